What follows belongs to an exercise in optimizing a design on an open flow for small area and a short achievable clock period; a production flow would make more cautious choices. Where RTL was checked, it was by simulation tests only, not by an equivalence proof against the original. The runs stand in the order in which they began. Some may have run side by side, so a run need not build on the results above it, and the first need not be the original design. The series may have gaps, and a smaller design here may also do less where the tests do not look. No functional check of the RTL was part of runs 7, 11 to 15 and 23. Power figures rest on the tool's default switching activity, not on a simulated workload.

`flow/config.mk`:
```
export PLATFORM = sky130hd
export DESIGN_NAME = three_stage_mult
export DESIGN_NICKNAME = three_stage_mult
export VERILOG_FILES = /design/flow/design.v
export SDC_FILE = /design/flow/constraint.sdc
export NUM_CORES = 4
export LEC_CHECK = 0
export CAP_MARGIN = 20
export CORE_MARGIN = 2
export CORE_UTILIZATION = 40
export SLEW_MARGIN = 20
```
`flow/run.sh`:
```
#!/bin/bash
# synth_recipe.tcl (not shown) runs the flow's synth.tcl, then flattens the netlist and writes it again
# the make line also repeats each setting of config.mk as NAME=value (left out here)
make -C /OpenROAD-flow-scripts/flow DESIGN_CONFIG=/design/flow/config.mk WORK_HOME=/design/flow/orfs CLKGATE_MAP_FILE= SYNTH_SCRIPT=/design/flow/synth_recipe.tcl finish
```
`flow/design.v`:
```
module three_stage_mult(input [15:0] a, input [15:0] b, output [31:0] out, input clk);
    logic [31:0] register;
    logic [31:0] register2;
    logic [31:0] register3;
    always @ (posedge clk) begin
        register <= a * b;
        register2 <= register;
        register3 <= register2;
    end
    assign out = register3;
endmodule
```
`flow/constraint.sdc`:
```
create_clock -name core_clock -period 8.0 [get_ports {clk}]
set_input_delay 1.6000 -clock core_clock [delete_from_list [all_inputs] [get_ports {clk}]]
set_output_delay 1.6000 -clock core_clock [all_outputs]
set_load 0.01 [all_outputs]
```
==> results of run 1 <==
## registers in the layout, indices dropped and copies added (netlist names)
register,count
register2,32
register3,32
register,32
## per-layer routing
| metal | up-vias | global-route usage [%] |
|---|---|---|
| li1 | 3446 | - |
| met2 | 173 | 32.70 |
| met5 | - | 0 |
| met4 | 0 | 4.723 |
| met3 | 40 | 2.329 |
| met1 | 3733 | 23.29 |
## cell usage in the layout (no fill, tap or decap), types with 5 or more instances in the layout
master and instances:
nor2_1 15, o21ai_0 17, nand2_1 151, a21oi_1 22, a21o_1 10, xnor2_1 18
buf_4 33, and2_1 125, dfxtp_1 96, inv_1 227, nand3_1 8, ha_1 104
a211oi_1 5, xor2_1 6, nor3_1 5, clkdlybuf4s50_1 64, fa_1 194, o21bai_1 7
clkbuf_16 9
## per-stage QoR
step	area [um^2]	utilization [%]	hold slack, ns
2_1_floorplan	10590	-	0.3096
4_1_cts	12060	46.29	0.3269
3_5_place_dp	11750	45.10	0.3121
5_1_grt	12060	46.29	0.3236
6_report	12060	46.29	0.3203
3_3_place_gp	11750	45.10	0.3104
## worst max path at each step
stage | end | slack (ns) | cells past startpoint
floorplan | register[23] | 1.30 | 19
global placement | register[31] | 0.34 | 19
detailed placement | register[31] | 0.25 | 19
CTS | register[31] | 0.60 | 19
global route | register[31] | 0.21 | 19
finish | register[31] | 0.62 | 19
## cell families (layout without fill, tap and decap cells)
kind of cell	count (synthesis)	in the layout	synth area share (%)
AOI/OAI and AO/OA	94	94	6.295
xor gates and xnor gates	24	24	1.984
adders and majority gates	298	298	48.94
buffers and inverters	264	340	9.448
DFF	96	96	18.14
muxes	1	1	0.09449
and+or+nand+nor	320	320	15.09
## area by class of cell
cell class / count / area (um^2)
well taps: 335 / 419.2
multi-input cells: 737 / 7671
repair buffers: 97 / 888.4
clock buffers: 9 / 225.2
inverters: 227 / 852.1
clock inverters: 7 / 85.08
flip-flops and latches: 96 / 1922
fillers: 2499 / 14000
==> results.sh, run 1 <==
export IMPL_drt_iter0_markers=315
export IMPL_hold_path_end="register2[4]"
export IMPL_worst_pin_slew_ns=0.7287
export IMPL_cp_end_kind="flop"
export IMPL_via_per_inst=4.902
export IMPL_io_pins=65
export IMPL_yosys_most_used_dff="dfxtp_1"
export IMPL_cts_buffers=9
export IMPL_critPathBufInv=4
export IMPL_dr_max_layer_used="met4"
export IMPL_cpPeakStageDelay_ns=0.88
export IMPL_rows=59
export IMPL_period_share_pct=92.23
export IMPL_yosys_warnings=1
export IMPL_outcome="no timing/DRC/antenna violations"
export IMPL_initial_utilization_pct=40.65
export IMPL_antenna_found_initial=0
export IMPL_detail_route_antenna_nets=0
export IMPL_nNetsFinal=1499
export IMPL_setup_tns_ns=0
export IMPL_stdcell_count=1508
export IMPL_worst_path_max_delay_cell="clkdlybuf4s50_1"
export IMPL_ys_seq_area_share_pct=18.14
export IMPL_synth_common_cells="inv_1, fa_1, nand2_1"
export IMPL_path_class="input port to flop"
export IMPL_cts_tree="done"
export IMPL_cts_sinks=96
export IMPL_hold_depth=0
export IMPL_rr_startpoint="register[29]"
export IMPL_synthCells=1097
export IMPL_placed_cells=1492
export IMPL_synth_seq_cells=96
export IMPL_cp_cell_sequence="clkdlybuf4s50_1 > nand2_1 > fa_1 > fa_1 > fa_1 > inv_1 > fa_1 > fa_1 > inv_1 > fa_1 > inv_1 > ha_1 > a21oi_1 > o21ai_0 > nor4_2 > o21ai_1 > a21oi_1 > nor2_1 > a211oi_1"
export IMPL_finalHoldViolCount=0
export IMPL_crit_family="adder cells"
export IMPL_worstPathRequired_ns=8.25
export IMPL_cts_hold_buffers=0
export IMPL_core_area_um2=26060
export IMPL_maxSlewViolCount=0
export IMPL_syn_area_um2=10590
export IMPL_clkLatencyLatePin_ns=0.34
export IMPL_rsz0062_at_grt="no"
export IMPL_vias=7392
export IMPL_worstSetupStartpoint="a[11]"
export IMPL_dp_slack_ns=0.2502
export IMPL_drc=0
export IMPL_clk_pin_slew_ns=0.07
export IMPL_grt_pass1_vias=7937
export IMPL_grt_max_degree=19
export IMPL_setup_viol=0
export IMPL_fmax_mhz=135.5
export IMPL_cp_max_fo=13
export IMPL_syn_to_final_growth_pct=13.87
export IMPL_worst_r2r_path_depth=0
export IMPL_fp_dieW_um=166.7
export IMPL_hp_start="register[4]"
export IMPL_wl_met2_um=12560
export IMPL_insertedDiodeCount=0
export IMPL_synth_top_area_cell="fa_1"
export IMPL_routedWlPerCell_um=16.00
export IMPL_dp_hpwl_um=20040
export IMPL_yosys_top_cells_area="fa_1, dfxtp_1, ha_1"
export IMPL_cap_violations=0
export IMPL_fin_crit_ns=7.378
export IMPL_die_area_um2=27800
export IMPL_met3_length_um=914
export IMPL_skew_ns=0.006802
export IMPL_rr_endpoint="register2[29]"
export IMPL_die_height_um=166.7
export IMPL_synth_edf_count=0
export IMPL_start_kind="input port"
export IMPL_slew_headroom_pct=51.27
export IMPL_wirelength_um=24130
export IMPL_worstPathArrival_ns=7.63
export IMPL_grt_use_total_pct=18.24
export IMPL_routedLengthMet1_um=10080
export IMPL_setup_ws_ns=0.6216
export IMPL_gr_total_overflow=0
export IMPL_crit_top_cell="fa_1"
export IMPL_rrSetupSlack_ns=7.57
export IMPL_synth_cell_types=48
export IMPL_clockBufferDepth=2
export IMPL_synth_top_area_share_pct=36.66
export IMPL_yosysMostFrequentCell="inv_1"
export IMPL_async_flop_share_pct=0
export IMPL_grt_first_pass_wirelength_um=40370
export IMPL_hold_class="flop to flop"
export IMPL_cts_root_buffer="clkbuf_16"
export IMPL_drive_gt1_share_pct=5.712
export IMPL_synth_area_per_cell_um2=9.657
export IMPL_place_gp_congestion=0.8769
export IMPL_htreeDepth=3
export IMPL_cts_resized=0
export IMPL_dr_pass1_iters=5
export IMPL_port_buffers=64
export IMPL_cts_setup_buffers=0
Power of run 1 is not shown: the default activity estimate is doubtful for this run.
==> run 2: changes to the inputs <==
==> flow/design.v (replaced) <==
module three_stage_mult(input [15:0] a, input [15:0] b, output [31:0] out, input clk);
  reg [15:0] ra;
  reg [7:0] rone, rtwo, rneg;
  reg [5:0] rl;
  reg [25:0] rx, ry;
  reg rc;
  reg [31:0] rp;
  wire pp1;
  wire pp2;
  wire pp3;
  wire pp4;
  wire pp5;
  wire pp6;
  wire pp7;
  wire pp8;
  wire pp9;
  wire pp10;
  wire pp11;
  wire pp12;
  wire pp13;
  wire pp14;
  wire pp15;
  wire pp16;
  wire pp17;
  wire ns18;
  wire pp19;
  wire pp20;
  wire pp21;
  wire pp22;
  wire pp23;
  wire pp24;
  wire pp25;
  wire pp26;
  wire pp27;
  wire pp28;
  wire pp29;
  wire pp30;
  wire pp31;
  wire pp32;
  wire pp33;
  wire pp34;
  wire pp35;
  wire ns36;
  wire pp37;
  wire pp38;
  wire pp39;
  wire pp40;
  wire pp41;
  wire pp42;
  wire pp43;
  wire pp44;
  wire pp45;
  wire pp46;
  wire pp47;
  wire pp48;
  wire pp49;
  wire pp50;
  wire pp51;
  wire pp52;
  wire pp53;
  wire ns54;
  wire pp55;
  wire pp56;
  wire pp57;
  wire pp58;
  wire pp59;
  wire pp60;
  wire pp61;
  wire pp62;
  wire pp63;
  wire pp64;
  wire pp65;
  wire pp66;
  wire pp67;
  wire pp68;
  wire pp69;
  wire pp70;
  wire pp71;
  wire ns72;
  wire pp73;
  wire pp74;
  wire pp75;
  wire pp76;
  wire pp77;
  wire pp78;
  wire pp79;
  wire pp80;
  wire pp81;
  wire pp82;
  wire pp83;
  wire pp84;
  wire pp85;
  wire pp86;
  wire pp87;
  wire pp88;
  wire pp89;
  wire ns90;
  wire pp91;
  wire pp92;
  wire pp93;
  wire pp94;
  wire pp95;
  wire pp96;
  wire pp97;
  wire pp98;
  wire pp99;
  wire pp100;
  wire pp101;
  wire pp102;
  wire pp103;
  wire pp104;
  wire pp105;
  wire pp106;
  wire pp107;
  wire ns108;
  wire pp109;
  wire pp110;
  wire pp111;
  wire pp112;
  wire pp113;
  wire pp114;
  wire pp115;
  wire pp116;
  wire pp117;
  wire pp118;
  wire pp119;
  wire pp120;
  wire pp121;
  wire pp122;
  wire pp123;
  wire pp124;
  wire pp125;
  wire ns126;
  wire pp127;
  wire pp128;
  wire pp129;
  wire pp130;
  wire pp131;
  wire pp132;
  wire pp133;
  wire pp134;
  wire pp135;
  wire pp136;
  wire pp137;
  wire pp138;
  wire pp139;
  wire pp140;
  wire pp141;
  wire pp142;
  wire pp143;
  wire ns144;
  wire pp145;
  wire pp146;
  wire pp147;
  wire pp148;
  wire pp149;
  wire pp150;
  wire pp151;
  wire pp152;
  wire pp153;
  wire pp154;
  wire pp155;
  wire pp156;
  wire pp157;
  wire pp158;
  wire pp159;
  wire pp160;
  wire s161;
  wire c162;
  wire s163;
  wire c164;
  wire s165;
  wire c166;
  wire s167;
  wire c168;
  wire s169;
  wire c170;
  wire s171;
  wire c172;
  wire s173;
  wire c174;
  wire s175;
  wire c176;
  wire s177;
  wire c178;
  wire s179;
  wire c180;
  wire s181;
  wire c182;
  wire s183;
  wire c184;
  wire s185;
  wire c186;
  wire s187;
  wire c188;
  wire s189;
  wire c190;
  wire s191;
  wire c192;
  wire s193;
  wire c194;
  wire s195;
  wire c196;
  wire s197;
  wire c198;
  wire s199;
  wire c200;
  wire s201;
  wire c202;
  wire s203;
  wire c204;
  wire s205;
  wire c206;
  wire s207;
  wire c208;
  wire s209;
  wire c210;
  wire s211;
  wire c212;
  wire s213;
  wire c214;
  wire s215;
  wire c216;
  wire s217;
  wire c218;
  wire s219;
  wire c220;
  wire s221;
  wire c222;
  wire s223;
  wire c224;
  wire s225;
  wire c226;
  wire s227;
  wire c228;
  wire s229;
  wire c230;
  wire s231;
  wire c232;
  wire s233;
  wire c234;
  wire s235;
  wire c236;
  wire s237;
  wire c238;
  wire s239;
  wire c240;
  wire s241;
  wire c242;
  wire s243;
  wire c244;
  wire s245;
  wire c246;
  wire s247;
  wire c248;
  wire s249;
  wire c250;
  wire s251;
  wire c252;
  wire s253;
  wire c254;
  wire s255;
  wire c256;
  wire s257;
  wire c258;
  wire s259;
  wire c260;
  wire s261;
  wire c262;
  wire s263;
  wire c264;
  wire s265;
  wire c266;
  wire s267;
  wire c268;
  wire s269;
  wire c270;
  wire s271;
  wire c272;
  wire s273;
  wire c274;
  wire s275;
  wire c276;
  wire s277;
  wire c278;
  wire s279;
  wire c280;
  wire s281;
  wire c282;
  wire s283;
  wire c284;
  wire s285;
  wire c286;
  wire s287;
  wire c288;
  wire s289;
  wire c290;
  wire s291;
  wire c292;
  wire s293;
  wire c294;
  wire s295;
  wire c296;
  wire s297;
  wire c298;
  wire s299;
  wire c300;
  wire s301;
  wire c302;
  wire s303;
  wire c304;
  wire s305;
  wire c306;
  wire s307;
  wire c308;
  wire s309;
  wire c310;
  wire s311;
  wire c312;
  wire s313;
  wire c314;
  wire s315;
  wire c316;
  wire s317;
  wire c318;
  wire s319;
  wire c320;
  wire s321;
  wire c322;
  wire s323;
  wire c324;
  wire s325;
  wire c326;
  wire s327;
  wire c328;
  wire s329;
  wire c330;
  wire s331;
  wire c332;
  wire s333;
  wire c334;
  wire s335;
  wire c336;
  wire s337;
  wire c338;
  wire s339;
  wire c340;
  wire s341;
  wire c342;
  wire s343;
  wire c344;
  wire s345;
  wire c346;
  wire s347;
  wire c348;
  wire s349;
  wire c350;
  wire s351;
  wire c352;
  wire s353;
  wire c354;
  wire s355;
  wire c356;
  wire s357;
  wire c358;
  wire s359;
  wire c360;
  wire s361;
  wire c362;
  wire s363;
  wire c364;
  wire s365;
  wire c366;
  wire s367;
  wire c368;
  wire s369;
  wire c370;
  wire s371;
  wire c372;
  wire s373;
  wire c374;
  wire s375;
  wire c376;
  wire s377;
  wire c378;
  wire s379;
  wire c380;
  wire s381;
  wire c382;
  wire s383;
  wire c384;
  wire s385;
  wire c386;
  wire s387;
  wire c388;
  wire s389;
  wire c390;
  wire s391;
  wire c392;
  wire s393;
  wire c394;
  wire s395;
  wire c396;
  wire s397;
  wire c398;
  wire s399;
  wire c400;
  wire s401;
  wire c402;
  wire s403;
  wire c404;
  wire s405;
  wire c406;
  wire s407;
  wire c408;
  wire s409;
  wire c410;
  wire s411;
  wire c412;
  wire s413;
  wire c414;
  wire s415;
  wire c416;
  wire s417;
  wire c418;
  wire s419;
  wire c420;
  wire s421;
  wire c422;
  wire s423;
  wire c424;
  wire s425;
  wire c426;
  wire s427;
  wire c428;
  wire s429;
  wire c430;
  wire s431;
  wire c432;
  wire s433;
  wire c434;
  wire s435;
  wire c436;
  wire s437;
  wire c438;
  wire s439;
  wire c440;
  wire s441;
  wire c442;
  assign pp1 = ((rone[0] & ra[0]) | (rtwo[0] & 1'b0)) ^ rneg[0];
  assign pp2 = ((rone[0] & ra[1]) | (rtwo[0] & ra[0])) ^ rneg[0];
  assign pp3 = ((rone[0] & ra[2]) | (rtwo[0] & ra[1])) ^ rneg[0];
  assign pp4 = ((rone[0] & ra[3]) | (rtwo[0] & ra[2])) ^ rneg[0];
  assign pp5 = ((rone[0] & ra[4]) | (rtwo[0] & ra[3])) ^ rneg[0];
  assign pp6 = ((rone[0] & ra[5]) | (rtwo[0] & ra[4])) ^ rneg[0];
  assign pp7 = ((rone[0] & ra[6]) | (rtwo[0] & ra[5])) ^ rneg[0];
  assign pp8 = ((rone[0] & ra[7]) | (rtwo[0] & ra[6])) ^ rneg[0];
  assign pp9 = ((rone[0] & ra[8]) | (rtwo[0] & ra[7])) ^ rneg[0];
  assign pp10 = ((rone[0] & ra[9]) | (rtwo[0] & ra[8])) ^ rneg[0];
  assign pp11 = ((rone[0] & ra[10]) | (rtwo[0] & ra[9])) ^ rneg[0];
  assign pp12 = ((rone[0] & ra[11]) | (rtwo[0] & ra[10])) ^ rneg[0];
  assign pp13 = ((rone[0] & ra[12]) | (rtwo[0] & ra[11])) ^ rneg[0];
  assign pp14 = ((rone[0] & ra[13]) | (rtwo[0] & ra[12])) ^ rneg[0];
  assign pp15 = ((rone[0] & ra[14]) | (rtwo[0] & ra[13])) ^ rneg[0];
  assign pp16 = ((rone[0] & ra[15]) | (rtwo[0] & ra[14])) ^ rneg[0];
  assign pp17 = ((rone[0] & 1'b0) | (rtwo[0] & ra[15])) ^ rneg[0];
  assign ns18 = ~rneg[0];
  assign pp19 = ((rone[1] & ra[0]) | (rtwo[1] & 1'b0)) ^ rneg[1];
  assign pp20 = ((rone[1] & ra[1]) | (rtwo[1] & ra[0])) ^ rneg[1];
  assign pp21 = ((rone[1] & ra[2]) | (rtwo[1] & ra[1])) ^ rneg[1];
  assign pp22 = ((rone[1] & ra[3]) | (rtwo[1] & ra[2])) ^ rneg[1];
  assign pp23 = ((rone[1] & ra[4]) | (rtwo[1] & ra[3])) ^ rneg[1];
  assign pp24 = ((rone[1] & ra[5]) | (rtwo[1] & ra[4])) ^ rneg[1];
  assign pp25 = ((rone[1] & ra[6]) | (rtwo[1] & ra[5])) ^ rneg[1];
  assign pp26 = ((rone[1] & ra[7]) | (rtwo[1] & ra[6])) ^ rneg[1];
  assign pp27 = ((rone[1] & ra[8]) | (rtwo[1] & ra[7])) ^ rneg[1];
  assign pp28 = ((rone[1] & ra[9]) | (rtwo[1] & ra[8])) ^ rneg[1];
  assign pp29 = ((rone[1] & ra[10]) | (rtwo[1] & ra[9])) ^ rneg[1];
  assign pp30 = ((rone[1] & ra[11]) | (rtwo[1] & ra[10])) ^ rneg[1];
  assign pp31 = ((rone[1] & ra[12]) | (rtwo[1] & ra[11])) ^ rneg[1];
  assign pp32 = ((rone[1] & ra[13]) | (rtwo[1] & ra[12])) ^ rneg[1];
  assign pp33 = ((rone[1] & ra[14]) | (rtwo[1] & ra[13])) ^ rneg[1];
  assign pp34 = ((rone[1] & ra[15]) | (rtwo[1] & ra[14])) ^ rneg[1];
  assign pp35 = ((rone[1] & 1'b0) | (rtwo[1] & ra[15])) ^ rneg[1];
  assign ns36 = ~rneg[1];
  assign pp37 = ((rone[2] & ra[0]) | (rtwo[2] & 1'b0)) ^ rneg[2];
  assign pp38 = ((rone[2] & ra[1]) | (rtwo[2] & ra[0])) ^ rneg[2];
  assign pp39 = ((rone[2] & ra[2]) | (rtwo[2] & ra[1])) ^ rneg[2];
  assign pp40 = ((rone[2] & ra[3]) | (rtwo[2] & ra[2])) ^ rneg[2];
  assign pp41 = ((rone[2] & ra[4]) | (rtwo[2] & ra[3])) ^ rneg[2];
  assign pp42 = ((rone[2] & ra[5]) | (rtwo[2] & ra[4])) ^ rneg[2];
  assign pp43 = ((rone[2] & ra[6]) | (rtwo[2] & ra[5])) ^ rneg[2];
  assign pp44 = ((rone[2] & ra[7]) | (rtwo[2] & ra[6])) ^ rneg[2];
  assign pp45 = ((rone[2] & ra[8]) | (rtwo[2] & ra[7])) ^ rneg[2];
  assign pp46 = ((rone[2] & ra[9]) | (rtwo[2] & ra[8])) ^ rneg[2];
  assign pp47 = ((rone[2] & ra[10]) | (rtwo[2] & ra[9])) ^ rneg[2];
  assign pp48 = ((rone[2] & ra[11]) | (rtwo[2] & ra[10])) ^ rneg[2];
  assign pp49 = ((rone[2] & ra[12]) | (rtwo[2] & ra[11])) ^ rneg[2];
  assign pp50 = ((rone[2] & ra[13]) | (rtwo[2] & ra[12])) ^ rneg[2];
  assign pp51 = ((rone[2] & ra[14]) | (rtwo[2] & ra[13])) ^ rneg[2];
  assign pp52 = ((rone[2] & ra[15]) | (rtwo[2] & ra[14])) ^ rneg[2];
  assign pp53 = ((rone[2] & 1'b0) | (rtwo[2] & ra[15])) ^ rneg[2];
  assign ns54 = ~rneg[2];
  assign pp55 = ((rone[3] & ra[0]) | (rtwo[3] & 1'b0)) ^ rneg[3];
  assign pp56 = ((rone[3] & ra[1]) | (rtwo[3] & ra[0])) ^ rneg[3];
  assign pp57 = ((rone[3] & ra[2]) | (rtwo[3] & ra[1])) ^ rneg[3];
  assign pp58 = ((rone[3] & ra[3]) | (rtwo[3] & ra[2])) ^ rneg[3];
  assign pp59 = ((rone[3] & ra[4]) | (rtwo[3] & ra[3])) ^ rneg[3];
  assign pp60 = ((rone[3] & ra[5]) | (rtwo[3] & ra[4])) ^ rneg[3];
  assign pp61 = ((rone[3] & ra[6]) | (rtwo[3] & ra[5])) ^ rneg[3];
  assign pp62 = ((rone[3] & ra[7]) | (rtwo[3] & ra[6])) ^ rneg[3];
  assign pp63 = ((rone[3] & ra[8]) | (rtwo[3] & ra[7])) ^ rneg[3];
  assign pp64 = ((rone[3] & ra[9]) | (rtwo[3] & ra[8])) ^ rneg[3];
  assign pp65 = ((rone[3] & ra[10]) | (rtwo[3] & ra[9])) ^ rneg[3];
  assign pp66 = ((rone[3] & ra[11]) | (rtwo[3] & ra[10])) ^ rneg[3];
  assign pp67 = ((rone[3] & ra[12]) | (rtwo[3] & ra[11])) ^ rneg[3];
  assign pp68 = ((rone[3] & ra[13]) | (rtwo[3] & ra[12])) ^ rneg[3];
  assign pp69 = ((rone[3] & ra[14]) | (rtwo[3] & ra[13])) ^ rneg[3];
  assign pp70 = ((rone[3] & ra[15]) | (rtwo[3] & ra[14])) ^ rneg[3];
  assign pp71 = ((rone[3] & 1'b0) | (rtwo[3] & ra[15])) ^ rneg[3];
  assign ns72 = ~rneg[3];
  assign pp73 = ((rone[4] & ra[0]) | (rtwo[4] & 1'b0)) ^ rneg[4];
  assign pp74 = ((rone[4] & ra[1]) | (rtwo[4] & ra[0])) ^ rneg[4];
  assign pp75 = ((rone[4] & ra[2]) | (rtwo[4] & ra[1])) ^ rneg[4];
  assign pp76 = ((rone[4] & ra[3]) | (rtwo[4] & ra[2])) ^ rneg[4];
  assign pp77 = ((rone[4] & ra[4]) | (rtwo[4] & ra[3])) ^ rneg[4];
  assign pp78 = ((rone[4] & ra[5]) | (rtwo[4] & ra[4])) ^ rneg[4];
  assign pp79 = ((rone[4] & ra[6]) | (rtwo[4] & ra[5])) ^ rneg[4];
  assign pp80 = ((rone[4] & ra[7]) | (rtwo[4] & ra[6])) ^ rneg[4];
  assign pp81 = ((rone[4] & ra[8]) | (rtwo[4] & ra[7])) ^ rneg[4];
  assign pp82 = ((rone[4] & ra[9]) | (rtwo[4] & ra[8])) ^ rneg[4];
  assign pp83 = ((rone[4] & ra[10]) | (rtwo[4] & ra[9])) ^ rneg[4];
  assign pp84 = ((rone[4] & ra[11]) | (rtwo[4] & ra[10])) ^ rneg[4];
  assign pp85 = ((rone[4] & ra[12]) | (rtwo[4] & ra[11])) ^ rneg[4];
  assign pp86 = ((rone[4] & ra[13]) | (rtwo[4] & ra[12])) ^ rneg[4];
  assign pp87 = ((rone[4] & ra[14]) | (rtwo[4] & ra[13])) ^ rneg[4];
  assign pp88 = ((rone[4] & ra[15]) | (rtwo[4] & ra[14])) ^ rneg[4];
  assign pp89 = ((rone[4] & 1'b0) | (rtwo[4] & ra[15])) ^ rneg[4];
  assign ns90 = ~rneg[4];
  assign pp91 = ((rone[5] & ra[0]) | (rtwo[5] & 1'b0)) ^ rneg[5];
  assign pp92 = ((rone[5] & ra[1]) | (rtwo[5] & ra[0])) ^ rneg[5];
  assign pp93 = ((rone[5] & ra[2]) | (rtwo[5] & ra[1])) ^ rneg[5];
  assign pp94 = ((rone[5] & ra[3]) | (rtwo[5] & ra[2])) ^ rneg[5];
  assign pp95 = ((rone[5] & ra[4]) | (rtwo[5] & ra[3])) ^ rneg[5];
  assign pp96 = ((rone[5] & ra[5]) | (rtwo[5] & ra[4])) ^ rneg[5];
  assign pp97 = ((rone[5] & ra[6]) | (rtwo[5] & ra[5])) ^ rneg[5];
  assign pp98 = ((rone[5] & ra[7]) | (rtwo[5] & ra[6])) ^ rneg[5];
  assign pp99 = ((rone[5] & ra[8]) | (rtwo[5] & ra[7])) ^ rneg[5];
  assign pp100 = ((rone[5] & ra[9]) | (rtwo[5] & ra[8])) ^ rneg[5];
  assign pp101 = ((rone[5] & ra[10]) | (rtwo[5] & ra[9])) ^ rneg[5];
  assign pp102 = ((rone[5] & ra[11]) | (rtwo[5] & ra[10])) ^ rneg[5];
  assign pp103 = ((rone[5] & ra[12]) | (rtwo[5] & ra[11])) ^ rneg[5];
  assign pp104 = ((rone[5] & ra[13]) | (rtwo[5] & ra[12])) ^ rneg[5];
  assign pp105 = ((rone[5] & ra[14]) | (rtwo[5] & ra[13])) ^ rneg[5];
  assign pp106 = ((rone[5] & ra[15]) | (rtwo[5] & ra[14])) ^ rneg[5];
  assign pp107 = ((rone[5] & 1'b0) | (rtwo[5] & ra[15])) ^ rneg[5];
  assign ns108 = ~rneg[5];
  assign pp109 = ((rone[6] & ra[0]) | (rtwo[6] & 1'b0)) ^ rneg[6];
  assign pp110 = ((rone[6] & ra[1]) | (rtwo[6] & ra[0])) ^ rneg[6];
  assign pp111 = ((rone[6] & ra[2]) | (rtwo[6] & ra[1])) ^ rneg[6];
  assign pp112 = ((rone[6] & ra[3]) | (rtwo[6] & ra[2])) ^ rneg[6];
  assign pp113 = ((rone[6] & ra[4]) | (rtwo[6] & ra[3])) ^ rneg[6];
  assign pp114 = ((rone[6] & ra[5]) | (rtwo[6] & ra[4])) ^ rneg[6];
  assign pp115 = ((rone[6] & ra[6]) | (rtwo[6] & ra[5])) ^ rneg[6];
  assign pp116 = ((rone[6] & ra[7]) | (rtwo[6] & ra[6])) ^ rneg[6];
  assign pp117 = ((rone[6] & ra[8]) | (rtwo[6] & ra[7])) ^ rneg[6];
  assign pp118 = ((rone[6] & ra[9]) | (rtwo[6] & ra[8])) ^ rneg[6];
  assign pp119 = ((rone[6] & ra[10]) | (rtwo[6] & ra[9])) ^ rneg[6];
  assign pp120 = ((rone[6] & ra[11]) | (rtwo[6] & ra[10])) ^ rneg[6];
  assign pp121 = ((rone[6] & ra[12]) | (rtwo[6] & ra[11])) ^ rneg[6];
  assign pp122 = ((rone[6] & ra[13]) | (rtwo[6] & ra[12])) ^ rneg[6];
  assign pp123 = ((rone[6] & ra[14]) | (rtwo[6] & ra[13])) ^ rneg[6];
  assign pp124 = ((rone[6] & ra[15]) | (rtwo[6] & ra[14])) ^ rneg[6];
  assign pp125 = ((rone[6] & 1'b0) | (rtwo[6] & ra[15])) ^ rneg[6];
  assign ns126 = ~rneg[6];
  assign pp127 = ((rone[7] & ra[0]) | (rtwo[7] & 1'b0)) ^ rneg[7];
  assign pp128 = ((rone[7] & ra[1]) | (rtwo[7] & ra[0])) ^ rneg[7];
  assign pp129 = ((rone[7] & ra[2]) | (rtwo[7] & ra[1])) ^ rneg[7];
  assign pp130 = ((rone[7] & ra[3]) | (rtwo[7] & ra[2])) ^ rneg[7];
  assign pp131 = ((rone[7] & ra[4]) | (rtwo[7] & ra[3])) ^ rneg[7];
  assign pp132 = ((rone[7] & ra[5]) | (rtwo[7] & ra[4])) ^ rneg[7];
  assign pp133 = ((rone[7] & ra[6]) | (rtwo[7] & ra[5])) ^ rneg[7];
  assign pp134 = ((rone[7] & ra[7]) | (rtwo[7] & ra[6])) ^ rneg[7];
  assign pp135 = ((rone[7] & ra[8]) | (rtwo[7] & ra[7])) ^ rneg[7];
  assign pp136 = ((rone[7] & ra[9]) | (rtwo[7] & ra[8])) ^ rneg[7];
  assign pp137 = ((rone[7] & ra[10]) | (rtwo[7] & ra[9])) ^ rneg[7];
  assign pp138 = ((rone[7] & ra[11]) | (rtwo[7] & ra[10])) ^ rneg[7];
  assign pp139 = ((rone[7] & ra[12]) | (rtwo[7] & ra[11])) ^ rneg[7];
  assign pp140 = ((rone[7] & ra[13]) | (rtwo[7] & ra[12])) ^ rneg[7];
  assign pp141 = ((rone[7] & ra[14]) | (rtwo[7] & ra[13])) ^ rneg[7];
  assign pp142 = ((rone[7] & ra[15]) | (rtwo[7] & ra[14])) ^ rneg[7];
  assign pp143 = ((rone[7] & 1'b0) | (rtwo[7] & ra[15])) ^ rneg[7];
  assign ns144 = ~rneg[7];
  assign pp145 = ra[0] & rneg[7];
  assign pp146 = ra[1] & rneg[7];
  assign pp147 = ra[2] & rneg[7];
  assign pp148 = ra[3] & rneg[7];
  assign pp149 = ra[4] & rneg[7];
  assign pp150 = ra[5] & rneg[7];
  assign pp151 = ra[6] & rneg[7];
  assign pp152 = ra[7] & rneg[7];
  assign pp153 = ra[8] & rneg[7];
  assign pp154 = ra[9] & rneg[7];
  assign pp155 = ra[10] & rneg[7];
  assign pp156 = ra[11] & rneg[7];
  assign pp157 = ra[12] & rneg[7];
  assign pp158 = ra[13] & rneg[7];
  assign pp159 = ra[14] & rneg[7];
  assign pp160 = ra[15] & rneg[7];
  mult_ha u_s161 (.x(1'b1), .y(ns18), .s(s161), .c(c162));
  mult_ha u_s163 (.x(1'b1), .y(pp147), .s(s163), .c(c164));
  mult_ha u_s165 (.x(rneg[5]), .y(pp11), .s(s165), .c(c166));
  mult_ha u_s167 (.x(pp12), .y(pp28), .s(s167), .c(c168));
  mult_fa u_s169 (.x(rneg[6]), .y(pp13), .z(pp29), .s(s169), .c(c170));
  mult_ha u_s171 (.x(pp45), .y(pp61), .s(s171), .c(c172));
  mult_fa u_s173 (.x(pp14), .y(pp30), .z(pp46), .s(s173), .c(c174));
  mult_ha u_s175 (.x(pp62), .y(pp78), .s(s175), .c(c176));
  mult_fa u_s177 (.x(rneg[7]), .y(pp15), .z(pp31), .s(s177), .c(c178));
  mult_fa u_s179 (.x(pp47), .y(pp63), .z(pp79), .s(s179), .c(c180));
  mult_ha u_s181 (.x(pp95), .y(pp111), .s(s181), .c(c182));
  mult_fa u_s183 (.x(pp16), .y(pp32), .z(pp48), .s(s183), .c(c184));
  mult_fa u_s185 (.x(pp64), .y(pp80), .z(pp96), .s(s185), .c(c186));
  mult_ha u_s187 (.x(pp112), .y(pp128), .s(s187), .c(c188));
  mult_fa u_s189 (.x(pp145), .y(pp17), .z(pp33), .s(s189), .c(c190));
  mult_fa u_s191 (.x(pp49), .y(pp65), .z(pp81), .s(s191), .c(c192));
  mult_fa u_s193 (.x(pp97), .y(pp113), .z(pp129), .s(s193), .c(c194));
  mult_fa u_s195 (.x(pp146), .y(s161), .z(pp34), .s(s195), .c(c196));
  mult_fa u_s197 (.x(pp50), .y(pp66), .z(pp82), .s(s197), .c(c198));
  mult_fa u_s199 (.x(pp98), .y(pp114), .z(pp130), .s(s199), .c(c200));
  mult_fa u_s201 (.x(c162), .y(s163), .z(pp35), .s(s201), .c(c202));
  mult_fa u_s203 (.x(pp51), .y(pp67), .z(pp83), .s(s203), .c(c204));
  mult_fa u_s205 (.x(pp99), .y(pp115), .z(pp131), .s(s205), .c(c206));
  mult_fa u_s207 (.x(ns36), .y(pp148), .z(c164), .s(s207), .c(c208));
  mult_fa u_s209 (.x(pp52), .y(pp68), .z(pp84), .s(s209), .c(c210));
  mult_fa u_s211 (.x(pp100), .y(pp116), .z(pp132), .s(s211), .c(c212));
  mult_fa u_s213 (.x(1'b1), .y(pp149), .z(pp53), .s(s213), .c(c214));
  mult_fa u_s215 (.x(pp69), .y(pp85), .z(pp101), .s(s215), .c(c216));
  mult_ha u_s217 (.x(pp117), .y(pp133), .s(s217), .c(c218));
  mult_fa u_s219 (.x(ns54), .y(pp150), .z(pp70), .s(s219), .c(c220));
  mult_fa u_s221 (.x(pp86), .y(pp102), .z(pp118), .s(s221), .c(c222));
  mult_fa u_s223 (.x(1'b1), .y(pp151), .z(pp71), .s(s223), .c(c224));
  mult_ha u_s225 (.x(pp87), .y(pp103), .s(s225), .c(c226));
  mult_fa u_s227 (.x(ns72), .y(pp152), .z(pp88), .s(s227), .c(c228));
  mult_ha u_s229 (.x(1'b1), .y(pp153), .s(s229), .c(c230));
  mult_ha u_s231 (.x(rneg[3]), .y(pp7), .s(s231), .c(c232));
  mult_ha u_s233 (.x(pp8), .y(pp24), .s(s233), .c(c234));
  mult_fa u_s235 (.x(rneg[4]), .y(pp9), .z(pp25), .s(s235), .c(c236));
  mult_ha u_s237 (.x(pp41), .y(pp57), .s(s237), .c(c238));
  mult_fa u_s239 (.x(pp10), .y(pp26), .z(pp42), .s(s239), .c(c240));
  mult_ha u_s241 (.x(pp58), .y(pp74), .s(s241), .c(c242));
  mult_fa u_s243 (.x(pp27), .y(pp43), .z(pp59), .s(s243), .c(c244));
  mult_fa u_s245 (.x(pp75), .y(pp91), .z(s165), .s(s245), .c(c246));
  mult_fa u_s247 (.x(pp44), .y(pp60), .z(pp76), .s(s247), .c(c248));
  mult_fa u_s249 (.x(pp92), .y(c166), .z(s167), .s(s249), .c(c250));
  mult_fa u_s251 (.x(pp77), .y(pp93), .z(pp109), .s(s251), .c(c252));
  mult_fa u_s253 (.x(c168), .y(s171), .z(s169), .s(s253), .c(c254));
  mult_fa u_s255 (.x(pp94), .y(pp110), .z(c172), .s(s255), .c(c256));
  mult_fa u_s257 (.x(s175), .y(c170), .z(s173), .s(s257), .c(c258));
  mult_fa u_s259 (.x(pp127), .y(c176), .z(s181), .s(s259), .c(c260));
  mult_fa u_s261 (.x(c174), .y(s177), .z(s179), .s(s261), .c(c262));
  mult_fa u_s263 (.x(c182), .y(s187), .z(c178), .s(s263), .c(c264));
  mult_fa u_s265 (.x(c180), .y(s183), .z(s185), .s(s265), .c(c266));
  mult_fa u_s267 (.x(c188), .y(c184), .z(c186), .s(s267), .c(c268));
  mult_fa u_s269 (.x(s189), .y(s191), .z(s193), .s(s269), .c(c270));
  mult_fa u_s271 (.x(c190), .y(c192), .z(c194), .s(s271), .c(c272));
  mult_fa u_s273 (.x(s195), .y(s197), .z(s199), .s(s273), .c(c274));
  mult_fa u_s275 (.x(c196), .y(c198), .z(c200), .s(s275), .c(c276));
  mult_fa u_s277 (.x(s201), .y(s203), .z(s205), .s(s277), .c(c278));
  mult_fa u_s279 (.x(s207), .y(c202), .z(c204), .s(s279), .c(c280));
  mult_fa u_s281 (.x(c206), .y(s209), .z(s211), .s(s281), .c(c282));
  mult_fa u_s283 (.x(s217), .y(c208), .z(c210), .s(s283), .c(c284));
  mult_fa u_s285 (.x(c212), .y(s213), .z(s215), .s(s285), .c(c286));
  mult_fa u_s287 (.x(pp134), .y(c218), .z(c214), .s(s287), .c(c288));
  mult_fa u_s289 (.x(c216), .y(s219), .z(s221), .s(s289), .c(c290));
  mult_fa u_s291 (.x(pp119), .y(pp135), .z(s225), .s(s291), .c(c292));
  mult_fa u_s293 (.x(c220), .y(c222), .z(s223), .s(s293), .c(c294));
  mult_fa u_s295 (.x(pp104), .y(pp120), .z(pp136), .s(s295), .c(c296));
  mult_fa u_s297 (.x(c226), .y(c224), .z(s227), .s(s297), .c(c298));
  mult_fa u_s299 (.x(s229), .y(pp89), .z(pp105), .s(s299), .c(c300));
  mult_fa u_s301 (.x(pp121), .y(pp137), .z(c228), .s(s301), .c(c302));
  mult_fa u_s303 (.x(ns90), .y(pp154), .z(c230), .s(s303), .c(c304));
  mult_fa u_s305 (.x(pp106), .y(pp122), .z(pp138), .s(s305), .c(c306));
  mult_fa u_s307 (.x(1'b1), .y(pp155), .z(pp107), .s(s307), .c(c308));
  mult_ha u_s309 (.x(pp123), .y(pp139), .s(s309), .c(c310));
  mult_fa u_s311 (.x(ns108), .y(pp156), .z(pp124), .s(s311), .c(c312));
  mult_ha u_s313 (.x(1'b1), .y(pp157), .s(s313), .c(c314));
  mult_ha u_s315 (.x(rneg[2]), .y(pp5), .s(s315), .c(c316));
  mult_ha u_s317 (.x(pp6), .y(pp22), .s(s317), .c(c318));
  mult_fa u_s319 (.x(pp23), .y(pp39), .z(pp55), .s(s319), .c(c320));
  mult_fa u_s321 (.x(pp40), .y(pp56), .z(c232), .s(s321), .c(c322));
  mult_fa u_s323 (.x(pp73), .y(c234), .z(s237), .s(s323), .c(c324));
  mult_fa u_s325 (.x(c238), .y(s241), .z(c236), .s(s325), .c(c326));
  mult_fa u_s327 (.x(c242), .y(c240), .z(s243), .s(s327), .c(c328));
  mult_fa u_s329 (.x(c244), .y(s247), .z(c246), .s(s329), .c(c330));
  mult_fa u_s331 (.x(c248), .y(s251), .z(c250), .s(s331), .c(c332));
  mult_fa u_s333 (.x(c252), .y(s255), .z(c254), .s(s333), .c(c334));
  mult_fa u_s335 (.x(c256), .y(s259), .z(c258), .s(s335), .c(c336));
  mult_fa u_s337 (.x(c260), .y(c262), .z(s263), .s(s337), .c(c338));
  mult_fa u_s339 (.x(c264), .y(c266), .z(s267), .s(s339), .c(c340));
  mult_fa u_s341 (.x(c268), .y(c270), .z(s271), .s(s341), .c(c342));
  mult_fa u_s343 (.x(c272), .y(c274), .z(s275), .s(s343), .c(c344));
  mult_fa u_s345 (.x(c276), .y(c278), .z(s279), .s(s345), .c(c346));
  mult_fa u_s347 (.x(c280), .y(c282), .z(s283), .s(s347), .c(c348));
  mult_fa u_s349 (.x(c284), .y(c286), .z(s287), .s(s349), .c(c350));
  mult_fa u_s351 (.x(s291), .y(c288), .z(c290), .s(s351), .c(c352));
  mult_fa u_s353 (.x(s295), .y(c292), .z(c294), .s(s353), .c(c354));
  mult_fa u_s355 (.x(c296), .y(s299), .z(c298), .s(s355), .c(c356));
  mult_fa u_s357 (.x(s303), .y(c300), .z(s305), .s(s357), .c(c358));
  mult_fa u_s359 (.x(s309), .y(c304), .z(c306), .s(s359), .c(c360));
  mult_fa u_s361 (.x(pp140), .y(c310), .z(c308), .s(s361), .c(c362));
  mult_fa u_s363 (.x(s313), .y(pp125), .z(pp141), .s(s363), .c(c364));
  mult_fa u_s365 (.x(ns126), .y(pp158), .z(c314), .s(s365), .c(c366));
  mult_ha u_s367 (.x(1'b1), .y(pp159), .s(s367), .c(c368));
  mult_ha u_s369 (.x(rneg[1]), .y(pp3), .s(s369), .c(c370));
  mult_ha u_s371 (.x(pp4), .y(pp20), .s(s371), .c(c372));
  mult_fa u_s373 (.x(pp21), .y(pp37), .z(s315), .s(s373), .c(c374));
  mult_fa u_s375 (.x(pp38), .y(c316), .z(s317), .s(s375), .c(c376));
  mult_fa u_s377 (.x(c318), .y(s231), .z(s319), .s(s377), .c(c378));
  mult_fa u_s379 (.x(s233), .y(c320), .z(s321), .s(s379), .c(c380));
  mult_fa u_s381 (.x(s235), .y(c322), .z(s323), .s(s381), .c(c382));
  mult_fa u_s383 (.x(s239), .y(c324), .z(s325), .s(s383), .c(c384));
  mult_fa u_s385 (.x(s245), .y(c326), .z(s327), .s(s385), .c(c386));
  mult_fa u_s387 (.x(s249), .y(c328), .z(s329), .s(s387), .c(c388));
  mult_fa u_s389 (.x(s253), .y(c330), .z(s331), .s(s389), .c(c390));
  mult_fa u_s391 (.x(s257), .y(c332), .z(s333), .s(s391), .c(c392));
  mult_fa u_s393 (.x(s261), .y(c334), .z(s335), .s(s393), .c(c394));
  mult_fa u_s395 (.x(s265), .y(c336), .z(s337), .s(s395), .c(c396));
  mult_fa u_s397 (.x(s269), .y(c338), .z(s339), .s(s397), .c(c398));
  mult_fa u_s399 (.x(s273), .y(c340), .z(s341), .s(s399), .c(c400));
  mult_fa u_s401 (.x(s277), .y(c342), .z(s343), .s(s401), .c(c402));
  mult_fa u_s403 (.x(s281), .y(c344), .z(s345), .s(s403), .c(c404));
  mult_fa u_s405 (.x(s285), .y(c346), .z(s347), .s(s405), .c(c406));
  mult_fa u_s407 (.x(s289), .y(c348), .z(s349), .s(s407), .c(c408));
  mult_fa u_s409 (.x(s293), .y(c350), .z(s351), .s(s409), .c(c410));
  mult_fa u_s411 (.x(s297), .y(c352), .z(s353), .s(s411), .c(c412));
  mult_fa u_s413 (.x(s301), .y(c354), .z(s355), .s(s413), .c(c414));
  mult_fa u_s415 (.x(c302), .y(s357), .z(c356), .s(s415), .c(c416));
  mult_fa u_s417 (.x(s307), .y(c358), .z(s359), .s(s417), .c(c418));
  mult_fa u_s419 (.x(s311), .y(c360), .z(s361), .s(s419), .c(c420));
  mult_fa u_s421 (.x(c312), .y(s363), .z(c362), .s(s421), .c(c422));
  mult_fa u_s423 (.x(pp142), .y(s365), .z(c364), .s(s423), .c(c424));
  mult_fa u_s425 (.x(s367), .y(pp143), .z(c366), .s(s425), .c(c426));
  mult_fa u_s427 (.x(ns144), .y(pp160), .z(c368), .s(s427), .c(c428));
  mult_ha u_s429 (.x(rneg[0]), .y(pp1), .s(s429), .c(c430));
  mult_ha u_s431 (.x(pp2), .y(c430), .s(s431), .c(c432));
  mult_fa u_s433 (.x(pp19), .y(s369), .z(c432), .s(s433), .c(c434));
  mult_fa u_s435 (.x(c370), .y(s371), .z(c434), .s(s435), .c(c436));
  mult_fa u_s437 (.x(c372), .y(s373), .z(c436), .s(s437), .c(c438));
  mult_fa u_s439 (.x(c374), .y(s375), .z(c438), .s(s439), .c(c440));
  mult_fa u_s441 (.x(c376), .y(s377), .z(c440), .s(s441), .c(c442));
  always @(posedge clk) begin
    ra <= a;
    rone[0] <= b[0] ^ 1'b0;
    rtwo[0] <= (b[1] & ~b[0] & ~1'b0) | (~b[1] & b[0] & 1'b0);
    rneg[0] <= b[1];
    rone[1] <= b[2] ^ b[1];
    rtwo[1] <= (b[3] & ~b[2] & ~b[1]) | (~b[3] & b[2] & b[1]);
    rneg[1] <= b[3];
    rone[2] <= b[4] ^ b[3];
    rtwo[2] <= (b[5] & ~b[4] & ~b[3]) | (~b[5] & b[4] & b[3]);
    rneg[2] <= b[5];
    rone[3] <= b[6] ^ b[5];
    rtwo[3] <= (b[7] & ~b[6] & ~b[5]) | (~b[7] & b[6] & b[5]);
    rneg[3] <= b[7];
    rone[4] <= b[8] ^ b[7];
    rtwo[4] <= (b[9] & ~b[8] & ~b[7]) | (~b[9] & b[8] & b[7]);
    rneg[4] <= b[9];
    rone[5] <= b[10] ^ b[9];
    rtwo[5] <= (b[11] & ~b[10] & ~b[9]) | (~b[11] & b[10] & b[9]);
    rneg[5] <= b[11];
    rone[6] <= b[12] ^ b[11];
    rtwo[6] <= (b[13] & ~b[12] & ~b[11]) | (~b[13] & b[12] & b[11]);
    rneg[6] <= b[13];
    rone[7] <= b[14] ^ b[13];
    rtwo[7] <= (b[15] & ~b[14] & ~b[13]) | (~b[15] & b[14] & b[13]);
    rneg[7] <= b[15];
    rl[0] <= s429;
    rl[1] <= s431;
    rl[2] <= s433;
    rl[3] <= s435;
    rl[4] <= s437;
    rl[5] <= s439;
    rx[0] <= c376;
    ry[0] <= s377;
    rx[1] <= c378;
    ry[1] <= s379;
    rx[2] <= c380;
    ry[2] <= s381;
    rx[3] <= c382;
    ry[3] <= s383;
    rx[4] <= c384;
    ry[4] <= s385;
    rx[5] <= c386;
    ry[5] <= s387;
    rx[6] <= c388;
    ry[6] <= s389;
    rx[7] <= c390;
    ry[7] <= s391;
    rx[8] <= c392;
    ry[8] <= s393;
    rx[9] <= c394;
    ry[9] <= s395;
    rx[10] <= c396;
    ry[10] <= s397;
    rx[11] <= c398;
    ry[11] <= s399;
    rx[12] <= c400;
    ry[12] <= s401;
    rx[13] <= c402;
    ry[13] <= s403;
    rx[14] <= c404;
    ry[14] <= s405;
    rx[15] <= c406;
    ry[15] <= s407;
    rx[16] <= c408;
    ry[16] <= s409;
    rx[17] <= c410;
    ry[17] <= s411;
    rx[18] <= c412;
    ry[18] <= s413;
    rx[19] <= c414;
    ry[19] <= s415;
    rx[20] <= c416;
    ry[20] <= s417;
    rx[21] <= c418;
    ry[21] <= s419;
    rx[22] <= c420;
    ry[22] <= s421;
    rx[23] <= c422;
    ry[23] <= s423;
    rx[24] <= c424;
    ry[24] <= s425;
    rx[25] <= c426;
    ry[25] <= s427;
    rc <= c440;
  end
  wire [25:0] hi;
  assign hi = rx + ry + rc;
  always @(posedge clk) rp <= {hi, rl[5], rl[4], rl[3], rl[2], rl[1], rl[0]};
  assign out = rp;
endmodule
module mult_fa(input x, input y, input z, output s, output c);
  assign s = x ^ y ^ z;
  assign c = (x & y) | (x & z) | (y & z);
endmodule
module mult_ha(input x, input y, output s, output c);
  assign s = x ^ y;
  assign c = x & y;
endmodule
--- a/flow/config.mk
+++ b/flow/config.mk
@@ -9,3 +9,4 @@
 export CORE_MARGIN = 2
 export CORE_UTILIZATION = 40
 export SLEW_MARGIN = 20
+export SYNTH_HIERARCHICAL = 1
==> run 2 against run 1 <==
  * Via count decreased by 16%
  * First-iteration DRC count increased by 50%
  * Non-clock buffer count decreased by 26
  * Clock skew increased by 0.0020 ns
  * Routed wire length decreased by 10%
  * Fmax increased by 110%
  * Sequential share of layout area increased by 8.7 points
  * Setup slack improved by 3.9 ns
  * Critical path depth decreased by 13
  * Global-route usage increased by 0.63 points
  * Sequential cell count increased by 35
  * Final area decreased by 12%
==> results.sh, run 2 <==
export IMPL_cts_root_buffer="clkbuf_16"
export IMPL_routedWlPerCell_um=18.85
export IMPL_crit_family="adder cells"
export IMPL_initial_utilization_pct=40.77
export IMPL_hp_start="rl[0]"
export IMPL_dp_hpwl_um=14940
export IMPL_antenna_found_initial=0
export IMPL_path_class="flop to flop"
export IMPL_rr_endpoint="ry[12]"
export IMPL_worst_pin_slew_ns=1.070
export IMPL_power_density_nw_per_um2=386.6
export IMPL_yosys_most_used_dff="dfxtp_1"
export IMPL_vias=6206
export IMPL_cpPeakStageDelay_ns=0.99
export IMPL_cp_max_fo=19
export IMPL_cts_tree="done"
export IMPL_synth_top_area_cell="dfxtp_1"
export IMPL_outcome="no timing/DRC/antenna violations"
export IMPL_rr_startpoint="rneg[0]"
export IMPL_synth_seq_cells=131
export IMPL_cts_resized=0
export IMPL_nNetsFinal=1049
export IMPL_dr_max_layer_used="met4"
export IMPL_insertedDiodeCount=0
export IMPL_synth_area_per_cell_um2=11.05
export IMPL_rrSetupSlack_ns=4.51
export IMPL_vdd_drop_max_v=0.0001282
export IMPL_fp_dieW_um=156.1
export IMPL_port_buffers=64
export IMPL_worst_r2r_path_depth=6
export IMPL_clk_pin_slew_ns=0.06
export IMPL_htreeDepth=4
export IMPL_synth_common_cells="xnor2_1, dfxtp_1, a22oi_1"
export IMPL_clockBufferDepth=2
export IMPL_clkLatencyLatePin_ns=0.43
export IMPL_ys_seq_area_share_pct=28.32
export IMPL_hold_path_end="rp[0]"
export IMPL_synth_compound_area_share_pct=14.92
export IMPL_cp_end_kind="flop"
export IMPL_hold_class="flop to flop"
export IMPL_setup_tns_ns=0
export IMPL_rsz0062_at_grt="no"
export IMPL_synthMuxAreaShare_pct=0
export IMPL_async_flop_share_pct=0
export IMPL_wl_met2_um=9720
export IMPL_drive_gt1_share_pct=5.446
export IMPL_cp_cell_sequence="inv_1 > ha_1 > fa_1 > fa_1 > fa_1 > fa_1"
export IMPL_die_area_um2=24380
export IMPL_multi_input_area_um2=6302
export IMPL_cts_sinks=131
export IMPL_top_regs="rp: 32 flops, rx: 26 flops, ry: 26 flops"
export IMPL_die_height_um=156.1
export IMPL_top_register="rp"
export IMPL_yosys_area_share_simple_pct=5.122
export IMPL_syn_to_final_growth_pct=14.97
export IMPL_slew_headroom_pct=28.56
export IMPL_period_share_pct=43.58
export IMPL_largest_register_ffs=32
export IMPL_fin_crit_ns=3.486
export IMPL_hold_depth=0
export IMPL_crit_top_cell="fa_1"
export IMPL_layout_commonest_cell="xnor2_1"
export IMPL_worstPathArrival_ns=3.78
export IMPL_drt_iter0_markers=472
export IMPL_skew_ns=0.008795
export IMPL_routedLengthMet1_um=9741
export IMPL_critPathBufInv=1
export IMPL_cts_hold_buffers=0
export IMPL_wirelength_um=21640
export IMPL_synth_top_family_by_area="adder cells"
export IMPL_via_per_inst=5.406
export IMPL_setup_viol=0
export IMPL_final_cell_mix="xnor2_1, dfxtp_1, a22oi_1, fa_1, clkdlybuf4s50_1"
export IMPL_core_area_um2=22710
export IMPL_rows=55
export IMPL_cap_violations=0
export IMPL_yosys_area_share_adder_pct=32.00
export IMPL_finalHoldViolCount=0
export IMPL_syn_area_um2=9259
export IMPL_met3_length_um=1619
export IMPL_grt_first_pass_wirelength_um=35490
export IMPL_power_leakage_uw=0.004059
export IMPL_cts_setup_buffers=0
export IMPL_drc=0
export IMPL_place_gp_congestion=0.8389
export IMPL_synthCells=838
export IMPL_synth_edf_count=0
export IMPL_cts_buffers=17
export IMPL_grt_max_degree=36
export IMPL_yosys_warnings=7
export IMPL_detail_route_antenna_nets=0
export IMPL_dr_pass1_iters=5
export IMPL_yosysMostFrequentCell="xnor2_1"
export IMPL_gr_total_overflow=0
export IMPL_grt_pass1_vias=6436
export IMPL_synth_top_area_share_pct=28.32
export IMPL_synthXorXnorAreaFrac_pct=15.70
export IMPL_synth_cell_types=43
export IMPL_fill_cells=2101
export IMPL_maxSlewViolCount=0
export IMPL_regArea_um2=2623
export IMPL_fmax_mhz=286.9
export IMPL_hold_ws_ns=0.3260
export IMPL_start_kind="flop"
export IMPL_worst_path_max_delay_cell="dfxtp_1"
export IMPL_worstPathRequired_ns=8.30
export IMPL_yosys_top_cells_area="dfxtp_1, fa_1, xnor2_1"
export IMPL_io_pins=65
export IMPL_grt_use_total_pct=18.87
-- run 2: area by class of cell --
type | count | area share, %
multi-input cells | 618 | 59.20
clock inverters | 14 | 1.881
clock buffers | 18 | 4.032
well taps | 285 | 3.350
repair buffers | 71 | 6.512
inverters | 11 | 0.3879
flip-flops and latches | 131 | 24.64
-- run 2: where the power goes --
part	total (uW)	switching [uW]	internal [uW]
sequential	1080	139	943
clock	838	312	526
combinational	2200	1140	1050
total	4120	1590	2520
-- run 2: logic make-up after synthesis --
group	after synthesis
AOI/OAI and AO/OA	191
xor gates and xnor gates	166
adders and majority gates	166
buffers and inverters	96
DFF	131
other	1
and+or+nand+nor	87
-- run 2: stage by stage --
stage | cell area (um^2) | power [uW] | cells | setup WS [ns] | utilization, %
final | 10650 | 4115 | 1148 | 4.514 | 46.88
after global routing | 10650 | 4474 | 1148 | 4.350 | 46.88
after global placement | 10020 | 3241 | 1116 | 4.554 | 44.10
after detailed placement | 10020 | 3299 | 1116 | 4.484 | 44.10
after CTS | 10650 | 4155 | 1148 | 4.484 | 46.88
after floorplan | 9285 | 2635 | 845 | 4.478 | -
-- run 2: how the worst max path moves through the flow --
stage	cells after the start	start	to
after floorplan	9	rneg[0]	rl[5]
after global placement	7	rneg[0]	rl[5]
after detailed placement	7	rneg[0]	rl[5]
after CTS	7	rneg[0]	rl[5]
after global routing	6	rneg[0]	ry[12]
final	6	rneg[0]	ry[12]
-- run 2: routing by layer --
layer  up-vias  track usage (%)
li1       2876                -
met1      3029            26.08
met3        48            4.194
met5         -                0
met2       253            29.03
met4         0            7.077
-- run 2: Yosys stat by module, one instance, submodules excluded --
| module | cell area (um^2) | flip-flops and latches | cells |
|---|---|---|---|
| mult_fa | 20.02 | 0 | 1 |
| mult_ha | 12.51 | 0 | 1 |
| three_stage_mult | 6636 | 131 | 698 |
==> run 3: changes to the inputs <==
--- a/flow/config.mk
+++ b/flow/config.mk
@@ -7,6 +7,7 @@
 export LEC_CHECK = 0
 export CAP_MARGIN = 20
 export CORE_MARGIN = 2
-export CORE_UTILIZATION = 40
+export CORE_UTILIZATION = 65
+export PLACE_DENSITY = 0.75
 export SLEW_MARGIN = 20
 export SYNTH_HIERARCHICAL = 1
==> run 3 against run 2 <==
  * Synthesized cell count unchanged
  * Sequential power about the same
  * Area after synthesis is the same
  * Cell count is 9.6% lower
  * Count of clock-buffer cells in the layout up 1
  * Largest power group unchanged
  * Critical endpoint is now rl[5]
  * Via count increased by 2.9%
==> results.sh, run 3 <==
export IMPL_fmax_mhz=285.1
export IMPL_synth_edf_count=0
export IMPL_vias=6388
export IMPL_ys_seq_area_share_pct=28.32
export IMPL_clockBufferDepth=2
export IMPL_cts_tree="done"
export IMPL_rr_endpoint="rl[5]"
export IMPL_clkLatencyLatePin_ns=0.41
export IMPL_gr_total_overflow=0
export IMPL_setup_viol=0
export IMPL_cts_setup_buffers=0
export IMPL_grt_use_total_pct=29.62
export IMPL_wirelength_um=21200
export IMPL_cap_violations=0
export IMPL_yosysMostFrequentCell="xnor2_1"
export IMPL_rrSetupSlack_ns=4.49
export IMPL_crit_top_cell="fa_1"
export IMPL_hold_depth=0
export IMPL_fin_crit_ns=3.508
export IMPL_synth_cell_types=43
export IMPL_rr_startpoint="ra[2]"
export IMPL_rsz0062_at_grt="no"
export IMPL_cp_max_fo=17
export IMPL_dr_max_layer_used="met4"
export IMPL_die_area_um2=15220
export IMPL_cts_resized=0
export IMPL_antenna_found_initial=1
export IMPL_dp_hpwl_um=14870
export IMPL_final_cell_mix="xnor2_1, dfxtp_1, a22oi_1, fa_1, clkdlybuf4s50_1"
export IMPL_die_height_um=123.4
export IMPL_period_share_pct=43.85
export IMPL_rows=43
export IMPL_initial_utilization_pct=66.70
export IMPL_cp_end_kind="flop"
export IMPL_dr_pass1_iters=6
export IMPL_maxSlewViolCount=0
export IMPL_top_regs="rp: 32 flops, rx: 26 flops, ry: 26 flops"
export IMPL_core_area_um2=13880
export IMPL_grt_max_degree=36
export IMPL_outcome="no timing/DRC/antenna violations"
export IMPL_endpoint="rl[5]"
export IMPL_syn_area_um2=9259
export IMPL_hold_ws_ns=0.3317
export IMPL_largest_register_ffs=32
export IMPL_synth_seq_cells=131
export IMPL_cts_buffers=17
export IMPL_worst_pin_slew_ns=1.142
export IMPL_synth_top_area_cell="dfxtp_1"
export IMPL_met3_length_um=1621
export IMPL_setup_ws_ns=4.492
export IMPL_top_register="rp"
export IMPL_final_cell_area_um2=10460
export IMPL_start_kind="flop"
export IMPL_wl_met2_um=9895
export IMPL_yosys_most_used_dff="dfxtp_1"
export IMPL_port_buffers=64
export IMPL_place_gp_congestion=0.9473
export IMPL_synth_top_area_share_pct=28.32
export IMPL_worstSetupStartpoint="ra[2]"
export IMPL_nNetsFinal=1045
export IMPL_stdcell_count=1038
export IMPL_drive_gt1_share_pct=5.128
export IMPL_setup_tns_ns=0
export IMPL_insertedDiodeCount=0
export IMPL_detail_route_antenna_nets=0
export IMPL_drc=0
export IMPL_htreeDepth=4
export IMPL_synth_area_per_cell_um2=11.05
export IMPL_slew_headroom_pct=23.73
export IMPL_synth_common_cells="xnor2_1, dfxtp_1, a22oi_1"
export IMPL_dp_slack_ns=4.533
export IMPL_yosys_warnings=7
export IMPL_vdd_drop_max_v=0.0001782
export IMPL_clk_pin_slew_ns=0.06
export IMPL_grt_first_pass_wirelength_um=33950
export IMPL_syn_to_final_growth_pct=13.00
export IMPL_cts_root_buffer="clkbuf_16"
export IMPL_placed_area_um2=9854
export IMPL_async_flop_share_pct=0
export IMPL_routedWlPerCell_um=20.42
export IMPL_via_per_inst=6.154
export IMPL_hold_class="flop to flop"
export IMPL_layout_commonest_cell="xnor2_1"
export IMPL_placed_cells=1007
export IMPL_worstPathArrival_ns=3.80
export IMPL_grt_pass1_vias=6571
export IMPL_cts_sinks=131
export IMPL_fp_dieW_um=123.4
export IMPL_cp_cell_sequence="a22oi_1 > xnor2_1 > ha_1 > fa_1 > fa_1 > fa_1 > fa_1"
export IMPL_yosys_top_cells_area="dfxtp_1, fa_1, xnor2_1"
export IMPL_io_pins=65
export IMPL_power_density_nw_per_um2=396.7
export IMPL_finalHoldViolCount=0
export IMPL_skew_ns=0.006914
export IMPL_cpPeakStageDelay_ns=0.83
export IMPL_cts_hold_buffers=0
export IMPL_drt_iter0_markers=818
export IMPL_worst_r2r_path_depth=7
export IMPL_worstPathRequired_ns=8.29
export IMPL_synthCells=838
export IMPL_routedLengthMet1_um=9218
export IMPL_path_class="flop to flop"
export IMPL_worst_path_max_delay_cell="dfxtp_1"
export IMPL_power_leakage_uw=0.004033
## run 3: how the worst min path moves through the flow
stage,from,end,slack (ns)
final,rl[5],rp[5],0.33
after global routing,rl[5],rp[5],0.34
after CTS,rl[3],rp[3],0.34
after detailed placement,rl[3],rp[3],0.32
after global placement,rl[4],rp[4],0.31
after floorplan,rl[0],rp[0],0.31
## run 3: layout make-up
class                           count  area (um^2)
Multi-Input combinational cell    618         6302
Clock buffer                       19        452.9
Fill cell                         935         3418
Clock inverter                     12        153.9
Tap cell                          180        225.2
Inverter                           11        41.29
Sequential cell                   131         2624
Timing Repair Buffer               67        663.1
## run 3: cell families (layout without fill, tap and decap cells)
logic type	after synthesis	in the layout	synth area share (%)
flip-flops	131	131	28.32
buffers and inverters	96	109	3.892
XOR/XNOR	166	166	15.70
adder cells (fa/ha/maj)	166	166	32.00
AND/OR/NAND/NOR	87	87	5.122
other	1	8	0.04050
AO/OA/AOI/OAI	191	191	14.92
## run 3: per-stage QoR
stage | total power [uW] | utilization, %
2_1_floorplan | 2635 | -
3_3_place_gp | 3214 | 70.99
3_5_place_dp | 3317 | 70.99
4_1_cts | 4142 | 75.37
5_1_grt | 4481 | 75.37
6_report | 4150 | 75.37
## run 3: modules after synthesis (local to each module, per instance)
module / times used / flops+latches
mult_fa: 116 / 0
three_stage_mult: 1 / 131
mult_ha: 24 / 0
## run 3: per-layer routing
layer	GRT usage (%)	vias up
met5	0	-
met3	7.103	35
met1	40.63	3151
li1	-	2868
met4	10.37	0
met2	46.19	334
## run 3: power by group
| part | internal [uW] | total [uW] | switching [uW] | leakage, uW |
|---|---|---|---|---|
| Sequential | 944 | 1090 | 148 | 0.00110 |
| Clock | 505 | 799 | 294 | 0.000292 |
| Combinational | 1090 | 2260 | 1170 | 0.00264 |
| Total | 2530 | 4150 | 1620 | 0.00403 |
## run 3: critical path, delay by kind of cell, from the launching register on
kind | cells | cell delay (ns)
flops | 1 | 0.83
xor+xnor | 1 | 0.18
fa+ha+maj | 5 | 2.11
compound gates | 1 | 0.25
==> run 4: changes to the inputs <==
--- a/flow/config.mk
+++ b/flow/config.mk
@@ -7,7 +7,7 @@
 export LEC_CHECK = 0
 export CAP_MARGIN = 20
 export CORE_MARGIN = 2
-export CORE_UTILIZATION = 65
-export PLACE_DENSITY = 0.75
+export CORE_UTILIZATION = 40
+export SETUP_SLACK_MARGIN = 5
 export SLEW_MARGIN = 20
 export SYNTH_HIERARCHICAL = 1
==> run 4 against run 3 <==
  * Non-clock buffer count up 51
  * Clock power rose by 5.4%
  * Area after synthesis stayed put
  * Setup slack gained 0.56 ns
  * Count of clock-buffer cells in the layout unchanged
  * Worst hold slack worse by 0.0024 ns
  * Total power grew 0.18%
  * First-iteration DRC count fell by 36%
  * Global-route usage shrank 10 points
  * Sequential power about the same
  * Clock skew grew 0.0025 ns
==> results.sh, run 4 <==
export IMPL_worst_pin_slew_ns=0.5188
export IMPL_hold_depth=0
export IMPL_syn_to_final_growth_pct=21.27
export IMPL_syn_area_um2=9259
export IMPL_placed_area_um2=10000
export IMPL_drc=0
export IMPL_rsz0062_at_grt="yes"
export IMPL_grt_first_pass_wirelength_um=35750
export IMPL_hold_class="flop to flop"
export IMPL_cts_root_buffer="clkbuf_16"
export IMPL_stdcell_count=1195
export IMPL_dr_pass1_iters=7
export IMPL_cp_max_fo=15
export IMPL_cpPeakStageDelay_ns=0.58
export IMPL_grt_max_degree=20
export IMPL_rows=55
export IMPL_cp_end_kind="flop"
export IMPL_fp_dieW_um=156.1
export IMPL_synthCells=838
export IMPL_period_share_pct=36.91
export IMPL_synth_seq_cells=131
export IMPL_grtUsageMet2_pct=29.14
export IMPL_crit_family="adder cells"
export IMPL_setup_viol=0
export IMPL_power_density_nw_per_um2=370.3
export IMPL_power_leakage_uw=0.004329
export IMPL_place_gp_congestion=0.8682
export IMPL_final_cell_area_um2=11230
export IMPL_worst_r2r_path_depth=6
export IMPL_vias=6428
export IMPL_rrSetupSlack_ns=5.05
export IMPL_core_area_um2=22710
export IMPL_maxSlewViolCount=0
export IMPL_finalHoldViolCount=0
export IMPL_worstPathArrival_ns=3.25
export IMPL_top_regs="rp: 32 flops, rx: 26 flops, ry: 26 flops"
export IMPL_yosys_top_cells_area="dfxtp_1, fa_1, xnor2_1"
export IMPL_die_height_um=156.1
export IMPL_p_total_uw=4158
export IMPL_cts_sinks=131
export IMPL_drt_iter0_markers=520
export IMPL_largest_register_ffs=32
export IMPL_synth_cell_types=43
export IMPL_clockBufferDepth=2
export IMPL_cts_tree="done"
export IMPL_synth_area_per_cell_um2=11.05
export IMPL_synth_top_area_share_pct=28.32
export IMPL_layout_commonest_cell="xnor2_1"
export IMPL_drive_gt1_share_pct=14.84
export IMPL_grt_pass1_vias=6561
export IMPL_path_class="flop to flop"
export IMPL_final_cell_mix="xnor2_1, a22oi_1, fa_1, dfxtp_1, clkdlybuf4s50_1"
export IMPL_slew_headroom_pct=64.52
export IMPL_skew_ns=0.009444
export IMPL_crit_top_cell="fa_1"
export IMPL_top_register="rp"
export IMPL_antenna_found_initial=0
export IMPL_detail_route_antenna_nets=0
export IMPL_grtUsageMet3_pct=4.250
export IMPL_worstPathRequired_ns=8.30
export IMPL_htreeDepth=4
export IMPL_die_area_um2=24380
export IMPL_async_flop_share_pct=0
export IMPL_grt_busiest_layer="met2"
export IMPL_clk_pin_slew_ns=0.06
export IMPL_io_pins=65
export IMPL_yosys_most_used_dff="dfxtp_1"
export IMPL_initial_utilization_pct=40.77
export IMPL_cap_violations=0
export IMPL_synth_common_cells="xnor2_1, dfxtp_1, a22oi_1"
export IMPL_path_depth=6
export IMPL_nNetsFinal=1096
export IMPL_ys_seq_area_share_pct=28.32
export IMPL_grt_use_total_pct=19.13
export IMPL_via_per_inst=5.379
export IMPL_dp_slack_ns=4.437
export IMPL_fmax_mhz=338.7
export IMPL_port_buffers=64
export IMPL_setup_tns_ns=0
export IMPL_critPathBufInv=0
export IMPL_cts_buffers=17
export IMPL_gr_total_overflow=0
export IMPL_vdd_drop_max_v=0.0001401
export IMPL_synth_edf_count=0
export IMPL_routedWlPerCell_um=19.13
export IMPL_wirelength_um=22860
export IMPL_worst_path_max_delay_cell="fa_1"
export IMPL_placed_cells=1114
export IMPL_grt_met1_usage_pct=26.79
export IMPL_insertedDiodeCount=0
export IMPL_yosys_warnings=7
export IMPL_setup_ws_ns=5.047
export IMPL_dp_hpwl_um=14750
export IMPL_start_kind="flop"
export IMPL_outcome="no timing/DRC/antenna violations"
export IMPL_yosysMostFrequentCell="xnor2_1"
export IMPL_clkLatencyLatePin_ns=0.42
export IMPL_fin_crit_ns=2.953
export IMPL_synth_top_area_cell="dfxtp_1"
export IMPL_cts_hold_buffers=0
export IMPL_cp_cell_sequence="a22oi_1 > xnor2_1 > fa_1 > fa_1 > fa_1 > fa_1"
## run 4: kinds of logic after synthesis
family                   share of synthesized area (%)
flip-flops                                       28.32
adder cells (fa/ha/maj)                          32.00
other                                          0.04050
AND/OR/NAND/NOR                                  5.122
XOR/XNOR                                         15.70
buffers and inverters                            3.892
AO/OA/AOI/OAI                                    14.92
## run 4: timing repair
| item | CTS | global route |
|---|---|---|
| setup buffers | 8 | 40 |
| endpoints found under the setup margin | 33 | 18 |
| resized for setup | 74 | 11 |
| pin swaps | 0 | 8 |
| cloned | 1 | 0 |
## run 4: final timing paths
check,endpoint,startpoint
worst max-delay path,ry[14],ra[13]
worst min-delay path,rp[3],rl[3]
worst max register to register,ry[14],ra[13]
worst min register to register,rp[3],rl[3]
## run 4: per-module statistics from Yosys, one instance, submodules excluded
module	area (um^2)	copies in the design	flops+latches
mult_fa	20.02	116	0
mult_ha	12.51	24	0
three_stage_mult	6636	1	131
## run 4: layer usage
| metal | part of all wire, % | vias to the layer above |
|---|---|---|
| li1 | - | 2975 |
| met1 | 46 | 3159 |
| met2 | 45 | 257 |
| met3 | 6.6 | 37 |
| met4 | 2.2 | 0 |
| met5 | 0 | - |
## run 4: final cells by class
| class | count | area, um^2 |
|---|---|---|
| Inverter | 11 | 41.29 |
| Fill cell | 2063 | 11480 |
| Clock buffer | 19 | 432.9 |
| Sequential cell | 131 | 2755 |
| Timing Repair Buffer | 118 | 1107 |
| Tap cell | 285 | 356.6 |
| Multi-Input combinational cell | 618 | 6339 |
| Clock inverter | 13 | 196.4 |
## run 4: power by group
part           total, uW  leakage, uW  switching, uW  internal (uW)
logic               2240      0.00291           1160           1080
registers           1070      0.00112            133            941
clock network        842     0.000300            314            528
## run 4: per-stage QoR
stage | hold WS [ns] | utilization [%]
floorplan | 0.3096 | -
global placement | 0.3128 | 44.04
detailed placement | 0.3161 | 44.04
CTS | 0.3315 | 47.86
global route | 0.3337 | 49.44
finish | 0.3293 | 49.44
==> run 5: changes to the inputs <==
--- a/flow/config.mk
+++ b/flow/config.mk
@@ -8,6 +8,6 @@
 export CAP_MARGIN = 20
 export CORE_MARGIN = 2
 export CORE_UTILIZATION = 40
-export SETUP_SLACK_MARGIN = 5
+export SETUP_SLACK_MARGIN = 4.5
 export SLEW_MARGIN = 20
 export SYNTH_HIERARCHICAL = 1
==> run 5 against run 4 <==
  * Still clean
  * Fmax down 14%
  * Critical path depth unchanged
  * Sequential power hardly changed
  * First-iteration DRC count rose by 21%
  * Via count shrank 4.0%
  * Worst hold slack got worse by 0.0034 ns
  * Count of clock-buffer cells in the layout increased by 1
  * Sequential share of layout area rose by 0.37 points
  * Combinational power down 3%
  * Critical endpoint is now ry[12]
==> results.sh, run 5 <==
export IMPL_nNetsFinal=1047
export IMPL_grt_first_pass_wirelength_um=35430
export IMPL_cts_buffers=17
export IMPL_hold_class="flop to flop"
export IMPL_yosys_most_used_dff="dfxtp_1"
export IMPL_rows=55
export IMPL_antenna_found_initial=0
export IMPL_io_pins=65
export IMPL_synth_top_area_cell="dfxtp_1"
export IMPL_crit_top_cell="fa_1"
export IMPL_hold_depth=0
export IMPL_top_regs="rp: 32 flops, rx: 26 flops, ry: 26 flops"
export IMPL_start_kind="flop"
export IMPL_synthXorXnorAreaFrac_pct=15.70
export IMPL_clk_pin_slew_ns=0.06
export IMPL_ys_seq_area_share_pct=28.32
export IMPL_synthMuxAreaShare_pct=0
export IMPL_top_register="rp"
export IMPL_cpPeakStageDelay_ns=0.86
export IMPL_syn_area_um2=9259
export IMPL_grt_pass1_vias=6416
export IMPL_cts_setup_buffers=0
export IMPL_period_share_pct=42.84
export IMPL_worstPathArrival_ns=3.73
export IMPL_rr_startpoint="ra[4]"
export IMPL_synthCells=838
export IMPL_slew_headroom_pct=44.28
export IMPL_fp_dieW_um=156.1
export IMPL_worst_r2r_path_depth=6
export IMPL_syn_to_final_growth_pct=14.89
export IMPL_path_depth=6
export IMPL_cts_sinks=131
export IMPL_rr_endpoint="ry[12]"
export IMPL_synth_cell_types=43
export IMPL_layout_commonest_cell="xnor2_1"
export IMPL_fmax_mhz=291.8
export IMPL_rsz0062_at_grt="yes"
export IMPL_synth_area_per_cell_um2=11.05
export IMPL_clkLatencyLatePin_ns=0.42
export IMPL_grt_use_total_pct=18.82
export IMPL_power_density_nw_per_um2=383.0
export IMPL_place_gp_congestion=0.8573
export IMPL_drive_gt1_share_pct=7.674
export IMPL_finalHoldViolCount=0
export IMPL_yosys_top_cells_area="dfxtp_1, fa_1, xnor2_1"
export IMPL_skew_ns=0.006958
export IMPL_setup_viol=0
export IMPL_drc=0
export IMPL_async_flop_share_pct=0
export IMPL_largest_register_ffs=32
export IMPL_outcome="no timing/DRC/antenna violations"
export IMPL_insertedDiodeCount=0
export IMPL_cts_tree="done"
export IMPL_die_height_um=156.1
export IMPL_worst_path_max_delay_cell="dfxtp_1"
export IMPL_final_cell_mix="xnor2_1, a22oi_1, fa_1, dfxtp_1, clkdlybuf4s50_1"
export IMPL_worstSetupStartpoint="ra[4]"
export IMPL_gr_total_overflow=0
export IMPL_worst_pin_slew_ns=0.8346
export IMPL_vias=6168
export IMPL_initial_utilization_pct=40.77
export IMPL_yosys_area_share_simple_pct=5.122
export IMPL_fin_crit_ns=3.427
export IMPL_yosys_warnings=7
export IMPL_endpoint="ry[12]"
export IMPL_power_leakage_uw=0.004052
export IMPL_synth_compound_area_share_pct=14.92
export IMPL_yosysMostFrequentCell="xnor2_1"
export IMPL_cp_end_kind="flop"
export IMPL_synth_seq_cells=131
export IMPL_dr_pass1_iters=5
export IMPL_cp_cell_sequence="a22oi_1 > xnor2_1 > fa_1 > fa_1 > fa_1 > fa_1"
export IMPL_vdd_drop_max_v=0.0001558
export IMPL_drt_iter0_markers=631
export IMPL_maxSlewViolCount=0
export IMPL_grt_max_degree=36
export IMPL_synth_top_area_share_pct=28.32
export IMPL_crit_family="adder cells"
export IMPL_clockBufferDepth=2
export IMPL_fin_util_pct=46.84
export IMPL_routedWlPerCell_um=19.06
export IMPL_synth_top_family_by_area="adder cells"
export IMPL_critPathBufInv=0
export IMPL_core_area_um2=22710
export IMPL_port_buffers=64
export IMPL_yosys_area_share_adder_pct=32.00
export IMPL_cap_violations=0
export IMPL_die_area_um2=24380
export IMPL_worstPathRequired_ns=8.30
export IMPL_cp_max_fo=17
export IMPL_setup_tns_ns=0
export IMPL_detail_route_antenna_nets=0
export IMPL_path_class="flop to flop"
export IMPL_synth_common_cells="xnor2_1, dfxtp_1, a22oi_1"
export IMPL_cts_root_buffer="clkbuf_16"
export IMPL_htreeDepth=4
export IMPL_dp_hpwl_um=14570
export IMPL_rrSetupSlack_ns=4.57
export IMPL_wirelength_um=21820
export IMPL_synth_edf_count=0
export IMPL_via_per_inst=5.387
-- run 5: cell types whose count changed in the layout (fill, tap and decap cells not counted), sizes merged --
cell      previous run  this run
inv                 16        13
bufbuf               1         0
clkbuf              19        20
bufinv               4         3
clkinvlp             2         0
clkinv               2         6
buf                 53         5
-- run 5: area by class of cell --
cell class,count,area [um^2]
fill,2106,12070
multi-input combinational,618,6302
sequential,131,2650
timing repair buffer,69,678.2
clock buffer,20,456.7
tap,285,356.6
clock inverter,11,152.6
inverter,11,41.29
-- run 5: Yosys stat by module, one instance, submodules excluded --
module	cells inside	flops+latches	cell area, um^2	times used
mult_fa	1	0	20.02	116
mult_ha	1	0	12.51	24
three_stage_mult	698	131	6636	1
-- run 5: cells by family (layout without fill, tap and decap cells) --
logic type	Yosys count	in the layout
AOI/OAI and AO/OA	191	191
buffers and inverters	96	111
adders and majority gates	166	166
and+or+nand+nor	87	87
DFF	131	131
xor gates and xnor gates	166	166
other	1	8
-- run 5: report_power, final --
part           switching [uW]  total (uW)  internal [uW]
combinational            1120        2170           1050
sequential                148        1090            945
clock                     302         810            507
-- run 5: metrics by stage --
stage | instances | setup slack [ns] | hold slack [ns] | instance area, um^2 | total power, uW
floorplan | 845 | 4.613 | 0.3096 | 9286 | 2635
global placement | 1114 | 4.506 | 0.3130 | 10000 | 3229
detailed placement | 1114 | 4.475 | 0.3121 | 10000 | 3276
CTS | 1145 | 4.500 | 0.3256 | 10610 | 4108
global route | 1145 | 4.496 | 0.3285 | 10640 | 4434
finish | 1145 | 4.573 | 0.3259 | 10640 | 4074
-- run 5: per-layer routing --
| metal | vias up | global-route usage (%) | share of wire [%] |
|---|---|---|---|
| met5 | - | 0 | 0 |
| met4 | 0 | 6.378 | 1.7 |
| met3 | 28 | 3.444 | 7.1 |
| met2 | 244 | 29.08 | 45 |
| met1 | 3017 | 26.66 | 47 |
| li1 | 2879 | - | - |
-- run 5: what timing repair did --
action / 4_1_cts / 5_1_grt
setup endpoints to repair: 4 / 17
endpoints found under the hold margin: 0 / 0
gates resized for setup: 3 / 19
hold buffers: 0 / 0
-- run 5: how the worst min path moves through the flow --
stage                     slack, ns    end  start
final                          0.33  rp[4]  rl[4]
after global routing           0.33  rp[4]  rl[4]
after CTS                      0.33  rp[4]  rl[4]
after detailed placement       0.31  rp[4]  rl[4]
after global placement         0.31  rp[2]  rl[2]
after floorplan                0.31  rp[0]  rl[0]
==> run 6: changes to the inputs <==
==> flow/flow/run.sh (new file) <==
#!/bin/bash
# Own layout flow: the standard synthesis and layout, except that the port
# buffers are plain buffers (buffer_ports -buffer_cell) rather than the delay
# buffers buffer_ports picks by default. Each step's full output goes to its own log.
set -euo pipefail
bash standard.sh synth > flow_synth.log 2>&1
bash standard.sh "BUFFER_PORTS_ARGS=-buffer_cell sky130_fd_sc_hd__buf_2" finish > flow_layout.log 2>&1
==> flow/standard.sh (new file) <==
#!/bin/bash
# synth_recipe.tcl (not shown) runs the flow's synth.tcl, then flattens the netlist and writes it again
# the make line also repeats each setting of config.mk as NAME=value (left out here)
make -C /OpenROAD-flow-scripts/flow DESIGN_CONFIG=/design/flow/config.mk WORK_HOME=/design/flow/orfs CLKGATE_MAP_FILE= SYNTH_SCRIPT=/design/flow/synth_recipe.tcl "${@:-finish}"
--- a/flow/config.mk
+++ b/flow/config.mk
@@ -8,6 +8,6 @@
 export CAP_MARGIN = 20
 export CORE_MARGIN = 2
 export CORE_UTILIZATION = 40
-export SETUP_SLACK_MARGIN = 4.5
+export SETUP_SLACK_MARGIN = 5
 export SLEW_MARGIN = 20
 export SYNTH_HIERARCHICAL = 1
removed: flow/run.sh
==> run 6 against run 5 <==
  * Count of clock-buffer cells in the layout decreased by 1
  * Core utilization increased by 1.9 points
  * Sequential share of layout area decreased by 0.064 points
  * Synthesized cell count unchanged
  * Clock skew increased by 0.0016 ns
  * Worst hold slack improved by 0.0011 ns
  * Setup slack improved by 0.45 ns
  * Cell count increased by 6.5%
==> results.sh, run 6 <==
export IMPL_outcome="no timing/DRC/antenna violations"
export IMPL_power_leakage_uw=0.004430
export IMPL_setup_tns_ns=0
export IMPL_cts_sinks=131
export IMPL_htreeDepth=4
export IMPL_top_register="rp"
export IMPL_cap_violations=0
export IMPL_drive_gt1_share_pct=24.20
export IMPL_fmax_mhz=336.4
export IMPL_power_density_nw_per_um2=365.4
export IMPL_skew_ns=0.008545
export IMPL_regArea_um2=2751
export IMPL_dp_hpwl_um=14740
export IMPL_port_buffers=64
export IMPL_cts_buffers=17
export IMPL_io_pins=65
export IMPL_routedWlPerCell_um=18.78
export IMPL_via_per_inst=5.359
export IMPL_gr_total_overflow=0
export IMPL_rows=55
export IMPL_worstSetupStartpoint="ra[9]"
export IMPL_period_share_pct=37.16
export IMPL_syn_area_um2=9259
export IMPL_grt_max_degree=20
export IMPL_die_height_um=156.1
export IMPL_hp_start="rl[0]"
export IMPL_synth_top_area_cell="dfxtp_1"
export IMPL_core_area_um2=22710
export IMPL_layout_commonest_cell="xnor2_1"
export IMPL_yosys_warnings=7
export IMPL_endpoint="ry[7]"
export IMPL_die_area_um2=24380
export IMPL_rr_startpoint="ra[9]"
export IMPL_place_gp_congestion=0.8342
export IMPL_met3_length_um=1977
export IMPL_yosys_top_cells_area="dfxtp_1, fa_1, xnor2_1"
export IMPL_detail_route_antenna_nets=0
export IMPL_start_kind="flop"
export IMPL_drc=0
export IMPL_clkLatencyLatePin_ns=0.43
export IMPL_rsz0062_at_grt="yes"
export IMPL_wl_met2_um=10060
export IMPL_setup_viol=0
export IMPL_ys_seq_area_share_pct=28.32
export IMPL_maxSlewViolCount=0
export IMPL_syn_to_final_growth_pct=19.59
export IMPL_dr_max_layer_used="met4"
export IMPL_cp_max_fo=9
export IMPL_fin_util_pct=48.76
export IMPL_synth_common_cells="xnor2_1, dfxtp_1, a22oi_1"
export IMPL_synth_top_area_share_pct=28.32
export IMPL_async_flop_share_pct=0
export IMPL_drt_iter0_markers=536
export IMPL_hold_class="flop to flop"
export IMPL_wirelength_um=22890
export IMPL_worst_r2r_path_depth=7
export IMPL_grt_first_pass_wirelength_um=35350
export IMPL_cts_hold_buffers=0
export IMPL_largest_register_ffs=32
export IMPL_grt_use_total_pct=18.93
export IMPL_routedLengthMet1_um=10400
export IMPL_synth_seq_cells=131
export IMPL_rrSetupSlack_ns=5.03
export IMPL_worstPathRequired_ns=8.30
export IMPL_cts_root_buffer="clkbuf_16"
export IMPL_fill_cells=2065
export IMPL_vias=6533
export IMPL_synthCells=838
export IMPL_synth_cell_types=43
export IMPL_yosysMostFrequentCell="xnor2_1"
export IMPL_clockBufferDepth=2
export IMPL_initial_utilization_pct=40.77
export IMPL_grt_pass1_vias=6514
export IMPL_yosys_most_used_dff="dfxtp_1"
export IMPL_synth_edf_count=0
export IMPL_cts_tree="done"
export IMPL_top_regs="rp: 32 flops, rx: 26 flops, ry: 26 flops"
export IMPL_multi_input_area_um2=6346
export IMPL_finalHoldViolCount=0
export IMPL_final_cell_mix="xnor2_1, a22oi_1, fa_1, dfxtp_1, buf_4"
export IMPL_antenna_found_initial=0
export IMPL_stdcell_count=1219
export IMPL_cp_end_kind="flop"
export IMPL_dr_pass1_iters=5
export IMPL_placed_cells=1115
export IMPL_slew_headroom_pct=68.00
export IMPL_worst_pin_slew_ns=0.4679
export IMPL_insertedDiodeCount=0
export IMPL_nNetsFinal=1120
export IMPL_clk_pin_slew_ns=0.06
export IMPL_fin_crit_ns=2.973
export IMPL_rr_endpoint="ry[7]"
export IMPL_fp_dieW_um=156.1
export IMPL_path_class="flop to flop"
export IMPL_synth_area_per_cell_um2=11.05
export IMPL_worstPathArrival_ns=3.28
export IMPL_vdd_drop_max_v=0.0001701
-- run 6: where the power goes --
group	switching, uW	internal (uW)
Sequential	116	941
Combinational	1170	1020
Clock	307	495
-- run 6: what timing repair did --
action / CTS / global route
setup endpoints to repair: 33 / 22
pin swaps: 0 / 14
setup buffers: 8 / 63
resized for setup: 72 / 15
gates cloned: 1 / 0
-- run 6: worst min-delay path by stage --
stage	slack, ns	endpoint	cells past startpoint
detailed placement	0.31	rp[0]	0
CTS	0.33	rp[0]	0
global placement	0.31	rp[1]	0
floorplan	0.31	rp[0]	0
global route	0.33	rp[0]	0
finish	0.33	rp[0]	0
-- run 6: per-module statistics from Yosys (local to each module, per instance) --
| module | copies in the design | cell area, um^2 | cells | flip-flops and latches |
|---|---|---|---|---|
| mult_fa | 116 | 20.02 | 1 | 0 |
| three_stage_mult | 1 | 6636 | 698 | 131 |
| mult_ha | 24 | 12.51 | 1 | 0 |
-- run 6: layout make-up --
type                    count  share of cell area [%]
clock inverters            13                   1.571
well taps                 285                   3.220
flip-flops and latches    131                   24.85
multi-input cells         618                   57.31
repair buffers            142                   8.768
inverters                  11                  0.3729
clock buffers              19                   3.910
-- run 6: worst max-delay path: stages (launching register included) --
cell      delay [ns]
dfxtp_4         0.43
clkbuf_4        0.24
a22oi_1         0.10
xnor2_1         0.25
fa_2            0.50
fa_1            0.41
fa_1            0.51
fa_1            0.41
-- run 6: logic make-up (layout without fill, tap and decap cells) --
group	after synthesis	in the layout	synth area share [%]
compound gates	191	191	14.92
xor+xnor	166	166	15.70
fa+ha+maj	166	166	32.00
buf+inv	96	185	3.892
flops	131	131	28.32
other cells	1	8	0.04050
simple gates	87	87	5.122
-- run 6: layer usage --
metal  vias to the layer above  track usage (%)
met3                        39            4.528
met4                         0            7.296
met1                      3187            26.73
li1                       3012                -
met2                       295            28.11
met5                         -                0
-- run 6: stage by stage --
step / hold slack [ns] / total power [uW] / area [um^2] / setup WS, ns
after floorplan: 0.3096 / 2643 / 9410 / 4.955
after global placement: 0.3147 / 3151 / 9688 / 4.565
after detailed placement: 0.3128 / 3202 / 9688 / 4.503
after CTS: 0.3274 / 4024 / 10530 / 4.977
after global routing: 0.3333 / 4432 / 11070 / 4.910
final: 0.3270 / 4046 / 11070 / 5.027
==> run 7: changes to the inputs <==
==> flow/design.v (replaced) <==
module three_stage_mult(input [15:0] a, input [15:0] b, output [31:0] out, input clk);
  reg [15:0] ra;
  reg [7:0] rone, rtwo, rneg;
  reg [31:0] rp;
  reg r2_f249;
  reg r2_f328;
  reg r2_f329;
  reg r2_f253;
  reg r2_f330;
  reg r2_f331;
  reg r2_f257;
  reg r2_f332;
  reg r2_f333;
  reg r2_f261;
  reg r2_f334;
  reg r2_f335;
  reg r2_f265;
  reg r2_f336;
  reg r2_f337;
  reg r2_f269;
  reg r2_f338;
  reg r2_f339;
  reg r2_f273;
  reg r2_f340;
  reg r2_f341;
  reg r2_f277;
  reg r2_f342;
  reg r2_f343;
  reg r2_f281;
  reg r2_f344;
  reg r2_f345;
  reg r2_f285;
  reg r2_f346;
  reg r2_f347;
  reg r2_f289;
  reg r2_f348;
  reg r2_f349;
  reg r2_f293;
  reg r2_f350;
  reg r2_f351;
  reg r2_f297;
  reg r2_f352;
  reg r2_f353;
  reg r2_f301;
  reg r2_f354;
  reg r2_f355;
  reg r2_f302;
  reg r2_f357;
  reg r2_f356;
  reg r2_h372;
  reg r2_f373;
  reg r2_f436;
  reg r2_f374;
  reg r2_f375;
  reg r2_f382;
  reg r2_f383;
  reg r2_f384;
  reg r2_f385;
  reg r2_f386;
  reg r2_f417;
  reg r2_f418;
  reg r2_f419;
  reg r2_g443;
  reg r2_p444;
  reg r2_g441;
  reg r2_p442;
  reg r2_g445;
  reg r2_p446;
  reg r2_g485;
  reg r2_p486;
  reg r2_g487;
  reg r2_p488;
  reg r2_g489;
  reg r2_p490;
  reg r2_p492;
  reg r2_h429;
  reg r2_h431;
  reg r2_f433;
  reg r2_f435;
  wire pp1;
  wire pp2;
  wire pp3;
  wire pp4;
  wire pp5;
  wire pp6;
  wire pp7;
  wire pp8;
  wire pp9;
  wire pp10;
  wire pp11;
  wire pp12;
  wire pp13;
  wire pp14;
  wire pp15;
  wire pp16;
  wire pp17;
  wire ns18;
  wire pp19;
  wire pp20;
  wire pp21;
  wire pp22;
  wire pp23;
  wire pp24;
  wire pp25;
  wire pp26;
  wire pp27;
  wire pp28;
  wire pp29;
  wire pp30;
  wire pp31;
  wire pp32;
  wire pp33;
  wire pp34;
  wire pp35;
  wire ns36;
  wire pp37;
  wire pp38;
  wire pp39;
  wire pp40;
  wire pp41;
  wire pp42;
  wire pp43;
  wire pp44;
  wire pp45;
  wire pp46;
  wire pp47;
  wire pp48;
  wire pp49;
  wire pp50;
  wire pp51;
  wire pp52;
  wire pp53;
  wire ns54;
  wire pp55;
  wire pp56;
  wire pp57;
  wire pp58;
  wire pp59;
  wire pp60;
  wire pp61;
  wire pp62;
  wire pp63;
  wire pp64;
  wire pp65;
  wire pp66;
  wire pp67;
  wire pp68;
  wire pp69;
  wire pp70;
  wire pp71;
  wire ns72;
  wire pp73;
  wire pp74;
  wire pp75;
  wire pp76;
  wire pp77;
  wire pp78;
  wire pp79;
  wire pp80;
  wire pp81;
  wire pp82;
  wire pp83;
  wire pp84;
  wire pp85;
  wire pp86;
  wire pp87;
  wire pp88;
  wire pp89;
  wire ns90;
  wire pp91;
  wire pp92;
  wire pp93;
  wire pp94;
  wire pp95;
  wire pp96;
  wire pp97;
  wire pp98;
  wire pp99;
  wire pp100;
  wire pp101;
  wire pp102;
  wire pp103;
  wire pp104;
  wire pp105;
  wire pp106;
  wire pp107;
  wire ns108;
  wire pp109;
  wire pp110;
  wire pp111;
  wire pp112;
  wire pp113;
  wire pp114;
  wire pp115;
  wire pp116;
  wire pp117;
  wire pp118;
  wire pp119;
  wire pp120;
  wire pp121;
  wire pp122;
  wire pp123;
  wire pp124;
  wire pp125;
  wire ns126;
  wire pp127;
  wire pp128;
  wire pp129;
  wire pp130;
  wire pp131;
  wire pp132;
  wire pp133;
  wire pp134;
  wire pp135;
  wire pp136;
  wire pp137;
  wire pp138;
  wire pp139;
  wire pp140;
  wire pp141;
  wire pp142;
  wire pp143;
  wire ns144;
  wire pp145;
  wire pp146;
  wire pp147;
  wire pp148;
  wire pp149;
  wire pp150;
  wire pp151;
  wire pp152;
  wire pp153;
  wire pp154;
  wire pp155;
  wire pp156;
  wire pp157;
  wire pp158;
  wire pp159;
  wire pp160;
  wire h161, h162;
  wire h163, h164;
  wire h165, h166;
  wire h167, h168;
  wire f169, f170;
  wire h171, h172;
  wire f173, f174;
  wire h175, h176;
  wire f177, f178;
  wire f179, f180;
  wire h181, h182;
  wire f183, f184;
  wire f185, f186;
  wire h187, h188;
  wire f189, f190;
  wire f191, f192;
  wire f193, f194;
  wire f195, f196;
  wire f197, f198;
  wire f199, f200;
  wire f201, f202;
  wire f203, f204;
  wire f205, f206;
  wire f207, f208;
  wire f209, f210;
  wire f211, f212;
  wire f213, f214;
  wire f215, f216;
  wire h217, h218;
  wire f219, f220;
  wire f221, f222;
  wire f223, f224;
  wire h225, h226;
  wire f227, f228;
  wire h229, h230;
  wire h231, h232;
  wire h233, h234;
  wire f235, f236;
  wire h237, h238;
  wire f239, f240;
  wire h241, h242;
  wire f243, f244;
  wire f245, f246;
  wire f247, f248;
  wire f249, f250;
  wire f251, f252;
  wire f253, f254;
  wire f255, f256;
  wire f257, f258;
  wire f259, f260;
  wire f261, f262;
  wire f263, f264;
  wire f265, f266;
  wire f267, f268;
  wire f269, f270;
  wire f271, f272;
  wire f273, f274;
  wire f275, f276;
  wire f277, f278;
  wire f279, f280;
  wire f281, f282;
  wire f283, f284;
  wire f285, f286;
  wire f287, f288;
  wire f289, f290;
  wire f291, f292;
  wire f293, f294;
  wire f295, f296;
  wire f297, f298;
  wire f299, f300;
  wire f301, f302;
  wire f303, f304;
  wire f305, f306;
  wire f307, f308;
  wire h309, h310;
  wire f311, f312;
  wire h313, h314;
  wire h315, h316;
  wire h317, h318;
  wire f319, f320;
  wire f321, f322;
  wire f323, f324;
  wire f325, f326;
  wire f327, f328;
  wire f329, f330;
  wire f331, f332;
  wire f333, f334;
  wire f335, f336;
  wire f337, f338;
  wire f339, f340;
  wire f341, f342;
  wire f343, f344;
  wire f345, f346;
  wire f347, f348;
  wire f349, f350;
  wire f351, f352;
  wire f353, f354;
  wire f355, f356;
  wire f357, f358;
  wire f359, f360;
  wire f361, f362;
  wire f363, f364;
  wire f365, f366;
  wire h367, h368;
  wire h369, h370;
  wire h371, h372;
  wire f373, f374;
  wire f375, f376;
  wire f377, f378;
  wire f379, f380;
  wire f381, f382;
  wire f383, f384;
  wire f385, f386;
  wire f387, f388;
  wire f389, f390;
  wire f391, f392;
  wire f393, f394;
  wire f395, f396;
  wire f397, f398;
  wire f399, f400;
  wire f401, f402;
  wire f403, f404;
  wire f405, f406;
  wire f407, f408;
  wire f409, f410;
  wire f411, f412;
  wire f413, f414;
  wire f415, f416;
  wire f417, f418;
  wire f419, f420;
  wire f421, f422;
  wire f423, f424;
  wire f425, f426;
  wire f427, f428;
  wire h429, h430;
  wire h431, h432;
  wire f433, f434;
  wire f435, f436;
  wire f437, f438;
  wire f439, f440;
  wire g441;
  wire p442;
  wire g443;
  wire p444;
  wire g445;
  wire p446;
  wire g447;
  wire p448;
  wire g449;
  wire p450;
  wire g451;
  wire p452;
  wire g453;
  wire p454;
  wire g455;
  wire p456;
  wire g457;
  wire p458;
  wire g459;
  wire p460;
  wire g461;
  wire p462;
  wire g463;
  wire p464;
  wire g465;
  wire p466;
  wire g467;
  wire p468;
  wire g469;
  wire p470;
  wire g471;
  wire p472;
  wire g473;
  wire p474;
  wire g475;
  wire p476;
  wire g477;
  wire p478;
  wire g479;
  wire p480;
  wire g481;
  wire p482;
  wire g483;
  wire p484;
  wire g485;
  wire p486;
  wire g487;
  wire p488;
  wire g489;
  wire p490;
  wire p492;
  wire g493;
  wire p494;
  wire g495;
  wire p496;
  wire g497;
  wire p498;
  wire g499;
  wire p500;
  wire g501;
  wire p502;
  wire g503;
  wire p504;
  wire g505;
  wire p506;
  wire g507;
  wire p508;
  wire g509;
  wire p510;
  wire g511;
  wire p512;
  wire g513;
  wire p514;
  wire g515;
  wire p516;
  wire g517;
  wire p518;
  wire g519;
  wire p520;
  wire g521;
  wire p522;
  wire g523;
  wire p524;
  wire g525;
  wire p526;
  wire g527;
  wire p528;
  wire g529;
  wire p530;
  wire g531;
  wire p532;
  wire g533;
  wire p534;
  wire g535;
  wire p536;
  wire g537;
  wire p538;
  wire g539;
  wire p540;
  wire g543;
  wire p544;
  wire g545;
  wire p546;
  wire g547;
  wire p548;
  wire g549;
  wire p550;
  wire g551;
  wire p552;
  wire g553;
  wire p554;
  wire g555;
  wire p556;
  wire g557;
  wire p558;
  wire g559;
  wire p560;
  wire g561;
  wire p562;
  wire g563;
  wire p564;
  wire g565;
  wire p566;
  wire g567;
  wire p568;
  wire g569;
  wire p570;
  wire g571;
  wire p572;
  wire g573;
  wire p574;
  wire g575;
  wire p576;
  wire g577;
  wire p578;
  wire g579;
  wire p580;
  wire g581;
  wire p582;
  wire g583;
  wire p584;
  wire g585;
  wire p586;
  wire g587;
  wire p588;
  wire g591;
  wire p592;
  wire g593;
  wire p594;
  wire g595;
  wire p596;
  wire g597;
  wire p598;
  wire g599;
  wire p600;
  wire g601;
  wire p602;
  wire g603;
  wire p604;
  wire g605;
  wire p606;
  wire g607;
  wire p608;
  wire g609;
  wire p610;
  wire g611;
  wire p612;
  wire g613;
  wire p614;
  wire g615;
  wire p616;
  wire g617;
  wire p618;
  wire g619;
  wire p620;
  wire g621;
  wire p622;
  wire g623;
  wire p624;
  wire g625;
  wire p626;
  wire g627;
  wire p628;
  wire g629;
  wire p630;
  wire g631;
  wire p632;
  wire g635;
  wire p636;
  wire g637;
  wire p638;
  wire g639;
  wire p640;
  wire g641;
  wire p642;
  wire g643;
  wire p644;
  wire g645;
  wire p646;
  wire g647;
  wire p648;
  wire g649;
  wire p650;
  wire g651;
  wire p652;
  wire g653;
  wire p654;
  wire g655;
  wire p656;
  wire g657;
  wire p658;
  wire g659;
  wire p660;
  wire g661;
  wire p662;
  wire g663;
  wire p664;
  wire g665;
  wire p666;
  wire g667;
  wire p668;
  wire g671;
  wire p672;
  wire g673;
  wire p674;
  wire g675;
  wire p676;
  wire g677;
  wire p678;
  wire g679;
  wire p680;
  wire g681;
  wire p682;
  wire g683;
  wire p684;
  wire g685;
  wire p686;
  wire g687;
  wire p688;
  wire q691;
  wire k692;
  wire q693;
  wire k694;
  wire q695;
  wire k696;
  wire q697;
  wire k698;
  wire q699;
  wire k700;
  wire q701;
  wire k702;
  wire q703;
  wire k704;
  wire q705;
  wire k706;
  wire q707;
  wire k708;
  wire q709;
  wire k710;
  wire q711;
  wire k712;
  wire q713;
  wire k714;
  wire q715;
  wire k716;
  wire q717;
  wire k718;
  wire q719;
  wire k720;
  wire q721;
  wire k722;
  wire q723;
  wire k724;
  wire q725;
  wire k726;
  wire q727;
  wire k728;
  wire q729;
  wire k730;
  wire q731;
  wire k732;
  wire q733;
  wire k734;
  wire q735;
  wire k736;
  wire q737;
  wire k738;
  wire q739;
  wire k740;
  wire q741;
  always @(posedge clk) begin
    ra <= a;
    rone[0] <= b[0] ^ 1'b0;
    rtwo[0] <= (b[1] & ~b[0] & ~1'b0) | (~b[1] & b[0] & 1'b0);
    rneg[0] <= b[1];
    rone[1] <= b[2] ^ b[1];
    rtwo[1] <= (b[3] & ~b[2] & ~b[1]) | (~b[3] & b[2] & b[1]);
    rneg[1] <= b[3];
    rone[2] <= b[4] ^ b[3];
    rtwo[2] <= (b[5] & ~b[4] & ~b[3]) | (~b[5] & b[4] & b[3]);
    rneg[2] <= b[5];
    rone[3] <= b[6] ^ b[5];
    rtwo[3] <= (b[7] & ~b[6] & ~b[5]) | (~b[7] & b[6] & b[5]);
    rneg[3] <= b[7];
    rone[4] <= b[8] ^ b[7];
    rtwo[4] <= (b[9] & ~b[8] & ~b[7]) | (~b[9] & b[8] & b[7]);
    rneg[4] <= b[9];
    rone[5] <= b[10] ^ b[9];
    rtwo[5] <= (b[11] & ~b[10] & ~b[9]) | (~b[11] & b[10] & b[9]);
    rneg[5] <= b[11];
    rone[6] <= b[12] ^ b[11];
    rtwo[6] <= (b[13] & ~b[12] & ~b[11]) | (~b[13] & b[12] & b[11]);
    rneg[6] <= b[13];
    rone[7] <= b[14] ^ b[13];
    rtwo[7] <= (b[15] & ~b[14] & ~b[13]) | (~b[15] & b[14] & b[13]);
    rneg[7] <= b[15];
    r2_f249 <= f249;
    r2_f328 <= f328;
    r2_f329 <= f329;
    r2_f253 <= f253;
    r2_f330 <= f330;
    r2_f331 <= f331;
    r2_f257 <= f257;
    r2_f332 <= f332;
    r2_f333 <= f333;
    r2_f261 <= f261;
    r2_f334 <= f334;
    r2_f335 <= f335;
    r2_f265 <= f265;
    r2_f336 <= f336;
    r2_f337 <= f337;
    r2_f269 <= f269;
    r2_f338 <= f338;
    r2_f339 <= f339;
    r2_f273 <= f273;
    r2_f340 <= f340;
    r2_f341 <= f341;
    r2_f277 <= f277;
    r2_f342 <= f342;
    r2_f343 <= f343;
    r2_f281 <= f281;
    r2_f344 <= f344;
    r2_f345 <= f345;
    r2_f285 <= f285;
    r2_f346 <= f346;
    r2_f347 <= f347;
    r2_f289 <= f289;
    r2_f348 <= f348;
    r2_f349 <= f349;
    r2_f293 <= f293;
    r2_f350 <= f350;
    r2_f351 <= f351;
    r2_f297 <= f297;
    r2_f352 <= f352;
    r2_f353 <= f353;
    r2_f301 <= f301;
    r2_f354 <= f354;
    r2_f355 <= f355;
    r2_f302 <= f302;
    r2_f357 <= f357;
    r2_f356 <= f356;
    r2_h372 <= h372;
    r2_f373 <= f373;
    r2_f436 <= f436;
    r2_f374 <= f374;
    r2_f375 <= f375;
    r2_f382 <= f382;
    r2_f383 <= f383;
    r2_f384 <= f384;
    r2_f385 <= f385;
    r2_f386 <= f386;
    r2_f417 <= f417;
    r2_f418 <= f418;
    r2_f419 <= f419;
    r2_g443 <= g443;
    r2_p444 <= p444;
    r2_g441 <= g441;
    r2_p442 <= p442;
    r2_g445 <= g445;
    r2_p446 <= p446;
    r2_g485 <= g485;
    r2_p486 <= p486;
    r2_g487 <= g487;
    r2_p488 <= p488;
    r2_g489 <= g489;
    r2_p490 <= p490;
    r2_p492 <= p492;
    r2_h429 <= h429;
    r2_h431 <= h431;
    r2_f433 <= f433;
    r2_f435 <= f435;
    rp <= {q741, q739, q737, q735, q733, q731, q729, q727, q725, q723, q721, q719, q717, q715, q713, q711, q709, q707, q705, q703, q701, q699, q697, q695, q693, q691, f439, f437, r2_f435, r2_f433, r2_h431, r2_h429};
  end
  assign pp1 = (rone[0] & ra[0]) ^ rneg[0];
  assign pp2 = ((rone[0] & ra[1]) | (rtwo[0] & ra[0])) ^ rneg[0];
  assign pp3 = ((rone[0] & ra[2]) | (rtwo[0] & ra[1])) ^ rneg[0];
  assign pp4 = ((rone[0] & ra[3]) | (rtwo[0] & ra[2])) ^ rneg[0];
  assign pp5 = ((rone[0] & ra[4]) | (rtwo[0] & ra[3])) ^ rneg[0];
  assign pp6 = ((rone[0] & ra[5]) | (rtwo[0] & ra[4])) ^ rneg[0];
  assign pp7 = ((rone[0] & ra[6]) | (rtwo[0] & ra[5])) ^ rneg[0];
  assign pp8 = ((rone[0] & ra[7]) | (rtwo[0] & ra[6])) ^ rneg[0];
  assign pp9 = ((rone[0] & ra[8]) | (rtwo[0] & ra[7])) ^ rneg[0];
  assign pp10 = ((rone[0] & ra[9]) | (rtwo[0] & ra[8])) ^ rneg[0];
  assign pp11 = ((rone[0] & ra[10]) | (rtwo[0] & ra[9])) ^ rneg[0];
  assign pp12 = ((rone[0] & ra[11]) | (rtwo[0] & ra[10])) ^ rneg[0];
  assign pp13 = ((rone[0] & ra[12]) | (rtwo[0] & ra[11])) ^ rneg[0];
  assign pp14 = ((rone[0] & ra[13]) | (rtwo[0] & ra[12])) ^ rneg[0];
  assign pp15 = ((rone[0] & ra[14]) | (rtwo[0] & ra[13])) ^ rneg[0];
  assign pp16 = ((rone[0] & ra[15]) | (rtwo[0] & ra[14])) ^ rneg[0];
  assign pp17 = (rtwo[0] & ra[15]) ^ rneg[0];
  assign ns18 = ~rneg[0];
  assign pp19 = (rone[1] & ra[0]) ^ rneg[1];
  assign pp20 = ((rone[1] & ra[1]) | (rtwo[1] & ra[0])) ^ rneg[1];
  assign pp21 = ((rone[1] & ra[2]) | (rtwo[1] & ra[1])) ^ rneg[1];
  assign pp22 = ((rone[1] & ra[3]) | (rtwo[1] & ra[2])) ^ rneg[1];
  assign pp23 = ((rone[1] & ra[4]) | (rtwo[1] & ra[3])) ^ rneg[1];
  assign pp24 = ((rone[1] & ra[5]) | (rtwo[1] & ra[4])) ^ rneg[1];
  assign pp25 = ((rone[1] & ra[6]) | (rtwo[1] & ra[5])) ^ rneg[1];
  assign pp26 = ((rone[1] & ra[7]) | (rtwo[1] & ra[6])) ^ rneg[1];
  assign pp27 = ((rone[1] & ra[8]) | (rtwo[1] & ra[7])) ^ rneg[1];
  assign pp28 = ((rone[1] & ra[9]) | (rtwo[1] & ra[8])) ^ rneg[1];
  assign pp29 = ((rone[1] & ra[10]) | (rtwo[1] & ra[9])) ^ rneg[1];
  assign pp30 = ((rone[1] & ra[11]) | (rtwo[1] & ra[10])) ^ rneg[1];
  assign pp31 = ((rone[1] & ra[12]) | (rtwo[1] & ra[11])) ^ rneg[1];
  assign pp32 = ((rone[1] & ra[13]) | (rtwo[1] & ra[12])) ^ rneg[1];
  assign pp33 = ((rone[1] & ra[14]) | (rtwo[1] & ra[13])) ^ rneg[1];
  assign pp34 = ((rone[1] & ra[15]) | (rtwo[1] & ra[14])) ^ rneg[1];
  assign pp35 = (rtwo[1] & ra[15]) ^ rneg[1];
  assign ns36 = ~rneg[1];
  assign pp37 = (rone[2] & ra[0]) ^ rneg[2];
  assign pp38 = ((rone[2] & ra[1]) | (rtwo[2] & ra[0])) ^ rneg[2];
  assign pp39 = ((rone[2] & ra[2]) | (rtwo[2] & ra[1])) ^ rneg[2];
  assign pp40 = ((rone[2] & ra[3]) | (rtwo[2] & ra[2])) ^ rneg[2];
  assign pp41 = ((rone[2] & ra[4]) | (rtwo[2] & ra[3])) ^ rneg[2];
  assign pp42 = ((rone[2] & ra[5]) | (rtwo[2] & ra[4])) ^ rneg[2];
  assign pp43 = ((rone[2] & ra[6]) | (rtwo[2] & ra[5])) ^ rneg[2];
  assign pp44 = ((rone[2] & ra[7]) | (rtwo[2] & ra[6])) ^ rneg[2];
  assign pp45 = ((rone[2] & ra[8]) | (rtwo[2] & ra[7])) ^ rneg[2];
  assign pp46 = ((rone[2] & ra[9]) | (rtwo[2] & ra[8])) ^ rneg[2];
  assign pp47 = ((rone[2] & ra[10]) | (rtwo[2] & ra[9])) ^ rneg[2];
  assign pp48 = ((rone[2] & ra[11]) | (rtwo[2] & ra[10])) ^ rneg[2];
  assign pp49 = ((rone[2] & ra[12]) | (rtwo[2] & ra[11])) ^ rneg[2];
  assign pp50 = ((rone[2] & ra[13]) | (rtwo[2] & ra[12])) ^ rneg[2];
  assign pp51 = ((rone[2] & ra[14]) | (rtwo[2] & ra[13])) ^ rneg[2];
  assign pp52 = ((rone[2] & ra[15]) | (rtwo[2] & ra[14])) ^ rneg[2];
  assign pp53 = (rtwo[2] & ra[15]) ^ rneg[2];
  assign ns54 = ~rneg[2];
  assign pp55 = (rone[3] & ra[0]) ^ rneg[3];
  assign pp56 = ((rone[3] & ra[1]) | (rtwo[3] & ra[0])) ^ rneg[3];
  assign pp57 = ((rone[3] & ra[2]) | (rtwo[3] & ra[1])) ^ rneg[3];
  assign pp58 = ((rone[3] & ra[3]) | (rtwo[3] & ra[2])) ^ rneg[3];
  assign pp59 = ((rone[3] & ra[4]) | (rtwo[3] & ra[3])) ^ rneg[3];
  assign pp60 = ((rone[3] & ra[5]) | (rtwo[3] & ra[4])) ^ rneg[3];
  assign pp61 = ((rone[3] & ra[6]) | (rtwo[3] & ra[5])) ^ rneg[3];
  assign pp62 = ((rone[3] & ra[7]) | (rtwo[3] & ra[6])) ^ rneg[3];
  assign pp63 = ((rone[3] & ra[8]) | (rtwo[3] & ra[7])) ^ rneg[3];
  assign pp64 = ((rone[3] & ra[9]) | (rtwo[3] & ra[8])) ^ rneg[3];
  assign pp65 = ((rone[3] & ra[10]) | (rtwo[3] & ra[9])) ^ rneg[3];
  assign pp66 = ((rone[3] & ra[11]) | (rtwo[3] & ra[10])) ^ rneg[3];
  assign pp67 = ((rone[3] & ra[12]) | (rtwo[3] & ra[11])) ^ rneg[3];
  assign pp68 = ((rone[3] & ra[13]) | (rtwo[3] & ra[12])) ^ rneg[3];
  assign pp69 = ((rone[3] & ra[14]) | (rtwo[3] & ra[13])) ^ rneg[3];
  assign pp70 = ((rone[3] & ra[15]) | (rtwo[3] & ra[14])) ^ rneg[3];
  assign pp71 = (rtwo[3] & ra[15]) ^ rneg[3];
  assign ns72 = ~rneg[3];
  assign pp73 = (rone[4] & ra[0]) ^ rneg[4];
  assign pp74 = ((rone[4] & ra[1]) | (rtwo[4] & ra[0])) ^ rneg[4];
  assign pp75 = ((rone[4] & ra[2]) | (rtwo[4] & ra[1])) ^ rneg[4];
  assign pp76 = ((rone[4] & ra[3]) | (rtwo[4] & ra[2])) ^ rneg[4];
  assign pp77 = ((rone[4] & ra[4]) | (rtwo[4] & ra[3])) ^ rneg[4];
  assign pp78 = ((rone[4] & ra[5]) | (rtwo[4] & ra[4])) ^ rneg[4];
  assign pp79 = ((rone[4] & ra[6]) | (rtwo[4] & ra[5])) ^ rneg[4];
  assign pp80 = ((rone[4] & ra[7]) | (rtwo[4] & ra[6])) ^ rneg[4];
  assign pp81 = ((rone[4] & ra[8]) | (rtwo[4] & ra[7])) ^ rneg[4];
  assign pp82 = ((rone[4] & ra[9]) | (rtwo[4] & ra[8])) ^ rneg[4];
  assign pp83 = ((rone[4] & ra[10]) | (rtwo[4] & ra[9])) ^ rneg[4];
  assign pp84 = ((rone[4] & ra[11]) | (rtwo[4] & ra[10])) ^ rneg[4];
  assign pp85 = ((rone[4] & ra[12]) | (rtwo[4] & ra[11])) ^ rneg[4];
  assign pp86 = ((rone[4] & ra[13]) | (rtwo[4] & ra[12])) ^ rneg[4];
  assign pp87 = ((rone[4] & ra[14]) | (rtwo[4] & ra[13])) ^ rneg[4];
  assign pp88 = ((rone[4] & ra[15]) | (rtwo[4] & ra[14])) ^ rneg[4];
  assign pp89 = (rtwo[4] & ra[15]) ^ rneg[4];
  assign ns90 = ~rneg[4];
  assign pp91 = (rone[5] & ra[0]) ^ rneg[5];
  assign pp92 = ((rone[5] & ra[1]) | (rtwo[5] & ra[0])) ^ rneg[5];
  assign pp93 = ((rone[5] & ra[2]) | (rtwo[5] & ra[1])) ^ rneg[5];
  assign pp94 = ((rone[5] & ra[3]) | (rtwo[5] & ra[2])) ^ rneg[5];
  assign pp95 = ((rone[5] & ra[4]) | (rtwo[5] & ra[3])) ^ rneg[5];
  assign pp96 = ((rone[5] & ra[5]) | (rtwo[5] & ra[4])) ^ rneg[5];
  assign pp97 = ((rone[5] & ra[6]) | (rtwo[5] & ra[5])) ^ rneg[5];
  assign pp98 = ((rone[5] & ra[7]) | (rtwo[5] & ra[6])) ^ rneg[5];
  assign pp99 = ((rone[5] & ra[8]) | (rtwo[5] & ra[7])) ^ rneg[5];
  assign pp100 = ((rone[5] & ra[9]) | (rtwo[5] & ra[8])) ^ rneg[5];
  assign pp101 = ((rone[5] & ra[10]) | (rtwo[5] & ra[9])) ^ rneg[5];
  assign pp102 = ((rone[5] & ra[11]) | (rtwo[5] & ra[10])) ^ rneg[5];
  assign pp103 = ((rone[5] & ra[12]) | (rtwo[5] & ra[11])) ^ rneg[5];
  assign pp104 = ((rone[5] & ra[13]) | (rtwo[5] & ra[12])) ^ rneg[5];
  assign pp105 = ((rone[5] & ra[14]) | (rtwo[5] & ra[13])) ^ rneg[5];
  assign pp106 = ((rone[5] & ra[15]) | (rtwo[5] & ra[14])) ^ rneg[5];
  assign pp107 = (rtwo[5] & ra[15]) ^ rneg[5];
  assign ns108 = ~rneg[5];
  assign pp109 = (rone[6] & ra[0]) ^ rneg[6];
  assign pp110 = ((rone[6] & ra[1]) | (rtwo[6] & ra[0])) ^ rneg[6];
  assign pp111 = ((rone[6] & ra[2]) | (rtwo[6] & ra[1])) ^ rneg[6];
  assign pp112 = ((rone[6] & ra[3]) | (rtwo[6] & ra[2])) ^ rneg[6];
  assign pp113 = ((rone[6] & ra[4]) | (rtwo[6] & ra[3])) ^ rneg[6];
  assign pp114 = ((rone[6] & ra[5]) | (rtwo[6] & ra[4])) ^ rneg[6];
  assign pp115 = ((rone[6] & ra[6]) | (rtwo[6] & ra[5])) ^ rneg[6];
  assign pp116 = ((rone[6] & ra[7]) | (rtwo[6] & ra[6])) ^ rneg[6];
  assign pp117 = ((rone[6] & ra[8]) | (rtwo[6] & ra[7])) ^ rneg[6];
  assign pp118 = ((rone[6] & ra[9]) | (rtwo[6] & ra[8])) ^ rneg[6];
  assign pp119 = ((rone[6] & ra[10]) | (rtwo[6] & ra[9])) ^ rneg[6];
  assign pp120 = ((rone[6] & ra[11]) | (rtwo[6] & ra[10])) ^ rneg[6];
  assign pp121 = ((rone[6] & ra[12]) | (rtwo[6] & ra[11])) ^ rneg[6];
  assign pp122 = ((rone[6] & ra[13]) | (rtwo[6] & ra[12])) ^ rneg[6];
  assign pp123 = ((rone[6] & ra[14]) | (rtwo[6] & ra[13])) ^ rneg[6];
  assign pp124 = ((rone[6] & ra[15]) | (rtwo[6] & ra[14])) ^ rneg[6];
  assign pp125 = (rtwo[6] & ra[15]) ^ rneg[6];
  assign ns126 = ~rneg[6];
  assign pp127 = (rone[7] & ra[0]) ^ rneg[7];
  assign pp128 = ((rone[7] & ra[1]) | (rtwo[7] & ra[0])) ^ rneg[7];
  assign pp129 = ((rone[7] & ra[2]) | (rtwo[7] & ra[1])) ^ rneg[7];
  assign pp130 = ((rone[7] & ra[3]) | (rtwo[7] & ra[2])) ^ rneg[7];
  assign pp131 = ((rone[7] & ra[4]) | (rtwo[7] & ra[3])) ^ rneg[7];
  assign pp132 = ((rone[7] & ra[5]) | (rtwo[7] & ra[4])) ^ rneg[7];
  assign pp133 = ((rone[7] & ra[6]) | (rtwo[7] & ra[5])) ^ rneg[7];
  assign pp134 = ((rone[7] & ra[7]) | (rtwo[7] & ra[6])) ^ rneg[7];
  assign pp135 = ((rone[7] & ra[8]) | (rtwo[7] & ra[7])) ^ rneg[7];
  assign pp136 = ((rone[7] & ra[9]) | (rtwo[7] & ra[8])) ^ rneg[7];
  assign pp137 = ((rone[7] & ra[10]) | (rtwo[7] & ra[9])) ^ rneg[7];
  assign pp138 = ((rone[7] & ra[11]) | (rtwo[7] & ra[10])) ^ rneg[7];
  assign pp139 = ((rone[7] & ra[12]) | (rtwo[7] & ra[11])) ^ rneg[7];
  assign pp140 = ((rone[7] & ra[13]) | (rtwo[7] & ra[12])) ^ rneg[7];
  assign pp141 = ((rone[7] & ra[14]) | (rtwo[7] & ra[13])) ^ rneg[7];
  assign pp142 = ((rone[7] & ra[15]) | (rtwo[7] & ra[14])) ^ rneg[7];
  assign pp143 = (rtwo[7] & ra[15]) ^ rneg[7];
  assign ns144 = ~rneg[7];
  assign pp145 = ra[0] & rneg[7];
  assign pp146 = ra[1] & rneg[7];
  assign pp147 = ra[2] & rneg[7];
  assign pp148 = ra[3] & rneg[7];
  assign pp149 = ra[4] & rneg[7];
  assign pp150 = ra[5] & rneg[7];
  assign pp151 = ra[6] & rneg[7];
  assign pp152 = ra[7] & rneg[7];
  assign pp153 = ra[8] & rneg[7];
  assign pp154 = ra[9] & rneg[7];
  assign pp155 = ra[10] & rneg[7];
  assign pp156 = ra[11] & rneg[7];
  assign pp157 = ra[12] & rneg[7];
  assign pp158 = ra[13] & rneg[7];
  assign pp159 = ra[14] & rneg[7];
  assign pp160 = ra[15] & rneg[7];
  mult_ha u_h161 (.x(1'b1), .y(ns18), .s(h161), .c(h162));
  mult_ha u_h163 (.x(1'b1), .y(pp147), .s(h163), .c(h164));
  mult_ha u_h165 (.x(rneg[5]), .y(pp11), .s(h165), .c(h166));
  mult_ha u_h167 (.x(pp12), .y(pp28), .s(h167), .c(h168));
  mult_fa u_f169 (.x(rneg[6]), .y(pp13), .z(pp29), .s(f169), .c(f170));
  mult_ha u_h171 (.x(pp45), .y(pp61), .s(h171), .c(h172));
  mult_fa u_f173 (.x(pp14), .y(pp30), .z(pp46), .s(f173), .c(f174));
  mult_ha u_h175 (.x(pp62), .y(pp78), .s(h175), .c(h176));
  mult_fa u_f177 (.x(rneg[7]), .y(pp15), .z(pp31), .s(f177), .c(f178));
  mult_fa u_f179 (.x(pp47), .y(pp63), .z(pp79), .s(f179), .c(f180));
  mult_ha u_h181 (.x(pp95), .y(pp111), .s(h181), .c(h182));
  mult_fa u_f183 (.x(pp16), .y(pp32), .z(pp48), .s(f183), .c(f184));
  mult_fa u_f185 (.x(pp64), .y(pp80), .z(pp96), .s(f185), .c(f186));
  mult_ha u_h187 (.x(pp112), .y(pp128), .s(h187), .c(h188));
  mult_fa u_f189 (.x(pp145), .y(pp17), .z(pp33), .s(f189), .c(f190));
  mult_fa u_f191 (.x(pp49), .y(pp65), .z(pp81), .s(f191), .c(f192));
  mult_fa u_f193 (.x(pp97), .y(pp113), .z(pp129), .s(f193), .c(f194));
  mult_fa u_f195 (.x(pp146), .y(h161), .z(pp34), .s(f195), .c(f196));
  mult_fa u_f197 (.x(pp50), .y(pp66), .z(pp82), .s(f197), .c(f198));
  mult_fa u_f199 (.x(pp98), .y(pp114), .z(pp130), .s(f199), .c(f200));
  mult_fa u_f201 (.x(h162), .y(h163), .z(pp35), .s(f201), .c(f202));
  mult_fa u_f203 (.x(pp51), .y(pp67), .z(pp83), .s(f203), .c(f204));
  mult_fa u_f205 (.x(pp99), .y(pp115), .z(pp131), .s(f205), .c(f206));
  mult_fa u_f207 (.x(ns36), .y(pp148), .z(h164), .s(f207), .c(f208));
  mult_fa u_f209 (.x(pp52), .y(pp68), .z(pp84), .s(f209), .c(f210));
  mult_fa u_f211 (.x(pp100), .y(pp116), .z(pp132), .s(f211), .c(f212));
  mult_fa u_f213 (.x(1'b1), .y(pp149), .z(pp53), .s(f213), .c(f214));
  mult_fa u_f215 (.x(pp69), .y(pp85), .z(pp101), .s(f215), .c(f216));
  mult_ha u_h217 (.x(pp117), .y(pp133), .s(h217), .c(h218));
  mult_fa u_f219 (.x(ns54), .y(pp150), .z(pp70), .s(f219), .c(f220));
  mult_fa u_f221 (.x(pp86), .y(pp102), .z(pp118), .s(f221), .c(f222));
  mult_fa u_f223 (.x(1'b1), .y(pp151), .z(pp71), .s(f223), .c(f224));
  mult_ha u_h225 (.x(pp87), .y(pp103), .s(h225), .c(h226));
  mult_fa u_f227 (.x(ns72), .y(pp152), .z(pp88), .s(f227), .c(f228));
  mult_ha u_h229 (.x(1'b1), .y(pp153), .s(h229), .c(h230));
  mult_ha u_h231 (.x(rneg[3]), .y(pp7), .s(h231), .c(h232));
  mult_ha u_h233 (.x(pp8), .y(pp24), .s(h233), .c(h234));
  mult_fa u_f235 (.x(rneg[4]), .y(pp9), .z(pp25), .s(f235), .c(f236));
  mult_ha u_h237 (.x(pp41), .y(pp57), .s(h237), .c(h238));
  mult_fa u_f239 (.x(pp10), .y(pp26), .z(pp42), .s(f239), .c(f240));
  mult_ha u_h241 (.x(pp58), .y(pp74), .s(h241), .c(h242));
  mult_fa u_f243 (.x(pp27), .y(pp43), .z(pp59), .s(f243), .c(f244));
  mult_fa u_f245 (.x(pp75), .y(pp91), .z(h165), .s(f245), .c(f246));
  mult_fa u_f247 (.x(pp44), .y(pp60), .z(pp76), .s(f247), .c(f248));
  mult_fa u_f249 (.x(pp92), .y(h166), .z(h167), .s(f249), .c(f250));
  mult_fa u_f251 (.x(pp77), .y(pp93), .z(pp109), .s(f251), .c(f252));
  mult_fa u_f253 (.x(h168), .y(h171), .z(f169), .s(f253), .c(f254));
  mult_fa u_f255 (.x(pp94), .y(pp110), .z(h172), .s(f255), .c(f256));
  mult_fa u_f257 (.x(h175), .y(f170), .z(f173), .s(f257), .c(f258));
  mult_fa u_f259 (.x(pp127), .y(h176), .z(h181), .s(f259), .c(f260));
  mult_fa u_f261 (.x(f174), .y(f177), .z(f179), .s(f261), .c(f262));
  mult_fa u_f263 (.x(h182), .y(h187), .z(f178), .s(f263), .c(f264));
  mult_fa u_f265 (.x(f180), .y(f183), .z(f185), .s(f265), .c(f266));
  mult_fa u_f267 (.x(h188), .y(f184), .z(f186), .s(f267), .c(f268));
  mult_fa u_f269 (.x(f189), .y(f191), .z(f193), .s(f269), .c(f270));
  mult_fa u_f271 (.x(f190), .y(f192), .z(f194), .s(f271), .c(f272));
  mult_fa u_f273 (.x(f195), .y(f197), .z(f199), .s(f273), .c(f274));
  mult_fa u_f275 (.x(f196), .y(f198), .z(f200), .s(f275), .c(f276));
  mult_fa u_f277 (.x(f201), .y(f203), .z(f205), .s(f277), .c(f278));
  mult_fa u_f279 (.x(f207), .y(f202), .z(f204), .s(f279), .c(f280));
  mult_fa u_f281 (.x(f206), .y(f209), .z(f211), .s(f281), .c(f282));
  mult_fa u_f283 (.x(h217), .y(f208), .z(f210), .s(f283), .c(f284));
  mult_fa u_f285 (.x(f212), .y(f213), .z(f215), .s(f285), .c(f286));
  mult_fa u_f287 (.x(pp134), .y(h218), .z(f214), .s(f287), .c(f288));
  mult_fa u_f289 (.x(f216), .y(f219), .z(f221), .s(f289), .c(f290));
  mult_fa u_f291 (.x(pp119), .y(pp135), .z(h225), .s(f291), .c(f292));
  mult_fa u_f293 (.x(f220), .y(f222), .z(f223), .s(f293), .c(f294));
  mult_fa u_f295 (.x(pp104), .y(pp120), .z(pp136), .s(f295), .c(f296));
  mult_fa u_f297 (.x(h226), .y(f224), .z(f227), .s(f297), .c(f298));
  mult_fa u_f299 (.x(h229), .y(pp89), .z(pp105), .s(f299), .c(f300));
  mult_fa u_f301 (.x(pp121), .y(pp137), .z(f228), .s(f301), .c(f302));
  mult_fa u_f303 (.x(ns90), .y(pp154), .z(h230), .s(f303), .c(f304));
  mult_fa u_f305 (.x(pp106), .y(pp122), .z(pp138), .s(f305), .c(f306));
  mult_fa u_f307 (.x(1'b1), .y(pp155), .z(pp107), .s(f307), .c(f308));
  mult_ha u_h309 (.x(pp123), .y(pp139), .s(h309), .c(h310));
  mult_fa u_f311 (.x(ns108), .y(pp156), .z(pp124), .s(f311), .c(f312));
  mult_ha u_h313 (.x(1'b1), .y(pp157), .s(h313), .c(h314));
  mult_ha u_h315 (.x(rneg[2]), .y(pp5), .s(h315), .c(h316));
  mult_ha u_h317 (.x(pp6), .y(pp22), .s(h317), .c(h318));
  mult_fa u_f319 (.x(pp23), .y(pp39), .z(pp55), .s(f319), .c(f320));
  mult_fa u_f321 (.x(pp40), .y(pp56), .z(h232), .s(f321), .c(f322));
  mult_fa u_f323 (.x(pp73), .y(h234), .z(h237), .s(f323), .c(f324));
  mult_fa u_f325 (.x(h238), .y(h241), .z(f236), .s(f325), .c(f326));
  mult_fa u_f327 (.x(h242), .y(f240), .z(f243), .s(f327), .c(f328));
  mult_fa u_f329 (.x(f244), .y(f247), .z(f246), .s(f329), .c(f330));
  mult_fa u_f331 (.x(f248), .y(f251), .z(f250), .s(f331), .c(f332));
  mult_fa u_f333 (.x(f252), .y(f255), .z(f254), .s(f333), .c(f334));
  mult_fa u_f335 (.x(f256), .y(f259), .z(f258), .s(f335), .c(f336));
  mult_fa u_f337 (.x(f260), .y(f262), .z(f263), .s(f337), .c(f338));
  mult_fa u_f339 (.x(f264), .y(f266), .z(f267), .s(f339), .c(f340));
  mult_fa u_f341 (.x(f268), .y(f270), .z(f271), .s(f341), .c(f342));
  mult_fa u_f343 (.x(f272), .y(f274), .z(f275), .s(f343), .c(f344));
  mult_fa u_f345 (.x(f276), .y(f278), .z(f279), .s(f345), .c(f346));
  mult_fa u_f347 (.x(f280), .y(f282), .z(f283), .s(f347), .c(f348));
  mult_fa u_f349 (.x(f284), .y(f286), .z(f287), .s(f349), .c(f350));
  mult_fa u_f351 (.x(f291), .y(f288), .z(f290), .s(f351), .c(f352));
  mult_fa u_f353 (.x(f295), .y(f292), .z(f294), .s(f353), .c(f354));
  mult_fa u_f355 (.x(f296), .y(f299), .z(f298), .s(f355), .c(f356));
  mult_fa u_f357 (.x(f303), .y(f300), .z(f305), .s(f357), .c(f358));
  mult_fa u_f359 (.x(h309), .y(f304), .z(f306), .s(f359), .c(f360));
  mult_fa u_f361 (.x(pp140), .y(h310), .z(f308), .s(f361), .c(f362));
  mult_fa u_f363 (.x(h313), .y(pp125), .z(pp141), .s(f363), .c(f364));
  mult_fa u_f365 (.x(ns126), .y(pp158), .z(h314), .s(f365), .c(f366));
  mult_ha u_h367 (.x(1'b1), .y(pp159), .s(h367), .c(h368));
  mult_ha u_h369 (.x(rneg[1]), .y(pp3), .s(h369), .c(h370));
  mult_ha u_h371 (.x(pp4), .y(pp20), .s(h371), .c(h372));
  mult_fa u_f373 (.x(pp21), .y(pp37), .z(h315), .s(f373), .c(f374));
  mult_fa u_f375 (.x(pp38), .y(h316), .z(h317), .s(f375), .c(f376));
  mult_fa u_f377 (.x(h318), .y(h231), .z(f319), .s(f377), .c(f378));
  mult_fa u_f379 (.x(h233), .y(f320), .z(f321), .s(f379), .c(f380));
  mult_fa u_f381 (.x(f235), .y(f322), .z(f323), .s(f381), .c(f382));
  mult_fa u_f383 (.x(f239), .y(f324), .z(f325), .s(f383), .c(f384));
  mult_fa u_f385 (.x(f245), .y(f326), .z(f327), .s(f385), .c(f386));
  mult_fa u_f387 (.x(r2_f249), .y(r2_f328), .z(r2_f329), .s(f387), .c(f388));
  mult_fa u_f389 (.x(r2_f253), .y(r2_f330), .z(r2_f331), .s(f389), .c(f390));
  mult_fa u_f391 (.x(r2_f257), .y(r2_f332), .z(r2_f333), .s(f391), .c(f392));
  mult_fa u_f393 (.x(r2_f261), .y(r2_f334), .z(r2_f335), .s(f393), .c(f394));
  mult_fa u_f395 (.x(r2_f265), .y(r2_f336), .z(r2_f337), .s(f395), .c(f396));
  mult_fa u_f397 (.x(r2_f269), .y(r2_f338), .z(r2_f339), .s(f397), .c(f398));
  mult_fa u_f399 (.x(r2_f273), .y(r2_f340), .z(r2_f341), .s(f399), .c(f400));
  mult_fa u_f401 (.x(r2_f277), .y(r2_f342), .z(r2_f343), .s(f401), .c(f402));
  mult_fa u_f403 (.x(r2_f281), .y(r2_f344), .z(r2_f345), .s(f403), .c(f404));
  mult_fa u_f405 (.x(r2_f285), .y(r2_f346), .z(r2_f347), .s(f405), .c(f406));
  mult_fa u_f407 (.x(r2_f289), .y(r2_f348), .z(r2_f349), .s(f407), .c(f408));
  mult_fa u_f409 (.x(r2_f293), .y(r2_f350), .z(r2_f351), .s(f409), .c(f410));
  mult_fa u_f411 (.x(r2_f297), .y(r2_f352), .z(r2_f353), .s(f411), .c(f412));
  mult_fa u_f413 (.x(r2_f301), .y(r2_f354), .z(r2_f355), .s(f413), .c(f414));
  mult_fa u_f415 (.x(r2_f302), .y(r2_f357), .z(r2_f356), .s(f415), .c(f416));
  mult_fa u_f417 (.x(f307), .y(f358), .z(f359), .s(f417), .c(f418));
  mult_fa u_f419 (.x(f311), .y(f360), .z(f361), .s(f419), .c(f420));
  mult_fa u_f421 (.x(f312), .y(f363), .z(f362), .s(f421), .c(f422));
  mult_fa u_f423 (.x(pp142), .y(f365), .z(f364), .s(f423), .c(f424));
  mult_fa u_f425 (.x(h367), .y(pp143), .z(f366), .s(f425), .c(f426));
  mult_fa u_f427 (.x(ns144), .y(pp160), .z(h368), .s(f427), .c(f428));
  mult_ha u_h429 (.x(rneg[0]), .y(pp1), .s(h429), .c(h430));
  mult_ha u_h431 (.x(pp2), .y(h430), .s(h431), .c(h432));
  mult_fa u_f433 (.x(pp19), .y(h369), .z(h432), .s(f433), .c(f434));
  mult_fa u_f435 (.x(h370), .y(h371), .z(f434), .s(f435), .c(f436));
  mult_fa u_f437 (.x(r2_h372), .y(r2_f373), .z(r2_f436), .s(f437), .c(f438));
  mult_fa u_f439 (.x(r2_f374), .y(r2_f375), .z(f438), .s(f439), .c(f440));
  assign g441 = f376 & f377;
  assign p442 = f376 ^ f377;
  assign g443 = f378 & f379;
  assign p444 = f378 ^ f379;
  assign g445 = f380 & f381;
  assign p446 = f380 ^ f381;
  assign g447 = r2_f382 & r2_f383;
  assign p448 = r2_f382 ^ r2_f383;
  assign g449 = r2_f384 & r2_f385;
  assign p450 = r2_f384 ^ r2_f385;
  assign g451 = r2_f386 & f387;
  assign p452 = r2_f386 ^ f387;
  assign g453 = f388 & f389;
  assign p454 = f388 ^ f389;
  assign g455 = f390 & f391;
  assign p456 = f390 ^ f391;
  assign g457 = f392 & f393;
  assign p458 = f392 ^ f393;
  assign g459 = f394 & f395;
  assign p460 = f394 ^ f395;
  assign g461 = f396 & f397;
  assign p462 = f396 ^ f397;
  assign g463 = f398 & f399;
  assign p464 = f398 ^ f399;
  assign g465 = f400 & f401;
  assign p466 = f400 ^ f401;
  assign g467 = f402 & f403;
  assign p468 = f402 ^ f403;
  assign g469 = f404 & f405;
  assign p470 = f404 ^ f405;
  assign g471 = f406 & f407;
  assign p472 = f406 ^ f407;
  assign g473 = f408 & f409;
  assign p474 = f408 ^ f409;
  assign g475 = f410 & f411;
  assign p476 = f410 ^ f411;
  assign g477 = f412 & f413;
  assign p478 = f412 ^ f413;
  assign g479 = f414 & f415;
  assign p480 = f414 ^ f415;
  assign g481 = f416 & r2_f417;
  assign p482 = f416 ^ r2_f417;
  assign g483 = r2_f418 & r2_f419;
  assign p484 = r2_f418 ^ r2_f419;
  assign g485 = f420 & f421;
  assign p486 = f420 ^ f421;
  assign g487 = f422 & f423;
  assign p488 = f422 ^ f423;
  assign g489 = f424 & f425;
  assign p490 = f424 ^ f425;
  assign p492 = f426 ^ f427;
  assign g493 = r2_g443 | (r2_p444 & r2_g441);
  assign p494 = r2_p444 & r2_p442;
  assign g495 = r2_g445 | (r2_p446 & r2_g443);
  assign p496 = r2_p446 & r2_p444;
  assign g497 = g447 | (p448 & r2_g445);
  assign p498 = p448 & r2_p446;
  assign g499 = g449 | (p450 & g447);
  assign p500 = p450 & p448;
  assign g501 = g451 | (p452 & g449);
  assign p502 = p452 & p450;
  assign g503 = g453 | (p454 & g451);
  assign p504 = p454 & p452;
  assign g505 = g455 | (p456 & g453);
  assign p506 = p456 & p454;
  assign g507 = g457 | (p458 & g455);
  assign p508 = p458 & p456;
  assign g509 = g459 | (p460 & g457);
  assign p510 = p460 & p458;
  assign g511 = g461 | (p462 & g459);
  assign p512 = p462 & p460;
  assign g513 = g463 | (p464 & g461);
  assign p514 = p464 & p462;
  assign g515 = g465 | (p466 & g463);
  assign p516 = p466 & p464;
  assign g517 = g467 | (p468 & g465);
  assign p518 = p468 & p466;
  assign g519 = g469 | (p470 & g467);
  assign p520 = p470 & p468;
  assign g521 = g471 | (p472 & g469);
  assign p522 = p472 & p470;
  assign g523 = g473 | (p474 & g471);
  assign p524 = p474 & p472;
  assign g525 = g475 | (p476 & g473);
  assign p526 = p476 & p474;
  assign g527 = g477 | (p478 & g475);
  assign p528 = p478 & p476;
  assign g529 = g479 | (p480 & g477);
  assign p530 = p480 & p478;
  assign g531 = g481 | (p482 & g479);
  assign p532 = p482 & p480;
  assign g533 = g483 | (p484 & g481);
  assign p534 = p484 & p482;
  assign g535 = r2_g485 | (r2_p486 & g483);
  assign p536 = r2_p486 & p484;
  assign g537 = r2_g487 | (r2_p488 & r2_g485);
  assign p538 = r2_p488 & r2_p486;
  assign g539 = r2_g489 | (r2_p490 & r2_g487);
  assign p540 = r2_p490 & r2_p488;
  assign g543 = g495 | (p496 & r2_g441);
  assign p544 = p496 & r2_p442;
  assign g545 = g497 | (p498 & g493);
  assign p546 = p498 & p494;
  assign g547 = g499 | (p500 & g495);
  assign p548 = p500 & p496;
  assign g549 = g501 | (p502 & g497);
  assign p550 = p502 & p498;
  assign g551 = g503 | (p504 & g499);
  assign p552 = p504 & p500;
  assign g553 = g505 | (p506 & g501);
  assign p554 = p506 & p502;
  assign g555 = g507 | (p508 & g503);
  assign p556 = p508 & p504;
  assign g557 = g509 | (p510 & g505);
  assign p558 = p510 & p506;
  assign g559 = g511 | (p512 & g507);
  assign p560 = p512 & p508;
  assign g561 = g513 | (p514 & g509);
  assign p562 = p514 & p510;
  assign g563 = g515 | (p516 & g511);
  assign p564 = p516 & p512;
  assign g565 = g517 | (p518 & g513);
  assign p566 = p518 & p514;
  assign g567 = g519 | (p520 & g515);
  assign p568 = p520 & p516;
  assign g569 = g521 | (p522 & g517);
  assign p570 = p522 & p518;
  assign g571 = g523 | (p524 & g519);
  assign p572 = p524 & p520;
  assign g573 = g525 | (p526 & g521);
  assign p574 = p526 & p522;
  assign g575 = g527 | (p528 & g523);
  assign p576 = p528 & p524;
  assign g577 = g529 | (p530 & g525);
  assign p578 = p530 & p526;
  assign g579 = g531 | (p532 & g527);
  assign p580 = p532 & p528;
  assign g581 = g533 | (p534 & g529);
  assign p582 = p534 & p530;
  assign g583 = g535 | (p536 & g531);
  assign p584 = p536 & p532;
  assign g585 = g537 | (p538 & g533);
  assign p586 = p538 & p534;
  assign g587 = g539 | (p540 & g535);
  assign p588 = p540 & p536;
  assign g591 = g547 | (p548 & r2_g441);
  assign p592 = p548 & r2_p442;
  assign g593 = g549 | (p550 & g493);
  assign p594 = p550 & p494;
  assign g595 = g551 | (p552 & g543);
  assign p596 = p552 & p544;
  assign g597 = g553 | (p554 & g545);
  assign p598 = p554 & p546;
  assign g599 = g555 | (p556 & g547);
  assign p600 = p556 & p548;
  assign g601 = g557 | (p558 & g549);
  assign p602 = p558 & p550;
  assign g603 = g559 | (p560 & g551);
  assign p604 = p560 & p552;
  assign g605 = g561 | (p562 & g553);
  assign p606 = p562 & p554;
  assign g607 = g563 | (p564 & g555);
  assign p608 = p564 & p556;
  assign g609 = g565 | (p566 & g557);
  assign p610 = p566 & p558;
  assign g611 = g567 | (p568 & g559);
  assign p612 = p568 & p560;
  assign g613 = g569 | (p570 & g561);
  assign p614 = p570 & p562;
  assign g615 = g571 | (p572 & g563);
  assign p616 = p572 & p564;
  assign g617 = g573 | (p574 & g565);
  assign p618 = p574 & p566;
  assign g619 = g575 | (p576 & g567);
  assign p620 = p576 & p568;
  assign g621 = g577 | (p578 & g569);
  assign p622 = p578 & p570;
  assign g623 = g579 | (p580 & g571);
  assign p624 = p580 & p572;
  assign g625 = g581 | (p582 & g573);
  assign p626 = p582 & p574;
  assign g627 = g583 | (p584 & g575);
  assign p628 = p584 & p576;
  assign g629 = g585 | (p586 & g577);
  assign p630 = p586 & p578;
  assign g631 = g587 | (p588 & g579);
  assign p632 = p588 & p580;
  assign g635 = g599 | (p600 & r2_g441);
  assign p636 = p600 & r2_p442;
  assign g637 = g601 | (p602 & g493);
  assign p638 = p602 & p494;
  assign g639 = g603 | (p604 & g543);
  assign p640 = p604 & p544;
  assign g641 = g605 | (p606 & g545);
  assign p642 = p606 & p546;
  assign g643 = g607 | (p608 & g591);
  assign p644 = p608 & p592;
  assign g645 = g609 | (p610 & g593);
  assign p646 = p610 & p594;
  assign g647 = g611 | (p612 & g595);
  assign p648 = p612 & p596;
  assign g649 = g613 | (p614 & g597);
  assign p650 = p614 & p598;
  assign g651 = g615 | (p616 & g599);
  assign p652 = p616 & p600;
  assign g653 = g617 | (p618 & g601);
  assign p654 = p618 & p602;
  assign g655 = g619 | (p620 & g603);
  assign p656 = p620 & p604;
  assign g657 = g621 | (p622 & g605);
  assign p658 = p622 & p606;
  assign g659 = g623 | (p624 & g607);
  assign p660 = p624 & p608;
  assign g661 = g625 | (p626 & g609);
  assign p662 = p626 & p610;
  assign g663 = g627 | (p628 & g611);
  assign p664 = p628 & p612;
  assign g665 = g629 | (p630 & g613);
  assign p666 = p630 & p614;
  assign g667 = g631 | (p632 & g615);
  assign p668 = p632 & p616;
  assign g671 = g651 | (p652 & r2_g441);
  assign p672 = p652 & r2_p442;
  assign g673 = g653 | (p654 & g493);
  assign p674 = p654 & p494;
  assign g675 = g655 | (p656 & g543);
  assign p676 = p656 & p544;
  assign g677 = g657 | (p658 & g545);
  assign p678 = p658 & p546;
  assign g679 = g659 | (p660 & g591);
  assign p680 = p660 & p592;
  assign g681 = g661 | (p662 & g593);
  assign p682 = p662 & p594;
  assign g683 = g663 | (p664 & g595);
  assign p684 = p664 & p596;
  assign g685 = g665 | (p666 & g597);
  assign p686 = p666 & p598;
  assign g687 = g667 | (p668 & g635);
  assign p688 = p668 & p636;
  assign q691 = r2_p442 ^ f440;
  assign k692 = r2_g441 | (r2_p442 & f440);
  assign q693 = r2_p444 ^ k692;
  assign k694 = g493 | (p494 & f440);
  assign q695 = r2_p446 ^ k694;
  assign k696 = g543 | (p544 & f440);
  assign q697 = p448 ^ k696;
  assign k698 = g545 | (p546 & f440);
  assign q699 = p450 ^ k698;
  assign k700 = g591 | (p592 & f440);
  assign q701 = p452 ^ k700;
  assign k702 = g593 | (p594 & f440);
  assign q703 = p454 ^ k702;
  assign k704 = g595 | (p596 & f440);
  assign q705 = p456 ^ k704;
  assign k706 = g597 | (p598 & f440);
  assign q707 = p458 ^ k706;
  assign k708 = g635 | (p636 & f440);
  assign q709 = p460 ^ k708;
  assign k710 = g637 | (p638 & f440);
  assign q711 = p462 ^ k710;
  assign k712 = g639 | (p640 & f440);
  assign q713 = p464 ^ k712;
  assign k714 = g641 | (p642 & f440);
  assign q715 = p466 ^ k714;
  assign k716 = g643 | (p644 & f440);
  assign q717 = p468 ^ k716;
  assign k718 = g645 | (p646 & f440);
  assign q719 = p470 ^ k718;
  assign k720 = g647 | (p648 & f440);
  assign q721 = p472 ^ k720;
  assign k722 = g649 | (p650 & f440);
  assign q723 = p474 ^ k722;
  assign k724 = g671 | (p672 & f440);
  assign q725 = p476 ^ k724;
  assign k726 = g673 | (p674 & f440);
  assign q727 = p478 ^ k726;
  assign k728 = g675 | (p676 & f440);
  assign q729 = p480 ^ k728;
  assign k730 = g677 | (p678 & f440);
  assign q731 = p482 ^ k730;
  assign k732 = g679 | (p680 & f440);
  assign q733 = p484 ^ k732;
  assign k734 = g681 | (p682 & f440);
  assign q735 = r2_p486 ^ k734;
  assign k736 = g683 | (p684 & f440);
  assign q737 = r2_p488 ^ k736;
  assign k738 = g685 | (p686 & f440);
  assign q739 = r2_p490 ^ k738;
  assign k740 = g687 | (p688 & f440);
  assign q741 = r2_p492 ^ k740;
  assign out = rp;
endmodule
module mult_fa(input x, input y, input z, output s, output c);
  assign s = x ^ y ^ z;
  assign c = (x & y) | (x & z) | (y & z);
endmodule
module mult_ha(input x, input y, output s, output c);
  assign s = x ^ y;
  assign c = x & y;
endmodule
==> flow/flow/run.sh (replaced) <==
#!/bin/bash
# Own layout flow: the standard synthesis and layout, except that the port
# buffers are plain buffers (buffer_ports -buffer_cell) rather than the delay
# buffers buffer_ports picks by default, and timing repair aims at a larger setup
# margin. Each step's full output goes to its own log.
set -euo pipefail
bash standard.sh synth > flow_synth.log 2>&1
bash standard.sh "BUFFER_PORTS_ARGS=-buffer_cell sky130_fd_sc_hd__buf_2" \
  SETUP_SLACK_MARGIN=5.6 finish > flow_layout.log 2>&1
==> run 7 against run 6 <==
  * Synthesized cell count grew 2.7%
  * Setup slack gained 0.28 ns
  * Sequential power grew about 20%
  * Global-route usage grew 0.98 points
  * Routed wire length grew 15%
  * Fmax grew 10%
  * Non-clock buffer count grew 52
  * Critical path type unchanged
==> results.sh, run 7 <==
export IMPL_dp_slack_ns=4.941
export IMPL_antenna_found_initial=0
export IMPL_grt_max_degree=20
export IMPL_start_kind="flop"
export IMPL_fin_crit_ns=2.693
export IMPL_stdcell_count=1329
export IMPL_cap_violations=0
export IMPL_die_area_um2=25240
export IMPL_top_register="rp"
export IMPL_synth_top_area_cell="dfxtp_1"
export IMPL_via_per_inst=5.326
export IMPL_clockBufferDepth=2
export IMPL_async_flop_share_pct=0
export IMPL_grt_met1_usage_pct=27.70
export IMPL_fin_util_pct=54.83
export IMPL_vias=7078
export IMPL_yosys_most_used_dff="dfxtp_1"
export IMPL_dp_hpwl_um=15830
export IMPL_path_class="flop to flop"
export IMPL_vdd_drop_max_v=0.0002884
export IMPL_fill_cells=2001
export IMPL_power_leakage_uw=0.005074
export IMPL_crit_top_cell="fa_2"
export IMPL_finalHoldViolCount=0
export IMPL_net_switching_power_uw=2420
export IMPL_seq_power_share_pct=22.2
export IMPL_skew_ns=0.01460
export IMPL_grtUsageMet3_pct=3.997
export IMPL_htreeDepth=4
export IMPL_period_share_pct=33.66
export IMPL_wirelength_um=26400
export IMPL_drive_gt1_share_pct=44.65
export IMPL_setup_tns_ns=0
export IMPL_outcome="no timing/DRC/antenna violations"
export IMPL_clkLatencyLatePin_ns=0.43
export IMPL_ys_seq_area_share_pct=30.68
export IMPL_synth_top_area_share_pct=30.68
export IMPL_worstPathArrival_ns=3.01
export IMPL_rsz0062_at_grt="yes"
export IMPL_largest_register_ffs=32
export IMPL_dr_pass1_iters=5
export IMPL_fmax_mhz=371.3
export IMPL_synth_edf_count=0
export IMPL_top_regs="rp: 32 flops, ra: 16 flops"
export IMPL_yosys_top_cells_area="dfxtp_1, fa_1, xnor2_1"
export IMPL_syn_to_final_growth_pct=34.56
export IMPL_routedWlPerCell_um=19.86
export IMPL_synth_common_cells="xnor2_1, dfxtp_1, a22oi_1"
export IMPL_cts_root_buffer="clkbuf_16"
export IMPL_cts_sinks=147
export IMPL_setup_ws_ns=5.307
export IMPL_fp_dieW_um=158.9
export IMPL_cpPeakStageDelay_ns=0.39
export IMPL_worstPathRequired_ns=8.31
export IMPL_gr_total_overflow=0
export IMPL_drc=0
export IMPL_multi_input_area_um2=7161
export IMPL_syn_area_um2=9593
export IMPL_placed_area_um2=10270
export IMPL_insertedDiodeCount=0
export IMPL_placed_cells=1172
export IMPL_initial_utilization_pct=40.75
export IMPL_grt_use_total_pct=19.91
export IMPL_rows=56
export IMPL_nNetsFinal=1196
export IMPL_synth_seq_cells=147
export IMPL_synth_cell_types=47
export IMPL_cp_max_fo=3
export IMPL_worst_path_max_delay_cell="fa_2"
export IMPL_regArea_um2=3092
export IMPL_cts_tree="done"
export IMPL_p_int_uw=3305
export IMPL_power_density_nw_per_um2=443.5
export IMPL_synthCells=861
export IMPL_power_share_combinational_pct=64.2
export IMPL_port_buffers=64
export IMPL_die_height_um=158.9
export IMPL_clk_pin_slew_ns=0.07
export IMPL_setup_viol=0
export IMPL_yosysMostFrequentCell="xnor2_1"
export IMPL_maxSlewViolCount=0
export IMPL_grt_busiest_layer="met2"
export IMPL_core_area_um2=23540
export IMPL_final_cell_area_um2=12910
export IMPL_hold_class="flop to flop"
export IMPL_grt_pass1_vias=6975
export IMPL_final_cell_mix="xnor2_1, dfxtp_1, buf_4, fa_1"
export IMPL_layout_commonest_cell="xnor2_1"
export IMPL_cp_cell_sequence="fa_2 > fa_2 > a211oi_4 > o21ai_2 > a2111oi_4 > o22ai_2 > a311oi_4 > o21ai_1 > xor2_1"
export IMPL_io_pins=65
export IMPL_synth_area_per_cell_um2=11.14
export IMPL_grt_first_pass_wirelength_um=39200
export IMPL_swShare_pct=42.26
export IMPL_detail_route_antenna_nets=0
export IMPL_yosys_warnings=7
export IMPL_grtUsageMet2_pct=31.18
export IMPL_clkPwrFrac_pct=13.6
export IMPL_cts_buffers=17
export IMPL_place_gp_congestion=0.8201
export IMPL_cp_end_kind="flop"
export IMPL_drt_iter0_markers=599
run 7: path summary, 6_finish.rpt:
check	start	slack, ns	end	cells after the start
setup / recovery	r2_f373	5.31	rp[28]	9
hold / removal	r2_h431	0.33	rp[1]	0
setup reg to reg	r2_f373	5.31	rp[28]	9
hold reg to reg	r2_h431	0.33	rp[1]	0
run 7: cells by family (layout without fill, tap and decap cells):
family	Yosys count	count (layout)	synth area share, %
fa+ha+maj	166	166	30.73
simple gates	90	90	4.943
xor+xnor	169	169	15.43
other cells	1	8	0.03909
compound gates	191	191	14.39
flops	147	147	30.68
buf+inv	97	239	3.795
run 7: through the flow:
step / hold slack (ns) / power (uW)
global placement: 0.3129 / 4111
floorplan: 0.3096 / 3458
detailed placement: 0.3154 / 4153
CTS: 0.3338 / 5307
finish: 0.3299 / 5725
global route: 0.3437 / 6174
run 7: critical path: cells and delay by family, from the launching register on:
kind	cells	cell delay [ns]
compound gates	6	1.35
fa+ha+maj	2	0.77
flops	1	0.32
xor+xnor	1	0.14
run 7: area by class of cell:
cell class	instances	area share, %
multi-input cells	624	55.47
flip-flops and latches	147	23.95
repair buffers	194	12.72
inverters	13	0.3780
well taps	319	3.092
clock inverters	15	1.095
clock buffers	17	3.296
run 7: Yosys stat by module, one instance, submodules excluded:
| module | flops+latches | times used | cell area, um^2 |
|---|---|---|---|
| mult_ha | 0 | 24 | 12.51 |
| three_stage_mult | 147 | 1 | 6970 |
| mult_fa | 0 | 116 | 20.02 |
run 7: power by group through the flow:
| stage | combinational (uW) | clock (uW) | sequential (uW) |
|---|---|---|---|
| CTS | 3240 | 792 | 1270 |
| global placement | 2820 | 0 | 1290 |
| finish | 3680 | 776 | 1270 |
| floorplan | 2220 | 0 | 1240 |
| detailed placement | 2860 | 0 | 1300 |
| global route | 4040 | 828 | 1300 |
run 7: routing by layer:
layer	vias to the layer above	wire length, um
met5	-	0
met4	0	696
met3	56	2001
met2	337	12040
met1	3487	11650
li1	3198	-
run 7: repair_timing:
| action | 4_1_cts | 5_1_grt |
|---|---|---|
| pin swaps | 49 | 117 |
| hold buffers | 0 | 0 |
| gates resized for setup | 128 | 129 |
| gates cloned | 1 | 0 |
| setup endpoints to repair | 108 | 85 |
| buffers inserted | 64 | 60 |
==> run 8: changes to the inputs <==
==> flow/design.v: back to that of run 2 <==
==> flow/flow/run.sh (replaced) <==
#!/bin/bash
# Own layout flow: the standard synthesis and layout, except that the port
# buffers are plain buffers (buffer_ports -buffer_cell) rather than the delay
# buffers buffer_ports picks by default. Each step's full output goes to its own log.
set -euo pipefail
bash standard.sh synth > flow_synth.log 2>&1
bash standard.sh "BUFFER_PORTS_ARGS=-buffer_cell sky130_fd_sc_hd__buf_2" finish > flow_layout.log 2>&1
--- a/flow/config.mk
+++ b/flow/config.mk
@@ -8,6 +8,9 @@
 export CAP_MARGIN = 20
 export CORE_MARGIN = 2
 export CORE_UTILIZATION = 40
+export CTS_BUF_LIST = sky130_fd_sc_hd__clkbuf_8
+export CTS_CLUSTER_DIAMETER = 100
+export CTS_CLUSTER_SIZE = 30
 export SETUP_SLACK_MARGIN = 5
 export SLEW_MARGIN = 20
 export SYNTH_HIERARCHICAL = 1
==> run 8 against run 7 <==
  * Cell count decreased by 9.0%
  * Via count decreased by 8.8%
  * Fmax decreased by 8.4%
  * Clock skew decreased by 0.00079 ns
  * Still clean
  * Area after synthesis decreased by 3.5%
  * Core utilization decreased by 7.0 points
  * Clock power decreased by 24%
  * Register-to-register slack got worse by 0.25 ns
  * Critical endpoint is now ry[10]
==> results.sh, run 8 <==
export IMPL_outcome="no timing/DRC/antenna violations"
export IMPL_cp_max_fo=8
export IMPL_setup_tns_ns=0
export IMPL_fin_crit_ns=2.939
export IMPL_synth_compound_area_share_pct=14.92
export IMPL_rows=55
export IMPL_top_register="rp"
export IMPL_worstPathRequired_ns=8.34
export IMPL_hold_depth=0
export IMPL_die_area_um2=24380
export IMPL_drt_iter0_markers=589
export IMPL_worst_pin_slew_ns=0.4679
export IMPL_yosysMostFrequentCell="xnor2_1"
export IMPL_finalHoldViolCount=0
export IMPL_synth_area_per_cell_um2=11.05
export IMPL_fp_dieW_um=156.1
export IMPL_grt_met1_usage_pct=27.12
export IMPL_power_density_nw_per_um2=352.1
export IMPL_final_cell_area_um2=10870
export IMPL_wirelength_um=22520
export IMPL_top_regs="rp: 32 flops, rx: 26 flops, ry: 26 flops"
export IMPL_io_pins=65
export IMPL_vdd_drop_max_v=0.0001400
export IMPL_period_share_pct=36.73
export IMPL_yosys_area_share_simple_pct=5.122
export IMPL_drive_gt1_share_pct=24.22
export IMPL_syn_to_final_growth_pct=17.43
export IMPL_via_per_inst=5.335
export IMPL_cp_end_kind="flop"
export IMPL_placed_area_um2=9688
export IMPL_synth_cell_types=43
export IMPL_cap_violations=0
export IMPL_rr_startpoint="ra[9]"
export IMPL_yosys_area_share_adder_pct=32.00
export IMPL_power_leakage_uw=0.004330
export IMPL_ys_seq_area_share_pct=28.32
export IMPL_start_kind="flop"
export IMPL_largest_register_ffs=32
export IMPL_synth_seq_cells=131
export IMPL_gr_total_overflow=0
export IMPL_cts_buffers=17
export IMPL_fin_util_pct=47.88
export IMPL_routedWlPerCell_um=18.61
export IMPL_nNetsFinal=1111
export IMPL_clkLatencyLatePin_ns=0.45
export IMPL_die_height_um=156.1
export IMPL_synth_edf_count=0
export IMPL_path_class="flop to flop"
export IMPL_detail_route_antenna_nets=0
export IMPL_worstPathArrival_ns=3.27
export IMPL_dr_pass1_iters=5
export IMPL_multi_input_area_um2=6389
export IMPL_synthMuxAreaShare_pct=0
export IMPL_yosys_top_cells_area="dfxtp_1, fa_1, xnor2_1"
export IMPL_fill_cells=2091
export IMPL_synth_top_area_share_pct=28.32
export IMPL_htreeDepth=4
export IMPL_rr_endpoint="ry[10]"
export IMPL_hold_class="flop to flop"
export IMPL_hp_start="rl[0]"
export IMPL_initial_utilization_pct=40.77
export IMPL_setup_viol=0
export IMPL_rrSetupSlack_ns=5.06
export IMPL_grt_use_total_pct=18.79
export IMPL_insertedDiodeCount=0
export IMPL_dp_hpwl_um=14740
export IMPL_clockBufferDepth=2
export IMPL_antenna_found_initial=0
export IMPL_async_flop_share_pct=0
export IMPL_grtUsageMet3_pct=3.833
export IMPL_synth_top_area_cell="dfxtp_1"
export IMPL_grt_pass1_vias=6435
export IMPL_vias=6455
export IMPL_worst_r2r_path_depth=7
export IMPL_grt_first_pass_wirelength_um=35250
export IMPL_cts_sinks=131
export IMPL_fmax_mhz=340.3
export IMPL_clk_pin_slew_ns=0.08
export IMPL_cts_tree="done"
export IMPL_final_cell_mix="xnor2_1, a22oi_1, fa_1, dfxtp_1, buf_2"
export IMPL_layout_commonest_cell="xnor2_1"
export IMPL_place_gp_congestion=0.8342
export IMPL_hold_path_end="rp[0]"
export IMPL_yosys_warnings=7
export IMPL_cts_root_buffer="clkbuf_8"
export IMPL_core_area_um2=22710
export IMPL_drc=0
export IMPL_slew_headroom_pct=68.00
export IMPL_port_buffers=64
export IMPL_synthXorXnorAreaFrac_pct=15.70
export IMPL_rsz0062_at_grt="yes"
export IMPL_grtUsageMet2_pct=28.30
export IMPL_regArea_um2=2754
export IMPL_grt_max_degree=20
export IMPL_maxSlewViolCount=0
export IMPL_synth_common_cells="xnor2_1, dfxtp_1, a22oi_1"
export IMPL_hold_ws_ns=0.3335
export IMPL_yosys_most_used_dff="dfxtp_1"
export IMPL_skew_ns=0.01380
export IMPL_syn_area_um2=9259
export IMPL_grt_busiest_layer="met2"
export IMPL_synth_top_family_by_area="adder cells"
export IMPL_synthCells=838
==> run 8: cell types whose count changed in the layout (fill, tap and decap cells not counted), sizes merged, moves of 4 or more <==
cell and change:
nor2 -4, a21o +7, buf -62, dfxtp -16, a21oi -7, a31oi +5
==> run 8: worst max-delay path by stage <==
stage	endpoint	slack (ns)	startpoint
after floorplan	rl[5]	4.96	ra[0]
after global placement	rl[5]	4.56	rneg[0]
after detailed placement	rl[5]	4.50	rneg[0]
after CTS	ry[14]	5.00	ra[11]
after global routing	rl[5]	4.97	ra[2]
final	ry[10]	5.06	ra[9]
==> run 8: per-module statistics from Yosys (local to each module, per instance) <==
module	flops+latches	area, um^2
three_stage_mult	131	6636
mult_ha	0	12.51
mult_fa	0	20.02
==> run 8: area by class of cell <==
cell class	instances	share of cell area [%]
Multi-Input combinational cell	618	58.76
Clock buffer	17	2.152
Timing Repair Buffer	133	8.435
Inverter	11	0.3797
Tap cell	285	3.280
Sequential cell	131	25.33
Clock inverter	15	1.669
==> run 8: where the power goes <==
| part | internal (uW) | switching [uW] | total [uW] |
|---|---|---|---|
| clock | 311 | 281 | 592 |
| sequential | 940 | 120 | 1060 |
| combinational | 1020 | 1160 | 2180 |
==> run 8: kinds of logic (layout without fill, tap and decap cells) <==
kind of cell	Yosys count	count (layout)
other cells	1	8
buf+inv	96	176
compound gates	191	191
flops	131	131
simple gates	87	87
fa+ha+maj	166	166
xor+xnor	166	166
==> run 8: repair_timing <==
item	in CTS	in global routing
setup endpoints to repair	33	23
buffers inserted	9	53
gates resized for setup	73	25
gates cloned	1	0
pin swaps	0	17
hold buffers	0	0
==> run 8: stage by stage <==
step / std cells / worst slack, ns / power [uW]
4_1_cts: 1157 / 5.002 / 3813
6_report: 1210 / 5.061 / 3828
2_1_floorplan: 845 / 4.955 / 2643
3_5_place_dp: 1115 / 4.503 / 3202
3_3_place_gp: 1115 / 4.565 / 3151
5_1_grt: 1210 / 4.970 / 4207
==> run 8: routing by layer <==
metal / routed length [um] / part of all wire (%)
met1: 10290 / 46
met2: 10030 / 45
met3: 1780 / 7.9
met4: 416 / 1.8
met5: 0 / 0
==> run 8: worst max-delay path: stages, from the launching register on <==
cell	delay, ns
dfxtp_4	0.40
buf_4	0.19
a22oi_2	0.18
xnor2_1	0.16
fa_1	0.46
fa_1	0.43
fa_1	0.58
fa_1	0.42
--- run 9: outline of the changes from run 8 ---
flow/design.v: 849 -> 1242 lines; modules unchanged: 2
  three_stage_mult: edited, 841 -> 1220 lines, shown in part
  mult_pi: new, 4 lines
  mult_pj: new, 4 lines
  mult_gi: new, 3 lines
  mult_gj: new, 3 lines
==> module three_stage_mult, changes in run 9, first 101 of 1838 lines <==
@@ -1,10 +1,186 @@
 module three_stage_mult(input [15:0] a, input [15:0] b, output [31:0] out, input clk);
   reg [15:0] ra;
-  reg [7:0] rone, rtwo, rneg;
-  reg [5:0] rl;
-  reg [25:0] rx, ry;
-  reg rc;
+  reg [17:1] rt;
+  reg [7:0] rc1, rc2, rc3;
   reg [31:0] rp;
+  reg r2_f254;
+  reg r2_f195;
+  reg r2_f255;
+  reg r2_f199;
+  reg r2_f256;
+  reg r2_f257;
+  reg r2_f203;
+  reg r2_f258;
+  reg r2_f259;
+  reg r2_f207;
+  reg r2_f260;
+  reg r2_f261;
+  reg r2_f211;
+  reg r2_f262;
+  reg r2_f263;
+  reg r2_f215;
+  reg r2_f264;
+  reg r2_f265;
+  reg r2_f219;
+  reg r2_f266;
+  reg r2_f267;
+  reg r2_f223;
+  reg r2_f268;
+  reg r2_f269;
+  reg r2_f227;
+  reg r2_f270;
+  reg r2_f271;
+  reg r2_f231;
+  reg r2_f272;
+  reg r2_f273;
+  reg r2_f232;
+  reg r2_f275;
+  reg r2_f274;
+  reg r2_f286;
+  reg r2_f287;
+  reg r2_f342;
+  reg r2_f294;
+  reg r2_f295;
+  reg r2_f296;
+  reg r2_f297;
+  reg r2_f298;
+  reg r2_f299;
+  reg r2_f300;
+  reg r2_f301;
+  reg r2_f302;
+  reg r2_f325;
+  reg r2_f326;
+  reg r2_f327;
+  reg r2_f328;
+  reg r2_f329;
+  reg r2_f330;
+  reg r2_f331;
+  reg r2_h501;
+  reg r2_h500;
+  reg r2_h503;
+  reg r2_h502;
+  reg r2_h505;
+  reg r2_h504;
+  reg r2_h545;
+  reg r2_h544;
+  reg r2_m553;
+  reg r2_m554;
+  reg r2_m595;
+  reg r2_m596;
+  reg r2_m597;
+  reg r2_m598;
+  reg r2_h546;
+  reg r2_h548;
+  reg r2_p550;
+  reg r2_pp1;
+  reg r2_pp2;
+  reg r2_f337;
+  reg r2_f339;
+  reg r2_f341;
+  wire h345, h346;
+  wire h347, h348;
+  wire h349, h350;
+  wire h351, h352;
+  wire h353, h354;
+  wire h355, h356;
+  wire h357, h358;
+  wire h359, h360;
+  wire h361, h362;
+  wire h363, h364;
+  wire h365, h366;
+  wire h367, h368;
+  wire h369, h370;
+  wire h371, h372;
+  wire h373, h374;
+  wire m375;
+  wire m376, m377;
==> module mult_pi as of run 9 <==
module mult_pi(input gi, input pi, input gj, input pj, output g, output p);
  assign g = ~(gi | (pi & gj));
  assign p = ~(pi & pj);
endmodule
==> module mult_pj as of run 9 <==
module mult_pj(input gi, input pi, input gj, input pj, output g, output p);
  assign g = ~(gi & (pi | gj));
  assign p = ~(pi | pj);
endmodule
==> module mult_gi as of run 9 <==
module mult_gi(input gi, input pi, input gj, output g);
  assign g = ~(gi | (pi & gj));
endmodule
==> module mult_gj as of run 9 <==
module mult_gj(input gi, input pi, input gj, output g);
  assign g = ~(gi & (pi | gj));
endmodule
==> flow/flow/run.sh (replaced) <==
#!/bin/bash
# Own layout flow: the standard synthesis and layout, except that the port
# buffers are plain buffers (buffer_ports -buffer_cell) rather than the delay
# buffers buffer_ports picks by default, and timing repair aims at a larger setup
# margin. Each step's full output goes to its own log.
set -euo pipefail
bash standard.sh synth > flow_synth.log 2>&1
bash standard.sh "BUFFER_PORTS_ARGS=-buffer_cell sky130_fd_sc_hd__buf_2" \
  SETUP_SLACK_MARGIN=5.4 finish > flow_layout.log 2>&1
--- a/flow/config.mk
+++ b/flow/config.mk
@@ -6,6 +6,8 @@
 export NUM_CORES = 4
 export LEC_CHECK = 0
 export CAP_MARGIN = 20
+export CELL_PAD_IN_SITES_DETAIL_PLACEMENT = 1
+export CELL_PAD_IN_SITES_GLOBAL_PLACEMENT = 1
 export CORE_MARGIN = 2
 export CORE_UTILIZATION = 40
 export CTS_BUF_LIST = sky130_fd_sc_hd__clkbuf_8
==> run 9 against run 8 <==
  * Still clean on timing, DRC and antenna
  * Routed wire length rose by 24%
  * Critical path depth fell by 1
  * Fmax grew 12%
  * Core utilization down 2.4 points
  * Final area is 1.0% higher
  * Combinational power grew 35%
  * Sequential cell count rose by 32
  * Via count rose by 14%
  * Clock skew increased by 0.0061 ns
  * Largest cell class unchanged
==> results.sh, run 9 <==
export IMPL_period_share_pct=32.79
export IMPL_placed_area_um2=10280
export IMPL_setup_tns_ns=0
export IMPL_power_share_combinational_pct=60.3
export IMPL_rr_startpoint="rc1[0]"
export IMPL_clockBufferDepth=2
export IMPL_outcome="no timing/DRC/antenna violations"
export IMPL_power_density_nw_per_um2=444.8
export IMPL_hp_start="r2_f339"
export IMPL_grt_pass1_vias=7902
export IMPL_core_area_um2=24180
export IMPL_clkPwrFrac_pct=12.4
export IMPL_synthCells=857
export IMPL_hold_ws_ns=0.3551
export IMPL_syn_to_final_growth_pct=12.29
export IMPL_cpPeakStageDelay_ns=0.58
export IMPL_path_class="flop to flop"
export IMPL_dr_pass1_iters=13
export IMPL_placed_cells=1194
export IMPL_vias=7369
export IMPL_yosys_most_used_dff="dfxtp_1"
export IMPL_synth_seq_cells=163
export IMPL_cp_end_kind="flop"
export IMPL_start_kind="flop"
export IMPL_finalHoldViolCount=0
export IMPL_place_gp_congestion=0.8699
export IMPL_regArea_um2=3381
export IMPL_power_leakage_uw=0.003991
export IMPL_clk_pin_slew_ns=0.10
export IMPL_cts_hold_buffers=0
export IMPL_net_switching_power_uw=2364
export IMPL_cts_tree="done"
export IMPL_p_int_uw=2522
export IMPL_synth_edf_count=0
export IMPL_skew_ns=0.01991
export IMPL_synth_common_cells="dfxtp_1, a222oi_1, fa_1"
export IMPL_stdcell_count=1243
export IMPL_routedWlPerCell_um=22.50
export IMPL_final_cell_area_um2=10980
export IMPL_vdd_drop_max_v=0.0001809
export IMPL_htreeDepth=4
export IMPL_drive_gt1_share_pct=34.60
export IMPL_fin_crit_ns=2.623
export IMPL_yosys_top_cells_area="dfxtp_1, fa_1, a222oi_1"
export IMPL_rrSetupSlack_ns=5.38
export IMPL_synth_top_area_cell="dfxtp_1"
export IMPL_drc=0
export IMPL_worstPathArrival_ns=3.03
export IMPL_multi_input_area_um2=6208
export IMPL_fill_cells=2588
export IMPL_clkLatencyLatePin_ns=0.47
export IMPL_cap_violations=0
export IMPL_yosys_warnings=7
export IMPL_synth_cell_types=25
export IMPL_seq_power_share_pct=27.3
export IMPL_swShare_pct=48.38
export IMPL_cp_cell_sequence="buf_12 > a222oi_1 > fa_1 > fa_1 > ha_4 > a21oi_2"
export IMPL_largest_register_ffs=32
export IMPL_drt_iter0_markers=1201
export IMPL_gr_total_overflow=0
export IMPL_cts_buffers=17
export IMPL_hold_class="flop to flop"
export IMPL_grt_first_pass_wirelength_um=45190
export IMPL_rows=57
export IMPL_cts_sinks=163
export IMPL_cp_max_fo=5
export IMPL_io_pins=65
export IMPL_antenna_found_initial=1
export IMPL_insertedDiodeCount=0
export IMPL_crit_top_cell="fa_1"
export IMPL_fmax_mhz=381.3
export IMPL_fp_dieW_um=160.4
export IMPL_hold_path_end="rp[3]"
export IMPL_maxSlewViolCount=0
export IMPL_worst_r2r_path_depth=6
export IMPL_wirelength_um=27970
export IMPL_setup_viol=0
export IMPL_async_flop_share_pct=0
export IMPL_worstPathRequired_ns=8.40
export IMPL_synth_area_per_cell_um2=11.41
export IMPL_grt_max_degree=19
export IMPL_syn_area_um2=9782
export IMPL_dp_hpwl_um=21640
export IMPL_cts_root_buffer="clkbuf_8"
export IMPL_detail_route_antenna_nets=0
export IMPL_initial_utilization_pct=40.46
export IMPL_top_register="rp"
export IMPL_final_cell_mix="a222oi_1, dfxtp_1, fa_1, a21oi_2, nand2_1"
export IMPL_worst_pin_slew_ns=0.6000
export IMPL_die_height_um=160.4
export IMPL_die_area_um2=25720
export IMPL_port_buffers=64
export IMPL_layout_commonest_cell="a222oi_1"
export IMPL_top_regs="rp: 32 flops, rt: 17 flops, ra: 16 flops"
export IMPL_hold_depth=1
export IMPL_worst_path_max_delay_cell="a222oi_1"
export IMPL_slew_headroom_pct=60.00
export IMPL_ys_seq_area_share_pct=33.36
export IMPL_rr_endpoint="r2_m553"
export IMPL_critPathBufInv=1
export IMPL_yosysMostFrequentCell="dfxtp_1"
export IMPL_grt_use_total_pct=22.12
export IMPL_via_per_inst=5.928
export IMPL_nNetsFinal=1080
export IMPL_crit_family="adder cells"
export IMPL_synth_top_area_share_pct=33.36
export IMPL_rsz0062_at_grt="yes"
-- run 9: changes by cell type after synthesis, moves of 44 or more --
cell	before	now
xnor2_1	150	16
a222oi_1	0	120
a22oi_1	120	8
a21oi_2	1	87
clkbuf_1	81	6
nand2_1	25	69
-- run 9: per-stage QoR --
stage	power (uW)	utilization, %	setup slack [ns]
5_1_grt	5317	45.43	5.357
2_1_floorplan	3466	-	5.256
3_3_place_gp	4249	42.50	5.005
4_1_cts	4928	44.40	5.397
6_report	4885	45.43	5.377
3_5_place_dp	4279	42.50	4.950
-- run 9: worst reg2reg max path: stages (launching register included) --
cell and delay, ns:
dfxtp_4 0.39, buf_12 0.13, a222oi_1 0.58, fa_1 0.55
fa_1 0.58, ha_4 0.23, a21oi_2 0.12
-- run 9: modules after synthesis (local to each module, per instance) --
module / cells inside / cell area, um^2
three_stage_mult: 472 / 5702
mult_fa: 1 / 20.02
mult_ha: 1 / 12.51
mult_pi: 2 / 12.51
mult_pj: 2 / 12.51
mult_gi: 1 / 8.758
mult_gj: 1 / 5.005
-- run 9: final cells by class --
cell class                      count  share of cell area, %
Clock inverter                     14                  1.458
Clock buffer                       18                  2.255
Tap cell                          324                  3.691
Timing Repair Buffer               81                  4.203
Sequential cell                   163                  30.78
Multi-Input combinational cell    611                  56.52
Inverter                           32                  1.094
-- run 9: power groups by stage --
stage | clock (uW) | combinational (uW) | sequential [uW]
6_report | 605 | 2950 | 1330
3_5_place_dp | 0 | 2920 | 1350
4_1_cts | 631 | 2960 | 1340
5_1_grt | 667 | 3280 | 1370
3_3_place_gp | 0 | 2900 | 1340
2_1_floorplan | 0 | 2190 | 1280
-- run 9: kinds of logic (layout without fill, tap and decap cells) --
group           after synthesis  after routing  synth area share [%]
buf+inv                      96            145                 5.807
compound gates              278            278                 25.48
xor+xnor                     40             40                 3.581
other cells                   1             14               0.03834
simple gates                138            138                 6.025
flops                       163            163                 33.36
fa+ha+maj                   141            141                 25.71
-- run 9: what timing repair did --
item / 4_1_cts / 5_1_grt
setup buffers: 1 / 16
resized for setup: 32 / 51
endpoints found under the setup margin: 36 / 30
pin swaps: 9 / 36
-- run 9: per-layer routing --
layer | up-vias | track usage [%] | routed length, um
li1 | 3282 | - | -
met1 | 3669 | 30.04 | 12010
met2 | 383 | 35.72 | 13200
met3 | 35 | 4.752 | 2345
met4 | 0 | 6.429 | 406
met5 | - | 0 | 0
-- run 9: worst max-delay path by stage --
| stage | from | cells after the start | end |
|---|---|---|---|
| floorplan | a[2] | 8 | rt[16] |
| global placement | a[2] | 9 | rt[16] |
| detailed placement | a[2] | 9 | rt[16] |
| CTS | ra[3] | 4 | r2_f301 |
| global route | rc1[0] | 6 | r2_m553 |
| finish | rc1[0] | 6 | r2_m553 |
==> run 10: changes to the inputs <==
--- a/flow/config.mk
+++ b/flow/config.mk
@@ -6,8 +6,6 @@
 export NUM_CORES = 4
 export LEC_CHECK = 0
 export CAP_MARGIN = 20
-export CELL_PAD_IN_SITES_DETAIL_PLACEMENT = 1
-export CELL_PAD_IN_SITES_GLOBAL_PLACEMENT = 1
 export CORE_MARGIN = 2
 export CORE_UTILIZATION = 40
 export CTS_BUF_LIST = sky130_fd_sc_hd__clkbuf_8
==> run 10 against run 9 <==
  * Cell count is 0.97% lower
  * Combinational power is 3% lower
  * Setup slack better by 0.077 ns
  * Synthesized cell count stayed put
  * First-iteration DRC count is 12% higher
  * Highest routed layer unchanged
  * Critical endpoint unchanged
  * Worst hold slack better by 0.0054 ns
  * Total power is 2.5% lower
  * Die area stayed put
==> results.sh, run 10 <==
export IMPL_antenna_found_initial=0
export IMPL_synth_top_area_share_pct=33.36
export IMPL_skew_ns=0.01373
export IMPL_port_buffers=64
export IMPL_cts_tree="done"
export IMPL_grt_first_pass_wirelength_um=39470
export IMPL_clkLatencyLatePin_ns=0.46
export IMPL_rsz0062_at_grt="yes"
export IMPL_synth_edf_count=0
export IMPL_power_density_nw_per_um2=441.3
export IMPL_placed_cells=1194
export IMPL_fmax_mhz=392.8
export IMPL_multi_input_area_um2=6178
export IMPL_synth_cell_types=25
export IMPL_detail_route_antenna_nets=0
export IMPL_grt_use_total_pct=19.19
export IMPL_dr_max_layer_used="met4"
export IMPL_fp_dieW_um=160.4
export IMPL_nNetsFinal=1068
export IMPL_regArea_um2=3336
export IMPL_wl_met2_um=10590
export IMPL_layout_commonest_cell="dfxtp_1"
export IMPL_async_flop_share_pct=0
export IMPL_hold_ws_ns=0.3605
export IMPL_start_kind="flop"
export IMPL_rows=57
export IMPL_via_per_inst=5.859
export IMPL_fin_util_pct=44.63
export IMPL_setup_tns_ns=0
export IMPL_gr_total_overflow=0
export IMPL_cts_hold_buffers=0
export IMPL_drive_gt1_share_pct=32.30
export IMPL_clockBufferDepth=2
export IMPL_final_cell_mix="dfxtp_1, a222oi_1, fa_1, a21oi_2, nand2_1"
export IMPL_place_gp_congestion=0.9103
export IMPL_worstPathArrival_ns=2.94
export IMPL_grt_max_degree=19
export IMPL_synth_area_per_cell_um2=11.41
export IMPL_drc=0
export IMPL_met3_length_um=2384
export IMPL_stdcell_count=1231
export IMPL_yosys_most_used_dff="dfxtp_1"
export IMPL_insertedDiodeCount=0
export IMPL_synth_seq_cells=163
export IMPL_vdd_drop_max_v=0.0002070
export IMPL_synthCells=857
export IMPL_cp_end_kind="flop"
export IMPL_syn_area_um2=9782
export IMPL_clk_pin_slew_ns=0.10
export IMPL_maxSlewViolCount=0
export IMPL_vias=7213
export IMPL_cts_root_buffer="clkbuf_8"
export IMPL_routedLengthMet1_um=10710
export IMPL_drt_iter0_markers=1347
export IMPL_core_area_um2=24180
export IMPL_hold_class="flop to flop"
export IMPL_cts_sinks=163
export IMPL_period_share_pct=31.82
export IMPL_synth_common_cells="dfxtp_1, a222oi_1, fa_1"
export IMPL_synth_top_area_cell="dfxtp_1"
export IMPL_ys_seq_area_share_pct=33.36
export IMPL_routedWlPerCell_um=19.74
export IMPL_yosys_warnings=7
export IMPL_top_regs="rp: 32 flops, rt: 17 flops, ra: 16 flops"
export IMPL_fill_cells=2280
export IMPL_fin_crit_ns=2.546
export IMPL_path_class="flop to flop"
export IMPL_dr_pass1_iters=12
export IMPL_cts_buffers=17
export IMPL_worstPathRequired_ns=8.40
export IMPL_wirelength_um=24300
export IMPL_yosysMostFrequentCell="dfxtp_1"
export IMPL_syn_to_final_growth_pct=10.30
export IMPL_power_leakage_uw=0.003913
export IMPL_initial_utilization_pct=40.46
export IMPL_cap_violations=0
export IMPL_outcome="no timing/DRC/antenna violations"
export IMPL_grt_pass1_vias=7360
export IMPL_top_register="rp"
export IMPL_cp_max_fo=16
export IMPL_largest_register_ffs=32
export IMPL_rrSetupSlack_ns=5.45
export IMPL_die_area_um2=25720
export IMPL_yosys_top_cells_area="dfxtp_1, fa_1, a222oi_1"
export IMPL_setup_viol=0
export IMPL_dp_hpwl_um=18530
export IMPL_htreeDepth=4
export IMPL_io_pins=65
export IMPL_die_height_um=160.4
export IMPL_finalHoldViolCount=0
run 10: stage by stage:
| stage | instance area, um^2 | setup WS [ns] | power (uW) |
|---|---|---|---|
| final | 10790 | 5.454 | 4762 |
| after global routing | 10790 | 5.360 | 5153 |
| after CTS | 10720 | 5.378 | 4786 |
| after detailed placement | 10280 | 4.982 | 4163 |
| after global placement | 10280 | 5.033 | 4149 |
| after floorplan | 9998 | 5.256 | 3466 |
run 10: final timing paths:
check / startpoint / end / cells after the start
worst min-delay path: r2_f339 / rp[3] / 1
worst min register to register: r2_f339 / rp[3] / 1
worst max register to register: ra[8] / r2_m553 / 5
worst max-delay path: ra[8] / r2_m553 / 5
run 10: cells by family (layout without fill, tap and decap cells):
logic type	count (synthesis)	in the layout	share of synthesized area, %
xor+xnor	40	40	3.581
buf+inv	96	133	5.807
compound gates	278	278	25.48
other cells	1	14	0.03834
simple gates	138	138	6.025
fa+ha+maj	141	141	25.71
flops	163	163	33.36
run 10: area by class of cell:
class | count | share of cell area [%]
multi-input combinational | 611 | 57.27
tap | 324 | 3.757
clock buffer | 17 | 2.169
timing repair buffer | 69 | 3.317
clock inverter | 15 | 1.461
sequential | 163 | 30.92
inverter | 32 | 1.113
run 10: metal layers:
metal / global-route usage, % / up-vias
li1: - / 3258
met1: 26.89 / 3487
met2: 28.82 / 412
met3: 4.649 / 56
met4: 6.962 / 0
met5: 0.9470 / -
run 10: Yosys stat by module (local to each module, per instance):
module	times used	flip-flops and latches	cells inside
mult_ha	40	0	1
mult_pi	62	0	2
three_stage_mult	1	163	472
mult_gi	25	0	1
mult_pj	41	0	2
mult_fa	100	0	1
mult_gj	14	0	1
run 10: what timing repair did:
action	4_1_cts	5_1_grt
pin swaps	5	15
gates resized for setup	27	25
gates cloned	0	0
setup buffers	1	4
endpoints found under the setup margin	30	36
run 10: worst max-delay path, cell delays in order (launching register included):
cell and delay [ns]:
dfxtp_2 0.45, a222oi_1 0.55, fa_1 0.53, fa_1 0.47
ha_1 0.35, a21oi_2 0.14
run 10: power by group:
group	total [uW]	internal, uW	switching, uW
Sequential	1330	1120	206
Combinational	2850	1130	1720
Clock	584	235	349
## Run 11: large edit since run 10, in outline
flow/design.v: 1242 -> 1469 lines; modules unchanged: 6
  three_stage_mult: edited, 1220 -> 1444 lines, shown in part
  mult_ao22: new, 3 lines
==> module three_stage_mult, changes in run 11, first 107 of 2452 lines <==
@@ -3,388 +3,447 @@
   reg [17:1] rt;
   reg [7:0] rc1, rc2, rc3;
   reg [31:0] rp;
-  reg r2_f254;
-  reg r2_f195;
-  reg r2_f255;
-  reg r2_f199;
-  reg r2_f256;
-  reg r2_f257;
-  reg r2_f203;
-  reg r2_f258;
-  reg r2_f259;
-  reg r2_f207;
-  reg r2_f260;
-  reg r2_f261;
-  reg r2_f211;
-  reg r2_f262;
-  reg r2_f263;
-  reg r2_f215;
-  reg r2_f264;
-  reg r2_f265;
-  reg r2_f219;
-  reg r2_f266;
-  reg r2_f267;
-  reg r2_f223;
-  reg r2_f268;
-  reg r2_f269;
-  reg r2_f227;
-  reg r2_f270;
-  reg r2_f271;
-  reg r2_f231;
-  reg r2_f272;
-  reg r2_f273;
-  reg r2_f232;
-  reg r2_f275;
-  reg r2_f274;
-  reg r2_f286;
-  reg r2_f287;
-  reg r2_f342;
-  reg r2_f294;
-  reg r2_f295;
-  reg r2_f296;
-  reg r2_f297;
-  reg r2_f298;
-  reg r2_f299;
-  reg r2_f300;
-  reg r2_f301;
-  reg r2_f302;
-  reg r2_f325;
-  reg r2_f326;
+  reg r2_f374;
+  reg r2_f315;
+  reg r2_f375;
+  reg r2_f319;
+  reg r2_f376;
+  reg r2_f377;
+  reg r2_f323;
+  reg r2_f378;
+  reg r2_f379;
   reg r2_f327;
-  reg r2_f328;
-  reg r2_f329;
-  reg r2_f330;
+  reg r2_f380;
+  reg r2_f381;
   reg r2_f331;
-  reg r2_h501;
-  reg r2_h500;
-  reg r2_h503;
-  reg r2_h502;
-  reg r2_h505;
-  reg r2_h504;
-  reg r2_h545;
-  reg r2_h544;
-  reg r2_m553;
-  reg r2_m554;
-  reg r2_m595;
-  reg r2_m596;
-  reg r2_m597;
-  reg r2_m598;
-  reg r2_h546;
-  reg r2_h548;
-  reg r2_p550;
-  reg r2_pp1;
-  reg r2_pp2;
-  reg r2_f337;
+  reg r2_f382;
+  reg r2_f383;
+  reg r2_f335;
+  reg r2_f384;
+  reg r2_f385;
   reg r2_f339;
-  reg r2_f341;
-  wire h345, h346;
-  wire h347, h348;
-  wire h349, h350;
-  wire h351, h352;
-  wire h353, h354;
-  wire h355, h356;
-  wire h357, h358;
-  wire h359, h360;
-  wire h361, h362;
-  wire h363, h364;
-  wire h365, h366;
-  wire h367, h368;
-  wire h369, h370;
==> module mult_ao22 as of run 11 <==
module mult_ao22(input a1, input a2, input b1, input b2, output x);
  assign x = (a1 & a2) | (b1 & b2);
endmodule
==> flow/flow/run.sh (replaced) <==
#!/bin/bash
# Own layout flow: the standard synthesis and layout, except that the port
# buffers are plain buffers (buffer_ports -buffer_cell) rather than the delay
# buffers buffer_ports picks by default, clock tree synthesis adds no dummy loads,
# and timing repair aims at a larger setup margin. Each step's full output goes to
# its own log.
set -euo pipefail
bash standard.sh synth > flow_synth.log 2>&1
bash standard.sh "BUFFER_PORTS_ARGS=-buffer_cell sky130_fd_sc_hd__buf_2" \
  "CTS_ARGS=-sink_clustering_enable -repair_clock_nets -sink_clustering_size 30 -sink_clustering_max_diameter 100 -buf_list sky130_fd_sc_hd__clkbuf_8 -dont_use_dummy_load" \
  SETUP_SLACK_MARGIN=5.5 finish > flow_layout.log 2>&1
==> run 11 against run 10 <==
  * Still clean
  * Fmax is 2.4% higher
  * Final area is 8.1% higher
  * Clock skew is 0.015 ns higher
  * Sequential cell count stayed put
  * Worst hold slack worse by 0.0080 ns
  * Setup slack better by 0.060 ns
  * Count of clock-buffer cells in the layout stayed put
  * Combinational power is 4% higher
  * Routed wire length is 9.8% higher
  * Critical endpoint is now out[27]
  * Largest power group unchanged
==> results.sh, run 11 <==
export IMPL_grtUsageMet2_pct=31.31
export IMPL_dp_slack_ns=5.109
export IMPL_clockBufferDepth=2
export IMPL_rows=58
export IMPL_layout_commonest_cell="a21oi_2"
export IMPL_regArea_um2=3418
export IMPL_yosys_top_cells_area="dfxtp_1, fa_1, a21oi_2"
export IMPL_htreeDepth=4
export IMPL_period_share_pct=31.08
export IMPL_maxSlewViolCount=0
export IMPL_grt_pass1_vias=7546
export IMPL_final_cell_area_um2=11670
export IMPL_cp_cell_sequence="buf_2"
export IMPL_cts_sinks=163
export IMPL_crit_family="flip-flops"
export IMPL_synth_area_per_cell_um2=11.05
export IMPL_routedWlPerCell_um=19.94
export IMPL_clk_pin_slew_ns=0.09
export IMPL_drive_gt1_share_pct=38.69
export IMPL_top_regs="rp: 32 flops, rt: 17 flops, ra: 16 flops"
export IMPL_hold_class="flop to flop"
export IMPL_grt_met1_usage_pct=28.31
export IMPL_placed_cells=1314
export IMPL_grt_use_total_pct=20.46
export IMPL_grt_first_pass_wirelength_um=42490
export IMPL_drc=0
export IMPL_drt_iter0_markers=351
export IMPL_fp_dieW_um=165.1
export IMPL_cap_violations=0
export IMPL_power_leakage_uw=0.004205
export IMPL_final_cell_mix="a21oi_2, a22o_1, fa_1, dfxtp_1, nand2_1"
export IMPL_core_area_um2=25330
export IMPL_dr_pass1_iters=5
export IMPL_fill_cells=2431
export IMPL_synth_edf_count=0
export IMPL_stdcell_count=1338
export IMPL_start_kind="flop"
export IMPL_setup_tns_ns=0
export IMPL_cts_root_buffer="clkbuf_8"
export IMPL_syn_to_final_growth_pct=12.42
export IMPL_cp_max_fo=1
export IMPL_cts_tree="done"
export IMPL_synth_top_area_cell="dfxtp_1"
export IMPL_nNetsFinal=1184
export IMPL_synth_seq_cells=163
export IMPL_synth_cell_types=25
export IMPL_initial_utilization_pct=40.98
export IMPL_async_flop_share_pct=0
export IMPL_cts_buffers=17
export IMPL_yosys_warnings=7
export IMPL_detail_route_antenna_nets=0
export IMPL_clkLatencyLatePin_ns=0.45
export IMPL_port_buffers=64
export IMPL_synth_common_cells="dfxtp_1, a21oi_2, a22o_1"
export IMPL_io_pins=65
export IMPL_worst_pin_slew_ns=0.5148
export IMPL_cpPeakStageDelay_ns=0.32
export IMPL_wirelength_um=26680
export IMPL_slew_headroom_pct=65.68
export IMPL_outcome="no timing/DRC/antenna violations"
export IMPL_place_gp_congestion=0.8908
export IMPL_die_area_um2=27250
export IMPL_yosys_most_used_dff="dfxtp_1"
export IMPL_setup_viol=0
export IMPL_fin_crit_ns=2.486
export IMPL_power_density_nw_per_um2=408.7
export IMPL_placed_area_um2=11110
export IMPL_yosysMostFrequentCell="dfxtp_1"
export IMPL_path_class="flop to output pin"
export IMPL_setup_ws_ns=5.514
export IMPL_synthCells=939
export IMPL_grt_max_degree=19
export IMPL_grtUsageMet3_pct=4.196
export IMPL_grt_busiest_layer="met2"
export IMPL_die_height_um=165.1
export IMPL_dp_hpwl_um=19790
export IMPL_worst_path_max_delay_cell="dfxtp_1"
export IMPL_antenna_found_initial=0
export IMPL_worstPathRequired_ns=6.40
export IMPL_worstPathArrival_ns=0.89
export IMPL_fin_util_pct=46.07
export IMPL_insertedDiodeCount=0
export IMPL_ys_seq_area_share_pct=31.44
export IMPL_fmax_mhz=402.2
export IMPL_finalHoldViolCount=0
export IMPL_gr_total_overflow=0
export IMPL_multi_input_area_um2=7056
export IMPL_syn_area_um2=10380
export IMPL_via_per_inst=5.575
export IMPL_largest_register_ffs=32
export IMPL_synth_top_area_share_pct=31.44
export IMPL_cp_end_kind="output pin"
export IMPL_vdd_drop_max_v=0.0002582
export IMPL_vias=7459
export IMPL_rsz0062_at_grt="yes"
export IMPL_critPathBufInv=1
export IMPL_skew_ns=0.02897
export IMPL_top_register="rp"
run 11: kinds of logic (layout without fill, tap and decap cells):
logic type                 after synthesis  count (layout)  synth area share, %
AOI/OAI and AO/OA                      398             398                31.10
xor gates and xnor gates                40              40                3.376
adders and majority gates              141             141                24.23
buffers and inverters                   58             114                4.135
DFF                                    163             163                31.44
other                                    1              14              0.03613
and+or+nand+nor                        138             138                5.678
run 11: cell type report:
type	count	area share, %
tap	330	3.539
inverter	25	0.8043
clock buffer	17	2.005
timing repair buffer	72	3.882
sequential	163	29.30
multi-input combinational	731	60.47
run 11: worst paths after layout:
kind	startpoint	end	slack, ns	depth (start not counted)
max	rp[27]	out[27]	5.51	1
min	r2_f457	rp[2]	0.35	1
max reg2reg	rt[15]	r2_f445	5.54	4
min reg2reg	r2_f457	rp[2]	0.35	1
run 11: timing repair:
| item | 4_1_cts | 5_1_grt |
|---|---|---|
| gates resized for setup | 58 | 59 |
| endpoints found under the setup margin | 66 | 62 |
| hold endpoints to repair | 0 | 0 |
| hold buffers | 0 | 0 |
| pin swaps | 1 | 5 |
| setup buffers | 1 | 6 |
run 11: power by group:
| part | total (uW) | internal [uW] | switching, uW |
|---|---|---|---|
| registers | 1380 | 1130 | 247 |
| clock network | 444 | 188 | 256 |
| logic | 2950 | 1200 | 1740 |
| total | 4770 | 2520 | 2250 |
run 11: modules after synthesis (local to each module, per instance):
module	times used	flip-flops and latches	cells inside	cell area, um^2
mult_pj	42	0	2	12.51
mult_ao22	120	0	1	8.758
mult_pi	61	0	2	12.51
mult_fa	100	0	1	20.02
mult_ha	40	0	1	12.51
three_stage_mult	1	163	434	5266
mult_gj	19	0	1	5.005
mult_gi	20	0	1	8.758
run 11: metrics by stage:
step                      total power [uW]  hold WS (ns)
after floorplan                       3515        0.3379
after global placement                4238        0.3446
after detailed placement              4257        0.3440
after CTS                             4737        0.3555
after global routing                  5208        0.3606
final                                 4768        0.3525
run 11: metal layers:
metal  vias to the layer above  part of all wire, %
li1                       3474                    -
met1                      3616                   45
met2                       302                   44
met3                        67                  7.2
met4                         0                  3.2
met5                         -                    0
==> run 12: changes to the inputs <==
--- a/flow/design.v
+++ b/flow/design.v
@@ -61,16 +61,13 @@
   reg r2_h621;
   reg r2_h624;
   reg r2_h623;
+  reg r2_m693;
+  reg r2_m694;
   reg r2_h664;
   reg r2_h663;
-  reg r2_m672;
-  reg r2_m673;
-  reg r2_m714;
-  reg r2_m715;
-  reg r2_m716;
-  reg r2_m717;
-  reg r2_h665;
+  reg r2_h668;
   reg r2_h667;
+  reg r2_h665;
   reg r2_p669;
   reg r2_pp1;
   reg r2_pp3;
@@ -571,134 +568,86 @@
   wire h667, h668;
   wire p669;
   wire g670;
-  wire m671;
-  wire m672, m673;
-  wire m674, m675;
-  wire m676, m677;
-  wire m678, m679;
-  wire m680, m681;
-  wire m682, m683;
-  wire m684, m685;
-  wire m686, m687;
-  wire m688, m689;
-  wire m690, m691;
-  wire m692, m693;
-  wire m694, m695;
-  wire m696, m697;
-  wire m698, m699;
-  wire m700, m701;
-  wire m702, m703;
-  wire m704, m705;
-  wire m706, m707;
-  wire m708, m709;
-  wire m710, m711;
-  wire m712, m713;
-  wire m714, m715;
-  wire m716, m717;
-  wire iv720;
-  wire m721;
-  wire m722;
+  wire m671, m672;
+  wire m673, m674;
+  wire m675, m676;
+  wire m677, m678;
+  wire m679, m680;
+  wire m681, m682;
+  wire m683, m684;
+  wire m685, m686;
+  wire m687, m688;
+  wire m689, m690;
+  wire m691, m692;
+  wire m693, m694;
+  wire m697, m698;
+  wire m699, m700;
+  wire m701, m702;
+  wire m703, m704;
+  wire m705, m706;
+  wire m707, m708;
+  wire m709, m710;
+  wire m711, m712;
+  wire m713, m714;
+  wire m715, m716;
+  wire iv717;
+  wire iv718;
+  wire m719, m720;
+  wire iv721;
+  wire iv722;
   wire m723, m724;
   wire m725, m726;
-  wire m727, m728;
+  wire iv727;
+  wire iv728;
   wire m729, m730;
   wire m731, m732;
   wire m733, m734;
   wire m735, m736;
   wire m737, m738;
-  wire m739, m740;
-  wire m741, m742;
-  wire m743, m744;
+  wire iv743;
+  wire iv744;
   wire m745, m746;
   wire m747, m748;
   wire m749, m750;
   wire m751, m752;
   wire m753, m754;
-  wire m755, m756;
+  wire iv755;
+  wire iv756;
   wire m757, m758;
   wire m759, m760;
   wire m761, m762;
   wire m763, m764;
-  wire m767;
-  wire iv768;
-  wire m769;
-  wire m770;
-  wire m771;
-  wire m772, m773;
-  wire m774, m775;
-  wire m776, m777;
-  wire m778, m779;
-  wire m780, m781;
-  wire m782, m783;
-  wire m784, m785;
-  wire m786, m787;
-  wire m788, m789;
-  wire m790, m791;
-  wire m792, m793;
-  wire m794, m795;
-  wire m796, m797;
-  wire m798, m799;
-  wire m800, m801;
-  wire m802, m803;
-  wire m804, m805;
-  wire m808;
-  wire m809;
-  wire iv810;
-  wire m811;
-  wire iv812;
-  wire m813;
-  wire m814;
-  wire m815;
-  wire m816;
-  wire m817;
-  wire m818, m819;
-  wire m820, m821;
-  wire m822, m823;
-  wire m824, m825;
-  wire m826, m827;
-  wire m828, m829;
-  wire m830, m831;
-  wire m832, m833;
-  wire m834, m835;
-  wire m838;
-  wire m839;
-  wire m840;
-  wire m841;
-  wire iv842;
-  wire m843;
-  wire iv844;
-  wire m845;
-  wire iv846;
-  wire m847;
-  wire iv848;
-  wire m849;
-  wire m850;
-  wire q852;
-  wire q853;
-  wire q854;
-  wire q855;
-  wire q856;
-  wire q857;
-  wire q858;
-  wire q859;
-  wire q860;
-  wire q861;
-  wire q862;
-  wire q863;
-  wire q864;
-  wire q865;
-  wire q866;
-  wire q867;
-  wire q868;
-  wire q869;
-  wire q870;
-  wire q871;
-  wire q872;
-  wire q873;
-  wire q874;
-  wire q875;
-  wire q876;
-  wire q877;
+  wire iv765;
+  wire iv766;
+  wire m767, m768;
+  wire m769, m770;
+  wire m771, m772;
+  wire q773;
+  wire q774;
+  wire q775;
+  wire q776;
+  wire q777;
+  wire q778;
+  wire q779;
+  wire q780;
+  wire q781;
+  wire q782;
+  wire q783;
+  wire q784;
+  wire q785;
+  wire q786;
+  wire q787;
+  wire q788;
+  wire q789;
+  wire q790;
+  wire q791;
+  wire q792;
+  wire q793;
+  wire q794;
+  wire q795;
+  wire q796;
+  wire q797;
+  wire q798;
   always @(posedge clk) begin
     ra <= a;
     rc1[0] <= ~b[1] & b[0];
@@ -800,23 +749,20 @@
     r2_h621 <= h621;
     r2_h624 <= h624;
     r2_h623 <= h623;
+    r2_m693 <= m693;
+    r2_m694 <= m694;
     r2_h664 <= h664;
     r2_h663 <= h663;
-    r2_m672 <= m672;
-    r2_m673 <= m673;
-    r2_m714 <= m714;
-    r2_m715 <= m715;
-    r2_m716 <= m716;
-    r2_m717 <= m717;
-    r2_h665 <= h665;
+    r2_h668 <= h668;
     r2_h667 <= h667;
+    r2_h665 <= h665;
     r2_p669 <= p669;
     r2_pp1 <= pp1;
     r2_pp3 <= pp3;
     r2_f457 <= f457;
     r2_f459 <= f459;
     r2_f461 <= f461;
-    rp <= {q877, q876, q875, q874, q873, q872, q871, q870, q869, q868, q867, q866, q865, q864, q863, q862, q861, q860, q859, q858, q857, q856, q855, q854, q853, q852, ~f463, ~r2_f461, ~r2_f459, ~r2_f457, ~r2_pp3, ~r2_pp1};
+    rp <= {q798, q797, q796, q795, q794, q793, q792, q791, q790, q789, q788, q787, q786, q785, q784, q783, q782, q781, q780, q779, q778, q777, q776, q775, q774, q773, ~f463, ~r2_f461, ~r2_f459, ~r2_f457, ~r2_pp3, ~r2_pp1};
   end
   mult_ha u_h465 (.x(a[1]), .y(a[0]), .s(h465), .c(h466));
   mult_ha u_h467 (.x(a[2]), .y(a[1]), .s(h467), .c(h468));
@@ -1312,134 +1258,86 @@
   mult_ha u_h667 (.x(f456), .y(pp263), .s(h667), .c(h668));
   assign p669 = ~pp264;
   assign g670 = r2_h620 | (r2_h619 & f464);
-  mult_gi u_m671 (.gi(r2_h622), .pi(r2_h621), .gj(g670), .g(m671));
-  mult_pi u_m672 (.gi(h624), .pi(h623), .gj(h622), .pj(h621), .g(m672), .p(m673));
-  mult_pi u_m674 (.gi(h626), .pi(h625), .gj(r2_h624), .pj(r2_h623), .g(m674), .p(m675));
-  mult_pi u_m676 (.gi(h628), .pi(h627), .gj(h626), .pj(h625), .g(m676), .p(m677));
-  mult_pi u_m678 (.gi(h630), .pi(h629), .gj(h628), .pj(h627), .g(m678), .p(m679));
-  mult_pi u_m680 (.gi(h632), .pi(h631), .gj(h630), .pj(h629), .g(m680), .p(m681));
-  mult_pi u_m682 (.gi(h634), .pi(h633), .gj(h632), .pj(h631), .g(m682), .p(m683));
-  mult_pi u_m684 (.gi(h636), .pi(h635), .gj(h634), .pj(h633), .g(m684), .p(m685));
-  mult_pi u_m686 (.gi(h638), .pi(h637), .gj(h636), .pj(h635), .g(m686), .p(m687));
-  mult_pi u_m688 (.gi(h640), .pi(h639), .gj(h638), .pj(h637), .g(m688), .p(m689));
-  mult_pi u_m690 (.gi(h642), .pi(h641), .gj(h640), .pj(h639), .g(m690), .p(m691));
-  mult_pi u_m692 (.gi(h644), .pi(h643), .gj(h642), .pj(h641), .g(m692), .p(m693));
-  mult_pi u_m694 (.gi(h646), .pi(h645), .gj(h644), .pj(h643), .g(m694), .p(m695));
-  mult_pi u_m696 (.gi(h648), .pi(h647), .gj(h646), .pj(h645), .g(m696), .p(m697));
-  mult_pi u_m698 (.gi(h650), .pi(h649), .gj(h648), .pj(h647), .g(m698), .p(m699));
-  mult_pi u_m700 (.gi(h652), .pi(h651), .gj(h650), .pj(h649), .g(m700), .p(m701));
-  mult_pi u_m702 (.gi(h654), .pi(h653), .gj(h652), .pj(h651), .g(m702), .p(m703));
-  mult_pi u_m704 (.gi(h656), .pi(h655), .gj(h654), .pj(h653), .g(m704), .p(m705));
-  mult_pi u_m706 (.gi(h658), .pi(h657), .gj(h656), .pj(h655), .g(m706), .p(m707));
-  mult_pi u_m708 (.gi(h660), .pi(h659), .gj(h658), .pj(h657), .g(m708), .p(m709));
-  mult_pi u_m710 (.gi(h662), .pi(h661), .gj(h660), .pj(h659), .g(m710), .p(m711));
-  mult_pi u_m712 (.gi(r2_h664), .pi(r2_h663), .gj(h662), .pj(h661), .g(m712), .p(m713));
-  mult_pi u_m714 (.gi(h666), .pi(h665), .gj(h664), .pj(h663), .g(m714), .p(m715));
-  mult_pi u_m716 (.gi(h668), .pi(h667), .gj(h666), .pj(h665), .g(m716), .p(m717));
-  assign iv720 = ~g670;
-  mult_gj u_m721 (.gi(r2_m672), .pi(r2_m673), .gj(iv720), .g(m721));
-  mult_gj u_m722 (.gi(m674), .pi(m675), .gj(m671), .g(m722));
-  mult_pj u_m723 (.gi(m676), .pi(m677), .gj(r2_m672), .pj(r2_m673), .g(m723), .p(m724));
-  mult_pj u_m725 (.gi(m678), .pi(m679), .gj(m674), .pj(m675), .g(m725), .p(m726));
-  mult_pj u_m727 (.gi(m680), .pi(m681), .gj(m676), .pj(m677), .g(m727), .p(m728));
-  mult_pj u_m729 (.gi(m682), .pi(m683), .gj(m678), .pj(m679), .g(m729), .p(m730));
-  mult_pj u_m731 (.gi(m684), .pi(m685), .gj(m680), .pj(m681), .g(m731), .p(m732));
-  mult_pj u_m733 (.gi(m686), .pi(m687), .gj(m682), .pj(m683), .g(m733), .p(m734));
-  mult_pj u_m735 (.gi(m688), .pi(m689), .gj(m684), .pj(m685), .g(m735), .p(m736));
-  mult_pj u_m737 (.gi(m690), .pi(m691), .gj(m686), .pj(m687), .g(m737), .p(m738));
-  mult_pj u_m739 (.gi(m692), .pi(m693), .gj(m688), .pj(m689), .g(m739), .p(m740));
-  mult_pj u_m741 (.gi(m694), .pi(m695), .gj(m690), .pj(m691), .g(m741), .p(m742));
-  mult_pj u_m743 (.gi(m696), .pi(m697), .gj(m692), .pj(m693), .g(m743), .p(m744));
-  mult_pj u_m745 (.gi(m698), .pi(m699), .gj(m694), .pj(m695), .g(m745), .p(m746));
-  mult_pj u_m747 (.gi(m700), .pi(m701), .gj(m696), .pj(m697), .g(m747), .p(m748));
-  mult_pj u_m749 (.gi(m702), .pi(m703), .gj(m698), .pj(m699), .g(m749), .p(m750));
-  mult_pj u_m751 (.gi(m704), .pi(m705), .gj(m700), .pj(m701), .g(m751), .p(m752));
-  mult_pj u_m753 (.gi(m706), .pi(m707), .gj(m702), .pj(m703), .g(m753), .p(m754));
-  mult_pj u_m755 (.gi(m708), .pi(m709), .gj(m704), .pj(m705), .g(m755), .p(m756));
-  mult_pj u_m757 (.gi(m710), .pi(m711), .gj(m706), .pj(m707), .g(m757), .p(m758));
-  mult_pj u_m759 (.gi(m712), .pi(m713), .gj(m708), .pj(m709), .g(m759), .p(m760));
-  mult_pj u_m761 (.gi(r2_m714), .pi(r2_m715), .gj(m710), .pj(m711), .g(m761), .p(m762));
-  mult_pj u_m763 (.gi(r2_m716), .pi(r2_m717), .gj(m712), .pj(m713), .g(m763), .p(m764));
-  mult_gi u_m767 (.gi(m723), .pi(m724), .gj(g670), .g(m767));
-  assign iv768 = ~m671;
-  mult_gi u_m769 (.gi(m725), .pi(m726), .gj(iv768), .g(m769));
-  mult_gi u_m770 (.gi(m727), .pi(m728), .gj(m721), .g(m770));
-  mult_gi u_m771 (.gi(m729), .pi(m730), .gj(m722), .g(m771));
-  mult_pi u_m772 (.gi(m731), .pi(m732), .gj(m723), .pj(m724), .g(m772), .p(m773));
-  mult_pi u_m774 (.gi(m733), .pi(m734), .gj(m725), .pj(m726), .g(m774), .p(m775));
-  mult_pi u_m776 (.gi(m735), .pi(m736), .gj(m727), .pj(m728), .g(m776), .p(m777));
-  mult_pi u_m778 (.gi(m737), .pi(m738), .gj(m729), .pj(m730), .g(m778), .p(m779));
-  mult_pi u_m780 (.gi(m739), .pi(m740), .gj(m731), .pj(m732), .g(m780), .p(m781));
-  mult_pi u_m782 (.gi(m741), .pi(m742), .gj(m733), .pj(m734), .g(m782), .p(m783));
-  mult_pi u_m784 (.gi(m743), .pi(m744), .gj(m735), .pj(m736), .g(m784), .p(m785));
-  mult_pi u_m786 (.gi(m745), .pi(m746), .gj(m737), .pj(m738), .g(m786), .p(m787));
-  mult_pi u_m788 (.gi(m747), .pi(m748), .gj(m739), .pj(m740), .g(m788), .p(m789));
-  mult_pi u_m790 (.gi(m749), .pi(m750), .gj(m741), .pj(m742), .g(m790), .p(m791));
-  mult_pi u_m792 (.gi(m751), .pi(m752), .gj(m743), .pj(m744), .g(m792), .p(m793));
-  mult_pi u_m794 (.gi(m753), .pi(m754), .gj(m745), .pj(m746), .g(m794), .p(m795));
-  mult_pi u_m796 (.gi(m755), .pi(m756), .gj(m747), .pj(m748), .g(m796), .p(m797));
-  mult_pi u_m798 (.gi(m757), .pi(m758), .gj(m749), .pj(m750), .g(m798), .p(m799));
-  mult_pi u_m800 (.gi(m759), .pi(m760), .gj(m751), .pj(m752), .g(m800), .p(m801));
-  mult_pi u_m802 (.gi(m761), .pi(m762), .gj(m753), .pj(m754), .g(m802), .p(m803));
-  mult_pi u_m804 (.gi(m763), .pi(m764), .gj(m755), .pj(m756), .g(m804), .p(m805));
-  mult_gj u_m808 (.gi(m772), .pi(m773), .gj(iv720), .g(m808));
-  mult_gj u_m809 (.gi(m774), .pi(m775), .gj(m671), .g(m809));
-  assign iv810 = ~m721;
-  mult_gj u_m811 (.gi(m776), .pi(m777), .gj(iv810), .g(m811));
-  assign iv812 = ~m722;
-  mult_gj u_m813 (.gi(m778), .pi(m779), .gj(iv812), .g(m813));
-  mult_gj u_m814 (.gi(m780), .pi(m781), .gj(m767), .g(m814));
-  mult_gj u_m815 (.gi(m782), .pi(m783), .gj(m769), .g(m815));
-  mult_gj u_m816 (.gi(m784), .pi(m785), .gj(m770), .g(m816));
-  mult_gj u_m817 (.gi(m786), .pi(m787), .gj(m771), .g(m817));
-  mult_pj u_m818 (.gi(m788), .pi(m789), .gj(m772), .pj(m773), .g(m818), .p(m819));
-  mult_pj u_m820 (.gi(m790), .pi(m791), .gj(m774), .pj(m775), .g(m820), .p(m821));
-  mult_pj u_m822 (.gi(m792), .pi(m793), .gj(m776), .pj(m777), .g(m822), .p(m823));
-  mult_pj u_m824 (.gi(m794), .pi(m795), .gj(m778), .pj(m779), .g(m824), .p(m825));
-  mult_pj u_m826 (.gi(m796), .pi(m797), .gj(m780), .pj(m781), .g(m826), .p(m827));
-  mult_pj u_m828 (.gi(m798), .pi(m799), .gj(m782), .pj(m783), .g(m828), .p(m829));
-  mult_pj u_m830 (.gi(m800), .pi(m801), .gj(m784), .pj(m785), .g(m830), .p(m831));
-  mult_pj u_m832 (.gi(m802), .pi(m803), .gj(m786), .pj(m787), .g(m832), .p(m833));
-  mult_pj u_m834 (.gi(m804), .pi(m805), .gj(m788), .pj(m789), .g(m834), .p(m835));
-  mult_gi u_m838 (.gi(m818), .pi(m819), .gj(g670), .g(m838));
-  mult_gi u_m839 (.gi(m820), .pi(m821), .gj(iv768), .g(m839));
-  mult_gi u_m840 (.gi(m822), .pi(m823), .gj(m721), .g(m840));
-  mult_gi u_m841 (.gi(m824), .pi(m825), .gj(m722), .g(m841));
-  assign iv842 = ~m767;
-  mult_gi u_m843 (.gi(m826), .pi(m827), .gj(iv842), .g(m843));
-  assign iv844 = ~m769;
-  mult_gi u_m845 (.gi(m828), .pi(m829), .gj(iv844), .g(m845));
-  assign iv846 = ~m770;
-  mult_gi u_m847 (.gi(m830), .pi(m831), .gj(iv846), .g(m847));
-  assign iv848 = ~m771;
-  mult_gi u_m849 (.gi(m832), .pi(m833), .gj(iv848), .g(m849));
-  mult_gi u_m850 (.gi(m834), .pi(m835), .gj(m808), .g(m850));
-  assign q852 = ~(r2_h619 ^ f464);
-  assign q853 = ~(r2_h621 ^ g670);
-  assign q854 = r2_h623 ^ m671;
-  assign q855 = ~(h625 ^ m721);
-  assign q856 = ~(h627 ^ m722);
-  assign q857 = h629 ^ m767;
-  assign q858 = h631 ^ m769;
-  assign q859 = h633 ^ m770;
-  assign q860 = h635 ^ m771;
-  assign q861 = ~(h637 ^ m808);
-  assign q862 = ~(h639 ^ m809);
-  assign q863 = ~(h641 ^ m811);
-  assign q864 = ~(h643 ^ m813);
-  assign q865 = ~(h645 ^ m814);
-  assign q866 = ~(h647 ^ m815);
-  assign q867 = ~(h649 ^ m816);
-  assign q868 = ~(h651 ^ m817);
-  assign q869 = h653 ^ m838;
-  assign q870 = h655 ^ m839;
-  assign q871 = h657 ^ m840;
-  assign q872 = h659 ^ m841;
-  assign q873 = h661 ^ m843;
-  assign q874 = r2_h663 ^ m845;
-  assign q875 = r2_h665 ^ m847;
-  assign q876 = r2_h667 ^ m849;
-  assign q877 = r2_p669 ^ m850;
+  mult_pi u_m671 (.gi(r2_h622), .pi(r2_h621), .gj(g670), .pj(r2_h619), .g(m671), .p(m672));
+  mult_pi u_m673 (.gi(h626), .pi(h625), .gj(r2_h624), .pj(r2_h623), .g(m673), .p(m674));
+  mult_pi u_m675 (.gi(h630), .pi(h629), .gj(h628), .pj(h627), .g(m675), .p(m676));
+  mult_pi u_m677 (.gi(h634), .pi(h633), .gj(h632), .pj(h631), .g(m677), .p(m678));
+  mult_pi u_m679 (.gi(h638), .pi(h637), .gj(h636), .pj(h635), .g(m679), .p(m680));
+  mult_pi u_m681 (.gi(h642), .pi(h641), .gj(h640), .pj(h639), .g(m681), .p(m682));
+  mult_pi u_m683 (.gi(h646), .pi(h645), .gj(h644), .pj(h643), .g(m683), .p(m684));
+  mult_pi u_m685 (.gi(h650), .pi(h649), .gj(h648), .pj(h647), .g(m685), .p(m686));
+  mult_pi u_m687 (.gi(h654), .pi(h653), .gj(h652), .pj(h651), .g(m687), .p(m688));
+  mult_pi u_m689 (.gi(h658), .pi(h657), .gj(h656), .pj(h655), .g(m689), .p(m690));
+  mult_pi u_m691 (.gi(h662), .pi(h661), .gj(h660), .pj(h659), .g(m691), .p(m692));
+  mult_pi u_m693 (.gi(h666), .pi(h665), .gj(h664), .pj(h663), .g(m693), .p(m694));
+  mult_pj u_m697 (.gi(m673), .pi(m674), .gj(m671), .pj(m672), .g(m697), .p(m698));
+  mult_pj u_m699 (.gi(m677), .pi(m678), .gj(m675), .pj(m676), .g(m699), .p(m700));
+  mult_pj u_m701 (.gi(m681), .pi(m682), .gj(m679), .pj(m680), .g(m701), .p(m702));
+  mult_pj u_m703 (.gi(m685), .pi(m686), .gj(m683), .pj(m684), .g(m703), .p(m704));
+  mult_pj u_m705 (.gi(m689), .pi(m690), .gj(m687), .pj(m688), .g(m705), .p(m706));
+  mult_pj u_m707 (.gi(r2_m693), .pi(r2_m694), .gj(m691), .pj(m692), .g(m707), .p(m708));
+  mult_pi u_m709 (.gi(m699), .pi(m700), .gj(m697), .pj(m698), .g(m709), .p(m710));
+  mult_pi u_m711 (.gi(m703), .pi(m704), .gj(m701), .pj(m702), .g(m711), .p(m712));
+  mult_pi u_m713 (.gi(m707), .pi(m708), .gj(m705), .pj(m706), .g(m713), .p(m714));
+  mult_pj u_m715 (.gi(m711), .pi(m712), .gj(m709), .pj(m710), .g(m715), .p(m716));
+  assign iv717 = ~m715;
+  assign iv718 = ~m716;
+  mult_pj u_m719 (.gi(m713), .pi(m714), .gj(iv717), .pj(iv718), .g(m719), .p(m720));
+  assign iv721 = ~m709;
+  assign iv722 = ~m710;
+  mult_pi u_m723 (.gi(m701), .pi(m702), .gj(iv721), .pj(iv722), .g(m723), .p(m724));
+  mult_pi u_m725 (.gi(m705), .pi(m706), .gj(m715), .pj(m716), .g(m725), .p(m726));
+  assign iv727 = ~m697;
+  assign iv728 = ~m698;
+  mult_pj u_m729 (.gi(m675), .pi(m676), .gj(iv727), .pj(iv728), .g(m729), .p(m730));
+  mult_pj u_m731 (.gi(m679), .pi(m680), .gj(m709), .pj(m710), .g(m731), .p(m732));
+  mult_pj u_m733 (.gi(m683), .pi(m684), .gj(m723), .pj(m724), .g(m733), .p(m734));
+  mult_pj u_m735 (.gi(m687), .pi(m688), .gj(iv717), .pj(iv718), .g(m735), .p(m736));
+  mult_pj u_m737 (.gi(m691), .pi(m692), .gj(m725), .pj(m726), .g(m737), .p(m738));
+  assign iv743 = ~m671;
+  assign iv744 = ~m672;
+  mult_pi u_m745 (.gi(r2_h624), .pi(r2_h623), .gj(iv743), .pj(iv744), .g(m745), .p(m746));
+  mult_pi u_m747 (.gi(h628), .pi(h627), .gj(m697), .pj(m698), .g(m747), .p(m748));
+  mult_pi u_m749 (.gi(h632), .pi(h631), .gj(m729), .pj(m730), .g(m749), .p(m750));
+  mult_pi u_m751 (.gi(h636), .pi(h635), .gj(iv721), .pj(iv722), .g(m751), .p(m752));
+  mult_pi u_m753 (.gi(h640), .pi(h639), .gj(m731), .pj(m732), .g(m753), .p(m754));
+  assign iv755 = ~m723;
+  assign iv756 = ~m724;
+  mult_pi u_m757 (.gi(h644), .pi(h643), .gj(iv755), .pj(iv756), .g(m757), .p(m758));
+  mult_pi u_m759 (.gi(h648), .pi(h647), .gj(m733), .pj(m734), .g(m759), .p(m760));
+  mult_pi u_m761 (.gi(h652), .pi(h651), .gj(m715), .pj(m716), .g(m761), .p(m762));
+  mult_pi u_m763 (.gi(h656), .pi(h655), .gj(m735), .pj(m736), .g(m763), .p(m764));
+  assign iv765 = ~m725;
+  assign iv766 = ~m726;
+  mult_pi u_m767 (.gi(h660), .pi(h659), .gj(iv765), .pj(iv766), .g(m767), .p(m768));
+  mult_pi u_m769 (.gi(r2_h664), .pi(r2_h663), .gj(m737), .pj(m738), .g(m769), .p(m770));
+  mult_pi u_m771 (.gi(r2_h668), .pi(r2_h667), .gj(m719), .pj(m720), .g(m771), .p(m772));
+  assign q773 = ~(r2_h619 ^ f464);
+  assign q774 = ~(r2_h621 ^ g670);
+  assign q775 = r2_h623 ^ m671;
+  assign q776 = h625 ^ m745;
+  assign q777 = ~(h627 ^ m697);
+  assign q778 = h629 ^ m747;
+  assign q779 = ~(h631 ^ m729);
+  assign q780 = h633 ^ m749;
+  assign q781 = h635 ^ m709;
+  assign q782 = h637 ^ m751;
+  assign q783 = ~(h639 ^ m731);
+  assign q784 = h641 ^ m753;
+  assign q785 = h643 ^ m723;
+  assign q786 = h645 ^ m757;
+  assign q787 = ~(h647 ^ m733);
+  assign q788 = h649 ^ m759;
+  assign q789 = ~(h651 ^ m715);
+  assign q790 = h653 ^ m761;
+  assign q791 = ~(h655 ^ m735);
+  assign q792 = h657 ^ m763;
+  assign q793 = h659 ^ m725;
+  assign q794 = h661 ^ m767;
+  assign q795 = ~(r2_h663 ^ m737);
+  assign q796 = r2_h665 ^ m769;
+  assign q797 = ~(r2_h667 ^ m719);
+  assign q798 = r2_p669 ^ m771;
   assign out = rp;
 endmodule
 module mult_pi(input gi, input pi, input gj, input pj, output g, output p);
==> run 12 against run 11 <==
  * Final area is 4.6% lower
  * Routed wire length is 12% lower
  * Sequential cell count fell by 3
  * Clock skew grew 0.019 ns
  * Still clean
  * Total power decreased by 12%
  * Setup slack lost 0.029 ns
==> results.sh, run 12 <==
export IMPL_cap_violations=0
export IMPL_antenna_found_initial=0
export IMPL_layout_commonest_cell="a21oi_2"
export IMPL_initial_utilization_pct=40.91
export IMPL_worstPathArrival_ns=0.92
export IMPL_met3_length_um=1133
export IMPL_vias=6674
export IMPL_drive_gt1_share_pct=40.49
export IMPL_worst_path_max_delay_cell="dfxtp_2"
export IMPL_crit_family="flip-flops"
export IMPL_slew_headroom_pct=59.96
export IMPL_top_regs="rp: 32 flops, rt: 17 flops, ra: 16 flops"
export IMPL_power_leakage_uw=0.004049
export IMPL_via_per_inst=5.457
export IMPL_rows=56
export IMPL_detail_route_antenna_nets=0
export IMPL_finalHoldViolCount=0
export IMPL_dr_max_layer_used="met4"
export IMPL_grt_pass1_vias=6974
export IMPL_clkPwrFrac_pct=10.5
export IMPL_largest_register_ffs=32
export IMPL_die_height_um=159.4
export IMPL_port_buffers=64
export IMPL_fmax_mhz=397.5
export IMPL_synth_area_per_cell_um2=11.64
export IMPL_critPathBufInv=1
export IMPL_rrSetupSlack_ns=5.57
export IMPL_drc=0
export IMPL_stdcell_count=1223
export IMPL_cts_tree="done"
export IMPL_period_share_pct=31.44
export IMPL_grt_first_pass_wirelength_um=38460
export IMPL_routedLengthMet1_um=10460
export IMPL_skew_ns=0.04808
export IMPL_insertedDiodeCount=0
export IMPL_io_pins=65
export IMPL_placed_cells=1193
export IMPL_net_switching_power_uw=1703
export IMPL_dr_pass1_iters=5
export IMPL_fp_dieW_um=159.4
export IMPL_routedWlPerCell_um=19.09
export IMPL_cts_hold_buffers=0
export IMPL_wirelength_um=23350
export IMPL_seq_power_share_pct=32.0
export IMPL_setup_tns_ns=0
export IMPL_place_gp_congestion=0.8625
export IMPL_setup_viol=0
export IMPL_synthCells=830
export IMPL_syn_to_final_growth_pct=15.24
export IMPL_vdd_drop_max_v=0.0002147
export IMPL_start_kind="flop"
export IMPL_cts_buffers=17
export IMPL_die_area_um2=25410
export IMPL_power_density_nw_per_um2=377.3
export IMPL_p_int_uw=2498
export IMPL_fill_cells=2180
export IMPL_final_cell_mix="a21oi_2, a22o_1, fa_1, dfxtp_1, buf_2"
export IMPL_cpPeakStageDelay_ns=0.33
export IMPL_yosys_warnings=7
export IMPL_clk_pin_slew_ns=0.10
export IMPL_path_class="flop to output pin"
export IMPL_hold_class="flop to flop"
export IMPL_htreeDepth=4
export IMPL_cp_end_kind="output pin"
export IMPL_cp_cell_sequence="buf_6"
export IMPL_drt_iter0_markers=512
export IMPL_maxSlewViolCount=0
export IMPL_clkLatencyLatePin_ns=0.47
export IMPL_power_share_combinational_pct=57.5
export IMPL_swShare_pct=40.54
export IMPL_gr_total_overflow=0
export IMPL_worstPathRequired_ns=6.40
export IMPL_outcome="no timing/DRC/antenna violations"
export IMPL_final_cell_area_um2=11130
export IMPL_syn_area_um2=9661
export IMPL_cts_root_buffer="clkbuf_8"
export IMPL_multi_input_area_um2=6580
export IMPL_dp_hpwl_um=16650
export IMPL_cp_max_fo=1
export IMPL_rsz0062_at_grt="yes"
export IMPL_core_area_um2=23610
export IMPL_regArea_um2=3353
export IMPL_hold_ws_ns=0.3264
export IMPL_worst_pin_slew_ns=0.5997
export IMPL_fin_crit_ns=2.515
export IMPL_placed_area_um2=10390
export IMPL_top_register="rp"
export IMPL_wl_met2_um=11390
export IMPL_clockBufferDepth=2
export IMPL_nNetsFinal=1080
export IMPL_grt_use_total_pct=19.02
export IMPL_cts_sinks=160
export IMPL_grt_max_degree=19
## run 12: cell count changes in the layout (fill, tap and decap cells not counted), sizes merged
cell   change
o21ai     -27
a21oi     -25
inv        -2
nand2     -27
xor2       +1
or2        +1
dfxtp      -3
nor2      -26
buf        +5
xnor2      -1
## run 12: worst paths after layout
path / start / end / depth (start not counted)
max: rp[5] / out[5] / 1
min: r2_f459 / rp[3] / 1
max reg2reg: rt[10] / r2_f421 / 4
min reg2reg: r2_f459 / rp[3] / 1
## run 12: through the flow
step	utilization [%]	total power [uW]	worst slack, ns
floorplan	-	2842	5.432
global placement	44.00	3300	5.101
detailed placement	44.00	3312	5.108
CTS	45.65	3919	5.444
global route	47.15	4597	5.429
finish	47.15	4200	5.485
## run 12: what timing repair did
item,in CTS,in global routing
gates resized for setup,55,76
setup endpoints to repair,77,60
setup buffers,7,6
pin swaps,11,14
## run 12: final cells by class
class,count,area share (%)
Sequential cell,160,30.12
Multi-Input combinational cell,627,59.10
Tap cell,319,3.585
Timing Repair Buffer,77,4.316
Clock buffer,17,2.102
Inverter,23,0.7755
## run 12: power by group through the flow
stage	combinational [uW]	sequential (uW)	clock, uW
2_1_floorplan	1570	1270	0
3_3_place_gp	1960	1340	0
3_5_place_dp	1970	1350	0
4_1_cts	2120	1330	463
5_1_grt	2730	1380	493
6_report	2420	1350	439
## run 12: per-layer routing
metal	vias up	track usage, %
met5	-	0
met3	24	2.891
met4	0	5.868
met2	214	31.90
li1	3102	-
met1	3334	25.39
==> run 13: changes to the inputs <==
--- a/flow/design.v
+++ b/flow/design.v
@@ -55,115 +55,115 @@
   reg r2_f449;
   reg r2_f450;
   reg r2_f451;
-  reg r2_h620;
-  reg r2_h619;
-  reg r2_h622;
-  reg r2_h621;
   reg r2_h624;
   reg r2_h623;
-  reg r2_m693;
-  reg r2_m694;
-  reg r2_h664;
-  reg r2_h663;
+  reg r2_h626;
+  reg r2_h625;
+  reg r2_h628;
+  reg r2_h627;
+  reg r2_m697;
+  reg r2_m698;
   reg r2_h668;
   reg r2_h667;
-  reg r2_h665;
-  reg r2_p669;
+  reg r2_h672;
+  reg r2_h671;
+  reg r2_h669;
+  reg r2_p673;
   reg r2_pp1;
   reg r2_pp3;
   reg r2_f457;
   reg r2_f459;
   reg r2_f461;
-  wire h465, h466;
-  wire h467, h468;
-  wire h469, h470;
-  wire h471, h472;
-  wire h473, h474;
-  wire h475, h476;
-  wire h477, h478;
-  wire h479, h480;
-  wire h481, h482;
-  wire h483, h484;
-  wire h485, h486;
-  wire h487, h488;
-  wire h489, h490;
-  wire h491, h492;
-  wire h493, h494;
-  wire m495;
-  wire m496, m497;
-  wire m498, m499;
-  wire m500, m501;
-  wire m502, m503;
-  wire m504, m505;
-  wire m506, m507;
-  wire m508, m509;
-  wire m510, m511;
-  wire m512, m513;
-  wire m514, m515;
-  wire m516, m517;
-  wire m518, m519;
-  wire m520, m521;
-  wire g522;
-  wire p523;
-  wire g524;
-  wire p525;
-  wire iv526;
-  wire m527;
-  wire m528;
+  wire k465, k466;
+  wire x467;
+  wire k468, k469;
+  wire x470;
+  wire k471, k472;
+  wire x473;
+  wire k474, k475;
+  wire x476;
+  wire k477, k478;
+  wire x479;
+  wire k480, k481;
+  wire x482;
+  wire k483, k484;
+  wire x485;
+  wire k486, k487;
+  wire x488;
+  wire k489, k490;
+  wire x491;
+  wire k492, k493;
+  wire x494;
+  wire k495, k496;
+  wire x497;
+  wire k498, k499;
+  wire x500;
+  wire k501, k502;
+  wire x503;
+  wire k504, k505;
+  wire x506;
+  wire k507, k508;
+  wire x509;
+  wire m510;
+  wire m511, m512;
+  wire m513, m514;
+  wire m515, m516;
+  wire m517, m518;
+  wire m519, m520;
+  wire m521, m522;
+  wire m523, m524;
+  wire m525, m526;
+  wire m527, m528;
   wire m529, m530;
   wire m531, m532;
   wire m533, m534;
   wire m535, m536;
-  wire m537, m538;
-  wire m539, m540;
-  wire m541, m542;
-  wire m543, m544;
-  wire m545, m546;
-  wire m547, m548;
-  wire m549, m550;
-  wire iv551;
-  wire iv552;
-  wire m553, m554;
-  wire iv555;
-  wire iv556;
-  wire m557, m558;
-  wire m559;
-  wire iv560;
-  wire m561;
-  wire m562;
-  wire m563;
+  wire g537;
+  wire p538;
+  wire g539;
+  wire p540;
+  wire iv541;
+  wire m542;
+  wire m543;
+  wire m544, m545;
+  wire m546, m547;
+  wire m548, m549;
+  wire m550, m551;
+  wire m552, m553;
+  wire m554, m555;
+  wire m556, m557;
+  wire m558, m559;
+  wire m560, m561;
+  wire m562, m563;
   wire m564, m565;
   wire m566, m567;
   wire m568, m569;
-  wire m570, m571;
-  wire m572, m573;
-  wire m574, m575;
-  wire m576, m577;
-  wire iv578;
-  wire iv579;
-  wire m580, m581;
-  wire iv582;
-  wire iv583;
-  wire m584, m585;
-  wire m586;
-  wire m587;
-  wire iv588;
-  wire m589;
-  wire iv590;
-  wire m591;
-  wire m592;
+  wire m570;
+  wire iv571;
+  wire m572;
+  wire m573;
+  wire m574;
+  wire m575, m576;
+  wire m577, m578;
+  wire m579, m580;
+  wire m581, m582;
+  wire m583, m584;
+  wire m585, m586;
+  wire m587, m588;
+  wire m589, m590;
+  wire m591, m592;
   wire m593;
   wire m594;
   wire iv595;
   wire m596;
   wire iv597;
-  wire iv598;
-  wire m599, m600;
+  wire m598;
+  wire m599;
+  wire m600;
   wire m601;
-  wire q602;
-  wire q603;
-  wire q604;
-  wire q605;
+  wire m602;
+  wire m603, m604;
+  wire m605;
   wire q606;
   wire q607;
   wire q608;
@@ -177,6 +177,10 @@
   wire q616;
   wire q617;
   wire q618;
+  wire q619;
+  wire q620;
+  wire q621;
+  wire q622;
   wire pp1;
   wire ao2;
   wire pp3;
@@ -541,8 +545,6 @@
   wire f459, f460;
   wire f461, f462;
   wire f463, f464;
-  wire h619, h620;
-  wire h621, h622;
   wire h623, h624;
   wire h625, h626;
   wire h627, h628;
@@ -566,10 +568,10 @@
   wire h663, h664;
   wire h665, h666;
   wire h667, h668;
-  wire p669;
-  wire g670;
-  wire m671, m672;
-  wire m673, m674;
+  wire h669, h670;
+  wire h671, h672;
+  wire p673;
+  wire g674;
   wire m675, m676;
   wire m677, m678;
   wire m679, m680;
@@ -580,8 +582,8 @@
   wire m689, m690;
   wire m691, m692;
   wire m693, m694;
+  wire m695, m696;
   wire m697, m698;
-  wire m699, m700;
   wire m701, m702;
   wire m703, m704;
   wire m705, m706;
@@ -590,42 +592,40 @@
   wire m711, m712;
   wire m713, m714;
   wire m715, m716;
-  wire iv717;
-  wire iv718;
+  wire m717, m718;
   wire m719, m720;
   wire iv721;
   wire iv722;
   wire m723, m724;
-  wire m725, m726;
-  wire iv727;
-  wire iv728;
+  wire iv725;
+  wire iv726;
+  wire m727, m728;
   wire m729, m730;
-  wire m731, m732;
+  wire iv731;
+  wire iv732;
   wire m733, m734;
   wire m735, m736;
   wire m737, m738;
-  wire iv743;
-  wire iv744;
-  wire m745, m746;
-  wire m747, m748;
+  wire m739, m740;
+  wire m741, m742;
+  wire iv747;
+  wire iv748;
   wire m749, m750;
   wire m751, m752;
   wire m753, m754;
-  wire iv755;
-  wire iv756;
+  wire m755, m756;
   wire m757, m758;
-  wire m759, m760;
+  wire iv759;
+  wire iv760;
   wire m761, m762;
   wire m763, m764;
-  wire iv765;
-  wire iv766;
+  wire m765, m766;
   wire m767, m768;
-  wire m769, m770;
+  wire iv769;
+  wire iv770;
   wire m771, m772;
-  wire q773;
-  wire q774;
-  wire q775;
-  wire q776;
+  wire m773, m774;
+  wire m775, m776;
   wire q777;
   wire q778;
   wire q779;
@@ -648,6 +648,10 @@
   wire q796;
   wire q797;
   wire q798;
+  wire q799;
+  wire q800;
+  wire q801;
+  wire q802;
   always @(posedge clk) begin
     ra <= a;
     rc1[0] <= ~b[1] & b[0];
@@ -674,23 +678,23 @@
     rc1[7] <= ~b[15] & b[14];
     rc2[7] <= b[15] & ~b[14];
     rc3[7] <= b[15] & b[14];
-    rt[1] <= q602;
-    rt[2] <= q603;
-    rt[3] <= q604;
-    rt[4] <= q605;
-    rt[5] <= q606;
-    rt[6] <= q607;
-    rt[7] <= q608;
-    rt[8] <= q609;
-    rt[9] <= q610;
-    rt[10] <= q611;
-    rt[11] <= q612;
-    rt[12] <= q613;
-    rt[13] <= q614;
-    rt[14] <= q615;
-    rt[15] <= q616;
-    rt[16] <= q617;
-    rt[17] <= q618;
+    rt[1] <= q606;
+    rt[2] <= q607;
+    rt[3] <= q608;
+    rt[4] <= q609;
+    rt[5] <= q610;
+    rt[6] <= q611;
+    rt[7] <= q612;
+    rt[8] <= q613;
+    rt[9] <= q614;
+    rt[10] <= q615;
+    rt[11] <= q616;
+    rt[12] <= q617;
+    rt[13] <= q618;
+    rt[14] <= q619;
+    rt[15] <= q620;
+    rt[16] <= q621;
+    rt[17] <= q622;
     r2_f374 <= f374;
     r2_f315 <= f315;
     r2_f375 <= f375;
@@ -743,130 +747,134 @@
     r2_f449 <= f449;
     r2_f450 <= f450;
     r2_f451 <= f451;
-    r2_h620 <= h620;
-    r2_h619 <= h619;
-    r2_h622 <= h622;
-    r2_h621 <= h621;
     r2_h624 <= h624;
     r2_h623 <= h623;
-    r2_m693 <= m693;
-    r2_m694 <= m694;
-    r2_h664 <= h664;
-    r2_h663 <= h663;
+    r2_h626 <= h626;
+    r2_h625 <= h625;
+    r2_h628 <= h628;
+    r2_h627 <= h627;
+    r2_m697 <= m697;
+    r2_m698 <= m698;
     r2_h668 <= h668;
     r2_h667 <= h667;
-    r2_h665 <= h665;
-    r2_p669 <= p669;
+    r2_h672 <= h672;
+    r2_h671 <= h671;
+    r2_h669 <= h669;
+    r2_p673 <= p673;
     r2_pp1 <= pp1;
     r2_pp3 <= pp3;
     r2_f457 <= f457;
     r2_f459 <= f459;
     r2_f461 <= f461;
-    rp <= {q798, q797, q796, q795, q794, q793, q792, q791, q790, q789, q788, q787, q786, q785, q784, q783, q782, q781, q780, q779, q778, q777, q776, q775, q774, q773, ~f463, ~r2_f461, ~r2_f459, ~r2_f457, ~r2_pp3, ~r2_pp1};
+    rp <= {q802, q801, q800, q799, q798, q797, q796, q795, q794, q793, q792, q791, q790, q789, q788, q787, q786, q785, q784, q783, q782, q781, q780, q779, q778, q777, ~f463, ~r2_f461, ~r2_f459, ~r2_f457, ~r2_pp3, ~r2_pp1};
   end
-  mult_ha u_h465 (.x(a[1]), .y(a[0]), .s(h465), .c(h466));
-  mult_ha u_h467 (.x(a[2]), .y(a[1]), .s(h467), .c(h468));
-  mult_ha u_h469 (.x(a[3]), .y(a[2]), .s(h469), .c(h470));
-  mult_ha u_h471 (.x(a[4]), .y(a[3]), .s(h471), .c(h472));
-  mult_ha u_h473 (.x(a[5]), .y(a[4]), .s(h473), .c(h474));
-  mult_ha u_h475 (.x(a[6]), .y(a[5]), .s(h475), .c(h476));
-  mult_ha u_h477 (.x(a[7]), .y(a[6]), .s(h477), .c(h478));
-  mult_ha u_h479 (.x(a[8]), .y(a[7]), .s(h479), .c(h480));
-  mult_ha u_h481 (.x(a[9]), .y(a[8]), .s(h481), .c(h482));
-  mult_ha u_h483 (.x(a[10]), .y(a[9]), .s(h483), .c(h484));
-  mult_ha u_h485 (.x(a[11]), .y(a[10]), .s(h485), .c(h486));
-  mult_ha u_h487 (.x(a[12]), .y(a[11]), .s(h487), .c(h488));
-  mult_ha u_h489 (.x(a[13]), .y(a[12]), .s(h489), .c(h490));
-  mult_ha u_h491 (.x(a[14]), .y(a[13]), .s(h491), .c(h492));
-  mult_ha u_h493 (.x(a[15]), .y(a[14]), .s(h493), .c(h494));
-  mult_gi u_m495 (.gi(h468), .pi(h467), .gj(h466), .g(m495));
-  mult_pi u_m496 (.gi(h470), .pi(h469), .gj(h468), .pj(h467), .g(m496), .p(m497));
-  mult_pi u_m498 (.gi(h472), .pi(h471), .gj(h470), .pj(h469), .g(m498), .p(m499));
-  mult_pi u_m500 (.gi(h474), .pi(h473), .gj(h472), .pj(h471), .g(m500), .p(m501));
-  mult_pi u_m502 (.gi(h476), .pi(h475), .gj(h474), .pj(h473), .g(m502), .p(m503));
-  mult_pi u_m504 (.gi(h478), .pi(h477), .gj(h476), .pj(h475), .g(m504), .p(m505));
-  mult_pi u_m506 (.gi(h480), .pi(h479), .gj(h478), .pj(h477), .g(m506), .p(m507));
-  mult_pi u_m508 (.gi(h482), .pi(h481), .gj(h480), .pj(h479), .g(m508), .p(m509));
-  mult_pi u_m510 (.gi(h484), .pi(h483), .gj(h482), .pj(h481), .g(m510), .p(m511));
-  mult_pi u_m512 (.gi(h486), .pi(h485), .gj(h484), .pj(h483), .g(m512), .p(m513));
-  mult_pi u_m514 (.gi(h488), .pi(h487), .gj(h486), .pj(h485), .g(m514), .p(m515));
-  mult_pi u_m516 (.gi(h490), .pi(h489), .gj(h488), .pj(h487), .g(m516), .p(m517));
-  mult_pi u_m518 (.gi(h492), .pi(h491), .gj(h490), .pj(h489), .g(m518), .p(m519));
-  mult_pi u_m520 (.gi(h494), .pi(h493), .gj(h492), .pj(h491), .g(m520), .p(m521));
-  assign g522 = 1'b0 | (a[15] & h494);
-  assign p523 = a[15] & h493;
-  assign g524 = 1'b0 | (1'b0 & 1'b0);
-  assign p525 = 1'b0 & a[15];
-  assign iv526 = ~h466;
-  mult_gj u_m527 (.gi(m496), .pi(m497), .gj(iv526), .g(m527));
-  mult_gj u_m528 (.gi(m498), .pi(m499), .gj(m495), .g(m528));
-  mult_pj u_m529 (.gi(m500), .pi(m501), .gj(m496), .pj(m497), .g(m529), .p(m530));
-  mult_pj u_m531 (.gi(m502), .pi(m503), .gj(m498), .pj(m499), .g(m531), .p(m532));
-  mult_pj u_m533 (.gi(m504), .pi(m505), .gj(m500), .pj(m501), .g(m533), .p(m534));
-  mult_pj u_m535 (.gi(m506), .pi(m507), .gj(m502), .pj(m503), .g(m535), .p(m536));
-  mult_pj u_m537 (.gi(m508), .pi(m509), .gj(m504), .pj(m505), .g(m537), .p(m538));
-  mult_pj u_m539 (.gi(m510), .pi(m511), .gj(m506), .pj(m507), .g(m539), .p(m540));
-  mult_pj u_m541 (.gi(m512), .pi(m513), .gj(m508), .pj(m509), .g(m541), .p(m542));
-  mult_pj u_m543 (.gi(m514), .pi(m515), .gj(m510), .pj(m511), .g(m543), .p(m544));
-  mult_pj u_m545 (.gi(m516), .pi(m517), .gj(m512), .pj(m513), .g(m545), .p(m546));
-  mult_pj u_m547 (.gi(m518), .pi(m519), .gj(m514), .pj(m515), .g(m547), .p(m548));
-  mult_pj u_m549 (.gi(m520), .pi(m521), .gj(m516), .pj(m517), .g(m549), .p(m550));
-  assign iv551 = ~m518;
-  assign iv552 = ~m519;
-  mult_pi u_m553 (.gi(g522), .pi(p523), .gj(iv551), .pj(iv552), .g(m553), .p(m554));
-  assign iv555 = ~m520;
-  assign iv556 = ~m521;
-  mult_pi u_m557 (.gi(g524), .pi(p525), .gj(iv555), .pj(iv556), .g(m557), .p(m558));
-  mult_gi u_m559 (.gi(m529), .pi(m530), .gj(h466), .g(m559));
-  assign iv560 = ~m495;
-  mult_gi u_m561 (.gi(m531), .pi(m532), .gj(iv560), .g(m561));
-  mult_gi u_m562 (.gi(m533), .pi(m534), .gj(m527), .g(m562));
-  mult_gi u_m563 (.gi(m535), .pi(m536), .gj(m528), .g(m563));
-  mult_pi u_m564 (.gi(m537), .pi(m538), .gj(m529), .pj(m530), .g(m564), .p(m565));
-  mult_pi u_m566 (.gi(m539), .pi(m540), .gj(m531), .pj(m532), .g(m566), .p(m567));
-  mult_pi u_m568 (.gi(m541), .pi(m542), .gj(m533), .pj(m534), .g(m568), .p(m569));
-  mult_pi u_m570 (.gi(m543), .pi(m544), .gj(m535), .pj(m536), .g(m570), .p(m571));
-  mult_pi u_m572 (.gi(m545), .pi(m546), .gj(m537), .pj(m538), .g(m572), .p(m573));
-  mult_pi u_m574 (.gi(m547), .pi(m548), .gj(m539), .pj(m540), .g(m574), .p(m575));
-  mult_pi u_m576 (.gi(m549), .pi(m550), .gj(m541), .pj(m542), .g(m576), .p(m577));
-  assign iv578 = ~m543;
-  assign iv579 = ~m544;
-  mult_pj u_m580 (.gi(m553), .pi(m554), .gj(iv578), .pj(iv579), .g(m580), .p(m581));
-  assign iv582 = ~m545;
-  assign iv583 = ~m546;
-  mult_pj u_m584 (.gi(m557), .pi(m558), .gj(iv582), .pj(iv583), .g(m584), .p(m585));
-  mult_gj u_m586 (.gi(m564), .pi(m565), .gj(iv526), .g(m586));
-  mult_gj u_m587 (.gi(m566), .pi(m567), .gj(m495), .g(m587));
-  assign iv588 = ~m527;
-  mult_gj u_m589 (.gi(m568), .pi(m569), .gj(iv588), .g(m589));
-  assign iv590 = ~m528;
-  mult_gj u_m591 (.gi(m570), .pi(m571), .gj(iv590), .g(m591));
-  mult_gj u_m592 (.gi(m572), .pi(m573), .gj(m559), .g(m592));
-  mult_gj u_m593 (.gi(m574), .pi(m575), .gj(m561), .g(m593));
-  mult_gj u_m594 (.gi(m576), .pi(m577), .gj(m562), .g(m594));
-  assign iv595 = ~m563;
-  mult_gi u_m596 (.gi(m580), .pi(m581), .gj(iv595), .g(m596));
-  assign iv597 = ~m564;
-  assign iv598 = ~m565;
-  mult_pi u_m599 (.gi(m584), .pi(m585), .gj(iv597), .pj(iv598), .g(m599), .p(m600));
-  mult_gj u_m601 (.gi(m599), .pi(m600), .gj(iv526), .g(m601));
-  assign q602 = h465;
-  assign q603 = h467 ^ h466;
-  assign q604 = ~(h469 ^ m495);
-  assign q605 = h471 ^ m527;
-  assign q606 = h473 ^ m528;
-  assign q607 = ~(h475 ^ m559);
-  assign q608 = ~(h477 ^ m561);
-  assign q609 = ~(h479 ^ m562);
-  assign q610 = ~(h481 ^ m563);
-  assign q611 = h483 ^ m586;
-  assign q612 = h485 ^ m587;
-  assign q613 = h487 ^ m589;
-  assign q614 = h489 ^ m591;
-  assign q615 = h491 ^ m592;
-  assign q616 = h493 ^ m593;
-  assign q617 = a[15] ^ m594;
-  assign q618 = ~m596;
+  mult_gk u_k465 (.x(a[1]), .y(a[0]), .gn(k465), .kn(k466));
+  assign x467 = a[1] ^ a[0];
+  mult_gk u_k468 (.x(a[2]), .y(a[1]), .gn(k468), .kn(k469));
+  assign x470 = a[2] ^ a[1];
+  mult_gk u_k471 (.x(a[3]), .y(a[2]), .gn(k471), .kn(k472));
+  assign x473 = a[3] ^ a[2];
+  mult_gk u_k474 (.x(a[4]), .y(a[3]), .gn(k474), .kn(k475));
+  assign x476 = a[4] ^ a[3];
+  mult_gk u_k477 (.x(a[5]), .y(a[4]), .gn(k477), .kn(k478));
+  assign x479 = a[5] ^ a[4];
+  mult_gk u_k480 (.x(a[6]), .y(a[5]), .gn(k480), .kn(k481));
+  assign x482 = a[6] ^ a[5];
+  mult_gk u_k483 (.x(a[7]), .y(a[6]), .gn(k483), .kn(k484));
+  assign x485 = a[7] ^ a[6];
+  mult_gk u_k486 (.x(a[8]), .y(a[7]), .gn(k486), .kn(k487));
+  assign x488 = a[8] ^ a[7];
+  mult_gk u_k489 (.x(a[9]), .y(a[8]), .gn(k489), .kn(k490));
+  assign x491 = a[9] ^ a[8];
+  mult_gk u_k492 (.x(a[10]), .y(a[9]), .gn(k492), .kn(k493));
+  assign x494 = a[10] ^ a[9];
+  mult_gk u_k495 (.x(a[11]), .y(a[10]), .gn(k495), .kn(k496));
+  assign x497 = a[11] ^ a[10];
+  mult_gk u_k498 (.x(a[12]), .y(a[11]), .gn(k498), .kn(k499));
+  assign x500 = a[12] ^ a[11];
+  mult_gk u_k501 (.x(a[13]), .y(a[12]), .gn(k501), .kn(k502));
+  assign x503 = a[13] ^ a[12];
+  mult_gk u_k504 (.x(a[14]), .y(a[13]), .gn(k504), .kn(k505));
+  assign x506 = a[14] ^ a[13];
+  mult_gk u_k507 (.x(a[15]), .y(a[14]), .gn(k507), .kn(k508));
+  assign x509 = a[15] ^ a[14];
+  mult_gj u_m510 (.gi(k468), .pi(k469), .gj(k465), .g(m510));
+  mult_pj u_m511 (.gi(k471), .pi(k472), .gj(k468), .pj(k469), .g(m511), .p(m512));
+  mult_pj u_m513 (.gi(k474), .pi(k475), .gj(k471), .pj(k472), .g(m513), .p(m514));
+  mult_pj u_m515 (.gi(k477), .pi(k478), .gj(k474), .pj(k475), .g(m515), .p(m516));
+  mult_pj u_m517 (.gi(k480), .pi(k481), .gj(k477), .pj(k478), .g(m517), .p(m518));
+  mult_pj u_m519 (.gi(k483), .pi(k484), .gj(k480), .pj(k481), .g(m519), .p(m520));
+  mult_pj u_m521 (.gi(k486), .pi(k487), .gj(k483), .pj(k484), .g(m521), .p(m522));
+  mult_pj u_m523 (.gi(k489), .pi(k490), .gj(k486), .pj(k487), .g(m523), .p(m524));
+  mult_pj u_m525 (.gi(k492), .pi(k493), .gj(k489), .pj(k490), .g(m525), .p(m526));
+  mult_pj u_m527 (.gi(k495), .pi(k496), .gj(k492), .pj(k493), .g(m527), .p(m528));
+  mult_pj u_m529 (.gi(k498), .pi(k499), .gj(k495), .pj(k496), .g(m529), .p(m530));
+  mult_pj u_m531 (.gi(k501), .pi(k502), .gj(k498), .pj(k499), .g(m531), .p(m532));
+  mult_pj u_m533 (.gi(k504), .pi(k505), .gj(k501), .pj(k502), .g(m533), .p(m534));
+  mult_pj u_m535 (.gi(k507), .pi(k508), .gj(k504), .pj(k505), .g(m535), .p(m536));
+  assign g537 = 1'b0 | (a[15] & ~k507);
+  assign p538 = a[15] & ~k508;
+  assign g539 = 1'b0 | (1'b0 & 1'b0);
+  assign p540 = 1'b0 & a[15];
+  assign iv541 = ~k465;
+  mult_gi u_m542 (.gi(m511), .pi(m512), .gj(iv541), .g(m542));
+  mult_gi u_m543 (.gi(m513), .pi(m514), .gj(m510), .g(m543));
+  mult_pi u_m544 (.gi(m515), .pi(m516), .gj(m511), .pj(m512), .g(m544), .p(m545));
+  mult_pi u_m546 (.gi(m517), .pi(m518), .gj(m513), .pj(m514), .g(m546), .p(m547));
+  mult_pi u_m548 (.gi(m519), .pi(m520), .gj(m515), .pj(m516), .g(m548), .p(m549));
+  mult_pi u_m550 (.gi(m521), .pi(m522), .gj(m517), .pj(m518), .g(m550), .p(m551));
+  mult_pi u_m552 (.gi(m523), .pi(m524), .gj(m519), .pj(m520), .g(m552), .p(m553));
+  mult_pi u_m554 (.gi(m525), .pi(m526), .gj(m521), .pj(m522), .g(m554), .p(m555));
+  mult_pi u_m556 (.gi(m527), .pi(m528), .gj(m523), .pj(m524), .g(m556), .p(m557));
+  mult_pi u_m558 (.gi(m529), .pi(m530), .gj(m525), .pj(m526), .g(m558), .p(m559));
+  mult_pi u_m560 (.gi(m531), .pi(m532), .gj(m527), .pj(m528), .g(m560), .p(m561));
+  mult_pi u_m562 (.gi(m533), .pi(m534), .gj(m529), .pj(m530), .g(m562), .p(m563));
+  mult_pi u_m564 (.gi(m535), .pi(m536), .gj(m531), .pj(m532), .g(m564), .p(m565));
+  mult_pi u_m566 (.gi(g537), .pi(p538), .gj(m533), .pj(m534), .g(m566), .p(m567));
+  mult_pi u_m568 (.gi(g539), .pi(p540), .gj(m535), .pj(m536), .g(m568), .p(m569));
+  mult_gj u_m570 (.gi(m544), .pi(m545), .gj(k465), .g(m570));
+  assign iv571 = ~m510;
+  mult_gj u_m572 (.gi(m546), .pi(m547), .gj(iv571), .g(m572));
+  mult_gj u_m573 (.gi(m548), .pi(m549), .gj(m542), .g(m573));
+  mult_gj u_m574 (.gi(m550), .pi(m551), .gj(m543), .g(m574));
+  mult_pj u_m575 (.gi(m552), .pi(m553), .gj(m544), .pj(m545), .g(m575), .p(m576));
+  mult_pj u_m577 (.gi(m554), .pi(m555), .gj(m546), .pj(m547), .g(m577), .p(m578));
+  mult_pj u_m579 (.gi(m556), .pi(m557), .gj(m548), .pj(m549), .g(m579), .p(m580));
+  mult_pj u_m581 (.gi(m558), .pi(m559), .gj(m550), .pj(m551), .g(m581), .p(m582));
+  mult_pj u_m583 (.gi(m560), .pi(m561), .gj(m552), .pj(m553), .g(m583), .p(m584));
+  mult_pj u_m585 (.gi(m562), .pi(m563), .gj(m554), .pj(m555), .g(m585), .p(m586));
+  mult_pj u_m587 (.gi(m564), .pi(m565), .gj(m556), .pj(m557), .g(m587), .p(m588));
+  mult_pj u_m589 (.gi(m566), .pi(m567), .gj(m558), .pj(m559), .g(m589), .p(m590));
+  mult_pj u_m591 (.gi(m568), .pi(m569), .gj(m560), .pj(m561), .g(m591), .p(m592));
+  mult_gi u_m593 (.gi(m575), .pi(m576), .gj(iv541), .g(m593));
+  mult_gi u_m594 (.gi(m577), .pi(m578), .gj(m510), .g(m594));
+  assign iv595 = ~m542;
+  mult_gi u_m596 (.gi(m579), .pi(m580), .gj(iv595), .g(m596));
+  assign iv597 = ~m543;
+  mult_gi u_m598 (.gi(m581), .pi(m582), .gj(iv597), .g(m598));
+  mult_gi u_m599 (.gi(m583), .pi(m584), .gj(m570), .g(m599));
+  mult_gi u_m600 (.gi(m585), .pi(m586), .gj(m572), .g(m600));
+  mult_gi u_m601 (.gi(m587), .pi(m588), .gj(m573), .g(m601));
+  mult_gi u_m602 (.gi(m589), .pi(m590), .gj(m574), .g(m602));
+  mult_pi u_m603 (.gi(m591), .pi(m592), .gj(m575), .pj(m576), .g(m603), .p(m604));
+  mult_gj u_m605 (.gi(m603), .pi(m604), .gj(k465), .g(m605));
+  assign q606 = x467;
+  mult_xnr u_q607 (.p(x470), .c(k465), .s(q607));
+  mult_xr u_q608 (.p(x473), .c(m510), .s(q608));
+  mult_xnr u_q609 (.p(x476), .c(m542), .s(q609));
+  mult_xnr u_q610 (.p(x479), .c(m543), .s(q610));
+  mult_xr u_q611 (.p(x482), .c(m570), .s(q611));
+  mult_xr u_q612 (.p(x485), .c(m572), .s(q612));
+  mult_xr u_q613 (.p(x488), .c(m573), .s(q613));
+  mult_xr u_q614 (.p(x491), .c(m574), .s(q614));
+  mult_xnr u_q615 (.p(x494), .c(m593), .s(q615));
+  mult_xnr u_q616 (.p(x497), .c(m594), .s(q616));
+  mult_xnr u_q617 (.p(x500), .c(m596), .s(q617));
+  mult_xnr u_q618 (.p(x503), .c(m598), .s(q618));
+  mult_xnr u_q619 (.p(x506), .c(m599), .s(q619));
+  mult_xnr u_q620 (.p(x509), .c(m600), .s(q620));
+  mult_xnr u_q621 (.p(a[15]), .c(m601), .s(q621));
+  assign q622 = ~m602;
   assign pp1 = ~((rc1[0] & ra[0]) | (rc3[0] & ra[0]));
   mult_ao22 u_ao2 (.a1(rc1[0]), .a2(ra[1]), .b1(rc2[0]), .b2(ra[0]), .x(ao2));
   assign pp3 = ~(ao2 | (rc3[0] & rt[1]));
@@ -1231,113 +1239,113 @@
   mult_fa u_f459 (.x(pp7), .y(pp36), .z(f458), .s(f459), .c(f460));
   mult_fa u_f461 (.x(pp67), .y(f405), .z(f460), .s(f461), .c(f462));
   mult_fa u_f463 (.x(r2_f406), .y(r2_f407), .z(r2_f462), .s(f463), .c(f464));
-  mult_ha u_h619 (.x(f408), .y(f409), .s(h619), .c(h620));
-  mult_ha u_h621 (.x(f410), .y(f411), .s(h621), .c(h622));
-  mult_ha u_h623 (.x(f412), .y(f413), .s(h623), .c(h624));
-  mult_ha u_h625 (.x(r2_f414), .y(r2_f415), .s(h625), .c(h626));
-  mult_ha u_h627 (.x(r2_f416), .y(r2_f417), .s(h627), .c(h628));
-  mult_ha u_h629 (.x(r2_f418), .y(r2_f419), .s(h629), .c(h630));
-  mult_ha u_h631 (.x(r2_f420), .y(r2_f421), .s(h631), .c(h632));
-  mult_ha u_h633 (.x(r2_f422), .y(f423), .s(h633), .c(h634));
-  mult_ha u_h635 (.x(f424), .y(f425), .s(h635), .c(h636));
-  mult_ha u_h637 (.x(f426), .y(f427), .s(h637), .c(h638));
-  mult_ha u_h639 (.x(f428), .y(f429), .s(h639), .c(h640));
-  mult_ha u_h641 (.x(f430), .y(f431), .s(h641), .c(h642));
-  mult_ha u_h643 (.x(f432), .y(f433), .s(h643), .c(h644));
-  mult_ha u_h645 (.x(f434), .y(f435), .s(h645), .c(h646));
-  mult_ha u_h647 (.x(f436), .y(f437), .s(h647), .c(h648));
-  mult_ha u_h649 (.x(f438), .y(f439), .s(h649), .c(h650));
-  mult_ha u_h651 (.x(f440), .y(f441), .s(h651), .c(h652));
-  mult_ha u_h653 (.x(f442), .y(f443), .s(h653), .c(h654));
-  mult_ha u_h655 (.x(f444), .y(r2_f445), .s(h655), .c(h656));
-  mult_ha u_h657 (.x(r2_f446), .y(r2_f447), .s(h657), .c(h658));
-  mult_ha u_h659 (.x(r2_f448), .y(r2_f449), .s(h659), .c(h660));
-  mult_ha u_h661 (.x(r2_f450), .y(r2_f451), .s(h661), .c(h662));
-  mult_ha u_h663 (.x(f452), .y(f453), .s(h663), .c(h664));
-  mult_ha u_h665 (.x(f454), .y(f455), .s(h665), .c(h666));
-  mult_ha u_h667 (.x(f456), .y(pp263), .s(h667), .c(h668));
-  assign p669 = ~pp264;
-  assign g670 = r2_h620 | (r2_h619 & f464);
-  mult_pi u_m671 (.gi(r2_h622), .pi(r2_h621), .gj(g670), .pj(r2_h619), .g(m671), .p(m672));
-  mult_pi u_m673 (.gi(h626), .pi(h625), .gj(r2_h624), .pj(r2_h623), .g(m673), .p(m674));
-  mult_pi u_m675 (.gi(h630), .pi(h629), .gj(h628), .pj(h627), .g(m675), .p(m676));
-  mult_pi u_m677 (.gi(h634), .pi(h633), .gj(h632), .pj(h631), .g(m677), .p(m678));
-  mult_pi u_m679 (.gi(h638), .pi(h637), .gj(h636), .pj(h635), .g(m679), .p(m680));
-  mult_pi u_m681 (.gi(h642), .pi(h641), .gj(h640), .pj(h639), .g(m681), .p(m682));
-  mult_pi u_m683 (.gi(h646), .pi(h645), .gj(h644), .pj(h643), .g(m683), .p(m684));
-  mult_pi u_m685 (.gi(h650), .pi(h649), .gj(h648), .pj(h647), .g(m685), .p(m686));
-  mult_pi u_m687 (.gi(h654), .pi(h653), .gj(h652), .pj(h651), .g(m687), .p(m688));
-  mult_pi u_m689 (.gi(h658), .pi(h657), .gj(h656), .pj(h655), .g(m689), .p(m690));
-  mult_pi u_m691 (.gi(h662), .pi(h661), .gj(h660), .pj(h659), .g(m691), .p(m692));
-  mult_pi u_m693 (.gi(h666), .pi(h665), .gj(h664), .pj(h663), .g(m693), .p(m694));
-  mult_pj u_m697 (.gi(m673), .pi(m674), .gj(m671), .pj(m672), .g(m697), .p(m698));
-  mult_pj u_m699 (.gi(m677), .pi(m678), .gj(m675), .pj(m676), .g(m699), .p(m700));
-  mult_pj u_m701 (.gi(m681), .pi(m682), .gj(m679), .pj(m680), .g(m701), .p(m702));
-  mult_pj u_m703 (.gi(m685), .pi(m686), .gj(m683), .pj(m684), .g(m703), .p(m704));
-  mult_pj u_m705 (.gi(m689), .pi(m690), .gj(m687), .pj(m688), .g(m705), .p(m706));
-  mult_pj u_m707 (.gi(r2_m693), .pi(r2_m694), .gj(m691), .pj(m692), .g(m707), .p(m708));
-  mult_pi u_m709 (.gi(m699), .pi(m700), .gj(m697), .pj(m698), .g(m709), .p(m710));
-  mult_pi u_m711 (.gi(m703), .pi(m704), .gj(m701), .pj(m702), .g(m711), .p(m712));
-  mult_pi u_m713 (.gi(m707), .pi(m708), .gj(m705), .pj(m706), .g(m713), .p(m714));
-  mult_pj u_m715 (.gi(m711), .pi(m712), .gj(m709), .pj(m710), .g(m715), .p(m716));
-  assign iv717 = ~m715;
-  assign iv718 = ~m716;
-  mult_pj u_m719 (.gi(m713), .pi(m714), .gj(iv717), .pj(iv718), .g(m719), .p(m720));
-  assign iv721 = ~m709;
-  assign iv722 = ~m710;
-  mult_pi u_m723 (.gi(m701), .pi(m702), .gj(iv721), .pj(iv722), .g(m723), .p(m724));
-  mult_pi u_m725 (.gi(m705), .pi(m706), .gj(m715), .pj(m716), .g(m725), .p(m726));
-  assign iv727 = ~m697;
-  assign iv728 = ~m698;
-  mult_pj u_m729 (.gi(m675), .pi(m676), .gj(iv727), .pj(iv728), .g(m729), .p(m730));
-  mult_pj u_m731 (.gi(m679), .pi(m680), .gj(m709), .pj(m710), .g(m731), .p(m732));
-  mult_pj u_m733 (.gi(m683), .pi(m684), .gj(m723), .pj(m724), .g(m733), .p(m734));
-  mult_pj u_m735 (.gi(m687), .pi(m688), .gj(iv717), .pj(iv718), .g(m735), .p(m736));
-  mult_pj u_m737 (.gi(m691), .pi(m692), .gj(m725), .pj(m726), .g(m737), .p(m738));
-  assign iv743 = ~m671;
-  assign iv744 = ~m672;
-  mult_pi u_m745 (.gi(r2_h624), .pi(r2_h623), .gj(iv743), .pj(iv744), .g(m745), .p(m746));
-  mult_pi u_m747 (.gi(h628), .pi(h627), .gj(m697), .pj(m698), .g(m747), .p(m748));
-  mult_pi u_m749 (.gi(h632), .pi(h631), .gj(m729), .pj(m730), .g(m749), .p(m750));
-  mult_pi u_m751 (.gi(h636), .pi(h635), .gj(iv721), .pj(iv722), .g(m751), .p(m752));
-  mult_pi u_m753 (.gi(h640), .pi(h639), .gj(m731), .pj(m732), .g(m753), .p(m754));
-  assign iv755 = ~m723;
-  assign iv756 = ~m724;
-  mult_pi u_m757 (.gi(h644), .pi(h643), .gj(iv755), .pj(iv756), .g(m757), .p(m758));
-  mult_pi u_m759 (.gi(h648), .pi(h647), .gj(m733), .pj(m734), .g(m759), .p(m760));
-  mult_pi u_m761 (.gi(h652), .pi(h651), .gj(m715), .pj(m716), .g(m761), .p(m762));
-  mult_pi u_m763 (.gi(h656), .pi(h655), .gj(m735), .pj(m736), .g(m763), .p(m764));
-  assign iv765 = ~m725;
-  assign iv766 = ~m726;
-  mult_pi u_m767 (.gi(h660), .pi(h659), .gj(iv765), .pj(iv766), .g(m767), .p(m768));
-  mult_pi u_m769 (.gi(r2_h664), .pi(r2_h663), .gj(m737), .pj(m738), .g(m769), .p(m770));
-  mult_pi u_m771 (.gi(r2_h668), .pi(r2_h667), .gj(m719), .pj(m720), .g(m771), .p(m772));
-  assign q773 = ~(r2_h619 ^ f464);
-  assign q774 = ~(r2_h621 ^ g670);
-  assign q775 = r2_h623 ^ m671;
-  assign q776 = h625 ^ m745;
-  assign q777 = ~(h627 ^ m697);
-  assign q778 = h629 ^ m747;
-  assign q779 = ~(h631 ^ m729);
-  assign q780 = h633 ^ m749;
-  assign q781 = h635 ^ m709;
-  assign q782 = h637 ^ m751;
-  assign q783 = ~(h639 ^ m731);
-  assign q784 = h641 ^ m753;
-  assign q785 = h643 ^ m723;
-  assign q786 = h645 ^ m757;
-  assign q787 = ~(h647 ^ m733);
-  assign q788 = h649 ^ m759;
-  assign q789 = ~(h651 ^ m715);
-  assign q790 = h653 ^ m761;
-  assign q791 = ~(h655 ^ m735);
-  assign q792 = h657 ^ m763;
-  assign q793 = h659 ^ m725;
-  assign q794 = h661 ^ m767;
-  assign q795 = ~(r2_h663 ^ m737);
-  assign q796 = r2_h665 ^ m769;
-  assign q797 = ~(r2_h667 ^ m719);
-  assign q798 = r2_p669 ^ m771;
+  mult_ha u_h623 (.x(f408), .y(f409), .s(h623), .c(h624));
+  mult_ha u_h625 (.x(f410), .y(f411), .s(h625), .c(h626));
+  mult_ha u_h627 (.x(f412), .y(f413), .s(h627), .c(h628));
+  mult_ha u_h629 (.x(r2_f414), .y(r2_f415), .s(h629), .c(h630));
+  mult_ha u_h631 (.x(r2_f416), .y(r2_f417), .s(h631), .c(h632));
+  mult_ha u_h633 (.x(r2_f418), .y(r2_f419), .s(h633), .c(h634));
+  mult_ha u_h635 (.x(r2_f420), .y(r2_f421), .s(h635), .c(h636));
+  mult_ha u_h637 (.x(r2_f422), .y(f423), .s(h637), .c(h638));
+  mult_ha u_h639 (.x(f424), .y(f425), .s(h639), .c(h640));
+  mult_ha u_h641 (.x(f426), .y(f427), .s(h641), .c(h642));
+  mult_ha u_h643 (.x(f428), .y(f429), .s(h643), .c(h644));
+  mult_ha u_h645 (.x(f430), .y(f431), .s(h645), .c(h646));
+  mult_ha u_h647 (.x(f432), .y(f433), .s(h647), .c(h648));
+  mult_ha u_h649 (.x(f434), .y(f435), .s(h649), .c(h650));
+  mult_ha u_h651 (.x(f436), .y(f437), .s(h651), .c(h652));
+  mult_ha u_h653 (.x(f438), .y(f439), .s(h653), .c(h654));
+  mult_ha u_h655 (.x(f440), .y(f441), .s(h655), .c(h656));
+  mult_ha u_h657 (.x(f442), .y(f443), .s(h657), .c(h658));
+  mult_ha u_h659 (.x(f444), .y(r2_f445), .s(h659), .c(h660));
+  mult_ha u_h661 (.x(r2_f446), .y(r2_f447), .s(h661), .c(h662));
+  mult_ha u_h663 (.x(r2_f448), .y(r2_f449), .s(h663), .c(h664));
+  mult_ha u_h665 (.x(r2_f450), .y(r2_f451), .s(h665), .c(h666));
+  mult_ha u_h667 (.x(f452), .y(f453), .s(h667), .c(h668));
+  mult_ha u_h669 (.x(f454), .y(f455), .s(h669), .c(h670));
+  mult_ha u_h671 (.x(f456), .y(pp263), .s(h671), .c(h672));
+  assign p673 = ~pp264;
+  assign g674 = r2_h624 | (r2_h623 & f464);
+  mult_pi u_m675 (.gi(r2_h626), .pi(r2_h625), .gj(g674), .pj(r2_h623), .g(m675), .p(m676));
+  mult_pi u_m677 (.gi(h630), .pi(h629), .gj(r2_h628), .pj(r2_h627), .g(m677), .p(m678));
+  mult_pi u_m679 (.gi(h634), .pi(h633), .gj(h632), .pj(h631), .g(m679), .p(m680));
+  mult_pi u_m681 (.gi(h638), .pi(h637), .gj(h636), .pj(h635), .g(m681), .p(m682));
+  mult_pi u_m683 (.gi(h642), .pi(h641), .gj(h640), .pj(h639), .g(m683), .p(m684));
+  mult_pi u_m685 (.gi(h646), .pi(h645), .gj(h644), .pj(h643), .g(m685), .p(m686));
+  mult_pi u_m687 (.gi(h650), .pi(h649), .gj(h648), .pj(h647), .g(m687), .p(m688));
+  mult_pi u_m689 (.gi(h654), .pi(h653), .gj(h652), .pj(h651), .g(m689), .p(m690));
+  mult_pi u_m691 (.gi(h658), .pi(h657), .gj(h656), .pj(h655), .g(m691), .p(m692));
+  mult_pi u_m693 (.gi(h662), .pi(h661), .gj(h660), .pj(h659), .g(m693), .p(m694));
+  mult_pi u_m695 (.gi(h666), .pi(h665), .gj(h664), .pj(h663), .g(m695), .p(m696));
+  mult_pi u_m697 (.gi(h670), .pi(h669), .gj(h668), .pj(h667), .g(m697), .p(m698));
+  mult_pj u_m701 (.gi(m677), .pi(m678), .gj(m675), .pj(m676), .g(m701), .p(m702));
+  mult_pj u_m703 (.gi(m681), .pi(m682), .gj(m679), .pj(m680), .g(m703), .p(m704));
+  mult_pj u_m705 (.gi(m685), .pi(m686), .gj(m683), .pj(m684), .g(m705), .p(m706));
+  mult_pj u_m707 (.gi(m689), .pi(m690), .gj(m687), .pj(m688), .g(m707), .p(m708));
+  mult_pj u_m709 (.gi(m693), .pi(m694), .gj(m691), .pj(m692), .g(m709), .p(m710));
+  mult_pj u_m711 (.gi(r2_m697), .pi(r2_m698), .gj(m695), .pj(m696), .g(m711), .p(m712));
+  mult_pi u_m713 (.gi(m703), .pi(m704), .gj(m701), .pj(m702), .g(m713), .p(m714));
+  mult_pi u_m715 (.gi(m707), .pi(m708), .gj(m705), .pj(m706), .g(m715), .p(m716));
+  mult_pi u_m717 (.gi(m711), .pi(m712), .gj(m709), .pj(m710), .g(m717), .p(m718));
+  mult_pj u_m719 (.gi(m715), .pi(m716), .gj(m713), .pj(m714), .g(m719), .p(m720));
+  assign iv721 = ~m719;
+  assign iv722 = ~m720;
+  mult_pj u_m723 (.gi(m717), .pi(m718), .gj(iv721), .pj(iv722), .g(m723), .p(m724));
+  assign iv725 = ~m713;
+  assign iv726 = ~m714;
+  mult_pi u_m727 (.gi(m705), .pi(m706), .gj(iv725), .pj(iv726), .g(m727), .p(m728));
+  mult_pi u_m729 (.gi(m709), .pi(m710), .gj(m719), .pj(m720), .g(m729), .p(m730));
+  assign iv731 = ~m701;
+  assign iv732 = ~m702;
+  mult_pj u_m733 (.gi(m679), .pi(m680), .gj(iv731), .pj(iv732), .g(m733), .p(m734));
+  mult_pj u_m735 (.gi(m683), .pi(m684), .gj(m713), .pj(m714), .g(m735), .p(m736));
+  mult_pj u_m737 (.gi(m687), .pi(m688), .gj(m727), .pj(m728), .g(m737), .p(m738));
+  mult_pj u_m739 (.gi(m691), .pi(m692), .gj(iv721), .pj(iv722), .g(m739), .p(m740));
+  mult_pj u_m741 (.gi(m695), .pi(m696), .gj(m729), .pj(m730), .g(m741), .p(m742));
+  assign iv747 = ~m675;
+  assign iv748 = ~m676;
+  mult_pi u_m749 (.gi(r2_h628), .pi(r2_h627), .gj(iv747), .pj(iv748), .g(m749), .p(m750));
+  mult_pi u_m751 (.gi(h632), .pi(h631), .gj(m701), .pj(m702), .g(m751), .p(m752));
+  mult_pi u_m753 (.gi(h636), .pi(h635), .gj(m733), .pj(m734), .g(m753), .p(m754));
+  mult_pi u_m755 (.gi(h640), .pi(h639), .gj(iv725), .pj(iv726), .g(m755), .p(m756));
+  mult_pi u_m757 (.gi(h644), .pi(h643), .gj(m735), .pj(m736), .g(m757), .p(m758));
+  assign iv759 = ~m727;
+  assign iv760 = ~m728;
+  mult_pi u_m761 (.gi(h648), .pi(h647), .gj(iv759), .pj(iv760), .g(m761), .p(m762));
+  mult_pi u_m763 (.gi(h652), .pi(h651), .gj(m737), .pj(m738), .g(m763), .p(m764));
+  mult_pi u_m765 (.gi(h656), .pi(h655), .gj(m719), .pj(m720), .g(m765), .p(m766));
+  mult_pi u_m767 (.gi(h660), .pi(h659), .gj(m739), .pj(m740), .g(m767), .p(m768));
+  assign iv769 = ~m729;
+  assign iv770 = ~m730;
+  mult_pi u_m771 (.gi(h664), .pi(h663), .gj(iv769), .pj(iv770), .g(m771), .p(m772));
+  mult_pi u_m773 (.gi(r2_h668), .pi(r2_h667), .gj(m741), .pj(m742), .g(m773), .p(m774));
+  mult_pi u_m775 (.gi(r2_h672), .pi(r2_h671), .gj(m723), .pj(m724), .g(m775), .p(m776));
+  mult_xnr u_q777 (.p(r2_h623), .c(f464), .s(q777));
+  mult_xnr u_q778 (.p(r2_h625), .c(g674), .s(q778));
+  mult_xr u_q779 (.p(r2_h627), .c(m675), .s(q779));
+  mult_xr u_q780 (.p(h629), .c(m749), .s(q780));
+  mult_xnr u_q781 (.p(h631), .c(m701), .s(q781));
+  mult_xr u_q782 (.p(h633), .c(m751), .s(q782));
+  mult_xnr u_q783 (.p(h635), .c(m733), .s(q783));
+  mult_xr u_q784 (.p(h637), .c(m753), .s(q784));
+  mult_xr u_q785 (.p(h639), .c(m713), .s(q785));
+  mult_xr u_q786 (.p(h641), .c(m755), .s(q786));
+  mult_xnr u_q787 (.p(h643), .c(m735), .s(q787));
+  mult_xr u_q788 (.p(h645), .c(m757), .s(q788));
+  mult_xr u_q789 (.p(h647), .c(m727), .s(q789));
+  mult_xr u_q790 (.p(h649), .c(m761), .s(q790));
+  mult_xnr u_q791 (.p(h651), .c(m737), .s(q791));
+  mult_xr u_q792 (.p(h653), .c(m763), .s(q792));
+  mult_xnr u_q793 (.p(h655), .c(m719), .s(q793));
+  mult_xr u_q794 (.p(h657), .c(m765), .s(q794));
+  mult_xnr u_q795 (.p(h659), .c(m739), .s(q795));
+  mult_xr u_q796 (.p(h661), .c(m767), .s(q796));
+  mult_xr u_q797 (.p(h663), .c(m729), .s(q797));
+  mult_xr u_q798 (.p(h665), .c(m771), .s(q798));
+  mult_xnr u_q799 (.p(r2_h667), .c(m741), .s(q799));
+  mult_xr u_q800 (.p(r2_h669), .c(m773), .s(q800));
+  mult_xnr u_q801 (.p(r2_h671), .c(m723), .s(q801));
+  mult_xr u_q802 (.p(r2_p673), .c(m775), .s(q802));
   assign out = rp;
 endmodule
 module mult_pi(input gi, input pi, input gj, input pj, output g, output p);
@@ -1354,6 +1362,16 @@
 module mult_gj(input gi, input pi, input gj, output g);
   assign g = ~(gi & (pi | gj));
 endmodule
+module mult_gk(input x, input y, output gn, output kn);
+  assign gn = ~(x & y);
+  assign kn = ~(x | y);
+endmodule
+module mult_xr(input p, input c, output s);
+  assign s = p ^ c;
+endmodule
+module mult_xnr(input p, input c, output s);
+  assign s = ~(p ^ c);
+endmodule
 module mult_ao22(input a1, input a2, input b1, input b2, output x);
   assign x = (a1 & a2) | (b1 & b2);
 endmodule
--- a/flow/flow/run.sh
+++ b/flow/flow/run.sh
@@ -7,5 +7,5 @@
 set -euo pipefail
 bash standard.sh synth > flow_synth.log 2>&1
 bash standard.sh "BUFFER_PORTS_ARGS=-buffer_cell sky130_fd_sc_hd__buf_2" \
-  "CTS_ARGS=-sink_clustering_enable -repair_clock_nets -sink_clustering_size 30 -sink_clustering_max_diameter 100 -buf_list sky130_fd_sc_hd__clkbuf_8 -dont_use_dummy_load" \
-  SETUP_SLACK_MARGIN=5.5 finish > flow_layout.log 2>&1
+  "CTS_ARGS=-sink_clustering_enable -repair_clock_nets -sink_clustering_size 30 -sink_clustering_max_diameter 100 -buf_list sky130_fd_sc_hd__clkbuf_8 -dont_use_dummy_load -root_buf sky130_fd_sc_hd__clkbuf_16" \
+  SETUP_SLACK_MARGIN=5.6 finish > flow_layout.log 2>&1
==> run 13 against run 12 <==
  * Still clean
  * Combinational power hardly changed
  * Largest cell class unchanged
  * Final area is 4.5% higher
  * Critical path type unchanged
  * Sequential power hardly changed
  * Core utilization is 0.96 points higher
  * Synthesized cell count is 2.8% higher
  * Total power is 0.92% higher
==> results.sh, run 13 <==
export IMPL_outcome="no timing/DRC/antenna violations"
export IMPL_p_total_uw=4239
export IMPL_setup_tns_ns=0
export IMPL_antenna_found_initial=0
export IMPL_initial_utilization_pct=40.48
export IMPL_power_density_nw_per_um2=364.4
export IMPL_finalHoldViolCount=0
export IMPL_maxSlewViolCount=0
export IMPL_syn_area_um2=9786
export IMPL_grt_first_pass_wirelength_um=38900
export IMPL_gr_total_overflow=0
export IMPL_p_int_uw=2493
export IMPL_cts_root_buffer="clkbuf_16"
export IMPL_grt_pass1_vias=7063
export IMPL_worstPathRequired_ns=6.40
export IMPL_grt_max_degree=19
export IMPL_cpPeakStageDelay_ns=0.33
export IMPL_setup_viol=0
export IMPL_swShare_pct=41.18
export IMPL_skew_ns=0.03501
export IMPL_core_area_um2=24180
export IMPL_crit_family="flip-flops"
export IMPL_fmax_mhz=412.8
export IMPL_dp_hpwl_um=16790
export IMPL_syn_to_final_growth_pct=18.87
export IMPL_top_register="rp"
export IMPL_die_area_um2=25730
export IMPL_clk_pin_slew_ns=0.09
export IMPL_synth_area_per_cell_um2=11.47
export IMPL_drc=0
export IMPL_cp_end_kind="output pin"
export IMPL_path_depth=1
export IMPL_fill_cells=2227
export IMPL_nNetsFinal=1118
export IMPL_clockBufferDepth=2
export IMPL_critPathBufInv=1
export IMPL_yosys_warnings=7
export IMPL_rows=57
export IMPL_fin_crit_ns=2.423
export IMPL_layout_commonest_cell="a21oi_2"
export IMPL_insertedDiodeCount=0
export IMPL_final_cell_mix="a21oi_2, a22o_1, fa_1, dfxtp_1, buf_2"
export IMPL_rsz0062_at_grt="yes"
export IMPL_power_leakage_uw=0.004278
export IMPL_path_class="flop to output pin"
export IMPL_period_share_pct=30.28
export IMPL_largest_register_ffs=32
export IMPL_io_pins=65
export IMPL_cts_tree="done"
export IMPL_start_kind="flop"
export IMPL_cts_buffers=17
export IMPL_port_buffers=64
export IMPL_drive_gt1_share_pct=44.89
export IMPL_htreeDepth=4
export IMPL_place_gp_congestion=0.9174
export IMPL_routedWlPerCell_um=19.54
export IMPL_clkPwrFrac_pct=10.6
export IMPL_cts_sinks=160
export IMPL_cp_cell_sequence="buf_6"
export IMPL_clkLatencyLatePin_ns=0.39
export IMPL_die_height_um=160.4
export IMPL_via_per_inst=5.520
export IMPL_net_switching_power_uw=1745
export IMPL_setup_ws_ns=5.577
export IMPL_power_share_combinational_pct=57.5
export IMPL_detail_route_antenna_nets=0
export IMPL_drt_iter0_markers=599
export IMPL_top_regs="rp: 32 flops, rt: 17 flops, ra: 16 flops"
export IMPL_fp_dieW_um=160.4
export IMPL_vdd_drop_max_v=0.0002005
export IMPL_worst_r2r_path_depth=6
export IMPL_hold_class="flop to flop"
export IMPL_cap_violations=0
export IMPL_cp_max_fo=1
export IMPL_synthCells=853
export IMPL_dp_slack_ns=5.065
export IMPL_worstPathArrival_ns=0.82
export IMPL_wirelength_um=25050
export IMPL_grt_use_total_pct=19.25
export IMPL_dr_pass1_iters=5
export IMPL_worst_path_max_delay_cell="dfxtp_2"
export IMPL_seq_power_share_pct=31.9
export IMPL_vias=7076
export IMPL_hold_depth=1
[run 13: area by class of cell]
cell class / instances / area (um^2) / area share, %
timing repair buffer: 108 / 818.3 / 7.035
inverter: 17 / 63.81 / 0.5486
clock buffer: 17 / 245.2 / 2.108
sequential: 160 / 3386 / 29.11
multi-input combinational: 656 / 6714 / 57.72
tap: 324 / 405.4 / 3.485
[run 13: metrics by stage]
stage | utilization [%] | cell area, um^2 | cells | hold slack, ns
finish | 48.11 | 11630 | 1282 | 0.3576
global route | 48.11 | 11630 | 1282 | 0.3738
CTS | 45.16 | 10920 | 1244 | 0.3614
detailed placement | 42.57 | 10290 | 1221 | 0.3446
global placement | 42.57 | 10290 | 1221 | 0.3390
floorplan | - | 9901 | 866 | 0.3379
[run 13: final timing paths]
| path | startpoint | end | slack, ns |
|---|---|---|---|
| setup / recovery | rp[26] | out[26] | 5.58 |
| setup reg to reg | rc1[2] | r2_f381 | 5.59 |
| hold reg to reg | r2_pp1 | rp[0] | 0.36 |
| hold / removal | r2_pp1 | rp[0] | 0.36 |
[run 13: power by group through the flow]
stage          logic (uW)  clock network, uW  registers (uW)
6_report             2440                451            1350
5_1_grt              2730                504            1380
4_1_cts              2260                474            1340
3_5_place_dp         1960                  0            1360
3_3_place_gp         1950                  0            1360
2_1_floorplan        1570                  0            1270
[run 13: what timing repair did]
item,CTS,global route
pin swaps,13,33
endpoints found under the setup margin,100,80
setup buffers,6,38
resized for setup,117,106
hold buffers,0,0
[run 13: routing by layer]
metal	track usage, %	part of all wire (%)	up-vias
li1	-	-	3225
met1	26.67	44	3492
met2	30.70	47	302
met3	3.332	6.3	57
met4	6.347	2.6	0
met5	0	0	-
==> run 14: changes to the inputs <==
--- a/flow/flow/run.sh
+++ b/flow/flow/run.sh
@@ -7,5 +7,5 @@
 set -euo pipefail
 bash standard.sh synth > flow_synth.log 2>&1
 bash standard.sh "BUFFER_PORTS_ARGS=-buffer_cell sky130_fd_sc_hd__buf_2" \
-  "CTS_ARGS=-sink_clustering_enable -repair_clock_nets -sink_clustering_size 30 -sink_clustering_max_diameter 100 -buf_list sky130_fd_sc_hd__clkbuf_8 -dont_use_dummy_load -root_buf sky130_fd_sc_hd__clkbuf_16" \
-  SETUP_SLACK_MARGIN=5.6 finish > flow_layout.log 2>&1
+  "CTS_ARGS=-sink_clustering_enable -repair_clock_nets -sink_clustering_size 30 -sink_clustering_max_diameter 100 -buf_list sky130_fd_sc_hd__clkbuf_8 -dont_use_dummy_load" \
+  SETUP_SLACK_MARGIN=5.5 finish > flow_layout.log 2>&1
==> run 14 against run 13 <==
  * Synthesized cell count unchanged
  * Sequential power is essentially flat
  * Non-clock buffer count fell by 39
  * Combinational power down 6%
  * Die area did not move
  * Via count down 4.6%
  * Fmax fell by 3.1%
  * Global-route usage decreased by 0.55 points
  * Final area is 6.6% lower
  * Sequential cell count unchanged
  * Largest power group unchanged
  * Highest routed layer unchanged
==> results.sh, run 14 <==
export IMPL_cts_root_buffer="clkbuf_8"
export IMPL_syn_to_final_growth_pct=10.97
export IMPL_clkLatencyLatePin_ns=0.46
export IMPL_worst_path_max_delay_cell="dfxtp_2"
export IMPL_layout_commonest_cell="a22o_1"
export IMPL_core_area_um2=24180
export IMPL_clkPwrFrac_pct=10.6
export IMPL_worstPathArrival_ns=0.90
export IMPL_setup_tns_ns=0
export IMPL_synth_area_per_cell_um2=11.47
export IMPL_io_pins=65
export IMPL_grt_pass1_vias=6888
export IMPL_worstPathRequired_ns=6.40
export IMPL_finalHoldViolCount=0
export IMPL_clockBufferDepth=2
export IMPL_fmax_mhz=399.8
export IMPL_maxSlewViolCount=0
export IMPL_stdcell_count=1243
export IMPL_drc=0
export IMPL_hold_class="flop to flop"
export IMPL_top_regs="rp: 32 flops, rt: 17 flops, ra: 16 flops"
export IMPL_die_area_um2=25730
export IMPL_fin_crit_ns=2.501
export IMPL_fin_util_pct=44.92
export IMPL_start_kind="flop"
export IMPL_power_share_combinational_pct=56.2
export IMPL_nNetsFinal=1079
export IMPL_crit_family="flip-flops"
export IMPL_syn_area_um2=9786
export IMPL_dp_hpwl_um=16630
export IMPL_cap_violations=0
export IMPL_cp_cell_sequence="buf_6"
export IMPL_grt_max_degree=19
export IMPL_p_int_uw=2381
export IMPL_grt_use_total_pct=18.70
export IMPL_htreeDepth=4
export IMPL_wirelength_um=23230
export IMPL_cts_sinks=160
export IMPL_final_cell_mix="a22o_1, a21oi_2, dfxtp_1, fa_1, buf_2"
export IMPL_cpPeakStageDelay_ns=0.33
export IMPL_port_buffers=64
export IMPL_fp_dieW_um=160.4
export IMPL_initial_utilization_pct=40.48
export IMPL_drive_gt1_share_pct=35.15
export IMPL_cts_buffers=17
export IMPL_outcome="no timing/DRC/antenna violations"
export IMPL_setup_viol=0
export IMPL_die_height_um=160.4
export IMPL_period_share_pct=31.27
export IMPL_synthCells=853
export IMPL_top_register="rp"
export IMPL_grt_first_pass_wirelength_um=37790
export IMPL_p_total_uw=4076
export IMPL_cp_end_kind="output pin"
export IMPL_seq_power_share_pct=33.2
export IMPL_drt_iter0_markers=494
export IMPL_routedWlPerCell_um=18.69
export IMPL_vdd_drop_max_v=0.0002611
export IMPL_placed_cells=1221
export IMPL_cts_tree="done"
export IMPL_insertedDiodeCount=0
export IMPL_swShare_pct=41.59
export IMPL_via_per_inst=5.430
export IMPL_net_switching_power_uw=1695
export IMPL_slew_headroom_pct=58.45
export IMPL_largest_register_ffs=32
export IMPL_vias=6749
export IMPL_skew_ns=0.03778
export IMPL_rsz0062_at_grt="yes"
export IMPL_rows=57
export IMPL_cp_max_fo=1
export IMPL_power_leakage_uw=0.003998
export IMPL_worst_pin_slew_ns=0.6224
export IMPL_gr_total_overflow=0
export IMPL_power_density_nw_per_um2=375.4
export IMPL_yosys_warnings=7
export IMPL_detail_route_antenna_nets=0
export IMPL_clk_pin_slew_ns=0.09
export IMPL_place_gp_congestion=0.8903
export IMPL_path_class="flop to output pin"
export IMPL_critPathBufInv=1
export IMPL_antenna_found_initial=0
export IMPL_dr_pass1_iters=7
[run 14: final timing paths]
check        slack [ns]  cells past startpoint    start      end
max                5.50                      1   rp[30]  out[30]
min                0.32                      1  r2_f459    rp[3]
max reg2reg        5.55                      5   rc1[0]  r2_f381
min reg2reg        0.32                      1  r2_f459    rp[3]
[run 14: stage by stage]
stage                     instance area [um^2]  setup slack, ns  hold WS, ns
after floorplan                           9838            5.501       0.3379
after global placement                   10230            5.110       0.3385
after detailed placement                 10230            5.054       0.3420
after CTS                                10560            5.449       0.3168
after global routing                     10860            5.443       0.3254
final                                    10860            5.499       0.3201
[run 14: timing repair]
item	in CTS	in global routing
resized for setup	52	65
cloned	0	0
hold endpoints to repair	0	0
hold buffers	0	0
setup buffers	1	4
pin swaps	1	11
endpoints found under the setup margin	76	59
[run 14: cell type report]
| class | instances | area [um^2] |
|---|---|---|
| inverter | 17 | 63.81 |
| sequential | 160 | 3332 |
| tap | 324 | 405.4 |
| clock buffer | 17 | 234.0 |
| multi-input combinational | 656 | 6429 |
| fill | 2261 | 13320 |
| timing repair buffer | 69 | 395.4 |
[run 14: metal layers]
metal	part of all wire, %	track usage, %	wire length, um
met1	44	24.76	10130
met2	48	30.53	11090
met3	6.0	4.055	1398
met4	2.6	6.224	608
met5	0	0	0
[run 14: worst register-to-register path, stage by stage (launching register included)]
cell and delay (ns):
dfxtp_4 0.41, a22o_1 0.25, a21oi_1 0.20, fa_1 0.52, fa_1 0.47, fa_1 0.47
[run 14: power groups by stage]
| stage | clock network [uW] | registers [uW] | logic, uW |
|---|---|---|---|
| after global routing | 485 | 1390 | 2590 |
| after floorplan | 0 | 1270 | 1570 |
| after global placement | 0 | 1350 | 1940 |
| after CTS | 458 | 1340 | 2040 |
| final | 433 | 1350 | 2290 |
| after detailed placement | 0 | 1360 | 1970 |
==> run 15: changes to the inputs <==
==> flow/flow/run.sh (replaced) <==
#!/bin/bash
# Own layout flow: the standard synthesis and layout, except that
#  - after synthesis every combinational cell is set to its smallest drive strength
#    (flow/downsize.tcl); timing repair then sizes up the cells that need it,
#  - the port buffers are plain buffers (buffer_ports -buffer_cell) rather than the
#    delay buffers buffer_ports picks by default,
#  - clock tree synthesis adds no dummy loads,
#  - timing repair aims at a larger setup margin.
# Each step's full output goes to its own log in this folder.
set -euo pipefail
bash standard.sh synth > flow_synth.log 2>&1
DOWNSIZE_ODB=orfs/results/sky130hd/three_stage_mult/base/1_synth.odb \
  openroad -no_init -exit flow/downsize.tcl > flow_downsize.log 2>&1
bash standard.sh "BUFFER_PORTS_ARGS=-buffer_cell sky130_fd_sc_hd__buf_2" \
  "CTS_ARGS=-sink_clustering_enable -repair_clock_nets -sink_clustering_size 30 -sink_clustering_max_diameter 100 -buf_list sky130_fd_sc_hd__clkbuf_8 -dont_use_dummy_load" \
  SETUP_SLACK_MARGIN=5.5 finish > flow_layout.log 2>&1
==> flow/flow/downsize.tcl (new file) <==
# Replace every combinational cell of the synthesized netlist by the smallest cell of
# the same function (same name up to the drive-strength suffix), keeping flip-flops as
# they are. Timing repair later sizes up the cells on critical paths.
set odb_file $::env(DOWNSIZE_ODB)
read_db $odb_file
set db [ord::get_db]
set block [ord::get_db_block]
# smallest master per base name (area, then the larger drive on a tie)
array set best {}
foreach lib [$db getLibs] {
  foreach m [$lib getMasters] {
    set n [$m getName]
    if {![regexp {^(sky130_fd_sc_hd__[a-z0-9]+)_([0-9]+)$} $n -> base drv]} { continue }
    set a [expr {[$m getWidth] * [$m getHeight]}]
    if {![info exists best($base)]} { set best($base) [list $a $drv $m]; continue }
    lassign $best($base) ba bd bm
    if {$a < $ba || ($a == $ba && $drv > $bd)} { set best($base) [list $a $drv $m] }
  }
}
set n 0
foreach inst [$block getInsts] {
  set m [$inst getMaster]
  set name [$m getName]
  if {![regexp {^(sky130_fd_sc_hd__[a-z0-9]+)_([0-9]+)$} $name -> base drv]} { continue }
  if {[regexp {__(df|dl|sdf|edf|conb|clk|tap|fill|decap|diode)} $name]} { continue }
  set bm [lindex $best($base) 2]
  if {[$bm getName] ne $name && [expr {[$bm getWidth] * [$bm getHeight]}] < [expr {[$m getWidth] * [$m getHeight]}]} {
    if {[$inst swapMaster $bm]} { incr n }
  }
}
puts "downsized $n cells"
write_db $odb_file
==> run 15 against run 14 <==
  * Global-route usage about the same
  * Sequential share of layout area increased by 2.1 points
  * Area after synthesis decreased by 8.9%
  * Critical endpoint is now out[29]
  * Largest cell class unchanged
  * Largest power group unchanged
==> results.sh, run 15 <==
export IMPL_synth_area_per_cell_um2=10.45
export IMPL_worstPathArrival_ns=0.90
export IMPL_hold_depth=1
export IMPL_cts_tree="done"
export IMPL_grt_first_pass_wirelength_um=35020
export IMPL_fp_dieW_um=153.3
export IMPL_drive_gt1_share_pct=19.13
export IMPL_cts_hold_buffers=0
export IMPL_grt_max_degree=19
export IMPL_top_register="rp"
export IMPL_io_pins=65
export IMPL_drt_iter0_markers=498
export IMPL_rr_endpoint="r2_f419"
export IMPL_cp_end_kind="output pin"
export IMPL_layout_commonest_cell="a21oi_1"
export IMPL_maxSlewViolCount=0
export IMPL_insertedDiodeCount=0
export IMPL_htreeDepth=4
export IMPL_grt_use_total_pct=18.66
export IMPL_clkPwrFrac_pct=11.6
export IMPL_cts_buffers=17
export IMPL_p_int_uw=2213
export IMPL_worstPathRequired_ns=6.40
export IMPL_setup_viol=0
export IMPL_hold_class="flop to flop"
export IMPL_hp_start="r2_f461"
export IMPL_slew_headroom_pct=66.09
export IMPL_clkLatencyLatePin_ns=0.45
export IMPL_start_kind="flop"
export IMPL_routedWlPerCell_um=17.78
export IMPL_dp_hpwl_um=15330
export IMPL_vias=6683
export IMPL_antenna_found_initial=0
export IMPL_hold_path_end="rp[4]"
export IMPL_largest_register_ffs=32
export IMPL_syn_to_final_growth_pct=13.69
export IMPL_finalHoldViolCount=0
export IMPL_skew_ns=0.04384
export IMPL_syn_area_um2=8911
export IMPL_nNetsFinal=1080
export IMPL_die_height_um=153.3
export IMPL_detail_route_antenna_nets=0
export IMPL_critPathBufInv=1
export IMPL_grt_pass1_vias=6686
export IMPL_power_share_combinational_pct=52.6
export IMPL_swShare_pct=39.89
export IMPL_p_total_uw=3682
export IMPL_cp_cell_sequence="buf_6"
export IMPL_wirelength_um=21340
export IMPL_synthCells=853
export IMPL_worst_r2r_path_depth=4
export IMPL_power_density_nw_per_um2=363.5
export IMPL_cp_max_fo=1
export IMPL_dr_pass1_iters=5
export IMPL_port_buffers=64
export IMPL_rows=54
export IMPL_top_regs="rp: 32 flops, rt: 17 flops, ra: 16 flops"
export IMPL_drc=0
export IMPL_die_area_um2=23490
export IMPL_fin_crit_ns=2.498
export IMPL_outcome="no timing/DRC/antenna violations"
export IMPL_place_gp_congestion=0.8804
export IMPL_net_switching_power_uw=1469
export IMPL_rsz0062_at_grt="yes"
export IMPL_worst_path_max_delay_cell="dfxtp_2"
export IMPL_worst_pin_slew_ns=0.5079
export IMPL_seq_power_share_pct=35.8
export IMPL_final_cell_mix="a21oi_1, a22o_1, dfxtp_1, fa_1, buf_2"
export IMPL_vdd_drop_max_v=0.0002033
export IMPL_cap_violations=0
export IMPL_initial_utilization_pct=40.83
export IMPL_rrSetupSlack_ns=5.54
export IMPL_path_class="flop to output pin"
export IMPL_clockBufferDepth=2
export IMPL_fmax_mhz=400.3
export IMPL_crit_family="flip-flops"
export IMPL_clk_pin_slew_ns=0.10
export IMPL_cpPeakStageDelay_ns=0.33
export IMPL_core_area_um2=21820
export IMPL_power_leakage_uw=0.003899
export IMPL_period_share_pct=31.23
export IMPL_setup_tns_ns=0
export IMPL_rr_startpoint="rt[9]"
export IMPL_cts_root_buffer="clkbuf_8"
export IMPL_yosys_warnings=7
export IMPL_via_per_inst=5.569
export IMPL_gr_total_overflow=0
export IMPL_cts_sinks=160
-- run 15: layout make-up --
| cell class | count | area (um^2) |
|---|---|---|
| repair buffers | 70 | 400.4 |
| inverters | 17 | 63.81 |
| flip-flops and latches | 160 | 3321 |
| fillers | 2087 | 11690 |
| multi-input cells | 656 | 5762 |
| clock buffers | 17 | 234.0 |
| well taps | 280 | 350.3 |
-- run 15: what timing repair did --
item,CTS,global route
pin swaps,3,14
cloned,0,0
buffers inserted,1,5
setup endpoints to repair,64,55
resized for setup,52,68
-- run 15: routing by layer --
layer	GRT usage [%]	vias up	wire length, um	part of all wire (%)
met1	24.90	3250	9433	44
li1	-	3144	-	-
met2	30.29	251	10110	47
met3	3.657	38	1372	6.4
met4	6.658	0	423	2.0
met5	0	-	0	0
-- run 15: worst max-delay path by stage --
stage                        from       to  slack (ns)  depth (start not counted)
final                      rp[29]  out[29]        5.50                          1
after global routing       rp[26]  out[26]        5.44                          1
after global placement    r2_f407   rp[29]        5.02                         10
after detailed placement  r2_f407   rp[29]        4.99                         10
after CTS                 r2_f378   rp[29]        5.45                         10
after floorplan            rc3[4]  r2_f421        5.49                          6
-- run 15: power by group through the flow --
stage | registers [uW] | clock network [uW] | logic, uW
final | 1320 | 428 | 1940
after global routing | 1350 | 483 | 2210
after CTS | 1310 | 448 | 1740
after detailed placement | 1320 | 0 | 1660
after global placement | 1320 | 0 | 1630
after floorplan | 1270 | 0 | 1250
-- run 15: stage by stage --
step / cell area [um^2] / hold slack, ns / std cells / worst slack [ns] / util [%]
after floorplan: 8970 / 0.3379 / 866 / 5.491 / -
after global placement: 9508 / 0.3389 / 1177 / 5.016 / 43.57
after detailed placement: 9508 / 0.3445 / 1177 / 4.989 / 43.57
after CTS: 9847 / 0.3541 / 1195 / 5.448 / 45.12
after global routing: 10130 / 0.3637 / 1200 / 5.443 / 46.42
final: 10130 / 0.3509 / 1200 / 5.502 / 46.42
==> run 16: too many edits to list; what changed since run 15 <==
flow/design.v: 1385 -> 1383 lines; modules unchanged: 9
  three_stage_mult: edited, 1350 -> 1348 lines, shown in part
  mult_aoi22: new, 3 lines
  removed: mult_ao22
==> module three_stage_mult, changes in run 16, first 100 of 1238 lines <==
@@ -30,17 +30,15 @@
   reg r2_f347;
   reg r2_f390;
   reg r2_f391;
-  reg r2_f351;
-  reg r2_f392;
+  reg r2_f348;
   reg r2_f393;
+  reg r2_f392;
   reg r2_f352;
   reg r2_f395;
   reg r2_f394;
-  reg r2_f406;
+  reg r2_h406;
   reg r2_f407;
   reg r2_f462;
-  reg r2_f414;
-  reg r2_f415;
   reg r2_f416;
   reg r2_f417;
   reg r2_f418;
@@ -53,25 +51,27 @@
   reg r2_f447;
   reg r2_f448;
   reg r2_f449;
-  reg r2_f450;
-  reg r2_f451;
   reg r2_h624;
   reg r2_h623;
   reg r2_h626;
   reg r2_h625;
+  reg r2_h630;
+  reg r2_h629;
   reg r2_h628;
   reg r2_h627;
+  reg r2_h666;
+  reg r2_h665;
+  reg r2_m696;
   reg r2_m697;
-  reg r2_m698;
   reg r2_h668;
   reg r2_h667;
   reg r2_h672;
   reg r2_h671;
   reg r2_h669;
-  reg r2_p673;
+  reg r2_pp264;
   reg r2_pp1;
   reg r2_pp3;
-  reg r2_f457;
+  reg r2_h457;
   reg r2_f459;
   reg r2_f461;
   wire k465, k466;
@@ -445,10 +445,10 @@
   wire pp262;
   wire pp263;
   wire pp264;
-  wire f265, f266;
+  wire h265, h266;
   wire f267, f268;
   wire f269, f270;
-  wire f271, f272;
+  wire h271, h272;
   wire f273, f274;
   wire f275, f276;
   wire f277, f278;
@@ -456,15 +456,15 @@
   wire f281, f282;
   wire f283, f284;
   wire f285, f286;
-  wire f287, f288;
+  wire h287, h288;
   wire f289, f290;
-  wire f291, f292;
+  wire h291, h292;
   wire f293, f294;
-  wire f295, f296;
-  wire f297, f298;
+  wire h295, h296;
+  wire h297, h298;
   wire f299, f300;
   wire f301, f302;
-  wire f303, f304;
+  wire h303, h304;
   wire f305, f306;
   wire f307, f308;
   wire f309, f310;
@@ -490,10 +490,10 @@
   wire f349, f350;
   wire f351, f352;
   wire f353, f354;
-  wire f355, f356;
+  wire h355, h356;
   wire f357, f358;
-  wire f359, f360;
-  wire f361, f362;
+  wire h359, h360;
+  wire h361, h362;
   wire f363, f364;
==> module mult_aoi22 as of run 16 <==
module mult_aoi22(input a1, input a2, input b1, input b2, output y);
  assign y = ~((a1 & a2) | (b1 & b2));
endmodule
==> run 16 against run 15 <==
  * Still clean on timing, DRC and antenna
  * Clock skew down 0.0047 ns
  * Core utilization up 0.22 points
  * Critical path depth unchanged
==> results.sh, run 16 <==
export IMPL_cts_root_buffer="clkbuf_8"
export IMPL_worst_pin_slew_ns=0.7059
export IMPL_drt_iter0_markers=496
export IMPL_drive_gt1_share_pct=17.92
export IMPL_grt_use_total_pct=19.78
export IMPL_top_register="rp"
export IMPL_syn_area_um2=8571
export IMPL_cts_sinks=160
export IMPL_rsz0062_at_grt="yes"
export IMPL_dp_hpwl_um=15140
export IMPL_worst_path_max_delay_cell="dfxtp_2"
export IMPL_core_area_um2=21020
export IMPL_via_per_inst=5.690
export IMPL_drc=0
export IMPL_vias=6771
export IMPL_cp_max_fo=1
export IMPL_antenna_found_initial=0
export IMPL_maxSlewViolCount=0
export IMPL_io_pins=65
export IMPL_setup_tns_ns=0
export IMPL_p_total_uw=3413
export IMPL_fin_util_pct=46.64
export IMPL_dr_pass1_iters=6
export IMPL_fp_dieW_um=150.4
export IMPL_skew_ns=0.03910
export IMPL_net_switching_power_uw=1329
export IMPL_die_area_um2=22610
export IMPL_cp_cell_sequence="buf_6"
export IMPL_hold_ws_ns=0.3294
export IMPL_clockBufferDepth=2
export IMPL_power_density_nw_per_um2=348.1
export IMPL_yosys_warnings=7
export IMPL_grt_first_pass_wirelength_um=34780
export IMPL_port_buffers=64
export IMPL_layout_commonest_cell="a22oi_1"
export IMPL_cts_tree="done"
export IMPL_outcome="no timing/DRC/antenna violations"
export IMPL_fill_cells=1999
export IMPL_initial_utilization_pct=40.77
export IMPL_grt_max_degree=19
export IMPL_finalHoldViolCount=0
export IMPL_final_cell_mix="a22oi_1, dfxtp_1, o21ai_1, fa_1, o21ai_0"
export IMPL_swShare_pct=38.94
export IMPL_seq_power_share_pct=37.7
export IMPL_routedWlPerCell_um=17.86
export IMPL_p_int_uw=2084
export IMPL_htreeDepth=4
export IMPL_clkLatencyLatePin_ns=0.45
export IMPL_setup_ws_ns=5.509
export IMPL_insertedDiodeCount=0
export IMPL_hold_class="flop to flop"
export IMPL_top_regs="rp: 32 flops, rt: 17 flops, ra: 16 flops"
export IMPL_hp_start="r2_pp1"
export IMPL_vdd_drop_max_v=0.0001680
export IMPL_rows=53
export IMPL_die_height_um=150.4
export IMPL_nNetsFinal=1075
export IMPL_fin_crit_ns=2.491
export IMPL_grt_pass1_vias=6667
export IMPL_place_gp_congestion=0.9237
export IMPL_setup_viol=0
export IMPL_start_kind="flop"
export IMPL_clkPwrFrac_pct=12.4
export IMPL_wirelength_um=21250
export IMPL_period_share_pct=31.13
export IMPL_clk_pin_slew_ns=0.09
export IMPL_slew_headroom_pct=52.88
export IMPL_detail_route_antenna_nets=0
export IMPL_rr_startpoint="rc2[5]"
export IMPL_dp_slack_ns=4.955
export IMPL_worstPathRequired_ns=6.40
export IMPL_cts_buffers=17
export IMPL_largest_register_ffs=32
export IMPL_cap_violations=0
export IMPL_worstSetupStartpoint="rp[27]"
export IMPL_gr_total_overflow=0
export IMPL_cp_end_kind="output pin"
export IMPL_power_share_combinational_pct=49.9
export IMPL_synth_area_per_cell_um2=10.23
export IMPL_path_class="flop to output pin"
export IMPL_cts_hold_buffers=0
export IMPL_cpPeakStageDelay_ns=0.33
export IMPL_critPathBufInv=1
export IMPL_fmax_mhz=401.5
export IMPL_crit_family="flip-flops"
export IMPL_synthCells=838
export IMPL_power_leakage_uw=0.003953
export IMPL_worstPathArrival_ns=0.89
export IMPL_syn_to_final_growth_pct=14.39
run 16: changes by cell type in the layout (fill, tap and decap cells not counted), moves of 10 or more:
cell | before | now
a22o_1 | 120 | 0
a22oi_1 | 8 | 120
a21oi_2 | 24 | 7
fa_1 | 98 | 84
conb_1 | 14 | 0
o21ai_0 | 8 | 64
nand2_1 | 46 | 56
a21oi_1 | 145 | 41
ha_1 | 22 | 36
o21ai_1 | 32 | 95
run 16: worst paths after layout:
kind	end	slack, ns	depth (start not counted)
min	rp[0]	0.33	0
max reg2reg	r2_f445	5.59	5
min reg2reg	rp[0]	0.33	0
max	out[27]	5.51	1
run 16: layout make-up:
type	instances	area, um^2	share of cell area [%]
Timing Repair Buffer	70	421.7	4.301
Sequential cell	160	3307	33.73
Clock buffer	17	234.0	2.386
Inverter	18	67.56	0.6891
Tap cell	275	344.1	3.509
Multi-Input combinational cell	650	5430	55.39
run 16: power groups by stage:
stage,logic (uW),registers (uW),clock network (uW)
floorplan,1050,1260,0
finish,1700,1290,423
CTS,1500,1280,443
global route,1950,1320,476
global placement,1420,1290,0
detailed placement,1440,1290,0
run 16: routing by layer:
metal	vias to the layer above	global-route usage (%)	share of wire (%)
met5	-	0	0
met4	0	9.575	2.8
met3	47	4.515	6.8
met2	285	31.00	46
met1	3266	25.84	44
li1	3173	-	-
run 16: what timing repair did:
item | in CTS | in global routing
resized for setup | 39 | 74
setup endpoints to repair | 64 | 58
pin swaps | 1 | 5
hold endpoints to repair | 0 | 0
gates cloned | 0 | 0
setup buffers | 1 | 5
run 16: through the flow:
step | instances | cell area, um^2
final | 1190 | 9804
after global routing | 1190 | 9804
after CTS | 1185 | 9519
after detailed placement | 1167 | 9205
after global placement | 1167 | 9205
after floorplan | 838 | 8578
==> run 17: changes to the inputs <==
--- a/flow/flow/run.sh
+++ b/flow/flow/run.sh
@@ -13,4 +13,4 @@
   openroad -no_init -exit flow/downsize.tcl > flow_downsize.log 2>&1
 bash standard.sh "BUFFER_PORTS_ARGS=-buffer_cell sky130_fd_sc_hd__buf_2" \
   "CTS_ARGS=-sink_clustering_enable -repair_clock_nets -sink_clustering_size 30 -sink_clustering_max_diameter 100 -buf_list sky130_fd_sc_hd__clkbuf_8 -dont_use_dummy_load" \
-  SETUP_SLACK_MARGIN=5.5 finish > flow_layout.log 2>&1
+  SETUP_SLACK_MARGIN=5.45 finish > flow_layout.log 2>&1
==> run 17 against run 16 <==
  * Via count shrank 1.0%
  * Area after synthesis is the same
  * Count of clock-buffer cells in the layout is the same
  * Critical path depth is the same
  * Total power shrank 4.9%
  * Global-route usage grew 0.26 points
  * Clock skew shrank 0.0051 ns
  * Clock power grew 3%
  * Routed wire length grew 1.4%
  * Core utilization shrank 1.1 points
  * Sequential share of layout area grew 0.21 points
  * Critical path type unchanged
  * Critical endpoint is now out[30]
==> results.sh, run 17 <==
export IMPL_place_gp_congestion=0.9165
export IMPL_hold_class="flop to flop"
export IMPL_top_register="rp"
export IMPL_nNetsFinal=1071
export IMPL_power_density_nw_per_um2=339.2
export IMPL_worst_path_max_delay_cell="dfxtp_2"
export IMPL_detail_route_antenna_nets=0
export IMPL_start_kind="flop"
export IMPL_grt_pass1_vias=6766
export IMPL_setup_tns_ns=0
export IMPL_initial_utilization_pct=40.77
export IMPL_regArea_um2=3248
export IMPL_rsz0062_at_grt="yes"
export IMPL_hold_path_end="rp[3]"
export IMPL_drive_gt1_share_pct=14.16
export IMPL_top_regs="rp: 32 flops, rt: 17 flops, ra: 16 flops"
export IMPL_fill_cells=2029
export IMPL_cpPeakStageDelay_ns=0.33
export IMPL_die_height_um=150.4
export IMPL_drc=0
export IMPL_grt_use_total_pct=20.05
export IMPL_worst_r2r_path_depth=5
export IMPL_grt_first_pass_wirelength_um=35360
export IMPL_cts_tree="done"
export IMPL_cap_violations=0
export IMPL_insertedDiodeCount=0
export IMPL_dr_pass1_iters=9
export IMPL_yosys_warnings=7
export IMPL_clk_pin_slew_ns=0.10
export IMPL_rr_endpoint="r2_f381"
export IMPL_synth_area_per_cell_um2=10.23
export IMPL_clockBufferDepth=2
export IMPL_core_area_um2=21020
export IMPL_synthCells=838
export IMPL_period_share_pct=31.23
export IMPL_largest_register_ffs=32
export IMPL_crit_family="flip-flops"
export IMPL_worstPathRequired_ns=6.40
export IMPL_dp_hpwl_um=15460
export IMPL_htreeDepth=4
export IMPL_finalHoldViolCount=0
export IMPL_clkLatencyLatePin_ns=0.45
export IMPL_fmax_mhz=400.3
export IMPL_path_class="flop to output pin"
export IMPL_syn_to_final_growth_pct=11.65
export IMPL_hp_start="r2_f459"
export IMPL_slew_headroom_pct=53.52
export IMPL_setup_viol=0
export IMPL_setup_ws_ns=5.502
export IMPL_rows=53
export IMPL_cp_end_kind="output pin"
export IMPL_outcome="no timing/DRC/antenna violations"
export IMPL_cp_cell_sequence="buf_6"
export IMPL_dp_slack_ns=4.956
export IMPL_cp_max_fo=1
export IMPL_worst_pin_slew_ns=0.6962
export IMPL_maxSlewViolCount=0
export IMPL_grt_max_degree=19
export IMPL_layout_commonest_cell="dfxtp_1"
export IMPL_power_leakage_uw=0.003909
export IMPL_critPathBufInv=1
export IMPL_via_per_inst=5.652
export IMPL_vdd_drop_max_v=0.0001284
export IMPL_fin_crit_ns=2.498
export IMPL_wirelength_um=21550
export IMPL_final_cell_mix="dfxtp_1, a22oi_1, o21ai_1, fa_1, o21ai_0"
export IMPL_syn_area_um2=8571
export IMPL_port_buffers=64
export IMPL_fp_dieW_um=150.4
export IMPL_antenna_found_initial=0
export IMPL_cts_hold_buffers=0
export IMPL_rr_startpoint="ra[15]"
export IMPL_cts_sinks=160
export IMPL_rrSetupSlack_ns=5.51
export IMPL_hold_depth=0
export IMPL_multi_input_area_um2=5321
export IMPL_worstPathArrival_ns=0.90
export IMPL_routedWlPerCell_um=18.17
export IMPL_skew_ns=0.03403
export IMPL_vias=6703
export IMPL_gr_total_overflow=0
export IMPL_cts_buffers=17
export IMPL_die_area_um2=22610
export IMPL_drt_iter0_markers=610
export IMPL_cts_root_buffer="clkbuf_8"
export IMPL_io_pins=65
==> run 17: worst max path at each step <==
stage | to | cells after the start | start
2_1_floorplan | rt[16] | 6 | a[2]
3_3_place_gp | rp[29] | 10 | r2_f407
3_5_place_dp | rp[29] | 10 | r2_f407
4_1_cts | rp[29] | 11 | r2_f407
5_1_grt | rp[21] | 11 | r2_f315
6_report | out[30] | 1 | rp[30]
==> run 17: area by class of cell <==
class / instances / share of cell area, %
repair buffers: 66 / 3.700
well taps: 275 / 3.596
multi-input cells: 650 / 55.61
clock buffers: 17 / 2.445
flip-flops and latches: 160 / 33.94
inverters: 18 / 0.7061
==> run 17: report_power, final <==
part / internal (uW) / switching (uW) / leakage, uW
registers: 1080 / 206 / 0.00134
clock network: 188 / 247 / 0.000122
logic: 708 / 818 / 0.00244
total: 1970 / 1270 / 0.00391
==> run 17: metal layers <==
metal  track usage [%]  share of wire [%]  up-vias
li1                  -                  -     3155
met1             26.10                 43     3206
met2             32.02                 47      282
met3             4.515                6.5       60
met4             8.774                3.2        0
met5                 0                  0        -
==> run 17: metrics by stage <==
step / utilization (%) / total power, uW / hold WS [ns] / instances / cell area, um^2
2_1_floorplan: - / 2307 / 0.3096 / 838 / 8574
3_3_place_gp: 43.77 / 2720 / 0.3112 / 1167 / 9201
3_5_place_dp: 43.77 / 2748 / 0.3121 / 1167 / 9201
4_1_cts: 45.19 / 3228 / 0.3240 / 1185 / 9499
5_1_grt: 45.52 / 3554 / 0.3317 / 1186 / 9569
6_report: 45.52 / 3246 / 0.3193 / 1186 / 9569
==> run 17: repair_timing <==
action / 4_1_cts / 5_1_grt
endpoints found under the hold margin: 0 / 0
buffers inserted: 1 / 1
pin swaps: 2 / 2
setup endpoints to repair: 39 / 20
gates resized for setup: 35 / 16
==> run 18: changes to the inputs <==
--- a/flow/flow/run.sh
+++ b/flow/flow/run.sh
@@ -11,6 +11,6 @@
 bash standard.sh synth > flow_synth.log 2>&1
 DOWNSIZE_ODB=orfs/results/sky130hd/three_stage_mult/base/1_synth.odb \
   openroad -no_init -exit flow/downsize.tcl > flow_downsize.log 2>&1
-bash standard.sh "BUFFER_PORTS_ARGS=-buffer_cell sky130_fd_sc_hd__buf_2" \
+bash standard.sh "BUFFER_PORTS_ARGS=-buffer_cell sky130_fd_sc_hd__buf_1" \
   "CTS_ARGS=-sink_clustering_enable -repair_clock_nets -sink_clustering_size 30 -sink_clustering_max_diameter 100 -buf_list sky130_fd_sc_hd__clkbuf_8 -dont_use_dummy_load" \
-  SETUP_SLACK_MARGIN=5.45 finish > flow_layout.log 2>&1
+  SETUP_SLACK_MARGIN=5.5 finish > flow_layout.log 2>&1
==> run 18 against run 17 <==
  * Via count is 1.1% higher
  * Setup slack worse by 0.0014 ns
  * Register-to-register slack better by 0.04 ns
  * Total power is 3.7% higher
  * Clock power hardly changed
  * Non-clock buffer count is 2 higher
  * Sequential share of layout area hardly changed
  * First-iteration DRC count is 8.9% lower
  * Final area is 1.6% higher
  * Area after synthesis stayed put
  * Worst hold slack better by 0.0093 ns
  * Critical path type unchanged
  * Highest routed layer unchanged
==> results.sh, run 18 <==
export IMPL_die_height_um=150.4
export IMPL_drive_gt1_share_pct=14.90
export IMPL_outcome="no timing/DRC/antenna violations"
export IMPL_worstPathRequired_ns=6.40
export IMPL_fill_cells=2014
export IMPL_gr_total_overflow=0
export IMPL_drt_iter0_markers=556
export IMPL_cap_violations=0
export IMPL_insertedDiodeCount=0
export IMPL_rrSetupSlack_ns=5.55
export IMPL_worst_pin_slew_ns=0.6797
export IMPL_place_gp_congestion=0.9251
export IMPL_drc=0
export IMPL_syn_to_final_growth_pct=13.43
export IMPL_skew_ns=0.04165
export IMPL_critPathBufInv=1
export IMPL_cpPeakStageDelay_ns=0.32
export IMPL_maxSlewViolCount=0
export IMPL_cts_tree="done"
export IMPL_met3_length_um=1507
export IMPL_clkLatencyLatePin_ns=0.46
export IMPL_dr_pass1_iters=6
export IMPL_wl_met2_um=10160
export IMPL_power_density_nw_per_um2=346.3
export IMPL_dp_hpwl_um=15350
export IMPL_slew_headroom_pct=54.62
export IMPL_via_per_inst=5.706
export IMPL_cp_cell_sequence="buf_2"
export IMPL_start_kind="flop"
export IMPL_grt_first_pass_wirelength_um=34930
export IMPL_cts_root_buffer="clkbuf_8"
export IMPL_path_class="flop to output pin"
export IMPL_dr_max_layer_used="met4"
export IMPL_routedLengthMet1_um=9330
export IMPL_power_leakage_uw=0.003890
export IMPL_synthCells=838
export IMPL_fp_dieW_um=150.4
export IMPL_cp_end_kind="output pin"
export IMPL_vdd_drop_max_v=0.0001903
export IMPL_final_cell_mix="a22oi_1, dfxtp_1, o21ai_1, fa_1, o21ai_0"
export IMPL_layout_commonest_cell="a22oi_1"
export IMPL_cts_buffers=17
export IMPL_grt_max_degree=19
export IMPL_clk_pin_slew_ns=0.10
export IMPL_fin_crit_ns=2.500
export IMPL_top_register="rp"
export IMPL_rsz0062_at_grt="yes"
export IMPL_synth_area_per_cell_um2=10.23
export IMPL_yosys_warnings=7
export IMPL_grt_pass1_vias=6701
export IMPL_grt_use_total_pct=19.94
export IMPL_antenna_found_initial=0
export IMPL_hold_class="flop to flop"
export IMPL_top_regs="rp: 32 flops, rt: 17 flops, ra: 16 flops"
export IMPL_rows=53
export IMPL_hold_ws_ns=0.3286
export IMPL_detail_route_antenna_nets=0
export IMPL_worst_path_max_delay_cell="dfxtp_1"
export IMPL_nNetsFinal=1073
export IMPL_htreeDepth=4
export IMPL_worstPathArrival_ns=0.90
export IMPL_wirelength_um=21600
export IMPL_finalHoldViolCount=0
export IMPL_period_share_pct=31.25
export IMPL_cts_sinks=160
export IMPL_setup_tns_ns=0
export IMPL_cp_max_fo=1
export IMPL_port_buffers=64
export IMPL_core_area_um2=21020
export IMPL_syn_area_um2=8571
export IMPL_clockBufferDepth=2
export IMPL_die_area_um2=22610
export IMPL_vias=6779
export IMPL_io_pins=65
export IMPL_fmax_mhz=400.0
export IMPL_initial_utilization_pct=40.77
export IMPL_largest_register_ffs=32
export IMPL_crit_family="flip-flops"
export IMPL_routedWlPerCell_um=18.18
export IMPL_setup_viol=0
-- run 18: changes by cell type in the layout (fill, tap and decap cells not counted), sizes merged --
cell	change
buf	-9
clkbuf	+11
-- run 18: stage by stage --
stage	power (uW)	std cells	util (%)	instance area, um^2	worst slack (ns)
floorplan	2307	838	-	8578	5.489
global placement	2703	1167	43.41	9125	5.023
detailed placement	2717	1167	43.41	9125	4.941
CTS	3231	1185	45.10	9482	5.444
global route	3664	1188	46.25	9722	5.413
finish	3367	1188	46.25	9722	5.500
-- run 18: path summary, 6_finish.rpt --
check        cells past startpoint  endpoint    from
max                              1   out[29]  rp[29]
min                              0     rp[1]  r2_pp3
max reg2reg                      4   r2_f383   rt[8]
min reg2reg                      0     rp[1]  r2_pp3
-- run 18: final cells by class --
| type | instances | area [um^2] | share of cell area (%) |
|---|---|---|---|
| clock buffer | 17 | 234.0 | 2.407 |
| inverter | 18 | 67.56 | 0.6950 |
| timing repair buffer | 68 | 369.1 | 3.797 |
| tap | 275 | 344.1 | 3.539 |
| sequential | 160 | 3304 | 33.99 |
| multi-input combinational | 650 | 5403 | 55.57 |
-- run 18: where the power goes --
| part | switching (uW) | internal (uW) | total (uW) |
|---|---|---|---|
| clock | 244 | 187 | 431 |
| sequential | 206 | 1080 | 1280 |
| combinational | 881 | 769 | 1650 |
-- run 18: repair_timing --
item,in CTS,in global routing
hold buffers,0,0
cloned,0,0
buffers inserted,1,3
endpoints found under the hold margin,0,0
resized for setup,72,75
pin swaps,3,13
setup endpoints to repair,75,64
-- run 18: metal layers --
layer,vias to the layer above,GRT usage (%)
met5,-,0
met4,0,8.632
met1,3260,25.98
met3,44,4.485
met2,317,31.89
li1,3158,-
==> run 19: changes to the inputs <==
--- a/flow/flow/run.sh
+++ b/flow/flow/run.sh
@@ -13,4 +13,4 @@
   openroad -no_init -exit flow/downsize.tcl > flow_downsize.log 2>&1
 bash standard.sh "BUFFER_PORTS_ARGS=-buffer_cell sky130_fd_sc_hd__buf_1" \
   "CTS_ARGS=-sink_clustering_enable -repair_clock_nets -sink_clustering_size 30 -sink_clustering_max_diameter 100 -buf_list sky130_fd_sc_hd__clkbuf_8 -dont_use_dummy_load" \
-  SETUP_SLACK_MARGIN=5.5 finish > flow_layout.log 2>&1
+  SETUP_SLACK_MARGIN=5.45 finish > flow_layout.log 2>&1
==> run 19 against run 18 <==
  * Critical path depth did not move
  * Clock power hardly changed
  * Sequential share of layout area up 0.064 points
  * Core utilization is 0.51 points lower
  * First-iteration DRC count decreased by 13%
  * Still clean
  * Register-to-register slack got worse by 0.02 ns
  * Setup slack better by 0.0081 ns
  * Global-route usage up 0.31 points
  * Sequential cell count is the same
  * Largest power group unchanged
  * Largest cell class unchanged
==> results.sh, run 19 <==
export IMPL_fp_dieW_um=150.4
export IMPL_drt_iter0_markers=481
export IMPL_endpoint="out[21]"
export IMPL_cts_tree="done"
export IMPL_rr_endpoint="r2_f421"
export IMPL_die_height_um=150.4
export IMPL_synth_area_per_cell_um2=10.23
export IMPL_drc=0
export IMPL_cap_violations=0
export IMPL_clk_pin_slew_ns=0.08
export IMPL_syn_to_final_growth_pct=12.19
export IMPL_syn_area_um2=8571
export IMPL_via_per_inst=5.595
export IMPL_cp_max_fo=1
export IMPL_start_kind="flop"
export IMPL_io_pins=65
export IMPL_worst_pin_slew_ns=0.6906
export IMPL_clockBufferDepth=2
export IMPL_largest_register_ffs=32
export IMPL_cp_cell_sequence="buf_1"
export IMPL_rows=53
export IMPL_fmax_mhz=401.3
export IMPL_worstPathArrival_ns=0.89
export IMPL_htreeDepth=4
export IMPL_final_cell_area_um2=9615
export IMPL_fill_cells=2050
export IMPL_insertedDiodeCount=0
export IMPL_power_density_nw_per_um2=347.1
export IMPL_maxSlewViolCount=0
export IMPL_finalHoldViolCount=0
export IMPL_grt_use_total_pct=20.25
export IMPL_vias=6664
export IMPL_dr_pass1_iters=6
export IMPL_slew_headroom_pct=53.89
export IMPL_yosys_warnings=7
export IMPL_dp_hpwl_um=15560
export IMPL_setup_tns_ns=0
export IMPL_cts_hold_buffers=0
export IMPL_setup_viol=0
export IMPL_drive_gt1_share_pct=11.68
export IMPL_antenna_found_initial=0
export IMPL_gr_total_overflow=0
export IMPL_wirelength_um=21660
export IMPL_layout_commonest_cell="dfxtp_1"
export IMPL_p_total_uw=3338
export IMPL_path_class="flop to output pin"
export IMPL_routedWlPerCell_um=18.19
export IMPL_initial_utilization_pct=40.77
export IMPL_fin_crit_ns=2.492
export IMPL_stdcell_count=1191
export IMPL_hp_start="r2_f461"
export IMPL_path_depth=1
export IMPL_rrSetupSlack_ns=5.53
export IMPL_cts_root_buffer="clkbuf_8"
export IMPL_grt_max_degree=19
export IMPL_worst_path_max_delay_cell="dfxtp_1"
export IMPL_worstPathRequired_ns=6.40
export IMPL_final_cell_mix="dfxtp_1, a22oi_1, o21ai_1, fa_1, o21ai_0"
export IMPL_regArea_um2=3274
export IMPL_crit_family="flip-flops"
export IMPL_cp_end_kind="output pin"
export IMPL_place_gp_congestion=0.9237
export IMPL_clkLatencyLatePin_ns=0.45
export IMPL_fin_util_pct=45.74
export IMPL_rsz0062_at_grt="yes"
export IMPL_placed_area_um2=9121
export IMPL_placed_cells=1167
export IMPL_grt_first_pass_wirelength_um=35270
export IMPL_grt_pass1_vias=6682
export IMPL_core_area_um2=21020
export IMPL_detail_route_antenna_nets=0
export IMPL_power_leakage_uw=0.003833
export IMPL_port_buffers=64
export IMPL_period_share_pct=31.15
export IMPL_worstSetupStartpoint="rp[21]"
export IMPL_multi_input_area_um2=5364
export IMPL_top_regs="rp: 32 flops, rt: 17 flops, ra: 16 flops"
export IMPL_top_register="rp"
export IMPL_critPathBufInv=1
export IMPL_worst_r2r_path_depth=4
export IMPL_nNetsFinal=1076
export IMPL_hold_class="flop to flop"
export IMPL_synthCells=838
export IMPL_cts_buffers=17
export IMPL_die_area_um2=22610
export IMPL_vdd_drop_max_v=0.0002019
export IMPL_cpPeakStageDelay_ns=0.31
export IMPL_skew_ns=0.03931
export IMPL_cts_sinks=160
export IMPL_outcome="no timing/DRC/antenna violations"
export IMPL_rr_startpoint="rt[6]"
run 19: changes by cell type in the layout (fill, tap and decap cells not counted), moves of 2 or more:
cell,before,now
buf_4,4,7
buf_6,7,1
clkbuf_2,11,19
dfxtp_4,19,11
dfxtp_1,117,125
a21oi_4,3,1
buf_1,20,38
buf_2,26,6
run 19: routing by layer:
| layer | global-route usage (%) | part of all wire, % | up-vias |
|---|---|---|---|
| met1 | 27.02 | 43 | 3180 |
| met4 | 8.443 | 2.6 | 0 |
| met3 | 4.121 | 6.4 | 38 |
| li1 | - | - | 3178 |
| met2 | 32.11 | 48 | 268 |
| met5 | 0 | 0 | - |
run 19: worst min-delay path by stage:
stage / to / cells after the start
after floorplan: rp[0] / 0
after global routing: rp[3] / 0
after CTS: rp[4] / 0
after detailed placement: rp[4] / 0
after global placement: rp[0] / 0
final: rp[4] / 0
run 19: power breakdown:
part / internal, uW / leakage (uW) / switching, uW
combinational: 761 / 0.00236 / 863
clock: 188 / 0.000122 / 245
sequential: 1080 / 0.00135 / 204
run 19: timing repair:
action | CTS | global route
endpoints found under the hold margin | 0 | 0
pin swaps | 1 | 5
setup buffers | 2 | 5
gates resized for setup | 44 | 53
setup endpoints to repair | 45 | 43
run 19: layout make-up:
| class | instances | area share (%) |
|---|---|---|
| Inverter | 18 | 0.7027 |
| Tap cell | 275 | 3.578 |
| Timing Repair Buffer | 71 | 3.448 |
| Sequential cell | 160 | 34.05 |
| Multi-Input combinational cell | 650 | 55.78 |
| Clock buffer | 17 | 2.433 |
run 19: through the flow:
stage	hold WS, ns	setup slack (ns)
after global placement	0.3107	4.969
after detailed placement	0.3121	4.970
after global routing	0.3183	5.426
final	0.3159	5.508
after CTS	0.3170	5.451
after floorplan	0.3096	5.454
==> run 20: changes to the inputs <==
--- a/flow/flow/run.sh
+++ b/flow/flow/run.sh
@@ -13,4 +13,4 @@
   openroad -no_init -exit flow/downsize.tcl > flow_downsize.log 2>&1
 bash standard.sh "BUFFER_PORTS_ARGS=-buffer_cell sky130_fd_sc_hd__buf_1" \
   "CTS_ARGS=-sink_clustering_enable -repair_clock_nets -sink_clustering_size 30 -sink_clustering_max_diameter 100 -buf_list sky130_fd_sc_hd__clkbuf_8 -dont_use_dummy_load" \
-  SETUP_SLACK_MARGIN=5.45 finish > flow_layout.log 2>&1
+  SETUP_SLACK_MARGIN=5.3 finish > flow_layout.log 2>&1
==> run 20 against run 19 <==
  * Highest routed layer unchanged
  * Routed wire length decreased by 1.0%
  * Setup slack got worse by 0.098 ns
  * Non-clock buffer count decreased by 6
  * Fmax decreased by 3.8%
  * Cell count decreased by 0.50%
  * Clock skew decreased by 0.0041 ns
  * Sequential cell count unchanged
  * First-iteration DRC count increased by 6.7%
  * Sequential power about the same
  * Worst hold slack got worse by 0.0012 ns
  * Register-to-register slack got worse by 0.12 ns
  * Sequential share of layout area increased by 0.30 points
==> results.sh, run 20 <==
export IMPL_grt_max_degree=19
export IMPL_setup_tns_ns=0
export IMPL_stdcell_count=1185
export IMPL_worstPathArrival_ns=2.91
export IMPL_syn_area_um2=8571
export IMPL_gr_total_overflow=0
export IMPL_rr_startpoint="ra[3]"
export IMPL_clkPwrFrac_pct=13.5
export IMPL_vias=6715
export IMPL_worst_pin_slew_ns=0.7579
export IMPL_largest_register_ffs=32
export IMPL_grt_use_total_pct=20.07
export IMPL_syn_to_final_growth_pct=10.07
export IMPL_die_area_um2=22610
export IMPL_fill_cells=2038
export IMPL_period_share_pct=32.37
export IMPL_rsz0062_at_grt="yes"
export IMPL_clockBufferDepth=2
export IMPL_multi_input_area_um2=5300
export IMPL_insertedDiodeCount=0
export IMPL_synthCells=838
export IMPL_detail_route_antenna_nets=0
export IMPL_die_height_um=150.4
export IMPL_grt_first_pass_wirelength_um=34960
export IMPL_cts_hold_buffers=0
export IMPL_finalHoldViolCount=0
export IMPL_top_register="rp"
export IMPL_fin_crit_ns=2.590
export IMPL_htreeDepth=4
export IMPL_skew_ns=0.03516
export IMPL_p_int_uw=1922
export IMPL_wirelength_um=21440
export IMPL_layout_commonest_cell="dfxtp_1"
export IMPL_yosys_warnings=7
export IMPL_regArea_um2=3241
export IMPL_via_per_inst=5.667
export IMPL_cap_violations=0
export IMPL_cts_tree="done"
export IMPL_cts_sinks=160
export IMPL_port_buffers=64
export IMPL_cts_root_buffer="clkbuf_8"
export IMPL_fp_dieW_um=150.4
export IMPL_dp_hpwl_um=15510
export IMPL_routedWlPerCell_um=18.09
export IMPL_seq_power_share_pct=40.6
export IMPL_drive_gt1_share_pct=6.154
export IMPL_maxSlewViolCount=0
export IMPL_drc=0
export IMPL_cp_max_fo=16
export IMPL_final_cell_mix="dfxtp_1, a22oi_1, o21ai_1, fa_1, o21ai_0"
export IMPL_hold_class="flop to flop"
export IMPL_antenna_found_initial=0
export IMPL_synth_area_per_cell_um2=10.23
export IMPL_clk_pin_slew_ns=0.09
export IMPL_initial_utilization_pct=40.77
export IMPL_net_switching_power_uw=1238
export IMPL_clkLatencyLatePin_ns=0.46
export IMPL_setup_viol=0
export IMPL_placed_cells=1167
export IMPL_power_share_combinational_pct=45.9
export IMPL_swShare_pct=39.18
export IMPL_rrSetupSlack_ns=5.41
export IMPL_power_density_nw_per_um2=334.9
export IMPL_start_kind="flop"
export IMPL_outcome="no timing/DRC/antenna violations"
export IMPL_slew_headroom_pct=49.40
export IMPL_fmax_mhz=386.2
export IMPL_rr_endpoint="r2_f421"
export IMPL_worstPathRequired_ns=8.32
export IMPL_cts_buffers=17
export IMPL_cp_end_kind="flop"
export IMPL_grt_pass1_vias=6638
export IMPL_rows=53
export IMPL_vdd_drop_max_v=0.0001715
export IMPL_dr_pass1_iters=9
export IMPL_top_regs="rp: 32 flops, rt: 17 flops, ra: 16 flops"
export IMPL_worstSetupStartpoint="ra[3]"
export IMPL_endpoint="r2_f421"
export IMPL_worst_r2r_path_depth=5
export IMPL_core_area_um2=21020
export IMPL_drt_iter0_markers=513
export IMPL_place_gp_congestion=0.9220
export IMPL_dp_slack_ns=4.943
export IMPL_setup_ws_ns=5.410
export IMPL_nNetsFinal=1070
export IMPL_power_leakage_uw=0.003711
export IMPL_path_class="flop to flop"
export IMPL_io_pins=65
==> run 20: cell types whose count changed in the layout (fill, tap and decap cells not counted), moves of 6 or more <==
cell      previous run  this run
dfxtp_4             11         0
buf_4                7         1
dfxtp_2             24        30
buf_2                6         0
clkbuf_2            19         0
buf_1               38        64
==> run 20: worst min-delay path by stage <==
stage | startpoint | endpoint | slack, ns | cells after the start
finish | r2_h457 | rp[2] | 0.31 | 0
global route | r2_h457 | rp[2] | 0.32 | 0
CTS | r2_h457 | rp[2] | 0.32 | 0
detailed placement | r2_f461 | rp[4] | 0.31 | 0
global placement | r2_pp1 | rp[0] | 0.31 | 0
floorplan | r2_pp1 | rp[0] | 0.31 | 0
==> run 20: cell type report <==
| cell class | instances | share of cell area, % |
|---|---|---|
| multi-input combinational | 650 | 56.18 |
| tap | 275 | 3.647 |
| sequential | 160 | 34.35 |
| inverter | 18 | 0.7162 |
| timing repair buffer | 65 | 2.626 |
| clock buffer | 17 | 2.480 |
==> run 20: critical path, cell delays in order (launching register included) <==
cell     delay, ns
dfxtp_1       0.77
a22oi_1       0.13
o21ai_1       0.15
fa_1          0.46
fa_1          0.54
fa_1          0.41
==> run 20: through the flow <==
stage	area, um^2	utilization (%)	power (uW)	hold slack (ns)
after floorplan	8571	-	2307	0.3096
after global placement	9117	43.37	2696	0.3115
after detailed placement	9117	43.37	2721	0.3121
after CTS	9382	44.63	3193	0.3152
after global routing	9434	44.88	3482	0.3163
final	9434	44.88	3160	0.3148
==> run 20: what timing repair did <==
item | in CTS | in global routing
pin swaps | 1 | 0
setup endpoints to repair | 13 | 30
buffers inserted | 1 | 0
hold endpoints to repair | 0 | 0
resized for setup | 10 | 29
==> run 20: per-layer routing <==
metal  share of wire (%)  GRT usage (%)  wire length (um)
met1                  43          26.31              9265
met2                  47          32.25             10060
met3                 7.0          4.121              1509
met4                 2.8          8.538               601
met5                   0              0                 0
==> run 20: power groups by stage <==
stage | combinational, uW | clock, uW | sequential [uW]
floorplan | 1050 | 0 | 1260
global placement | 1400 | 0 | 1290
detailed placement | 1420 | 0 | 1300
CTS | 1470 | 449 | 1280
global route | 1680 | 486 | 1310
finish | 1450 | 428 | 1280
==> run 21: changes to the inputs <==
--- a/flow/flow/run.sh
+++ b/flow/flow/run.sh
@@ -11,6 +11,6 @@
 bash standard.sh synth > flow_synth.log 2>&1
 DOWNSIZE_ODB=orfs/results/sky130hd/three_stage_mult/base/1_synth.odb \
   openroad -no_init -exit flow/downsize.tcl > flow_downsize.log 2>&1
-bash standard.sh "BUFFER_PORTS_ARGS=-buffer_cell sky130_fd_sc_hd__buf_1" \
+bash standard.sh "BUFFER_PORTS_ARGS=-buffer_cell sky130_fd_sc_hd__buf_2" \
   "CTS_ARGS=-sink_clustering_enable -repair_clock_nets -sink_clustering_size 30 -sink_clustering_max_diameter 100 -buf_list sky130_fd_sc_hd__clkbuf_8 -dont_use_dummy_load" \
-  SETUP_SLACK_MARGIN=5.3 finish > flow_layout.log 2>&1
+  SETUP_SLACK_MARGIN=5.4 finish > flow_layout.log 2>&1
==> run 21 against run 20 <==
  * Non-clock buffer count grew 1
  * Count of clock-buffer cells in the layout unchanged
  * Total power is 2.6% higher
  * Register-to-register slack better by 0.10 ns
  * Area after synthesis unchanged
  * Final area is 1.3% higher
  * Synthesized cell count unchanged
  * Combinational power increased by 6%
  * Core utilization rose by 0.57 points
  * Global-route usage shrank 0.17 points
  * Sequential power about the same
==> results.sh, run 21 <==
export IMPL_hold_path_end="rp[3]"
export IMPL_fp_dieW_um=150.4
export IMPL_met3_length_um=1500
export IMPL_wirelength_um=21260
export IMPL_top_regs="rp: 32 flops, rt: 17 flops, ra: 16 flops"
export IMPL_critPathBufInv=1
export IMPL_nNetsFinal=1071
export IMPL_grt_pass1_vias=6660
export IMPL_drt_iter0_markers=552
export IMPL_largest_register_ffs=32
export IMPL_cp_max_fo=1
export IMPL_dr_pass1_iters=7
export IMPL_grt_use_total_pct=19.90
export IMPL_clockBufferDepth=2
export IMPL_antenna_found_initial=0
export IMPL_htreeDepth=4
export IMPL_rrSetupSlack_ns=5.51
export IMPL_drive_gt1_share_pct=14.16
export IMPL_routedWlPerCell_um=17.93
export IMPL_worstPathRequired_ns=6.40
export IMPL_cts_hold_buffers=0
export IMPL_initial_utilization_pct=40.77
export IMPL_die_area_um2=22610
export IMPL_worst_pin_slew_ns=0.7187
export IMPL_place_gp_congestion=0.9124
export IMPL_clkLatencyLatePin_ns=0.46
export IMPL_hp_start="r2_f459"
export IMPL_grt_first_pass_wirelength_um=34850
export IMPL_vias=6708
export IMPL_worstPathArrival_ns=0.90
export IMPL_path_class="flop to output pin"
export IMPL_insertedDiodeCount=0
export IMPL_cap_violations=0
export IMPL_dr_max_layer_used="met4"
export IMPL_wl_met2_um=9864
export IMPL_grt_max_degree=19
export IMPL_dp_hpwl_um=15330
export IMPL_cpPeakStageDelay_ns=0.32
export IMPL_syn_to_final_growth_pct=11.47
export IMPL_setup_viol=0
export IMPL_rsz0062_at_grt="no"
export IMPL_skew_ns=0.03328
export IMPL_synth_area_per_cell_um2=10.23
export IMPL_hold_ws_ns=0.3228
export IMPL_die_height_um=150.4
export IMPL_hold_depth=0
export IMPL_crit_family="flip-flops"
export IMPL_layout_commonest_cell="dfxtp_1"
export IMPL_yosys_warnings=7
export IMPL_rr_startpoint="ra[12]"
export IMPL_maxSlewViolCount=0
export IMPL_outcome="no timing/DRC/antenna violations"
export IMPL_final_cell_mix="dfxtp_1, a22oi_1, o21ai_1, fa_1, o21ai_0"
export IMPL_slew_headroom_pct=52.02
export IMPL_cts_tree="done"
export IMPL_top_register="rp"
export IMPL_fin_crit_ns=2.496
export IMPL_cts_sinks=160
export IMPL_worst_path_max_delay_cell="dfxtp_1"
export IMPL_finalHoldViolCount=0
export IMPL_port_buffers=64
export IMPL_cp_cell_sequence="buf_2"
export IMPL_synthCells=838
export IMPL_syn_area_um2=8571
export IMPL_fmax_mhz=400.6
export IMPL_power_leakage_uw=0.003906
export IMPL_rr_endpoint="r2_f383"
export IMPL_cts_buffers=17
export IMPL_rows=53
export IMPL_power_density_nw_per_um2=339.4
export IMPL_fill_cells=1992
export IMPL_hold_class="flop to flop"
export IMPL_drc=0
export IMPL_core_area_um2=21020
export IMPL_routedLengthMet1_um=9330
export IMPL_period_share_pct=31.20
export IMPL_worst_r2r_path_depth=5
export IMPL_gr_total_overflow=0
export IMPL_io_pins=65
export IMPL_vdd_drop_max_v=0.0001661
export IMPL_clk_pin_slew_ns=0.09
export IMPL_detail_route_antenna_nets=0
export IMPL_cp_end_kind="output pin"
export IMPL_via_per_inst=5.656
export IMPL_start_kind="flop"
export IMPL_fin_util_pct=45.45
export IMPL_regArea_um2=3243
export IMPL_setup_tns_ns=0
export IMPL_multi_input_area_um2=5330
export IMPL_cts_root_buffer="clkbuf_8"
run 21: how the worst max path moves through the flow:
stage | from | endpoint | slack (ns) | cells after the start
2_1_floorplan | a[1] | rt[15] | 5.44 | 6
3_3_place_gp | r2_f407 | rp[29] | 5.00 | 10
3_5_place_dp | r2_f407 | rp[29] | 4.96 | 10
4_1_cts | r2_f407 | rp[29] | 5.40 | 11
5_1_grt | r2_f390 | rp[25] | 5.39 | 10
6_report | rp[27] | out[27] | 5.50 | 1
run 21: report_power, final:
part	internal, uW	leakage [uW]	switching, uW
Clock	187	0.000122	242
Combinational	708	0.00244	828
Sequential	1080	0.00134	200
run 21: cell type report:
| type | instances | area share [%] |
|---|---|---|
| well taps | 275 | 3.601 |
| repair buffers | 66 | 3.510 |
| flip-flops and latches | 160 | 33.94 |
| multi-input cells | 650 | 55.79 |
| inverters | 18 | 0.7072 |
| clock buffers | 17 | 2.449 |
run 21: stage by stage:
stage          total power (uW)  std cells  instance area [um^2]  setup slack, ns
3_5_place_dp               2734       1167                  9198            4.956
3_3_place_gp               2716       1167                  9198            4.995
4_1_cts                    3208       1185                  9480            5.402
6_report                   3243       1186                  9554            5.504
5_1_grt                    3555       1186                  9554            5.385
2_1_floorplan              2307        838                  8571            5.440
run 21: layer usage:
| metal | vias to the layer above | track usage (%) |
|---|---|---|
| li1 | 3156 | - |
| met1 | 3239 | 26.17 |
| met2 | 266 | 31.89 |
| met3 | 47 | 4.364 |
| met4 | 0 | 8.019 |
| met5 | - | 0 |
run 21: repair_timing:
action / CTS / global route
pin swaps: 1 / 2
setup endpoints to repair: 32 / 34
setup buffers: 1 / 1
gates cloned: 0 / 0
resized for setup: 25 / 23
==> run 22: changes to the inputs <==
--- a/flow/config.mk
+++ b/flow/config.mk
@@ -7,7 +7,7 @@
 export LEC_CHECK = 0
 export CAP_MARGIN = 20
 export CORE_MARGIN = 2
-export CORE_UTILIZATION = 40
+export CORE_UTILIZATION = 55
 export CTS_BUF_LIST = sky130_fd_sc_hd__clkbuf_8
 export CTS_CLUSTER_DIAMETER = 100
 export CTS_CLUSTER_SIZE = 30
==> run 22 against run 21 <==
  * Worst hold slack improved by 0.0086 ns
  * Critical path depth rose by 9
  * Total power fell by 0.27%
  * Setup slack got worse by 0.029 ns
  * Count of clock-buffer cells in the layout did not move
  * Cell count fell by 7.4%
  * Highest routed layer unchanged
  * Critical endpoint is now rp[29]
==> results.sh, run 22 <==
export IMPL_rsz0062_at_grt="yes"
export IMPL_hold_class="flop to flop"
export IMPL_die_area_um2=16600
export IMPL_final_cell_mix="dfxtp_1, a22oi_1, o21ai_1, fa_1, o21ai_0"
export IMPL_top_register="rp"
export IMPL_power_share_combinational_pct=47.2
export IMPL_cap_violations=0
export IMPL_fin_util_pct=61.99
export IMPL_insertedDiodeCount=0
export IMPL_largest_register_ffs=32
export IMPL_yosys_warnings=7
export IMPL_finalHoldViolCount=0
export IMPL_dr_pass1_iters=8
export IMPL_vdd_drop_max_v=0.0002292
export IMPL_slew_headroom_pct=52.53
export IMPL_swShare_pct=39.50
export IMPL_grt_use_total_pct=27.12
export IMPL_p_int_uw=1957
export IMPL_seq_power_share_pct=39.7
export IMPL_initial_utilization_pct=56.38
export IMPL_rows=45
export IMPL_drc=0
export IMPL_outcome="no timing/DRC/antenna violations"
export IMPL_cts_tree="done"
export IMPL_syn_area_um2=8571
export IMPL_path_class="flop to flop"
export IMPL_top_regs="rp: 32 flops, rt: 17 flops, ra: 16 flops"
export IMPL_htreeDepth=4
export IMPL_maxSlewViolCount=0
export IMPL_drive_gt1_share_pct=13.63
export IMPL_detail_route_antenna_nets=0
export IMPL_synthCells=838
export IMPL_die_height_um=128.8
export IMPL_cp_cell_sequence="fa_1 > ha_1 > a21oi_1 > o21ai_1 > a21oi_2 > o21ai_4 > a21oi_2 > o21ai_1 > a21oi_1 > xnor2_1"
export IMPL_cp_end_kind="flop"
export IMPL_via_per_inst=6.299
export IMPL_gr_total_overflow=0
export IMPL_worstPathRequired_ns=8.38
export IMPL_core_area_um2=15200
export IMPL_place_gp_congestion=0.9325
export IMPL_antenna_found_initial=0
export IMPL_cp_max_fo=4
export IMPL_power_leakage_uw=0.003896
export IMPL_cts_root_buffer="clkbuf_8"
export IMPL_drt_iter0_markers=621
export IMPL_setup_viol=0
export IMPL_clk_pin_slew_ns=0.09
export IMPL_nNetsFinal=1070
export IMPL_grt_pass1_vias=7048
export IMPL_net_switching_power_uw=1278
export IMPL_dp_slack_ns=4.973
export IMPL_synth_area_per_cell_um2=10.23
export IMPL_wirelength_um=21320
export IMPL_vias=6916
export IMPL_period_share_pct=31.56
export IMPL_setup_ws_ns=5.475
export IMPL_grt_first_pass_wirelength_um=34930
export IMPL_syn_to_final_growth_pct=9.956
export IMPL_dp_hpwl_um=15320
export IMPL_layout_commonest_cell="dfxtp_1"
export IMPL_power_density_nw_per_um2=343.2
export IMPL_worst_pin_slew_ns=0.7110
export IMPL_clkLatencyLatePin_ns=0.45
export IMPL_cts_sinks=160
export IMPL_cpPeakStageDelay_ns=0.47
export IMPL_worst_path_max_delay_cell="fa_1"
export IMPL_clkPwrFrac_pct=13.2
export IMPL_start_kind="flop"
export IMPL_final_cell_area_um2=9424
export IMPL_skew_ns=0.03510
export IMPL_port_buffers=64
export IMPL_placed_area_um2=9089
export IMPL_grt_max_degree=19
export IMPL_io_pins=65
export IMPL_routedWlPerCell_um=19.42
export IMPL_worstPathArrival_ns=2.91
export IMPL_fp_dieW_um=128.8
export IMPL_fmax_mhz=396.1
export IMPL_cts_buffers=17
export IMPL_clockBufferDepth=2
export IMPL_fin_crit_ns=2.525
export IMPL_setup_tns_ns=0
-- run 22: repair_timing --
action | CTS | global route
pin swaps | 1 | 1
hold buffers | 0 | 0
endpoints found under the setup margin | 28 | 35
setup buffers | 0 | 1
resized for setup | 27 | 18
gates cloned | 0 | 0
-- run 22: worst paths after layout --
kind,from,to,slack (ns),depth (start not counted)
max,r2_f378,rp[29],5.48,10
max reg2reg,r2_f378,rp[29],5.48,10
min,r2_f461,rp[4],0.33,0
min reg2reg,r2_f461,rp[4],0.33,0
-- run 22: per-layer routing --
metal	GRT usage (%)	vias up	wire length [um]
met1	34.51	3311	8653
met2	43.54	374	9992
met4	14.00	0	871
met3	6.154	73	1801
met5	0	-	0
li1	-	3158	-
-- run 22: area by class of cell --
type                       count  area, um^2
clock buffer                  17       234.0
sequential                   160        3242
inverter                      18       67.56
tap                          188       235.2
fill                        1279        5778
timing repair buffer          65       327.8
multi-input combinational    650        5318
-- run 22: power by group through the flow --
stage	logic [uW]	clock network (uW)	registers, uW
after floorplan	1050	0	1260
after global placement	1410	0	1280
after detailed placement	1450	0	1290
after CTS	1490	442	1280
after global routing	1740	473	1310
final	1530	425	1280
-- run 22: critical path, delay by kind of cell, from the launching register on --
kind / cells / cell delay [ns]
adders and majority gates: 2 / 0.82
DFF: 1 / 0.31
xor gates and xnor gates: 1 / 0.13
AOI/OAI and AO/OA: 7 / 1.23
-- run 22: through the flow --
step / hold WS (ns) / cells / power (uW)
finish: 0.3314 / 1098 / 3234
global route: 0.3388 / 1098 / 3523
CTS: 0.3324 / 1097 / 3212
detailed placement: 0.3121 / 1080 / 2744
global placement: 0.3118 / 1080 / 2689
floorplan: 0.3096 / 838 / 2307
==> run 23: changes to the inputs <==
--- a/flow/design.v
+++ b/flow/design.v
@@ -3,9 +3,6 @@
   reg [17:1] rt;
   reg [7:0] rc1, rc2, rc3;
   reg [31:0] rp;
-  reg r2_f374;
-  reg r2_f315;
-  reg r2_f375;
   reg r2_f319;
   reg r2_f376;
   reg r2_f377;
@@ -33,78 +30,80 @@
   reg r2_f348;
   reg r2_f393;
   reg r2_f392;
-  reg r2_f352;
-  reg r2_f395;
-  reg r2_f394;
-  reg r2_h406;
-  reg r2_f407;
-  reg r2_f462;
-  reg r2_f416;
-  reg r2_f417;
-  reg r2_f418;
-  reg r2_f419;
-  reg r2_f420;
-  reg r2_f421;
   reg r2_f422;
+  reg r2_f423;
+  reg r2_f424;
+  reg r2_f443;
+  reg r2_f444;
   reg r2_f445;
-  reg r2_f446;
-  reg r2_f447;
-  reg r2_f448;
-  reg r2_f449;
-  reg r2_h624;
-  reg r2_h623;
-  reg r2_h626;
-  reg r2_h625;
-  reg r2_h630;
-  reg r2_h629;
-  reg r2_h628;
-  reg r2_h627;
+  reg r2_h634;
+  reg r2_h633;
+  reg r2_h632;
+  reg r2_h631;
+  reg r2_h636;
+  reg r2_h635;
+  reg r2_h662;
+  reg r2_h661;
   reg r2_h666;
   reg r2_h665;
-  reg r2_m696;
-  reg r2_m697;
+  reg r2_h664;
+  reg r2_h663;
+  reg r2_m678;
+  reg r2_m679;
+  reg r2_m702;
+  reg r2_m703;
+  reg r2_m698;
+  reg r2_m699;
+  reg r2_h628;
+  reg r2_h627;
   reg r2_h668;
   reg r2_h667;
   reg r2_h672;
   reg r2_h671;
+  reg r2_h629;
   reg r2_h669;
   reg r2_pp264;
   reg r2_pp1;
   reg r2_pp3;
   reg r2_h457;
   reg r2_f459;
-  reg r2_f461;
-  wire k465, k466;
-  wire x467;
-  wire k468, k469;
-  wire x470;
-  wire k471, k472;
-  wire x473;
-  wire k474, k475;
-  wire x476;
-  wire k477, k478;
-  wire x479;
-  wire k480, k481;
-  wire x482;
-  wire k483, k484;
-  wire x485;
-  wire k486, k487;
-  wire x488;
-  wire k489, k490;
-  wire x491;
-  wire k492, k493;
-  wire x494;
-  wire k495, k496;
-  wire x497;
-  wire k498, k499;
-  wire x500;
-  wire k501, k502;
-  wire x503;
-  wire k504, k505;
-  wire x506;
-  wire k507, k508;
-  wire x509;
-  wire m510;
+  reg r2_q786;
+  reg r2_q787;
+  reg r2_q788;
+  reg r2_q789;
+  wire k461, k462;
+  wire x463;
+  wire k464, k465;
+  wire x466;
+  wire k467, k468;
+  wire x469;
+  wire k470, k471;
+  wire x472;
+  wire k473, k474;
+  wire x475;
+  wire k476, k477;
+  wire x478;
+  wire k479, k480;
+  wire x481;
+  wire k482, k483;
+  wire x484;
+  wire k485, k486;
+  wire x487;
+  wire k488, k489;
+  wire x490;
+  wire k491, k492;
+  wire x493;
+  wire k494, k495;
+  wire x496;
+  wire k497, k498;
+  wire x499;
+  wire k500, k501;
+  wire x502;
+  wire k503, k504;
+  wire x505;
+  wire m506;
+  wire m507, m508;
+  wire m509, m510;
   wire m511, m512;
   wire m513, m514;
   wire m515, m516;
@@ -116,15 +115,15 @@
   wire m527, m528;
   wire m529, m530;
   wire m531, m532;
-  wire m533, m534;
-  wire m535, m536;
-  wire g537;
-  wire p538;
-  wire g539;
-  wire p540;
-  wire iv541;
-  wire m542;
-  wire m543;
+  wire g533;
+  wire p534;
+  wire g535;
+  wire p536;
+  wire iv537;
+  wire m538;
+  wire m539;
+  wire m540, m541;
+  wire m542, m543;
   wire m544, m545;
   wire m546, m547;
   wire m548, m549;
@@ -136,13 +135,13 @@
   wire m560, m561;
   wire m562, m563;
   wire m564, m565;
-  wire m566, m567;
-  wire m568, m569;
+  wire m566;
+  wire iv567;
+  wire m568;
+  wire m569;
   wire m570;
-  wire iv571;
-  wire m572;
-  wire m573;
-  wire m574;
+  wire m571, m572;
+  wire m573, m574;
   wire m575, m576;
   wire m577, m578;
   wire m579, m580;
@@ -150,20 +149,22 @@
   wire m583, m584;
   wire m585, m586;
   wire m587, m588;
-  wire m589, m590;
-  wire m591, m592;
-  wire m593;
+  wire m589;
+  wire m590;
+  wire iv591;
+  wire m592;
+  wire iv593;
   wire m594;
-  wire iv595;
+  wire m595;
   wire m596;
-  wire iv597;
+  wire m597;
   wire m598;
-  wire m599;
-  wire m600;
+  wire m599, m600;
   wire m601;
-  wire m602;
-  wire m603, m604;
-  wire m605;
+  wire q602;
+  wire q603;
+  wire q604;
+  wire q605;
   wire q606;
   wire q607;
   wire q608;
@@ -177,10 +178,6 @@
   wire q616;
   wire q617;
   wire q618;
-  wire q619;
-  wire q620;
-  wire q621;
-  wire q622;
   wire pp1;
   wire ao2;
   wire pp3;
@@ -543,8 +540,8 @@
   wire h455, h456;
   wire h457, h458;
   wire f459, f460;
-  wire f461, f462;
-  wire f463, f464;
+  wire h619, h620;
+  wire h621, h622;
   wire h623, h624;
   wire h625, h626;
   wire h627, h628;
@@ -583,39 +580,37 @@
   wire m692, m693;
   wire m694, m695;
   wire m696, m697;
-  wire m700, m701;
+  wire m698, m699;
   wire m702, m703;
   wire m704, m705;
   wire m706, m707;
   wire m708, m709;
   wire m710, m711;
   wire m712, m713;
-  wire m714, m715;
-  wire m716, m717;
   wire m718, m719;
-  wire iv720;
-  wire iv721;
+  wire m720, m721;
   wire m722, m723;
-  wire iv724;
-  wire iv725;
-  wire m726, m727;
+  wire m724, m725;
+  wire iv726;
+  wire iv727;
   wire m728, m729;
   wire iv730;
   wire iv731;
   wire m732, m733;
   wire m734, m735;
-  wire m736, m737;
-  wire m738, m739;
-  wire m740, m741;
-  wire iv744;
-  wire iv745;
+  wire iv736;
+  wire iv737;
+  wire iv740;
+  wire iv741;
+  wire m742, m743;
+  wire m744, m745;
   wire m746, m747;
   wire m748, m749;
   wire m750, m751;
   wire m752, m753;
-  wire m754, m755;
-  wire iv756;
-  wire iv757;
+  wire iv754;
+  wire iv755;
+  wire m756, m757;
   wire m758, m759;
   wire m760, m761;
   wire m762, m763;
@@ -625,18 +620,13 @@
   wire m768, m769;
   wire m770, m771;
   wire m772, m773;
-  wire q774;
-  wire q775;
-  wire q776;
-  wire q777;
-  wire q778;
-  wire q779;
-  wire q780;
-  wire q781;
-  wire q782;
-  wire q783;
-  wire q784;
-  wire q785;
+  wire m774, m775;
+  wire iv776;
+  wire iv777;
+  wire m778, m779;
+  wire m780, m781;
+  wire m782, m783;
+  wire m784, m785;
   wire q786;
   wire q787;
   wire q788;
@@ -651,6 +641,20 @@
   wire q797;
   wire q798;
   wire q799;
+  wire q800;
+  wire q801;
+  wire q802;
+  wire q803;
+  wire q804;
+  wire q805;
+  wire q806;
+  wire q807;
+  wire q808;
+  wire q809;
+  wire q810;
+  wire q811;
+  wire q812;
+  wire q813;
   always @(posedge clk) begin
     ra <= a;
     rc1[0] <= ~b[1] & b[0];
@@ -677,26 +681,23 @@
     rc1[7] <= ~b[15] & b[14];
     rc2[7] <= b[15] & ~b[14];
     rc3[7] <= ~(b[15] & b[14]);
-    rt[1] <= q606;
-    rt[2] <= q607;
-    rt[3] <= q608;
-    rt[4] <= q609;
-    rt[5] <= q610;
-    rt[6] <= q611;
-    rt[7] <= q612;
-    rt[8] <= q613;
-    rt[9] <= q614;
-    rt[10] <= q615;
-    rt[11] <= q616;
-    rt[12] <= q617;
-    rt[13] <= q618;
-    rt[14] <= q619;
-    rt[15] <= q620;
-    rt[16] <= q621;
-    rt[17] <= q622;
-    r2_f374 <= f374;
-    r2_f315 <= f315;
-    r2_f375 <= f375;
+    rt[1] <= q602;
+    rt[2] <= q603;
+    rt[3] <= q604;
+    rt[4] <= q605;
+    rt[5] <= q606;
+    rt[6] <= q607;
+    rt[7] <= q608;
+    rt[8] <= q609;
+    rt[9] <= q610;
+    rt[10] <= q611;
+    rt[11] <= q612;
+    rt[12] <= q613;
+    rt[13] <= q614;
+    rt[14] <= q615;
+    rt[15] <= q616;
+    rt[16] <= q617;
+    rt[17] <= q618;
     r2_f319 <= f319;
     r2_f376 <= f376;
     r2_f377 <= f377;
@@ -724,100 +725,102 @@
     r2_f348 <= f348;
     r2_f393 <= f393;
     r2_f392 <= f392;
-    r2_f352 <= f352;
-    r2_f395 <= f395;
-    r2_f394 <= f394;
-    r2_h406 <= h406;
-    r2_f407 <= f407;
-    r2_f462 <= f462;
-    r2_f416 <= f416;
-    r2_f417 <= f417;
-    r2_f418 <= f418;
-    r2_f419 <= f419;
-    r2_f420 <= f420;
-    r2_f421 <= f421;
     r2_f422 <= f422;
+    r2_f423 <= f423;
+    r2_f424 <= f424;
+    r2_f443 <= f443;
+    r2_f444 <= f444;
     r2_f445 <= f445;
-    r2_f446 <= f446;
-    r2_f447 <= f447;
-    r2_f448 <= f448;
-    r2_f449 <= f449;
-    r2_h624 <= h624;
-    r2_h623 <= h623;
-    r2_h626 <= h626;
-    r2_h625 <= h625;
-    r2_h630 <= h630;
-    r2_h629 <= h629;
-    r2_h628 <= h628;
-    r2_h627 <= h627;
+    r2_h634 <= h634;
+    r2_h633 <= h633;
+    r2_h632 <= h632;
+    r2_h631 <= h631;
+    r2_h636 <= h636;
+    r2_h635 <= h635;
+    r2_h662 <= h662;
+    r2_h661 <= h661;
     r2_h666 <= h666;
     r2_h665 <= h665;
-    r2_m696 <= m696;
-    r2_m697 <= m697;
+    r2_h664 <= h664;
+    r2_h663 <= h663;
+    r2_m678 <= m678;
+    r2_m679 <= m679;
+    r2_m702 <= m702;
+    r2_m703 <= m703;
+    r2_m698 <= m698;
+    r2_m699 <= m699;
+    r2_h628 <= h628;
+    r2_h627 <= h627;
     r2_h668 <= h668;
     r2_h667 <= h667;
     r2_h672 <= h672;
     r2_h671 <= h671;
+    r2_h629 <= h629;
     r2_h669 <= h669;
     r2_pp264 <= pp264;
     r2_pp1 <= pp1;
     r2_pp3 <= pp3;
     r2_h457 <= h457;
     r2_f459 <= f459;
-    r2_f461 <= f461;
-    rp <= {q799, q798, q797, q796, q795, q794, q793, q792, q791, q790, q789, q788, q787, q786, q785, q784, q783, q782, q781, q780, q779, q778, q777, q776, q775, q774, f463, r2_f461, r2_f459, r2_h457, r2_pp3, r2_pp1};
+    r2_q786 <= q786;
+    r2_q787 <= q787;
+    r2_q788 <= q788;
+    r2_q789 <= q789;
+    rp <= {q813, q812, q811, q810, q809, q808, q807, q806, q805, q804, q803, q802, q801, q800, q799, q798, q797, q796, q795, q794, q793, q792, q791, q790, r2_q789, r2_q788, r2_q787, r2_q786, r2_f459, r2_h457, r2_pp3, r2_pp1};
   end
-  mult_gk u_k465 (.x(a[1]), .y(a[0]), .gn(k465), .kn(k466));
-  assign x467 = a[1] ^ a[0];
-  mult_gk u_k468 (.x(a[2]), .y(a[1]), .gn(k468), .kn(k469));
-  assign x470 = a[2] ^ a[1];
-  mult_gk u_k471 (.x(a[3]), .y(a[2]), .gn(k471), .kn(k472));
-  assign x473 = a[3] ^ a[2];
-  mult_gk u_k474 (.x(a[4]), .y(a[3]), .gn(k474), .kn(k475));
-  assign x476 = a[4] ^ a[3];
-  mult_gk u_k477 (.x(a[5]), .y(a[4]), .gn(k477), .kn(k478));
-  assign x479 = a[5] ^ a[4];
-  mult_gk u_k480 (.x(a[6]), .y(a[5]), .gn(k480), .kn(k481));
-  assign x482 = a[6] ^ a[5];
-  mult_gk u_k483 (.x(a[7]), .y(a[6]), .gn(k483), .kn(k484));
-  assign x485 = a[7] ^ a[6];
-  mult_gk u_k486 (.x(a[8]), .y(a[7]), .gn(k486), .kn(k487));
-  assign x488 = a[8] ^ a[7];
-  mult_gk u_k489 (.x(a[9]), .y(a[8]), .gn(k489), .kn(k490));
-  assign x491 = a[9] ^ a[8];
-  mult_gk u_k492 (.x(a[10]), .y(a[9]), .gn(k492), .kn(k493));
-  assign x494 = a[10] ^ a[9];
-  mult_gk u_k495 (.x(a[11]), .y(a[10]), .gn(k495), .kn(k496));
-  assign x497 = a[11] ^ a[10];
-  mult_gk u_k498 (.x(a[12]), .y(a[11]), .gn(k498), .kn(k499));
-  assign x500 = a[12] ^ a[11];
-  mult_gk u_k501 (.x(a[13]), .y(a[12]), .gn(k501), .kn(k502));
-  assign x503 = a[13] ^ a[12];
-  mult_gk u_k504 (.x(a[14]), .y(a[13]), .gn(k504), .kn(k505));
-  assign x506 = a[14] ^ a[13];
-  mult_gk u_k507 (.x(a[15]), .y(a[14]), .gn(k507), .kn(k508));
-  assign x509 = a[15] ^ a[14];
-  mult_gj u_m510 (.gi(k468), .pi(k469), .gj(k465), .g(m510));
-  mult_pj u_m511 (.gi(k471), .pi(k472), .gj(k468), .pj(k469), .g(m511), .p(m512));
-  mult_pj u_m513 (.gi(k474), .pi(k475), .gj(k471), .pj(k472), .g(m513), .p(m514));
-  mult_pj u_m515 (.gi(k477), .pi(k478), .gj(k474), .pj(k475), .g(m515), .p(m516));
-  mult_pj u_m517 (.gi(k480), .pi(k481), .gj(k477), .pj(k478), .g(m517), .p(m518));
-  mult_pj u_m519 (.gi(k483), .pi(k484), .gj(k480), .pj(k481), .g(m519), .p(m520));
-  mult_pj u_m521 (.gi(k486), .pi(k487), .gj(k483), .pj(k484), .g(m521), .p(m522));
-  mult_pj u_m523 (.gi(k489), .pi(k490), .gj(k486), .pj(k487), .g(m523), .p(m524));
-  mult_pj u_m525 (.gi(k492), .pi(k493), .gj(k489), .pj(k490), .g(m525), .p(m526));
-  mult_pj u_m527 (.gi(k495), .pi(k496), .gj(k492), .pj(k493), .g(m527), .p(m528));
-  mult_pj u_m529 (.gi(k498), .pi(k499), .gj(k495), .pj(k496), .g(m529), .p(m530));
-  mult_pj u_m531 (.gi(k501), .pi(k502), .gj(k498), .pj(k499), .g(m531), .p(m532));
-  mult_pj u_m533 (.gi(k504), .pi(k505), .gj(k501), .pj(k502), .g(m533), .p(m534));
-  mult_pj u_m535 (.gi(k507), .pi(k508), .gj(k504), .pj(k505), .g(m535), .p(m536));
-  assign g537 = 1'b0 | (a[15] & ~k507);
-  assign p538 = a[15] & ~k508;
-  assign g539 = 1'b0 | (1'b0 & 1'b0);
-  assign p540 = 1'b0 & a[15];
-  assign iv541 = ~k465;
-  mult_gi u_m542 (.gi(m511), .pi(m512), .gj(iv541), .g(m542));
-  mult_gi u_m543 (.gi(m513), .pi(m514), .gj(m510), .g(m543));
+  mult_gk u_k461 (.x(a[1]), .y(a[0]), .gn(k461), .kn(k462));
+  assign x463 = a[1] ^ a[0];
+  mult_gk u_k464 (.x(a[2]), .y(a[1]), .gn(k464), .kn(k465));
+  assign x466 = a[2] ^ a[1];
+  mult_gk u_k467 (.x(a[3]), .y(a[2]), .gn(k467), .kn(k468));
+  assign x469 = a[3] ^ a[2];
+  mult_gk u_k470 (.x(a[4]), .y(a[3]), .gn(k470), .kn(k471));
+  assign x472 = a[4] ^ a[3];
+  mult_gk u_k473 (.x(a[5]), .y(a[4]), .gn(k473), .kn(k474));
+  assign x475 = a[5] ^ a[4];
+  mult_gk u_k476 (.x(a[6]), .y(a[5]), .gn(k476), .kn(k477));
+  assign x478 = a[6] ^ a[5];
+  mult_gk u_k479 (.x(a[7]), .y(a[6]), .gn(k479), .kn(k480));
+  assign x481 = a[7] ^ a[6];
+  mult_gk u_k482 (.x(a[8]), .y(a[7]), .gn(k482), .kn(k483));
+  assign x484 = a[8] ^ a[7];
+  mult_gk u_k485 (.x(a[9]), .y(a[8]), .gn(k485), .kn(k486));
+  assign x487 = a[9] ^ a[8];
+  mult_gk u_k488 (.x(a[10]), .y(a[9]), .gn(k488), .kn(k489));
+  assign x490 = a[10] ^ a[9];
+  mult_gk u_k491 (.x(a[11]), .y(a[10]), .gn(k491), .kn(k492));
+  assign x493 = a[11] ^ a[10];
+  mult_gk u_k494 (.x(a[12]), .y(a[11]), .gn(k494), .kn(k495));
+  assign x496 = a[12] ^ a[11];
+  mult_gk u_k497 (.x(a[13]), .y(a[12]), .gn(k497), .kn(k498));
+  assign x499 = a[13] ^ a[12];
+  mult_gk u_k500 (.x(a[14]), .y(a[13]), .gn(k500), .kn(k501));
+  assign x502 = a[14] ^ a[13];
+  mult_gk u_k503 (.x(a[15]), .y(a[14]), .gn(k503), .kn(k504));
+  assign x505 = a[15] ^ a[14];
+  mult_gj u_m506 (.gi(k464), .pi(k465), .gj(k461), .g(m506));
+  mult_pj u_m507 (.gi(k467), .pi(k468), .gj(k464), .pj(k465), .g(m507), .p(m508));
+  mult_pj u_m509 (.gi(k470), .pi(k471), .gj(k467), .pj(k468), .g(m509), .p(m510));
+  mult_pj u_m511 (.gi(k473), .pi(k474), .gj(k470), .pj(k471), .g(m511), .p(m512));
+  mult_pj u_m513 (.gi(k476), .pi(k477), .gj(k473), .pj(k474), .g(m513), .p(m514));
+  mult_pj u_m515 (.gi(k479), .pi(k480), .gj(k476), .pj(k477), .g(m515), .p(m516));
+  mult_pj u_m517 (.gi(k482), .pi(k483), .gj(k479), .pj(k480), .g(m517), .p(m518));
+  mult_pj u_m519 (.gi(k485), .pi(k486), .gj(k482), .pj(k483), .g(m519), .p(m520));
+  mult_pj u_m521 (.gi(k488), .pi(k489), .gj(k485), .pj(k486), .g(m521), .p(m522));
+  mult_pj u_m523 (.gi(k491), .pi(k492), .gj(k488), .pj(k489), .g(m523), .p(m524));
+  mult_pj u_m525 (.gi(k494), .pi(k495), .gj(k491), .pj(k492), .g(m525), .p(m526));
+  mult_pj u_m527 (.gi(k497), .pi(k498), .gj(k494), .pj(k495), .g(m527), .p(m528));
+  mult_pj u_m529 (.gi(k500), .pi(k501), .gj(k497), .pj(k498), .g(m529), .p(m530));
+  mult_pj u_m531 (.gi(k503), .pi(k504), .gj(k500), .pj(k501), .g(m531), .p(m532));
+  assign g533 = 1'b0 | (a[15] & ~k503);
+  assign p534 = a[15] & ~k504;
+  assign g535 = 1'b0 | (1'b0 & 1'b0);
+  assign p536 = 1'b0 & a[15];
+  assign iv537 = ~k461;
+  mult_gi u_m538 (.gi(m507), .pi(m508), .gj(iv537), .g(m538));
+  mult_gi u_m539 (.gi(m509), .pi(m510), .gj(m506), .g(m539));
+  mult_pi u_m540 (.gi(m511), .pi(m512), .gj(m507), .pj(m508), .g(m540), .p(m541));
+  mult_pi u_m542 (.gi(m513), .pi(m514), .gj(m509), .pj(m510), .g(m542), .p(m543));
   mult_pi u_m544 (.gi(m515), .pi(m516), .gj(m511), .pj(m512), .g(m544), .p(m545));
   mult_pi u_m546 (.gi(m517), .pi(m518), .gj(m513), .pj(m514), .g(m546), .p(m547));
   mult_pi u_m548 (.gi(m519), .pi(m520), .gj(m515), .pj(m516), .g(m548), .p(m549));
@@ -827,15 +830,15 @@
   mult_pi u_m556 (.gi(m527), .pi(m528), .gj(m523), .pj(m524), .g(m556), .p(m557));
   mult_pi u_m558 (.gi(m529), .pi(m530), .gj(m525), .pj(m526), .g(m558), .p(m559));
   mult_pi u_m560 (.gi(m531), .pi(m532), .gj(m527), .pj(m528), .g(m560), .p(m561));
-  mult_pi u_m562 (.gi(m533), .pi(m534), .gj(m529), .pj(m530), .g(m562), .p(m563));
-  mult_pi u_m564 (.gi(m535), .pi(m536), .gj(m531), .pj(m532), .g(m564), .p(m565));
-  mult_pi u_m566 (.gi(g537), .pi(p538), .gj(m533), .pj(m534), .g(m566), .p(m567));
-  mult_pi u_m568 (.gi(g539), .pi(p540), .gj(m535), .pj(m536), .g(m568), .p(m569));
-  mult_gj u_m570 (.gi(m544), .pi(m545), .gj(k465), .g(m570));
-  assign iv571 = ~m510;
-  mult_gj u_m572 (.gi(m546), .pi(m547), .gj(iv571), .g(m572));
-  mult_gj u_m573 (.gi(m548), .pi(m549), .gj(m542), .g(m573));
-  mult_gj u_m574 (.gi(m550), .pi(m551), .gj(m543), .g(m574));
+  mult_pi u_m562 (.gi(g533), .pi(p534), .gj(m529), .pj(m530), .g(m562), .p(m563));
+  mult_pi u_m564 (.gi(g535), .pi(p536), .gj(m531), .pj(m532), .g(m564), .p(m565));
+  mult_gj u_m566 (.gi(m540), .pi(m541), .gj(k461), .g(m566));
+  assign iv567 = ~m506;
+  mult_gj u_m568 (.gi(m542), .pi(m543), .gj(iv567), .g(m568));
+  mult_gj u_m569 (.gi(m544), .pi(m545), .gj(m538), .g(m569));
+  mult_gj u_m570 (.gi(m546), .pi(m547), .gj(m539), .g(m570));
+  mult_pj u_m571 (.gi(m548), .pi(m549), .gj(m540), .pj(m541), .g(m571), .p(m572));
+  mult_pj u_m573 (.gi(m550), .pi(m551), .gj(m542), .pj(m543), .g(m573), .p(m574));
   mult_pj u_m575 (.gi(m552), .pi(m553), .gj(m544), .pj(m545), .g(m575), .p(m576));
   mult_pj u_m577 (.gi(m554), .pi(m555), .gj(m546), .pj(m547), .g(m577), .p(m578));
   mult_pj u_m579 (.gi(m556), .pi(m557), .gj(m548), .pj(m549), .g(m579), .p(m580));
@@ -843,37 +846,35 @@
   mult_pj u_m583 (.gi(m560), .pi(m561), .gj(m552), .pj(m553), .g(m583), .p(m584));
   mult_pj u_m585 (.gi(m562), .pi(m563), .gj(m554), .pj(m555), .g(m585), .p(m586));
   mult_pj u_m587 (.gi(m564), .pi(m565), .gj(m556), .pj(m557), .g(m587), .p(m588));
-  mult_pj u_m589 (.gi(m566), .pi(m567), .gj(m558), .pj(m559), .g(m589), .p(m590));
-  mult_pj u_m591 (.gi(m568), .pi(m569), .gj(m560), .pj(m561), .g(m591), .p(m592));
-  mult_gi u_m593 (.gi(m575), .pi(m576), .gj(iv541), .g(m593));
-  mult_gi u_m594 (.gi(m577), .pi(m578), .gj(m510), .g(m594));
-  assign iv595 = ~m542;
-  mult_gi u_m596 (.gi(m579), .pi(m580), .gj(iv595), .g(m596));
-  assign iv597 = ~m543;
-  mult_gi u_m598 (.gi(m581), .pi(m582), .gj(iv597), .g(m598));
-  mult_gi u_m599 (.gi(m583), .pi(m584), .gj(m570), .g(m599));
-  mult_gi u_m600 (.gi(m585), .pi(m586), .gj(m572), .g(m600));
-  mult_gi u_m601 (.gi(m587), .pi(m588), .gj(m573), .g(m601));
-  mult_gi u_m602 (.gi(m589), .pi(m590), .gj(m574), .g(m602));
-  mult_pi u_m603 (.gi(m591), .pi(m592), .gj(m575), .pj(m576), .g(m603), .p(m604));
-  mult_gj u_m605 (.gi(m603), .pi(m604), .gj(k465), .g(m605));
-  assign q606 = ~x467;
-  mult_xr u_q607 (.p(x470), .c(k465), .s(q607));
-  mult_xnr u_q608 (.p(x473), .c(m510), .s(q608));
-  mult_xr u_q609 (.p(x476), .c(m542), .s(q609));
-  mult_xr u_q610 (.p(x479), .c(m543), .s(q610));
-  mult_xnr u_q611 (.p(x482), .c(m570), .s(q611));
-  mult_xnr u_q612 (.p(x485), .c(m572), .s(q612));
-  mult_xnr u_q613 (.p(x488), .c(m573), .s(q613));
-  mult_xnr u_q614 (.p(x491), .c(m574), .s(q614));
-  mult_xr u_q615 (.p(x494), .c(m593), .s(q615));
-  mult_xr u_q616 (.p(x497), .c(m594), .s(q616));
-  mult_xr u_q617 (.p(x500), .c(m596), .s(q617));
-  mult_xr u_q618 (.p(x503), .c(m598), .s(q618));
-  mult_xr u_q619 (.p(x506), .c(m599), .s(q619));
-  mult_xr u_q620 (.p(x509), .c(m600), .s(q620));
-  mult_xr u_q621 (.p(a[15]), .c(m601), .s(q621));
-  assign q622 = m602;
+  mult_gi u_m589 (.gi(m571), .pi(m572), .gj(iv537), .g(m589));
+  mult_gi u_m590 (.gi(m573), .pi(m574), .gj(m506), .g(m590));
+  assign iv591 = ~m538;
+  mult_gi u_m592 (.gi(m575), .pi(m576), .gj(iv591), .g(m592));
+  assign iv593 = ~m539;
+  mult_gi u_m594 (.gi(m577), .pi(m578), .gj(iv593), .g(m594));
+  mult_gi u_m595 (.gi(m579), .pi(m580), .gj(m566), .g(m595));
+  mult_gi u_m596 (.gi(m581), .pi(m582), .gj(m568), .g(m596));
+  mult_gi u_m597 (.gi(m583), .pi(m584), .gj(m569), .g(m597));
+  mult_gi u_m598 (.gi(m585), .pi(m586), .gj(m570), .g(m598));
+  mult_pi u_m599 (.gi(m587), .pi(m588), .gj(m571), .pj(m572), .g(m599), .p(m600));
+  mult_gj u_m601 (.gi(m599), .pi(m600), .gj(k461), .g(m601));
+  assign q602 = ~x463;
+  mult_xr u_q603 (.p(x466), .c(k461), .s(q603));
+  mult_xnr u_q604 (.p(x469), .c(m506), .s(q604));
+  mult_xr u_q605 (.p(x472), .c(m538), .s(q605));
+  mult_xr u_q606 (.p(x475), .c(m539), .s(q606));
+  mult_xnr u_q607 (.p(x478), .c(m566), .s(q607));
+  mult_xnr u_q608 (.p(x481), .c(m568), .s(q608));
+  mult_xnr u_q609 (.p(x484), .c(m569), .s(q609));
+  mult_xnr u_q610 (.p(x487), .c(m570), .s(q610));
+  mult_xr u_q611 (.p(x490), .c(m589), .s(q611));
+  mult_xr u_q612 (.p(x493), .c(m590), .s(q612));
+  mult_xr u_q613 (.p(x496), .c(m592), .s(q613));
+  mult_xr u_q614 (.p(x499), .c(m594), .s(q614));
+  mult_xr u_q615 (.p(x502), .c(m595), .s(q615));
+  mult_xr u_q616 (.p(x505), .c(m596), .s(q616));
+  mult_xr u_q617 (.p(a[15]), .c(m597), .s(q617));
+  assign q618 = m598;
   assign pp1 = (rc1[0] | ~rc3[0]) & ra[0];
   mult_aoi22 u_ao2 (.a1(rc1[0]), .a2(ra[1]), .b1(rc2[0]), .b2(ra[0]), .y(ao2));
   assign pp3 = ~((rc3[0] | rt[1]) & ao2);
@@ -1217,7 +1218,7 @@
   mult_fa u_f417 (.x(f301), .y(f368), .z(f369), .s(f417), .c(f418));
   mult_fa u_f419 (.x(f307), .y(f370), .z(f371), .s(f419), .c(f420));
   mult_fa u_f421 (.x(f311), .y(f372), .z(f373), .s(f421), .c(f422));
-  mult_fa u_f423 (.x(r2_f374), .y(r2_f315), .z(r2_f375), .s(f423), .c(f424));
+  mult_fa u_f423 (.x(f374), .y(f315), .z(f375), .s(f423), .c(f424));
   mult_fa u_f425 (.x(r2_f319), .y(r2_f376), .z(r2_f377), .s(f425), .c(f426));
   mult_fa u_f427 (.x(r2_f323), .y(r2_f378), .z(r2_f379), .s(f427), .c(f428));
   mult_fa u_f429 (.x(r2_f327), .y(r2_f380), .z(r2_f381), .s(f429), .c(f430));
@@ -1227,7 +1228,7 @@
   mult_fa u_f437 (.x(r2_f343), .y(r2_f388), .z(r2_f389), .s(f437), .c(f438));
   mult_fa u_f439 (.x(r2_f347), .y(r2_f390), .z(r2_f391), .s(f439), .c(f440));
   mult_fa u_f441 (.x(r2_f348), .y(r2_f393), .z(r2_f392), .s(f441), .c(f442));
-  mult_fa u_f443 (.x(r2_f352), .y(r2_f395), .z(r2_f394), .s(f443), .c(f444));
+  mult_fa u_f443 (.x(f352), .y(f395), .z(f394), .s(f443), .c(f444));
   mult_fa u_f445 (.x(f357), .y(f396), .z(f397), .s(f445), .c(f446));
   mult_fa u_f447 (.x(f358), .y(f399), .z(f398), .s(f447), .c(f448));
   mult_fa u_f449 (.x(h360), .y(f401), .z(f400), .s(f449), .c(f450));
@@ -1236,17 +1237,17 @@
   mult_ha u_h455 (.x(pp231), .y(pp262), .s(h455), .c(h456));
   mult_ha u_h457 (.x(pp5), .y(pp34), .s(h457), .c(h458));
   mult_fa u_f459 (.x(pp7), .y(pp36), .z(h458), .s(f459), .c(f460));
-  mult_fa u_f461 (.x(pp67), .y(h405), .z(f460), .s(f461), .c(f462));
-  mult_fa u_f463 (.x(r2_h406), .y(r2_f407), .z(r2_f462), .s(f463), .c(f464));
+  mult_ha u_h619 (.x(h405), .y(pp67), .s(h619), .c(h620));
+  mult_ha u_h621 (.x(h406), .y(f407), .s(h621), .c(h622));
   mult_ha u_h623 (.x(f408), .y(f409), .s(h623), .c(h624));
   mult_ha u_h625 (.x(f410), .y(f411), .s(h625), .c(h626));
   mult_ha u_h627 (.x(f412), .y(f413), .s(h627), .c(h628));
   mult_ha u_h629 (.x(f414), .y(f415), .s(h629), .c(h630));
-  mult_ha u_h631 (.x(r2_f416), .y(r2_f417), .s(h631), .c(h632));
-  mult_ha u_h633 (.x(r2_f418), .y(r2_f419), .s(h633), .c(h634));
-  mult_ha u_h635 (.x(r2_f420), .y(r2_f421), .s(h635), .c(h636));
-  mult_ha u_h637 (.x(r2_f422), .y(f423), .s(h637), .c(h638));
-  mult_ha u_h639 (.x(f424), .y(f425), .s(h639), .c(h640));
+  mult_ha u_h631 (.x(f416), .y(f417), .s(h631), .c(h632));
+  mult_ha u_h633 (.x(f418), .y(f419), .s(h633), .c(h634));
+  mult_ha u_h635 (.x(f420), .y(f421), .s(h635), .c(h636));
+  mult_ha u_h637 (.x(r2_f422), .y(r2_f423), .s(h637), .c(h638));
+  mult_ha u_h639 (.x(r2_f424), .y(f425), .s(h639), .c(h640));
   mult_ha u_h641 (.x(f426), .y(f427), .s(h641), .c(h642));
   mult_ha u_h643 (.x(f428), .y(f429), .s(h643), .c(h644));
   mult_ha u_h645 (.x(f430), .y(f431), .s(h645), .c(h646));
@@ -1255,95 +1256,102 @@
   mult_ha u_h651 (.x(f436), .y(f437), .s(h651), .c(h652));
   mult_ha u_h653 (.x(f438), .y(f439), .s(h653), .c(h654));
   mult_ha u_h655 (.x(f440), .y(f441), .s(h655), .c(h656));
-  mult_ha u_h657 (.x(f442), .y(f443), .s(h657), .c(h658));
-  mult_ha u_h659 (.x(f444), .y(r2_f445), .s(h659), .c(h660));
-  mult_ha u_h661 (.x(r2_f446), .y(r2_f447), .s(h661), .c(h662));
-  mult_ha u_h663 (.x(r2_f448), .y(r2_f449), .s(h663), .c(h664));
+  mult_ha u_h657 (.x(f442), .y(r2_f443), .s(h657), .c(h658));
+  mult_ha u_h659 (.x(r2_f444), .y(r2_f445), .s(h659), .c(h660));
+  mult_ha u_h661 (.x(f446), .y(f447), .s(h661), .c(h662));
+  mult_ha u_h663 (.x(f448), .y(f449), .s(h663), .c(h664));
   mult_ha u_h665 (.x(f450), .y(f451), .s(h665), .c(h666));
   mult_ha u_h667 (.x(f452), .y(f453), .s(h667), .c(h668));
   mult_ha u_h669 (.x(f454), .y(h455), .s(h669), .c(h670));
   mult_ha u_h671 (.x(h456), .y(pp263), .s(h671), .c(h672));
-  assign g673 = r2_h624 | (r2_h623 & f464);
-  mult_pi u_m674 (.gi(r2_h626), .pi(r2_h625), .gj(g673), .pj(r2_h623), .g(m674), .p(m675));
-  mult_pi u_m676 (.gi(r2_h630), .pi(r2_h629), .gj(r2_h628), .pj(r2_h627), .g(m676), .p(m677));
-  mult_pi u_m678 (.gi(h634), .pi(h633), .gj(h632), .pj(h631), .g(m678), .p(m679));
-  mult_pi u_m680 (.gi(h638), .pi(h637), .gj(h636), .pj(h635), .g(m680), .p(m681));
-  mult_pi u_m682 (.gi(h642), .pi(h641), .gj(h640), .pj(h639), .g(m682), .p(m683));
-  mult_pi u_m684 (.gi(h646), .pi(h645), .gj(h644), .pj(h643), .g(m684), .p(m685));
-  mult_pi u_m686 (.gi(h650), .pi(h649), .gj(h648), .pj(h647), .g(m686), .p(m687));
-  mult_pi u_m688 (.gi(h654), .pi(h653), .gj(h652), .pj(h651), .g(m688), .p(m689));
-  mult_pi u_m690 (.gi(h658), .pi(h657), .gj(h656), .pj(h655), .g(m690), .p(m691));
-  mult_pi u_m692 (.gi(h662), .pi(h661), .gj(h660), .pj(h659), .g(m692), .p(m693));
-  mult_pi u_m694 (.gi(r2_h666), .pi(r2_h665), .gj(h664), .pj(h663), .g(m694), .p(m695));
-  mult_pi u_m696 (.gi(h670), .pi(h669), .gj(h668), .pj(h667), .g(m696), .p(m697));
-  mult_pj u_m700 (.gi(m676), .pi(m677), .gj(m674), .pj(m675), .g(m700), .p(m701));
-  mult_pj u_m702 (.gi(m680), .pi(m681), .gj(m678), .pj(m679), .g(m702), .p(m703));
-  mult_pj u_m704 (.gi(m684), .pi(m685), .gj(m682), .pj(m683), .g(m704), .p(m705));
-  mult_pj u_m706 (.gi(m688), .pi(m689), .gj(m686), .pj(m687), .g(m706), .p(m707));
-  mult_pj u_m708 (.gi(m692), .pi(m693), .gj(m690), .pj(m691), .g(m708), .p(m709));
-  mult_pj u_m710 (.gi(r2_m696), .pi(r2_m697), .gj(m694), .pj(m695), .g(m710), .p(m711));
-  mult_pi u_m712 (.gi(m702), .pi(m703), .gj(m700), .pj(m701), .g(m712), .p(m713));
-  mult_pi u_m714 (.gi(m706), .pi(m707), .gj(m704), .pj(m705), .g(m714), .p(m715));
-  mult_pi u_m716 (.gi(m710), .pi(m711), .gj(m708), .pj(m709), .g(m716), .p(m717));
-  mult_pj u_m718 (.gi(m714), .pi(m715), .gj(m712), .pj(m713), .g(m718), .p(m719));
-  assign iv720 = ~m718;
-  assign iv721 = ~m719;
-  mult_pj u_m722 (.gi(m716), .pi(m717), .gj(iv720), .pj(iv721), .g(m722), .p(m723));
-  assign iv724 = ~m712;
-  assign iv725 = ~m713;
-  mult_pi u_m726 (.gi(m704), .pi(m705), .gj(iv724), .pj(iv725), .g(m726), .p(m727));
-  mult_pi u_m728 (.gi(m708), .pi(m709), .gj(m718), .pj(m719), .g(m728), .p(m729));
-  assign iv730 = ~m700;
-  assign iv731 = ~m701;
-  mult_pj u_m732 (.gi(m678), .pi(m679), .gj(iv730), .pj(iv731), .g(m732), .p(m733));
-  mult_pj u_m734 (.gi(m682), .pi(m683), .gj(m712), .pj(m713), .g(m734), .p(m735));
-  mult_pj u_m736 (.gi(m686), .pi(m687), .gj(m726), .pj(m727), .g(m736), .p(m737));
-  mult_pj u_m738 (.gi(m690), .pi(m691), .gj(iv720), .pj(iv721), .g(m738), .p(m739));
-  mult_pj u_m740 (.gi(m694), .pi(m695), .gj(m728), .pj(m729), .g(m740), .p(m741));
-  assign iv744 = ~m674;
-  assign iv745 = ~m675;
-  mult_pi u_m746 (.gi(r2_h628), .pi(r2_h627), .gj(iv744), .pj(iv745), .g(m746), .p(m747));
-  mult_pi u_m748 (.gi(h632), .pi(h631), .gj(m700), .pj(m701), .g(m748), .p(m749));
-  mult_pi u_m750 (.gi(h636), .pi(h635), .gj(m732), .pj(m733), .g(m750), .p(m751));
-  mult_pi u_m752 (.gi(h640), .pi(h639), .gj(iv724), .pj(iv725), .g(m752), .p(m753));
-  mult_pi u_m754 (.gi(h644), .pi(h643), .gj(m734), .pj(m735), .g(m754), .p(m755));
-  assign iv756 = ~m726;
-  assign iv757 = ~m727;
-  mult_pi u_m758 (.gi(h648), .pi(h647), .gj(iv756), .pj(iv757), .g(m758), .p(m759));
-  mult_pi u_m760 (.gi(h652), .pi(h651), .gj(m736), .pj(m737), .g(m760), .p(m761));
-  mult_pi u_m762 (.gi(h656), .pi(h655), .gj(m718), .pj(m719), .g(m762), .p(m763));
-  mult_pi u_m764 (.gi(h660), .pi(h659), .gj(m738), .pj(m739), .g(m764), .p(m765));
-  assign iv766 = ~m728;
-  assign iv767 = ~m729;
-  mult_pi u_m768 (.gi(h664), .pi(h663), .gj(iv766), .pj(iv767), .g(m768), .p(m769));
-  mult_pi u_m770 (.gi(r2_h668), .pi(r2_h667), .gj(m740), .pj(m741), .g(m770), .p(m771));
-  mult_pi u_m772 (.gi(r2_h672), .pi(r2_h671), .gj(m722), .pj(m723), .g(m772), .p(m773));
-  mult_xr u_q774 (.p(r2_h623), .c(f464), .s(q774));
-  mult_xr u_q775 (.p(r2_h625), .c(g673), .s(q775));
-  mult_xnr u_q776 (.p(r2_h627), .c(m674), .s(q776));
-  mult_xnr u_q777 (.p(r2_h629), .c(m746), .s(q777));
-  mult_xr u_q778 (.p(h631), .c(m700), .s(q778));
-  mult_xnr u_q779 (.p(h633), .c(m748), .s(q779));
-  mult_xr u_q780 (.p(h635), .c(m732), .s(q780));
-  mult_xnr u_q781 (.p(h637), .c(m750), .s(q781));
-  mult_xnr u_q782 (.p(h639), .c(m712), .s(q782));
-  mult_xnr u_q783 (.p(h641), .c(m752), .s(q783));
-  mult_xr u_q784 (.p(h643), .c(m734), .s(q784));
-  mult_xnr u_q785 (.p(h645), .c(m754), .s(q785));
-  mult_xnr u_q786 (.p(h647), .c(m726), .s(q786));
-  mult_xnr u_q787 (.p(h649), .c(m758), .s(q787));
-  mult_xr u_q788 (.p(h651), .c(m736), .s(q788));
-  mult_xnr u_q789 (.p(h653), .c(m760), .s(q789));
-  mult_xr u_q790 (.p(h655), .c(m718), .s(q790));
-  mult_xnr u_q791 (.p(h657), .c(m762), .s(q791));
-  mult_xr u_q792 (.p(h659), .c(m738), .s(q792));
-  mult_xnr u_q793 (.p(h661), .c(m764), .s(q793));
-  mult_xnr u_q794 (.p(h663), .c(m728), .s(q794));
-  mult_xnr u_q795 (.p(r2_h665), .c(m768), .s(q795));
-  mult_xr u_q796 (.p(r2_h667), .c(m740), .s(q796));
-  mult_xnr u_q797 (.p(r2_h669), .c(m770), .s(q797));
-  mult_xr u_q798 (.p(r2_h671), .c(m722), .s(q798));
-  mult_xnr u_q799 (.p(r2_pp264), .c(m772), .s(q799));
+  assign g673 = h620 | (h619 & f460);
+  mult_pi u_m674 (.gi(h622), .pi(h621), .gj(g673), .pj(h619), .g(m674), .p(m675));
+  mult_pi u_m676 (.gi(h626), .pi(h625), .gj(h624), .pj(h623), .g(m676), .p(m677));
+  mult_pi u_m678 (.gi(h630), .pi(h629), .gj(h628), .pj(h627), .g(m678), .p(m679));
+  mult_pi u_m680 (.gi(r2_h634), .pi(r2_h633), .gj(r2_h632), .pj(r2_h631), .g(m680), .p(m681));
+  mult_pi u_m682 (.gi(h638), .pi(h637), .gj(r2_h636), .pj(r2_h635), .g(m682), .p(m683));
+  mult_pi u_m684 (.gi(h642), .pi(h641), .gj(h640), .pj(h639), .g(m684), .p(m685));
+  mult_pi u_m686 (.gi(h646), .pi(h645), .gj(h644), .pj(h643), .g(m686), .p(m687));
+  mult_pi u_m688 (.gi(h650), .pi(h649), .gj(h648), .pj(h647), .g(m688), .p(m689));
+  mult_pi u_m690 (.gi(h654), .pi(h653), .gj(h652), .pj(h651), .g(m690), .p(m691));
+  mult_pi u_m692 (.gi(h658), .pi(h657), .gj(h656), .pj(h655), .g(m692), .p(m693));
+  mult_pi u_m694 (.gi(r2_h662), .pi(r2_h661), .gj(h660), .pj(h659), .g(m694), .p(m695));
+  mult_pi u_m696 (.gi(r2_h666), .pi(r2_h665), .gj(r2_h664), .pj(r2_h663), .g(m696), .p(m697));
+  mult_pi u_m698 (.gi(h670), .pi(h669), .gj(h668), .pj(h667), .g(m698), .p(m699));
+  mult_pj u_m702 (.gi(m676), .pi(m677), .gj(m674), .pj(m675), .g(m702), .p(m703));
+  mult_pj u_m704 (.gi(m680), .pi(m681), .gj(r2_m678), .pj(r2_m679), .g(m704), .p(m705));
+  mult_pj u_m706 (.gi(m684), .pi(m685), .gj(m682), .pj(m683), .g(m706), .p(m707));
+  mult_pj u_m708 (.gi(m688), .pi(m689), .gj(m686), .pj(m687), .g(m708), .p(m709));
+  mult_pj u_m710 (.gi(m692), .pi(m693), .gj(m690), .pj(m691), .g(m710), .p(m711));
+  mult_pj u_m712 (.gi(m696), .pi(m697), .gj(m694), .pj(m695), .g(m712), .p(m713));
+  mult_pi u_m718 (.gi(m704), .pi(m705), .gj(r2_m702), .pj(r2_m703), .g(m718), .p(m719));
+  mult_pi u_m720 (.gi(m708), .pi(m709), .gj(m706), .pj(m707), .g(m720), .p(m721));
+  mult_pi u_m722 (.gi(m712), .pi(m713), .gj(m710), .pj(m711), .g(m722), .p(m723));
+  mult_pj u_m724 (.gi(m720), .pi(m721), .gj(m718), .pj(m719), .g(m724), .p(m725));
+  assign iv726 = ~m724;
+  assign iv727 = ~m725;
+  mult_pj u_m728 (.gi(m722), .pi(m723), .gj(iv726), .pj(iv727), .g(m728), .p(m729));
+  assign iv730 = ~m718;
+  assign iv731 = ~m719;
+  mult_pi u_m732 (.gi(m706), .pi(m707), .gj(iv730), .pj(iv731), .g(m732), .p(m733));
+  mult_pi u_m734 (.gi(m710), .pi(m711), .gj(m724), .pj(m725), .g(m734), .p(m735));
+  assign iv736 = ~m728;
+  assign iv737 = ~m729;
+  assign iv740 = ~r2_m702;
+  assign iv741 = ~r2_m703;
+  mult_pj u_m742 (.gi(r2_m678), .pi(r2_m679), .gj(iv740), .pj(iv741), .g(m742), .p(m743));
+  mult_pj u_m744 (.gi(m682), .pi(m683), .gj(m718), .pj(m719), .g(m744), .p(m745));
+  mult_pj u_m746 (.gi(m686), .pi(m687), .gj(m732), .pj(m733), .g(m746), .p(m747));
+  mult_pj u_m748 (.gi(m690), .pi(m691), .gj(iv726), .pj(iv727), .g(m748), .p(m749));
+  mult_pj u_m750 (.gi(m694), .pi(m695), .gj(m734), .pj(m735), .g(m750), .p(m751));
+  mult_pj u_m752 (.gi(r2_m698), .pi(r2_m699), .gj(iv736), .pj(iv737), .g(m752), .p(m753));
+  assign iv754 = ~m674;
+  assign iv755 = ~m675;
+  mult_pi u_m756 (.gi(h624), .pi(h623), .gj(iv754), .pj(iv755), .g(m756), .p(m757));
+  mult_pi u_m758 (.gi(r2_h628), .pi(r2_h627), .gj(r2_m702), .pj(r2_m703), .g(m758), .p(m759));
+  mult_pi u_m760 (.gi(r2_h632), .pi(r2_h631), .gj(m742), .pj(m743), .g(m760), .p(m761));
+  mult_pi u_m762 (.gi(r2_h636), .pi(r2_h635), .gj(iv730), .pj(iv731), .g(m762), .p(m763));
+  mult_pi u_m764 (.gi(h640), .pi(h639), .gj(m744), .pj(m745), .g(m764), .p(m765));
+  assign iv766 = ~m732;
+  assign iv767 = ~m733;
+  mult_pi u_m768 (.gi(h644), .pi(h643), .gj(iv766), .pj(iv767), .g(m768), .p(m769));
+  mult_pi u_m770 (.gi(h648), .pi(h647), .gj(m746), .pj(m747), .g(m770), .p(m771));
+  mult_pi u_m772 (.gi(h652), .pi(h651), .gj(m724), .pj(m725), .g(m772), .p(m773));
+  mult_pi u_m774 (.gi(h656), .pi(h655), .gj(m748), .pj(m749), .g(m774), .p(m775));
+  assign iv776 = ~m734;
+  assign iv777 = ~m735;
+  mult_pi u_m778 (.gi(h660), .pi(h659), .gj(iv776), .pj(iv777), .g(m778), .p(m779));
+  mult_pi u_m780 (.gi(r2_h664), .pi(r2_h663), .gj(m750), .pj(m751), .g(m780), .p(m781));
+  mult_pi u_m782 (.gi(r2_h668), .pi(r2_h667), .gj(m728), .pj(m729), .g(m782), .p(m783));
+  mult_pi u_m784 (.gi(r2_h672), .pi(r2_h671), .gj(m752), .pj(m753), .g(m784), .p(m785));
+  mult_xr u_q786 (.p(h619), .c(f460), .s(q786));
+  mult_xr u_q787 (.p(h621), .c(g673), .s(q787));
+  mult_xnr u_q788 (.p(h623), .c(m674), .s(q788));
+  mult_xnr u_q789 (.p(h625), .c(m756), .s(q789));
+  mult_xr u_q790 (.p(r2_h627), .c(r2_m702), .s(q790));
+  mult_xnr u_q791 (.p(r2_h629), .c(m758), .s(q791));
+  mult_xr u_q792 (.p(r2_h631), .c(m742), .s(q792));
+  mult_xnr u_q793 (.p(r2_h633), .c(m760), .s(q793));
+  mult_xnr u_q794 (.p(r2_h635), .c(m718), .s(q794));
+  mult_xnr u_q795 (.p(h637), .c(m762), .s(q795));
+  mult_xr u_q796 (.p(h639), .c(m744), .s(q796));
+  mult_xnr u_q797 (.p(h641), .c(m764), .s(q797));
+  mult_xnr u_q798 (.p(h643), .c(m732), .s(q798));
+  mult_xnr u_q799 (.p(h645), .c(m768), .s(q799));
+  mult_xr u_q800 (.p(h647), .c(m746), .s(q800));
+  mult_xnr u_q801 (.p(h649), .c(m770), .s(q801));
+  mult_xr u_q802 (.p(h651), .c(m724), .s(q802));
+  mult_xnr u_q803 (.p(h653), .c(m772), .s(q803));
+  mult_xr u_q804 (.p(h655), .c(m748), .s(q804));
+  mult_xnr u_q805 (.p(h657), .c(m774), .s(q805));
+  mult_xnr u_q806 (.p(h659), .c(m734), .s(q806));
+  mult_xnr u_q807 (.p(r2_h661), .c(m778), .s(q807));
+  mult_xr u_q808 (.p(r2_h663), .c(m750), .s(q808));
+  mult_xnr u_q809 (.p(r2_h665), .c(m780), .s(q809));
+  mult_xr u_q810 (.p(r2_h667), .c(m728), .s(q810));
+  mult_xnr u_q811 (.p(r2_h669), .c(m782), .s(q811));
+  mult_xr u_q812 (.p(r2_h671), .c(m752), .s(q812));
+  mult_xnr u_q813 (.p(r2_pp264), .c(m784), .s(q813));
   assign out = rp;
 endmodule
 module mult_pi(input gi, input pi, input gj, input pj, output g, output p);
--- a/flow/config.mk
+++ b/flow/config.mk
@@ -7,7 +7,7 @@
 export LEC_CHECK = 0
 export CAP_MARGIN = 20
 export CORE_MARGIN = 2
-export CORE_UTILIZATION = 55
+export CORE_UTILIZATION = 40
 export CTS_BUF_LIST = sky130_fd_sc_hd__clkbuf_8
 export CTS_CLUSTER_DIAMETER = 100
 export CTS_CLUSTER_SIZE = 30
==> run 23 against run 22 <==
  * Still clean
  * Critical path depth down 5
  * Clock power barely moved
  * Sequential power about the same
  * Via count rose by 2.4%
  * First-iteration DRC count rose by 34%
  * Routed wire length grew 13%
  * Largest cell class unchanged
  * Highest routed layer unchanged
==> results.sh, run 23 <==
export IMPL_wl_met2_um=10880
export IMPL_hold_class="flop to flop"
export IMPL_cts_buffers=17
export IMPL_insertedDiodeCount=0
export IMPL_clockBufferDepth=2
export IMPL_dp_slack_ns=4.960
export IMPL_cp_max_fo=8
export IMPL_grt_max_degree=19
export IMPL_place_gp_congestion=0.9048
export IMPL_largest_register_ffs=32
export IMPL_top_register="rp"
export IMPL_fmax_mhz=380.5
export IMPL_drc=0
export IMPL_grt_first_pass_wirelength_um=37300
export IMPL_skew_ns=0.04506
export IMPL_p_int_uw=2087
export IMPL_drt_iter0_markers=831
export IMPL_net_switching_power_uw=1398
export IMPL_setup_ws_ns=5.372
export IMPL_maxSlewViolCount=0
export IMPL_clk_pin_slew_ns=0.07
export IMPL_layout_commonest_cell="a22oi_1"
export IMPL_routedWlPerCell_um=19.43
export IMPL_routedLengthMet1_um=9933
export IMPL_worst_path_max_delay_cell="dfxtp_1"
export IMPL_seq_power_share_pct=35.9
export IMPL_finalHoldViolCount=0
export IMPL_setup_viol=0
export IMPL_worstPathRequired_ns=8.32
export IMPL_synthCells=841
export IMPL_cp_cell_sequence="o21ai_1 > fa_1 > fa_1 > fa_1 > ha_1"
export IMPL_fin_crit_ns=2.628
export IMPL_syn_area_um2=8516
export IMPL_power_density_nw_per_um2=342.8
export IMPL_htreeDepth=4
export IMPL_swShare_pct=40.11
export IMPL_period_share_pct=32.85
export IMPL_power_share_combinational_pct=52.0
export IMPL_path_class="flop to flop"
export IMPL_cts_root_buffer="clkbuf_8"
export IMPL_antenna_found_initial=0
export IMPL_cts_hold_buffers=0
export IMPL_io_pins=65
export IMPL_wirelength_um=24100
export IMPL_top_regs="rp: 32 flops, rt: 17 flops, ra: 16 flops"
export IMPL_rsz0062_at_grt="yes"
export IMPL_gr_total_overflow=0
export IMPL_met3_length_um=2234
export IMPL_drive_gt1_share_pct=22.90
export IMPL_fin_util_pct=48.52
export IMPL_die_height_um=149.9
export IMPL_final_cell_mix="a22oi_1, o21ai_1, dfxtp_1, fa_1, buf_2"
export IMPL_rows=53
export IMPL_worst_pin_slew_ns=0.6735
export IMPL_grt_use_total_pct=21.74
export IMPL_synth_area_per_cell_um2=10.13
export IMPL_dr_pass1_iters=7
export IMPL_clkLatencyLatePin_ns=0.47
export IMPL_crit_top_cell="fa_1"
export IMPL_cts_sinks=156
export IMPL_cap_violations=0
export IMPL_worstPathArrival_ns=2.95
export IMPL_fp_dieW_um=149.9
export IMPL_nNetsFinal=1125
export IMPL_power_leakage_uw=0.004161
export IMPL_cp_end_kind="flop"
export IMPL_yosys_warnings=7
export IMPL_initial_utilization_pct=40.64
export IMPL_port_buffers=64
export IMPL_die_area_um2=22470
export IMPL_outcome="no timing/DRC/antenna violations"
export IMPL_cts_tree="done"
export IMPL_vias=7081
export IMPL_dp_hpwl_um=16830
export IMPL_cpPeakStageDelay_ns=0.58
export IMPL_dr_max_layer_used="met4"
export IMPL_syn_to_final_growth_pct=19.40
export IMPL_core_area_um2=20960
export IMPL_clkPwrFrac_pct=12.2
export IMPL_start_kind="flop"
export IMPL_slew_headroom_pct=55.04
export IMPL_hold_ws_ns=0.3184
export IMPL_detail_route_antenna_nets=0
export IMPL_grt_pass1_vias=6859
export IMPL_setup_tns_ns=0
export IMPL_via_per_inst=5.710
export IMPL_vdd_drop_max_v=0.0001643
[run 23: timing repair]
action                                 4_1_cts  5_1_grt
setup endpoints to repair                   47       32
resized for setup                           73       64
pin swaps                                    7       34
buffers inserted                            34       19
endpoints found under the hold margin        0        0
[run 23: layout make-up]
class	count	area (um^2)
fill	2027	10790
tap	275	344.1
clock buffer	17	234.0
timing repair buffer	117	767.0
inverter	19	71.32
sequential	156	3269
multi-input combinational	656	5482
[run 23: worst paths after layout]
kind	from	end	slack, ns	cells after the start
setup / recovery	rt[9]	r2_h635	5.37	5
hold / removal	r2_q789	rp[7]	0.32	0
setup reg to reg	rt[9]	r2_h635	5.37	5
hold reg to reg	r2_q789	rp[7]	0.32	0
[run 23: power groups by stage]
| stage | Combinational [uW] | Sequential, uW | Clock, uW |
|---|---|---|---|
| after floorplan | 1010 | 1240 | 0 |
| after global placement | 1460 | 1270 | 0 |
| after detailed placement | 1480 | 1270 | 0 |
| after global routing | 2030 | 1270 | 477 |
| final | 1810 | 1250 | 425 |
| after CTS | 1590 | 1240 | 444 |
[run 23: stage by stage]
step | power, uW | std cells | cell area [um^2]
after floorplan | 2248 | 841 | 8529
final | 3485 | 1240 | 10170
after global placement | 2733 | 1170 | 9151
after detailed placement | 2751 | 1170 | 9151
after CTS | 3275 | 1221 | 9801
after global routing | 3784 | 1240 | 10170
[run 23: worst max-delay path: cells and delay by family, from the launching register on]
kind            cells  cell delay, ns
compound gates      1            0.14
flops               1            0.58
fa+ha+maj           4            1.78
[run 23: metal layers]
metal | up-vias | GRT usage [%]
li1 | 3270 | -
met1 | 3337 | 28.94
met2 | 399 | 33.88
met3 | 75 | 4.726
met4 | 0 | 9.953
met5 | - | 0

-- afterwards: timing with drivers on the ports --
In the flow no input, the clock included, has a driving cell. The finished layouts below were timed again as built, in two steps. Step 1 assumes that a clkbuf_16 drives the clock port and a buf_2 every other input. Step 2 also shifts input and output timing later by t, the mid clock arrival at the registers, as if the neighbouring blocks saw the same clock. a / b / c = no drivers / after step 1 / after step 2; a / b = the first two.
| run | shift t [ns] | slack for setup (ns) | clock arrival spread, ns |
|---|---|---|---|
| run 1 | 0.376 | 0.622 / 0.638 / 0.262 | 0.008 / 0.008 |
| run 2 | 0.466 | 4.514 / 4.514 / 4.514 | 0.009 / 0.008 |
| run 3 | 0.458 | 4.492 / 4.492 / 4.492 | 0.008 / 0.007 |
| run 4 | 0.463 | 5.047 / 5.047 / 5.047 | 0.010 / 0.010 |
| run 5 | 0.466 | 4.573 / 4.573 / 4.573 | 0.007 / 0.007 |
| run 6 | 0.469 | 5.027 / 5.027 / 5.027 | 0.009 / 0.009 |
| run 7 | 0.471 | 5.307 / 5.307 / 5.307 | 0.015 / 0.014 |
| run 8 | 0.490 | 5.061 / 5.061 / 5.061 | 0.014 / 0.014 |
| run 9 | 0.501 | 5.377 / 5.377 / 4.994 | 0.020 / 0.020 |
| run 10 | 0.494 | 5.454 / 5.454 / 5.035 | 0.014 / 0.014 |
| run 11 | 0.478 | 5.514 / 5.473 / 5.125 | 0.034 / 0.034 |
| run 12 | 0.490 | 5.485 / 5.442 / 5.073 | 0.048 / 0.049 |
| run 13 | 0.417 | 5.577 / 5.531 / 5.199 | 0.035 / 0.035 |
| run 14 | 0.479 | 5.499 / 5.460 / 5.105 | 0.038 / 0.038 |
| run 15 | 0.472 | 5.502 / 5.460 / 5.142 | 0.044 / 0.044 |
| run 16 | 0.477 | 5.509 / 5.467 / 5.089 | 0.039 / 0.040 |
| run 17 | 0.478 | 5.502 / 5.460 / 5.170 | 0.034 / 0.034 |
| run 18 | 0.478 | 5.500 / 5.459 / 5.111 | 0.041 / 0.041 |
| run 19 | 0.473 | 5.508 / 5.466 / 5.083 | 0.040 / 0.039 |
| run 20 | 0.484 | 5.410 / 5.410 / 5.009 | 0.035 / 0.035 |
| run 21 | 0.485 | 5.504 / 5.463 / 5.128 | 0.033 / 0.034 |
| run 22 | 0.468 | 5.475 / 5.455 / 5.117 | 0.035 / 0.035 |
| run 23 | 0.485 | 5.372 / 5.372 / 5.076 | 0.045 / 0.045 |
After both steps every run listed still meets setup and hold. The setup slack of run 19, which loses most, moves by -0.042 ns with the drivers and by -0.425 ns with both steps.
